What follows belongs to an exercise in optimizing a design on an open flow for small area, a short achievable clock period and few clock cycles; a production flow would make more cautious choices.
RTL that was checked went through simulation tests only; none was proved equivalent to the original.
The runs stand in the order in which they began. Some may have run side by side, so a run need not build on the results above it, and the first need not be the original design.
Some runs may be left out. An edit can pass the tests and still lose a function that they never use.
Only the layout flow was run in runs 2, 8, 11, 13 to 17, 31 and 39; the RTL was not checked for function there.
No activity file was given, so power comes from the tool's default toggle rates.

**flow/run.sh**
```bash
#!/bin/bash
# synth_recipe.tcl (not shown) runs the flow's synth.tcl, then flattens the netlist and writes it again
# the make line also repeats each setting of config.mk as NAME=value (left out here)
make -C /OpenROAD-flow-scripts/flow DESIGN_CONFIG=/design/flow/config.mk WORK_HOME=/design/flow/orfs CLKGATE_MAP_FILE= SYNTH_SCRIPT=/design/flow/synth_recipe.tcl finish
```
**flow/config.mk**
```make
export PLATFORM = sky130hd
export DESIGN_NAME = LBP
export DESIGN_NICKNAME = LBP
export VERILOG_FILES = /design/flow/design.v
export SDC_FILE = /design/flow/constraint.sdc
export NUM_CORES = 4
export LEC_CHECK = 0
export CAP_MARGIN = 20
export CORE_MARGIN = 2
export CORE_UTILIZATION = 40
export SLEW_MARGIN = 20
```
**flow/constraint.sdc**
```tcl
create_clock -name core_clock -period 4.0 [get_ports {clk}]
set_input_delay 0.8000 -clock core_clock [delete_from_list [all_inputs] [get_ports {clk}]]
set_output_delay 0.8000 -clock core_clock [all_outputs]
set_load 0.01 [all_outputs]
```
**flow/design.v**
```verilog
`timescale 1ns/10ps
module LBP ( clk, reset, gray_addr, gray_req, gray_data, lbp_addr, lbp_write, lbp_data, finish);
input   	clk;
input   	reset;
output  [5:0] 	gray_addr;
output        	gray_req;
input   	[7:0] 	gray_data;
output reg [5:0] 	lbp_addr;
output reg 		lbp_write;
output reg [7:0] 	lbp_data;
output  	finish;
reg [6:0] cnt;
wire [2:0] r = cnt[5:3];
wire [2:0] c = cnt[2:0];
assign gray_addr = cnt[5:0];
assign gray_req  = 1'b1;
assign finish    = cnt[6];
always @(posedge clk or posedge reset)
begin
	if (reset) cnt <= 7'd0;
	else if (!cnt[6]) cnt <= cnt + 7'd1;
end
reg [7:0] s1, s2, s3, s4, s5, s6, s7, s8, s9;
wire [7:0] n = gray_data;     
wire [7:0] a = s9;            
wire [7:0] b = s8;            
wire [7:0] cc = s7;           
wire [7:0] d = s1;            
always @(posedge clk)
begin
	s1 <= n; s2 <= s1; s3 <= s2; s4 <= s3; s5 <= s4;
	s6 <= s5; s7 <= s6; s8 <= s7; s9 <= s8;
end
reg [3:0] l0_1, l0_2, l0_3, l0_4, l0_5, l0_6, l0_7, l0_8, l0_9;
reg [7:0] l4;
reg [1:0] l5;
reg       l6;
always @(posedge clk)
begin
	l0_1 <= {d >= n, cc >= n, b >= n, a >= n};
	l0_2 <= l0_1; l0_3 <= l0_2; l0_4 <= l0_3; l0_5 <= l0_4;
	l0_6 <= l0_5; l0_7 <= l0_6; l0_8 <= l0_7; l0_9 <= l0_8;
	l4 <= {l4[6:0], n >= d};
	l5 <= {l5[0], n >= cc};
	l6 <= n >= b;
	lbp_data <= {n >= a, l6, l5[1], l4[7], l0_9};
	lbp_addr <= {r - 3'd1, c - 3'd1};
end
always @(posedge clk or posedge reset)
begin
	if (reset) lbp_write <= 1'b0;
	else lbp_write <= !cnt[6] && (r >= 3'd2) && (c >= 3'd2);
end
endmodule
```
==> impl_metrics.py, run 1 <==
metrics = {
    "outcome": {
        "status": "timing/DRC/antenna clean",
    },
    "min_path": {
        "hold_start": "l0_6[0]",
        "min_path_type": "register to register",
    },
    "die": {
        "fp-row-count": 36,
        "die-width_um": 103,
        "die_h_um": 103,
        "initial_utilization": 0.405,
        "core_sq_um": 9640,
        "dieArea_sq_um": 10600,
        "num_io_pins": 33,
    },
    "place": {
        "routabilityCongestion": 0.730,
        "port_buffers": 31,
        "dpl_cell_area_sq_um": 4370,
        "dp_hpwl_um": 3620,
    },
    "sta": {
        "finalCritPeriodShare": 0.598,
        "setup_violations": 0,
        "finalSetupTns_ns": 0,
        "drv_slew": 0,
        "fin_crit_ns": 2.39,
        "max_freq_ghz": 0.418,
        "finClkSkew_ns": 0.00488,
        "hold_violations": 0,
        "rsz0062_at_grt": "false",
    },
    "synth": {
        "avgSynthCellArea_sq_um": 13.7,
        "yosysUniqueCellTypes": 23,
        "synth_area_leaders": "dfxtp_1 (68%), ha_1 (12%), dfrtp_1 (5.1%), inv_1 (3.5%), a21oi_1 (2.1%)",
        "async_flop_share": 0.0567,
        "netlist.area_leader.share": 0.682,
        "synth_edf_count": 0,
        "synthTopCellsByCount": "dfxtp_1 (133), ha_1 (36), inv_1 (36), a21oi_1 (16), nand4_1 (9)",
        "syn_inst": 285,
        "yosysSeqAreaShare": 0.734,
        "yosys.area.top_type": "dfxtp_1",
        "synth_ff_type": "dfxtp_1",
        "syn_area_sq_um": 3900,
        "synth_warnings": 1,
        "ys_seq_elements": 141,
        "synth_nets": 331,
        "synth.most_common_cell": "dfxtp_1",
    },
    "cells_and_area": {
        "syn_to_final_growth_pct": 26.5,
        "diodes": 0,
        "fin_nets": 380,
        "drive_gt1_frac": 0.104,
        "final_cell_area_sq_um": 4930,
        "nFillCells": 852,
    },
    "routing": {
        "post_drt_wl_per_cell_um": 11.1,
        "first_pass_iters": 4,
        "vias": 2036,
        "drc": 0,
        "drt-total-wl_um": 5310,
        "via_per_inst": 4.24,
        "ant_nets": 0,
        "drtIter0Drc": 22,
    },
    "setup_path": {
        "critPathMaxStageDelay_ns": 0.59,
        "reg2reg_from": "s9[1]",
        "worstPathRequired_ns": 3.20,
        "crit_fanout": 8,
        "worstSetupStartpoint": "cnt[6]",
        "crit_chain": "clkdlybuf4s50_1",
        "critPathArrivalTime_ns": 1.59,
        "critical_path_class": "register to output pin",
        "worstSetupStartpointType": "register",
        "cp-end-kind": "output pin",
        "crit_path_top_delay_cell": "clkdlybuf4s50_1",
        "crit_buf_inv": 1,
        "critPathTopFamily": "buffers and inverters",
        "ff2ff_setup_slack_ns": 2.64,
    },
    "global_route": {
        "grt_pass1_wl_um": 9120,
        "grt_max_degree": 17,
        "globalRouteOverflowTotal": 0,
        "antenna_found_initial": 0,
        "grt_usage": 0.119,
        "first_global_vias": 2061,
    },
    "job": {
        "drv_cap": 0,
    },
    "power_and_ir_drop": {
        "powerDensity_nw_per_um2": 631,
        "clkPwrFrac": 0.463,
        "cellLeakagePower_nw": 2.23,
        "power_switching_mw": 0.638,
        "switching_share": 0.205,
        "power.share.sequential": 0.497,
        "intPower_mw": 2.47,
        "comb_power_share": 0.040,
        "ir_worst_vdd_mv": 0.327,
    },
    "clock_network": {
        "clock_sinks": 141,
        "cts_resized": 0,
        "hold_buffers": 0,
        "cts_tree": "done",
        "clockBufferDepth": 2,
        "clkLatencyLatePin_ns": 0.51,
        "numCtsBuffers": 17,
        "post_cts_buffers": 0,
        "cts.htree.levels": 4,
        "clk_pin_slew_ns": 0.06,
        "cts_root_buffer": "clkbuf_8",
    },
}
==> logic make-up after synthesis <==
logic type / count (synthesis) / share of synthesized area
xor+xnor: 7 / 0.0157
compound gates: 35 / 0.0564
other cells: 1 / 0.000961
buf+inv: 37 / 0.0366
fa+ha+maj: 36 / 0.115
simple gates: 28 / 0.0414
flops: 141 / 0.734
==> sequential cells by signal (all words and copies together) (netlist names), 6 cells and up <==
signal / count
s7: 8
cnt: 7
lbp_data: 8
s2: 8
s1: 8
s3: 8
s9: 8
s8: 8
l4: 8
s5: 8
s4: 8
s6: 8
lbp_addr: 6
==> stage by stage <==
| stage | utilization | hold slack [ns] | setup slack (ns) | instances | total power [mW] |
|---|---|---|---|---|---|
| 2_1_floorplan | - | 0.310 | 2.25 | 285 | 1.64 |
| 3_3_place_gp | 0.454 | 0.310 | 1.63 | 448 | 1.70 |
| 3_5_place_dp | 0.454 | 0.312 | 1.60 | 448 | 1.70 |
| 4_1_cts | 0.512 | 0.322 | 1.57 | 480 | 3.16 |
| 5_1_grt | 0.512 | 0.325 | 1.54 | 480 | 3.25 |
| 6_report | 0.512 | 0.320 | 1.61 | 480 | 3.11 |
==> path summary, 6_finish.rpt <==
kind,end,cells past startpoint
hold reg to reg,l0_7[0],0
max in group asynchronous,cnt[4],2
min in group asynchronous,cnt[1],2
setup / recovery,finish,1
hold / removal,l0_7[0],0
setup reg to reg,lbp_data[7],6
==> power groups by stage <==
| stage | Combinational [mW] | Sequential (mW) | Clock [mW] |
|---|---|---|---|
| 4_1_cts | 0.128 | 1.55 | 1.48 |
| 2_1_floorplan | 0.0671 | 1.57 | 0 |
| 3_5_place_dp | 0.126 | 1.58 | 0 |
| 6_report | 0.125 | 1.55 | 1.44 |
| 3_3_place_gp | 0.123 | 1.58 | 0 |
| 5_1_grt | 0.144 | 1.56 | 1.54 |
==> final cells by class <==
type                    count  area (sq um)  area share
repair buffers             31           310      0.0629
inverters                  36           135      0.0274
well taps                 133           166      0.0337
clock buffers              24           480      0.0974
clock inverters             8          82.6      0.0167
flip-flops and latches    141          2860       0.580
multi-input cells         107           897       0.182
==> per-layer routing <==
| layer | track usage | vias up | share of wire | wire length [um] |
|---|---|---|---|---|
| met2 | 0.186 | 51 | 0.47 | 2500 |
| met3 | 0.0447 | 13 | 0.050 | 263 |
| met4 | 0.0830 | 0 | 0.027 | 142 |
| met1 | 0.135 | 935 | 0.45 | 2410 |
| met5 | 0 | - | 0 | 0 |
| li1 | - | 1037 | - | - |
==> cells in the final DEF (no fill, tap or decap), types with 2 or more instances in the layout <==
cell and instances:
clkdlybuf4s50_1 31, clkbuf_1 3, o22ai_1 5, ha_1 36, nand3_1 2, nor2b_1 4
clkbuf_8 5, xnor2_1 5, xor2_1 2, a31oi_1 4, dfrtp_1 8, a21oi_1 16
dfxtp_1 133, o21ai_0 5, or2_1 4, inv_1 36, clkbuf_16 16, o211ai_2 4
nand4_1 9, clkinv_2 2, nand2_1 5, clkinv_4 3
Testbench counts, summed over its fixed seeds: cycles 4,160.
==> run 2, diff against run 1 <==
--- a/flow/design.v
+++ b/flow/design.v
@@ -10,9 +10,10 @@
 output reg [7:0] 	lbp_data;
-output  	finish;
+output reg 	finish;
 reg [6:0] cnt;
-wire [2:0] r = cnt[5:3];
-wire [2:0] c = cnt[2:0];
+wire [6:0] m = cnt - 7'd1;
+wire [2:0] r = m[5:3];
+wire [2:0] c = m[2:0];
+wire busy = (cnt != 7'd0) && !m[6];
 assign gray_addr = cnt[5:0];
 assign gray_req  = 1'b1;
-assign finish    = cnt[6];
 always @(posedge clk or posedge reset)
@@ -20,6 +21,11 @@
 	if (reset) cnt <= 7'd0;
-	else if (!cnt[6]) cnt <= cnt + 7'd1;
+	else if (!m[6] || cnt == 7'd0) cnt <= cnt + 7'd1;
+end
+always @(posedge clk or posedge reset)
+begin
+	if (reset) finish <= 1'b0;
+	else if (m == 7'd63) finish <= 1'b1;
 end
 reg [7:0] s1, s2, s3, s4, s5, s6, s7, s8, s9;
-wire [7:0] n = gray_data;     
+reg [7:0] n;                  
 wire [7:0] a = s9;            
@@ -30,2 +36,3 @@
 begin
+	n <= gray_data;
 	s1 <= n; s2 <= s1; s3 <= s2; s4 <= s3; s5 <= s4;
@@ -51,3 +58,3 @@
 	if (reset) lbp_write <= 1'b0;
-	else lbp_write <= !cnt[6] && (r >= 3'd2) && (c >= 3'd2);
+	else lbp_write <= busy && (r >= 3'd2) && (c >= 3'd2);
 end
==> run 2 against run 1 <==
Against the previous run:
- still clean on timing, DRC and antenna
- first-iteration DRC count is 91% higher
- sequential share of layout area is 1.3 points lower
- combinational power is 4% lower
- synthesized cell count is 17% higher
- die area is 12% higher
- global-route usage is 0.66 points lower
- worst setup slack worse by 0.059 ns
- area after synthesis is 12% higher
- clock power is 4% higher
- critical path depth stayed put
- register-to-register slack worse by 0.52 ns
- critical path type unchanged
- critical endpoint is now gray_addr[3]
- highest routed layer unchanged
==> impl_metrics.py, run 2 <==
metrics = {
    "setup_path": {
        "crit_path_top_delay_cell": "clkdlybuf4s50_1",
        "critPathArrivalTime_ns": 1.65,
        "crit_chain": "clkdlybuf4s50_1",
        "critPathMaxStageDelay_ns": 0.61,
        "crit_buf_inv": 1,
        "worstPathRequired_ns": 3.20,
        "critical_path_class": "register to output pin",
        "cp-end-kind": "output pin",
        "critPathTopFamily": "buffers and inverters",
        "worstSetupStartpointType": "register",
        "crit_fanout": 8,
    },
    "routing": {
        "ant_nets": 0,
        "via_per_inst": 4.33,
        "drc": 0,
        "first_pass_iters": 4,
        "drt-total-wl_um": 5710,
        "vias": 2281,
        "post_drt_wl_per_cell_um": 10.8,
        "drtIter0Drc": 42,
    },
    "cells_and_area": {
        "fin_nets": 424,
        "layout_common_cells": "dfxtp_1 (141), inv_1 (43), ha_1 (40), clkdlybuf4s50_1 (31), clkbuf_16 (16)",
        "diodes": 0,
        "syn_to_final_growth_pct": 22.5,
        "drive_gt1_frac": 0.0904,
        "final_common_cell": "dfxtp_1",
    },
    "global_route": {
        "grt_max_degree": 17,
        "first_global_vias": 2227,
        "globalRouteOverflowTotal": 0,
        "antenna_found_initial": 0,
        "grt_usage": 0.112,
        "grt_pass1_wl_um": 9740,
    },
    "sta": {
        "max_freq_ghz": 0.408,
        "finClkSkew_ns": 0.0140,
        "finalSetupTns_ns": 0,
        "setup_violations": 0,
        "drv_slew": 0,
        "fin_crit_ns": 2.45,
        "rsz0062_at_grt": "false",
        "hold_violations": 0,
        "finalCritPeriodShare": 0.613,
    },
    "synth": {
        "netlist.area_leader.share": 0.643,
        "synthAdderAreaFrac": 0.114,
        "yosys.area.top_type": "dfxtp_1",
        "avgSynthCellArea_sq_um": 13.1,
        "synth_warnings": 1,
        "async_flop_share": 0.0600,
        "synth-compound-area-share": 0.0536,
        "yosysUniqueCellTypes": 33,
        "synth_area_leaders": "dfxtp_1 (64%), ha_1 (11%), dfrtp_1 (5.1%), inv_1 (3.7%), xnor2_1 (1.6%)",
        "synth.most_common_cell": "dfxtp_1",
        "synth_top_family_by_area": "adder cells",
        "synthTopCellsByCount": "dfxtp_1 (141), inv_1 (43), ha_1 (40)",
        "synth_nets": 384,
        "syn_area_sq_um": 4390,
        "synth_edf_count": 0,
        "ys_seq_elements": 150,
        "synth_xor_area_frac": 0.0260,
        "yosys.area_share.simple": 0.0505,
        "yosysSeqAreaShare": 0.695,
        "syn_inst": 334,
        "synth_ff_type": "dfxtp_1",
        "muxShareOfSynthArea": 0.00513,
    },
    "clock_network": {
        "clk_pin_slew_ns": 0.06,
        "clock_sinks": 150,
        "clkLatencyLatePin_ns": 0.51,
        "cts_tree": "done",
        "hold_buffers": 0,
        "clockBufferDepth": 2,
        "numCtsBuffers": 17,
        "post_cts_buffers": 0,
        "cts_root_buffer": "clkbuf_8",
        "cts_resized": 0,
        "cts.htree.levels": 4,
    },
    "die": {
        "die-width_um": 109,
        "num_io_pins": 33,
        "die_h_um": 109,
        "dieArea_sq_um": 11800,
        "initial_utilization": 0.406,
        "fp-row-count": 38,
        "core_sq_um": 10800,
    },
    "place": {
        "port_buffers": 31,
        "routabilityCongestion": 0.823,
        "dp_hpwl_um": 3910,
    },
    "job": {
        "drv_cap": 0,
    },
    "power_and_ir_drop": {
        "powerDensity_nw_per_um2": 607,
        "ir_worst_vdd_mv": 0.376,
        "cellLeakagePower_nw": 2.45,
        "power.total_mw": 3.26,
    },
    "min_path": {
        "min_path_type": "register to register",
    },
    "outcome": {
        "status": "timing/DRC/antenna clean",
    },
}
==> run 2: layout make-up <==
cell class,instances,area (sq um)
tap,140,175
multi-input combinational,131,1100
fill,951,5420
timing repair buffer,31,310
clock inverter,10,108
inverter,43,161
clock buffer,22,473
sequential,150,3050
==> run 2: through the flow <==
stage               instance area (sq um)  setup slack, ns  cells   util  hold slack (ns)
floorplan                            4390             2.37    334      -            0.310
CTS                                  5370             1.52    527  0.498            0.320
global placement                     4790             2.08    495  0.444            0.310
global route                         5370             1.45    527  0.498            0.325
detailed placement                   4790             2.07    495  0.444            0.312
finish                               5370             1.55    527  0.498            0.319
==> run 2: kinds of logic (layout without fill, tap and decap cells) <==
kind of cell | Yosys count | after routing
DFF | 150 | 150
buffers and inverters | 53 | 106
adders and majority gates | 40 | 40
AOI/OAI and AO/OA | 38 | 38
and+or+nand+nor | 38 | 38
xor gates and xnor gates | 13 | 13
other | 1 | 1
muxes | 1 | 1
==> run 2: path summary, 6_finish.rpt <==
path	slack, ns	to	startpoint	cells past startpoint
worst max-delay path	1.55	gray_addr[3]	cnt[3]	1
worst min-delay path	0.32	l0_2[0]	l0_1[0]	0
worst max register to register	2.12	finish	cnt[2]	7
worst min register to register	0.32	l0_2[0]	l0_1[0]	0
max in group asynchronous	3.17	cnt[0]	reset	2
min in group asynchronous	0.56	cnt[6]	reset	2
==> run 2: layer usage <==
layer  vias up  part of all wire  global-route usage
met5         -                 0                   0
met1      1075              0.45               0.119
li1       1157                 -                   -
met3         7             0.041              0.0466
met4         0             0.013              0.0659
met2        42              0.49               0.188
==> run 2: where the power goes <==
part | switching, mW | internal (mW)
sequential | 0.0316 | 1.61
combinational | 0.0560 | 0.0637
clock | 0.598 | 0.903
==> run 3, diff against run 2 <==
--- a/flow/design.v
+++ b/flow/design.v
@@ -10,10 +10,9 @@
 output reg [7:0] 	lbp_data;
-output reg 	finish;
+output  	finish;
 reg [6:0] cnt;
-wire [6:0] m = cnt - 7'd1;
-wire [2:0] r = m[5:3];
-wire [2:0] c = m[2:0];
-wire busy = (cnt != 7'd0) && !m[6];
+wire [2:0] r = cnt[5:3];
+wire [2:0] c = cnt[2:0];
 assign gray_addr = cnt[5:0];
 assign gray_req  = 1'b1;
+assign finish    = cnt[6];
 always @(posedge clk or posedge reset)
@@ -21,11 +20,6 @@
 	if (reset) cnt <= 7'd0;
-	else if (!m[6] || cnt == 7'd0) cnt <= cnt + 7'd1;
-end
-always @(posedge clk or posedge reset)
-begin
-	if (reset) finish <= 1'b0;
-	else if (m == 7'd63) finish <= 1'b1;
+	else if (!cnt[6]) cnt <= cnt + 7'd1;
 end
 reg [7:0] s1, s2, s3, s4, s5, s6, s7, s8, s9;
-reg [7:0] n;                  
+wire [7:0] n = gray_data;     
 wire [7:0] a = s9;            
@@ -36,3 +30,2 @@
 begin
-	n <= gray_data;
 	s1 <= n; s2 <= s1; s3 <= s2; s4 <= s3; s5 <= s4;
@@ -58,3 +51,3 @@
 	if (reset) lbp_write <= 1'b0;
-	else lbp_write <= busy && (r >= 3'd2) && (c >= 3'd2);
+	else lbp_write <= !cnt[6] && (r >= 3'd2) && (c >= 3'd2);
 end
--- a/flow/config.mk
+++ b/flow/config.mk
@@ -7,2 +7,3 @@
 export LEC_CHECK = 0
+export ABC_AREA = 1
 export CAP_MARGIN = 20
==> run 3 against run 2 <==
Against the previous run:
- clock skew down 0.0064 ns
- critical endpoint is now gray_addr[2]
- clock power barely moved
- via count shrank 8.1%
- first-iteration DRC count shrank 21%
- largest power group unchanged
- synthesized cell count decreased by 3.9%
==> impl_metrics.py, run 3 <==
metrics = {
    "outcome": {
        "status": "timing/DRC/antenna clean",
    },
    "die": {
        "initial_utilization": 0.408,
        "fp-row-count": 36,
        "die-width_um": 103,
        "die_h_um": 103,
        "core_sq_um": 9680,
        "num_io_pins": 33,
        "dieArea_sq_um": 10700,
    },
    "sta": {
        "finClkSkew_ns": 0.00759,
        "setup_violations": 0,
        "drv_slew": 0,
        "rsz0062_at_grt": "false",
        "setup_slack_ns": 1.64,
        "fin_crit_ns": 2.36,
        "finalCritPeriodShare": 0.591,
        "max_freq_ghz": 0.423,
        "hold_violations": 0,
        "hold_ws_ns": 0.323,
        "finalSetupTns_ns": 0,
    },
    "clock_network": {
        "clockBufferDepth": 2,
        "cts_resized": 0,
        "cts_tree": "done",
        "clock_sinks": 141,
        "hold_buffers": 0,
        "cts_root_buffer": "clkbuf_8",
        "cts.htree.levels": 4,
        "post_cts_buffers": 0,
        "numCtsBuffers": 17,
        "clk_pin_slew_ns": 0.07,
        "clkLatencyLatePin_ns": 0.51,
    },
    "cells_and_area": {
        "finalNonFillerCells": 516,
        "diodes": 0,
        "regArea_sq_um": 2860,
        "final_common_cell": "dfxtp_1",
        "final_cell_area_sq_um": 5000,
        "nFillCells": 853,
        "layout_common_cells": "dfxtp_1 (133), inv_1 (52), nand2_1 (44), ha_1 (36), clkdlybuf4s50_1 (31)",
        "syn_to_final_growth_pct": 26.6,
        "fin_util": 0.516,
        "drive_gt1_frac": 0.0888,
        "fin_nets": 416,
        "multi_input_area_sq_um": 885,
    },
    "place": {
        "place_ws_ns": 1.62,
        "dpl_cell_area_sq_um": 4420,
        "routabilityCongestion": 0.773,
        "dp_hpwl_um": 3570,
        "port_buffers": 31,
        "dpl.cell_count": 484,
    },
    "min_path": {
        "min_path_type": "register to register",
        "hold-path-cell-count": 0,
        "hold_start": "s3[0]",
        "min_to": "s4[0]",
    },
    "power_and_ir_drop": {
        "powerDensity_nw_per_um2": 634,
        "power.total_mw": 3.17,
        "ir_worst_vdd_mv": 0.296,
        "cellLeakagePower_nw": 2.40,
    },
    "synth": {
        "synth_warnings": 1,
        "synth_ff_type": "dfxtp_1",
        "synth_edf_count": 0,
        "avgSynthCellArea_sq_um": 12.3,
        "yosys.area.top_type": "dfxtp_1",
        "yosysSeqAreaShare": 0.725,
        "yosysUniqueCellTypes": 17,
        "synthTopCellsByCount": "dfxtp_1 (133), inv_1 (52), nand2_1 (44), ha_1 (36), nor2_1 (12)",
        "ys_seq_elements": 141,
        "synth.most_common_cell": "dfxtp_1",
        "syn_inst": 321,
        "async_flop_share": 0.0567,
        "netlist.area_leader.share": 0.674,
        "syn_area_sq_um": 3950,
        "synth_nets": 367,
        "synth_area_leaders": "dfxtp_1 (67%), ha_1 (11%), dfrtp_1 (5.1%), inv_1 (4.9%), nand2_1 (4.2%)",
    },
    "setup_path": {
        "r2r-end": "l6",
        "crit_chain": "clkdlybuf4s50_1",
        "ff2ff_setup_slack_ns": 2.72,
        "critPathTopFamily": "buffers and inverters",
        "worstPathRequired_ns": 3.20,
        "reg2reg_from": "s8[7]",
        "r2r_cells": 5,
        "critical_path_class": "register to output pin",
        "critPathMaxStageDelay_ns": 0.58,
        "worstSetupStartpointType": "register",
        "critPathArrivalTime_ns": 1.56,
        "crit_buf_inv": 1,
        "crit_path_top_delay_cell": "clkdlybuf4s50_1",
        "crit_fanout": 6,
        "cp-end-kind": "output pin",
    },
    "global_route": {
        "grt_usage": 0.112,
        "grt_max_degree": 17,
        "antenna_found_initial": 0,
        "first_global_vias": 2013,
        "grt_pass1_wl_um": 8710,
        "globalRouteOverflowTotal": 0,
    },
    "routing": {
        "first_pass_iters": 5,
        "drt-total-wl_um": 5040,
        "drtIter0Drc": 33,
        "drc": 0,
        "ant_nets": 0,
        "vias": 2097,
        "post_drt_wl_per_cell_um": 9.77,
        "via_per_inst": 4.06,
    },
    "job": {
        "drv_cap": 0,
    },
}
run 3: cell count changes after synthesis, moves of 7 or more:
cell / previous run / this run
dfxtp_1: 141 / 133
inv_1: 43 / 52
nand2_1: 6 / 44
nor2_1: 5 / 12
o21ai_1: 9 / 0
run 3: cell families (layout without fill, tap and decap cells):
family | count (synthesis) | after routing | synth area share
buf+inv | 53 | 115 | 0.0513
other cells | 1 | 1 | 0.000949
fa+ha+maj | 36 | 36 | 0.114
xor+xnor | 7 | 7 | 0.0155
simple gates | 67 | 67 | 0.0706
compound gates | 16 | 16 | 0.0228
flops | 141 | 141 | 0.725
run 3: final cells by class:
cell class                 count  share of cell area
sequential                   141               0.572
multi-input combinational    127               0.177
clock buffer                  17              0.0828
timing repair buffer          31              0.0620
inverter                      52              0.0390
clock inverter                15              0.0335
tap                          133              0.0333
run 3: metal layers:
metal / GRT usage / vias to the layer above / share of wire
met1: 0.130 / 942 / 0.47
met5: 0 / - / 0
met4: 0.0759 / 0 / 0.026
met3: 0.0423 / 14 / 0.047
met2: 0.172 / 45 / 0.45
li1: - / 1096 / -
run 3: power by group:
group / switching [mW] / internal [mW]
clock: 0.642 / 0.859
combinational: 0.0646 / 0.0598
sequential: 0.0252 / 1.52
run 3: worst max path at each step:
stage                     slack [ns]          from  cells past startpoint      endpoint
after global placement          1.67  gray_data[5]                      6         l4[0]
after floorplan                 2.43  gray_data[7]                      4         l4[0]
after CTS                       1.60        cnt[2]                      1  gray_addr[2]
final                           1.64        cnt[2]                      1  gray_addr[2]
after global routing            1.56        cnt[2]                      1  gray_addr[2]
after detailed placement        1.62  gray_data[5]                      6         l4[0]
Testbench counts for the RTL of run 3, summed over its fixed seeds: cycles 4,160.
==> run 4, diff against run 3 <==
--- a/flow/config.mk
+++ b/flow/config.mk
@@ -7,3 +7,2 @@
 export LEC_CHECK = 0
-export ABC_AREA = 1
 export CAP_MARGIN = 20
@@ -11,2 +10,6 @@
 export CORE_UTILIZATION = 40
+export CTS_BUF_LIST = sky130_fd_sc_hd__clkbuf_8 sky130_fd_sc_hd__clkbuf_4
+export CTS_CLUSTER_DIAMETER = 100
+export CTS_CLUSTER_SIZE = 40
+export SETUP_SLACK_MARGIN = 2.3
 export SLEW_MARGIN = 20
==> run 4 against run 3 <==
Against the previous run:
- still clean
- via count decreased by 2.1%
- sequential share of layout area increased by 1.0 points
- final cell count decreased by 5.4%
- clock skew about the same
- critical path type unchanged
- largest cell class unchanged
==> impl_metrics.py, run 4 <==
metrics = {
    "outcome": {
        "status": "timing/DRC/antenna clean",
    },
    "power_and_ir_drop": {
        "cellLeakagePower_nw": 2.24,
        "powerDensity_nw_per_um2": 560,
        "ir_worst_vdd_mv": 0.288,
    },
    "cells_and_area": {
        "drive_gt1_frac": 0.270,
        "final_cell_area_sq_um": 4930,
        "nFillCells": 856,
        "diodes": 0,
        "syn_to_final_growth_pct": 26.4,
        "final_common_cell": "dfxtp_1",
        "layout_common_cells": "dfxtp_1 (130), inv_1 (35), ha_1 (28), clkbuf_8 (23), buf_2 (14)",
        "fin_nets": 389,
        "fin_util": 0.512,
    },
    "sta": {
        "hold_violations": 0,
        "drv_slew": 0,
        "rsz0062_at_grt": "true",
        "finalCritPeriodShare": 0.439,
        "fin_crit_ns": 1.75,
        "finalSetupTns_ns": 0,
        "max_freq_ghz": 0.570,
        "hold_ws_ns": 0.325,
        "setup_slack_ns": 2.25,
        "setup_violations": 0,
        "finClkSkew_ns": 0.00796,
    },
    "setup_path": {
        "crit_chain": "buf_6",
        "critical_path_class": "register to output pin",
        "critPathTopFamily": "flip-flops",
        "crit_path_top_delay_cell": "dfrtp_2",
        "crit_fanout": 2,
        "critPathArrivalTime_ns": 0.95,
        "cp-end-kind": "output pin",
        "worstPathRequired_ns": 3.20,
        "crit_buf_inv": 1,
        "critPathMaxStageDelay_ns": 0.42,
        "worstSetupStartpointType": "register",
    },
    "synth": {
        "synthTopCellsByCount": "dfxtp_1 (133), ha_1 (36), inv_1 (36), a21oi_1 (16), nand4_1 (9)",
        "yosysSeqAreaShare": 0.734,
        "yosys.area_share.simple": 0.0414,
        "muxShareOfSynthArea": 0,
        "synth_ff_type": "dfxtp_1",
        "avgSynthCellArea_sq_um": 13.7,
        "yosysUniqueCellTypes": 23,
        "yosys.area.top_type": "dfxtp_1",
        "synth_warnings": 1,
        "synth_xor_area_frac": 0.0157,
        "synth_area_leaders": "dfxtp_1 (68%), ha_1 (12%), dfrtp_1 (5.1%), inv_1 (3.5%), a21oi_1 (2.1%)",
        "synth-compound-area-share": 0.0564,
        "synth_nets": 331,
        "synth.most_common_cell": "dfxtp_1",
        "ys_seq_elements": 141,
        "syn_inst": 285,
        "async_flop_share": 0.0567,
        "synth_edf_count": 0,
        "synth_top_family_by_area": "adder cells",
        "synthAdderAreaFrac": 0.115,
        "netlist.area_leader.share": 0.682,
        "syn_area_sq_um": 3900,
    },
    "job": {
        "drv_cap": 0,
    },
    "place": {
        "routabilityCongestion": 0.711,
        "dpl_cell_area_sq_um": 4450,
        "place_ws_ns": 1.45,
        "port_buffers": 31,
        "dp_hpwl_um": 3570,
    },
    "die": {
        "num_io_pins": 33,
        "initial_utilization": 0.405,
        "core_sq_um": 9640,
        "fp-row-count": 36,
        "die_h_um": 103,
        "dieArea_sq_um": 10600,
        "die-width_um": 103,
    },
    "clock_network": {
        "cts_root_buffer": "clkbuf_8",
        "cts_tree": "done",
        "cts.htree.levels": 4,
        "clockBufferDepth": 2,
        "clk_pin_slew_ns": 0.07,
        "numCtsBuffers": 17,
        "clock_sinks": 141,
        "clkLatencyLatePin_ns": 0.41,
    },
    "routing": {
        "ant_nets": 0,
        "vias": 2053,
        "drt-total-wl_um": 5260,
        "first_pass_iters": 4,
        "post_drt_wl_per_cell_um": 10.8,
        "drtIter0Drc": 20,
        "drc": 0,
        "via_per_inst": 4.21,
    },
    "global_route": {
        "grt_usage": 0.113,
        "globalRouteOverflowTotal": 0,
        "grt_max_degree": 17,
        "antenna_found_initial": 0,
        "first_global_vias": 1984,
        "grt_pass1_wl_um": 8780,
    },
    "min_path": {
        "min_path_type": "register to register",
    },
}
==> run 4: cell count changes after synthesis, moves of 4 or more <==
cell	delta
a21oi_1	+7
inv_1	-16
nor2b_1	+4
a21o_1	-4
o211ai_2	+4
nand2_1	-39
nand4_1	+5
nor2_1	-11
or2_1	+4
o22ai_1	+5
a31oi_1	+4
==> run 4: cells by family after synthesis <==
logic type	after synthesis
AND/OR/NAND/NOR	28
XOR/XNOR	7
other	1
adder cells (fa/ha/maj)	36
flip-flops	141
AO/OA/AOI/OAI	35
buffers and inverters	37
==> run 4: worst paths after layout <==
kind | start | endpoint | cells past startpoint | slack (ns)
setup / recovery | cnt[0] | gray_addr[0] | 1 | 2.25
hold / removal | l0_7[3] | l0_8[3] | 0 | 0.32
setup reg to reg | s8[1] | l6 | 6 | 2.67
hold reg to reg | l0_7[3] | l0_8[3] | 0 | 0.32
max in group asynchronous | reset | cnt[3] | 2 | 3.11
min in group asynchronous | reset | cnt[2] | 2 | 0.63
==> run 4: area by class of cell <==
cell class	count	area, sq um	share of cell area
multi-input cells	107	1040	0.211
well taps	133	166	0.0337
repair buffers	40	310	0.0629
clock inverters	7	77.6	0.0157
inverters	36	138	0.0279
clock buffers	24	324	0.0657
flip-flops and latches	141	2870	0.583
==> run 4: stage by stage <==
stage / instances / total power [mW]
global placement: 448 / 1.71
CTS: 486 / 2.80
global route: 488 / 2.90
finish: 488 / 2.76
detailed placement: 448 / 1.72
floorplan: 285 / 1.65
==> run 4: what timing repair did <==
action                     CTS  global route
gates resized for setup    120             9
hold buffers                 0             0
setup buffers                7             2
setup endpoints to repair   30            16
pin swaps                    4             1
==> run 4: routing by layer <==
metal,share of wire,vias to the layer above,GRT usage
met5,0,-,0
met4,0.014,0,0.0516
met3,0.050,7,0.0508
met2,0.48,40,0.183
met1,0.45,945,0.131
li1,-,1061,-
==> run 4: where the power goes <==
group	internal, mW	switching [mW]	leakage (nW)
registers	1.52	0.0268	1.21
logic	0.0627	0.0704	0.822
clock network	0.601	0.482	0.205
==> run 5, diff against run 4 <==
--- a/flow/config.mk
+++ b/flow/config.mk
@@ -9,3 +9,3 @@
 export CORE_MARGIN = 2
-export CORE_UTILIZATION = 40
+export CORE_UTILIZATION = 70
 export CTS_BUF_LIST = sky130_fd_sc_hd__clkbuf_8 sky130_fd_sc_hd__clkbuf_4
@@ -13,3 +13,3 @@
 export CTS_CLUSTER_SIZE = 40
-export SETUP_SLACK_MARGIN = 2.3
+export SETUP_SLACK_MARGIN = 2.5
 export SLEW_MARGIN = 20
==> run 5 against run 4 <==
Against the previous run:
- final area up 5.6%
- area after synthesis unchanged
- hold slack better by 0.0059 ns
- wire length up 130%
- critical path depth unchanged
- global-route usage up 22 points
- critical path type unchanged
- largest cell class unchanged
==> impl_metrics.py, run 5 <==
metrics = {
    "synth": {
        "yosysSeqAreaShare": 0.734,
        "syn_inst": 285,
        "synth_edf_count": 0,
        "syn_area_sq_um": 3900,
        "synth_area_leaders": "dfxtp_1 (68%), ha_1 (12%), dfrtp_1 (5.1%), inv_1 (3.5%), a21oi_1 (2.1%)",
        "yosys.area.top_type": "dfxtp_1",
        "synth_warnings": 1,
        "async_flop_share": 0.0567,
        "synthTopCellsByCount": "dfxtp_1 (133), ha_1 (36), inv_1 (36), a21oi_1 (16), nand4_1 (9)",
        "synth_nets": 331,
        "avgSynthCellArea_sq_um": 13.7,
        "yosysUniqueCellTypes": 23,
        "synth_ff_type": "dfxtp_1",
        "synth.most_common_cell": "dfxtp_1",
        "ys_seq_elements": 141,
        "netlist.area_leader.share": 0.682,
    },
    "global_route": {
        "grt_pass1_wl_um": 14300,
        "grt_usage": 0.333,
        "antenna_found_initial": 0,
        "globalRouteOverflowTotal": 0,
        "first_global_vias": 2676,
        "grt_max_degree": 17,
    },
    "cells_and_area": {
        "fin_nets": 390,
        "drive_gt1_frac": 0.385,
        "layout_common_cells": "dfxtp_1 (125), inv_1 (34), ha_4 (25), clkbuf_8 (17), buf_6 (15)",
        "diodes": 0,
        "regArea_sq_um": 2880,
        "nFillCells": 99,
        "syn_to_final_growth_pct": 33.4,
        "multi_input_area_sq_um": 1330,
        "final_cell_area_sq_um": 5210,
        "final_common_cell": "dfxtp_1",
    },
    "place": {
        "port_buffers": 31,
        "dpl_cell_area_sq_um": 4410,
        "place_ws_ns": 1.43,
        "routabilityCongestion": 0.766,
        "dp_hpwl_um": 4130,
    },
    "routing": {
        "post_drt_wl_per_cell_um": 28.7,
        "via_per_inst": 6.06,
        "ant_nets": 0,
        "drc": 0,
        "drtIter0Drc": 282,
        "drt-total-wl_um": 12300,
        "first_pass_iters": 5,
        "vias": 2594,
    },
    "setup_path": {
        "critical_path_class": "register to output pin",
        "cp-end-kind": "output pin",
        "crit_path_top_delay_cell": "dfrtp_2",
        "critPathTopFamily": "flip-flops",
        "crit_fanout": 2,
        "critPathArrivalTime_ns": 1.00,
        "critPathMaxStageDelay_ns": 0.43,
        "crit_buf_inv": 1,
        "worstSetupStartpointType": "register",
        "crit_chain": "buf_6",
        "worstPathRequired_ns": 3.20,
    },
    "die": {
        "initial_utilization": 0.718,
        "core_sq_um": 5440,
        "num_io_pins": 33,
        "die_h_um": 78.7,
        "die-width_um": 78.7,
        "dieArea_sq_um": 6190,
        "fp-row-count": 27,
    },
    "sta": {
        "fin_crit_ns": 1.80,
        "hold_violations": 0,
        "finalSetupTns_ns": 0,
        "setup_slack_ns": 2.20,
        "hold_ws_ns": 0.330,
        "max_freq_ghz": 0.555,
        "drv_slew": 0,
        "setup_violations": 0,
        "finClkSkew_ns": 0.0104,
        "rsz0062_at_grt": "true",
        "finalCritPeriodShare": 0.450,
    },
    "clock_network": {
        "hold_buffers": 0,
        "clkLatencyLatePin_ns": 0.45,
        "cts.htree.levels": 4,
        "clockBufferDepth": 2,
        "cts_tree": "done",
        "clk_pin_slew_ns": 0.08,
        "cts_root_buffer": "clkbuf_8",
        "clock_sinks": 141,
        "numCtsBuffers": 17,
    },
    "power_and_ir_drop": {
        "clkPwrFrac": 0.409,
        "intPower_mw": 2.25,
        "power.share.sequential": 0.516,
        "comb_power_share": 0.075,
        "ir_worst_vdd_mv": 0.577,
        "cellLeakagePower_nw": 2.26,
        "switching_share": 0.260,
        "power_switching_mw": 0.790,
        "power.total_mw": 3.04,
        "powerDensity_nw_per_um2": 584,
    },
    "job": {
        "drv_cap": 0,
    },
    "min_path": {
        "min_path_type": "register to register",
    },
    "outcome": {
        "status": "timing/DRC/antenna clean",
    },
}
-- run 5: cell counts after synthesis --
No cell type changed its count.
-- run 5: cell type report --
class,count,share of cell area
multi-input combinational,107,0.256
timing repair buffer,41,0.0671
tap,72,0.0173
sequential,141,0.553
inverter,36,0.0264
clock inverter,14,0.0348
clock buffer,17,0.0449
-- run 5: power by group through the flow --
stage                     sequential, mW  clock, mW  combinational, mW
final                               1.57       1.24              0.229
after global routing                1.57       1.29              0.238
after CTS                           1.55       1.18              0.175
after detailed placement            1.58          0              0.146
after global placement              1.58          0              0.137
after floorplan                     1.57          0             0.0815
-- run 5: repair_timing --
item                                    CTS  global route
buffers inserted                          8             2
cloned                                    0             0
endpoints found under the setup margin   30            29
pin swaps                                10            11
resized for setup                       174            38
-- run 5: path summary, 6_finish.rpt --
check,startpoint,to,slack (ns),cells after the start
worst max-delay path,cnt[0],gray_addr[0],2.20,1
max in group asynchronous,reset,cnt[2],3.10,2
worst min-delay path,l4[6],l4[7],0.33,0
worst min register to register,l4[6],l4[7],0.33,0
worst max register to register,cnt[3],cnt[5],2.39,5
min in group asynchronous,reset,lbp_write,0.63,2
-- run 5: cell families (layout without fill, tap and decap cells) --
family / count (synthesis) / in the layout / synth area share
simple gates: 28 / 28 / 0.0414
compound gates: 35 / 35 / 0.0564
xor+xnor: 7 / 7 / 0.0157
other cells: 1 / 1 / 0.000961
buf+inv: 37 / 108 / 0.0366
fa+ha+maj: 36 / 36 / 0.115
flops: 141 / 141 / 0.734
-- run 5: per-stage QoR --
stage,util,instances
3_3_place_gp,0.810,387
5_1_grt,0.957,428
2_1_floorplan,-,285
3_5_place_dp,0.810,387
6_report,0.957,428
4_1_cts,0.922,426
-- run 5: metal layers --
| metal | global-route usage | vias up | share of wire |
|---|---|---|---|
| met5 | 0 | - | 0 |
| met4 | 0.214 | 0 | 0.076 |
| met3 | 0.129 | 75 | 0.091 |
| met2 | 0.591 | 216 | 0.50 |
| met1 | 0.317 | 1242 | 0.33 |
| li1 | - | 1061 | - |
==> run 6, diff against run 5 <==
--- a/flow/config.mk
+++ b/flow/config.mk
@@ -10,5 +10,5 @@
 export CORE_UTILIZATION = 70
-export CTS_BUF_LIST = sky130_fd_sc_hd__clkbuf_8 sky130_fd_sc_hd__clkbuf_4
-export CTS_CLUSTER_DIAMETER = 100
-export CTS_CLUSTER_SIZE = 40
+export CTS_BUF_LIST = sky130_fd_sc_hd__clkbuf_16
+export CTS_CLUSTER_DIAMETER = 200
+export CTS_CLUSTER_SIZE = 100
 export SETUP_SLACK_MARGIN = 2.5
==> run 6 against run 5 <==
Against the previous run:
- the flow now stops in global routing
- area after synthesis unchanged
- synthesized cell count unchanged
==> impl_metrics.py, run 6 <==
metrics = {
    "synth": {
        "ys_seq_elements": 141,
        "synth_warnings": 1,
        "yosys.area.top_type": "dfxtp_1",
        "synthTopCellsByCount": "dfxtp_1 (133), ha_1 (36), inv_1 (36), a21oi_1 (16), nand4_1 (9)",
        "synth_area_leaders": "dfxtp_1 (68%), ha_1 (12%), dfrtp_1 (5.1%), inv_1 (3.5%), a21oi_1 (2.1%)",
        "yosysSeqAreaShare": 0.734,
        "syn_inst": 285,
        "synth.most_common_cell": "dfxtp_1",
        "synth_nets": 331,
        "netlist.area_leader.share": 0.682,
        "synth_edf_count": 0,
        "async_flop_share": 0.0567,
        "syn_area_sq_um": 3900,
        "synth_ff_type": "dfxtp_1",
        "yosysUniqueCellTypes": 23,
        "avgSynthCellArea_sq_um": 13.7,
    },
    "clock_network": {
        "clockBufferDepth": 2,
        "numCtsBuffers": 17,
        "cts_root_buffer": "clkbuf_16",
        "clock_sinks": 141,
        "cts.htree.levels": 4,
    },
    "place": {
        "port_buffers": 31,
        "routabilityCongestion": 0.766,
        "dpl.cell_count": 387,
        "dp_hpwl_um": 4130,
        "place_ws_ns": 1.43,
    },
    "die": {
        "initial_utilization": 0.718,
        "fp-row-count": 27,
        "die_h_um": 78.7,
        "die-width_um": 78.7,
        "num_io_pins": 33,
    },
    "global_route": {
        "grt_max_degree": 17,
    },
    "sta": {
        "endpoint_type": "top-level output",
        "worst_endpoint": "gray_addr[0]",
    },
    "outcome": {
        "stop_stage": "global routing",
        "status": "aborted with a tool error",
        "error": "[ERROR DPL-0038] Utilization greater than 100%, impossible to legalize",
    },
}
-- run 6: cell counts after synthesis --
No cell type changed its count.
-- run 6: how the worst max path moves through the flow --
stage / from / end / slack [ns] / cells after the start
after global placement: gray_data[1] / l5[0] / 1.51 / 6
after detailed placement: gray_data[1] / l5[0] / 1.43 / 6
after CTS: cnt[4] / gray_addr[4] / 2.23 / 1
after floorplan: gray_data[1] / l5[0] / 2.32 / 5
-- run 6: per-stage QoR --
stage | hold WS (ns) | util | cell area, sq um
floorplan | 0.310 | - | 4010
global placement | 0.310 | 0.810 | 4410
detailed placement | 0.312 | 0.810 | 4410
CTS | 0.322 | 0.971 | 5280
-- run 6: power groups by stage --
stage          clock network, mW  registers (mW)  logic, mW
3_3_place_gp                   0            1.58      0.137
4_1_cts                     1.62            1.56      0.190
3_5_place_dp                   0            1.58      0.146
2_1_floorplan                  0            1.57     0.0815
-- run 6: repair_timing --
action | CTS
gates resized for setup | 186
hold buffers | 0
cloned | 0
endpoints found under the setup margin | 30
buffers inserted | 9
pin swaps | 13
-- run 6: kinds of logic after synthesis --
logic type	after synthesis	synth area share
compound gates	35	0.0564
fa+ha+maj	36	0.115
flops	141	0.734
buf+inv	37	0.0366
other cells	1	0.000961
xor+xnor	7	0.0157
simple gates	28	0.0414
==> run 7, diff against run 6 <==
==> flow/config.mk (replaced) <==
export PLATFORM = sky130hd
export DESIGN_NAME = LBP
export DESIGN_NICKNAME = LBP
export VERILOG_FILES = /design/flow/design.v
export SDC_FILE = /design/flow/constraint.sdc
export NUM_CORES = 4
export LEC_CHECK = 0
export CAP_MARGIN = 20
export CORE_MARGIN = 2
export CORE_UTILIZATION = 55
export CTS_BUF_LIST = sky130_fd_sc_hd__clkbuf_8 sky130_fd_sc_hd__clkbuf_4
export CTS_CLUSTER_DIAMETER = 100
export CTS_CLUSTER_SIZE = 40
export SETUP_SLACK_MARGIN = 2.2
export SLEW_MARGIN = 20
==> run 7 against run 6 <==
Against the previous run:
- now clean on timing, DRC and antenna
- synthesized cell count unchanged
- area after synthesis did not move
==> impl_metrics.py, run 7 <==
metrics = {
    "outcome": {
        "status": "timing/DRC/antenna clean",
    },
    "place": {
        "port_buffers": 31,
        "dpl.cell_count": 411,
        "place_ws_ns": 1.56,
        "routabilityCongestion": 0.724,
        "dp_hpwl_um": 3400,
    },
    "min_path": {
        "hold-path-cell-count": 0,
        "min_to": "l0_3[1]",
        "hold_start": "l0_2[1]",
        "min_path_type": "register to register",
    },
    "setup_path": {
        "crit_buf_inv": 1,
        "crit_fanout": 2,
        "crit_chain": "buf_6",
        "cp-end-kind": "output pin",
        "crit_path_top_delay_cell": "dfrtp_2",
        "r2r_cells": 6,
        "worstSetupStartpointType": "register",
        "r2r-end": "l5[0]",
        "reg2reg_from": "s7[1]",
        "critical_path_class": "register to output pin",
        "critPathArrivalTime_ns": 0.96,
        "ff2ff_setup_slack_ns": 2.59,
        "critPathTopFamily": "flip-flops",
        "critPathMaxStageDelay_ns": 0.42,
        "worstPathRequired_ns": 3.20,
    },
    "power_and_ir_drop": {
        "cellLeakagePower_nw": 2.22,
        "powerDensity_nw_per_um2": 591,
        "power.total_mw": 2.79,
        "ir_worst_vdd_mv": 0.352,
    },
    "synth": {
        "yosysSeqAreaShare": 0.734,
        "synthTopCellsByCount": "dfxtp_1 (133), ha_1 (36), inv_1 (36), a21oi_1 (16), nand4_1 (9)",
        "yosys.area.top_type": "dfxtp_1",
        "syn_inst": 285,
        "synth.most_common_cell": "dfxtp_1",
        "avgSynthCellArea_sq_um": 13.7,
        "ys_seq_elements": 141,
        "synth_warnings": 1,
        "netlist.area_leader.share": 0.682,
        "yosysUniqueCellTypes": 23,
        "synth_nets": 331,
        "async_flop_share": 0.0567,
        "syn_area_sq_um": 3900,
        "synth_ff_type": "dfxtp_1",
        "synth_edf_count": 0,
        "synth_area_leaders": "dfxtp_1 (68%), ha_1 (12%), dfrtp_1 (5.1%), inv_1 (3.5%), a21oi_1 (2.1%)",
    },
    "cells_and_area": {
        "syn_to_final_growth_pct": 21.0,
        "final_common_cell": "dfxtp_1",
        "nFillCells": 525,
        "fin_nets": 387,
        "layout_common_cells": "dfxtp_1 (132), ha_1 (36), inv_1 (35), clkbuf_8 (17), a21oi_1 (15)",
        "drive_gt1_frac": 0.226,
        "fin_util": 0.691,
        "diodes": 0,
        "finalNonFillerCells": 450,
    },
    "clock_network": {
        "hold_buffers": 0,
        "clockBufferDepth": 2,
        "numCtsBuffers": 17,
        "clock_sinks": 141,
        "clk_pin_slew_ns": 0.08,
        "cts.htree.levels": 4,
        "cts_tree": "done",
        "clkLatencyLatePin_ns": 0.42,
        "cts_root_buffer": "clkbuf_8",
    },
    "sta": {
        "setup_slack_ns": 2.24,
        "setup_violations": 0,
        "finalCritPeriodShare": 0.439,
        "drv_slew": 0,
        "finClkSkew_ns": 0.0105,
        "hold_violations": 0,
        "max_freq_ghz": 0.569,
        "fin_crit_ns": 1.76,
        "rsz0062_at_grt": "true",
        "finalSetupTns_ns": 0,
    },
    "routing": {
        "drt-total-wl_um": 5140,
        "vias": 2031,
        "drc": 0,
        "drtIter0Drc": 62,
        "via_per_inst": 4.51,
        "first_pass_iters": 4,
        "post_drt_wl_per_cell_um": 11.4,
        "ant_nets": 0,
    },
    "die": {
        "die_h_um": 88.2,
        "num_io_pins": 33,
        "die-width_um": 88.2,
        "fp-row-count": 30,
        "core_sq_um": 6830,
        "dieArea_sq_um": 7790,
        "initial_utilization": 0.571,
    },
    "job": {
        "drv_cap": 0,
    },
    "global_route": {
        "grt_pass1_wl_um": 8840,
        "first_global_vias": 2075,
        "grt_usage": 0.157,
        "grt_max_degree": 17,
        "antenna_found_initial": 0,
        "globalRouteOverflowTotal": 0,
    },
}
==> run 7: cell counts after synthesis <==
No cell type changed its count.
==> run 7: cells by family after synthesis <==
logic type | synth area share
other | 0.000961
AO/OA/AOI/OAI | 0.0564
flip-flops | 0.734
AND/OR/NAND/NOR | 0.0414
adder cells (fa/ha/maj) | 0.115
XOR/XNOR | 0.0157
buffers and inverters | 0.0366
==> run 7: how the worst max path moves through the flow <==
stage | startpoint | to | cells past startpoint
2_1_floorplan | gray_data[1] | l4[0] | 5
5_1_grt | cnt[0] | gray_addr[0] | 1
6_report | cnt[4] | gray_addr[4] | 1
3_3_place_gp | gray_data[1] | l4[0] | 6
4_1_cts | cnt[6] | finish | 1
3_5_place_dp | gray_data[1] | l4[0] | 6
==> run 7: metrics by stage <==
step,hold WS [ns],cell area (sq um)
after floorplan,0.310,3900
after global placement,0.310,4330
after detailed placement,0.312,4330
after CTS,0.329,4760
after global routing,0.333,4720
final,0.328,4720
==> run 7: power by group <==
group          switching (mW)  internal, mW
clock                   0.552         0.578
sequential             0.0266          1.52
combinational          0.0643        0.0496
total                   0.643          2.14
==> run 7: repair_timing <==
action | in CTS | in global routing
buffers inserted | 7 | 0
endpoints found under the setup margin | 30 | 28
gates resized for setup | 73 | 30
==> run 7: cell type report <==
type,count,area [sq um],area share
well taps,96,120,0.0254
flip-flops and latches,141,2870,0.608
inverters,36,135,0.0286
repair buffers,38,279,0.0591
multi-input cells,107,906,0.192
clock inverters,15,175,0.0371
clock buffers,17,234,0.0496
==> run 7: routing by layer <==
metal,vias up,share of wire,GRT usage
met5,-,0,0
met4,0,0.015,0.0909
met3,7,0.048,0.0681
met2,42,0.50,0.263
met1,929,0.44,0.166
li1,1053,-,-
==> run 8, diff against run 7 <==
--- a/flow/design.v
+++ b/flow/design.v
@@ -37,11 +37,34 @@
 reg       l6;
+function [1:0] cmp;
+	input [7:0] x, y;
+	reg [7:0] g, e;
+	reg [3:0] g2, e2;
+	reg [1:0] g4, e4;
+	begin
+		g = x & ~y;
+		e = ~(x ^ y);
+		g2 = {g[7] | e[7] & g[6], g[5] | e[5] & g[4], g[3] | e[3] & g[2], g[1] | e[1] & g[0]};
+		e2 = {e[7] & e[6], e[5] & e[4], e[3] & e[2], e[1] & e[0]};
+		g4 = {g2[3] | e2[3] & g2[2], g2[1] | e2[1] & g2[0]};
+		e4 = {e2[3] & e2[2], e2[1] & e2[0]};
+		cmp = {g4[1] | e4[1] & g4[0], e4[1] & e4[0]};
+	end
+endfunction
+wire [1:0] ca = cmp(a, n);
+wire [1:0] cb = cmp(b, n);
+wire [1:0] cc2 = cmp(cc, n);
+wire [1:0] cd = cmp(d, n);
+wire a_ge = ca[1] | ca[0], n_ge_a = ~ca[1];
+wire b_ge = cb[1] | cb[0], n_ge_b = ~cb[1];
+wire c_ge = cc2[1] | cc2[0], n_ge_c = ~cc2[1];
+wire d_ge = cd[1] | cd[0], n_ge_d = ~cd[1];
 always @(posedge clk)
 begin
-	l0_1 <= {d >= n, cc >= n, b >= n, a >= n};
+	l0_1 <= {d_ge, c_ge, b_ge, a_ge};
 	l0_2 <= l0_1; l0_3 <= l0_2; l0_4 <= l0_3; l0_5 <= l0_4;
 	l0_6 <= l0_5; l0_7 <= l0_6; l0_8 <= l0_7; l0_9 <= l0_8;
-	l4 <= {l4[6:0], n >= d};
-	l5 <= {l5[0], n >= cc};
-	l6 <= n >= b;
-	lbp_data <= {n >= a, l6, l5[1], l4[7], l0_9};
+	l4 <= {l4[6:0], n_ge_d};
+	l5 <= {l5[0], n_ge_c};
+	l6 <= n_ge_b;
+	lbp_data <= {n_ge_a, l6, l5[1], l4[7], l0_9};
 	lbp_addr <= {r - 3'd1, c - 3'd1};
--- a/flow/config.mk
+++ b/flow/config.mk
@@ -9,3 +9,3 @@
 export CORE_MARGIN = 2
-export CORE_UTILIZATION = 55
+export CORE_UTILIZATION = 40
 export CTS_BUF_LIST = sky130_fd_sc_hd__clkbuf_8 sky130_fd_sc_hd__clkbuf_4
@@ -13,3 +13,3 @@
 export CTS_CLUSTER_SIZE = 40
-export SETUP_SLACK_MARGIN = 2.2
+export SETUP_SLACK_MARGIN = 2.3
 export SLEW_MARGIN = 20
==> run 8 against run 7 <==
Against the previous run:
- utilization fell by 15 points
- final area rose by 5.0%
- area after synthesis fell by 2.4%
- clock-buffer cell count rose by 1
- clock power rose by 12%
- die area rose by 32%
- worst setup slack got worse by 0.0056 ns
- total power rose by 5.8%
- synthesized cell count fell by 5.3%
- critical path depth did not move
- final cell count rose by 4.7%
==> impl_metrics.py, run 8 <==
metrics = {
    "synth": {
        "synth_ff_type": "dfxtp_1",
        "synth.most_common_cell": "dfxtp_1",
        "async_flop_share": 0.0567,
        "ys_seq_elements": 141,
        "synthTopCellsByCount": "dfxtp_1 (133), ha_1 (37), a21oi_1 (20), inv_1 (15), nand2_1 (13)",
        "syn_area_sq_um": 3810,
        "yosysUniqueCellTypes": 20,
        "syn_inst": 270,
        "synth_area_leaders": "dfxtp_1 (70%), ha_1 (12%), dfrtp_1 (5.3%), a21oi_1 (2.6%), inv_1 (1.5%)",
        "synth_edf_count": 0,
        "synth_nets": 317,
        "netlist.area_leader.share": 0.699,
        "avgSynthCellArea_sq_um": 14.1,
        "yosysSeqAreaShare": 0.752,
        "yosys.area.top_type": "dfxtp_1",
        "synth_warnings": 1,
    },
    "setup_path": {
        "worstPathRequired_ns": 3.20,
        "ff2ff_setup_slack_ns": 2.81,
        "reg2reg_from": "s7[7]",
        "r2r_cells": 4,
        "cp-end-kind": "output pin",
        "crit_chain": "buf_6",
        "r2r-end": "l0_1[2]",
        "crit_path_top_delay_cell": "dfrtp_2",
        "critPathTopFamily": "flip-flops",
        "crit_fanout": 2,
        "cp.depth": 1,
        "critical_path_class": "register to output pin",
        "crit_buf_inv": 1,
        "critPathArrivalTime_ns": 0.96,
        "worstSetupStartpointType": "register",
        "critPathMaxStageDelay_ns": 0.43,
    },
    "clock_network": {
        "clkLatencyLatePin_ns": 0.41,
        "cts_root_buffer": "clkbuf_8",
        "clockBufferDepth": 2,
        "clk_pin_slew_ns": 0.07,
        "clock_sinks": 141,
        "hold_buffers": 0,
        "numCtsBuffers": 17,
        "cts_tree": "done",
        "cts.htree.levels": 4,
    },
    "cells_and_area": {
        "multi_input_area_sq_um": 1070,
        "final_common_cell": "dfxtp_1",
        "fin_nets": 377,
        "fin_util": 0.536,
        "regArea_sq_um": 2870,
        "diodes": 0,
        "layout_common_cells": "dfxtp_1 (131), ha_1 (25), clkbuf_8 (17), nand2_1 (13), buf_2 (13)",
        "nFillCells": 800,
        "final_cell_area_sq_um": 4950,
        "drive_gt1_frac": 0.313,
        "syn_to_final_growth_pct": 30.1,
    },
    "sta": {
        "setup_violations": 0,
        "fin_crit_ns": 1.76,
        "hold_ws_ns": 0.325,
        "hold_violations": 0,
        "finClkSkew_ns": 0.00713,
        "max_freq_ghz": 0.568,
        "finalCritPeriodShare": 0.441,
        "finalSetupTns_ns": 0,
        "rsz0062_at_grt": "true",
        "drv_slew": 0,
    },
    "routing": {
        "via_per_inst": 4.32,
        "drtIter0Drc": 47,
        "ant_nets": 0,
        "vias": 2036,
        "post_drt_wl_per_cell_um": 11.2,
        "drt-total-wl_um": 5250,
        "drc": 0,
        "first_pass_iters": 4,
    },
    "die": {
        "num_io_pins": 33,
        "core_sq_um": 9240,
        "fp-row-count": 35,
        "die_h_um": 102,
        "initial_utilization": 0.412,
        "die-width_um": 102,
        "dieArea_sq_um": 10300,
    },
    "min_path": {
        "min_path_type": "register to register",
        "hold_start": "l0_2[0]",
        "min_to": "l0_3[0]",
        "hold-path-cell-count": 0,
    },
    "power_and_ir_drop": {
        "cellLeakagePower_nw": 2.16,
        "comb_power_share": 0.046,
        "ir_worst_vdd_mv": 0.245,
        "switching_share": 0.208,
        "power_switching_mw": 0.614,
        "intPower_mw": 2.34,
        "power.total_mw": 2.95,
        "powerDensity_nw_per_um2": 595,
        "power.share.sequential": 0.525,
        "clkPwrFrac": 0.429,
    },
    "place": {
        "port_buffers": 31,
        "routabilityCongestion": 0.747,
        "dp_hpwl_um": 3340,
        "dpl_cell_area_sq_um": 4270,
    },
    "global_route": {
        "first_global_vias": 2008,
        "globalRouteOverflowTotal": 0,
        "grt_max_degree": 17,
        "grt_usage": 0.118,
        "grt_pass1_wl_um": 8940,
        "antenna_found_initial": 0,
    },
    "job": {
        "drv_cap": 0,
    },
    "outcome": {
        "status": "timing/DRC/antenna clean",
    },
}
-- run 8: changes by cell type in the layout (fill, tap and decap cells not counted), moves of 8 or more --
cell | previous run | this run
a21oi_2 | 1 | 11
nand2_1 | 5 | 13
clkbuf_2 | 12 | 0
ha_4 | 0 | 11
inv_1 | 35 | 7
ha_1 | 36 | 25
-- run 8: final cells by class --
cell class / instances / share of cell area
Multi-Input combinational cell: 113 / 0.216
Tap cell: 129 / 0.0326
Sequential cell: 141 / 0.580
Clock inverter: 13 / 0.0429
Clock buffer: 18 / 0.0487
Timing Repair Buffer: 42 / 0.0677
Inverter: 15 / 0.0124
-- run 8: worst max path at each step --
stage / from / end / slack (ns)
finish: cnt[4] / gray_addr[4] / 2.24
floorplan: gray_data[3] / l0_1[2] / 2.30
global placement: gray_data[1] / l0_1[1] / 1.67
global route: cnt[0] / gray_addr[0] / 2.18
detailed placement: gray_data[1] / l0_1[1] / 1.65
CTS: cnt[6] / finish / 2.21
-- run 8: worst reg2reg max path, stage by stage, from the launching register on --
cell     delay, ns
dfxtp_1       0.33
ha_1          0.29
a21oi_1       0.21
o21ai_2       0.10
a21o_1        0.16
-- run 8: timing repair --
item	in CTS	in global routing
setup buffers	9	2
gates cloned	0	0
setup endpoints to repair	30	23
resized for setup	139	14
pin swaps	3	5
-- run 8: power by group through the flow --
stage                     Sequential [mW]  Clock, mW  Combinational (mW)
final                                1.55       1.27               0.136
after global routing                 1.56       1.37               0.156
after CTS                            1.55       1.30               0.130
after detailed placement             1.58          0               0.117
after global placement               1.57          0               0.115
after floorplan                      1.57          0              0.0634
-- run 8: kinds of logic (layout without fill, tap and decap cells) --
logic type                 Yosys count  after routing  synth area share
DFF                                141            141             0.752
AOI/OAI and AO/OA                   38             38            0.0559
adders and majority gates           37             37             0.122
and+or+nand+nor                     30             30            0.0368
buffers and inverters               16             88            0.0168
xor gates and xnor gates             7              7            0.0161
other                                1              1          0.000985
-- run 8: through the flow --
stage | instances | setup slack (ns)
floorplan | 270 | 2.30
global placement | 429 | 1.67
detailed placement | 429 | 1.65
CTS | 469 | 2.21
global route | 471 | 2.18
finish | 471 | 2.24
-- run 8: layer usage --
metal / share of wire / vias to the layer above / global-route usage
li1: - / 1028 / -
met1: 0.45 / 945 / 0.135
met2: 0.46 / 50 / 0.179
met3: 0.061 / 13 / 0.0663
met4: 0.027 / 0 / 0.0582
met5: 0 / - / 0
==> run 9, diff against run 8 <==
--- a/flow/design.v
+++ b/flow/design.v
@@ -37,34 +37,11 @@
 reg       l6;
-function [1:0] cmp;
-	input [7:0] x, y;
-	reg [7:0] g, e;
-	reg [3:0] g2, e2;
-	reg [1:0] g4, e4;
-	begin
-		g = x & ~y;
-		e = ~(x ^ y);
-		g2 = {g[7] | e[7] & g[6], g[5] | e[5] & g[4], g[3] | e[3] & g[2], g[1] | e[1] & g[0]};
-		e2 = {e[7] & e[6], e[5] & e[4], e[3] & e[2], e[1] & e[0]};
-		g4 = {g2[3] | e2[3] & g2[2], g2[1] | e2[1] & g2[0]};
-		e4 = {e2[3] & e2[2], e2[1] & e2[0]};
-		cmp = {g4[1] | e4[1] & g4[0], e4[1] & e4[0]};
-	end
-endfunction
-wire [1:0] ca = cmp(a, n);
-wire [1:0] cb = cmp(b, n);
-wire [1:0] cc2 = cmp(cc, n);
-wire [1:0] cd = cmp(d, n);
-wire a_ge = ca[1] | ca[0], n_ge_a = ~ca[1];
-wire b_ge = cb[1] | cb[0], n_ge_b = ~cb[1];
-wire c_ge = cc2[1] | cc2[0], n_ge_c = ~cc2[1];
-wire d_ge = cd[1] | cd[0], n_ge_d = ~cd[1];
 always @(posedge clk)
 begin
-	l0_1 <= {d_ge, c_ge, b_ge, a_ge};
+	l0_1 <= {d >= n, cc >= n, b >= n, a >= n};
 	l0_2 <= l0_1; l0_3 <= l0_2; l0_4 <= l0_3; l0_5 <= l0_4;
 	l0_6 <= l0_5; l0_7 <= l0_6; l0_8 <= l0_7; l0_9 <= l0_8;
-	l4 <= {l4[6:0], n_ge_d};
-	l5 <= {l5[0], n_ge_c};
-	l6 <= n_ge_b;
-	lbp_data <= {n_ge_a, l6, l5[1], l4[7], l0_9};
+	l4 <= {l4[6:0], n >= d};
+	l5 <= {l5[0], n >= cc};
+	l6 <= n >= b;
+	lbp_data <= {n >= a, l6, l5[1], l4[7], l0_9};
 	lbp_addr <= {r - 3'd1, c - 3'd1};
==> flow/config.mk (replaced) <==
export PLATFORM = sky130hd
export DESIGN_NAME = LBP
export DESIGN_NICKNAME = LBP
export VERILOG_FILES = /design/flow/design.v
export SDC_FILE = /design/flow/constraint.sdc
export NUM_CORES = 4
export LEC_CHECK = 0
export CAP_MARGIN = 20
export CORE_MARGIN = 2
export CORE_UTILIZATION = 55
export CTS_BUF_LIST = sky130_fd_sc_hd__clkbuf_16
export CTS_CLUSTER_DIAMETER = 200
export CTS_CLUSTER_SIZE = 100
export SETUP_SLACK_MARGIN = 2.2
export SLEW_MARGIN = 20
==> run 9 against run 8 <==
Against the previous run:
- flip-flop and latch count did not move
- still clean
- via count rose by 1.1%
- clock power rose by 23%
- utilization rose by 18 points
==> impl_metrics.py, run 9 <==
metrics = {
    "global_route": {
        "grt_usage": 0.160,
        "grt_pass1_wl_um": 8880,
        "first_global_vias": 2037,
        "grt_max_degree": 17,
        "globalRouteOverflowTotal": 0,
        "antenna_found_initial": 0,
    },
    "synth": {
        "synth_edf_count": 0,
        "synthTopCellsByCount": "dfxtp_1 (133), ha_1 (36), inv_1 (36), a21oi_1 (16), nand4_1 (9)",
        "synth.most_common_cell": "dfxtp_1",
        "synth_warnings": 1,
        "syn_inst": 285,
        "synth_area_leaders": "dfxtp_1 (68%), ha_1 (12%), dfrtp_1 (5.1%), inv_1 (3.5%), a21oi_1 (2.1%)",
        "syn_area_sq_um": 3900,
        "ys_seq_elements": 141,
        "yosysSeqAreaShare": 0.734,
        "avgSynthCellArea_sq_um": 13.7,
        "yosysUniqueCellTypes": 23,
        "yosys.area.top_type": "dfxtp_1",
        "async_flop_share": 0.0567,
        "synth_nets": 331,
        "synth_ff_type": "dfxtp_1",
        "netlist.area_leader.share": 0.682,
    },
    "die": {
        "fp-row-count": 30,
        "die-width_um": 88.2,
        "initial_utilization": 0.571,
        "core_sq_um": 6830,
        "num_io_pins": 33,
        "die_h_um": 88.2,
        "dieArea_sq_um": 7790,
    },
    "place": {
        "place_ws_ns": 1.56,
        "dp_hpwl_um": 3400,
        "routabilityCongestion": 0.724,
        "port_buffers": 31,
    },
    "min_path": {
        "hold_start": "l4[3]",
        "hold-path-cell-count": 0,
        "min_path_type": "register to register",
    },
    "setup_path": {
        "reg2reg_from": "s1[1]",
        "cp-end-kind": "output pin",
        "worstPathRequired_ns": 3.20,
        "critPathTopFamily": "flip-flops",
        "critPathMaxStageDelay_ns": 0.29,
        "worstSetupStartpointType": "register",
        "critical_path_class": "register to output pin",
        "crit_fanout": 1,
        "crit_chain": "dlygate4sd2_1",
        "cp.depth": 1,
        "crit_buf_inv": 1,
        "crit_path_top_delay_cell": "dfxtp_1",
        "worstSetupStartpoint": "lbp_addr[4]",
        "r2r_cells": 6,
        "critPathArrivalTime_ns": 0.96,
    },
    "cells_and_area": {
        "layout_common_cells": "dfxtp_1 (133), ha_1 (36), inv_1 (35), clkbuf_16 (17), a21oi_1 (15)",
        "nFillCells": 497,
        "fin_util": 0.721,
        "final_common_cell": "dfxtp_1",
        "fin_nets": 387,
        "drive_gt1_frac": 0.198,
        "syn_to_final_growth_pct": 26.2,
        "regArea_sq_um": 2870,
        "multi_input_area_sq_um": 908,
        "diodes": 0,
    },
    "sta": {
        "hold_ws_ns": 0.325,
        "finalCritPeriodShare": 0.441,
        "setup_violations": 0,
        "fin_crit_ns": 1.76,
        "rsz0062_at_grt": "false",
        "drv_slew": 0,
        "setup_slack_ns": 2.24,
        "max_freq_ghz": 0.567,
        "finalSetupTns_ns": 0,
        "hold_violations": 0,
        "finClkSkew_ns": 0.00782,
    },
    "clock_network": {
        "cts.htree.levels": 4,
        "clk_pin_slew_ns": 0.06,
        "clockBufferDepth": 2,
        "clock_sinks": 141,
        "numCtsBuffers": 17,
        "cts_tree": "done",
        "cts_root_buffer": "clkbuf_16",
        "clkLatencyLatePin_ns": 0.41,
        "hold_buffers": 0,
    },
    "power_and_ir_drop": {
        "cellLeakagePower_nw": 2.30,
        "ir_worst_vdd_mv": 0.431,
        "powerDensity_nw_per_um2": 654,
    },
    "job": {
        "drv_cap": 0,
    },
    "routing": {
        "drtIter0Drc": 59,
        "vias": 2059,
        "drc": 0,
        "post_drt_wl_per_cell_um": 11.9,
        "via_per_inst": 4.58,
        "ant_nets": 0,
        "drt-total-wl_um": 5340,
        "first_pass_iters": 4,
    },
    "outcome": {
        "status": "timing/DRC/antenna clean",
    },
}
run 9: final cells by class:
cell class | count | share of cell area
clock buffers | 17 | 0.0864
clock inverters | 15 | 0.0356
inverters | 36 | 0.0274
multi-input cells | 107 | 0.184
flip-flops and latches | 141 | 0.583
well taps | 96 | 0.0244
repair buffers | 38 | 0.0587
run 9: power by group:
group / switching, mW / leakage (nW) / internal [mW] / total, mW
combinational: 0.0651 / 0.798 / 0.0524 / 0.117
clock: 0.614 / 0.291 / 0.941 / 1.56
sequential: 0.0270 / 1.21 / 1.52 / 1.55
run 9: worst paths after layout:
path                          endpoint  slack, ns
hold / removal                   l4[4]       0.32
min in group asynchronous    lbp_write       0.64
hold reg to reg                  l4[4]       0.32
max in group asynchronous       cnt[1]       3.10
setup / recovery           lbp_addr[4]       2.24
setup reg to reg                 l4[0]       2.61
run 9: stage by stage:
stage          total power, mW  cell area, sq um  cells
6_report                  3.22              4920    450
5_1_grt                   3.34              4920    450
4_1_cts                   3.25              4930    450
3_5_place_dp              1.70              4330    411
3_3_place_gp              1.70              4330    411
2_1_floorplan             1.64              3900    285
run 9: logic make-up (layout without fill, tap and decap cells):
logic type      Yosys count  in the layout  share of synthesized area
flops                   141            141                      0.734
other cells               1              1                   0.000961
fa+ha+maj                36             36                      0.115
xor+xnor                  7              7                     0.0157
buf+inv                  37            106                     0.0366
simple gates             28             28                     0.0414
compound gates           35             35                     0.0564
run 9: repair_timing:
action | CTS | global route
pin swaps | 0 | 0
cloned | 0 | 0
setup endpoints to repair | 30 | 21
setup buffers | 7 | 0
gates resized for setup | 58 | 24
run 9: per-layer routing:
layer | up-vias | GRT usage | routed length (um)
li1 | 1059 | - | -
met5 | - | 0 | 0
met4 | 0 | 0.0868 | 113
met3 | 12 | 0.0709 | 252
met2 | 41 | 0.267 | 2640
met1 | 947 | 0.172 | 2340
Testbench counts for the RTL of run 9, summed over its fixed seeds: cycles 4,160.
==> run 10, diff against run 9 <==
--- a/flow/config.mk
+++ b/flow/config.mk
@@ -7,2 +7,3 @@
 export LEC_CHECK = 0
+export ABC_AREA = 1
 export CAP_MARGIN = 20
@@ -10,5 +11,5 @@
 export CORE_UTILIZATION = 55
-export CTS_BUF_LIST = sky130_fd_sc_hd__clkbuf_16
-export CTS_CLUSTER_DIAMETER = 200
-export CTS_CLUSTER_SIZE = 100
+export CTS_BUF_LIST = sky130_fd_sc_hd__clkbuf_8 sky130_fd_sc_hd__clkbuf_4
+export CTS_CLUSTER_DIAMETER = 100
+export CTS_CLUSTER_SIZE = 40
 export SETUP_SLACK_MARGIN = 2.2
==> run 10 against run 9 <==
Against the previous run:
- maximum frequency about the same
- register-to-register slack improved by 0.09 ns
- clock skew increased by 0.0043 ns
- wire length decreased by 3.3%
- total power decreased by 16%
- final cell count increased by 8.2%
- final area decreased by 3.9%
- synthesized cell count increased by 13%
- worst setup slack improved by 0.0016 ns
- critical endpoint is now gray_addr[2]
- via count increased by 3.1%
- combinational power about the same
==> impl_metrics.py, run 10 <==
metrics = {
    "clock_network": {
        "clk_pin_slew_ns": 0.08,
        "cts.htree.levels": 4,
        "clkLatencyLatePin_ns": 0.42,
        "hold_buffers": 0,
        "clock_sinks": 141,
        "cts_root_buffer": "clkbuf_8",
        "cts_tree": "done",
        "numCtsBuffers": 17,
        "clockBufferDepth": 2,
    },
    "routing": {
        "drt-total-wl_um": 5170,
        "post_drt_wl_per_cell_um": 10.6,
        "first_pass_iters": 4,
        "drc": 0,
        "vias": 2122,
        "via_per_inst": 4.36,
        "ant_nets": 0,
        "drtIter0Drc": 36,
    },
    "global_route": {
        "first_global_vias": 1997,
        "met3_usage": 0.0718,
        "grt_pass1_wl_um": 8560,
        "use_met2": 0.238,
        "grt_usage": 0.151,
        "met1_usage": 0.166,
        "globalRouteOverflowTotal": 0,
        "grt.busiest_layer": "met2",
        "antenna_found_initial": 0,
        "grt_max_degree": 17,
    },
    "setup_path": {
        "r2r_cells": 6,
        "cp-end-kind": "output pin",
        "crit_buf_inv": 1,
        "worstSetupStartpointType": "register",
        "critPathMaxStageDelay_ns": 0.41,
        "worstPathRequired_ns": 3.20,
        "critical_path_class": "register to output pin",
        "crit_chain": "buf_2",
        "crit_path_top_delay_cell": "dfrtp_2",
        "crit_fanout": 2,
        "cp.depth": 1,
        "critPathArrivalTime_ns": 0.96,
        "critPathTopFamily": "flip-flops",
    },
    "cells_and_area": {
        "syn_to_final_growth_pct": 19.8,
        "diodes": 0,
        "layout_common_cells": "dfxtp_1 (132), inv_1 (51), nand2_1 (44), ha_1 (36), clkbuf_8 (17)",
        "finalNonFillerCells": 487,
        "fin_util": 0.689,
        "fin_nets": 424,
        "drive_gt1_frac": 0.176,
        "final_common_cell": "dfxtp_1",
        "nFillCells": 540,
    },
    "synth": {
        "yosys.area.top_type": "dfxtp_1",
        "ys_seq_elements": 141,
        "syn_area_sq_um": 3950,
        "synth_nets": 367,
        "synth_warnings": 1,
        "synth_area_leaders": "dfxtp_1 (67%), ha_1 (11%), dfrtp_1 (5.1%), inv_1 (4.9%), nand2_1 (4.2%)",
        "netlist.area_leader.share": 0.674,
        "avgSynthCellArea_sq_um": 12.3,
        "synth.most_common_cell": "dfxtp_1",
        "synth_ff_type": "dfxtp_1",
        "synth_edf_count": 0,
        "yosysUniqueCellTypes": 17,
        "syn_inst": 321,
        "synthTopCellsByCount": "dfxtp_1 (133), inv_1 (52), nand2_1 (44), ha_1 (36), nor2_1 (12)",
        "async_flop_share": 0.0567,
        "yosysSeqAreaShare": 0.725,
    },
    "outcome": {
        "status": "timing/DRC/antenna clean",
    },
    "place": {
        "routabilityCongestion": 0.781,
        "dpl.cell_count": 447,
        "dp_hpwl_um": 3410,
        "port_buffers": 31,
    },
    "power_and_ir_drop": {
        "power.total_mw": 2.69,
        "powerDensity_nw_per_um2": 569,
        "ir_worst_vdd_mv": 0.332,
        "cellLeakagePower_nw": 2.38,
    },
    "sta": {
        "drv_slew": 0,
        "hold_violations": 0,
        "hold_ws_ns": 0.314,
        "finClkSkew_ns": 0.0122,
        "rsz0062_at_grt": "true",
        "finalSetupTns_ns": 0,
        "setup_violations": 0,
        "fin_crit_ns": 1.76,
        "finalCritPeriodShare": 0.440,
        "max_freq_ghz": 0.568,
    },
    "job": {
        "drv_cap": 0,
    },
    "die": {
        "initial_utilization": 0.575,
        "core_sq_um": 6870,
        "fp-row-count": 30,
        "die-width_um": 88.7,
        "num_io_pins": 33,
        "die_h_um": 88.7,
        "dieArea_sq_um": 7880,
    },
    "min_path": {
        "min_path_type": "register to register",
        "hold-path-cell-count": 0,
    },
}
## run 10: final timing paths
path / startpoint / to / slack (ns)
max in group asynchronous: reset / cnt[2] / 3.13
hold reg to reg: l0_1[0] / l0_2[0] / 0.31
setup / recovery: cnt[2] / gray_addr[2] / 2.24
setup reg to reg: cnt[0] / cnt[4] / 2.70
hold / removal: l0_1[0] / l0_2[0] / 0.31
min in group asynchronous: reset / cnt[5] / 0.62
## run 10: per-stage QoR
stage | setup WS, ns | instance area [sq um]
finish | 2.24 | 4730
global route | 2.19 | 4730
CTS | 2.12 | 4770
detailed placement | 1.68 | 4370
global placement | 1.69 | 4370
floorplan | 2.43 | 3950
## run 10: layer usage
metal / wire length [um] / share of wire
met1: 2400 / 0.47
met2: 2390 / 0.46
met3: 283 / 0.055
met4: 91 / 0.018
met5: 0 / 0
## run 10: area by class of cell
| type | count | area (sq um) | share of cell area |
|---|---|---|---|
| Clock inverter | 14 | 133 | 0.0280 |
| Tap cell | 96 | 120 | 0.0254 |
| Inverter | 52 | 195 | 0.0412 |
| Timing Repair Buffer | 39 | 290 | 0.0613 |
| Clock buffer | 18 | 241 | 0.0510 |
| Multi-Input combinational cell | 127 | 885 | 0.187 |
| Sequential cell | 141 | 2870 | 0.606 |
## run 10: cell families after synthesis
group,share of synthesized area
other,0.000949
adder cells (fa/ha/maj),0.114
XOR/XNOR,0.0155
AND/OR/NAND/NOR,0.0706
AO/OA/AOI/OAI,0.0228
buffers and inverters,0.0513
flip-flops,0.725
## run 10: power by group
group	switching, mW	internal, mW
Clock	0.526	0.507
Combinational	0.0647	0.0497
Sequential	0.0276	1.52
## run 10: what timing repair did
item | 4_1_cts | 5_1_grt
cloned | 0 | 0
setup endpoints to repair | 28 | 25
setup buffers | 7 | 1
gates resized for setup | 67 | 21
==> run 11, diff against run 10 <==
--- a/flow/design.v
+++ b/flow/design.v
@@ -37,11 +37,34 @@
 reg       l6;
+function [1:0] cmp;
+	input [7:0] x, y;
+	reg [7:0] g, e;
+	reg [3:0] g2, e2;
+	reg [1:0] g4, e4;
+	begin
+		g = x & ~y;
+		e = ~(x ^ y);
+		g2 = {g[7] | e[7] & g[6], g[5] | e[5] & g[4], g[3] | e[3] & g[2], g[1] | e[1] & g[0]};
+		e2 = {e[7] & e[6], e[5] & e[4], e[3] & e[2], e[1] & e[0]};
+		g4 = {g2[3] | e2[3] & g2[2], g2[1] | e2[1] & g2[0]};
+		e4 = {e2[3] & e2[2], e2[1] & e2[0]};
+		cmp = {g4[1] | e4[1] & g4[0], e4[1] & e4[0]};
+	end
+endfunction
+wire [1:0] ca = cmp(a, n);
+wire [1:0] cb = cmp(b, n);
+wire [1:0] cc2 = cmp(cc, n);
+wire [1:0] cd = cmp(d, n);
+wire a_ge = ca[1] | ca[0], n_ge_a = ~ca[1];
+wire b_ge = cb[1] | cb[0], n_ge_b = ~cb[1];
+wire c_ge = cc2[1] | cc2[0], n_ge_c = ~cc2[1];
+wire d_ge = cd[1] | cd[0], n_ge_d = ~cd[1];
 always @(posedge clk)
 begin
-	l0_1 <= {d >= n, cc >= n, b >= n, a >= n};
+	l0_1 <= {d_ge, c_ge, b_ge, a_ge};
 	l0_2 <= l0_1; l0_3 <= l0_2; l0_4 <= l0_3; l0_5 <= l0_4;
 	l0_6 <= l0_5; l0_7 <= l0_6; l0_8 <= l0_7; l0_9 <= l0_8;
-	l4 <= {l4[6:0], n >= d};
-	l5 <= {l5[0], n >= cc};
-	l6 <= n >= b;
-	lbp_data <= {n >= a, l6, l5[1], l4[7], l0_9};
+	l4 <= {l4[6:0], n_ge_d};
+	l5 <= {l5[0], n_ge_c};
+	l6 <= n_ge_b;
+	lbp_data <= {n_ge_a, l6, l5[1], l4[7], l0_9};
 	lbp_addr <= {r - 3'd1, c - 3'd1};
--- a/flow/config.mk
+++ b/flow/config.mk
@@ -7,3 +7,2 @@
 export LEC_CHECK = 0
-export ABC_AREA = 1
 export CAP_MARGIN = 20
==> run 11 against run 10 <==
Against the previous run:
- worst setup slack worse by 0.014 ns
- via count down 5.3%
- total power up 3.9%
- hold slack better by 0.0090 ns
- register-to-register slack better by 0.11 ns
- final cell count down 14%
- clock power up 9%
- sequential share of layout area down 0.48 points
- final area up 0.85%
- maximum frequency down 0.81%
- clock skew down 0.0027 ns
- synthesized cell count down 16%
==> impl_metrics.py, run 11 <==
metrics = {
    "outcome": {
        "status": "timing/DRC/antenna clean",
    },
    "routing": {
        "vias": 2010,
        "drc": 0,
        "via_per_inst": 4.80,
        "post_drt_wl_per_cell_um": 12.3,
        "ant_nets": 0,
        "drt-total-wl_um": 5170,
        "drtIter0Drc": 52,
        "first_pass_iters": 4,
    },
    "sta": {
        "hold_ws_ns": 0.323,
        "setup_violations": 0,
        "hold_violations": 0,
        "setup_slack_ns": 2.22,
        "rsz0062_at_grt": "true",
        "finalCritPeriodShare": 0.444,
        "finalSetupTns_ns": 0,
        "max_freq_ghz": 0.563,
        "drv_slew": 0,
        "fin_crit_ns": 1.78,
        "finClkSkew_ns": 0.00946,
    },
    "synth": {
        "synthAdderAreaFrac": 0.122,
        "netlist.area_leader.share": 0.699,
        "synth_nets": 317,
        "synth-compound-area-share": 0.0559,
        "synth_xor_area_frac": 0.0161,
        "synth_warnings": 1,
        "synth_top_family_by_area": "adder cells",
        "synth.most_common_cell": "dfxtp_1",
        "syn_area_sq_um": 3810,
        "yosysUniqueCellTypes": 20,
        "yosys.area_share.simple": 0.0368,
        "synth_edf_count": 0,
        "ys_seq_elements": 141,
        "synth_ff_type": "dfxtp_1",
        "muxShareOfSynthArea": 0,
        "avgSynthCellArea_sq_um": 14.1,
        "yosys.area.top_type": "dfxtp_1",
        "synth_area_leaders": "dfxtp_1 (70%), ha_1 (12%), dfrtp_1 (5.3%), a21oi_1 (2.6%), inv_1 (1.5%)",
        "async_flop_share": 0.0567,
        "yosysSeqAreaShare": 0.752,
        "synthTopCellsByCount": "dfxtp_1 (133), ha_1 (37), a21oi_1 (20), inv_1 (15), nand2_1 (13)",
        "syn_inst": 270,
    },
    "setup_path": {
        "critPathMaxStageDelay_ns": 0.49,
        "crit_chain": "clkdlybuf4s50_1 -> inv_2 -> ha_1 -> a21oi_1 -> o21ai_0 -> a21o_1",
        "worstPathRequired_ns": 4.31,
        "crit_fanout": 4,
        "critical_path_class": "input pin to register",
        "ff2ff_setup_slack_ns": 2.81,
        "worstSetupStartpointType": "input pin",
        "r2r-end": "l0_1[3]",
        "critPathArrivalTime_ns": 2.09,
        "reg2reg_from": "s1[3]",
        "cp-end-kind": "register",
        "crit_path_top_delay_cell": "clkdlybuf4s50_1",
        "r2r_cells": 4,
    },
    "clock_network": {
        "cts.htree.levels": 4,
        "clockBufferDepth": 2,
        "clk_pin_slew_ns": 0.08,
        "cts_tree": "done",
        "cts_root_buffer": "clkbuf_8",
        "numCtsBuffers": 17,
        "clock_sinks": 141,
        "clkLatencyLatePin_ns": 0.42,
    },
    "cells_and_area": {
        "diodes": 0,
        "drive_gt1_frac": 0.265,
        "fin_nets": 374,
        "layout_common_cells": "dfxtp_1 (133), ha_1 (28), clkbuf_8 (18), nand2_1 (13), clkbuf_2 (11)",
        "final_cell_area_sq_um": 4770,
        "final_common_cell": "dfxtp_1",
        "syn_to_final_growth_pct": 25.4,
    },
    "global_route": {
        "antenna_found_initial": 0,
        "grt_max_degree": 17,
        "grt_pass1_wl_um": 8350,
        "first_global_vias": 1936,
        "globalRouteOverflowTotal": 0,
        "grt_usage": 0.152,
    },
    "power_and_ir_drop": {
        "powerDensity_nw_per_um2": 586,
        "power.total_mw": 2.80,
        "cellLeakagePower_nw": 2.13,
        "ir_worst_vdd_mv": 0.446,
    },
    "place": {
        "place_ws_ns": 1.60,
        "routabilityCongestion": 0.753,
        "dp_hpwl_um": 3400,
        "dpl_cell_area_sq_um": 4210,
        "port_buffers": 31,
    },
    "min_path": {
        "min_path_type": "register to register",
        "hold-path-cell-count": 0,
        "min_to": "lbp_data[6]",
        "hold_start": "l6",
    },
    "die": {
        "core_sq_um": 6760,
        "initial_utilization": 0.564,
        "die-width_um": 87.2,
        "die_h_um": 87.2,
        "fp-row-count": 30,
        "num_io_pins": 33,
        "dieArea_sq_um": 7600,
    },
    "job": {
        "drv_cap": 0,
    },
}
==> run 11: cell count changes after synthesis, moves of 4 or more <==
cell and delta:
inv_1 -37, nand2_1 -31, a21oi_1 +11, nor2_1 -7
o21ai_0 +6, o211ai_1 +4
==> run 11: stage by stage <==
stage                util  cells
finish              0.706    419
CTS                 0.703    418
global placement    0.623    380
floorplan               -    270
detailed placement  0.623    380
global route        0.706    419
==> run 11: cell type report <==
| cell class | instances | area, sq um |
|---|---|---|
| Tap cell | 80 | 100 |
| Clock inverter | 13 | 158 |
| Timing Repair Buffer | 39 | 305 |
| Fill cell | 490 | 1980 |
| Inverter | 15 | 61.3 |
| Sequential cell | 141 | 2870 |
| Clock buffer | 18 | 248 |
| Multi-Input combinational cell | 113 | 1030 |
==> run 11: cells by family (layout without fill, tap and decap cells) <==
family / count (synthesis) / count (layout)
other cells: 1 / 1
simple gates: 30 / 30
xor+xnor: 7 / 7
flops: 141 / 141
fa+ha+maj: 37 / 37
compound gates: 38 / 38
buf+inv: 16 / 85
==> run 11: repair_timing <==
action                     4_1_cts  5_1_grt
setup buffers                    7        1
gates resized for setup         84       31
pin swaps                        2        1
hold endpoints to repair         0        0
setup endpoints to repair       30       25
hold buffers                     0        0
==> run 11: power by group <==
part / internal [mW] / total [mW] / switching, mW / leakage (nW)
clock: 0.584 / 1.12 / 0.537 / 0.203
combinational: 0.0623 / 0.131 / 0.0686 / 0.715
sequential: 1.52 / 1.55 / 0.0293 / 1.21
==> run 11: how the worst max path moves through the flow <==
stage              end  cells past startpoint         start
6_report       l0_1[1]                      6  gray_data[7]
4_1_cts         finish                      1        cnt[6]
3_5_place_dp   l0_1[1]                      6  gray_data[1]
3_3_place_gp   l0_1[1]                      6  gray_data[1]
5_1_grt        l0_1[1]                      6  gray_data[5]
2_1_floorplan  l0_1[2]                      5  gray_data[3]
==> run 11: worst max-delay path, delay by kind of cell <==
family / cells / cell delay (ns)
AO/OA/AOI/OAI: 3 / 0.43
adder cells (fa/ha/maj): 1 / 0.29
buffers and inverters: 2 / 0.56
==> run 11: layer usage <==
| layer | track usage | routed length, um | up-vias |
|---|---|---|---|
| li1 | - | - | 1021 |
| met1 | 0.173 | 2280 | 931 |
| met2 | 0.239 | 2530 | 47 |
| met3 | 0.0682 | 257 | 11 |
| met4 | 0.0797 | 95 | 0 |
| met5 | 0 | 0 | - |
==> run 12, diff against run 11 <==
==> flow/design.v (replaced) <==
`timescale 1ns/10ps
module LBP ( clk, reset, gray_addr, gray_req, gray_data, lbp_addr, lbp_write, lbp_data, finish);
input   	clk;
input   	reset;
output  [5:0] 	gray_addr;
output        	gray_req;
input   	[7:0] 	gray_data;
output reg [5:0] 	lbp_addr;
output reg 		lbp_write;
output reg [7:0] 	lbp_data;
output reg 	finish;
reg [5:0] cnt;
wire [2:0] r = cnt[5:3];
wire [2:0] c = cnt[2:0];
wire last = (cnt == 6'd63);
assign gray_addr = cnt;
assign gray_req  = 1'b1;
always @(posedge clk or posedge reset)
begin
	if (reset) cnt <= 6'd0;
	else if (!last) cnt <= cnt + 6'd1;
end
always @(posedge clk)
begin
	finish <= last;
	lbp_write <= !finish && (r >= 3'd2) && (c >= 3'd2);
end
reg [7:0] s1, s2, s3, s4, s5, s6, s7, s8, s9;
wire [7:0] n = gray_data;     
wire [7:0] a = s9;            
wire [7:0] b = s8;            
wire [7:0] cc = s7;           
wire [7:0] d = s1;            
always @(posedge clk)
begin
	s1 <= n; s2 <= s1; s3 <= s2; s4 <= s3; s5 <= s4;
	s6 <= s5; s7 <= s6; s8 <= s7; s9 <= s8;
end
reg [3:0] l0_1, l0_2, l0_3, l0_4, l0_5, l0_6, l0_7, l0_8, l0_9;
reg [7:0] l4;
reg [1:0] l5;
reg       l6;
always @(posedge clk)
begin
	l0_1 <= {d >= n, cc >= n, b >= n, a >= n};
	l0_2 <= l0_1; l0_3 <= l0_2; l0_4 <= l0_3; l0_5 <= l0_4;
	l0_6 <= l0_5; l0_7 <= l0_6; l0_8 <= l0_7; l0_9 <= l0_8;
	l4 <= {l4[6:0], n >= d};
	l5 <= {l5[0], n >= cc};
	l6 <= n >= b;
	lbp_data <= {n >= a, l6, l5[1], l4[7], l0_9};
	lbp_addr <= {r - 3'd1, c - 3'd1};
end
endmodule
==> run 12 against run 11 <==
Against the previous run:
- largest power group unchanged
- flip-flop and latch count unchanged
- sequential share of layout area down 0.37 points
- area after synthesis up 3.6%
- synthesized cell count up 8.9%
- final cell count up 8.6%
==> impl_metrics.py, run 12 <==
metrics = {
    "sta": {
        "finClkSkew_ns": 0.0106,
        "hold_ws_ns": 0.325,
        "finalCritPeriodShare": 0.442,
        "fin_crit_ns": 1.77,
        "setup_violations": 0,
        "finalSetupTns_ns": 0,
        "max_freq_ghz": 0.565,
        "hold_violations": 0,
        "rsz0062_at_grt": "true",
        "drv_slew": 0,
    },
    "power_and_ir_drop": {
        "powerDensity_nw_per_um2": 599,
        "power.total_mw": 2.86,
        "ir_worst_vdd_mv": 0.357,
        "cellLeakagePower_nw": 2.25,
    },
    "cells_and_area": {
        "syn_to_final_growth_pct": 21.2,
        "layout_common_cells": "dfxtp_1 (134), inv_1 (36), ha_1 (34), a21oi_1 (18), clkbuf_8 (17)",
        "finalNonFillerCells": 455,
        "drive_gt1_frac": 0.214,
        "final_cell_area_sq_um": 4780,
        "diodes": 0,
        "fin_nets": 395,
        "final_common_cell": "dfxtp_1",
    },
    "setup_path": {
        "cp-end-kind": "register",
        "worstPathRequired_ns": 4.31,
        "crit_fanout": 5,
        "reg2reg_from": "cnt[1]",
        "critPathArrivalTime_ns": 2.08,
        "critPathMaxStageDelay_ns": 0.38,
        "crit_path_top_delay_cell": "ha_1",
        "critical_path_class": "input pin to register",
        "crit_chain": "clkdlybuf4s15_1 -> ha_1 -> a21oi_1 -> o21ai_1 -> or2_2",
        "worstSetupStartpointType": "input pin",
        "worstSetupStartpoint": "gray_data[7]",
    },
    "clock_network": {
        "clkLatencyLatePin_ns": 0.42,
        "cts.htree.levels": 4,
        "hold_buffers": 0,
        "numCtsBuffers": 17,
        "cts_root_buffer": "clkbuf_8",
        "clockBufferDepth": 2,
        "clock_sinks": 141,
        "cts_tree": "done",
        "clk_pin_slew_ns": 0.07,
    },
    "min_path": {
        "hold_start": "l4[6]",
        "min_path_type": "register to register",
    },
    "global_route": {
        "grt_pass1_wl_um": 9050,
        "met1_usage": 0.165,
        "antenna_found_initial": 0,
        "grt_usage": 0.161,
        "grt_max_degree": 17,
        "first_global_vias": 2126,
        "globalRouteOverflowTotal": 0,
        "grt.busiest_layer": "met2",
        "use_met2": 0.264,
        "met3_usage": 0.0849,
    },
    "routing": {
        "ant_nets": 0,
        "drt-total-wl_um": 5300,
        "post_drt_wl_per_cell_um": 11.7,
        "first_pass_iters": 5,
        "via_per_inst": 4.58,
        "drc": 0,
        "drtIter0Drc": 41,
        "vias": 2082,
    },
    "place": {
        "dp_hpwl_um": 3600,
        "routabilityCongestion": 0.737,
        "dpl.cell_count": 418,
        "port_buffers": 31,
        "dpl_cell_area_sq_um": 4400,
    },
    "die": {
        "fp-row-count": 30,
        "dieArea_sq_um": 7870,
        "num_io_pins": 33,
        "initial_utilization": 0.574,
        "die_h_um": 88.7,
        "core_sq_um": 6870,
        "die-width_um": 88.7,
    },
    "synth": {
        "avgSynthCellArea_sq_um": 13.4,
        "synth.most_common_cell": "dfxtp_1",
        "async_flop_share": 0.0426,
        "synth_edf_count": 0,
        "synth_ff_type": "dfxtp_1",
        "yosysUniqueCellTypes": 26,
        "synth_nets": 342,
        "synthTopCellsByCount": "dfxtp_1 (135), ha_1 (38), inv_1 (37), a21oi_1 (18), nand4_1 (9)",
        "yosysSeqAreaShare": 0.723,
        "netlist.area_leader.share": 0.685,
        "ys_seq_elements": 141,
        "syn_inst": 294,
        "synth_area_leaders": "dfxtp_1 (69%), ha_1 (12%), dfrtp_1 (3.8%), inv_1 (3.5%), a21oi_1 (2.3%)",
        "yosys.area.top_type": "dfxtp_1",
        "syn_area_sq_um": 3950,
        "synth_warnings": 1,
    },
    "outcome": {
        "status": "timing/DRC/antenna clean",
    },
    "job": {
        "drv_cap": 0,
    },
}
==> run 12: critical path: cells and delay by family <==
kind | cells | cell delay [ns]
fa+ha+maj | 1 | 0.38
simple gates | 1 | 0.31
buf+inv | 1 | 0.28
compound gates | 2 | 0.31
==> run 12: what timing repair did <==
item,CTS,global route
resized for setup,72,26
setup endpoints to repair,30,27
pin swaps,0,3
buffers inserted,6,0
==> run 12: where the power goes <==
part,switching (mW),internal [mW],total (mW)
Clock,0.507,0.700,1.21
Sequential,0.0259,1.52,1.54
Combinational,0.0639,0.0501,0.114
==> run 12: layer usage <==
layer | wire length, um | part of all wire | up-vias
met1 | 2290 | 0.43 | 957
li1 | - | - | 1070
met3 | 238 | 0.045 | 11
met5 | 0 | 0 | -
met2 | 2640 | 0.50 | 44
met4 | 137 | 0.026 | 0
==> run 12: path summary, 6_finish.rpt <==
kind	to	slack (ns)	cells after the start
max reg2reg	cnt[1]	2.40	6
max in group asynchronous	cnt[1]	3.16	2
min	l4[7]	0.32	0
max	l4[0]	2.23	5
min in group asynchronous	cnt[0]	0.61	2
min reg2reg	l4[7]	0.32	0
==> run 12: cells by family (layout without fill, tap and decap cells) <==
logic type / after synthesis / count (layout) / share of synthesized area
DFF: 141 / 141 / 0.723
and+or+nand+nor: 32 / 32 / 0.0469
other: 1 / 1 / 0.000951
AOI/OAI and AO/OA: 36 / 36 / 0.0517
xor gates and xnor gates: 5 / 5 / 0.0130
adders and majority gates: 38 / 38 / 0.121
buffers and inverters: 41 / 106 / 0.0438
==> run 12: layout make-up <==
type	count	area, sq um
multi-input cells	112	970
flip-flops and latches	141	2860
repair buffers	37	255
well taps	96	120
fillers	522	2090
clock inverters	12	188
clock buffers	19	249
inverters	38	143
==> run 12: through the flow <==
step	utilization	setup slack, ns
4_1_cts	0.706	2.20
2_1_floorplan	-	2.21
3_5_place_dp	0.640	1.35
6_report	0.696	2.23
5_1_grt	0.696	2.18
3_3_place_gp	0.640	1.38
Testbench counts for the RTL of run 12, summed over its fixed seeds: cycles 4,160.
==> run 13, diff against run 12 <==
--- a/flow/design.v
+++ b/flow/design.v
@@ -42,11 +42,31 @@
 reg       l6;
+function [1:0] cmp;
+	input [7:0] x, y;
+	reg [7:0] g, e;
+	reg [3:0] g2, e2;
+	reg [1:0] g4, e4;
+	begin
+		g = x & ~y;
+		e = ~(x ^ y);
+		g2 = {g[7] | e[7] & g[6], g[5] | e[5] & g[4], g[3] | e[3] & g[2], g[1] | e[1] & g[0]};
+		e2 = {e[7] & e[6], e[5] & e[4], e[3] & e[2], e[1] & e[0]};
+		g4 = {g2[3] | e2[3] & g2[2], g2[1] | e2[1] & g2[0]};
+		e4 = {e2[3] & e2[2], e2[1] & e2[0]};
+		cmp = {g4[1] | e4[1] & g4[0], e4[1] & e4[0]};
+	end
+endfunction
+wire [1:0] ca = cmp(a, n), cb = cmp(b, n), cc2 = cmp(cc, n), cd = cmp(d, n);
+wire a_ge = ca[1] | ca[0], n_ge_a = ~ca[1];
+wire b_ge = cb[1] | cb[0], n_ge_b = ~cb[1];
+wire c_ge = cc2[1] | cc2[0], n_ge_c = ~cc2[1];
+wire d_ge = cd[1] | cd[0], n_ge_d = ~cd[1];
 always @(posedge clk)
 begin
-	l0_1 <= {d >= n, cc >= n, b >= n, a >= n};
+	l0_1 <= {d_ge, c_ge, b_ge, a_ge};
 	l0_2 <= l0_1; l0_3 <= l0_2; l0_4 <= l0_3; l0_5 <= l0_4;
 	l0_6 <= l0_5; l0_7 <= l0_6; l0_8 <= l0_7; l0_9 <= l0_8;
-	l4 <= {l4[6:0], n >= d};
-	l5 <= {l5[0], n >= cc};
-	l6 <= n >= b;
-	lbp_data <= {n >= a, l6, l5[1], l4[7], l0_9};
+	l4 <= {l4[6:0], n_ge_d};
+	l5 <= {l5[0], n_ge_c};
+	l6 <= n_ge_b;
+	lbp_data <= {n_ge_a, l6, l5[1], l4[7], l0_9};
 	lbp_addr <= {r - 3'd1, c - 3'd1};
--- a/flow/config.mk
+++ b/flow/config.mk
@@ -10,5 +10,5 @@
 export CORE_UTILIZATION = 55
-export CTS_BUF_LIST = sky130_fd_sc_hd__clkbuf_8 sky130_fd_sc_hd__clkbuf_4
-export CTS_CLUSTER_DIAMETER = 100
-export CTS_CLUSTER_SIZE = 40
+export CTS_BUF_LIST = sky130_fd_sc_hd__clkbuf_4
+export CTS_CLUSTER_DIAMETER = 60
+export CTS_CLUSTER_SIZE = 30
 export SETUP_SLACK_MARGIN = 2.2
==> run 13 against run 12 <==
Against the previous run:
- hold slack gained 0.0012 ns
- clock power decreased by 16%
- utilization shrank 1.5 points
- synthesized cell count down 6.8%
- wire length down 3.5%
- register-to-register slack better by 0.07 ns
- sequential share of layout area grew 2.4 points
- highest routed layer unchanged
- final area shrank 3.8%
- flip-flop and latch count did not move
- largest cell class unchanged
- combinational power is 4% higher
- critical path depth rose by 1
- maximum frequency decreased by 5.6%
- critical path type unchanged
==> impl_metrics.py, run 13 <==
metrics = {
    "global_route": {
        "grt_usage": 0.154,
        "grt_pass1_wl_um": 8520,
        "antenna_found_initial": 0,
        "grt_max_degree": 17,
        "globalRouteOverflowTotal": 0,
        "first_global_vias": 1969,
    },
    "sta": {
        "finClkSkew_ns": 0.0101,
        "finalCritPeriodShare": 0.468,
        "setup_violations": 0,
        "finalSetupTns_ns": 0,
        "setup_slack_ns": 2.13,
        "fin_crit_ns": 1.87,
        "drv_slew": 0,
        "hold_violations": 0,
        "max_freq_ghz": 0.534,
        "hold_ws_ns": 0.326,
        "rsz0062_at_grt": "true",
    },
    "setup_path": {
        "crit_chain": "clkdlybuf4s50_1 -> inv_1 -> ha_1 -> a21oi_1 -> o21ai_0 -> a21oi_1",
        "worstPathRequired_ns": 4.39,
        "crit_path_top_delay_cell": "clkdlybuf4s50_1",
        "critical_path_class": "input pin to register",
        "reg2reg_from": "cnt[1]",
        "critPathArrivalTime_ns": 2.26,
        "crit_top_cell": "a21oi_1",
        "cp-end-kind": "register",
        "critPathMaxStageDelay_ns": 0.47,
        "worstSetupStartpoint": "gray_data[1]",
        "worstSetupStartpointType": "input pin",
        "crit_fanout": 4,
    },
    "outcome": {
        "status": "timing/DRC/antenna clean",
    },
    "synth": {
        "syn_area_sq_um": 3830,
        "synthTopCellsByCount": "dfxtp_1 (135), ha_1 (37), a21oi_1 (21), inv_1 (16), nand2_1 (14)",
        "yosys.area.top_type": "dfxtp_1",
        "synthAdderAreaFrac": 0.121,
        "yosysUniqueCellTypes": 24,
        "muxShareOfSynthArea": 0.00556,
        "synth_xor_area_frac": 0.0114,
        "syn_inst": 274,
        "yosys.area_share.simple": 0.0382,
        "synth_area_leaders": "dfxtp_1 (71%), ha_1 (12%), dfrtp_1 (3.9%), a21oi_1 (2.7%), inv_1 (1.6%)",
        "synth_warnings": 1,
        "synth_edf_count": 0,
        "avgSynthCellArea_sq_um": 14.0,
        "synth_ff_type": "dfxtp_1",
        "synth.most_common_cell": "dfxtp_1",
        "synth_nets": 321,
        "ys_seq_elements": 141,
        "netlist.area_leader.share": 0.706,
        "yosysSeqAreaShare": 0.745,
        "synth-compound-area-share": 0.0549,
        "synth_top_family_by_area": "adder cells",
        "async_flop_share": 0.0426,
    },
    "cells_and_area": {
        "drive_gt1_frac": 0.226,
        "fin_util": 0.681,
        "finalNonFillerCells": 420,
        "final_common_cell": "dfxtp_1",
        "fin_nets": 376,
        "diodes": 0,
        "final_cell_area_sq_um": 4600,
        "syn_to_final_growth_pct": 20.2,
        "layout_common_cells": "dfxtp_1 (132), ha_1 (34), clkbuf_4 (19), a21oi_1 (16), buf_2 (16)",
    },
    "clock_network": {
        "cts_tree": "done",
        "clock_sinks": 141,
        "numCtsBuffers": 17,
        "clockBufferDepth": 2,
        "clkLatencyLatePin_ns": 0.48,
        "cts_root_buffer": "clkbuf_4",
        "hold_buffers": 0,
        "cts.htree.levels": 4,
        "clk_pin_slew_ns": 0.11,
    },
    "power_and_ir_drop": {
        "power.total_mw": 2.69,
        "ir_worst_vdd_mv": 0.341,
        "cellLeakagePower_nw": 2.10,
        "powerDensity_nw_per_um2": 584,
    },
    "place": {
        "dp_hpwl_um": 3320,
        "routabilityCongestion": 0.748,
        "dpl_cell_area_sq_um": 4220,
        "port_buffers": 31,
        "dpl.cell_count": 382,
        "place_ws_ns": 1.63,
    },
    "routing": {
        "post_drt_wl_per_cell_um": 12.2,
        "drt-total-wl_um": 5120,
        "vias": 2022,
        "drc": 0,
        "ant_nets": 0,
        "drtIter0Drc": 86,
        "via_per_inst": 4.81,
        "first_pass_iters": 5,
    },
    "die": {
        "num_io_pins": 33,
        "fp-row-count": 30,
        "die_h_um": 87.4,
        "die-width_um": 87.4,
        "dieArea_sq_um": 7640,
        "core_sq_um": 6760,
        "initial_utilization": 0.567,
    },
    "min_path": {
        "min_path_type": "register to register",
        "hold_start": "l0_5[2]",
    },
    "job": {
        "drv_cap": 0,
    },
}
## run 13: cell type report
type                            instances  area (sq um)
Tap cell                               80           100
Sequential cell                       141          2860
Multi-Input combinational cell        113           945
Inverter                               17          63.8
Clock inverter                         11           193
Timing Repair Buffer                   39           298
Clock buffer                           19           143
Fill cell                             494          2150
## run 13: kinds of logic (layout without fill, tap and decap cells)
kind of cell / Yosys count / after routing
compound gates: 38 / 38
simple gates: 30 / 30
other cells: 1 / 1
fa+ha+maj: 37 / 37
buf+inv: 20 / 86
xor+xnor: 5 / 5
mux: 2 / 2
flops: 141 / 141
## run 13: critical path: cells and delay by family
kind            cells  cell delay, ns
fa+ha+maj           1            0.32
buf+inv             2            0.57
compound gates      3            0.58
## run 13: layer usage
layer,share of wire,track usage
met4,0.019,0.0741
met1,0.46,0.168
met3,0.050,0.0806
met5,0,0
met2,0.47,0.244
## run 13: report_power, final
group | switching (mW) | internal [mW]
logic | 0.0633 | 0.0551
registers | 0.0289 | 1.52
clock network | 0.457 | 0.568
## run 13: timing repair
item / in CTS / in global routing
endpoints found under the setup margin: 24 / 27
setup buffers: 6 / 2
pin swaps: 1 / 1
gates resized for setup: 97 / 13
cloned: 0 / 0
## run 13: final timing paths
kind | endpoint | slack (ns) | cells past startpoint
setup / recovery | l6 | 2.13 | 6
hold / removal | l0_6[2] | 0.33 | 0
setup reg to reg | cnt[0] | 2.47 | 5
hold reg to reg | l0_6[2] | 0.33 | 0
max in group asynchronous | cnt[2] | 3.26 | 2
min in group asynchronous | cnt[5] | 0.53 | 2
==> run 14, diff against run 13 <==
==> flow/flow/run.sh (new file) <==
#!/bin/bash
# The standard layout, with plain buf_4 cells as the port buffers instead of
# the slow delay cells buffer_ports picks by default.
set -euo pipefail
export BUFFER_PORTS_ARGS="-buffer_cell sky130_fd_sc_hd__buf_4"
bash standard.sh > standard.log 2>&1
==> flow/standard.sh (new file) <==
#!/bin/bash
# synth_recipe.tcl (not shown) runs the flow's synth.tcl, then flattens the netlist and writes it again
# the make line also repeats each setting of config.mk as NAME=value (left out here)
make -C /OpenROAD-flow-scripts/flow DESIGN_CONFIG=/design/flow/config.mk WORK_HOME=/design/flow/orfs CLKGATE_MAP_FILE= SYNTH_SCRIPT=/design/flow/synth_recipe.tcl "${@:-finish}"
--- a/flow/config.mk
+++ b/flow/config.mk
@@ -10,5 +10,5 @@
 export CORE_UTILIZATION = 55
-export CTS_BUF_LIST = sky130_fd_sc_hd__clkbuf_4
-export CTS_CLUSTER_DIAMETER = 60
-export CTS_CLUSTER_SIZE = 30
+export CTS_BUF_LIST = sky130_fd_sc_hd__clkbuf_8 sky130_fd_sc_hd__clkbuf_4
+export CTS_CLUSTER_DIAMETER = 100
+export CTS_CLUSTER_SIZE = 40
 export SETUP_SLACK_MARGIN = 2.2
removed: flow/run.sh
==> run 14 against run 13 <==
Against the previous run:
- clock power up 17%
- combinational power down 8%
- clock-buffer cell count down 1
- final cell count up 0.95%
- critical path depth down 5
- global-route usage up 0.40 points
- non-clock buffer count up 2
- via count down 0.20%
- total power up 5.8%
- clock skew down 0.0023 ns
- largest power group unchanged
- highest routed layer unchanged
==> impl_metrics.py, run 14 <==
metrics = {
    "setup_path": {
        "crit_chain": "buf_6",
        "worstPathRequired_ns": 3.20,
        "r2r_cells": 6,
        "r2r-end": "cnt[0]",
        "critPathMaxStageDelay_ns": 0.42,
        "crit_fanout": 2,
        "critPathArrivalTime_ns": 0.96,
        "crit_path_top_delay_cell": "dfrtp_2",
        "reg2reg_from": "cnt[1]",
        "crit_buf_inv": 1,
        "critPathTopFamily": "flip-flops",
        "cp-end-kind": "output pin",
        "ff2ff_setup_slack_ns": 2.35,
        "critical_path_class": "register to output pin",
        "worstSetupStartpointType": "register",
    },
    "sta": {
        "hold_ws_ns": 0.290,
        "max_freq_ghz": 0.568,
        "finalCritPeriodShare": 0.440,
        "fin_crit_ns": 1.76,
        "finalSetupTns_ns": 0,
        "setup_violations": 0,
        "hold_violations": 0,
        "drv_slew": 0,
        "rsz0062_at_grt": "true",
        "finClkSkew_ns": 0.00786,
    },
    "synth": {
        "avgSynthCellArea_sq_um": 14.0,
        "synth_warnings": 1,
        "synth_top_family_by_area": "adder cells",
        "muxShareOfSynthArea": 0.00556,
        "synth_area_leaders": "dfxtp_1 (71%), ha_1 (12%), dfrtp_1 (3.9%), a21oi_1 (2.7%), inv_1 (1.6%)",
        "ys_seq_elements": 141,
        "yosysSeqAreaShare": 0.745,
        "async_flop_share": 0.0426,
        "yosys.area.top_type": "dfxtp_1",
        "synthAdderAreaFrac": 0.121,
        "syn_area_sq_um": 3830,
        "synth-compound-area-share": 0.0549,
        "netlist.area_leader.share": 0.706,
        "synth_xor_area_frac": 0.0114,
        "synth_ff_type": "dfxtp_1",
        "yosys.area_share.simple": 0.0382,
        "synth.most_common_cell": "dfxtp_1",
        "synth_nets": 321,
        "synthTopCellsByCount": "dfxtp_1 (135), ha_1 (37), a21oi_1 (21), inv_1 (16), nand2_1 (14)",
        "yosysUniqueCellTypes": 24,
        "synth_edf_count": 0,
        "syn_inst": 274,
    },
    "job": {
        "drv_cap": 0,
    },
    "clock_network": {
        "numCtsBuffers": 17,
        "clk_pin_slew_ns": 0.08,
        "cts.htree.levels": 4,
        "hold_buffers": 0,
        "clock_sinks": 141,
        "clkLatencyLatePin_ns": 0.43,
        "cts_root_buffer": "clkbuf_8",
        "cts_tree": "done",
        "clockBufferDepth": 2,
    },
    "power_and_ir_drop": {
        "power.share.sequential": 0.543,
        "powerDensity_nw_per_um2": 610,
        "comb_power_share": 0.038,
        "ir_worst_vdd_mv": 0.363,
        "switching_share": 0.222,
        "cellLeakagePower_nw": 2.17,
        "power_switching_mw": 0.632,
        "clkPwrFrac": 0.418,
        "intPower_mw": 2.21,
    },
    "place": {
        "routabilityCongestion": 0.726,
        "dp_hpwl_um": 3460,
        "port_buffers": 31,
    },
    "die": {
        "num_io_pins": 33,
        "core_sq_um": 6760,
        "initial_utilization": 0.567,
        "die_h_um": 87.4,
        "dieArea_sq_um": 7640,
        "fp-row-count": 30,
        "die-width_um": 87.4,
    },
    "min_path": {
        "min_path_type": "input pin to async pin",
    },
    "cells_and_area": {
        "syn_to_final_growth_pct": 21.9,
        "final_common_cell": "dfxtp_1",
        "layout_common_cells": "dfxtp_1 (135), ha_1 (37), buf_4 (36), a21oi_1 (21), clkbuf_8 (18)",
        "drive_gt1_frac": 0.230,
        "fin_nets": 378,
        "diodes": 0,
    },
    "global_route": {
        "grt_usage": 0.158,
        "grt_pass1_wl_um": 8490,
        "antenna_found_initial": 0,
        "grt_max_degree": 17,
        "globalRouteOverflowTotal": 0,
        "first_global_vias": 1930,
    },
    "routing": {
        "vias": 2018,
        "post_drt_wl_per_cell_um": 12.4,
        "drtIter0Drc": 51,
        "first_pass_iters": 4,
        "ant_nets": 0,
        "drt-total-wl_um": 5260,
        "via_per_inst": 4.76,
        "drc": 0,
    },
    "outcome": {
        "status": "timing/DRC/antenna clean",
    },
}
run 14: changes by cell type in the layout (fill, tap and decap cells not counted), moves of 5 or more:
cell             before  now
a21oi_1              16   21
buf_2                16    0
clkdlybuf4s50_1       9    0
clkbuf_8              0   18
clkbuf_4             19    0
a21oi_2               5    0
buf_4                 8   36
run 14: metrics by stage:
stage               setup slack (ns)  std cells  power (mW)  utilization  area (sq um)
detailed placement              2.01        382        1.69        0.612          4140
global placement                2.03        382        1.68        0.612          4140
floorplan                       2.29        274        1.64            -          3830
finish                          2.24        424        2.84        0.691          4670
CTS                             2.19        420        2.88        0.684          4620
global route                    2.18        424        2.97        0.691          4670
run 14: cells by family after synthesis:
group	after synthesis
AND/OR/NAND/NOR	30
XOR/XNOR	5
other	1
adder cells (fa/ha/maj)	37
multiplexers	2
buffers and inverters	20
AO/OA/AOI/OAI	38
flip-flops	141
run 14: routing by layer:
metal  global-route usage  vias up  routed length (um)
li1                     -     1026                   -
met1                0.160      936                2230
met2                0.258       46                2660
met3               0.0929       10                 294
met4               0.0755        0                  80
met5                    0        -                   0
run 14: timing repair:
action / CTS / global route
endpoints found under the setup margin: 6 / 6
buffers inserted: 6 / 4
gates resized for setup: 5 / 3
run 14: final cells by class:
class                           instances  area [sq um]
Inverter                               17          63.8
Tap cell                               80           100
Clock buffer                           18           248
Fill cell                             490          2090
Clock inverter                         14           183
Sequential cell                       141          2860
Multi-Input combinational cell        113           888
Timing Repair Buffer                   41           327
run 14: power groups by stage:
stage                     combinational (mW)  sequential, mW  clock, mW
after floorplan                       0.0631            1.57          0
after global placement                 0.108            1.58          0
after detailed placement               0.111            1.58          0
after CTS                              0.112            1.55       1.22
after global routing                   0.126            1.56       1.29
final                                  0.109            1.55       1.19
run 14: worst max path at each step:
stage                             from      endpoint  slack (ns)  depth (start not counted)
after global placement    gray_data[1]       l0_1[0]        2.03                          6
after global routing            cnt[1]  gray_addr[1]        2.18                          1
after floorplan           gray_data[3]       l0_1[2]        2.29                          5
final                           cnt[5]  gray_addr[5]        2.24                          1
after CTS                       cnt[2]  gray_addr[2]        2.19                          1
after detailed placement  gray_data[3]       l0_1[2]        2.01                          6
==> run 15, diff against run 14 <==
==> flow/flow/run.sh (replaced) <==
#!/bin/bash
# The standard layout, with plain buf_2 cells as the port buffers instead of
# the slow delay cells buffer_ports picks by default.
set -euo pipefail
export BUFFER_PORTS_ARGS="-buffer_cell sky130_fd_sc_hd__buf_2"
bash standard.sh > standard.log 2>&1
==> run 15 against run 14 <==
Against the previous run:
- final area is 2.6% lower
- clock-buffer cell count fell by 1
- clock skew rose by 0.00078 ns
- non-clock buffer count shrank 2
==> impl_metrics.py, run 15 <==
metrics = {
    "cells_and_area": {
        "fin_util": 0.673,
        "fin_nets": 376,
        "layout_common_cells": "dfxtp_1 (135), ha_1 (37), buf_2 (28), a21oi_1 (21), clkbuf_8 (17)",
        "final_common_cell": "dfxtp_1",
        "syn_to_final_growth_pct": 18.7,
        "nFillCells": 506,
        "diodes": 0,
        "drive_gt1_frac": 0.225,
    },
    "setup_path": {
        "worstPathRequired_ns": 3.20,
        "crit_fanout": 2,
        "critPathTopFamily": "flip-flops",
        "cp-end-kind": "output pin",
        "ff2ff_setup_slack_ns": 2.34,
        "r2r-end": "cnt[0]",
        "crit_end": "gray_addr[1]",
        "worstSetupStartpointType": "register",
        "crit_buf_inv": 1,
        "worstSetupStartpoint": "cnt[1]",
        "reg2reg_from": "cnt[1]",
        "critPathMaxStageDelay_ns": 0.43,
        "cp.depth": 1,
        "critical_path_class": "register to output pin",
        "crit_path_top_delay_cell": "dfrtp_2",
        "r2r_cells": 6,
        "crit_chain": "buf_6",
        "critPathArrivalTime_ns": 0.98,
    },
    "die": {
        "num_io_pins": 33,
        "die-width_um": 87.4,
        "die_h_um": 87.4,
        "initial_utilization": 0.567,
        "dieArea_sq_um": 7640,
        "fp-row-count": 30,
        "core_sq_um": 6760,
    },
    "synth": {
        "yosysSeqAreaShare": 0.745,
        "avgSynthCellArea_sq_um": 14.0,
        "async_flop_share": 0.0426,
        "synth_area_leaders": "dfxtp_1 (71%), ha_1 (12%), dfrtp_1 (3.9%), a21oi_1 (2.7%), inv_1 (1.6%)",
        "ys_seq_elements": 141,
        "syn_area_sq_um": 3830,
        "yosys.area.top_type": "dfxtp_1",
        "synth.most_common_cell": "dfxtp_1",
        "synth_ff_type": "dfxtp_1",
        "yosysUniqueCellTypes": 24,
        "netlist.area_leader.share": 0.706,
        "synthTopCellsByCount": "dfxtp_1 (135), ha_1 (37), a21oi_1 (21), inv_1 (16), nand2_1 (14)",
        "synth_nets": 321,
        "synth_edf_count": 0,
        "syn_inst": 274,
        "synth_warnings": 1,
    },
    "routing": {
        "wl_met2_um": 2430,
        "drc": 0,
        "vias": 1997,
        "drt-total-wl_um": 5020,
        "routed.top_layer": "met4",
        "first_pass_iters": 4,
        "ant_nets": 0,
        "drtIter0Drc": 56,
        "post_drt_wl_per_cell_um": 11.9,
        "wl_met1_um": 2200,
        "met3WireLength_um": 291,
        "via_per_inst": 4.73,
    },
    "clock_network": {
        "numCtsBuffers": 17,
        "hold_buffers": 0,
        "cts_root_buffer": "clkbuf_8",
        "cts_tree": "done",
        "clockBufferDepth": 2,
        "clkLatencyLatePin_ns": 0.43,
        "cts.htree.levels": 4,
        "clk_pin_slew_ns": 0.08,
        "clock_sinks": 141,
    },
    "job": {
        "drv_cap": 0,
    },
    "sta": {
        "finClkSkew_ns": 0.00864,
        "fin_crit_ns": 1.78,
        "finalSetupTns_ns": 0,
        "finalCritPeriodShare": 0.445,
        "hold_violations": 0,
        "max_freq_ghz": 0.562,
        "rsz0062_at_grt": "true",
        "setup_violations": 0,
        "drv_slew": 0,
    },
    "global_route": {
        "first_global_vias": 1880,
        "grt_max_degree": 17,
        "grt_usage": 0.150,
        "globalRouteOverflowTotal": 0,
        "grt_pass1_wl_um": 8120,
        "antenna_found_initial": 0,
    },
    "min_path": {
        "min_path_type": "input pin to async pin",
    },
    "power_and_ir_drop": {
        "powerDensity_nw_per_um2": 607,
        "cellLeakagePower_nw": 2.12,
        "ir_worst_vdd_mv": 0.378,
    },
    "outcome": {
        "status": "timing/DRC/antenna clean",
    },
    "place": {
        "port_buffers": 31,
        "dp_hpwl_um": 3390,
        "routabilityCongestion": 0.733,
    },
}
-- run 15: repair_timing --
action | 4_1_cts | 5_1_grt
setup endpoints to repair | 6 | 4
pin swaps | 0 | 0
cloned | 0 | 0
buffers inserted | 6 | 2
gates resized for setup | 5 | 1
-- run 15: worst min-delay path by stage --
stage,endpoint,slack (ns),cells past startpoint
floorplan,l0_2[0],0.31,0
global placement,s7[7],0.31,0
detailed placement,l0_3[2],0.31,0
CTS,cnt[2],0.26,2
global route,cnt[2],0.26,2
finish,cnt[2],0.28,2
-- run 15: cells by family (layout without fill, tap and decap cells) --
| family | count (synthesis) | count (layout) | synth area share |
|---|---|---|---|
| other cells | 1 | 1 | 0.000979 |
| simple gates | 30 | 30 | 0.0382 |
| compound gates | 38 | 38 | 0.0549 |
| buf+inv | 20 | 88 | 0.0229 |
| fa+ha+maj | 37 | 37 | 0.121 |
| xor+xnor | 5 | 5 | 0.0114 |
| flops | 141 | 141 | 0.745 |
| mux | 2 | 2 | 0.00556 |
-- run 15: cell type report --
cell class	count	area, sq um	share of cell area
clock buffers	17	234	0.0515
clock inverters	15	168	0.0369
inverters	17	63.8	0.0140
multi-input cells	113	888	0.195
flip-flops and latches	141	2860	0.629
well taps	80	100	0.0220
repair buffers	39	234	0.0515
-- run 15: through the flow --
step                      area, sq um  hold slack, ns  setup WS [ns]  cells  power, mW
after floorplan                  3830           0.310           2.29    274       1.64
after global placement           4060           0.310           2.03    382       1.68
after detailed placement         4060           0.312           2.00    382       1.68
after CTS                        4520           0.263           2.20    420       2.80
after global routing             4540           0.264           2.18    422       2.88
final                            4540           0.278           2.22    422       2.76
-- run 15: report_power, final --
| group | switching [mW] | leakage [nW] | total (mW) | internal, mW |
|---|---|---|---|---|
| clock | 0.587 | 0.204 | 1.11 | 0.526 |
| sequential | 0.0278 | 1.20 | 1.54 | 1.52 |
| combinational | 0.0588 | 0.717 | 0.102 | 0.0435 |
-- run 15: routing by layer --
layer | global-route usage | vias up
li1 | - | 1031
met2 | 0.235 | 57
met3 | 0.0720 | 11
met5 | 0 | -
met4 | 0.0937 | 0
met1 | 0.161 | 898
==> run 16, diff against run 15 <==
--- a/flow/config.mk
+++ b/flow/config.mk
@@ -13,3 +13,3 @@
 export CTS_CLUSTER_SIZE = 40
-export SETUP_SLACK_MARGIN = 2.2
+export SETUP_SLACK_MARGIN = 2.35
 export SLEW_MARGIN = 20
==> run 16 against run 15 <==
Against the previous run:
- combinational power grew 5%
- non-clock buffer count up 1
- largest power group unchanged
- utilization grew 0.57 points
- maximum frequency increased by 1.1%
- critical path type unchanged
- clock skew shrank 0.00058 ns
- sequential power barely moved
- still clean
==> impl_metrics.py, run 16 <==
metrics = {
    "clock_network": {
        "clkLatencyLatePin_ns": 0.42,
        "cts_root_buffer": "clkbuf_8",
        "clk_pin_slew_ns": 0.08,
        "cts_tree": "done",
        "numCtsBuffers": 17,
        "hold_buffers": 0,
        "cts.htree.levels": 4,
        "clock_sinks": 141,
        "clockBufferDepth": 2,
    },
    "sta": {
        "finalSetupTns_ns": 0,
        "max_freq_ghz": 0.568,
        "hold_violations": 0,
        "finClkSkew_ns": 0.00805,
        "rsz0062_at_grt": "true",
        "setup_violations": 0,
        "drv_slew": 0,
        "finalCritPeriodShare": 0.440,
        "fin_crit_ns": 1.76,
    },
    "setup_path": {
        "ff2ff_setup_slack_ns": 2.39,
        "r2r-end": "cnt[0]",
        "crit_path_top_delay_cell": "dfrtp_2",
        "r2r_cells": 6,
        "cp-end-kind": "output pin",
        "crit_fanout": 2,
        "reg2reg_from": "cnt[1]",
        "critPathTopFamily": "flip-flops",
        "crit_chain": "buf_6",
        "critical_path_class": "register to output pin",
        "worstPathRequired_ns": 3.20,
        "critPathArrivalTime_ns": 0.96,
        "crit_buf_inv": 1,
        "worstSetupStartpoint": "cnt[5]",
        "critPathMaxStageDelay_ns": 0.42,
        "worstSetupStartpointType": "register",
        "cp.depth": 1,
    },
    "synth": {
        "synth_area_leaders": "dfxtp_1 (71%), ha_1 (12%), dfrtp_1 (3.9%), a21oi_1 (2.7%), inv_1 (1.6%)",
        "yosysUniqueCellTypes": 24,
        "synth.most_common_cell": "dfxtp_1",
        "synthTopCellsByCount": "dfxtp_1 (135), ha_1 (37), a21oi_1 (21), inv_1 (16), nand2_1 (14)",
        "avgSynthCellArea_sq_um": 14.0,
        "synth_edf_count": 0,
        "ys_seq_elements": 141,
        "synth_nets": 321,
        "synth_ff_type": "dfxtp_1",
        "synth_warnings": 1,
        "async_flop_share": 0.0426,
        "yosysSeqAreaShare": 0.745,
        "netlist.area_leader.share": 0.706,
        "syn_inst": 274,
        "yosys.area.top_type": "dfxtp_1",
        "syn_area_sq_um": 3830,
    },
    "cells_and_area": {
        "fin_nets": 377,
        "diodes": 0,
        "syn_to_final_growth_pct": 19.7,
        "drive_gt1_frac": 0.251,
        "final_cell_area_sq_um": 4580,
        "final_common_cell": "dfxtp_1",
        "layout_common_cells": "dfxtp_1 (131), ha_1 (37), buf_2 (24), clkbuf_8 (17)",
    },
    "power_and_ir_drop": {
        "switching_share": 0.238,
        "comb_power_share": 0.039,
        "ir_worst_vdd_mv": 0.358,
        "power_switching_mw": 0.648,
        "clkPwrFrac": 0.394,
        "powerDensity_nw_per_um2": 594,
        "intPower_mw": 2.08,
        "cellLeakagePower_nw": 2.13,
        "power.share.sequential": 0.567,
    },
    "routing": {
        "drtIter0Drc": 50,
        "post_drt_wl_per_cell_um": 11.5,
        "via_per_inst": 4.76,
        "drt-total-wl_um": 4850,
        "ant_nets": 0,
        "first_pass_iters": 4,
        "vias": 2012,
        "drc": 0,
    },
    "global_route": {
        "grt_usage": 0.151,
        "antenna_found_initial": 0,
        "grt_pass1_wl_um": 8110,
        "grt_max_degree": 17,
        "globalRouteOverflowTotal": 0,
        "first_global_vias": 1848,
    },
    "die": {
        "die_h_um": 87.4,
        "die-width_um": 87.4,
        "fp-row-count": 30,
        "core_sq_um": 6760,
        "num_io_pins": 33,
        "dieArea_sq_um": 7640,
        "initial_utilization": 0.567,
    },
    "place": {
        "routabilityCongestion": 0.733,
        "dpl_cell_area_sq_um": 4080,
        "port_buffers": 31,
        "dp_hpwl_um": 3360,
    },
    "min_path": {
        "min_path_type": "input pin to async pin",
    },
    "job": {
        "drv_cap": 0,
    },
    "outcome": {
        "status": "timing/DRC/antenna clean",
    },
}
## run 16: changes by cell type in the layout (fill, tap and decap cells not counted)
cell and delta:
a21oi_1 -5, buf_6 +4, dfxtp_1 -4, dfrtp_1 +1, clkinv_4 -1, buf_2 -4
clkinv_8 -1, buf_4 +1, inv_8 -2, clkinvlp_4 +3, a21oi_2 +5, inv_6 +1
dfrtp_2 -1, dfxtp_2 +4
## run 16: how the worst max path moves through the flow
stage / end / slack [ns]
final: gray_addr[5] / 2.24
after global routing: gray_addr[2] / 2.19
after CTS: gray_addr[5] / 2.21
after detailed placement: l0_1[3] / 2.04
after global placement: l0_1[2] / 2.05
after floorplan: l0_1[2] / 2.32
## run 16: kinds of logic (layout without fill, tap and decap cells)
family | count (synthesis) | in the layout | share of synthesized area
AOI/OAI and AO/OA | 38 | 38 | 0.0549
xor gates and xnor gates | 5 | 5 | 0.0114
adders and majority gates | 37 | 37 | 0.121
buffers and inverters | 20 | 89 | 0.0229
DFF | 141 | 141 | 0.745
muxes | 2 | 2 | 0.00556
other | 1 | 1 | 0.000979
and+or+nand+nor | 30 | 30 | 0.0382
## run 16: cell type report
class                           count  area (sq um)
Clock buffer                       17           234
Clock inverter                     15           151
Sequential cell                   141          2860
Multi-Input combinational cell    113           907
Fill cell                         499          2170
Timing Repair Buffer               40           267
Tap cell                           80           100
Inverter                           17          63.8
## run 16: per-stage QoR
step                      utilization  hold slack [ns]  setup slack (ns)  std cells  power (mW)
final                           0.678            0.285              2.24        423        2.72
after global routing            0.678            0.268              2.19        423        2.85
after CTS                       0.672            0.262              2.21        420        2.76
after detailed placement        0.604            0.312              2.04        382        1.69
after global placement          0.604            0.310              2.05        382        1.68
after floorplan                     -            0.310              2.32        274        1.64
## run 16: per-layer routing
metal / wire, um / track usage / vias to the layer above
met5: 0 / 0 / -
met4: 99 / 0.0839 / 0
met3: 244 / 0.0834 / 12
met2: 2370 / 0.233 / 45
met1: 2140 / 0.164 / 924
li1: - / - / 1031
## run 16: timing repair
action	4_1_cts	5_1_grt
setup endpoints to repair	22	22
gates resized for setup	8	5
pin swaps	0	0
setup buffers	6	3
## run 16: power groups by stage
stage	logic, mW	registers, mW	clock network, mW
6_report	0.107	1.54	1.07
5_1_grt	0.124	1.56	1.17
4_1_cts	0.108	1.55	1.10
3_5_place_dp	0.107	1.58	0
3_3_place_gp	0.104	1.58	0
2_1_floorplan	0.0672	1.57	0
==> run 17, diff against run 16 <==
--- a/flow/config.mk
+++ b/flow/config.mk
@@ -13,3 +13,3 @@
 export CTS_CLUSTER_SIZE = 40
-export SETUP_SLACK_MARGIN = 2.35
+export SETUP_SLACK_MARGIN = 2.5
 export SLEW_MARGIN = 20
==> run 17 against run 16 <==
Against the previous run:
- still clean
- area after synthesis is the same
- sequential share of layout area shrank 0.85 points
- die area is the same
- final cell count grew 0.24%
- wire length grew 1.1%
- synthesized cell count is the same
- clock skew grew 0.0025 ns
- critical path depth is the same
- flip-flop and latch count is the same
- hold slack gained 0.0048 ns
- critical endpoint is now gray_addr[2]
==> impl_metrics.py, run 17 <==
metrics = {
    "die": {
        "die_h_um": 87.4,
        "num_io_pins": 33,
        "initial_utilization": 0.567,
        "core_sq_um": 6760,
        "die-width_um": 87.4,
        "fp-row-count": 30,
        "dieArea_sq_um": 7640,
    },
    "synth": {
        "yosysSeqAreaShare": 0.745,
        "synth_top_family_by_area": "adder cells",
        "syn_inst": 274,
        "synth_ff_type": "dfxtp_1",
        "synth_edf_count": 0,
        "yosys.area_share.simple": 0.0382,
        "synthTopCellsByCount": "dfxtp_1 (135), ha_1 (37), a21oi_1 (21), inv_1 (16), nand2_1 (14)",
        "netlist.area_leader.share": 0.706,
        "synthAdderAreaFrac": 0.121,
        "synth_area_leaders": "dfxtp_1 (71%), ha_1 (12%), dfrtp_1 (3.9%), a21oi_1 (2.7%), inv_1 (1.6%)",
        "synth_nets": 321,
        "synth_warnings": 1,
        "yosys.area.top_type": "dfxtp_1",
        "synth.most_common_cell": "dfxtp_1",
        "yosysUniqueCellTypes": 24,
        "ys_seq_elements": 141,
        "synth-compound-area-share": 0.0549,
        "muxShareOfSynthArea": 0.00556,
        "async_flop_share": 0.0426,
        "avgSynthCellArea_sq_um": 14.0,
        "synth_xor_area_frac": 0.0114,
        "syn_area_sq_um": 3830,
    },
    "clock_network": {
        "cts.htree.levels": 4,
        "clkLatencyLatePin_ns": 0.42,
        "clockBufferDepth": 2,
        "numCtsBuffers": 17,
        "cts_tree": "done",
        "hold_buffers": 0,
        "cts_root_buffer": "clkbuf_8",
        "clock_sinks": 141,
        "clk_pin_slew_ns": 0.07,
    },
    "setup_path": {
        "cp-end-kind": "output pin",
        "crit_buf_inv": 1,
        "worstSetupStartpointType": "register",
        "critPathArrivalTime_ns": 0.95,
        "crit_chain": "buf_6",
        "worstSetupStartpoint": "cnt[2]",
        "reg2reg_from": "cnt[1]",
        "worstPathRequired_ns": 3.20,
        "crit_fanout": 2,
        "critPathTopFamily": "flip-flops",
        "crit_path_top_delay_cell": "dfrtp_2",
        "critPathMaxStageDelay_ns": 0.42,
        "critical_path_class": "register to output pin",
    },
    "min_path": {
        "min_path_type": "input pin to async pin",
    },
    "routing": {
        "ant_nets": 0,
        "drc": 0,
        "via_per_inst": 4.71,
        "drt-total-wl_um": 4910,
        "drtIter0Drc": 40,
        "first_pass_iters": 4,
        "post_drt_wl_per_cell_um": 11.6,
        "vias": 1997,
    },
    "place": {
        "routabilityCongestion": 0.762,
        "dp_hpwl_um": 3310,
        "dpl.cell_count": 382,
        "port_buffers": 31,
        "place_ws_ns": 2.01,
    },
    "global_route": {
        "grt_usage": 0.150,
        "grt_pass1_wl_um": 8230,
        "grt_max_degree": 17,
        "globalRouteOverflowTotal": 0,
        "antenna_found_initial": 0,
        "first_global_vias": 1903,
    },
    "cells_and_area": {
        "finalNonFillerCells": 424,
        "layout_common_cells": "dfxtp_1 (130), ha_1 (36), buf_2 (23), clkbuf_8 (17), a21oi_1 (15)",
        "final_common_cell": "dfxtp_1",
        "fin_nets": 378,
        "drive_gt1_frac": 0.276,
        "diodes": 0,
        "syn_to_final_growth_pct": 21.5,
        "nFillCells": 502,
    },
    "job": {
        "drv_cap": 0,
    },
    "sta": {
        "max_freq_ghz": 0.572,
        "finClkSkew_ns": 0.0105,
        "setup_violations": 0,
        "fin_crit_ns": 1.75,
        "drv_slew": 0,
        "hold_violations": 0,
        "finalSetupTns_ns": 0,
        "setup_slack_ns": 2.25,
        "finalCritPeriodShare": 0.437,
        "rsz0062_at_grt": "true",
    },
    "power_and_ir_drop": {
        "power_switching_mw": 0.596,
        "cellLeakagePower_nw": 2.14,
        "switching_share": 0.213,
        "powerDensity_nw_per_um2": 601,
        "ir_worst_vdd_mv": 0.274,
        "power.share.sequential": 0.552,
        "clkPwrFrac": 0.408,
        "comb_power_share": 0.039,
        "intPower_mw": 2.20,
    },
    "outcome": {
        "status": "timing/DRC/antenna clean",
    },
}
-- run 17: cell count changes in the layout (fill, tap and decap cells not counted), moves of 2 or more --
cell	before	now
clkbuf_4	0	2
clkinv_4	0	3
inv_1	16	13
bufinv_16	1	3
inv_2	1	4
inv_8	3	0
inv_6	6	2
-- run 17: worst paths after layout --
check / end / slack (ns) / cells after the start
hold / removal: cnt[4] / 0.29 / 2
min in group core_clock: l0_8[0] / 0.32 / 0
setup reg to reg: cnt[0] / 2.54 / 6
hold reg to reg: l0_8[0] / 0.32 / 0
setup / recovery: gray_addr[2] / 2.25 / 1
max in group asynchronous: cnt[5] / 3.50 / 2
-- run 17: kinds of logic after synthesis --
family,after synthesis
AOI/OAI and AO/OA,38
xor gates and xnor gates,5
adders and majority gates,37
buffers and inverters,20
DFF,141
muxes,2
other,1
and+or+nand+nor,30
-- run 17: timing repair --
action	in CTS	in global routing
cloned	0	0
pin swaps	0	0
setup endpoints to repair	25	31
gates resized for setup	12	12
setup buffers	6	4
-- run 17: area by class of cell --
type	instances	area, sq um	share of cell area
Clock buffer	19	249	0.0535
Clock inverter	13	166	0.0358
Inverter	17	63.8	0.0137
Multi-Input combinational cell	113	928	0.200
Sequential cell	141	2860	0.616
Tap cell	80	100	0.0215
Timing Repair Buffer	41	280	0.0603
-- run 17: per-stage QoR --
stage	util	power, mW	hold WS, ns	cell area (sq um)
final	0.688	2.80	0.290	4650
after global routing	0.688	2.93	0.273	4650
after CTS	0.678	2.83	0.265	4580
after detailed placement	0.604	1.68	0.312	4080
after global placement	0.604	1.68	0.310	4080
after floorplan	-	1.64	0.310	3850
-- run 17: power by group through the flow --
stage	clock [mW]	sequential, mW	combinational, mW
2_1_floorplan	0	1.57	0.0672
3_3_place_gp	0	1.57	0.104
3_5_place_dp	0	1.58	0.107
4_1_cts	1.17	1.55	0.110
5_1_grt	1.24	1.55	0.129
6_report	1.14	1.54	0.109
-- run 17: per-layer routing --
layer / global-route usage / share of wire / vias to the layer above
li1: - / - / 1029
met1: 0.165 / 0.46 / 915
met2: 0.233 / 0.48 / 49
met3: 0.0825 / 0.052 / 4
met4: 0.0797 / 0.0088 / 0
met5: 0 / 0 / -
==> run 18, diff against run 17 <==
--- a/flow/design.v
+++ b/flow/design.v
@@ -14,3 +14,2 @@
 wire [2:0] c = cnt[2:0];
-wire last = (cnt == 6'd63);
 assign gray_addr = cnt;
@@ -19,4 +18,9 @@
 begin
-	if (reset) cnt <= 6'd0;
-	else if (!last) cnt <= cnt + 6'd1;
+	if (reset) begin
+		cnt <= 6'd0;
+		finish <= 1'b0;
+	end else begin
+		cnt <= cnt + 6'd1;
+		if (cnt == 6'd63) finish <= 1'b1;
+	end
 end
@@ -24,3 +28,2 @@
 begin
-	finish <= last;
 	lbp_write <= !finish && (r >= 3'd2) && (c >= 3'd2);
@@ -42,15 +45,15 @@
 reg       l6;
-function [1:0] cmp;
+function [1:0] cmp;   
 	input [7:0] x, y;
-	reg [7:0] g, e;
-	reg [3:0] g2, e2;
-	reg [1:0] g4, e4;
+	reg [7:0] g, p;
+	reg [3:0] g2, p2;
+	reg [1:0] g4, p4;
 	begin
 		g = x & ~y;
-		e = ~(x ^ y);
-		g2 = {g[7] | e[7] & g[6], g[5] | e[5] & g[4], g[3] | e[3] & g[2], g[1] | e[1] & g[0]};
-		e2 = {e[7] & e[6], e[5] & e[4], e[3] & e[2], e[1] & e[0]};
-		g4 = {g2[3] | e2[3] & g2[2], g2[1] | e2[1] & g2[0]};
-		e4 = {e2[3] & e2[2], e2[1] & e2[0]};
-		cmp = {g4[1] | e4[1] & g4[0], e4[1] & e4[0]};
+		p = x | ~y;
+		g2 = {g[7] | p[7] & g[6], g[5] | p[5] & g[4], g[3] | p[3] & g[2], g[1] | p[1] & g[0]};
+		p2 = {g[7] | p[7] & p[6], g[5] | p[5] & p[4], g[3] | p[3] & p[2], g[1] | p[1] & p[0]};
+		g4 = {g2[3] | p2[3] & g2[2], g2[1] | p2[1] & g2[0]};
+		p4 = {g2[3] | p2[3] & p2[2], g2[1] | p2[1] & p2[0]};
+		cmp = {g4[1] | p4[1] & g4[0], g4[1] | p4[1] & p4[0]};
 	end
@@ -58,6 +61,6 @@
 wire [1:0] ca = cmp(a, n), cb = cmp(b, n), cc2 = cmp(cc, n), cd = cmp(d, n);
-wire a_ge = ca[1] | ca[0], n_ge_a = ~ca[1];
-wire b_ge = cb[1] | cb[0], n_ge_b = ~cb[1];
-wire c_ge = cc2[1] | cc2[0], n_ge_c = ~cc2[1];
-wire d_ge = cd[1] | cd[0], n_ge_d = ~cd[1];
+wire a_ge = ca[0], n_ge_a = ~ca[1];
+wire b_ge = cb[0], n_ge_b = ~cb[1];
+wire c_ge = cc2[0], n_ge_c = ~cc2[1];
+wire d_ge = cd[0], n_ge_d = ~cd[1];
 always @(posedge clk)
--- a/flow/config.mk
+++ b/flow/config.mk
@@ -13,3 +13,3 @@
 export CTS_CLUSTER_SIZE = 40
-export SETUP_SLACK_MARGIN = 2.5
+export SETUP_SLACK_MARGIN = 2.3
 export SLEW_MARGIN = 20
==> run 18 against run 17 <==
Against the previous run:
- synthesized cell count rose by 5.1%
- total power fell by 4.8%
- area after synthesis fell by 1.9%
- clock power fell by 11%
- final cell count rose by 2.6%
- combinational power fell by 6%
- first-iteration DRC count rose by 18%
- highest routed layer unchanged
==> impl_metrics.py, run 18 <==
metrics = {
    "die": {
        "die-width_um": 86.6,
        "fp-row-count": 30,
        "die_h_um": 86.6,
        "num_io_pins": 33,
        "dieArea_sq_um": 7500,
        "initial_utilization": 0.562,
        "core_sq_um": 6680,
    },
    "sta": {
        "finalSetupTns_ns": 0,
        "setup_violations": 0,
        "rsz0062_at_grt": "true",
        "hold_ws_ns": 0.294,
        "max_freq_ghz": 0.568,
        "drv_slew": 0,
        "fin_crit_ns": 1.76,
        "hold_violations": 0,
        "finClkSkew_ns": 0.0104,
        "finalCritPeriodShare": 0.440,
    },
    "clock_network": {
        "cts_root_buffer": "clkbuf_8",
        "clk_pin_slew_ns": 0.08,
        "numCtsBuffers": 17,
        "clockBufferDepth": 2,
        "clock_sinks": 141,
        "cts.htree.levels": 4,
        "cts_tree": "done",
        "clkLatencyLatePin_ns": 0.42,
        "hold_buffers": 0,
    },
    "synth": {
        "muxShareOfSynthArea": 0,
        "yosys.area.top_type": "dfxtp_1",
        "syn_area_sq_um": 3750,
        "synth_edf_count": 0,
        "synth-compound-area-share": 0.0690,
        "netlist.area_leader.share": 0.714,
        "synth_area_leaders": "dfxtp_1 (71%), dfrtp_1 (4.7%), maj3_1 (3.2%), nand2b_1 (1.8%), nand2_1 (1.8%)",
        "synth_top_family_by_area": "simple AND/OR/NAND/NOR gates",
        "async_flop_share": 0.0496,
        "synth_warnings": 1,
        "yosys.area_share.simple": 0.0810,
        "yosysUniqueCellTypes": 32,
        "synthTopCellsByCount": "dfxtp_1 (134), nand2_1 (18), inv_1 (16), maj3_1 (12), nand2b_1 (11)",
        "yosysSeqAreaShare": 0.761,
        "synth_ff_type": "dfxtp_1",
        "avgSynthCellArea_sq_um": 13.0,
        "synth.most_common_cell": "dfxtp_1",
        "ys_seq_elements": 141,
        "synthAdderAreaFrac": 0.0487,
        "syn_inst": 288,
        "synth_nets": 303,
        "synth_xor_area_frac": 0.0140,
    },
    "routing": {
        "ant_nets": 0,
        "via_per_inst": 4.66,
        "drc": 0,
        "first_pass_iters": 4,
        "drtIter0Drc": 47,
        "drt-total-wl_um": 5090,
        "post_drt_wl_per_cell_um": 11.7,
        "vias": 2028,
    },
    "setup_path": {
        "crit_chain": "buf_6",
        "crit_buf_inv": 1,
        "worstPathRequired_ns": 3.20,
        "cp-end-kind": "output pin",
        "crit_path_top_delay_cell": "dfrtp_2",
        "worstSetupStartpointType": "register",
        "critPathMaxStageDelay_ns": 0.42,
        "crit_fanout": 2,
        "critical_path_class": "register to output pin",
        "critPathArrivalTime_ns": 0.96,
        "critPathTopFamily": "flip-flops",
    },
    "job": {
        "drv_cap": 0,
    },
    "place": {
        "dp_hpwl_um": 3340,
        "port_buffers": 31,
        "routabilityCongestion": 0.739,
    },
    "cells_and_area": {
        "multi_input_area_sq_um": 802,
        "syn_to_final_growth_pct": 19.4,
        "nFillCells": 513,
        "diodes": 0,
        "fin_util": 0.671,
        "regArea_sq_um": 2870,
        "drive_gt1_frac": 0.262,
        "final_common_cell": "dfxtp_1",
        "layout_common_cells": "dfxtp_1 (129), buf_2 (22), nand2_1 (18), clkbuf_8 (17), inv_1 (16)",
        "fin_nets": 357,
    },
    "global_route": {
        "first_global_vias": 1910,
        "grt_usage": 0.154,
        "globalRouteOverflowTotal": 0,
        "grt_pass1_wl_um": 8490,
        "antenna_found_initial": 0,
        "grt_max_degree": 17,
    },
    "power_and_ir_drop": {
        "switching_share": 0.242,
        "intPower_mw": 2.02,
        "power_switching_mw": 0.645,
        "comb_power_share": 0.039,
        "power.share.sequential": 0.583,
        "clkPwrFrac": 0.378,
        "cellLeakagePower_nw": 1.97,
        "powerDensity_nw_per_um2": 594,
        "ir_worst_vdd_mv": 0.375,
    },
    "outcome": {
        "status": "timing/DRC/antenna clean",
    },
    "min_path": {
        "min_path_type": "input pin to async pin",
    },
}
## run 18: power groups by stage
stage	Combinational, mW	Clock (mW)	Sequential [mW]
final	0.103	1.01	1.55
after global routing	0.115	1.10	1.57
after CTS	0.102	1.04	1.56
after detailed placement	0.0990	0	1.59
after global placement	0.0978	0	1.58
after floorplan	0.0619	0	1.58
## run 18: kinds of logic after synthesis
| group | Yosys count |
|---|---|
| flip-flops | 141 |
| AND/OR/NAND/NOR | 60 |
| AO/OA/AOI/OAI | 39 |
| buffers and inverters | 24 |
| adder cells (fa/ha/maj) | 17 |
| XOR/XNOR | 6 |
| other | 1 |
## run 18: what timing repair did
action | CTS | global route
setup buffers | 7 | 2
setup endpoints to repair | 8 | 15
hold endpoints to repair | 0 | 0
resized for setup | 10 | 8
gates cloned | 0 | 0
## run 18: final timing paths
check                              from      endpoint  slack [ns]  depth (start not counted)
max in group asynchronous         reset        cnt[2]        3.47                          2
worst min-delay path              reset        finish        0.29                          2
worst max-delay path             cnt[4]  gray_addr[4]        2.24                          1
worst min register to register  l0_4[2]       l0_5[2]        0.32                          0
min in group core_clock         l0_4[2]       l0_5[2]        0.32                          0
worst max register to register    s1[4]       l0_1[3]        2.73                          5
## run 18: cell type report
cell class,count,area share
sequential,141,0.640
timing repair buffer,40,0.0622
inverter,19,0.0159
clock inverter,15,0.0287
multi-input combinational,123,0.179
tap,80,0.0223
clock buffer,17,0.0522
## run 18: routing by layer
| layer | GRT usage | vias up | wire (um) |
|---|---|---|---|
| li1 | - | 1050 | - |
| met1 | 0.171 | 924 | 2330 |
| met2 | 0.241 | 41 | 2430 |
| met3 | 0.0600 | 13 | 196 |
| met4 | 0.109 | 0 | 138 |
| met5 | 0 | - | 0 |
## run 18: metrics by stage
stage / power (mW) / setup slack [ns] / cells / instance area, sq um
after floorplan: 1.64 / 2.38 / 288 / 3750
after global placement: 1.68 / 2.14 / 394 / 3990
after detailed placement: 1.69 / 2.12 / 394 / 3990
after CTS: 2.70 / 2.21 / 433 / 4440
after global routing: 2.78 / 2.19 / 435 / 4480
final: 2.66 / 2.24 / 435 / 4480
Testbench counts for the RTL of run 18, summed over its fixed seeds: cycles 4,160.
==> run 19, diff against run 18 <==
==> flow/run.sh (new file) <==
#!/bin/bash
# synth_recipe.tcl (not shown) runs the flow's synth.tcl, then flattens the netlist and writes it again
# the make line also repeats each setting of config.mk as NAME=value (left out here)
make -C /OpenROAD-flow-scripts/flow DESIGN_CONFIG=/design/flow/config.mk WORK_HOME=/design/flow/orfs CLKGATE_MAP_FILE= SYNTH_SCRIPT=/design/flow/synth_recipe.tcl finish
removed: flow/flow/run.sh
removed: flow/standard.sh
==> run 19 against run 18 <==
Against the previous run:
- maximum frequency up 0.22%
- die area did not move
- global-route usage rose by 0.40 points
- critical path depth unchanged
- flip-flop and latch count did not move
- clock-buffer cell count grew 2
- clock skew is 0.0034 ns lower
- synthesized cell count is the same
- total power up 5.1%
- critical endpoint is now gray_addr[5]
- largest cell class unchanged
==> impl_metrics.py, run 19 <==
metrics = {
    "outcome": {
        "status": "timing/DRC/antenna clean",
    },
    "power_and_ir_drop": {
        "cellLeakagePower_nw": 1.99,
        "intPower_mw": 2.17,
        "power.total_mw": 2.80,
        "switching_share": 0.224,
        "power_switching_mw": 0.626,
        "ir_worst_vdd_mv": 0.428,
        "comb_power_share": 0.038,
        "powerDensity_nw_per_um2": 611,
        "clkPwrFrac": 0.407,
        "power.share.sequential": 0.555,
    },
    "setup_path": {
        "crit_fanout": 2,
        "critPathMaxStageDelay_ns": 0.42,
        "critPathArrivalTime_ns": 0.96,
        "critPathTopFamily": "flip-flops",
        "worstPathRequired_ns": 3.20,
        "critical_path_class": "register to output pin",
        "crit_path_top_delay_cell": "dfrtp_2",
        "worstSetupStartpointType": "register",
        "crit_buf_inv": 1,
        "crit_chain": "buf_6",
        "cp-end-kind": "output pin",
    },
    "synth": {
        "ys_seq_elements": 141,
        "yosysSeqAreaShare": 0.761,
        "synth_warnings": 1,
        "avgSynthCellArea_sq_um": 13.0,
        "netlist.area_leader.share": 0.714,
        "syn_inst": 288,
        "async_flop_share": 0.0496,
        "syn_area_sq_um": 3750,
        "synth_ff_type": "dfxtp_1",
        "synth_edf_count": 0,
        "synth_nets": 303,
        "yosysUniqueCellTypes": 32,
        "synth_area_leaders": "dfxtp_1 (71%), dfrtp_1 (4.7%), maj3_1 (3.2%), nand2b_1 (1.8%), nand2_1 (1.8%)",
        "synthTopCellsByCount": "dfxtp_1 (134), nand2_1 (18), inv_1 (16), maj3_1 (12), nand2b_1 (11)",
        "synth.most_common_cell": "dfxtp_1",
        "yosys.area.top_type": "dfxtp_1",
    },
    "place": {
        "place_ws_ns": 1.62,
        "dpl_cell_area_sq_um": 4140,
        "dp_hpwl_um": 3230,
        "routabilityCongestion": 0.767,
        "port_buffers": 31,
        "dpl.cell_count": 394,
    },
    "die": {
        "fp-row-count": 30,
        "core_sq_um": 6680,
        "initial_utilization": 0.562,
        "dieArea_sq_um": 7500,
        "die_h_um": 86.6,
        "num_io_pins": 33,
        "die-width_um": 86.6,
    },
    "job": {
        "drv_cap": 0,
    },
    "sta": {
        "finalSetupTns_ns": 0,
        "hold_ws_ns": 0.322,
        "rsz0062_at_grt": "true",
        "setup_slack_ns": 2.24,
        "finalCritPeriodShare": 0.439,
        "finClkSkew_ns": 0.00707,
        "fin_crit_ns": 1.76,
        "drv_slew": 0,
        "hold_violations": 0,
        "setup_violations": 0,
        "max_freq_ghz": 0.570,
    },
    "clock_network": {
        "numCtsBuffers": 17,
        "cts_root_buffer": "clkbuf_8",
        "clk_pin_slew_ns": 0.08,
        "cts_tree": "done",
        "cts.htree.levels": 4,
        "clock_sinks": 141,
        "hold_buffers": 0,
        "clockBufferDepth": 2,
        "clkLatencyLatePin_ns": 0.42,
    },
    "cells_and_area": {
        "syn_to_final_growth_pct": 22.1,
        "fin_util": 0.686,
        "final_common_cell": "dfxtp_1",
        "layout_common_cells": "dfxtp_1 (129), clkbuf_8 (19), nand2_1 (18), inv_1 (16), buf_2 (14)",
        "finalNonFillerCells": 436,
        "final_cell_area_sq_um": 4580,
        "fin_nets": 358,
        "drive_gt1_frac": 0.250,
        "diodes": 0,
    },
    "routing": {
        "vias": 2067,
        "ant_nets": 0,
        "via_per_inst": 4.74,
        "first_pass_iters": 4,
        "drt-total-wl_um": 5220,
        "drc": 0,
        "post_drt_wl_per_cell_um": 12.0,
        "drtIter0Drc": 58,
    },
    "global_route": {
        "antenna_found_initial": 0,
        "grt_usage": 0.158,
        "grt_max_degree": 17,
        "grt_pass1_wl_um": 8750,
        "globalRouteOverflowTotal": 0,
        "first_global_vias": 1986,
    },
    "min_path": {
        "min_path_type": "register to register",
    },
}
-- run 19: routing by layer --
metal | wire (um) | GRT usage
met3 | 261 | 0.0714
met1 | 2340 | 0.181
met5 | 0 | 0
met4 | 130 | 0.0810
met2 | 2490 | 0.249
-- run 19: cell type report --
| cell class | instances | area (sq um) |
|---|---|---|
| clock buffers | 19 | 262 |
| clock inverters | 13 | 156 |
| fillers | 498 | 2100 |
| inverters | 19 | 78.8 |
| multi-input cells | 123 | 807 |
| flip-flops and latches | 141 | 2870 |
| well taps | 80 | 100 |
| repair buffers | 41 | 312 |
-- run 19: kinds of logic after synthesis --
family	after synthesis	share of synthesized area
other	1	0.000999
AO/OA/AOI/OAI	39	0.0690
adder cells (fa/ha/maj)	17	0.0487
XOR/XNOR	6	0.0140
AND/OR/NAND/NOR	60	0.0810
buffers and inverters	24	0.0253
flip-flops	141	0.761
-- run 19: path summary, 6_finish.rpt --
kind / from / cells past startpoint / to / slack, ns
max: cnt[5] / 1 / gray_addr[5] / 2.24
min: l4[7] / 0 / lbp_data[4] / 0.32
max reg2reg: s8[4] / 5 / l6 / 2.74
min reg2reg: l4[7] / 0 / lbp_data[4] / 0.32
max in group asynchronous: reset / 2 / cnt[5] / 3.14
min in group asynchronous: reset / 2 / finish / 0.61
-- run 19: power by group through the flow --
stage                     clock network, mW  logic (mW)  registers [mW]
after CTS                              1.17       0.103            1.55
after global placement                    0       0.112            1.58
after floorplan                           0      0.0619            1.58
final                                  1.14       0.107            1.55
after global routing                   1.23       0.120            1.57
after detailed placement                  0       0.114            1.59
-- run 19: timing repair --
item | CTS | global route
setup buffers | 7 | 3
gates cloned | 0 | 0
gates resized for setup | 102 | 17
pin swaps | 1 | 0
endpoints found under the setup margin | 30 | 20
==> run 20, diff against run 19 <==
==> flow/flow/run.sh (new file) <==
#!/bin/bash
# The standard layout, with plain buf_2 cells as the port buffers and a
# clock tree without dummy loads.
set -euo pipefail
export BUFFER_PORTS_ARGS="-buffer_cell sky130_fd_sc_hd__buf_2"
export CTS_ARGS="-sink_clustering_enable -repair_clock_nets -sink_clustering_size 40 -sink_clustering_max_diameter 100 -buf_list {sky130_fd_sc_hd__clkbuf_8 sky130_fd_sc_hd__clkbuf_4} -dont_use_dummy_load -sink_buffer_max_cap_derate 1.0"
bash standard.sh > standard.log 2>&1
==> flow/standard.sh (new file) <==
#!/bin/bash
# synth_recipe.tcl (not shown) runs the flow's synth.tcl, then flattens the netlist and writes it again
# the make line also repeats each setting of config.mk as NAME=value (left out here)
make -C /OpenROAD-flow-scripts/flow DESIGN_CONFIG=/design/flow/config.mk WORK_HOME=/design/flow/orfs CLKGATE_MAP_FILE= SYNTH_SCRIPT=/design/flow/synth_recipe.tcl "${@:-finish}"
removed: flow/run.sh
==> run 20 against run 19 <==
Against the previous run:
- largest power group unchanged
- die area did not move
- sequential share of layout area increased by 3.3 points
- critical path depth unchanged
- critical endpoint unchanged
==> impl_metrics.py, run 20 <==
metrics = {
    "cells_and_area": {
        "fin_nets": 358,
        "nFillCells": 526,
        "final_common_cell": "dfxtp_1",
        "syn_to_final_growth_pct": 16.0,
        "diodes": 0,
        "layout_common_cells": "dfxtp_1 (129), buf_2 (22), nand2_1 (18), inv_1 (16), clkbuf_8 (16)",
        "drive_gt1_frac": 0.232,
    },
    "synth": {
        "synthTopCellsByCount": "dfxtp_1 (134), nand2_1 (18), inv_1 (16), maj3_1 (12), nand2b_1 (11)",
        "synth_ff_type": "dfxtp_1",
        "synth_xor_area_frac": 0.0140,
        "syn_inst": 288,
        "ys_seq_elements": 141,
        "yosysSeqAreaShare": 0.761,
        "synth_area_leaders": "dfxtp_1 (71%), dfrtp_1 (4.7%), maj3_1 (3.2%), nand2b_1 (1.8%), nand2_1 (1.8%)",
        "avgSynthCellArea_sq_um": 13.0,
        "yosys.area.top_type": "dfxtp_1",
        "muxShareOfSynthArea": 0,
        "syn_area_sq_um": 3750,
        "synthAdderAreaFrac": 0.0487,
        "synth_warnings": 1,
        "synth_edf_count": 0,
        "yosys.area_share.simple": 0.0810,
        "synth_top_family_by_area": "simple AND/OR/NAND/NOR gates",
        "synth.most_common_cell": "dfxtp_1",
        "synth_nets": 303,
        "netlist.area_leader.share": 0.714,
        "yosysUniqueCellTypes": 32,
        "async_flop_share": 0.0496,
        "synth-compound-area-share": 0.0690,
    },
    "place": {
        "routabilityCongestion": 0.739,
        "dp_hpwl_um": 3340,
        "port_buffers": 31,
    },
    "clock_network": {
        "hold_buffers": 0,
        "cts.htree.levels": 4,
        "numCtsBuffers": 17,
        "clkLatencyLatePin_ns": 0.54,
        "clock_sinks": 141,
        "clk_pin_slew_ns": 0.06,
        "cts_root_buffer": "clkbuf_4",
        "clockBufferDepth": 2,
        "cts_tree": "done",
    },
    "routing": {
        "drt-total-wl_um": 4980,
        "vias": 1971,
        "via_per_inst": 4.68,
        "post_drt_wl_per_cell_um": 11.8,
        "first_pass_iters": 4,
        "drc": 0,
        "drtIter0Drc": 50,
        "ant_nets": 0,
    },
    "global_route": {
        "antenna_found_initial": 0,
        "grt_usage": 0.149,
        "grt_pass1_wl_um": 8140,
        "grt_max_degree": 17,
        "globalRouteOverflowTotal": 0,
        "first_global_vias": 1816,
    },
    "sta": {
        "finalSetupTns_ns": 0,
        "fin_crit_ns": 1.86,
        "finClkSkew_ns": 0.0282,
        "setup_violations": 0,
        "finalCritPeriodShare": 0.465,
        "drv_slew": 0,
        "max_freq_ghz": 0.538,
        "hold_violations": 0,
        "rsz0062_at_grt": "true",
    },
    "power_and_ir_drop": {
        "powerDensity_nw_per_um2": 555,
        "power.total_mw": 2.42,
        "ir_worst_vdd_mv": 0.326,
        "cellLeakagePower_nw": 1.91,
    },
    "setup_path": {
        "crit_buf_inv": 1,
        "worstPathRequired_ns": 3.20,
        "critPathArrivalTime_ns": 1.06,
        "critical_path_class": "register to output pin",
        "crit_chain": "buf_6",
        "critPathMaxStageDelay_ns": 0.41,
        "critPathTopFamily": "flip-flops",
        "crit_path_top_delay_cell": "dfrtp_2",
        "crit_fanout": 2,
        "worstSetupStartpointType": "register",
        "cp-end-kind": "output pin",
    },
    "min_path": {
        "min_path_type": "input pin to async pin",
    },
    "die": {
        "num_io_pins": 33,
        "die-width_um": 86.6,
        "fp-row-count": 30,
        "dieArea_sq_um": 7500,
        "die_h_um": 86.6,
        "initial_utilization": 0.562,
        "core_sq_um": 6680,
    },
    "outcome": {
        "status": "timing/DRC/antenna clean",
    },
    "job": {
        "drv_cap": 0,
    },
}
[run 20: cell count changes in the layout (fill, tap and decap cells not counted), sizes merged]
cell,before,now
inv,22,19
bufinv,2,0
buf,32,41
clkbuf,21,17
clkdlybuf4s50,4,0
clkinv,6,0
dlygate4sd2,3,0
clkinvlp,2,0
[run 20: logic make-up after synthesis]
| family | count (synthesis) |
|---|---|
| AO/OA/AOI/OAI | 39 |
| XOR/XNOR | 6 |
| adder cells (fa/ha/maj) | 17 |
| buffers and inverters | 24 |
| flip-flops | 141 |
| other | 1 |
| AND/OR/NAND/NOR | 60 |
[run 20: cell type report]
class / count / area [sq um] / area share
sequential: 141 / 2870 / 0.659
multi-input combinational: 123 / 802 / 0.184
timing repair buffer: 41 / 287 / 0.0658
clock buffer: 17 / 228 / 0.0523
tap: 80 / 100 / 0.0230
inverter: 19 / 71.3 / 0.0164
[run 20: routing by layer]
layer,vias up,routed length [um],GRT usage
li1,1034,-,-
met1,895,2290,0.165
met2,36,2430,0.237
met3,6,203,0.0686
met4,0,47,0.0810
met5,-,0,0
[run 20: through the flow]
step	utilization	instances	setup slack [ns]	hold WS, ns	area (sq um)
2_1_floorplan	-	288	2.38	0.310	3750
3_3_place_gp	0.597	394	2.14	0.309	3990
3_5_place_dp	0.597	394	2.12	0.312	3990
4_1_cts	0.645	418	2.10	0.161	4310
5_1_grt	0.652	421	2.08	0.165	4360
6_report	0.652	421	2.14	0.196	4360
[run 20: where the power goes]
group / internal, mW / switching (mW) / leakage, nW
Combinational: 0.0473 / 0.0550 / 0.579
Sequential: 1.52 / 0.0324 / 1.21
Clock: 0.359 / 0.402 / 0.120
[run 20: path summary, 6_finish.rpt]
kind / slack, ns / endpoint / cells after the start / startpoint
max reg2reg: 2.77 / l0_1[3] / 5 / s1[4]
min: 0.20 / finish / 2 / reset
min in group core_clock: 0.31 / l0_5[2] / 0 / l0_4[2]
min reg2reg: 0.31 / l0_5[2] / 0 / l0_4[2]
max: 2.14 / gray_addr[5] / 1 / cnt[5]
max in group asynchronous: 3.57 / cnt[2] / 2 / reset
[run 20: timing repair]
action	in CTS	in global routing
resized for setup	12	6
pin swaps	0	0
setup endpoints to repair	22	22
setup buffers	7	3
hold endpoints to repair	0	0
==> run 21, diff against run 20 <==
==> flow/flow/run.sh (replaced) <==
#!/bin/bash
# The standard layout, with plain buf_2 cells as the port buffers and a
# clock tree without dummy loads.
set -euo pipefail
export BUFFER_PORTS_ARGS="-buffer_cell sky130_fd_sc_hd__buf_2"
export CTS_ARGS="-sink_clustering_enable -repair_clock_nets -sink_clustering_size 50 -sink_clustering_max_diameter 100 -buf_list {sky130_fd_sc_hd__clkbuf_16 sky130_fd_sc_hd__clkbuf_8} -root_buf sky130_fd_sc_hd__clkbuf_16 -dont_use_dummy_load -sink_buffer_max_cap_derate 1.0"
bash standard.sh > standard.log 2>&1
==> run 21 against run 20 <==
Against the previous run:
- still clean
- clock power rose by 55%
- sequential share of layout area shrank 2.5 points
- clock skew down 0.011 ns
- synthesized cell count unchanged
- die area is the same
- flip-flop and latch count unchanged
- first-iteration DRC count shrank 24%
==> impl_metrics.py, run 21 <==
metrics = {
    "outcome": {
        "status": "timing/DRC/antenna clean",
    },
    "setup_path": {
        "crit_buf_inv": 1,
        "worstPathRequired_ns": 3.20,
        "crit_fanout": 2,
        "worstSetupStartpointType": "register",
        "crit_chain": "buf_6",
        "critPathMaxStageDelay_ns": 0.41,
        "critPathArrivalTime_ns": 0.92,
        "crit_path_top_delay_cell": "dfrtp_2",
        "critPathTopFamily": "flip-flops",
        "critical_path_class": "register to output pin",
        "cp-end-kind": "output pin",
    },
    "global_route": {
        "grt_usage": 0.156,
        "first_global_vias": 1900,
        "grt_max_degree": 17,
        "grt_pass1_wl_um": 8540,
        "globalRouteOverflowTotal": 0,
        "antenna_found_initial": 0,
    },
    "cells_and_area": {
        "fin_util": 0.676,
        "final_common_cell": "dfxtp_1",
        "drive_gt1_frac": 0.217,
        "diodes": 0,
        "layout_common_cells": "dfxtp_1 (134), buf_2 (27), nand2_1 (18), clkbuf_16 (17), inv_1 (16)",
        "syn_to_final_growth_pct": 20.3,
        "fin_nets": 358,
    },
    "synth": {
        "async_flop_share": 0.0496,
        "syn_area_sq_um": 3750,
        "synth.most_common_cell": "dfxtp_1",
        "synthTopCellsByCount": "dfxtp_1 (134), nand2_1 (18), inv_1 (16), maj3_1 (12), nand2b_1 (11)",
        "synth_nets": 303,
        "yosysSeqAreaShare": 0.761,
        "ys_seq_elements": 141,
        "syn_inst": 288,
        "netlist.area_leader.share": 0.714,
        "avgSynthCellArea_sq_um": 13.0,
        "synth_area_leaders": "dfxtp_1 (71%), dfrtp_1 (4.7%), maj3_1 (3.2%), nand2b_1 (1.8%), nand2_1 (1.8%)",
        "synth_ff_type": "dfxtp_1",
        "synth_edf_count": 0,
        "yosysUniqueCellTypes": 32,
        "synth_warnings": 1,
        "yosys.area.top_type": "dfxtp_1",
    },
    "sta": {
        "hold_ws_ns": 0.306,
        "setup_slack_ns": 2.28,
        "setup_violations": 0,
        "finalCritPeriodShare": 0.430,
        "rsz0062_at_grt": "true",
        "max_freq_ghz": 0.582,
        "drv_slew": 0,
        "finalSetupTns_ns": 0,
        "finClkSkew_ns": 0.0172,
        "hold_violations": 0,
        "fin_crit_ns": 1.72,
    },
    "place": {
        "port_buffers": 31,
        "dp_hpwl_um": 3340,
        "place_ws_ns": 2.12,
        "routabilityCongestion": 0.739,
    },
    "clock_network": {
        "clk_pin_slew_ns": 0.05,
        "clkLatencyLatePin_ns": 0.40,
        "clockBufferDepth": 2,
        "cts_root_buffer": "clkbuf_16",
        "clock_sinks": 141,
        "cts.htree.levels": 4,
        "numCtsBuffers": 17,
        "cts_tree": "done",
    },
    "power_and_ir_drop": {
        "power.total_mw": 2.84,
        "cellLeakagePower_nw": 1.99,
        "powerDensity_nw_per_um2": 629,
        "ir_worst_vdd_mv": 0.364,
    },
    "routing": {
        "vias": 1990,
        "drc": 0,
        "drt-total-wl_um": 5130,
        "drtIter0Drc": 38,
        "via_per_inst": 4.73,
        "post_drt_wl_per_cell_um": 12.2,
        "first_pass_iters": 4,
        "ant_nets": 0,
    },
    "die": {
        "initial_utilization": 0.562,
        "die_h_um": 86.6,
        "core_sq_um": 6680,
        "num_io_pins": 33,
        "dieArea_sq_um": 7500,
        "fp-row-count": 30,
        "die-width_um": 86.6,
    },
    "min_path": {
        "min_path_type": "register to register",
    },
    "job": {
        "drv_cap": 0,
    },
}
## run 21: cell counts after synthesis
Identical to the previous run, type by type.
## run 21: logic make-up (layout without fill, tap and decap cells)
logic type,after synthesis,after routing,synth area share
DFF,141,141,0.761
and+or+nand+nor,60,60,0.0810
AOI/OAI and AO/OA,39,39,0.0690
buffers and inverters,24,77,0.0253
adders and majority gates,17,17,0.0487
xor gates and xnor gates,6,6,0.0140
other,1,1,0.000999
## run 21: what timing repair did
| item | 4_1_cts | 5_1_grt |
|---|---|---|
| buffers inserted | 7 | 3 |
| setup endpoints to repair | 7 | 7 |
| hold endpoints to repair | 0 | 0 |
| cloned | 0 | 0 |
| hold buffers | 0 | 0 |
| resized for setup | 8 | 0 |
## run 21: metrics by stage
stage / cells / cell area (sq um)
6_report: 421 / 4520
5_1_grt: 421 / 4520
4_1_cts: 418 / 4490
3_5_place_dp: 394 / 3990
3_3_place_gp: 394 / 3990
2_1_floorplan: 288 / 3750
## run 21: power breakdown
part | switching (mW) | leakage, nW | total (mW) | internal [mW]
logic | 0.0556 | 0.568 | 0.0983 | 0.0427
clock network | 0.452 | 0.209 | 1.18 | 0.732
registers | 0.0330 | 1.21 | 1.56 | 1.53
## run 21: worst paths after layout
kind                            startpoint           end  slack [ns]  cells past startpoint
worst max register to register       s1[4]       l0_1[3]        2.77                      5
max in group asynchronous            reset        cnt[2]        3.43                      2
worst max-delay path                cnt[4]  gray_addr[4]        2.28                      1
worst min register to register     l0_2[1]       l0_3[1]        0.31                      0
worst min-delay path               l0_2[1]       l0_3[1]        0.31                      0
min in group asynchronous            reset        finish        0.33                      2
## run 21: final cells by class
cell class | count | area, sq um
sequential | 141 | 2860
fill | 510 | 2160
multi-input combinational | 123 | 802
clock buffer | 17 | 425
timing repair buffer | 41 | 255
tap | 80 | 100
inverter | 19 | 71.3
## run 21: routing by layer
layer | vias to the layer above | routed length [um] | track usage | part of all wire
met4 | 0 | 72 | 0.0810 | 0.014
li1 | 1040 | - | - | -
met2 | 38 | 2520 | 0.249 | 0.49
met1 | 905 | 2310 | 0.174 | 0.45
met5 | - | 0 | 0 | 0
met3 | 7 | 220 | 0.0714 | 0.043
==> run 22, diff against run 21 <==
==> flow/flow/run.sh (replaced) <==
#!/bin/bash
# The standard layout, with plain buf_2 cells as the port buffers and a
# clock tree without dummy loads.
set -euo pipefail
export BUFFER_PORTS_ARGS="-buffer_cell sky130_fd_sc_hd__buf_2"
export CTS_ARGS="-repair_clock_nets -buf_list {sky130_fd_sc_hd__clkbuf_16} -root_buf sky130_fd_sc_hd__clkbuf_16 -dont_use_dummy_load"
bash standard.sh > standard.log 2>&1
==> run 22 against run 21 <==
Against the previous run:
- flip-flop and latch count stayed put
- total power did not move
- utilization unchanged
- synthesized cell count unchanged
- via count unchanged
- maximum frequency is the same
- clock skew did not move
- final area unchanged
- largest power group unchanged
- hold slack unchanged
- global-route usage unchanged
- still clean on timing, DRC and antenna
- clock-buffer cell count is the same
==> impl_metrics.py, run 22 <==
metrics = {
    "power_and_ir_drop": {
        "powerDensity_nw_per_um2": 629,
        "cellLeakagePower_nw": 1.99,
        "power.total_mw": 2.84,
        "ir_worst_vdd_mv": 0.364,
    },
    "job": {
        "drv_cap": 0,
    },
    "global_route": {
        "grt_pass1_wl_um": 8540,
        "antenna_found_initial": 0,
        "first_global_vias": 1900,
        "globalRouteOverflowTotal": 0,
        "grt_usage": 0.156,
        "grt_max_degree": 17,
    },
    "synth": {
        "synth.most_common_cell": "dfxtp_1",
        "synth_nets": 303,
        "yosysSeqAreaShare": 0.761,
        "syn_area_sq_um": 3750,
        "synth_ff_type": "dfxtp_1",
        "avgSynthCellArea_sq_um": 13.0,
        "async_flop_share": 0.0496,
        "synth_area_leaders": "dfxtp_1 (71%), dfrtp_1 (4.7%), maj3_1 (3.2%), nand2b_1 (1.8%), nand2_1 (1.8%)",
        "syn_inst": 288,
        "yosysUniqueCellTypes": 32,
        "ys_seq_elements": 141,
        "yosys.area.top_type": "dfxtp_1",
        "netlist.area_leader.share": 0.714,
        "synthTopCellsByCount": "dfxtp_1 (134), nand2_1 (18), inv_1 (16), maj3_1 (12), nand2b_1 (11)",
        "synth_edf_count": 0,
        "synth_warnings": 1,
    },
    "sta": {
        "finalSetupTns_ns": 0,
        "finClkSkew_ns": 0.0172,
        "hold_violations": 0,
        "max_freq_ghz": 0.582,
        "finalCritPeriodShare": 0.430,
        "setup_violations": 0,
        "fin_crit_ns": 1.72,
        "rsz0062_at_grt": "true",
        "drv_slew": 0,
    },
    "routing": {
        "drtIter0Drc": 38,
        "drt-total-wl_um": 5130,
        "vias": 1990,
        "drc": 0,
        "via_per_inst": 4.73,
        "ant_nets": 0,
        "post_drt_wl_per_cell_um": 12.2,
        "first_pass_iters": 4,
    },
    "cells_and_area": {
        "layout_common_cells": "dfxtp_1 (134), buf_2 (27), nand2_1 (18), clkbuf_16 (17), inv_1 (16)",
        "fin_nets": 358,
        "diodes": 0,
        "syn_to_final_growth_pct": 20.3,
        "drive_gt1_frac": 0.217,
        "final_common_cell": "dfxtp_1",
    },
    "clock_network": {
        "clockBufferDepth": 2,
        "cts_root_buffer": "clkbuf_16",
        "clock_sinks": 141,
        "clk_pin_slew_ns": 0.05,
        "numCtsBuffers": 17,
        "cts.htree.levels": 4,
        "cts_tree": "done",
        "clkLatencyLatePin_ns": 0.40,
    },
    "place": {
        "dp_hpwl_um": 3340,
        "port_buffers": 31,
        "routabilityCongestion": 0.739,
    },
    "setup_path": {
        "crit_buf_inv": 1,
        "critPathArrivalTime_ns": 0.92,
        "critPathTopFamily": "flip-flops",
        "critPathMaxStageDelay_ns": 0.41,
        "r2r_cells": 5,
        "crit_chain": "buf_6",
        "crit_fanout": 2,
        "cp-end-kind": "output pin",
        "cp.depth": 1,
        "crit_path_top_delay_cell": "dfrtp_2",
        "worstPathRequired_ns": 3.20,
        "critical_path_class": "register to output pin",
        "worstSetupStartpointType": "register",
    },
    "die": {
        "num_io_pins": 33,
        "die_h_um": 86.6,
        "fp-row-count": 30,
        "core_sq_um": 6680,
        "die-width_um": 86.6,
        "initial_utilization": 0.562,
        "dieArea_sq_um": 7500,
    },
    "min_path": {
        "hold-path-cell-count": 0,
        "min_path_type": "register to register",
    },
    "outcome": {
        "status": "timing/DRC/antenna clean",
    },
}
-- run 22: logic make-up after synthesis --
logic type               share of synthesized area
flip-flops                                   0.761
AND/OR/NAND/NOR                             0.0810
AO/OA/AOI/OAI                               0.0690
buffers and inverters                       0.0253
adder cells (fa/ha/maj)                     0.0487
XOR/XNOR                                    0.0140
other                                     0.000999
-- run 22: cell type report --
| type | count | area, sq um |
|---|---|---|
| clock buffers | 17 | 425 |
| fillers | 510 | 2160 |
| inverters | 19 | 71.3 |
| multi-input cells | 123 | 802 |
| flip-flops and latches | 141 | 2860 |
| well taps | 80 | 100 |
| repair buffers | 41 | 255 |
-- run 22: repair_timing --
| action | in CTS | in global routing |
|---|---|---|
| setup buffers | 7 | 3 |
| endpoints found under the setup margin | 7 | 7 |
| hold buffers | 0 | 0 |
| gates resized for setup | 8 | 0 |
| cloned | 0 | 0 |
-- run 22: final timing paths --
kind | from | slack, ns | end
max in group asynchronous | reset | 3.43 | cnt[2]
worst max register to register | s1[4] | 2.77 | l0_1[3]
worst min register to register | l0_2[1] | 0.31 | l0_3[1]
worst max-delay path | cnt[4] | 2.28 | gray_addr[4]
worst min-delay path | l0_2[1] | 0.31 | l0_3[1]
min in group asynchronous | reset | 0.33 | finish
-- run 22: per-layer routing --
layer	wire (um)	GRT usage	up-vias
li1	-	-	1040
met1	2310	0.174	905
met2	2520	0.249	38
met3	220	0.0714	7
met4	72	0.0810	0
met5	0	0	-
-- run 22: power breakdown --
group	internal (mW)	switching, mW	total [mW]
Clock	0.732	0.452	1.18
Combinational	0.0427	0.0556	0.0983
Sequential	1.53	0.0330	1.56
Total	2.30	0.541	2.84
-- run 22: through the flow --
stage	instances	setup WS (ns)	utilization	hold WS (ns)	cell area [sq um]
6_report	421	2.28	0.676	0.306	4520
5_1_grt	421	2.24	0.676	0.309	4520
4_1_cts	418	2.26	0.673	0.310	4490
3_5_place_dp	394	2.12	0.597	0.312	3990
3_3_place_gp	394	2.14	0.597	0.309	3990
2_1_floorplan	288	2.38	-	0.310	3750
==> run 23, diff against run 22 <==
==> flow/flow/run.sh (replaced) <==
#!/bin/bash
# The standard layout, with plain buf_2 cells as the port buffers and a
# clock tree without dummy loads.
set -euo pipefail
export BUFFER_PORTS_ARGS="-buffer_cell sky130_fd_sc_hd__buf_2"
export CTS_ARGS="-sink_clustering_enable -repair_clock_nets -sink_clustering_size 40 -sink_clustering_max_diameter 100 -sink_clustering_levels 1 -buf_list {sky130_fd_sc_hd__clkbuf_16 sky130_fd_sc_hd__clkbuf_8} -root_buf sky130_fd_sc_hd__clkbuf_16 -dont_use_dummy_load"
bash standard.sh > standard.log 2>&1
==> run 23 against run 22 <==
Against the previous run:
- final area unchanged
- register-to-register slack about the same
- non-clock buffer count unchanged
- synthesized cell count unchanged
- worst setup slack unchanged
- critical path type unchanged
==> impl_metrics.py, run 23 <==
metrics = {
    "min_path": {
        "hold_start": "l0_2[1]",
        "min_path_type": "register to register",
        "min_to": "l0_3[1]",
        "hold-path-cell-count": 0,
    },
    "sta": {
        "fin_crit_ns": 1.72,
        "drv_slew": 0,
        "setup_violations": 0,
        "hold_violations": 0,
        "rsz0062_at_grt": "true",
        "finalSetupTns_ns": 0,
        "max_freq_ghz": 0.582,
        "finalCritPeriodShare": 0.430,
        "finClkSkew_ns": 0.0172,
    },
    "die": {
        "core_sq_um": 6680,
        "num_io_pins": 33,
        "fp-row-count": 30,
        "initial_utilization": 0.562,
        "die-width_um": 86.6,
        "dieArea_sq_um": 7500,
        "die_h_um": 86.6,
    },
    "global_route": {
        "first_global_vias": 1900,
        "grt_pass1_wl_um": 8540,
        "grt_usage": 0.156,
        "globalRouteOverflowTotal": 0,
        "grt_max_degree": 17,
        "antenna_found_initial": 0,
    },
    "routing": {
        "drt-total-wl_um": 5130,
        "ant_nets": 0,
        "first_pass_iters": 4,
        "vias": 1990,
        "via_per_inst": 4.73,
        "drtIter0Drc": 38,
        "post_drt_wl_per_cell_um": 12.2,
        "drc": 0,
    },
    "synth": {
        "async_flop_share": 0.0496,
        "yosysUniqueCellTypes": 32,
        "synth_ff_type": "dfxtp_1",
        "yosys.area.top_type": "dfxtp_1",
        "synth_nets": 303,
        "synth_edf_count": 0,
        "synth_area_leaders": "dfxtp_1 (71%), dfrtp_1 (4.7%), maj3_1 (3.2%), nand2b_1 (1.8%), nand2_1 (1.8%)",
        "netlist.area_leader.share": 0.714,
        "syn_inst": 288,
        "yosysSeqAreaShare": 0.761,
        "synthTopCellsByCount": "dfxtp_1 (134), nand2_1 (18), inv_1 (16), maj3_1 (12), nand2b_1 (11)",
        "ys_seq_elements": 141,
        "syn_area_sq_um": 3750,
        "synth_warnings": 1,
        "avgSynthCellArea_sq_um": 13.0,
        "synth.most_common_cell": "dfxtp_1",
    },
    "setup_path": {
        "reg2reg_from": "s1[4]",
        "worstSetupStartpoint": "cnt[4]",
        "critical_path_class": "register to output pin",
        "critPathMaxStageDelay_ns": 0.41,
        "critPathTopFamily": "flip-flops",
        "worstPathRequired_ns": 3.20,
        "critPathArrivalTime_ns": 0.92,
        "r2r_cells": 5,
        "r2r-end": "l0_1[3]",
        "crit_buf_inv": 1,
        "crit_path_top_delay_cell": "dfrtp_2",
        "worstSetupStartpointType": "register",
        "ff2ff_setup_slack_ns": 2.77,
        "crit_chain": "buf_6",
        "crit_fanout": 2,
        "cp-end-kind": "output pin",
    },
    "place": {
        "dpl.cell_count": 394,
        "routabilityCongestion": 0.739,
        "dpl_cell_area_sq_um": 3990,
        "dp_hpwl_um": 3340,
        "port_buffers": 31,
    },
    "clock_network": {
        "clk_pin_slew_ns": 0.05,
        "numCtsBuffers": 17,
        "clock_sinks": 141,
        "clkLatencyLatePin_ns": 0.40,
        "clockBufferDepth": 2,
        "cts_root_buffer": "clkbuf_16",
        "cts.htree.levels": 4,
        "cts_tree": "done",
    },
    "power_and_ir_drop": {
        "cellLeakagePower_nw": 1.99,
        "powerDensity_nw_per_um2": 629,
        "power.total_mw": 2.84,
        "ir_worst_vdd_mv": 0.364,
    },
    "cells_and_area": {
        "fin_util": 0.676,
        "final_cell_area_sq_um": 4520,
        "drive_gt1_frac": 0.217,
        "syn_to_final_growth_pct": 20.3,
        "finalNonFillerCells": 421,
        "fin_nets": 358,
        "layout_common_cells": "dfxtp_1 (134), buf_2 (27), nand2_1 (18), clkbuf_16 (17), inv_1 (16)",
        "final_common_cell": "dfxtp_1",
        "diodes": 0,
    },
    "outcome": {
        "status": "timing/DRC/antenna clean",
    },
    "job": {
        "drv_cap": 0,
    },
}
[run 23: final cells by class]
class | instances | area (sq um)
Clock buffer | 17 | 425
Fill cell | 510 | 2160
Inverter | 19 | 71.3
Multi-Input combinational cell | 123 | 802
Sequential cell | 141 | 2860
Tap cell | 80 | 100
Timing Repair Buffer | 41 | 255
[run 23: report_power, final]
group,total (mW),leakage (nW),internal [mW],switching [mW]
combinational,0.0983,0.568,0.0427,0.0556
clock,1.18,0.209,0.732,0.452
sequential,1.56,1.21,1.53,0.0330
[run 23: timing repair]
action / CTS / global route
buffers inserted: 7 / 3
resized for setup: 8 / 0
hold endpoints to repair: 0 / 0
endpoints found under the setup margin: 7 / 7
hold buffers: 0 / 0
[run 23: how the worst max path moves through the flow]
| stage | to | depth (start not counted) | slack [ns] |
|---|---|---|---|
| 2_1_floorplan | lbp_data[7] | 6 | 2.38 |
| 3_3_place_gp | l0_1[3] | 6 | 2.14 |
| 3_5_place_dp | l0_1[3] | 6 | 2.12 |
| 4_1_cts | gray_addr[5] | 1 | 2.26 |
| 5_1_grt | gray_addr[4] | 1 | 2.24 |
| 6_report | gray_addr[4] | 1 | 2.28 |
[run 23: logic make-up after synthesis]
logic type      Yosys count  synth area share
simple gates             60            0.0810
fa+ha+maj                17            0.0487
compound gates           39            0.0690
flops                   141             0.761
xor+xnor                  6            0.0140
buf+inv                  24            0.0253
other cells               1          0.000999
[run 23: metrics by stage]
| step | worst slack (ns) | hold WS, ns |
|---|---|---|
| after floorplan | 2.38 | 0.310 |
| after global placement | 2.14 | 0.309 |
| after detailed placement | 2.12 | 0.312 |
| after CTS | 2.26 | 0.310 |
| after global routing | 2.24 | 0.309 |
| final | 2.28 | 0.306 |
[run 23: routing by layer]
metal  vias to the layer above  wire (um)  track usage  part of all wire
met5                         -          0            0                 0
met4                         0         72       0.0810             0.014
met3                         7        220       0.0714             0.043
met2                        38       2520        0.249              0.49
met1                       905       2310        0.174              0.45
li1                       1040          -            -                 -
==> run 24, diff against run 23 <==
==> flow/flow/run.sh (replaced) <==
#!/bin/bash
# The standard layout, with plain buf_2 cells as the port buffers instead of
# the slow delay cells buffer_ports picks by default.
set -euo pipefail
export BUFFER_PORTS_ARGS="-buffer_cell sky130_fd_sc_hd__buf_2"
bash standard.sh > standard.log 2>&1
--- a/flow/config.mk
+++ b/flow/config.mk
@@ -9,3 +9,3 @@
 export CORE_MARGIN = 2
-export CORE_UTILIZATION = 55
+export CORE_UTILIZATION = 68
 export CTS_BUF_LIST = sky130_fd_sc_hd__clkbuf_8 sky130_fd_sc_hd__clkbuf_4
==> run 24 against run 23 <==
Against the previous run:
- still clean on timing, DRC and antenna
- register-to-register slack worse by 0.03 ns
- critical path depth unchanged
- first-iteration DRC count up 130%
- clock power down 8%
- non-clock buffer count down 1
- hold slack worse by 0.0031 ns
- sequential share of layout area up 0.84 points
- combinational power about the same
- final cell count up 1.4%
- clock skew down 0.0068 ns
- die area down 18%
- clock-buffer cell count up 1
- critical path type unchanged
==> impl_metrics.py, run 24 <==
metrics = {
    "outcome": {
        "status": "timing/DRC/antenna clean",
    },
    "global_route": {
        "antenna_found_initial": 0,
        "grt_pass1_wl_um": 9030,
        "grt_max_degree": 17,
        "grt_usage": 0.199,
        "first_global_vias": 2084,
        "globalRouteOverflowTotal": 0,
    },
    "sta": {
        "finClkSkew_ns": 0.0104,
        "fin_crit_ns": 1.76,
        "drv_slew": 0,
        "finalCritPeriodShare": 0.441,
        "max_freq_ghz": 0.567,
        "rsz0062_at_grt": "true",
        "finalSetupTns_ns": 0,
        "hold_violations": 0,
        "setup_violations": 0,
    },
    "routing": {
        "post_drt_wl_per_cell_um": 12.6,
        "ant_nets": 0,
        "first_pass_iters": 4,
        "drt-total-wl_um": 5380,
        "vias": 2084,
        "drtIter0Drc": 86,
        "drc": 0,
        "via_per_inst": 4.88,
    },
    "setup_path": {
        "worstSetupStartpoint": "cnt[4]",
        "critPathTopFamily": "flip-flops",
        "worstSetupStartpointType": "register",
        "crit_fanout": 2,
        "crit_buf_inv": 1,
        "critPathMaxStageDelay_ns": 0.43,
        "crit_chain": "buf_6",
        "r2r_cells": 4,
        "worstPathRequired_ns": 3.20,
        "crit_end": "gray_addr[4]",
        "cp.depth": 1,
        "critical_path_class": "register to output pin",
        "crit_path_top_delay_cell": "dfrtp_2",
        "r2r-end": "l0_1[3]",
        "ff2ff_setup_slack_ns": 2.74,
        "critPathArrivalTime_ns": 0.96,
        "cp-end-kind": "output pin",
        "reg2reg_from": "s1[0]",
    },
    "min_path": {
        "min_path_type": "input pin to async pin",
    },
    "die": {
        "die_h_um": 78.3,
        "dieArea_sq_um": 6130,
        "die-width_um": 78.3,
        "num_io_pins": 33,
        "fp-row-count": 27,
        "initial_utilization": 0.695,
        "core_sq_um": 5410,
    },
    "cells_and_area": {
        "final_common_cell": "dfxtp_1",
        "syn_to_final_growth_pct": 18.7,
        "fin_nets": 357,
        "diodes": 0,
        "drive_gt1_frac": 0.248,
        "layout_common_cells": "dfxtp_1 (132), buf_2 (28), nand2_1 (18), clkbuf_8 (18), inv_1 (16)",
        "final_cell_area_sq_um": 4460,
    },
    "synth": {
        "synth.most_common_cell": "dfxtp_1",
        "syn_inst": 288,
        "synth_nets": 303,
        "synth_ff_type": "dfxtp_1",
        "avgSynthCellArea_sq_um": 13.0,
        "synth_edf_count": 0,
        "yosysSeqAreaShare": 0.761,
        "synth_area_leaders": "dfxtp_1 (71%), dfrtp_1 (4.7%), maj3_1 (3.2%), nand2b_1 (1.8%), nand2_1 (1.8%)",
        "synthTopCellsByCount": "dfxtp_1 (134), nand2_1 (18), inv_1 (16), maj3_1 (12), nand2b_1 (11)",
        "yosys.area.top_type": "dfxtp_1",
        "async_flop_share": 0.0496,
        "yosysUniqueCellTypes": 32,
        "syn_area_sq_um": 3750,
        "netlist.area_leader.share": 0.714,
        "synth_warnings": 1,
        "ys_seq_elements": 141,
    },
    "power_and_ir_drop": {
        "ir_worst_vdd_mv": 0.557,
        "powerDensity_nw_per_um2": 614,
        "cellLeakagePower_nw": 1.96,
    },
    "place": {
        "routabilityCongestion": 0.731,
        "dpl_cell_area_sq_um": 3980,
        "dp_hpwl_um": 3380,
        "port_buffers": 31,
    },
    "clock_network": {
        "clkLatencyLatePin_ns": 0.42,
        "clock_sinks": 141,
        "clockBufferDepth": 2,
        "hold_buffers": 0,
        "cts_root_buffer": "clkbuf_8",
        "numCtsBuffers": 17,
        "cts.htree.levels": 4,
        "cts_tree": "done",
        "clk_pin_slew_ns": 0.08,
    },
    "job": {
        "drv_cap": 0,
    },
}
-- run 24: cells by family after synthesis --
group | synth area share
xor gates and xnor gates | 0.0140
adders and majority gates | 0.0487
buffers and inverters | 0.0253
other | 0.000999
AOI/OAI and AO/OA | 0.0690
and+or+nand+nor | 0.0810
DFF | 0.761
-- run 24: worst min-delay path by stage --
stage                        from       to  slack [ns]  cells after the start
after global routing        reset   cnt[0]        0.31                      2
after detailed placement  l0_4[2]  l0_5[2]        0.31                      0
after CTS                   reset   cnt[0]        0.29                      2
final                       reset   cnt[0]        0.30                      2
after global placement      s6[0]    s7[0]        0.31                      0
after floorplan           l0_1[0]  l0_2[0]        0.31                      0
-- run 24: timing repair --
action                     4_1_cts  5_1_grt
setup endpoints to repair        8       10
pin swaps                        0        0
hold endpoints to repair         0        0
resized for setup                5        2
buffers inserted                 7        2
-- run 24: area by class of cell --
cell class	count	area, sq um
Multi-Input combinational cell	123	802
Clock buffer	18	248
Fill cell	315	947
Sequential cell	141	2860
Inverter	19	71.3
Timing Repair Buffer	40	241
Tap cell	72	90.1
Clock inverter	14	143
-- run 24: report_power, final --
group | total, mW | leakage (nW) | switching (mW) | internal (mW)
Combinational | 0.101 | 0.562 | 0.0571 | 0.0444
Clock | 1.08 | 0.190 | 0.554 | 0.529
Sequential | 1.55 | 1.21 | 0.0337 | 1.52
-- run 24: stage by stage --
step / instances / power, mW / setup slack, ns / util / hold slack [ns]
2_1_floorplan: 288 / 1.64 / 2.38 / - / 0.310
3_3_place_gp: 386 / 1.68 / 2.12 / 0.736 / 0.310
3_5_place_dp: 386 / 1.69 / 2.15 / 0.736 / 0.312
4_1_cts: 425 / 2.76 / 2.22 / 0.821 / 0.286
5_1_grt: 427 / 2.84 / 2.20 / 0.825 / 0.313
6_report: 427 / 2.74 / 2.24 / 0.825 / 0.303
-- run 24: routing by layer --
layer	routed length, um	vias to the layer above	part of all wire	GRT usage
met5	0	-	0	0
met4	153	0	0.028	0.121
met3	202	16	0.038	0.0701
met2	2700	46	0.50	0.338
met1	2320	971	0.43	0.214
li1	-	1051	-	-
==> run 25, diff against run 24 <==
==> flow/flow/run.sh (replaced) <==
#!/bin/bash
# The standard layout, with plain buf_2 cells as the port buffers and a
# clock tree without dummy loads.
set -euo pipefail
export BUFFER_PORTS_ARGS="-buffer_cell sky130_fd_sc_hd__buf_2"
export CTS_ARGS="-sink_clustering_enable -repair_clock_nets -sink_clustering_size 50 -sink_clustering_max_diameter 100 -buf_list {sky130_fd_sc_hd__clkbuf_16 sky130_fd_sc_hd__clkbuf_8} -root_buf sky130_fd_sc_hd__clkbuf_16 -dont_use_dummy_load -sink_buffer_max_cap_derate 1.0"
bash standard.sh > standard.log 2>&1
==> run 25 against run 24 <==
Against the previous run:
- total power increased by 4.6%
- critical endpoint unchanged
- largest cell class unchanged
- die area unchanged
- sequential share of layout area is 0.65 points lower
- worst setup slack gained 0.036 ns
- critical path type unchanged
- via count grew 1.6%
- flip-flop and latch count unchanged
- final cell count decreased by 3.0%
- non-clock buffer count rose by 2
- hold slack gained 0.0078 ns
- register-to-register slack is essentially flat
- utilization up 0.76 points
- clock-buffer cell count down 1
==> impl_metrics.py, run 25 <==
metrics = {
    "place": {
        "place_ws_ns": 2.15,
        "dp_hpwl_um": 3380,
        "port_buffers": 31,
        "dpl_cell_area_sq_um": 3980,
        "routabilityCongestion": 0.731,
    },
    "die": {
        "die_h_um": 78.3,
        "die-width_um": 78.3,
        "num_io_pins": 33,
        "core_sq_um": 5410,
        "initial_utilization": 0.695,
        "fp-row-count": 27,
        "dieArea_sq_um": 6130,
    },
    "routing": {
        "vias": 2117,
        "drt-total-wl_um": 6120,
        "ant_nets": 0,
        "first_pass_iters": 4,
        "via_per_inst": 5.11,
        "drtIter0Drc": 58,
        "drc": 0,
        "post_drt_wl_per_cell_um": 14.8,
    },
    "synth": {
        "yosysUniqueCellTypes": 32,
        "netlist.area_leader.share": 0.714,
        "syn_inst": 288,
        "synth_warnings": 1,
        "ys_seq_elements": 141,
        "synthAdderAreaFrac": 0.0487,
        "synth_nets": 303,
        "synth_xor_area_frac": 0.0140,
        "synth.most_common_cell": "dfxtp_1",
        "synth-compound-area-share": 0.0690,
        "avgSynthCellArea_sq_um": 13.0,
        "syn_area_sq_um": 3750,
        "yosysSeqAreaShare": 0.761,
        "synth_area_leaders": "dfxtp_1 (71%), dfrtp_1 (4.7%), maj3_1 (3.2%), nand2b_1 (1.8%), nand2_1 (1.8%)",
        "muxShareOfSynthArea": 0,
        "synth_top_family_by_area": "simple AND/OR/NAND/NOR gates",
        "yosys.area_share.simple": 0.0810,
        "synth_edf_count": 0,
        "yosys.area.top_type": "dfxtp_1",
        "synth_ff_type": "dfxtp_1",
        "synthTopCellsByCount": "dfxtp_1 (134), nand2_1 (18), inv_1 (16), maj3_1 (12), nand2b_1 (11)",
        "async_flop_share": 0.0496,
    },
    "global_route": {
        "first_global_vias": 2183,
        "grt_usage": 0.220,
        "grt_pass1_wl_um": 9850,
        "grt_max_degree": 17,
        "globalRouteOverflowTotal": 0,
        "antenna_found_initial": 0,
    },
    "sta": {
        "setup_violations": 0,
        "finalCritPeriodShare": 0.432,
        "fin_crit_ns": 1.73,
        "max_freq_ghz": 0.579,
        "setup_slack_ns": 2.27,
        "hold_violations": 0,
        "drv_slew": 0,
        "finalSetupTns_ns": 0,
        "finClkSkew_ns": 0.0199,
        "rsz0062_at_grt": "true",
    },
    "setup_path": {
        "worstPathRequired_ns": 3.20,
        "critPathMaxStageDelay_ns": 0.41,
        "cp-end-kind": "output pin",
        "crit_path_top_delay_cell": "dfrtp_2",
        "critical_path_class": "register to output pin",
        "critPathTopFamily": "flip-flops",
        "crit_fanout": 2,
        "crit_chain": "buf_6",
        "crit_buf_inv": 1,
        "critPathArrivalTime_ns": 0.93,
        "worstSetupStartpointType": "register",
    },
    "power_and_ir_drop": {
        "cellLeakagePower_nw": 1.99,
        "powerDensity_nw_per_um2": 637,
        "ir_worst_vdd_mv": 0.405,
    },
    "cells_and_area": {
        "diodes": 0,
        "layout_common_cells": "dfxtp_1 (134), buf_2 (29), nand2_1 (18), clkbuf_16 (17), inv_1 (16)",
        "final_cell_area_sq_um": 4500,
        "drive_gt1_frac": 0.213,
        "syn_to_final_growth_pct": 19.8,
        "fin_nets": 359,
        "final_common_cell": "dfxtp_1",
    },
    "clock_network": {
        "cts_tree": "done",
        "clock_sinks": 141,
        "hold_buffers": 0,
        "cts.htree.levels": 4,
        "clockBufferDepth": 2,
        "numCtsBuffers": 17,
        "clk_pin_slew_ns": 0.06,
        "clkLatencyLatePin_ns": 0.41,
        "cts_root_buffer": "clkbuf_16",
    },
    "outcome": {
        "status": "timing/DRC/antenna clean",
    },
    "job": {
        "drv_cap": 0,
    },
    "min_path": {
        "min_path_type": "register to register",
    },
}
## run 25: cell counts after synthesis
No cell type changed its count.
## run 25: cell type report
type                    count  area [sq um]
multi-input cells         123           802
flip-flops and latches    141          2860
fillers                   303           906
repair buffers             42           250
well taps                  72          90.1
clock buffers              17           425
inverters                  19          71.3
## run 25: power by group
| group | leakage (nW) | total (mW) | internal [mW] | switching, mW |
|---|---|---|---|---|
| logic | 0.570 | 0.102 | 0.0428 | 0.0591 |
| clock network | 0.209 | 1.20 | 0.732 | 0.468 |
| registers | 1.21 | 1.56 | 1.53 | 0.0369 |
## run 25: routing by layer
metal / vias to the layer above / global-route usage / share of wire
met5: - / 0 / 0
met4: 0 / 0.111 / 0.021
met3: 13 / 0.0885 / 0.046
met2: 57 / 0.382 / 0.52
met1: 1007 / 0.230 / 0.41
li1: 1040 / - / -
## run 25: cells by family (layout without fill, tap and decap cells)
| family | count (synthesis) | after routing |
|---|---|---|
| buffers and inverters | 24 | 78 |
| DFF | 141 | 141 |
| other | 1 | 1 |
| adders and majority gates | 17 | 17 |
| xor gates and xnor gates | 6 | 6 |
| and+or+nand+nor | 60 | 60 |
| AOI/OAI and AO/OA | 39 | 39 |
## run 25: worst paths after layout
check                              from  cells past startpoint           end  slack [ns]
min in group asynchronous         reset                      2        cnt[0]        0.34
worst min-delay path            l0_3[0]                      0       l0_4[0]        0.31
worst min register to register  l0_3[0]                      0       l0_4[0]        0.31
worst max register to register    s1[0]                      4       l0_1[3]        2.74
max in group asynchronous         reset                      2        cnt[2]        3.42
worst max-delay path             cnt[4]                      1  gray_addr[4]        2.27
## run 25: what timing repair did
action                                  4_1_cts  5_1_grt
setup buffers                                 7        4
pin swaps                                     0        0
resized for setup                             4        0
endpoints found under the setup margin        7        7
## run 25: per-stage QoR
step                      power [mW]   util  instances  hold WS, ns
after floorplan                 1.64      -        288        0.310
after global placement          1.68  0.736        386        0.310
after detailed placement        1.69  0.736        386        0.312
after CTS                       2.88  0.827        410        0.312
after global routing            2.96  0.832        414        0.314
final                           2.87  0.832        414        0.311
==> run 26, diff against run 25 <==
--- a/flow/design.v
+++ b/flow/design.v
@@ -42,3 +42,2 @@
 reg [3:0] l0_1, l0_2, l0_3, l0_4, l0_5, l0_6, l0_7, l0_8, l0_9;
-reg [7:0] l4;
 reg [1:0] l5;
@@ -60,3 +59,3 @@
 endfunction
-wire [1:0] ca = cmp(a, n), cb = cmp(b, n), cc2 = cmp(cc, n), cd = cmp(d, n);
+wire [1:0] ca = cmp(a, n), cb = cmp(b, n), cc2 = cmp(cc, n), cd = cmp(d, n), cba = cmp(b, a);
 wire a_ge = ca[0], n_ge_a = ~ca[1];
@@ -64,3 +63,4 @@
 wire c_ge = cc2[0], n_ge_c = ~cc2[1];
-wire d_ge = cd[0], n_ge_d = ~cd[1];
+wire d_ge = cd[0];
+wire b_ge_a = cba[0];
 always @(posedge clk)
@@ -70,6 +70,5 @@
 	l0_6 <= l0_5; l0_7 <= l0_6; l0_8 <= l0_7; l0_9 <= l0_8;
-	l4 <= {l4[6:0], n_ge_d};
 	l5 <= {l5[0], n_ge_c};
 	l6 <= n_ge_b;
-	lbp_data <= {n_ge_a, l6, l5[1], l4[7], l0_9};
+	lbp_data <= {n_ge_a, l6, l5[1], b_ge_a, l0_9};
 	lbp_addr <= {r - 3'd1, c - 3'd1};
--- a/flow/config.mk
+++ b/flow/config.mk
@@ -9,3 +9,3 @@
 export CORE_MARGIN = 2
-export CORE_UTILIZATION = 68
+export CORE_UTILIZATION = 55
 export CTS_BUF_LIST = sky130_fd_sc_hd__clkbuf_8 sky130_fd_sc_hd__clkbuf_4
==> run 26 against run 25 <==
Against the previous run:
- combinational power up 18%
- worst setup slack lost 0.077 ns
- total power down 4.1%
- die area rose by 20%
- still clean
- final cell count fell by 1.7%
- via count decreased by 7.8%
- clock power is 3% lower
- area after synthesis fell by 2.4%
==> impl_metrics.py, run 26 <==
metrics = {
    "min_path": {
        "min_path_type": "register to register",
        "hold-path-cell-count": 0,
        "min_to": "l0_4[0]",
        "hold_start": "l0_3[0]",
    },
    "global_route": {
        "grt_usage": 0.167,
        "grt_pass1_wl_um": 9040,
        "antenna_found_initial": 0,
        "globalRouteOverflowTotal": 0,
        "first_global_vias": 1985,
        "grt_max_degree": 17,
    },
    "synth": {
        "synth_warnings": 1,
        "yosys.area_share.simple": 0.0594,
        "synth_xor_area_frac": 0.0143,
        "ys_seq_elements": 133,
        "yosysUniqueCellTypes": 35,
        "synthTopCellsByCount": "dfxtp_1 (126), inv_1 (20), maj3_2 (17), a21oi_1 (14), maj3_1 (13)",
        "synth_top_family_by_area": "adder cells",
        "avgSynthCellArea_sq_um": 13.4,
        "synth_ff_type": "dfxtp_1",
        "synth.most_common_cell": "dfxtp_1",
        "yosysSeqAreaShare": 0.736,
        "synth_edf_count": 0,
        "syn_area_sq_um": 3660,
        "muxShareOfSynthArea": 0,
        "netlist.area_leader.share": 0.688,
        "async_flop_share": 0.0526,
        "yosys.area.top_type": "dfxtp_1",
        "synth_nets": 289,
        "synth-compound-area-share": 0.0567,
        "synthAdderAreaFrac": 0.105,
        "synth_area_leaders": "dfxtp_1 (69%), maj3_2 (5.2%), dfrtp_1 (4.8%), maj3_1 (3.6%), inv_1 (2.0%)",
        "syn_inst": 274,
    },
    "power_and_ir_drop": {
        "intPower_mw": 2.22,
        "cellLeakagePower_nw": 1.99,
        "powerDensity_nw_per_um2": 605,
        "power.total_mw": 2.75,
        "ir_worst_vdd_mv": 0.523,
        "power_switching_mw": 0.523,
        "clkPwrFrac": 0.423,
        "power.share.sequential": 0.533,
        "comb_power_share": 0.044,
        "switching_share": 0.190,
    },
    "setup_path": {
        "reg2reg_from": "s1[0]",
        "r2r_cells": 6,
        "crit_path_top_delay_cell": "maj3_2",
        "critPathTopFamily": "adder cells",
        "critPathMaxStageDelay_ns": 0.32,
        "crit_top_cell": "maj3_2",
        "critical_path_class": "input pin to register",
        "critPathArrivalTime_ns": 2.08,
        "worstPathRequired_ns": 4.27,
        "ff2ff_setup_slack_ns": 2.32,
        "worstSetupStartpointType": "input pin",
        "cp-end-kind": "register",
        "crit_chain": "buf_8 -> nand2b_4 -> maj3_2 -> maj3_2 -> maj3_2 -> o2bb2ai_2 -> o311a_1",
        "crit_fanout": 8,
        "crit_buf_inv": 1,
        "r2r-end": "l0_1[3]",
    },
    "clock_network": {
        "clk_pin_slew_ns": 0.05,
        "hold_buffers": 0,
        "numCtsBuffers": 17,
        "cts.htree.levels": 4,
        "clockBufferDepth": 2,
        "cts_tree": "done",
        "cts_root_buffer": "clkbuf_16",
        "clkLatencyLatePin_ns": 0.39,
        "clock_sinks": 133,
    },
    "cells_and_area": {
        "diodes": 0,
        "layout_common_cells": "dfxtp_1 (122), buf_2 (24), maj3_2 (22), inv_1 (17), clkbuf_16 (17)",
        "final_common_cell": "dfxtp_1",
        "syn_to_final_growth_pct": 23.8,
        "fin_util": 0.711,
        "drive_gt1_frac": 0.309,
        "fin_nets": 347,
    },
    "sta": {
        "hold_violations": 0,
        "finClkSkew_ns": 0.0157,
        "setup_violations": 0,
        "finalSetupTns_ns": 0,
        "finalCritPeriodShare": 0.451,
        "hold_ws_ns": 0.307,
        "rsz0062_at_grt": "true",
        "drv_slew": 0,
        "setup_slack_ns": 2.20,
        "fin_crit_ns": 1.80,
        "max_freq_ghz": 0.554,
    },
    "die": {
        "fp-row-count": 29,
        "die_h_um": 85.6,
        "initial_utilization": 0.574,
        "die-width_um": 85.6,
        "dieArea_sq_um": 7330,
        "num_io_pins": 33,
        "core_sq_um": 6390,
    },
    "outcome": {
        "status": "timing/DRC/antenna clean",
    },
    "place": {
        "routabilityCongestion": 0.885,
        "port_buffers": 31,
        "place_ws_ns": 1.76,
        "dp_hpwl_um": 3410,
    },
    "routing": {
        "vias": 1951,
        "drt-total-wl_um": 5200,
        "via_per_inst": 4.79,
        "ant_nets": 0,
        "drtIter0Drc": 59,
        "post_drt_wl_per_cell_um": 12.8,
        "first_pass_iters": 4,
        "drc": 0,
    },
    "job": {
        "drv_cap": 0,
    },
}
run 26: metal layers:
| metal | GRT usage | routed length (um) | up-vias |
|---|---|---|---|
| li1 | - | - | 1007 |
| met1 | 0.219 | 2610 | 903 |
| met2 | 0.239 | 2310 | 37 |
| met3 | 0.0703 | 228 | 4 |
| met4 | 0.0779 | 46 | 0 |
| met5 | 0 | 0 | - |
run 26: final cells by class:
class	instances	area, sq um
flip-flops and latches	133	2710
repair buffers	42	298
inverters	22	90.1
clock buffers	17	425
multi-input cells	116	920
well taps	77	96.3
fillers	467	1850
run 26: worst max-delay path by stage:
stage | start | to | depth (start not counted)
floorplan | gray_data[4] | l0_1[2] | 6
global placement | gray_data[1] | l0_1[3] | 7
detailed placement | gray_data[1] | l0_1[3] | 7
CTS | gray_data[0] | l0_1[3] | 7
global route | gray_data[0] | l0_1[3] | 7
finish | gray_data[0] | l0_1[3] | 7
run 26: stage by stage:
stage | cells | area, sq um
floorplan | 274 | 3690
CTS | 406 | 4490
global placement | 379 | 3910
global route | 407 | 4540
finish | 407 | 4540
detailed placement | 379 | 3910
run 26: kinds of logic after synthesis:
kind of cell	count (synthesis)
flip-flops	133
AND/OR/NAND/NOR	41
adder cells (fa/ha/maj)	35
AO/OA/AOI/OAI	33
buffers and inverters	25
XOR/XNOR	6
other	1
run 26: timing repair:
| action | 4_1_cts | 5_1_grt |
|---|---|---|
| resized for setup | 24 | 15 |
| setup endpoints to repair | 14 | 14 |
| pin swaps | 9 | 12 |
| buffers inserted | 10 | 1 |
run 26: worst register-to-register path, delay by kind of cell, from the launching register on:
family	cells	cell delay (ns)
compound gates	2	0.22
flops	1	0.31
fa+ha+maj	3	0.91
simple gates	1	0.13
run 26: power groups by stage:
stage | Sequential (mW) | Clock [mW] | Combinational (mW)
after floorplan | 1.48 | 0 | 0.0717
after global placement | 1.49 | 0 | 0.106
after detailed placement | 1.49 | 0 | 0.107
after CTS | 1.47 | 1.19 | 0.116
after global routing | 1.47 | 1.26 | 0.133
final | 1.46 | 1.16 | 0.120
Testbench counts for the RTL of run 26, summed over its fixed seeds: cycles 4,160.
==> run 27, diff against run 26 <==
==> flow/flow/run.sh (replaced) <==
#!/bin/bash
# The standard layout, with plain buf_2 cells as the port buffers instead of
# the slow delay cells buffer_ports picks by default.
set -euo pipefail
export BUFFER_PORTS_ARGS="-buffer_cell sky130_fd_sc_hd__buf_2"
bash standard.sh > standard.log 2>&1
==> run 27 against run 26 <==
Against the previous run:
- wire length increased by 0.44%
- largest power group unchanged
- area after synthesis unchanged
- via count increased by 1.3%
- clock power decreased by 17%
- critical path depth decreased by 6
- largest cell class unchanged
- worst setup slack improved by 0.039 ns
- still clean on timing, DRC and antenna
- critical endpoint is now gray_addr[5]
- final area decreased by 1.9%
- utilization decreased by 1.4 points
- non-clock buffer count decreased by 1
- synthesized cell count unchanged
==> impl_metrics.py, run 27 <==
metrics = {
    "outcome": {
        "status": "timing/DRC/antenna clean",
    },
    "synth": {
        "yosysUniqueCellTypes": 35,
        "synth.most_common_cell": "dfxtp_1",
        "yosys.area.top_type": "dfxtp_1",
        "synth_warnings": 1,
        "async_flop_share": 0.0526,
        "avgSynthCellArea_sq_um": 13.4,
        "netlist.area_leader.share": 0.688,
        "yosysSeqAreaShare": 0.736,
        "ys_seq_elements": 133,
        "syn_area_sq_um": 3660,
        "synthTopCellsByCount": "dfxtp_1 (126), inv_1 (20), maj3_2 (17), a21oi_1 (14), maj3_1 (13)",
        "synth_area_leaders": "dfxtp_1 (69%), maj3_2 (5.2%), dfrtp_1 (4.8%), maj3_1 (3.6%), inv_1 (2.0%)",
        "synth_edf_count": 0,
        "syn_inst": 274,
        "synth_ff_type": "dfxtp_1",
        "synth_nets": 289,
    },
    "setup_path": {
        "crit_chain": "buf_6",
        "crit_fanout": 2,
        "crit_buf_inv": 1,
        "worstPathRequired_ns": 3.20,
        "r2r_cells": 5,
        "cp.depth": 1,
        "critPathMaxStageDelay_ns": 0.42,
        "cp-end-kind": "output pin",
        "critical_path_class": "register to output pin",
        "critPathArrivalTime_ns": 0.97,
        "worstSetupStartpointType": "register",
        "crit_path_top_delay_cell": "dfrtp_2",
        "critPathTopFamily": "flip-flops",
    },
    "clock_network": {
        "clockBufferDepth": 2,
        "cts_root_buffer": "clkbuf_8",
        "clkLatencyLatePin_ns": 0.42,
        "clock_sinks": 133,
        "numCtsBuffers": 17,
        "hold_buffers": 0,
        "cts_tree": "done",
        "clk_pin_slew_ns": 0.08,
        "cts.htree.levels": 4,
    },
    "power_and_ir_drop": {
        "ir_worst_vdd_mv": 0.451,
        "cellLeakagePower_nw": 1.95,
        "powerDensity_nw_per_um2": 572,
        "power.total_mw": 2.54,
    },
    "global_route": {
        "globalRouteOverflowTotal": 0,
        "grt_usage": 0.165,
        "grt_max_degree": 17,
        "antenna_found_initial": 0,
        "first_global_vias": 1961,
        "grt_pass1_wl_um": 8800,
    },
    "die": {
        "initial_utilization": 0.574,
        "num_io_pins": 33,
        "dieArea_sq_um": 7330,
        "core_sq_um": 6390,
        "fp-row-count": 29,
        "die_h_um": 85.6,
        "die-width_um": 85.6,
    },
    "sta": {
        "finClkSkew_ns": 0.00921,
        "max_freq_ghz": 0.566,
        "finalSetupTns_ns": 0,
        "finalCritPeriodShare": 0.441,
        "fin_crit_ns": 1.77,
        "hold_violations": 0,
        "drv_slew": 0,
        "hold_ws_ns": 0.287,
        "setup_violations": 0,
        "rsz0062_at_grt": "true",
    },
    "routing": {
        "vias": 1977,
        "drc": 0,
        "drt-total-wl_um": 5220,
        "ant_nets": 0,
        "via_per_inst": 4.70,
        "post_drt_wl_per_cell_um": 12.4,
        "drtIter0Drc": 68,
        "first_pass_iters": 5,
    },
    "cells_and_area": {
        "diodes": 0,
        "layout_common_cells": "dfxtp_1 (121), buf_2 (22), maj3_2 (21), clkbuf_8 (18), inv_1 (17)",
        "syn_to_final_growth_pct": 21.4,
        "fin_util": 0.697,
        "finalNonFillerCells": 421,
        "final_common_cell": "dfxtp_1",
        "drive_gt1_frac": 0.331,
        "fin_nets": 346,
    },
    "place": {
        "dp_hpwl_um": 3410,
        "routabilityCongestion": 0.885,
        "port_buffers": 31,
        "dpl.cell_count": 379,
    },
    "job": {
        "drv_cap": 0,
    },
    "min_path": {
        "min_path_type": "input pin to async pin",
    },
}
run 27: cell counts after synthesis:
No cell type changed its count.
run 27: where the power goes:
part / internal [mW] / total, mW / leakage (nW) / switching (mW)
sequential: 1.43 / 1.46 / 1.14 / 0.0340
clock: 0.458 / 0.967 / 0.177 / 0.509
combinational: 0.0613 / 0.117 / 0.634 / 0.0559
total: 1.94 / 2.54 / 1.95 / 0.599
run 27: path summary, 6_finish.rpt:
| path | from | end | slack [ns] |
|---|---|---|---|
| setup / recovery | cnt[5] | gray_addr[5] | 2.23 |
| hold / removal | reset | cnt[1] | 0.29 |
| setup reg to reg | s9[6] | lbp_data[4] | 2.30 |
| hold reg to reg | l0_3[0] | l0_4[0] | 0.32 |
| max in group asynchronous | reset | cnt[4] | 3.48 |
| min in group core_clock | l0_3[0] | l0_4[0] | 0.32 |
run 27: area by class of cell:
class	count	area [sq um]
clock inverters	13	100
fillers	482	1940
multi-input cells	116	905
repair buffers	41	299
inverters	22	87.6
well taps	77	96.3
clock buffers	19	255
flip-flops and latches	133	2710
run 27: kinds of logic after synthesis:
family	Yosys count	share of synthesized area
compound gates	33	0.0567
xor+xnor	6	0.0143
other cells	1	0.00102
simple gates	41	0.0594
fa+ha+maj	35	0.105
flops	133	0.736
buf+inv	25	0.0277
run 27: layer usage:
| metal | wire (um) | global-route usage | vias up |
|---|---|---|---|
| li1 | - | - | 1018 |
| met1 | 2590 | 0.213 | 898 |
| met2 | 2220 | 0.224 | 47 |
| met3 | 274 | 0.0568 | 14 |
| met4 | 127 | 0.127 | 0 |
| met5 | 0 | 0 | - |
run 27: stage by stage:
stage / instance area (sq um) / setup WS, ns
2_1_floorplan: 3690 / 1.95
3_3_place_gp: 3910 / 1.77
3_5_place_dp: 3910 / 1.76
4_1_cts: 4390 / 2.20
5_1_grt: 4450 / 2.19
6_report: 4450 / 2.23
run 27: repair_timing:
action                     4_1_cts  5_1_grt
setup endpoints to repair       14       18
cloned                           0        0
setup buffers                    9        1
resized for setup               18       15
pin swaps                        2        9
==> run 28, diff against run 27 <==
==> flow/flow/run.sh (replaced) <==
#!/bin/bash
# The standard layout, with plain buf_2 cells as the port buffers and a
# clock tree without dummy loads.
set -euo pipefail
export BUFFER_PORTS_ARGS="-buffer_cell sky130_fd_sc_hd__buf_2"
export CTS_ARGS="-sink_clustering_enable -repair_clock_nets -sink_clustering_size 50 -sink_clustering_max_diameter 100 -buf_list {sky130_fd_sc_hd__clkbuf_8} -root_buf sky130_fd_sc_hd__clkbuf_16 -dont_use_dummy_load"
bash standard.sh > standard.log 2>&1
==> run 28 against run 27 <==
Against the previous run:
- first-iteration DRC count decreased by 13%
- flip-flop and latch count unchanged
- still clean on timing, DRC and antenna
- critical path depth increased by 6
- critical endpoint is now l0_1[3]
- final area decreased by 1.6%
- highest routed layer unchanged
==> impl_metrics.py, run 28 <==
metrics = {
    "routing": {
        "post_drt_wl_per_cell_um": 12.7,
        "via_per_inst": 4.79,
        "ant_nets": 0,
        "drtIter0Drc": 59,
        "drt-total-wl_um": 5190,
        "first_pass_iters": 4,
        "vias": 1954,
        "drc": 0,
    },
    "setup_path": {
        "crit_path_top_delay_cell": "maj3_2",
        "cp-end-kind": "register",
        "crit_fanout": 8,
        "worstPathRequired_ns": 4.23,
        "critPathMaxStageDelay_ns": 0.30,
        "crit_chain": "buf_12 -> nand2b_4 -> maj3_2 -> maj3_2 -> maj3_2 -> o2bb2ai_2 -> o311a_1",
        "worstSetupStartpointType": "input pin",
        "crit_top_cell": "maj3_2",
        "critical_path_class": "input pin to register",
        "critPathArrivalTime_ns": 2.05,
    },
    "synth": {
        "synth_nets": 289,
        "synth_ff_type": "dfxtp_1",
        "syn_area_sq_um": 3660,
        "netlist.area_leader.share": 0.688,
        "async_flop_share": 0.0526,
        "yosysUniqueCellTypes": 35,
        "synth.most_common_cell": "dfxtp_1",
        "yosysSeqAreaShare": 0.736,
        "synthTopCellsByCount": "dfxtp_1 (126), inv_1 (20), maj3_2 (17), a21oi_1 (14), maj3_1 (13)",
        "yosys.area.top_type": "dfxtp_1",
        "avgSynthCellArea_sq_um": 13.4,
        "ys_seq_elements": 133,
        "synth_edf_count": 0,
        "syn_inst": 274,
        "synth_warnings": 1,
        "synth_area_leaders": "dfxtp_1 (69%), maj3_2 (5.2%), dfrtp_1 (4.8%), maj3_1 (3.6%), inv_1 (2.0%)",
    },
    "place": {
        "routabilityCongestion": 0.885,
        "place_ws_ns": 1.76,
        "dp_hpwl_um": 3410,
        "port_buffers": 31,
        "dpl.cell_count": 379,
    },
    "clock_network": {
        "clkLatencyLatePin_ns": 0.35,
        "clock_sinks": 133,
        "cts_root_buffer": "clkbuf_16",
        "numCtsBuffers": 17,
        "cts.htree.levels": 4,
        "hold_buffers": 0,
        "clockBufferDepth": 2,
        "clk_pin_slew_ns": 0.07,
        "cts_tree": "done",
    },
    "sta": {
        "setup_violations": 0,
        "finClkSkew_ns": 0.0222,
        "rsz0062_at_grt": "true",
        "finalCritPeriodShare": 0.457,
        "fin_crit_ns": 1.83,
        "drv_slew": 0,
        "finalSetupTns_ns": 0,
        "hold_violations": 0,
        "max_freq_ghz": 0.547,
        "setup_slack_ns": 2.17,
    },
    "global_route": {
        "first_global_vias": 1974,
        "globalRouteOverflowTotal": 0,
        "grt_usage": 0.167,
        "grt_max_degree": 17,
        "antenna_found_initial": 0,
        "grt_pass1_wl_um": 8910,
    },
    "cells_and_area": {
        "syn_to_final_growth_pct": 19.5,
        "final_common_cell": "dfxtp_1",
        "layout_common_cells": "dfxtp_1 (123), buf_2 (24), maj3_2 (21), inv_1 (17), clkbuf_8 (16)",
        "finalNonFillerCells": 408,
        "nFillCells": 492,
        "diodes": 0,
        "fin_nets": 348,
        "drive_gt1_frac": 0.311,
    },
    "die": {
        "core_sq_um": 6390,
        "num_io_pins": 33,
        "initial_utilization": 0.574,
        "die_h_um": 85.6,
        "fp-row-count": 29,
        "die-width_um": 85.6,
        "dieArea_sq_um": 7330,
    },
    "power_and_ir_drop": {
        "powerDensity_nw_per_um2": 541,
        "power_switching_mw": 0.478,
        "switching_share": 0.202,
        "cellLeakagePower_nw": 1.92,
        "intPower_mw": 1.89,
        "power.share.sequential": 0.617,
        "ir_worst_vdd_mv": 0.422,
        "power.total_mw": 2.37,
        "clkPwrFrac": 0.331,
        "comb_power_share": 0.052,
    },
    "outcome": {
        "status": "timing/DRC/antenna clean",
    },
    "min_path": {
        "min_path_type": "register to register",
    },
    "job": {
        "drv_cap": 0,
    },
}
[run 28: worst max-delay path, delay by kind of cell]
kind                       cells  cell delay, ns
AOI/OAI and AO/OA              2            0.22
adders and majority gates      3            0.88
buffers and inverters          1            0.10
and+or+nand+nor                1            0.05
[run 28: per-layer routing]
layer / track usage / vias up / share of wire
li1: - / 1011 / -
met1: 0.213 / 887 / 0.50
met2: 0.231 / 41 / 0.43
met3: 0.0760 / 15 / 0.047
met4: 0.101 / 0 / 0.028
met5: 0 / - / 0
[run 28: worst paths after layout]
kind | from | to | slack [ns] | depth (start not counted)
max in group asynchronous | reset | cnt[4] | 3.40 | 2
hold reg to reg | l0_3[0] | l0_4[0] | 0.30 | 0
setup / recovery | gray_data[0] | l0_1[3] | 2.17 | 7
min in group asynchronous | reset | cnt[1] | 0.36 | 2
hold / removal | l0_3[0] | l0_4[0] | 0.30 | 0
setup reg to reg | s8[2] | lbp_data[4] | 2.33 | 6
[run 28: per-stage QoR]
stage	cell area, sq um	hold slack, ns	util
after floorplan	3690	0.310	-
after global placement	3910	0.310	0.613
after detailed placement	3910	0.312	0.613
after CTS	4330	0.303	0.678
after global routing	4380	0.311	0.686
final	4380	0.302	0.686
[run 28: power by group through the flow]
stage / clock (mW) / combinational, mW / sequential, mW
3_5_place_dp: 0 / 0.107 / 1.49
6_report: 0.784 / 0.123 / 1.46
3_3_place_gp: 0 / 0.106 / 1.49
2_1_floorplan: 0 / 0.0717 / 1.48
5_1_grt: 0.874 / 0.135 / 1.47
4_1_cts: 0.814 / 0.120 / 1.46
[run 28: layout make-up]
cell class	count	area, sq um	area share
tap	77	96.3	0.0220
sequential	133	2710	0.618
timing repair buffer	43	310	0.0709
clock buffer	17	245	0.0560
inverter	22	90.1	0.0206
multi-input combinational	116	932	0.213
[run 28: logic make-up after synthesis]
| group | after synthesis | synth area share |
|---|---|---|
| flip-flops | 133 | 0.736 |
| AND/OR/NAND/NOR | 41 | 0.0594 |
| adder cells (fa/ha/maj) | 35 | 0.105 |
| AO/OA/AOI/OAI | 33 | 0.0567 |
| buffers and inverters | 25 | 0.0277 |
| XOR/XNOR | 6 | 0.0143 |
| other | 1 | 0.00102 |
[run 28: what timing repair did]
action | 4_1_cts | 5_1_grt
pin swaps | 10 | 12
resized for setup | 28 | 13
endpoints found under the hold margin | 0 | 0
setup endpoints to repair | 14 | 12
buffers inserted | 11 | 1
==> run 29, diff against run 28 <==
--- a/flow/design.v
+++ b/flow/design.v
@@ -32,9 +32,9 @@
 wire [7:0] n = gray_data;     
-wire [7:0] a = s9;            
-wire [7:0] b = s8;            
-wire [7:0] cc = s7;           
-wire [7:0] d = s1;            
+wire [7:0] a = ~s9;           
+wire [7:0] b = ~s8;           
+wire [7:0] cc = ~s7;          
+wire [7:0] d = ~s1;           
 always @(posedge clk)
 begin
-	s1 <= n; s2 <= s1; s3 <= s2; s4 <= s3; s5 <= s4;
+	s1 <= ~n; s2 <= s1; s3 <= s2; s4 <= s3; s5 <= s4;
 	s6 <= s5; s7 <= s6; s8 <= s7; s9 <= s8;
==> flow/flow/run.sh (replaced) <==
#!/bin/bash
# The standard layout, with plain buf_2 cells as the port buffers instead of
# the slow delay cells buffer_ports picks by default.
set -euo pipefail
export BUFFER_PORTS_ARGS="-buffer_cell sky130_fd_sc_hd__buf_2"
bash standard.sh > standard.log 2>&1
==> run 29 against run 28 <==
Against the previous run:
- clock power up 45%
- via count up 7.1%
- critical path depth shrank 6
- clock skew fell by 0.0092 ns
- synthesized cell count increased by 5.8%
- wire length shrank 2.8%
==> impl_metrics.py, run 29 <==
metrics = {
    "place": {
        "dp_hpwl_um": 3300,
        "dpl_cell_area_sq_um": 3840,
        "port_buffers": 31,
        "routabilityCongestion": 0.795,
        "dpl.cell_count": 390,
        "place_ws_ns": 1.96,
    },
    "sta": {
        "hold_ws_ns": 0.315,
        "hold_violations": 0,
        "setup_slack_ns": 2.27,
        "drv_slew": 0,
        "finalSetupTns_ns": 0,
        "max_freq_ghz": 0.577,
        "finalCritPeriodShare": 0.433,
        "rsz0062_at_grt": "true",
        "finClkSkew_ns": 0.0130,
        "fin_crit_ns": 1.73,
        "setup_violations": 0,
    },
    "setup_path": {
        "critical_path_class": "register to output pin",
        "worstSetupStartpointType": "register",
        "worstPathRequired_ns": 3.20,
        "critPathTopFamily": "flip-flops",
        "crit_fanout": 2,
        "crit_path_top_delay_cell": "dfrtp_2",
        "critPathMaxStageDelay_ns": 0.42,
        "critPathArrivalTime_ns": 0.93,
        "cp-end-kind": "output pin",
        "crit_chain": "buf_6",
        "crit_buf_inv": 1,
    },
    "synth": {
        "ys_seq_elements": 133,
        "synth.most_common_cell": "dfxtp_1",
        "synth_warnings": 1,
        "synth_ff_type": "dfxtp_1",
        "syn_area_sq_um": 3620,
        "avgSynthCellArea_sq_um": 12.5,
        "synth_nets": 306,
        "syn_inst": 290,
        "async_flop_share": 0.0526,
        "synth_edf_count": 0,
        "synth_area_leaders": "dfxtp_1 (70%), dfrtp_1 (4.8%), a21oi_1 (3.6%), ha_1 (2.1%), inv_1 (2.1%)",
        "synthTopCellsByCount": "dfxtp_1 (126), a21oi_1 (26), inv_1 (20), nor2_1 (10), o21ai_0 (10)",
        "netlist.area_leader.share": 0.697,
        "yosys.area.top_type": "dfxtp_1",
        "yosysSeqAreaShare": 0.746,
        "yosysUniqueCellTypes": 35,
    },
    "routing": {
        "via_per_inst": 4.88,
        "first_pass_iters": 4,
        "drc": 0,
        "vias": 2092,
        "drt-total-wl_um": 5040,
        "drtIter0Drc": 70,
        "ant_nets": 0,
        "post_drt_wl_per_cell_um": 11.8,
    },
    "cells_and_area": {
        "multi_input_area_sq_um": 807,
        "diodes": 0,
        "nFillCells": 464,
        "drive_gt1_frac": 0.233,
        "final_cell_area_sq_um": 4340,
        "finalNonFillerCells": 429,
        "regArea_sq_um": 2700,
        "fin_util": 0.683,
        "fin_nets": 355,
        "final_common_cell": "dfxtp_1",
        "layout_common_cells": "dfxtp_1 (126), buf_2 (28), a21oi_1 (26), inv_1 (20), clkbuf_8 (18)",
        "syn_to_final_growth_pct": 19.8,
    },
    "global_route": {
        "grt_max_degree": 18,
        "grt_usage": 0.154,
        "globalRouteOverflowTotal": 0,
        "grt_pass1_wl_um": 8410,
        "antenna_found_initial": 0,
        "first_global_vias": 1962,
    },
    "die": {
        "die-width_um": 85.1,
        "initial_utilization": 0.570,
        "fp-row-count": 29,
        "core_sq_um": 6350,
        "die_h_um": 85.1,
        "dieArea_sq_um": 7240,
        "num_io_pins": 33,
    },
    "clock_network": {
        "clock_sinks": 133,
        "clockBufferDepth": 2,
        "cts_root_buffer": "clkbuf_8",
        "clk_pin_slew_ns": 0.07,
        "hold_buffers": 0,
        "numCtsBuffers": 17,
        "cts_tree": "done",
        "clkLatencyLatePin_ns": 0.41,
        "cts.htree.levels": 4,
    },
    "outcome": {
        "status": "timing/DRC/antenna clean",
    },
    "job": {
        "drv_cap": 0,
    },
    "power_and_ir_drop": {
        "ir_worst_vdd_mv": 0.622,
        "cellLeakagePower_nw": 1.90,
        "power.total_mw": 2.69,
        "powerDensity_nw_per_um2": 621,
    },
    "min_path": {
        "min_path_type": "input pin to async pin",
    },
}
==> run 29: worst paths after layout <==
check,from,to,slack (ns),cells past startpoint
min reg2reg,l0_2[1],l0_3[1],0.32,0
max,cnt[2],gray_addr[2],2.27,1
min in group core_clock,l0_2[1],l0_3[1],0.32,0
min,reset,finish,0.31,2
max reg2reg,s8[0],lbp_data[4],2.57,5
max in group asynchronous,reset,cnt[2],3.45,2
==> run 29: cell type report <==
type,count,share of cell area
inverter,22,0.0190
timing repair buffer,38,0.0522
clock inverter,14,0.0404
multi-input combinational,127,0.186
tap,77,0.0222
clock buffer,18,0.0571
sequential,133,0.623
==> run 29: where the power goes <==
| part | total [mW] | switching [mW] | internal, mW |
|---|---|---|---|
| Sequential | 1.46 | 0.0359 | 1.43 |
| Combinational | 0.0936 | 0.0524 | 0.0412 |
| Clock | 1.14 | 0.498 | 0.640 |
| Total | 2.69 | 0.587 | 2.11 |
==> run 29: routing by layer <==
layer / track usage / routed length [um] / share of wire / up-vias
li1: - / - / - / 1086
met1: 0.172 / 2330 / 0.46 / 957
met2: 0.251 / 2420 / 0.48 / 45
met3: 0.0691 / 242 / 0.048 / 4
met4: 0.0736 / 56 / 0.011 / 0
met5: 0 / 0 / 0 / -
==> run 29: kinds of logic after synthesis <==
logic type                 Yosys count  share of synthesized area
DFF                                133                      0.746
AOI/OAI and AO/OA                   63                      0.105
and+or+nand+nor                     45                     0.0609
buffers and inverters               30                     0.0342
adders and majority gates           12                     0.0387
xor gates and xnor gates             6                     0.0145
other                                1                    0.00104
==> run 29: worst reg2reg max path, cell delays in order, from the launching register on <==
cell       delay, ns
dfxtp_1         0.38
or3b_2          0.46
o2111ai_1       0.11
a32oi_1         0.14
o2111ai_1       0.10
nand3_1         0.12
==> run 29: what timing repair did <==
action | 4_1_cts | 5_1_grt
resized for setup | 6 | 0
setup endpoints to repair | 7 | 7
setup buffers | 7 | 0
Testbench counts for the RTL of run 29, summed over its fixed seeds: cycles 4,160.
==> run 30, diff against run 29 <==
==> flow/flow/run.sh (replaced) <==
#!/bin/bash
# The standard layout, with plain buf_2 cells as the port buffers and a
# clock tree without dummy loads.
set -euo pipefail
export BUFFER_PORTS_ARGS="-buffer_cell sky130_fd_sc_hd__buf_2"
export CTS_ARGS="-sink_clustering_enable -repair_clock_nets -sink_clustering_size 50 -sink_clustering_max_diameter 100 -buf_list {sky130_fd_sc_hd__clkbuf_16 sky130_fd_sc_hd__clkbuf_8} -root_buf sky130_fd_sc_hd__clkbuf_16 -dont_use_dummy_load -sink_buffer_max_cap_derate 1.0"
bash standard.sh > standard.log 2>&1
==> run 30 against run 29 <==
Against the previous run:
- wire length increased by 2.5%
- largest cell class unchanged
- maximum frequency up 1.7%
- critical path type unchanged
- final cell count shrank 3.5%
- highest routed layer unchanged
- clock-buffer cell count down 1
- still clean on timing, DRC and antenna
- largest power group unchanged
==> impl_metrics.py, run 30 <==
metrics = {
    "setup_path": {
        "critPathTopFamily": "flip-flops",
        "cp.depth": 1,
        "crit_path_top_delay_cell": "dfrtp_2",
        "crit_end": "gray_addr[2]",
        "worstSetupStartpoint": "cnt[2]",
        "cp-end-kind": "output pin",
        "crit_chain": "buf_6",
        "reg2reg_from": "s8[0]",
        "ff2ff_setup_slack_ns": 2.57,
        "worstSetupStartpointType": "register",
        "critPathMaxStageDelay_ns": 0.41,
        "crit_fanout": 2,
        "worstPathRequired_ns": 3.20,
        "critical_path_class": "register to output pin",
        "r2r_cells": 5,
        "critPathArrivalTime_ns": 0.90,
        "r2r-end": "lbp_data[4]",
        "crit_buf_inv": 1,
    },
    "global_route": {
        "grt_max_degree": 18,
        "grt_pass1_wl_um": 8580,
        "grt_usage": 0.159,
        "first_global_vias": 1965,
        "antenna_found_initial": 0,
        "globalRouteOverflowTotal": 0,
    },
    "synth": {
        "avgSynthCellArea_sq_um": 12.5,
        "synth_nets": 306,
        "syn_inst": 290,
        "synthTopCellsByCount": "dfxtp_1 (126), a21oi_1 (26), inv_1 (20), nor2_1 (10), o21ai_0 (10)",
        "synth_warnings": 1,
        "synth.most_common_cell": "dfxtp_1",
        "synth_ff_type": "dfxtp_1",
        "async_flop_share": 0.0526,
        "yosysSeqAreaShare": 0.746,
        "syn_area_sq_um": 3620,
        "synth_edf_count": 0,
        "synth_area_leaders": "dfxtp_1 (70%), dfrtp_1 (4.8%), a21oi_1 (3.6%), ha_1 (2.1%), inv_1 (2.1%)",
        "yosys.area.top_type": "dfxtp_1",
        "ys_seq_elements": 133,
        "netlist.area_leader.share": 0.697,
        "yosysUniqueCellTypes": 35,
    },
    "power_and_ir_drop": {
        "powerDensity_nw_per_um2": 629,
        "power.total_mw": 2.73,
        "ir_worst_vdd_mv": 0.533,
        "cellLeakagePower_nw": 1.90,
    },
    "sta": {
        "finalSetupTns_ns": 0,
        "finClkSkew_ns": 0.0176,
        "finalCritPeriodShare": 0.426,
        "hold_violations": 0,
        "hold_ws_ns": 0.304,
        "rsz0062_at_grt": "true",
        "fin_crit_ns": 1.70,
        "max_freq_ghz": 0.587,
        "setup_violations": 0,
        "drv_slew": 0,
        "setup_slack_ns": 2.30,
    },
    "clock_network": {
        "cts_tree": "done",
        "clockBufferDepth": 2,
        "clkLatencyLatePin_ns": 0.39,
        "clock_sinks": 133,
        "cts.htree.levels": 4,
        "hold_buffers": 0,
        "clk_pin_slew_ns": 0.06,
        "cts_root_buffer": "clkbuf_16",
        "numCtsBuffers": 17,
    },
    "die": {
        "die-width_um": 85.1,
        "die_h_um": 85.1,
        "initial_utilization": 0.570,
        "core_sq_um": 6350,
        "fp-row-count": 29,
        "dieArea_sq_um": 7240,
        "num_io_pins": 33,
    },
    "routing": {
        "post_drt_wl_per_cell_um": 12.5,
        "ant_nets": 0,
        "drc": 0,
        "vias": 2071,
        "drtIter0Drc": 105,
        "first_pass_iters": 4,
        "drt-total-wl_um": 5170,
        "via_per_inst": 5.00,
    },
    "cells_and_area": {
        "final_cell_area_sq_um": 4340,
        "diodes": 0,
        "fin_nets": 355,
        "syn_to_final_growth_pct": 19.9,
        "drive_gt1_frac": 0.199,
        "layout_common_cells": "dfxtp_1 (126), buf_2 (28), a21oi_1 (26), inv_1 (20), clkbuf_16 (17)",
        "final_common_cell": "dfxtp_1",
    },
    "outcome": {
        "status": "timing/DRC/antenna clean",
    },
    "min_path": {
        "min_path_type": "register to register",
    },
    "place": {
        "port_buffers": 31,
        "dpl_cell_area_sq_um": 3840,
        "dp_hpwl_um": 3300,
        "place_ws_ns": 1.96,
        "routabilityCongestion": 0.795,
    },
    "job": {
        "drv_cap": 0,
    },
}
==> run 30: cell counts after synthesis <==
Identical to the previous run, type by type.
==> run 30: layout make-up <==
cell class | instances | area [sq um]
Timing Repair Buffer | 38 | 226
Clock buffer | 17 | 425
Tap cell | 77 | 96.3
Fill cell | 449 | 2010
Inverter | 22 | 82.6
Sequential cell | 133 | 2700
Multi-Input combinational cell | 127 | 807
==> run 30: cell families after synthesis <==
kind of cell / Yosys count / synth area share
compound gates: 63 / 0.105
xor+xnor: 6 / 0.0145
fa+ha+maj: 12 / 0.0387
buf+inv: 30 / 0.0342
flops: 133 / 0.746
other cells: 1 / 0.00104
simple gates: 45 / 0.0609
==> run 30: per-stage QoR <==
step	util	cells
after global placement	0.605	390
after detailed placement	0.605	390
after global routing	0.683	414
after floorplan	-	290
final	0.683	414
after CTS	0.682	414
==> run 30: per-layer routing <==
metal,track usage,vias up,part of all wire
met5,0,-,0
met4,0.0736,0,0.016
met3,0.0749,5,0.049
met2,0.261,47,0.48
met1,0.176,947,0.45
li1,-,1072,-
==> run 30: report_power, final <==
part / leakage [nW] / internal, mW / switching (mW)
Combinational: 0.552 / 0.0412 / 0.0527
Clock: 0.209 / 0.731 / 0.436
Sequential: 1.14 / 1.43 / 0.0362
Total: 1.90 / 2.20 / 0.525
==> run 30: how the worst min path moves through the flow <==
stage          startpoint      end  slack, ns  cells after the start
4_1_cts           l0_6[0]  l0_7[0]       0.30                      0
3_5_place_dp      l0_3[0]  l0_4[0]       0.31                      0
3_3_place_gp      l0_5[3]  l0_6[3]       0.31                      0
6_report          l0_6[0]  l0_7[0]       0.30                      0
5_1_grt           l0_7[2]  l0_8[2]       0.32                      0
2_1_floorplan     l0_1[0]  l0_2[0]       0.31                      0
==> run 30: timing repair <==
item                                    4_1_cts  5_1_grt
setup buffers                                 7        0
cloned                                        0        0
endpoints found under the setup margin        7        7
pin swaps                                     0        0
hold endpoints to repair                      0        0
gates resized for setup                       5        1
==> run 31, diff against run 30 <==
--- a/flow/design.v
+++ b/flow/design.v
@@ -30,3 +30,3 @@
 end
-reg [7:0] s1, s2, s3, s4, s5, s6, s7, s8, s9;
+reg [7:0] s1, s2, s3, s4, s5, s6, s7, s8, s9, s10;
 wire [7:0] n = gray_data;     
@@ -35,3 +35,3 @@
 wire [7:0] cc = ~s7;          
-wire [7:0] d = ~s1;           
+wire [7:0] e = ~s10;          
 always @(posedge clk)
@@ -39,5 +39,5 @@
 	s1 <= ~n; s2 <= s1; s3 <= s2; s4 <= s3; s5 <= s4;
-	s6 <= s5; s7 <= s6; s8 <= s7; s9 <= s8;
+	s6 <= s5; s7 <= s6; s8 <= s7; s9 <= s8; s10 <= s9;
 end
-reg [3:0] l0_1, l0_2, l0_3, l0_4, l0_5, l0_6, l0_7, l0_8, l0_9;
+reg [2:0] l0_1, l0_2, l0_3, l0_4, l0_5, l0_6, l0_7, l0_8, l0_9;
 reg [1:0] l5;
@@ -59,3 +59,3 @@
 endfunction
-wire [1:0] ca = cmp(a, n), cb = cmp(b, n), cc2 = cmp(cc, n), cd = cmp(d, n), cba = cmp(b, a);
+wire [1:0] ca = cmp(a, n), cb = cmp(b, n), cc2 = cmp(cc, n), cea = cmp(e, a), cba = cmp(b, a);
 wire a_ge = ca[0], n_ge_a = ~ca[1];
@@ -63,3 +63,3 @@
 wire c_ge = cc2[0], n_ge_c = ~cc2[1];
-wire d_ge = cd[0];
+wire e_ge_a = cea[0];
 wire b_ge_a = cba[0];
@@ -67,3 +67,3 @@
 begin
-	l0_1 <= {d_ge, c_ge, b_ge, a_ge};
+	l0_1 <= {c_ge, b_ge, a_ge};
 	l0_2 <= l0_1; l0_3 <= l0_2; l0_4 <= l0_3; l0_5 <= l0_4;
@@ -72,3 +72,3 @@
 	l6 <= n_ge_b;
-	lbp_data <= {n_ge_a, l6, l5[1], b_ge_a, l0_9};
+	lbp_data <= {n_ge_a, l6, l5[1], b_ge_a, e_ge_a, l0_9};
 	lbp_addr <= {r - 3'd1, c - 3'd1};
==> run 31 against run 30 <==
Against the previous run:
- highest routed layer unchanged
- still clean on timing, DRC and antenna
- final area is 1.7% higher
- via count grew 1.8%
- critical path type unchanged
- combinational power increased by 11%
- final cell count increased by 0.72%
- sequential power about the same
- global-route usage is 0.85 points higher
- first-iteration DRC count down 36%
==> impl_metrics.py, run 31 <==
metrics = {
    "sta": {
        "max_freq_ghz": 0.581,
        "setup_slack_ns": 2.28,
        "finalCritPeriodShare": 0.430,
        "fin_crit_ns": 1.72,
        "hold_violations": 0,
        "finalSetupTns_ns": 0,
        "finClkSkew_ns": 0.0182,
        "rsz0062_at_grt": "true",
        "drv_slew": 0,
        "setup_violations": 0,
    },
    "power_and_ir_drop": {
        "power.total_mw": 2.73,
        "power_switching_mw": 0.537,
        "clkPwrFrac": 0.431,
        "switching_share": 0.197,
        "comb_power_share": 0.038,
        "ir_worst_vdd_mv": 0.549,
        "power.share.sequential": 0.531,
        "cellLeakagePower_nw": 1.93,
        "powerDensity_nw_per_um2": 619,
        "intPower_mw": 2.19,
    },
    "synth": {
        "ys_seq_elements": 132,
        "yosysSeqAreaShare": 0.736,
        "yosys.area.top_type": "dfxtp_1",
        "synth.most_common_cell": "dfxtp_1",
        "synth_ff_type": "dfxtp_1",
        "avgSynthCellArea_sq_um": 12.7,
        "async_flop_share": 0.0530,
        "netlist.area_leader.share": 0.688,
        "syn_area_sq_um": 3640,
        "synth_area_leaders": "dfxtp_1 (69%), maj3_1 (5.0%), dfrtp_1 (4.8%), inv_1 (2.3%), a21oi_1 (2.2%)",
        "syn_inst": 287,
        "yosysUniqueCellTypes": 35,
        "synthTopCellsByCount": "dfxtp_1 (125), inv_1 (22), maj3_1 (18), a21oi_1 (16), nand2_1 (13)",
        "synth_nets": 303,
        "synth_edf_count": 0,
        "synth_warnings": 1,
    },
    "cells_and_area": {
        "layout_common_cells": "dfxtp_1 (122), buf_2 (30), inv_1 (21), clkbuf_16 (17), a21oi_1 (16)",
        "final_common_cell": "dfxtp_1",
        "diodes": 0,
        "fin_nets": 358,
        "drive_gt1_frac": 0.235,
        "syn_to_final_growth_pct": 21.3,
        "fin_util": 0.691,
    },
    "clock_network": {
        "clockBufferDepth": 2,
        "cts.htree.levels": 4,
        "clk_pin_slew_ns": 0.06,
        "cts_root_buffer": "clkbuf_16",
        "numCtsBuffers": 17,
        "cts_tree": "done",
        "clock_sinks": 132,
        "clkLatencyLatePin_ns": 0.41,
    },
    "die": {
        "die_h_um": 85.3,
        "initial_utilization": 0.570,
        "dieArea_sq_um": 7280,
        "num_io_pins": 33,
        "fp-row-count": 29,
        "die-width_um": 85.3,
        "core_sq_um": 6390,
    },
    "routing": {
        "ant_nets": 0,
        "via_per_inst": 5.06,
        "first_pass_iters": 5,
        "post_drt_wl_per_cell_um": 13.1,
        "drtIter0Drc": 67,
        "drc": 0,
        "vias": 2108,
        "drt-total-wl_um": 5450,
    },
    "min_path": {
        "min_path_type": "register to register",
    },
    "setup_path": {
        "crit_path_top_delay_cell": "dfrtp_1",
        "cp-end-kind": "output pin",
        "ff2ff_setup_slack_ns": 2.34,
        "crit_fanout": 2,
        "crit_chain": "buf_2",
        "critPathArrivalTime_ns": 0.92,
        "worstPathRequired_ns": 3.20,
        "critPathTopFamily": "flip-flops",
        "critical_path_class": "register to output pin",
        "crit_buf_inv": 1,
        "worstSetupStartpointType": "register",
        "critPathMaxStageDelay_ns": 0.38,
    },
    "outcome": {
        "status": "timing/DRC/antenna clean",
    },
    "global_route": {
        "grt_max_degree": 17,
        "grt_pass1_wl_um": 8980,
        "grt_usage": 0.168,
        "first_global_vias": 2014,
        "antenna_found_initial": 0,
        "globalRouteOverflowTotal": 0,
    },
    "place": {
        "dp_hpwl_um": 3490,
        "place_ws_ns": 1.93,
        "routabilityCongestion": 0.755,
        "port_buffers": 31,
    },
    "job": {
        "drv_cap": 0,
    },
}
## run 31: worst paths after layout
path / cells past startpoint / startpoint / end
worst min register to register: 0 / s5[1] / s6[1]
worst min-delay path: 0 / s5[1] / s6[1]
worst max register to register: 6 / s10[0] / lbp_data[3]
worst max-delay path: 1 / cnt[3] / gray_addr[3]
max in group asynchronous: 2 / reset / cnt[2]
min in group asynchronous: 2 / reset / cnt[0]
## run 31: repair_timing
item / 4_1_cts / 5_1_grt
setup endpoints to repair: 8 / 11
cloned: 0 / 0
pin swaps: 4 / 2
endpoints found under the hold margin: 0 / 0
setup buffers: 7 / 4
gates resized for setup: 6 / 5
hold buffers: 0 / 0
## run 31: per-layer routing
| metal | track usage | wire length (um) | vias up |
|---|---|---|---|
| li1 | - | - | 1058 |
| met1 | 0.203 | 2570 | 998 |
| met2 | 0.246 | 2510 | 43 |
| met3 | 0.0720 | 259 | 9 |
| met4 | 0.104 | 111 | 0 |
| met5 | 0 | 0 | - |
## run 31: worst register-to-register path, stage by stage, from the launching register on
cell and delay [ns]:
dfxtp_1 0.29, nor2b_1 0.12, maj3_2 0.31, maj3_2 0.31, maj3_2 0.30, o2bb2ai_2 0.11
o311a_1 0.16
## run 31: kinds of logic (layout without fill, tap and decap cells)
group | after synthesis | in the layout | synth area share
compound gates | 51 | 51 | 0.0860
xor+xnor | 6 | 6 | 0.0145
fa+ha+maj | 27 | 27 | 0.0795
buf+inv | 28 | 81 | 0.0303
flops | 132 | 132 | 0.736
other cells | 1 | 1 | 0.00103
simple gates | 42 | 42 | 0.0526
## run 31: cell type report
type	count	area (sq um)
Clock buffer	17	425
Timing Repair Buffer	42	244
Fill cell	490	1970
Tap cell	77	96.3
Multi-Input combinational cell	127	881
Inverter	22	82.6
Sequential cell	132	2680
## run 31: power by group through the flow
stage	Sequential, mW	Combinational (mW)	Clock, mW
2_1_floorplan	1.47	0.0725	0
5_1_grt	1.46	0.117	1.26
4_1_cts	1.45	0.105	1.20
6_report	1.45	0.104	1.18
3_5_place_dp	1.47	0.102	0
3_3_place_gp	1.47	0.0992	0
## run 31: through the flow
stage	instance area, sq um	hold WS (ns)	std cells
after global placement	3880	0.310	389
after floorplan	3700	0.310	287
after detailed placement	3880	0.312	389
final	4410	0.310	417
after CTS	4380	0.315	413
after global routing	4410	0.314	417
==> run 32, diff against run 31 <==
--- a/flow/design.v
+++ b/flow/design.v
@@ -30,3 +30,3 @@
 end
-reg [7:0] s1, s2, s3, s4, s5, s6, s7, s8, s9, s10;
+reg [7:0] s1, s2, s3, s4, s5, s6, s7, s8, s9;
 wire [7:0] n = gray_data;     
@@ -35,3 +35,3 @@
 wire [7:0] cc = ~s7;          
-wire [7:0] e = ~s10;          
+wire [7:0] d = ~s1;           
 always @(posedge clk)
@@ -39,5 +39,5 @@
 	s1 <= ~n; s2 <= s1; s3 <= s2; s4 <= s3; s5 <= s4;
-	s6 <= s5; s7 <= s6; s8 <= s7; s9 <= s8; s10 <= s9;
+	s6 <= s5; s7 <= s6; s8 <= s7; s9 <= s8;
 end
-reg [2:0] l0_1, l0_2, l0_3, l0_4, l0_5, l0_6, l0_7, l0_8, l0_9;
+reg [3:0] l0_1, l0_2, l0_3, l0_4, l0_5, l0_6, l0_7, l0_8, l0_9;
 reg [1:0] l5;
@@ -59,3 +59,3 @@
 endfunction
-wire [1:0] ca = cmp(a, n), cb = cmp(b, n), cc2 = cmp(cc, n), cea = cmp(e, a), cba = cmp(b, a);
+wire [1:0] ca = cmp(a, n), cb = cmp(b, n), cc2 = cmp(cc, n), cd = cmp(d, n), cba = cmp(b, a);
 wire a_ge = ca[0], n_ge_a = ~ca[1];
@@ -63,3 +63,3 @@
 wire c_ge = cc2[0], n_ge_c = ~cc2[1];
-wire e_ge_a = cea[0];
+wire d_ge = cd[0];
 wire b_ge_a = cba[0];
@@ -67,3 +67,3 @@
 begin
-	l0_1 <= {c_ge, b_ge, a_ge};
+	l0_1 <= {d_ge, c_ge, b_ge, a_ge};
 	l0_2 <= l0_1; l0_3 <= l0_2; l0_4 <= l0_3; l0_5 <= l0_4;
@@ -72,3 +72,3 @@
 	l6 <= n_ge_b;
-	lbp_data <= {n_ge_a, l6, l5[1], b_ge_a, e_ge_a, l0_9};
+	lbp_data <= {n_ge_a, l6, l5[1], b_ge_a, l0_9};
 	lbp_addr <= {r - 3'd1, c - 3'd1};
--- a/flow/config.mk
+++ b/flow/config.mk
@@ -13,3 +13,3 @@
 export CTS_CLUSTER_SIZE = 40
-export SETUP_SLACK_MARGIN = 2.3
+export SETUP_SLACK_MARGIN = 2.4
 export SLEW_MARGIN = 20
==> run 32 against run 31 <==
Against the previous run:
- die area down 0.49%
- clock power is essentially flat
- clock skew down 0.0015 ns
- flip-flop and latch count is 1 higher
- first-iteration DRC count up 63%
- clock-buffer cell count did not move
- synthesized cell count up 1.0%
- largest cell class unchanged
==> impl_metrics.py, run 32 <==
metrics = {
    "outcome": {
        "status": "timing/DRC/antenna clean",
    },
    "cells_and_area": {
        "diodes": 0,
        "syn_to_final_growth_pct": 21.0,
        "final_common_cell": "dfxtp_1",
        "final_cell_area_sq_um": 4380,
        "finalNonFillerCells": 414,
        "fin_nets": 355,
        "drive_gt1_frac": 0.214,
        "layout_common_cells": "dfxtp_1 (121), a21oi_1 (26), buf_2 (23), inv_1 (20), clkbuf_16 (17)",
    },
    "die": {
        "num_io_pins": 33,
        "core_sq_um": 6350,
        "die_h_um": 85.1,
        "fp-row-count": 29,
        "die-width_um": 85.1,
        "initial_utilization": 0.570,
        "dieArea_sq_um": 7240,
    },
    "synth": {
        "syn_area_sq_um": 3620,
        "synth_edf_count": 0,
        "yosysSeqAreaShare": 0.746,
        "synth_warnings": 1,
        "async_flop_share": 0.0526,
        "netlist.area_leader.share": 0.697,
        "synth_ff_type": "dfxtp_1",
        "avgSynthCellArea_sq_um": 12.5,
        "synth_area_leaders": "dfxtp_1 (70%), dfrtp_1 (4.8%), a21oi_1 (3.6%), ha_1 (2.1%), inv_1 (2.1%)",
        "yosys.area.top_type": "dfxtp_1",
        "ys_seq_elements": 133,
        "synth_nets": 306,
        "syn_inst": 290,
        "synth.most_common_cell": "dfxtp_1",
        "yosysUniqueCellTypes": 35,
        "synthTopCellsByCount": "dfxtp_1 (126), a21oi_1 (26), inv_1 (20), nor2_1 (10), o21ai_0 (10)",
    },
    "clock_network": {
        "clock_sinks": 133,
        "cts.htree.levels": 4,
        "numCtsBuffers": 17,
        "hold_buffers": 0,
        "cts_tree": "done",
        "cts_root_buffer": "clkbuf_16",
        "clk_pin_slew_ns": 0.05,
        "clockBufferDepth": 2,
        "clkLatencyLatePin_ns": 0.40,
    },
    "setup_path": {
        "crit_buf_inv": 1,
        "critPathMaxStageDelay_ns": 0.41,
        "crit_fanout": 2,
        "crit_chain": "buf_6",
        "critPathArrivalTime_ns": 0.91,
        "worstPathRequired_ns": 3.20,
        "critPathTopFamily": "flip-flops",
        "critical_path_class": "register to output pin",
        "worstSetupStartpointType": "register",
        "crit_path_top_delay_cell": "dfrtp_2",
        "cp-end-kind": "output pin",
    },
    "sta": {
        "fin_crit_ns": 1.71,
        "finClkSkew_ns": 0.0167,
        "rsz0062_at_grt": "true",
        "finalSetupTns_ns": 0,
        "setup_violations": 0,
        "max_freq_ghz": 0.586,
        "hold_ws_ns": 0.312,
        "hold_violations": 0,
        "drv_slew": 0,
        "finalCritPeriodShare": 0.427,
    },
    "routing": {
        "drc": 0,
        "drtIter0Drc": 109,
        "first_pass_iters": 6,
        "via_per_inst": 5.06,
        "drt-total-wl_um": 5270,
        "vias": 2096,
        "ant_nets": 0,
        "post_drt_wl_per_cell_um": 12.7,
    },
    "place": {
        "dpl.cell_count": 390,
        "routabilityCongestion": 0.799,
        "dpl_cell_area_sq_um": 3840,
        "dp_hpwl_um": 3410,
        "port_buffers": 31,
    },
    "global_route": {
        "globalRouteOverflowTotal": 0,
        "grt_max_degree": 18,
        "grt_usage": 0.163,
        "grt_pass1_wl_um": 8890,
        "first_global_vias": 1992,
        "antenna_found_initial": 0,
    },
    "power_and_ir_drop": {
        "powerDensity_nw_per_um2": 626,
        "ir_worst_vdd_mv": 0.479,
        "cellLeakagePower_nw": 1.92,
    },
    "job": {
        "drv_cap": 0,
    },
    "min_path": {
        "min_path_type": "register to register",
    },
}
==> run 32: cell count changes after synthesis, sizes merged, moves of 2 or more <==
cell     before  now
a21oi        16   26
a31oi         8    5
nor3          5    8
clkbuf        4    6
nor2         12   10
maj3         21    6
nand3         3    9
a22oi         1    3
nand2        13    8
o2111ai       0    2
o221ai        0    4
==> run 32: kinds of logic (layout without fill, tap and decap cells) <==
kind of cell | after synthesis | after routing | share of synthesized area
AO/OA/AOI/OAI | 63 | 63 | 0.105
XOR/XNOR | 6 | 6 | 0.0145
adder cells (fa/ha/maj) | 12 | 12 | 0.0387
buffers and inverters | 30 | 77 | 0.0342
flip-flops | 133 | 133 | 0.746
other | 1 | 1 | 0.00104
AND/OR/NAND/NOR | 45 | 45 | 0.0609
==> run 32: timing repair <==
action | in CTS | in global routing
gates cloned | 0 | 0
pin swaps | 0 | 0
setup endpoints to repair | 24 | 24
gates resized for setup | 9 | 8
buffers inserted | 7 | 0
==> run 32: metal layers <==
metal	track usage	vias to the layer above	part of all wire
met2	0.265	52	0.49
met5	0	-	0
met1	0.182	954	0.44
met3	0.0642	18	0.045
met4	0.0952	0	0.027
li1	-	1072	-
==> run 32: power breakdown <==
part | internal, mW | total [mW] | switching, mW
Combinational | 0.0478 | 0.101 | 0.0529
Clock | 0.731 | 1.17 | 0.440
Sequential | 1.43 | 1.47 | 0.0376
==> run 32: path summary, 6_finish.rpt <==
check                        from      endpoint  slack, ns  cells after the start
max in group asynchronous   reset        cnt[2]       3.42                      2
setup / recovery           cnt[2]  gray_addr[2]       2.29                      1
min in group asynchronous   reset        cnt[4]       0.34                      2
setup reg to reg            s8[0]   lbp_data[4]       2.57                      5
hold reg to reg             s6[4]         s7[4]       0.31                      0
hold / removal              s6[4]         s7[4]       0.31                      0
==> run 32: final cells by class <==
| cell class | instances | area [sq um] |
|---|---|---|
| tap | 77 | 96.3 |
| timing repair buffer | 38 | 258 |
| sequential | 133 | 2710 |
| multi-input combinational | 127 | 811 |
| clock buffer | 17 | 425 |
| inverter | 22 | 82.6 |
| fill | 460 | 1970 |
==> run 32: through the flow <==
stage | worst slack [ns] | utilization | power (mW)
floorplan | 2.13 | - | 1.55
global placement | 1.99 | 0.605 | 1.58
detailed placement | 1.97 | 0.605 | 1.59
CTS | 2.27 | 0.685 | 2.78
global route | 2.26 | 0.690 | 2.85
finish | 2.29 | 0.690 | 2.74
Testbench counts for the RTL of run 32, summed over its fixed seeds: cycles 4,160.
==> run 33, diff against run 32 <==
==> flow/flow/run.sh (replaced) <==
#!/bin/bash
# The standard layout, with plain buf_2 cells as the port buffers and a
# clock tree without dummy loads.
set -euo pipefail
export BUFFER_PORTS_ARGS="-buffer_cell sky130_fd_sc_hd__buf_2"
export CTS_ARGS="-sink_clustering_enable -repair_clock_nets -sink_clustering_size 50 -sink_clustering_max_diameter 100 -buf_list {sky130_fd_sc_hd__clkbuf_8} -root_buf sky130_fd_sc_hd__clkbuf_16 -dont_use_dummy_load"
bash standard.sh > standard.log 2>&1
--- a/flow/config.mk
+++ b/flow/config.mk
@@ -13,3 +13,3 @@
 export CTS_CLUSTER_SIZE = 40
-export SETUP_SLACK_MARGIN = 2.4
+export SETUP_SLACK_MARGIN = 2.3
 export SLEW_MARGIN = 20
==> run 33 against run 32 <==
Against the previous run:
- still clean on timing, DRC and antenna
- worst setup slack better by 0.020 ns
- clock power is 33% lower
- clock-buffer cell count stayed put
- die area stayed put
- critical path depth stayed put
- flip-flop and latch count stayed put
- synthesized cell count stayed put
- utilization is 3.5 points lower
- sequential share of layout area is 3.2 points higher
- first-iteration DRC count is 14% lower
- highest routed layer unchanged
==> impl_metrics.py, run 33 <==
metrics = {
    "outcome": {
        "status": "timing/DRC/antenna clean",
    },
    "setup_path": {
        "critical_path_class": "register to output pin",
        "cp-end-kind": "output pin",
        "worstSetupStartpointType": "register",
        "crit_chain": "buf_2",
        "crit_path_top_delay_cell": "dfrtp_2",
        "reg2reg_from": "s8[0]",
        "critPathTopFamily": "flip-flops",
        "worstSetupStartpoint": "cnt[2]",
        "crit_fanout": 5,
        "crit_buf_inv": 1,
        "critPathMaxStageDelay_ns": 0.42,
        "critPathArrivalTime_ns": 0.89,
        "worstPathRequired_ns": 3.20,
    },
    "cells_and_area": {
        "final_cell_area_sq_um": 4160,
        "syn_to_final_growth_pct": 14.9,
        "regArea_sq_um": 2700,
        "drive_gt1_frac": 0.204,
        "layout_common_cells": "dfxtp_1 (126), buf_2 (30), a21oi_1 (26), inv_1 (20), clkbuf_8 (16)",
        "fin_nets": 357,
        "nFillCells": 483,
        "multi_input_area_sq_um": 807,
        "final_common_cell": "dfxtp_1",
        "diodes": 0,
        "fin_util": 0.655,
    },
    "die": {
        "fp-row-count": 29,
        "core_sq_um": 6350,
        "dieArea_sq_um": 7240,
        "die_h_um": 85.1,
        "num_io_pins": 33,
        "die-width_um": 85.1,
        "initial_utilization": 0.570,
    },
    "synth": {
        "synth_nets": 306,
        "async_flop_share": 0.0526,
        "synth_area_leaders": "dfxtp_1 (70%), dfrtp_1 (4.8%), a21oi_1 (3.6%), ha_1 (2.1%), inv_1 (2.1%)",
        "netlist.area_leader.share": 0.697,
        "avgSynthCellArea_sq_um": 12.5,
        "yosys.area.top_type": "dfxtp_1",
        "yosysSeqAreaShare": 0.746,
        "synth_warnings": 1,
        "syn_inst": 290,
        "synth_ff_type": "dfxtp_1",
        "ys_seq_elements": 133,
        "synthTopCellsByCount": "dfxtp_1 (126), a21oi_1 (26), inv_1 (20), nor2_1 (10), o21ai_0 (10)",
        "synth_edf_count": 0,
        "yosysUniqueCellTypes": 35,
        "synth.most_common_cell": "dfxtp_1",
        "syn_area_sq_um": 3620,
    },
    "clock_network": {
        "cts.htree.levels": 4,
        "hold_buffers": 0,
        "clock_sinks": 133,
        "clkLatencyLatePin_ns": 0.35,
        "clockBufferDepth": 2,
        "clk_pin_slew_ns": 0.08,
        "cts_tree": "done",
        "numCtsBuffers": 17,
        "cts_root_buffer": "clkbuf_16",
    },
    "sta": {
        "finalSetupTns_ns": 0,
        "drv_slew": 0,
        "fin_crit_ns": 1.69,
        "rsz0062_at_grt": "true",
        "finalCritPeriodShare": 0.422,
        "finClkSkew_ns": 0.0228,
        "max_freq_ghz": 0.593,
        "hold_ws_ns": 0.297,
        "setup_violations": 0,
        "hold_violations": 0,
    },
    "min_path": {
        "hold_start": "l0_6[0]",
        "min_path_type": "register to register",
    },
    "job": {
        "drv_cap": 0,
    },
    "global_route": {
        "first_global_vias": 1945,
        "grt_pass1_wl_um": 8290,
        "antenna_found_initial": 0,
        "grt_usage": 0.153,
        "globalRouteOverflowTotal": 0,
        "grt_max_degree": 18,
    },
    "routing": {
        "via_per_inst": 4.91,
        "post_drt_wl_per_cell_um": 12.0,
        "first_pass_iters": 4,
        "ant_nets": 0,
        "drt-total-wl_um": 4980,
        "drtIter0Drc": 94,
        "vias": 2041,
        "drc": 0,
    },
    "place": {
        "dp_hpwl_um": 3300,
        "routabilityCongestion": 0.795,
        "port_buffers": 31,
        "dpl_cell_area_sq_um": 3840,
    },
    "power_and_ir_drop": {
        "ir_worst_vdd_mv": 0.440,
        "cellLeakagePower_nw": 1.83,
        "powerDensity_nw_per_um2": 562,
    },
}
## run 33: cell counts after synthesis
No cell type changed its count.
## run 33: area by class of cell
type | count | area share
Sequential cell | 133 | 0.650
Multi-Input combinational cell | 127 | 0.194
Clock buffer | 17 | 0.0590
Timing Repair Buffer | 40 | 0.0542
Tap cell | 77 | 0.0232
Inverter | 22 | 0.0199
## run 33: metal layers
metal  track usage  wire length (um)  part of all wire
met5             0                 0                 0
met4        0.0736                57             0.011
met1         0.169              2330              0.47
met2         0.246              2380              0.48
met3        0.0749               209             0.042
## run 33: worst paths after layout
kind                                end  slack, ns  cells after the start
setup reg to reg            lbp_data[4]       2.57                      5
min in group asynchronous        finish       0.39                      2
hold / removal                  l0_7[0]       0.30                      0
max in group asynchronous        cnt[2]       3.36                      2
hold reg to reg                 l0_7[0]       0.30                      0
setup / recovery           gray_addr[2]       2.31                      1
## run 33: where the power goes
part	leakage (nW)	switching, mW	total, mW	internal, mW
Combinational	0.559	0.0526	0.0941	0.0415
Clock	0.127	0.380	0.779	0.398
Sequential	1.14	0.0356	1.46	1.43
## run 33: logic make-up (layout without fill, tap and decap cells)
family | Yosys count | in the layout | synth area share
flops | 133 | 133 | 0.746
fa+ha+maj | 12 | 12 | 0.0387
simple gates | 45 | 45 | 0.0609
compound gates | 63 | 63 | 0.105
other cells | 1 | 1 | 0.00104
xor+xnor | 6 | 6 | 0.0145
buf+inv | 30 | 79 | 0.0342
## run 33: timing repair
| item | CTS | global route |
|---|---|---|
| resized for setup | 3 | 2 |
| setup buffers | 5 | 4 |
| cloned | 0 | 0 |
| endpoints found under the setup margin | 6 | 6 |
## run 33: through the flow
| step | power (mW) | setup WS (ns) | cells |
|---|---|---|---|
| after detailed placement | 1.59 | 1.96 | 390 |
| after global placement | 1.58 | 1.99 | 390 |
| after floorplan | 1.55 | 2.13 | 290 |
| final | 2.34 | 2.31 | 416 |
| after global routing | 2.44 | 2.28 | 416 |
| after CTS | 2.36 | 2.26 | 412 |
==> run 34, diff against run 33 <==
--- a/flow/flow/run.sh
+++ b/flow/flow/run.sh
@@ -2,3 +2,3 @@
 # The standard layout, with plain buf_2 cells as the port buffers and a
-# clock tree without dummy loads.
+# clkbuf_16 root and clkbuf_8 leaves in the clock tree, without dummy loads.
 set -euo pipefail
==> run 34 against run 33 <==
Against the previous run:
- area after synthesis stayed put
- first-iteration DRC count stayed put
- largest cell class unchanged
- still clean on timing, DRC and antenna
- wire length stayed put
- total power stayed put
- clock power hardly changed
- via count stayed put
- sequential share of layout area stayed put
- flip-flop and latch count stayed put
==> impl_metrics.py, run 34 <==
metrics = {
    "outcome": {
        "status": "timing/DRC/antenna clean",
    },
    "die": {
        "die-width_um": 85.1,
        "num_io_pins": 33,
        "dieArea_sq_um": 7240,
        "die_h_um": 85.1,
        "initial_utilization": 0.570,
        "fp-row-count": 29,
        "core_sq_um": 6350,
    },
    "clock_network": {
        "cts_root_buffer": "clkbuf_16",
        "clock_sinks": 133,
        "clk_pin_slew_ns": 0.08,
        "hold_buffers": 0,
        "clockBufferDepth": 2,
        "clkLatencyLatePin_ns": 0.35,
        "numCtsBuffers": 17,
        "cts.htree.levels": 4,
        "cts_tree": "done",
    },
    "setup_path": {
        "crit_chain": "buf_2",
        "crit_buf_inv": 1,
        "critical_path_class": "register to output pin",
        "critPathArrivalTime_ns": 0.89,
        "critPathTopFamily": "flip-flops",
        "crit_path_top_delay_cell": "dfrtp_2",
        "worstSetupStartpointType": "register",
        "cp-end-kind": "output pin",
        "worstPathRequired_ns": 3.20,
        "critPathMaxStageDelay_ns": 0.42,
        "crit_fanout": 5,
    },
    "cells_and_area": {
        "final_common_cell": "dfxtp_1",
        "layout_common_cells": "dfxtp_1 (126), buf_2 (30), a21oi_1 (26), inv_1 (20), clkbuf_8 (16)",
        "drive_gt1_frac": 0.204,
        "finalNonFillerCells": 416,
        "syn_to_final_growth_pct": 14.9,
        "diodes": 0,
        "fin_nets": 357,
    },
    "routing": {
        "drtIter0Drc": 94,
        "via_per_inst": 4.91,
        "first_pass_iters": 4,
        "drc": 0,
        "ant_nets": 0,
        "drt-total-wl_um": 4980,
        "post_drt_wl_per_cell_um": 12.0,
        "vias": 2041,
    },
    "synth": {
        "yosys.area.top_type": "dfxtp_1",
        "synth.most_common_cell": "dfxtp_1",
        "synth_nets": 306,
        "synth_warnings": 1,
        "synth_edf_count": 0,
        "yosysUniqueCellTypes": 35,
        "synth_ff_type": "dfxtp_1",
        "avgSynthCellArea_sq_um": 12.5,
        "yosysSeqAreaShare": 0.746,
        "netlist.area_leader.share": 0.697,
        "ys_seq_elements": 133,
        "synth_area_leaders": "dfxtp_1 (70%), dfrtp_1 (4.8%), a21oi_1 (3.6%), ha_1 (2.1%), inv_1 (2.1%)",
        "syn_area_sq_um": 3620,
        "syn_inst": 290,
        "async_flop_share": 0.0526,
        "synthTopCellsByCount": "dfxtp_1 (126), a21oi_1 (26), inv_1 (20), nor2_1 (10), o21ai_0 (10)",
    },
    "global_route": {
        "grt_pass1_wl_um": 8290,
        "antenna_found_initial": 0,
        "grt_usage": 0.153,
        "globalRouteOverflowTotal": 0,
        "first_global_vias": 1945,
        "grt_max_degree": 18,
    },
    "place": {
        "dp_hpwl_um": 3300,
        "dpl.cell_count": 390,
        "port_buffers": 31,
        "routabilityCongestion": 0.795,
    },
    "sta": {
        "setup_violations": 0,
        "fin_crit_ns": 1.69,
        "rsz0062_at_grt": "true",
        "finClkSkew_ns": 0.0228,
        "finalCritPeriodShare": 0.422,
        "max_freq_ghz": 0.593,
        "drv_slew": 0,
        "finalSetupTns_ns": 0,
        "hold_violations": 0,
    },
    "power_and_ir_drop": {
        "powerDensity_nw_per_um2": 562,
        "power.total_mw": 2.34,
        "cellLeakagePower_nw": 1.83,
        "ir_worst_vdd_mv": 0.440,
    },
    "job": {
        "drv_cap": 0,
    },
    "min_path": {
        "min_path_type": "register to register",
    },
}
## run 34: metrics by stage
stage / setup slack, ns / hold slack (ns) / utilization / cell area [sq um]
global placement: 1.99 / 0.310 / 0.605 / 3840
floorplan: 2.13 / 0.310 / - / 3630
CTS: 2.26 / 0.297 / 0.650 / 4130
global route: 2.28 / 0.305 / 0.655 / 4160
detailed placement: 1.96 / 0.312 / 0.605 / 3840
finish: 2.31 / 0.297 / 0.655 / 4160
## run 34: worst paths after layout
kind,from,end,slack [ns],depth (start not counted)
worst max-delay path,cnt[2],gray_addr[2],2.31,1
worst min-delay path,l0_6[0],l0_7[0],0.30,0
worst max register to register,s8[0],lbp_data[4],2.57,5
worst min register to register,l0_6[0],l0_7[0],0.30,0
max in group asynchronous,reset,cnt[2],3.36,2
min in group asynchronous,reset,finish,0.39,2
## run 34: repair_timing
item,CTS,global route
setup buffers,5,4
endpoints found under the setup margin,6,6
resized for setup,3,2
hold endpoints to repair,0,0
## run 34: worst reg2reg max path, stage by stage (launching register included)
cell and delay, ns:
dfxtp_1 0.38, or3b_2 0.46, o2111ai_1 0.11, a32oi_1 0.14, o2111ai_1 0.10, nand3_1 0.12
## run 34: cell families (layout without fill, tap and decap cells)
| kind of cell | count (synthesis) | after routing | share of synthesized area |
|---|---|---|---|
| compound gates | 63 | 63 | 0.105 |
| simple gates | 45 | 45 | 0.0609 |
| xor+xnor | 6 | 6 | 0.0145 |
| buf+inv | 30 | 79 | 0.0342 |
| other cells | 1 | 1 | 0.00104 |
| fa+ha+maj | 12 | 12 | 0.0387 |
| flops | 133 | 133 | 0.746 |
## run 34: area by class of cell
class | instances | area [sq um]
tap | 77 | 96.3
clock buffer | 17 | 245
sequential | 133 | 2700
timing repair buffer | 40 | 225
multi-input combinational | 127 | 807
fill | 483 | 2190
inverter | 22 | 82.6
## run 34: where the power goes
group | switching, mW | internal (mW) | total (mW) | leakage (nW)
clock | 0.380 | 0.398 | 0.779 | 0.127
sequential | 0.0356 | 1.43 | 1.46 | 1.14
combinational | 0.0526 | 0.0415 | 0.0941 | 0.559
## run 34: routing by layer
metal | vias up | track usage | routed length, um
li1 | 1073 | - | -
met1 | 923 | 0.169 | 2330
met2 | 41 | 0.246 | 2380
met3 | 4 | 0.0749 | 209
met4 | 0 | 0.0736 | 57
met5 | - | 0 | 0
==> run 35, diff against run 34 <==
==> flow/flow/run.sh (replaced) <==
#!/bin/bash
# The standard layout, with plain buf_2 cells as the port buffers and a
# clkbuf_16 root and clkbuf_8 leaves in the clock tree, without dummy loads.
set -euo pipefail
export BUFFER_PORTS_ARGS="-buffer_cell sky130_fd_sc_hd__buf_2"
export CTS_ARGS="-sink_clustering_enable -repair_clock_nets -sink_clustering_size 50 -sink_clustering_max_diameter 100 -buf_list {sky130_fd_sc_hd__clkbuf_4} -root_buf sky130_fd_sc_hd__clkbuf_16 -dont_use_dummy_load"
bash standard.sh > standard.log 2>&1
==> run 35 against run 34 <==
Against the previous run:
- still clean
- area after synthesis is the same
- critical endpoint unchanged
- first-iteration DRC count shrank 15%
- non-clock buffer count is the same
- combinational power is essentially flat
- hold slack lost 0.014 ns
- flip-flop and latch count is the same
- wire length shrank 1.6%
- clock power shrank 26%
- register-to-register slack lost 0.02 ns
- worst setup slack gained 0.017 ns
- die area is the same
- largest power group unchanged
==> impl_metrics.py, run 35 <==
metrics = {
    "sta": {
        "finalCritPeriodShare": 0.417,
        "hold_violations": 0,
        "max_freq_ghz": 0.599,
        "drv_slew": 0,
        "finalSetupTns_ns": 0,
        "fin_crit_ns": 1.67,
        "finClkSkew_ns": 0.0373,
        "setup_violations": 0,
        "rsz0062_at_grt": "true",
    },
    "setup_path": {
        "critPathArrivalTime_ns": 0.87,
        "critPathTopFamily": "flip-flops",
        "crit_fanout": 5,
        "crit_path_top_delay_cell": "dfrtp_2",
        "critical_path_class": "register to output pin",
        "worstPathRequired_ns": 3.20,
        "worstSetupStartpointType": "register",
        "crit_chain": "buf_2",
        "critPathMaxStageDelay_ns": 0.43,
        "ff2ff_setup_slack_ns": 2.55,
        "crit_buf_inv": 1,
        "cp-end-kind": "output pin",
    },
    "routing": {
        "drt-total-wl_um": 4900,
        "drtIter0Drc": 80,
        "ant_nets": 0,
        "via_per_inst": 4.96,
        "vias": 2064,
        "first_pass_iters": 4,
        "post_drt_wl_per_cell_um": 11.8,
        "drc": 0,
    },
    "clock_network": {
        "hold_buffers": 0,
        "cts.htree.levels": 4,
        "numCtsBuffers": 17,
        "clk_pin_slew_ns": 0.12,
        "cts_root_buffer": "clkbuf_16",
        "clkLatencyLatePin_ns": 0.34,
        "clock_sinks": 133,
        "clockBufferDepth": 2,
        "cts_tree": "done",
    },
    "power_and_ir_drop": {
        "cellLeakagePower_nw": 1.79,
        "intPower_mw": 1.70,
        "power_switching_mw": 0.434,
        "switching_share": 0.203,
        "ir_worst_vdd_mv": 0.399,
        "power.share.sequential": 0.685,
        "comb_power_share": 0.044,
        "clkPwrFrac": 0.271,
        "powerDensity_nw_per_um2": 525,
    },
    "synth": {
        "syn_area_sq_um": 3620,
        "netlist.area_leader.share": 0.697,
        "syn_inst": 290,
        "async_flop_share": 0.0526,
        "synth_edf_count": 0,
        "avgSynthCellArea_sq_um": 12.5,
        "synth_area_leaders": "dfxtp_1 (70%), dfrtp_1 (4.8%), a21oi_1 (3.6%), ha_1 (2.1%), inv_1 (2.1%)",
        "synth_ff_type": "dfxtp_1",
        "synth_warnings": 1,
        "synth.most_common_cell": "dfxtp_1",
        "yosysUniqueCellTypes": 35,
        "synthTopCellsByCount": "dfxtp_1 (126), a21oi_1 (26), inv_1 (20), nor2_1 (10), o21ai_0 (10)",
        "yosysSeqAreaShare": 0.746,
        "synth_nets": 306,
        "yosys.area.top_type": "dfxtp_1",
        "ys_seq_elements": 133,
    },
    "die": {
        "initial_utilization": 0.570,
        "fp-row-count": 29,
        "dieArea_sq_um": 7240,
        "die_h_um": 85.1,
        "core_sq_um": 6350,
        "die-width_um": 85.1,
        "num_io_pins": 33,
    },
    "place": {
        "dp_hpwl_um": 3300,
        "routabilityCongestion": 0.795,
        "dpl.cell_count": 390,
        "port_buffers": 31,
    },
    "global_route": {
        "grt_pass1_wl_um": 8200,
        "grt_max_degree": 18,
        "globalRouteOverflowTotal": 0,
        "antenna_found_initial": 0,
        "first_global_vias": 1917,
        "grt_usage": 0.151,
    },
    "cells_and_area": {
        "nFillCells": 493,
        "fin_nets": 357,
        "final_common_cell": "dfxtp_1",
        "syn_to_final_growth_pct": 12.1,
        "finalNonFillerCells": 416,
        "layout_common_cells": "dfxtp_1 (126), buf_2 (30), a21oi_1 (26), inv_1 (20), clkbuf_4 (16)",
        "fin_util": 0.639,
        "drive_gt1_frac": 0.204,
        "diodes": 0,
    },
    "min_path": {
        "min_path_type": "register to register",
    },
    "job": {
        "drv_cap": 0,
    },
    "outcome": {
        "status": "timing/DRC/antenna clean",
    },
}
==> run 35: power by group through the flow <==
stage	registers, mW	clock network, mW	logic (mW)
after CTS	1.46	0.609	0.0948
after global routing	1.47	0.666	0.106
after detailed placement	1.49	0	0.0943
final	1.46	0.578	0.0939
after global placement	1.49	0	0.0933
after floorplan	1.49	0	0.0626
==> run 35: kinds of logic (layout without fill, tap and decap cells) <==
group           count (synthesis)  count (layout)  share of synthesized area
compound gates                 63              63                      0.105
xor+xnor                        6               6                     0.0145
fa+ha+maj                      12              12                     0.0387
buf+inv                        30              79                     0.0342
flops                         133             133                      0.746
other cells                     1               1                    0.00104
simple gates                   45              45                     0.0609
==> run 35: worst paths after layout <==
| path | startpoint | depth (start not counted) | end |
|---|---|---|---|
| min reg2reg | s6[7] | 0 | s7[7] |
| min | s6[7] | 0 | s7[7] |
| max reg2reg | s8[0] | 5 | lbp_data[4] |
| min in group asynchronous | reset | 2 | finish |
| max in group asynchronous | reset | 2 | cnt[2] |
| max | cnt[2] | 1 | gray_addr[2] |
==> run 35: final cells by class <==
type                            count  area [sq um]  share of cell area
Sequential cell                   133          2700               0.666
Tap cell                           77          96.3              0.0237
Clock buffer                       17           145              0.0358
Multi-Input combinational cell    127           807               0.199
Timing Repair Buffer               40           225              0.0555
Inverter                           22          82.6              0.0204
==> run 35: through the flow <==
step	cell area (sq um)	hold WS [ns]	power, mW	setup slack [ns]
6_report	4060	0.284	2.13	2.33
4_1_cts	4030	0.286	2.17	2.28
3_3_place_gp	3840	0.310	1.58	1.99
5_1_grt	4060	0.293	2.24	2.29
2_1_floorplan	3630	0.310	1.55	2.13
3_5_place_dp	3840	0.312	1.59	1.96
==> run 35: layer usage <==
metal,share of wire,global-route usage,vias to the layer above
li1,-,-,1080
met1,0.46,0.168,939
met5,0,0,-
met4,0.0086,0.0693,0
met3,0.049,0.0749,2
met2,0.48,0.242,43
==> run 35: timing repair <==
action,in CTS,in global routing
setup endpoints to repair,6,6
setup buffers,5,4
gates resized for setup,3,2
==> run 36, diff against run 35 <==
--- a/flow/flow/run.sh
+++ b/flow/flow/run.sh
@@ -2,3 +2,3 @@
 # The standard layout, with plain buf_2 cells as the port buffers and a
-# clkbuf_16 root and clkbuf_8 leaves in the clock tree, without dummy loads.
+# clkbuf_16 root and clkbuf_4 leaves in the clock tree, without dummy loads.
 set -euo pipefail
==> run 36 against run 35 <==
Against the previous run:
- maximum frequency did not move
- sequential share of layout area did not move
- final area did not move
- via count did not move
- non-clock buffer count did not move
- global-route usage did not move
- first-iteration DRC count did not move
- utilization did not move
- sequential power barely moved
==> impl_metrics.py, run 36 <==
metrics = {
    "outcome": {
        "status": "timing/DRC/antenna clean",
    },
    "cells_and_area": {
        "fin_nets": 357,
        "syn_to_final_growth_pct": 12.1,
        "diodes": 0,
        "layout_common_cells": "dfxtp_1 (126), buf_2 (30), a21oi_1 (26), inv_1 (20), clkbuf_4 (16)",
        "final_common_cell": "dfxtp_1",
        "drive_gt1_frac": 0.204,
    },
    "clock_network": {
        "clkLatencyLatePin_ns": 0.34,
        "clock_sinks": 133,
        "hold_buffers": 0,
        "clockBufferDepth": 2,
        "cts.htree.levels": 4,
        "cts_root_buffer": "clkbuf_16",
        "clk_pin_slew_ns": 0.12,
        "numCtsBuffers": 17,
        "cts_tree": "done",
    },
    "sta": {
        "setup_slack_ns": 2.33,
        "rsz0062_at_grt": "true",
        "finalSetupTns_ns": 0,
        "hold_violations": 0,
        "drv_slew": 0,
        "max_freq_ghz": 0.599,
        "finClkSkew_ns": 0.0373,
        "fin_crit_ns": 1.67,
        "finalCritPeriodShare": 0.417,
        "setup_violations": 0,
    },
    "place": {
        "place_ws_ns": 1.96,
        "dp_hpwl_um": 3300,
        "port_buffers": 31,
        "routabilityCongestion": 0.795,
    },
    "synth": {
        "ys_seq_elements": 133,
        "synth_top_family_by_area": "compound AO/OA/AOI/OAI gates",
        "yosys.area_share.simple": 0.0609,
        "synth_ff_type": "dfxtp_1",
        "synth_xor_area_frac": 0.0145,
        "netlist.area_leader.share": 0.697,
        "syn_inst": 290,
        "synth_warnings": 1,
        "syn_area_sq_um": 3620,
        "synth_area_leaders": "dfxtp_1 (70%), dfrtp_1 (4.8%), a21oi_1 (3.6%), ha_1 (2.1%), inv_1 (2.1%)",
        "muxShareOfSynthArea": 0,
        "async_flop_share": 0.0526,
        "synth.most_common_cell": "dfxtp_1",
        "avgSynthCellArea_sq_um": 12.5,
        "yosysUniqueCellTypes": 35,
        "synthAdderAreaFrac": 0.0387,
        "synth-compound-area-share": 0.105,
        "yosys.area.top_type": "dfxtp_1",
        "yosysSeqAreaShare": 0.746,
        "synth_nets": 306,
        "synthTopCellsByCount": "dfxtp_1 (126), a21oi_1 (26), inv_1 (20), nor2_1 (10), o21ai_0 (10)",
        "synth_edf_count": 0,
    },
    "min_path": {
        "min_path_type": "register to register",
        "hold-path-cell-count": 0,
        "hold_start": "s6[7]",
        "min_to": "s7[7]",
    },
    "routing": {
        "drc": 0,
        "vias": 2064,
        "drt-total-wl_um": 4900,
        "via_per_inst": 4.96,
        "first_pass_iters": 4,
        "drtIter0Drc": 80,
        "ant_nets": 0,
        "post_drt_wl_per_cell_um": 11.8,
    },
    "die": {
        "fp-row-count": 29,
        "die-width_um": 85.1,
        "core_sq_um": 6350,
        "die_h_um": 85.1,
        "num_io_pins": 33,
        "dieArea_sq_um": 7240,
        "initial_utilization": 0.570,
    },
    "setup_path": {
        "crit_path_top_delay_cell": "dfrtp_2",
        "ff2ff_setup_slack_ns": 2.55,
        "crit_chain": "buf_2",
        "crit_fanout": 5,
        "critPathArrivalTime_ns": 0.87,
        "r2r-end": "lbp_data[4]",
        "critical_path_class": "register to output pin",
        "reg2reg_from": "s8[0]",
        "cp-end-kind": "output pin",
        "critPathMaxStageDelay_ns": 0.43,
        "r2r_cells": 5,
        "worstSetupStartpointType": "register",
        "critPathTopFamily": "flip-flops",
        "crit_buf_inv": 1,
        "worstPathRequired_ns": 3.20,
    },
    "global_route": {
        "grt_pass1_wl_um": 8200,
        "antenna_found_initial": 0,
        "first_global_vias": 1917,
        "grt_max_degree": 18,
        "grt_usage": 0.151,
        "globalRouteOverflowTotal": 0,
    },
    "power_and_ir_drop": {
        "switching_share": 0.203,
        "comb_power_share": 0.044,
        "power_switching_mw": 0.434,
        "cellLeakagePower_nw": 1.79,
        "ir_worst_vdd_mv": 0.399,
        "power.total_mw": 2.13,
        "clkPwrFrac": 0.271,
        "powerDensity_nw_per_um2": 525,
        "power.share.sequential": 0.685,
        "intPower_mw": 1.70,
    },
    "job": {
        "drv_cap": 0,
    },
}
[run 36: through the flow]
step	util	instance area, sq um	std cells	hold slack [ns]
floorplan	-	3630	290	0.310
global placement	0.605	3840	390	0.310
detailed placement	0.605	3840	390	0.312
CTS	0.634	4030	412	0.286
global route	0.639	4060	416	0.293
finish	0.639	4060	416	0.284
[run 36: timing repair]
| action | in CTS | in global routing |
|---|---|---|
| pin swaps | 0 | 0 |
| cloned | 0 | 0 |
| setup endpoints to repair | 6 | 6 |
| setup buffers | 5 | 4 |
| gates resized for setup | 3 | 2 |
[run 36: worst max-delay path by stage]
stage / start / endpoint / slack (ns) / cells past startpoint
floorplan: gray_data[4] / lbp_data[7] / 2.13 / 6
global placement: gray_data[4] / lbp_data[7] / 1.99 / 6
detailed placement: gray_data[4] / lbp_data[7] / 1.96 / 6
CTS: cnt[2] / gray_addr[2] / 2.28 / 1
global route: cnt[2] / gray_addr[2] / 2.29 / 1
finish: cnt[2] / gray_addr[2] / 2.33 / 1
[run 36: per-layer routing]
layer	track usage	up-vias	part of all wire	wire length [um]
met5	0	-	0	0
met4	0.0693	0	0.0086	42
met3	0.0749	2	0.049	239
met2	0.242	43	0.48	2350
met1	0.168	939	0.46	2270
li1	-	1080	-	-
[run 36: kinds of logic after synthesis]
group | after synthesis
AND/OR/NAND/NOR | 45
XOR/XNOR | 6
adder cells (fa/ha/maj) | 12
buffers and inverters | 30
flip-flops | 133
other | 1
AO/OA/AOI/OAI | 63
[run 36: cell type report]
class	instances	area [sq um]
inverter	22	82.6
timing repair buffer	40	225
tap	77	96.3
sequential	133	2700
fill	493	2290
clock buffer	17	145
multi-input combinational	127	807
[run 36: power by group through the flow]
stage,clock [mW],sequential (mW),combinational [mW]
final,0.578,1.46,0.0939
after global routing,0.666,1.47,0.106
after CTS,0.609,1.46,0.0948
after detailed placement,0,1.49,0.0943
after global placement,0,1.49,0.0933
after floorplan,0,1.49,0.0626
==> run 37, diff against run 36 <==
--- a/flow/config.mk
+++ b/flow/config.mk
@@ -13,3 +13,3 @@
 export CTS_CLUSTER_SIZE = 40
-export SETUP_SLACK_MARGIN = 2.3
+export SETUP_SLACK_MARGIN = 2.2
 export SLEW_MARGIN = 20
==> run 37 against run 36 <==
Against the previous run:
- still clean
- die area unchanged
- critical path depth unchanged
- wire length decreased by 1.7%
- flip-flop and latch count unchanged
- first-iteration DRC count increased by 3.8%
==> impl_metrics.py, run 37 <==
metrics = {
    "outcome": {
        "status": "timing/DRC/antenna clean",
    },
    "min_path": {
        "min_to": "s7[7]",
        "hold_start": "s6[7]",
        "hold-path-cell-count": 0,
        "min_path_type": "register to register",
    },
    "sta": {
        "finalCritPeriodShare": 0.430,
        "hold_violations": 0,
        "finClkSkew_ns": 0.0377,
        "finalSetupTns_ns": 0,
        "rsz0062_at_grt": "false",
        "setup_violations": 0,
        "setup_slack_ns": 2.28,
        "hold_ws_ns": 0.283,
        "drv_slew": 0,
        "fin_crit_ns": 1.72,
        "max_freq_ghz": 0.581,
    },
    "setup_path": {
        "crit_chain": "buf_2",
        "worstPathRequired_ns": 3.20,
        "critPathMaxStageDelay_ns": 0.44,
        "crit_fanout": 5,
        "r2r-end": "lbp_data[4]",
        "ff2ff_setup_slack_ns": 2.55,
        "critPathArrivalTime_ns": 0.92,
        "reg2reg_from": "s8[0]",
        "critical_path_class": "register to output pin",
        "cp-end-kind": "output pin",
        "r2r_cells": 5,
        "crit_path_top_delay_cell": "dfrtp_1",
        "critPathTopFamily": "flip-flops",
        "crit_buf_inv": 1,
        "worstSetupStartpointType": "register",
    },
    "place": {
        "port_buffers": 31,
        "routabilityCongestion": 0.795,
        "place_ws_ns": 1.96,
        "dp_hpwl_um": 3300,
    },
    "cells_and_area": {
        "regArea_sq_um": 2700,
        "fin_util": 0.628,
        "final_common_cell": "dfxtp_1",
        "nFillCells": 503,
        "drive_gt1_frac": 0.179,
        "multi_input_area_sq_um": 807,
        "layout_common_cells": "dfxtp_1 (126), buf_2 (31), a21oi_1 (26), inv_1 (20), clkbuf_4 (16)",
        "diodes": 0,
        "syn_to_final_growth_pct": 10.2,
        "fin_nets": 348,
    },
    "global_route": {
        "grt_pass1_wl_um": 8150,
        "first_global_vias": 1902,
        "met3_usage": 0.0749,
        "met1_usage": 0.169,
        "antenna_found_initial": 0,
        "grt_usage": 0.150,
        "globalRouteOverflowTotal": 0,
        "grt.busiest_layer": "met2",
        "grt_max_degree": 18,
        "use_met2": 0.239,
    },
    "die": {
        "die_h_um": 85.1,
        "die-width_um": 85.1,
        "initial_utilization": 0.570,
        "fp-row-count": 29,
        "core_sq_um": 6350,
        "dieArea_sq_um": 7240,
        "num_io_pins": 33,
    },
    "routing": {
        "first_pass_iters": 4,
        "drc": 0,
        "ant_nets": 0,
        "via_per_inst": 5.00,
        "drtIter0Drc": 83,
        "post_drt_wl_per_cell_um": 11.8,
        "drt-total-wl_um": 4810,
        "vias": 2034,
    },
    "clock_network": {
        "clockBufferDepth": 2,
        "cts.htree.levels": 4,
        "post_cts_buffers": 0,
        "numCtsBuffers": 17,
        "clkLatencyLatePin_ns": 0.35,
        "cts_tree": "done",
        "clock_sinks": 133,
        "cts_resized": 0,
        "cts_root_buffer": "clkbuf_16",
        "hold_buffers": 0,
        "clk_pin_slew_ns": 0.12,
    },
    "synth": {
        "synth_edf_count": 0,
        "netlist.area_leader.share": 0.697,
        "synth_nets": 306,
        "synth_warnings": 1,
        "synth.most_common_cell": "dfxtp_1",
        "yosysUniqueCellTypes": 35,
        "syn_area_sq_um": 3620,
        "yosysSeqAreaShare": 0.746,
        "synth_area_leaders": "dfxtp_1 (70%), dfrtp_1 (4.8%), a21oi_1 (3.6%), ha_1 (2.1%), inv_1 (2.1%)",
        "avgSynthCellArea_sq_um": 12.5,
        "syn_inst": 290,
        "synth_ff_type": "dfxtp_1",
        "yosys.area.top_type": "dfxtp_1",
        "async_flop_share": 0.0526,
        "synthTopCellsByCount": "dfxtp_1 (126), a21oi_1 (26), inv_1 (20), nor2_1 (10), o21ai_0 (10)",
        "ys_seq_elements": 133,
    },
    "power_and_ir_drop": {
        "powerDensity_nw_per_um2": 535,
        "ir_worst_vdd_mv": 0.403,
        "cellLeakagePower_nw": 1.74,
    },
    "job": {
        "drv_cap": 0,
    },
}
run 37: cell count changes in the layout (fill, tap and decap cells not counted):
cell and change:
buf_4 -10, buf_2 +1, dfrtp_1 +1, dfrtp_2 -1
run 37: worst max path at each step:
| stage | from | endpoint | depth (start not counted) |
|---|---|---|---|
| detailed placement | gray_data[4] | lbp_data[7] | 6 |
| global route | cnt[5] | gray_addr[5] | 1 |
| finish | cnt[5] | gray_addr[5] | 1 |
| CTS | cnt[2] | gray_addr[2] | 1 |
| floorplan | gray_data[4] | lbp_data[7] | 6 |
| global placement | gray_data[4] | lbp_data[7] | 6 |
run 37: cells by family after synthesis:
| logic type | count (synthesis) | synth area share |
|---|---|---|
| DFF | 133 | 0.746 |
| xor gates and xnor gates | 6 | 0.0145 |
| other | 1 | 0.00104 |
| AOI/OAI and AO/OA | 63 | 0.105 |
| buffers and inverters | 30 | 0.0342 |
| and+or+nand+nor | 45 | 0.0609 |
| adders and majority gates | 12 | 0.0387 |
run 37: area by class of cell:
| cell class | instances | share of cell area |
|---|---|---|
| inverters | 22 | 0.0207 |
| clock buffers | 17 | 0.0364 |
| multi-input cells | 127 | 0.202 |
| repair buffers | 31 | 0.0389 |
| well taps | 77 | 0.0242 |
| flip-flops and latches | 133 | 0.677 |
run 37: per-layer routing:
metal | wire, um | part of all wire | vias up
met4 | 42 | 0.0087 | 0
li1 | - | - | 1060
met5 | 0 | 0 | -
met1 | 2240 | 0.46 | 927
met2 | 2300 | 0.48 | 45
met3 | 240 | 0.050 | 2
run 37: through the flow:
stage | total power, mW | instance area (sq um) | instances
final | 2.13 | 3990 | 407
after global routing | 2.24 | 3990 | 407
after CTS | 2.17 | 3980 | 407
after detailed placement | 1.59 | 3840 | 390
after global placement | 1.58 | 3840 | 390
after floorplan | 1.55 | 3630 | 290
run 37: report_power, final:
| group | leakage [nW] | switching, mW | internal (mW) |
|---|---|---|---|
| Clock | 0.0859 | 0.347 | 0.232 |
| Sequential | 1.14 | 0.0353 | 1.43 |
| Combinational | 0.513 | 0.0524 | 0.0412 |
| Total | 1.74 | 0.434 | 1.70 |
==> run 38, diff against run 37 <==
==> flow/flow/run.sh (replaced) <==
#!/bin/bash
# The standard layout, with plain buf_2 cells as the port buffers and a
# clkbuf_16 root and clkbuf_4 leaves in the clock tree, without dummy loads.
set -euo pipefail
export BUFFER_PORTS_ARGS="-buffer_cell sky130_fd_sc_hd__buf_2"
export CTS_ARGS="-sink_clustering_enable -repair_clock_nets -sink_clustering_size 50 -sink_clustering_max_diameter 100 -buf_list {sky130_fd_sc_hd__clkbuf_4} -root_buf sky130_fd_sc_hd__clkbuf_8 -dont_use_dummy_load"
bash standard.sh > standard.log 2>&1
--- a/flow/config.mk
+++ b/flow/config.mk
@@ -13,3 +13,3 @@
 export CTS_CLUSTER_SIZE = 40
-export SETUP_SLACK_MARGIN = 2.2
+export SETUP_SLACK_MARGIN = 2.3
 export SLEW_MARGIN = 20
==> run 38 against run 37 <==
Against the previous run:
- flip-flop and latch count is the same
- synthesized cell count did not move
- non-clock buffer count grew 7
- clock skew about the same
- final cell count increased by 1.7%
==> impl_metrics.py, run 38 <==
metrics = {
    "die": {
        "dieArea_sq_um": 7240,
        "num_io_pins": 33,
        "die-width_um": 85.1,
        "fp-row-count": 29,
        "die_h_um": 85.1,
        "initial_utilization": 0.570,
        "core_sq_um": 6350,
    },
    "synth": {
        "ys_seq_elements": 133,
        "synthTopCellsByCount": "dfxtp_1 (126), a21oi_1 (26), inv_1 (20), nor2_1 (10), o21ai_0 (10)",
        "synth_warnings": 1,
        "synth_edf_count": 0,
        "async_flop_share": 0.0526,
        "syn_area_sq_um": 3620,
        "avgSynthCellArea_sq_um": 12.5,
        "synth_area_leaders": "dfxtp_1 (70%), dfrtp_1 (4.8%), a21oi_1 (3.6%), ha_1 (2.1%), inv_1 (2.1%)",
        "synth.most_common_cell": "dfxtp_1",
        "netlist.area_leader.share": 0.697,
        "yosysSeqAreaShare": 0.746,
        "syn_inst": 290,
        "synth_nets": 306,
        "yosysUniqueCellTypes": 35,
        "yosys.area.top_type": "dfxtp_1",
        "synth_ff_type": "dfxtp_1",
    },
    "clock_network": {
        "clock_sinks": 133,
        "cts_root_buffer": "clkbuf_8",
        "cts_tree": "done",
        "clk_pin_slew_ns": 0.12,
        "hold_buffers": 0,
        "numCtsBuffers": 17,
        "cts.htree.levels": 4,
        "clockBufferDepth": 2,
        "clkLatencyLatePin_ns": 0.38,
    },
    "place": {
        "dp_hpwl_um": 3300,
        "port_buffers": 31,
        "routabilityCongestion": 0.795,
    },
    "sta": {
        "drv_slew": 0,
        "finalSetupTns_ns": 0,
        "setup_violations": 0,
        "rsz0062_at_grt": "true",
        "hold_violations": 0,
        "fin_crit_ns": 1.68,
        "max_freq_ghz": 0.595,
        "finClkSkew_ns": 0.0375,
        "finalCritPeriodShare": 0.420,
    },
    "setup_path": {
        "critPathTopFamily": "flip-flops",
        "critical_path_class": "register to output pin",
        "crit_buf_inv": 1,
        "critPathMaxStageDelay_ns": 0.41,
        "crit_fanout": 2,
        "crit_chain": "buf_6",
        "worstPathRequired_ns": 3.20,
        "worstSetupStartpointType": "register",
        "crit_path_top_delay_cell": "dfrtp_2",
        "cp-end-kind": "output pin",
        "critPathArrivalTime_ns": 0.88,
    },
    "power_and_ir_drop": {
        "powerDensity_nw_per_um2": 521,
        "ir_worst_vdd_mv": 0.398,
        "cellLeakagePower_nw": 1.77,
    },
    "routing": {
        "post_drt_wl_per_cell_um": 11.8,
        "drtIter0Drc": 78,
        "vias": 2051,
        "first_pass_iters": 4,
        "drt-total-wl_um": 4880,
        "ant_nets": 0,
        "drc": 0,
        "via_per_inst": 4.95,
    },
    "cells_and_area": {
        "fin_nets": 355,
        "layout_common_cells": "dfxtp_1 (126), buf_2 (28), a21oi_1 (26), inv_1 (20), clkbuf_4 (16)",
        "diodes": 0,
        "final_common_cell": "dfxtp_1",
        "drive_gt1_frac": 0.199,
        "fin_util": 0.637,
        "syn_to_final_growth_pct": 11.9,
    },
    "global_route": {
        "grt_max_degree": 18,
        "grt_pass1_wl_um": 8210,
        "first_global_vias": 1926,
        "grt_usage": 0.151,
        "globalRouteOverflowTotal": 0,
        "antenna_found_initial": 0,
    },
    "job": {
        "drv_cap": 0,
    },
    "outcome": {
        "status": "timing/DRC/antenna clean",
    },
    "min_path": {
        "min_path_type": "register to register",
    },
}
run 38: final timing paths:
path / start / endpoint / slack [ns] / cells after the start
worst max-delay path: cnt[5] / gray_addr[5] / 2.32 / 1
worst min-delay path: s6[7] / s7[7] / 0.28 / 0
worst min register to register: s6[7] / s7[7] / 0.28 / 0
max in group asynchronous: reset / cnt[2] / 3.39 / 2
worst max register to register: s8[0] / lbp_data[4] / 2.55 / 5
min in group asynchronous: reset / finish / 0.36 / 2
run 38: cells by family after synthesis:
kind of cell / Yosys count / share of synthesized area
AOI/OAI and AO/OA: 63 / 0.105
xor gates and xnor gates: 6 / 0.0145
adders and majority gates: 12 / 0.0387
buffers and inverters: 30 / 0.0342
DFF: 133 / 0.746
other: 1 / 0.00104
and+or+nand+nor: 45 / 0.0609
run 38: cell type report:
type,instances,area [sq um]
sequential,133,2700
timing repair buffer,38,226
multi-input combinational,127,807
inverter,22,82.6
tap,77,96.3
fill,488,2300
clock buffer,17,134
run 38: per-layer routing:
| metal | wire (um) | track usage | vias up | part of all wire |
|---|---|---|---|---|
| met5 | 0 | 0 | - | 0 |
| li1 | - | - | 1074 | - |
| met4 | 42 | 0.0693 | 0 | 0.0086 |
| met1 | 2270 | 0.168 | 932 | 0.46 |
| met2 | 2340 | 0.243 | 43 | 0.48 |
| met3 | 224 | 0.0749 | 2 | 0.046 |
run 38: per-stage QoR:
stage | area (sq um) | setup slack [ns] | hold WS [ns] | power, mW | cells
6_report | 4050 | 2.32 | 0.283 | 2.11 | 414
5_1_grt | 4050 | 2.26 | 0.293 | 2.22 | 414
4_1_cts | 4040 | 2.29 | 0.286 | 2.14 | 414
3_5_place_dp | 3840 | 1.96 | 0.312 | 1.59 | 390
3_3_place_gp | 3840 | 1.99 | 0.310 | 1.58 | 390
2_1_floorplan | 3630 | 2.13 | 0.310 | 1.55 | 290
run 38: power breakdown:
group | internal, mW | switching [mW]
logic | 0.0412 | 0.0522
registers | 1.43 | 0.0356
clock network | 0.209 | 0.344
run 38: timing repair:
item	in CTS	in global routing
buffers inserted	7	0
resized for setup	5	1
setup endpoints to repair	7	8
==> run 39, diff against run 38 <==
--- a/flow/design.v
+++ b/flow/design.v
@@ -47,4 +47,4 @@
 	reg [7:0] g, p;
-	reg [3:0] g2, p2;
-	reg [1:0] g4, p4;
+	reg gt, ge;
+	integer k;
 	begin
@@ -52,7 +52,9 @@
 		p = x | ~y;
-		g2 = {g[7] | p[7] & g[6], g[5] | p[5] & g[4], g[3] | p[3] & g[2], g[1] | p[1] & g[0]};
-		p2 = {g[7] | p[7] & p[6], g[5] | p[5] & p[4], g[3] | p[3] & p[2], g[1] | p[1] & p[0]};
-		g4 = {g2[3] | p2[3] & g2[2], g2[1] | p2[1] & g2[0]};
-		p4 = {g2[3] | p2[3] & p2[2], g2[1] | p2[1] & p2[0]};
-		cmp = {g4[1] | p4[1] & g4[0], g4[1] | p4[1] & p4[0]};
+		gt = 1'b0;
+		ge = 1'b1;
+		for (k = 0; k < 8; k = k + 1) begin
+			gt = g[k] | p[k] & gt;
+			ge = g[k] | p[k] & ge;
+		end
+		cmp = {gt, ge};
 	end
==> flow/flow/run.sh (replaced) <==
#!/bin/bash
# The standard layout, with plain buf_2 cells as the port buffers and a
# clkbuf_16 root and clkbuf_4 leaves in the clock tree, without dummy loads.
set -euo pipefail
export BUFFER_PORTS_ARGS="-buffer_cell sky130_fd_sc_hd__buf_2"
export CTS_ARGS="-sink_clustering_enable -repair_clock_nets -sink_clustering_size 50 -sink_clustering_max_diameter 100 -buf_list {sky130_fd_sc_hd__clkbuf_4} -root_buf sky130_fd_sc_hd__clkbuf_16 -dont_use_dummy_load"
bash standard.sh > standard.log 2>&1
==> run 39 against run 38 <==
Against the previous run:
- still clean on timing, DRC and antenna
- clock power grew 5.4%
- first-iteration DRC count did not move
- die area shrank 0.75%
- worst setup slack got worse by 0.26 ns
- via count shrank 1.6%
- register-to-register slack worse by 0.32 ns
- largest cell class unchanged
- largest power group unchanged
==> impl_metrics.py, run 39 <==
metrics = {
    "clock_network": {
        "numCtsBuffers": 17,
        "cts_tree": "done",
        "cts_root_buffer": "clkbuf_16",
        "clock_sinks": 133,
        "clkLatencyLatePin_ns": 0.34,
        "clockBufferDepth": 2,
        "cts.htree.levels": 4,
        "clk_pin_slew_ns": 0.11,
    },
    "sta": {
        "max_freq_ghz": 0.516,
        "hold_ws_ns": 0.306,
        "hold_violations": 0,
        "rsz0062_at_grt": "true",
        "finalCritPeriodShare": 0.484,
        "drv_slew": 0,
        "finalSetupTns_ns": 0,
        "finClkSkew_ns": 0.0326,
        "setup_violations": 0,
        "fin_crit_ns": 1.94,
    },
    "setup_path": {
        "critPathTopFamily": "compound AO/OA/AOI/OAI gates",
        "critical_path_class": "input pin to register",
        "crit_top_cell": "maj3_2",
        "cp-end-kind": "register",
        "crit_buf_inv": 1,
        "worstPathRequired_ns": 4.27,
        "critPathArrivalTime_ns": 2.21,
        "crit_fanout": 9,
        "critPathMaxStageDelay_ns": 0.35,
        "crit_chain": "buf_6 -> a31oi_4 -> nor2_2 -> maj3_2 -> maj3_2 -> a211o_2 -> a2bb2oi_2",
        "worstSetupStartpointType": "input pin",
        "crit_path_top_delay_cell": "a211o_2",
    },
    "place": {
        "routabilityCongestion": 0.775,
        "dp_hpwl_um": 3300,
        "dpl.cell_count": 377,
        "port_buffers": 31,
    },
    "cells_and_area": {
        "fin_nets": 341,
        "drive_gt1_frac": 0.235,
        "finalNonFillerCells": 400,
        "layout_common_cells": "dfxtp_1 (125), buf_2 (26), inv_1 (22), clkbuf_4 (16), nor2_1 (14)",
        "final_common_cell": "dfxtp_1",
        "diodes": 0,
        "syn_to_final_growth_pct": 13.6,
        "fin_util": 0.646,
    },
    "global_route": {
        "grt_max_degree": 17,
        "antenna_found_initial": 0,
        "first_global_vias": 1829,
        "grt_pass1_wl_um": 8000,
        "grt_usage": 0.149,
        "globalRouteOverflowTotal": 0,
    },
    "synth": {
        "syn_inst": 277,
        "netlist.area_leader.share": 0.703,
        "ys_seq_elements": 133,
        "synth.most_common_cell": "dfxtp_1",
        "synth_area_leaders": "dfxtp_1 (70%), dfrtp_1 (4.9%), inv_1 (2.4%), ha_1 (2.1%), a21oi_1 (2.0%)",
        "yosys.area.top_type": "dfxtp_1",
        "synth_nets": 293,
        "synthTopCellsByCount": "dfxtp_1 (126), inv_1 (23), nor2_1 (16), a21oi_1 (14), o21ai_0 (10)",
        "synth_edf_count": 0,
        "yosysSeqAreaShare": 0.751,
        "synth_warnings": 1,
        "syn_area_sq_um": 3590,
        "async_flop_share": 0.0526,
        "yosysUniqueCellTypes": 43,
        "avgSynthCellArea_sq_um": 13.0,
        "synth_ff_type": "dfxtp_1",
    },
    "job": {
        "drv_cap": 0,
    },
    "power_and_ir_drop": {
        "intPower_mw": 1.70,
        "power_switching_mw": 0.443,
        "clkPwrFrac": 0.272,
        "comb_power_share": 0.048,
        "switching_share": 0.207,
        "powerDensity_nw_per_um2": 526,
        "power.share.sequential": 0.680,
        "cellLeakagePower_nw": 1.78,
        "power.total_mw": 2.15,
        "ir_worst_vdd_mv": 0.346,
    },
    "die": {
        "num_io_pins": 33,
        "dieArea_sq_um": 7190,
        "die_h_um": 84.8,
        "fp-row-count": 29,
        "core_sq_um": 6310,
        "die-width_um": 84.8,
        "initial_utilization": 0.569,
    },
    "routing": {
        "drc": 0,
        "ant_nets": 0,
        "post_drt_wl_per_cell_um": 12.6,
        "drt-total-wl_um": 5060,
        "first_pass_iters": 4,
        "via_per_inst": 5.05,
        "vias": 2019,
        "drtIter0Drc": 78,
    },
    "outcome": {
        "status": "timing/DRC/antenna clean",
    },
    "min_path": {
        "min_path_type": "register to register",
    },
}
run 39: cell type report:
cell class / count / area, sq um
Fill cell: 516 / 2240
Tap cell: 77 / 96.3
Inverter: 23 / 86.3
Clock buffer: 17 / 145
Multi-Input combinational cell: 113 / 821
Timing Repair Buffer: 37 / 228
Sequential cell: 133 / 2700
run 39: worst reg2reg max path, cell delays in order, from the launching register on:
cell and delay, ns:
dfxtp_1 0.37, a31oi_4 0.19, nor2_2 0.05, maj3_2 0.29, maj3_2 0.32, a211o_2 0.35, a2bb2oi_2 0.12
run 39: routing by layer:
metal	global-route usage	wire length [um]	up-vias
met3	0.0649	264	6
met1	0.176	2380	948
met5	0	0	-
met2	0.229	2320	48
li1	-	-	1017
met4	0.0779	85	0
run 39: repair_timing:
item / CTS / global route
hold buffers: 0 / 0
pin swaps: 1 / 8
setup endpoints to repair: 8 / 8
setup buffers: 6 / 0
resized for setup: 7 / 16
hold endpoints to repair: 0 / 0
run 39: through the flow:
stage / worst slack, ns / area, sq um
2_1_floorplan: 1.86 / 3640
3_3_place_gp: 1.69 / 3800
4_1_cts: 2.07 / 4020
3_5_place_dp: 1.66 / 3800
5_1_grt: 2.02 / 4080
6_report: 2.06 / 4080
run 39: final timing paths:
path	to	cells past startpoint	slack, ns	start
worst max-delay path	l0_1[3]	7	2.06	gray_data[1]
worst min-delay path	lbp_data[6]	0	0.31	l6
worst max register to register	l0_1[3]	6	2.23	s1[0]
worst min register to register	lbp_data[6]	0	0.31	l6
max in group asynchronous	cnt[5]	2	3.37	reset
min in group asynchronous	cnt[0]	2	0.39	reset
run 39: cells by family (layout without fill, tap and decap cells):
| logic type | Yosys count | after routing | share of synthesized area |
|---|---|---|---|
| fa+ha+maj | 14 | 14 | 0.0439 |
| xor+xnor | 6 | 6 | 0.0146 |
| buf+inv | 31 | 77 | 0.0383 |
| other cells | 1 | 1 | 0.00104 |
| flops | 133 | 133 | 0.751 |
| compound gates | 58 | 58 | 0.108 |
| simple gates | 34 | 34 | 0.0422 |
run 39: power by group through the flow:
| stage | logic, mW | registers [mW] | clock network, mW |
|---|---|---|---|
| CTS | 0.0974 | 1.46 | 0.615 |
| global placement | 0.0933 | 1.49 | 0 |
| global route | 0.115 | 1.47 | 0.663 |
| floorplan | 0.0676 | 1.48 | 0 |
| detailed placement | 0.0947 | 1.49 | 0 |
| finish | 0.104 | 1.46 | 0.583 |
==> run 40, diff against run 39 <==
--- a/flow/design.v
+++ b/flow/design.v
@@ -47,4 +47,4 @@
 	reg [7:0] g, p;
-	reg gt, ge;
-	integer k;
+	reg [3:0] g2, p2;
+	reg [1:0] g4, p4;
 	begin
@@ -52,9 +52,7 @@
 		p = x | ~y;
-		gt = 1'b0;
-		ge = 1'b1;
-		for (k = 0; k < 8; k = k + 1) begin
-			gt = g[k] | p[k] & gt;
-			ge = g[k] | p[k] & ge;
-		end
-		cmp = {gt, ge};
+		g2 = {g[7] | p[7] & g[6], g[5] | p[5] & g[4], g[3] | p[3] & g[2], g[1] | p[1] & g[0]};
+		p2 = {g[7] | p[7] & p[6], g[5] | p[5] & p[4], g[3] | p[3] & p[2], g[1] | p[1] & p[0]};
+		g4 = {g2[3] | p2[3] & g2[2], g2[1] | p2[1] & g2[0]};
+		p4 = {g2[3] | p2[3] & p2[2], g2[1] | p2[1] & p2[0]};
+		cmp = {g4[1] | p4[1] & g4[0], g4[1] | p4[1] & p4[0]};
 	end
--- a/flow/config.mk
+++ b/flow/config.mk
@@ -9,3 +9,3 @@
 export CORE_MARGIN = 2
-export CORE_UTILIZATION = 55
+export CORE_UTILIZATION = 65
 export CTS_BUF_LIST = sky130_fd_sc_hd__clkbuf_8 sky130_fd_sc_hd__clkbuf_4
==> run 40 against run 39 <==
Against the previous run:
- hold slack worse by 0.00070 ns
- wire length up 3.2%
- global-route usage up 4.3 points
- clock skew up 0.0069 ns
- via count up 3.6%
- final area down 0.71%
- flip-flop and latch count unchanged
- sequential share of layout area up 0.44 points
- clock power about the same
- critical endpoint is now gray_addr[2]
- highest routed layer unchanged
==> impl_metrics.py, run 40 <==
metrics = {
    "synth": {
        "yosysSeqAreaShare": 0.746,
        "syn_inst": 290,
        "synth_nets": 306,
        "syn_area_sq_um": 3620,
        "netlist.area_leader.share": 0.697,
        "async_flop_share": 0.0526,
        "synth_edf_count": 0,
        "synth_warnings": 1,
        "yosysUniqueCellTypes": 35,
        "synth_ff_type": "dfxtp_1",
        "synth_area_leaders": "dfxtp_1 (70%), dfrtp_1 (4.8%), a21oi_1 (3.6%), ha_1 (2.1%), inv_1 (2.1%)",
        "yosys.area.top_type": "dfxtp_1",
        "synth.most_common_cell": "dfxtp_1",
        "avgSynthCellArea_sq_um": 12.5,
        "synthTopCellsByCount": "dfxtp_1 (126), a21oi_1 (26), inv_1 (20), nor2_1 (10), o21ai_0 (10)",
        "ys_seq_elements": 133,
    },
    "clock_network": {
        "clock_sinks": 133,
        "cts_tree": "done",
        "numCtsBuffers": 17,
        "clkLatencyLatePin_ns": 0.35,
        "cts_root_buffer": "clkbuf_16",
        "hold_buffers": 0,
        "cts.htree.levels": 4,
        "clockBufferDepth": 2,
        "clk_pin_slew_ns": 0.09,
    },
    "global_route": {
        "grt_usage": 0.192,
        "met1_usage": 0.218,
        "use_met2": 0.297,
        "first_global_vias": 1926,
        "grt_max_degree": 18,
        "grt_pass1_wl_um": 8560,
        "antenna_found_initial": 0,
        "grt.busiest_layer": "met2",
        "globalRouteOverflowTotal": 0,
        "met3_usage": 0.0943,
    },
    "die": {
        "num_io_pins": 33,
        "die_h_um": 78.6,
        "dieArea_sq_um": 6180,
        "die-width_um": 78.6,
        "initial_utilization": 0.665,
        "fp-row-count": 27,
        "core_sq_um": 5440,
    },
    "routing": {
        "drc": 0,
        "drt-total-wl_um": 5220,
        "first_pass_iters": 5,
        "drtIter0Drc": 81,
        "vias": 2091,
        "ant_nets": 0,
        "post_drt_wl_per_cell_um": 12.8,
        "via_per_inst": 5.11,
    },
    "sta": {
        "drv_slew": 0,
        "finClkSkew_ns": 0.0395,
        "hold_ws_ns": 0.305,
        "rsz0062_at_grt": "true",
        "max_freq_ghz": 0.601,
        "finalSetupTns_ns": 0,
        "hold_violations": 0,
        "fin_crit_ns": 1.67,
        "setup_violations": 0,
        "finalCritPeriodShare": 0.416,
    },
    "place": {
        "dpl.cell_count": 385,
        "dpl_cell_area_sq_um": 3830,
        "routabilityCongestion": 0.778,
        "dp_hpwl_um": 3340,
        "port_buffers": 31,
    },
    "power_and_ir_drop": {
        "cellLeakagePower_nw": 1.78,
        "clkPwrFrac": 0.273,
        "comb_power_share": 0.045,
        "ir_worst_vdd_mv": 0.376,
        "power.total_mw": 2.14,
        "power_switching_mw": 0.445,
        "power.share.sequential": 0.682,
        "switching_share": 0.208,
        "intPower_mw": 1.70,
        "powerDensity_nw_per_um2": 530,
    },
    "setup_path": {
        "critPathArrivalTime_ns": 0.87,
        "critPathTopFamily": "flip-flops",
        "worstSetupStartpointType": "register",
        "crit_path_top_delay_cell": "dfrtp_2",
        "critPathMaxStageDelay_ns": 0.40,
        "cp-end-kind": "output pin",
        "crit_chain": "buf_2",
        "crit_buf_inv": 1,
        "worstPathRequired_ns": 3.20,
        "critical_path_class": "register to output pin",
        "crit_fanout": 2,
    },
    "cells_and_area": {
        "diodes": 0,
        "drive_gt1_frac": 0.199,
        "syn_to_final_growth_pct": 11.9,
        "fin_nets": 355,
        "finalNonFillerCells": 409,
        "final_cell_area_sq_um": 4050,
        "layout_common_cells": "dfxtp_1 (126), buf_2 (29), a21oi_1 (26), inv_1 (20), clkbuf_4 (16)",
        "final_common_cell": "dfxtp_1",
    },
    "job": {
        "drv_cap": 0,
    },
    "outcome": {
        "status": "timing/DRC/antenna clean",
    },
    "min_path": {
        "min_path_type": "register to register",
    },
}
## run 40: per-stage QoR
step	setup WS, ns	utilization
after floorplan	2.13	-
after global placement	1.99	0.705
after detailed placement	1.93	0.705
after CTS	2.30	0.740
after global routing	2.29	0.744
final	2.33	0.744
## run 40: cells by family (layout without fill, tap and decap cells)
logic type / count (synthesis) / count (layout) / synth area share
other: 1 / 1 / 0.00104
AND/OR/NAND/NOR: 45 / 45 / 0.0609
adder cells (fa/ha/maj): 12 / 12 / 0.0387
AO/OA/AOI/OAI: 63 / 63 / 0.105
buffers and inverters: 30 / 77 / 0.0342
flip-flops: 133 / 133 / 0.746
XOR/XNOR: 6 / 6 / 0.0145
## run 40: cell type report
| type | instances | area, sq um |
|---|---|---|
| sequential | 133 | 2700 |
| fill | 382 | 1390 |
| multi-input combinational | 127 | 811 |
| timing repair buffer | 38 | 220 |
| clock buffer | 17 | 145 |
| tap | 72 | 90.1 |
| inverter | 22 | 82.6 |
## run 40: power groups by stage
| stage | sequential (mW) | combinational (mW) | clock [mW] |
|---|---|---|---|
| final | 1.46 | 0.0969 | 0.585 |
| after global routing | 1.47 | 0.110 | 0.672 |
| after CTS | 1.46 | 0.0964 | 0.607 |
| after detailed placement | 1.49 | 0.0949 | 0 |
| after global placement | 1.49 | 0.0921 | 0 |
| after floorplan | 1.49 | 0.0626 | 0 |
## run 40: path summary, 6_finish.rpt
path                          from            to  slack (ns)  cells after the start
setup / recovery            cnt[2]  gray_addr[2]        2.33                      1
hold / removal             l0_7[0]       l0_8[0]        0.31                      0
setup reg to reg             s9[4]   lbp_data[7]        2.54                      5
hold reg to reg            l0_7[0]       l0_8[0]        0.31                      0
max in group asynchronous    reset        cnt[4]        3.37                      2
min in group asynchronous    reset        cnt[5]        0.39                      2
## run 40: layer usage
layer	vias up	share of wire
met1	949	0.43
met3	12	0.063
met2	61	0.48
met4	0	0.023
li1	1069	-
met5	-	0
## run 40: repair_timing
action / CTS / global route
cloned: 0 / 0
setup buffers: 6 / 1
endpoints found under the setup margin: 6 / 9
gates resized for setup: 2 / 5
Testbench counts for the RTL of run 40, summed over its fixed seeds: cycles 4,160.
==> run 41, diff against run 40 <==
--- a/flow/config.mk
+++ b/flow/config.mk
@@ -10,5 +10,3 @@
 export CORE_UTILIZATION = 65
-export CTS_BUF_LIST = sky130_fd_sc_hd__clkbuf_8 sky130_fd_sc_hd__clkbuf_4
-export CTS_CLUSTER_DIAMETER = 100
-export CTS_CLUSTER_SIZE = 40
+export PLACE_DENSITY = 0.75
 export SETUP_SLACK_MARGIN = 2.3
==> run 41 against run 40 <==
Against the previous run:
- worst setup slack gained 0.0025 ns
- utilization is 0.11 points lower
- wire length shrank 1.4%
- global-route usage fell by 0.63 points
- critical path depth unchanged
- critical path type unchanged
==> impl_metrics.py, run 41 <==
metrics = {
    "synth": {
        "yosys.area.top_type": "dfxtp_1",
        "yosysUniqueCellTypes": 35,
        "synth.most_common_cell": "dfxtp_1",
        "async_flop_share": 0.0526,
        "synth_nets": 306,
        "ys_seq_elements": 133,
        "yosysSeqAreaShare": 0.746,
        "netlist.area_leader.share": 0.697,
        "synth_area_leaders": "dfxtp_1 (70%), dfrtp_1 (4.8%), a21oi_1 (3.6%), ha_1 (2.1%), inv_1 (2.1%)",
        "synth_edf_count": 0,
        "avgSynthCellArea_sq_um": 12.5,
        "synthTopCellsByCount": "dfxtp_1 (126), a21oi_1 (26), inv_1 (20), nor2_1 (10), o21ai_0 (10)",
        "synth_ff_type": "dfxtp_1",
        "synth_warnings": 1,
        "syn_area_sq_um": 3620,
        "syn_inst": 290,
    },
    "global_route": {
        "antenna_found_initial": 0,
        "grt_pass1_wl_um": 8350,
        "grt_max_degree": 18,
        "first_global_vias": 1934,
        "grt_usage": 0.185,
        "globalRouteOverflowTotal": 0,
    },
    "cells_and_area": {
        "fin_nets": 355,
        "layout_common_cells": "dfxtp_1 (126), buf_2 (30), a21oi_1 (26), inv_1 (20), clkbuf_4 (16)",
        "drive_gt1_frac": 0.199,
        "syn_to_final_growth_pct": 11.7,
        "final_cell_area_sq_um": 4040,
        "finalNonFillerCells": 409,
        "final_common_cell": "dfxtp_1",
        "diodes": 0,
    },
    "place": {
        "dpl.cell_count": 385,
        "dp_hpwl_um": 3430,
        "port_buffers": 31,
        "dpl_cell_area_sq_um": 3830,
        "routabilityCongestion": 0.806,
    },
    "setup_path": {
        "reg2reg_from": "s9[4]",
        "worstPathRequired_ns": 3.20,
        "worstSetupStartpointType": "register",
        "crit_buf_inv": 1,
        "critPathTopFamily": "flip-flops",
        "critPathMaxStageDelay_ns": 0.41,
        "crit_path_top_delay_cell": "dfrtp_2",
        "crit_fanout": 2,
        "critical_path_class": "register to output pin",
        "crit_chain": "buf_2",
        "ff2ff_setup_slack_ns": 2.55,
        "critPathArrivalTime_ns": 0.86,
        "worstSetupStartpoint": "cnt[2]",
        "cp.depth": 1,
        "r2r-end": "lbp_data[7]",
        "r2r_cells": 5,
        "cp-end-kind": "output pin",
    },
    "clock_network": {
        "clockBufferDepth": 2,
        "numCtsBuffers": 17,
        "clk_pin_slew_ns": 0.10,
        "cts.htree.levels": 4,
        "clock_sinks": 133,
        "clkLatencyLatePin_ns": 0.34,
        "cts_tree": "done",
        "cts_root_buffer": "clkbuf_16",
        "hold_buffers": 0,
    },
    "routing": {
        "first_pass_iters": 4,
        "ant_nets": 0,
        "vias": 2106,
        "drc": 0,
        "drtIter0Drc": 62,
        "drt-total-wl_um": 5150,
        "via_per_inst": 5.15,
        "post_drt_wl_per_cell_um": 12.6,
    },
    "power_and_ir_drop": {
        "ir_worst_vdd_mv": 0.480,
        "cellLeakagePower_nw": 1.78,
        "powerDensity_nw_per_um2": 531,
    },
    "sta": {
        "setup_violations": 0,
        "hold_violations": 0,
        "drv_slew": 0,
        "max_freq_ghz": 0.602,
        "finClkSkew_ns": 0.0320,
        "finalSetupTns_ns": 0,
        "fin_crit_ns": 1.66,
        "rsz0062_at_grt": "false",
        "finalCritPeriodShare": 0.416,
    },
    "min_path": {
        "min_to": "l0_2[0]",
        "hold-path-cell-count": 0,
        "min_path_type": "register to register",
        "hold_start": "l0_1[0]",
    },
    "die": {
        "core_sq_um": 5440,
        "num_io_pins": 33,
        "die_h_um": 78.6,
        "dieArea_sq_um": 6180,
        "die-width_um": 78.6,
        "fp-row-count": 27,
        "initial_utilization": 0.665,
    },
    "job": {
        "drv_cap": 0,
    },
    "outcome": {
        "status": "timing/DRC/antenna clean",
    },
}
run 41: layout make-up:
type	count	area, sq um
fillers	372	1400
flip-flops and latches	133	2700
clock buffers	17	145
well taps	72	90.1
multi-input cells	127	811
inverters	22	82.6
repair buffers	38	214
run 41: power breakdown:
group | total (mW) | switching, mW | internal [mW]
clock | 0.588 | 0.356 | 0.232
sequential | 1.46 | 0.0373 | 1.43
combinational | 0.0952 | 0.0533 | 0.0420
run 41: worst max-delay path by stage:
| stage | end |
|---|---|
| finish | gray_addr[2] |
| global route | gray_addr[2] |
| CTS | gray_addr[2] |
| detailed placement | lbp_data[7] |
| global placement | lbp_data[7] |
| floorplan | lbp_data[7] |
run 41: metrics by stage:
stage / util / setup slack (ns) / total power [mW] / hold slack (ns)
4_1_cts: 0.739 / 2.25 / 2.17 / 0.299
3_3_place_gp: 0.705 / 1.99 / 1.58 / 0.310
5_1_grt: 0.743 / 2.30 / 2.24 / 0.298
6_report: 0.743 / 2.34 / 2.15 / 0.295
3_5_place_dp: 0.705 / 1.95 / 1.59 / 0.312
2_1_floorplan: - / 2.13 / 1.55 / 0.310
run 41: cells by family after synthesis:
kind of cell	Yosys count	share of synthesized area
other	1	0.00104
adder cells (fa/ha/maj)	12	0.0387
buffers and inverters	30	0.0342
AO/OA/AOI/OAI	63	0.105
flip-flops	133	0.746
AND/OR/NAND/NOR	45	0.0609
XOR/XNOR	6	0.0145
run 41: layer usage:
| metal | routed length, um | up-vias | track usage |
|---|---|---|---|
| li1 | - | 1067 | - |
| met1 | 2280 | 974 | 0.210 |
| met2 | 2530 | 56 | 0.295 |
| met3 | 243 | 9 | 0.0759 |
| met4 | 93 | 0 | 0.105 |
| met5 | 0 | - | 0 |
run 41: timing repair:
item | CTS | global route
setup endpoints to repair | 7 | 3
setup buffers | 5 | 2
resized for setup | 3 | 2
==> run 42, diff against run 41 <==
--- a/flow/config.mk
+++ b/flow/config.mk
@@ -10,3 +10,3 @@
 export CORE_UTILIZATION = 65
-export PLACE_DENSITY = 0.75
+export GPL_ROUTABILITY_DRIVEN = 0
 export SETUP_SLACK_MARGIN = 2.3
==> run 42 against run 41 <==
Against the previous run:
- register-to-register slack about the same
- first-iteration DRC count up 31%
- largest power group unchanged
- combinational power increased by 2%
- sequential share of layout area decreased by 0.10 points
- critical path type unchanged
- highest routed layer unchanged
==> impl_metrics.py, run 42 <==
metrics = {
    "outcome": {
        "status": "timing/DRC/antenna clean",
    },
    "sta": {
        "finalSetupTns_ns": 0,
        "drv_slew": 0,
        "finalCritPeriodShare": 0.416,
        "finClkSkew_ns": 0.0395,
        "setup_violations": 0,
        "setup_slack_ns": 2.33,
        "hold_violations": 0,
        "rsz0062_at_grt": "true",
        "max_freq_ghz": 0.601,
        "fin_crit_ns": 1.67,
    },
    "routing": {
        "met3WireLength_um": 330,
        "routed.top_layer": "met4",
        "first_pass_iters": 5,
        "drt-total-wl_um": 5220,
        "post_drt_wl_per_cell_um": 12.8,
        "drc": 0,
        "ant_nets": 0,
        "wl_met1_um": 2270,
        "drtIter0Drc": 81,
        "wl_met2_um": 2500,
        "via_per_inst": 5.11,
        "vias": 2091,
    },
    "synth": {
        "synth_ff_type": "dfxtp_1",
        "ys_seq_elements": 133,
        "synth_area_leaders": "dfxtp_1 (70%), dfrtp_1 (4.8%), a21oi_1 (3.6%), ha_1 (2.1%), inv_1 (2.1%)",
        "syn_inst": 290,
        "synth_warnings": 1,
        "syn_area_sq_um": 3620,
        "yosysSeqAreaShare": 0.746,
        "synth.most_common_cell": "dfxtp_1",
        "yosysUniqueCellTypes": 35,
        "avgSynthCellArea_sq_um": 12.5,
        "async_flop_share": 0.0526,
        "synthTopCellsByCount": "dfxtp_1 (126), a21oi_1 (26), inv_1 (20), nor2_1 (10), o21ai_0 (10)",
        "synth_nets": 306,
        "yosys.area.top_type": "dfxtp_1",
        "synth_edf_count": 0,
        "netlist.area_leader.share": 0.697,
    },
    "setup_path": {
        "ff2ff_setup_slack_ns": 2.54,
        "critPathTopFamily": "flip-flops",
        "crit_buf_inv": 1,
        "crit_fanout": 2,
        "crit_path_top_delay_cell": "dfrtp_2",
        "r2r_cells": 5,
        "worstSetupStartpointType": "register",
        "worstSetupStartpoint": "cnt[2]",
        "crit_chain": "buf_2",
        "worstPathRequired_ns": 3.20,
        "critPathMaxStageDelay_ns": 0.40,
        "reg2reg_from": "s9[4]",
        "critPathArrivalTime_ns": 0.87,
        "cp-end-kind": "output pin",
        "critical_path_class": "register to output pin",
        "r2r-end": "lbp_data[7]",
    },
    "cells_and_area": {
        "diodes": 0,
        "layout_common_cells": "dfxtp_1 (126), buf_2 (29), a21oi_1 (26), inv_1 (20), clkbuf_4 (16)",
        "final_common_cell": "dfxtp_1",
        "nFillCells": 382,
        "regArea_sq_um": 2700,
        "syn_to_final_growth_pct": 11.9,
        "fin_nets": 355,
        "fin_util": 0.744,
        "drive_gt1_frac": 0.199,
        "multi_input_area_sq_um": 811,
    },
    "die": {
        "num_io_pins": 33,
        "die-width_um": 78.6,
        "initial_utilization": 0.665,
        "fp-row-count": 27,
        "core_sq_um": 5440,
        "dieArea_sq_um": 6180,
        "die_h_um": 78.6,
    },
    "power_and_ir_drop": {
        "ir_worst_vdd_mv": 0.376,
        "powerDensity_nw_per_um2": 530,
        "power.total_mw": 2.14,
        "cellLeakagePower_nw": 1.78,
    },
    "global_route": {
        "antenna_found_initial": 0,
        "globalRouteOverflowTotal": 0,
        "grt_pass1_wl_um": 8560,
        "grt_usage": 0.192,
        "grt_max_degree": 18,
        "first_global_vias": 1926,
    },
    "min_path": {
        "min_to": "l0_8[0]",
        "hold-path-cell-count": 0,
        "hold_start": "l0_7[0]",
        "min_path_type": "register to register",
    },
    "clock_network": {
        "clk_pin_slew_ns": 0.09,
        "hold_buffers": 0,
        "clkLatencyLatePin_ns": 0.35,
        "cts.htree.levels": 4,
        "cts_root_buffer": "clkbuf_16",
        "clockBufferDepth": 2,
        "clock_sinks": 133,
        "cts_tree": "done",
        "numCtsBuffers": 17,
    },
    "place": {
        "place_ws_ns": 1.93,
        "port_buffers": 31,
        "dp_hpwl_um": 3340,
    },
    "job": {
        "drv_cap": 0,
    },
}
==> run 42: layer usage <==
metal | vias up | track usage
li1 | 1069 | -
met5 | - | 0
met4 | 0 | 0.100
met1 | 949 | 0.218
met2 | 61 | 0.297
met3 | 12 | 0.0943
==> run 42: what timing repair did <==
item | 4_1_cts | 5_1_grt
setup buffers | 6 | 1
pin swaps | 0 | 0
gates resized for setup | 2 | 5
endpoints found under the setup margin | 6 | 9
==> run 42: worst max path at each step <==
stage                         endpoint  cells past startpoint  slack [ns]
final                     gray_addr[2]                      1        2.33
after global routing      gray_addr[3]                      1        2.29
after CTS                  lbp_data[7]                      6        2.30
after detailed placement         l5[0]                      6        1.93
after global placement     lbp_data[7]                      6        1.99
after floorplan            lbp_data[7]                      6        2.13
==> run 42: kinds of logic (layout without fill, tap and decap cells) <==
| kind of cell | count (synthesis) | count (layout) | synth area share |
|---|---|---|---|
| other cells | 1 | 1 | 0.00104 |
| buf+inv | 30 | 77 | 0.0342 |
| xor+xnor | 6 | 6 | 0.0145 |
| fa+ha+maj | 12 | 12 | 0.0387 |
| simple gates | 45 | 45 | 0.0609 |
| compound gates | 63 | 63 | 0.105 |
| flops | 133 | 133 | 0.746 |
==> run 42: per-stage QoR <==
step,instances,hold WS [ns],instance area [sq um]
6_report,409,0.305,4050
5_1_grt,409,0.308,4050
4_1_cts,408,0.306,4030
3_5_place_dp,385,0.312,3830
3_3_place_gp,385,0.310,3830
2_1_floorplan,290,0.310,3630
==> run 42: report_power, final <==
part	leakage [nW]	internal (mW)	switching, mW
Sequential	1.14	1.43	0.0367
Combinational	0.554	0.0420	0.0548
Clock	0.0859	0.232	0.354
Total	1.78	1.70	0.445
==> run 42: area by class of cell <==
cell class	count	share of cell area
flip-flops and latches	133	0.667
multi-input cells	127	0.200
repair buffers	38	0.0544
clock buffers	17	0.0358
well taps	72	0.0222
inverters	22	0.0204
==> run 43, diff against run 42 <==
--- a/flow/config.mk
+++ b/flow/config.mk
@@ -10,4 +10,3 @@
 export CORE_UTILIZATION = 65
-export GPL_ROUTABILITY_DRIVEN = 0
-export SETUP_SLACK_MARGIN = 2.3
+export SETUP_SLACK_MARGIN = 2.4
 export SLEW_MARGIN = 20
==> run 43 against run 42 <==
Against the previous run:
- still clean on timing, DRC and antenna
- worst setup slack improved by 0.013 ns
- final area grew 1.8%
- wire length rose by 3.9%
- total power is 0.52% higher
- flip-flop and latch count unchanged
- register-to-register slack about the same
- global-route usage up 0.30 points
- utilization is 1.3 points higher
- critical endpoint is now gray_addr[3]
- largest cell class unchanged
==> impl_metrics.py, run 43 <==
metrics = {
    "clock_network": {
        "clockBufferDepth": 2,
        "clk_pin_slew_ns": 0.11,
        "hold_buffers": 0,
        "cts_tree": "done",
        "cts_root_buffer": "clkbuf_16",
        "numCtsBuffers": 17,
        "clock_sinks": 133,
        "cts.htree.levels": 4,
        "clkLatencyLatePin_ns": 0.35,
    },
    "global_route": {
        "grt_usage": 0.195,
        "first_global_vias": 1989,
        "antenna_found_initial": 0,
        "grt_max_degree": 18,
        "globalRouteOverflowTotal": 0,
        "grt_pass1_wl_um": 8710,
    },
    "die": {
        "die-width_um": 78.6,
        "fp-row-count": 27,
        "core_sq_um": 5440,
        "initial_utilization": 0.665,
        "die_h_um": 78.6,
        "dieArea_sq_um": 6180,
        "num_io_pins": 33,
    },
    "routing": {
        "post_drt_wl_per_cell_um": 13.1,
        "drc": 0,
        "vias": 2116,
        "routed.top_layer": "met4",
        "via_per_inst": 5.12,
        "first_pass_iters": 4,
        "wl_met2_um": 2670,
        "drt-total-wl_um": 5420,
        "drtIter0Drc": 57,
        "met3WireLength_um": 309,
        "wl_met1_um": 2290,
        "ant_nets": 0,
    },
    "synth": {
        "ys_seq_elements": 133,
        "synth_warnings": 1,
        "yosys.area.top_type": "dfxtp_1",
        "synth_nets": 306,
        "yosysSeqAreaShare": 0.746,
        "yosysUniqueCellTypes": 35,
        "avgSynthCellArea_sq_um": 12.5,
        "syn_inst": 290,
        "netlist.area_leader.share": 0.697,
        "synth_ff_type": "dfxtp_1",
        "syn_area_sq_um": 3620,
        "synth_edf_count": 0,
        "synthTopCellsByCount": "dfxtp_1 (126), a21oi_1 (26), inv_1 (20), nor2_1 (10), o21ai_0 (10)",
        "synth.most_common_cell": "dfxtp_1",
        "synth_area_leaders": "dfxtp_1 (70%), dfrtp_1 (4.8%), a21oi_1 (3.6%), ha_1 (2.1%), inv_1 (2.1%)",
        "async_flop_share": 0.0526,
    },
    "cells_and_area": {
        "multi_input_area_sq_um": 826,
        "drive_gt1_frac": 0.226,
        "final_common_cell": "dfxtp_1",
        "diodes": 0,
        "syn_to_final_growth_pct": 13.9,
        "fin_nets": 359,
        "regArea_sq_um": 2700,
        "layout_common_cells": "dfxtp_1 (123), a21oi_1 (26), buf_2 (26), inv_1 (20), clkbuf_4 (16)",
        "nFillCells": 371,
    },
    "min_path": {
        "min_path_type": "register to register",
    },
    "power_and_ir_drop": {
        "powerDensity_nw_per_um2": 523,
        "cellLeakagePower_nw": 1.81,
        "ir_worst_vdd_mv": 0.355,
    },
    "setup_path": {
        "cp-end-kind": "output pin",
        "crit_buf_inv": 1,
        "critical_path_class": "register to output pin",
        "critPathMaxStageDelay_ns": 0.39,
        "crit_chain": "buf_2",
        "worstPathRequired_ns": 3.20,
        "ff2ff_setup_slack_ns": 2.54,
        "crit_fanout": 2,
        "crit_path_top_delay_cell": "dfrtp_1",
        "worstSetupStartpointType": "register",
        "critPathArrivalTime_ns": 0.85,
        "critPathTopFamily": "flip-flops",
    },
    "job": {
        "drv_cap": 0,
    },
    "place": {
        "place_ws_ns": 1.95,
        "dp_hpwl_um": 3510,
        "routabilityCongestion": 0.778,
        "port_buffers": 31,
    },
    "sta": {
        "drv_slew": 0,
        "finalCritPeriodShare": 0.413,
        "fin_crit_ns": 1.65,
        "setup_slack_ns": 2.35,
        "rsz0062_at_grt": "true",
        "setup_violations": 0,
        "finClkSkew_ns": 0.0311,
        "hold_violations": 0,
        "max_freq_ghz": 0.605,
        "finalSetupTns_ns": 0,
    },
    "outcome": {
        "status": "timing/DRC/antenna clean",
    },
}
[run 43: cell counts after synthesis]
Identical to the previous run, type by type.
[run 43: kinds of logic after synthesis]
group,count (synthesis),share of synthesized area
simple gates,45,0.0609
fa+ha+maj,12,0.0387
compound gates,63,0.105
buf+inv,30,0.0342
flops,133,0.746
other cells,1,0.00104
xor+xnor,6,0.0145
[run 43: worst paths after layout]
path / depth (start not counted) / startpoint / endpoint
worst max-delay path: 1 / cnt[3] / gray_addr[3]
worst min-delay path: 0 / l0_1[0] / l0_2[0]
worst max register to register: 5 / s8[0] / lbp_data[4]
worst min register to register: 0 / l0_1[0] / l0_2[0]
max in group asynchronous: 2 / reset / cnt[4]
min in group asynchronous: 2 / reset / finish
[run 43: area by class of cell]
cell class,count,share of cell area
Inverter,22,0.0210
Tap cell,72,0.0219
Timing Repair Buffer,42,0.0653
Clock buffer,17,0.0352
Sequential cell,133,0.656
Multi-Input combinational cell,127,0.200
[run 43: stage by stage]
step                total power, mW  hold WS (ns)  instance area (sq um)  cells  utilization
finish                         2.16         0.302                   4120    413        0.758
global route                   2.26         0.312                   4120    413        0.758
CTS                            2.18         0.299                   4060    409        0.746
detailed placement             1.59         0.312                   3830    385        0.705
global placement               1.58         0.310                   3830    385        0.705
floorplan                      1.55         0.310                   3640    290            -
[run 43: power by group]
part	switching (mW)	total, mW	internal [mW]
registers	0.0395	1.47	1.43
clock network	0.357	0.589	0.232
logic	0.0556	0.101	0.0457
[run 43: per-layer routing]
layer,track usage,vias up
li1,-,1082
met1,0.211,962
met2,0.314,55
met3,0.0920,17
met4,0.107,0
met5,0,-
[run 43: repair_timing]
action	4_1_cts	5_1_grt
pin swaps	0	0
resized for setup	7	10
setup buffers	7	4
setup endpoints to repair	15	20

-- what the ideal ports hide --
Ports are ideal in the flow. The routed layouts listed here were re-timed in OpenROAD.
Step 1: set_driving_cell puts a clkbuf_16 on clk and a buf_2 on each other input, an assumption about the parent block.
Step 2 times the ports against the registers' clock, not the clock port: input delays grow and output delays shrink by t, the midpoint of the rising clock arrivals with the driver on.
Three values: no drivers, after step 1, after step 2; two values: the first two.
run	t, ns	setup WS [ns]	worst hold slack (ns)	worst slew at a driven data input, ns
run 1	0.534	1.607 / 1.577 / 1.585	0.320 / 0.320 / 0.320	0.03
run 2	0.531	1.548 / 1.518 / 2.049	0.319 / 0.319 / 0.319	0.03
run 3	0.535	1.635 / 1.605 / 1.660	0.323 / 0.323 / 0.323	0.03
run 4	0.432	2.245 / 2.216 / 1.867	0.325 / 0.325 / 0.325	0.03
run 5	0.479	2.198 / 2.164 / 1.861	0.330 / 0.330 / 0.330	0.07
run 7	0.443	2.244 / 2.214 / 1.825	0.328 / 0.328 / 0.328	0.03
run 8	0.441	2.238 / 2.208 / 1.872	0.325 / 0.325 / 0.325	0.03
run 9	0.438	2.238 / 2.200 / 1.858	0.325 / 0.325 / 0.325	0.03
run 10	0.445	2.239 / 2.208 / 1.907	0.314 / 0.314 / 0.314	0.03
run 11	0.443	2.225 / 2.210 / 1.785	0.323 / 0.323 / 0.323	0.03
run 12	0.445	2.231 / 2.212 / 1.794	0.325 / 0.325 / 0.325	0.03
run 13	0.507	2.127 / 2.126 / 1.625	0.326 / 0.326 / 0.326	0.03
run 14	0.454	2.238 / 2.209 / 2.022	0.290 / 0.284 / 0.322	0.03
run 15	0.458	2.219 / 2.188 / 2.030	0.278 / 0.270 / 0.324	0.03
run 16	0.453	2.239 / 2.208 / 2.062	0.285 / 0.273 / 0.322	0.03
run 17	0.441	2.253 / 2.224 / 2.119	0.290 / 0.281 / 0.321	0.03
run 18	0.450	2.240 / 2.207 / 2.130	0.294 / 0.281 / 0.323	0.03
run 19	0.446	2.244 / 2.213 / 1.871	0.322 / 0.322 / 0.322	0.03
run 20	0.553	2.141 / 2.114 / 2.112	0.196 / 0.189 / 0.308	0.03
run 21	0.426	2.282 / 2.247 / 2.100	0.306 / 0.306 / 0.306	0.03
run 22	0.426	2.282 / 2.247 / 2.100	0.306 / 0.306 / 0.306	0.03
run 23	0.426	2.282 / 2.247 / 2.100	0.306 / 0.306 / 0.306	0.03
run 24	0.441	2.237 / 2.207 / 2.132	0.303 / 0.295 / 0.319	0.03
run 25	0.429	2.273 / 2.239 / 2.122	0.311 / 0.311 / 0.311	0.03
run 26	0.422	2.195 / 2.182 / 1.760	0.307 / 0.307 / 0.307	0.06
run 27	0.448	2.234 / 2.206 / 1.771	0.287 / 0.276 / 0.319	0.06
run 28	0.376	2.173 / 2.143 / 1.767	0.302 / 0.302 / 0.302	0.06
run 29	0.434	2.268 / 2.234 / 1.946	0.315 / 0.302 / 0.323	0.03
run 30	0.422	2.296 / 2.258 / 1.941	0.304 / 0.304 / 0.304	0.03
run 31	0.432	2.278 / 2.244 / 1.919	0.310 / 0.309 / 0.310	0.03
run 32	0.419	2.294 / 2.263 / 2.033	0.312 / 0.312 / 0.312	0.04
run 33	0.371	2.314 / 2.276 / 1.987	0.297 / 0.297 / 0.297	0.03
run 34	0.371	2.314 / 2.276 / 1.987	0.297 / 0.297 / 0.297	0.03
run 35	0.356	2.330 / 2.294 / 1.996	0.284 / 0.284 / 0.284	0.03
run 36	0.356	2.330 / 2.294 / 1.996	0.284 / 0.284 / 0.284	0.03
run 37	0.358	2.279 / 2.243 / 1.953	0.283 / 0.283 / 0.283	0.03
run 38	0.390	2.319 / 2.288 / 1.955	0.283 / 0.283 / 0.283	0.03
run 39	0.361	2.062 / 2.063 / 1.702	0.306 / 0.306 / 0.306	0.04
run 40	0.365	2.335 / 2.298 / 2.011	0.305 / 0.305 / 0.305	0.04
run 41	0.359	2.337 / 2.303 / 2.017	0.295 / 0.295 / 0.295	0.04
run 42	0.365	2.335 / 2.298 / 2.011	0.305 / 0.305 / 0.305	0.04
run 43	0.368	2.348 / 2.314 / 1.999	0.302 / 0.302 / 0.302	0.04
After both steps every run listed still meets setup and hold. For run 13, which loses most, drivers alone change the setup slack by -0.001 ns; drivers and shift together by -0.502 ns.
